This is an optimization exercise on Yosys and OpenROAD, whose aim is small area, not a production implementation. Function was checked by simulation only, so behaviour that the tests miss may differ from the original. Runs are listed by start time; runs that overlapped did not see each other's results, and the first one shown may already differ from the original design. Not every run is shown, and edits may drop behaviour that the tests do not exercise.

==> flow/design.v <==
module Multiplier #(parameter INT_BITS = 4) (
  input  [15:0] io_op1   ,
  input  [15:0] io_op2   ,
  output [15:0] io_output
);
  wire [16+INT_BITS:0] _zz__zz_io_output    ;
  wire [16+INT_BITS:0] _zz__zz_io_output_1  ;
  wire [         31:0] _zz__zz_io_output_2  ;
  wire [         47:0] _zz__zz_io_output_3  ;
  wire [         47:0] _zz__zz_io_output_4  ;
  wire [         31:0] _zz__zz_io_output_5  ;
  wire [         15:0] _zz__zz_io_output_6  ;
  wire [         15:0] _zz__zz_io_output_7  ;
  wire [16+INT_BITS:0] _zz_when_AFix_l756   ;
  wire [         15:0] _zz_when_AFix_l756_1 ;
  wire [16+INT_BITS:0] _zz_when_AFix_l756_2 ;
  wire [         15:0] _zz__zz_io_output_1_1;
  wire [         15:0] _zz__zz_io_output_1_2;
  wire [         15:0] _zz__zz_io_output_1_3;
  wire [         15:0] _zz__zz_io_output_1_4;
  wire [         15:0] _zz__zz_io_output_1_5;
  wire [16+INT_BITS:0] _zz__zz_io_output_1_6;
  wire [16+INT_BITS:0] _zz_when_AFix_l761   ;
  wire [16+INT_BITS:0] _zz_when_AFix_l761_1 ;
  wire [         15:0] _zz_when_AFix_l761_2 ;
  wire [         15:0] _zz_when_AFix_l761_3 ;
  wire [         15:0] _zz_io_output_2      ;
  wire [         15:0] _zz_io_output_3      ;
  wire [16+INT_BITS:0] _zz_io_output        ;
  reg  [         15:0] _zz_io_output_1      ;
  wire                 when_AFix_l756       ;
  wire                 when_AFix_l761       ;
  assign _zz__zz_io_output_1   = (_zz__zz_io_output_2 >>> (15-INT_BITS));
  assign _zz__zz_io_output     = _zz__zz_io_output_1;
  assign _zz__zz_io_output_2   = _zz__zz_io_output_3[31 : 0];
  assign _zz__zz_io_output_3   = _zz__zz_io_output_4;
  assign _zz__zz_io_output_4   = ($signed(_zz__zz_io_output_5) * $signed(_zz__zz_io_output_7));
  assign _zz__zz_io_output_6   = io_op1;
  assign _zz__zz_io_output_5   = {{16{_zz__zz_io_output_6[15]}}, _zz__zz_io_output_6};
  assign _zz__zz_io_output_7   = io_op2;
  assign _zz_when_AFix_l756_1  = {1'b0,15'h7fff};
  assign _zz_when_AFix_l756    = {{(1 + INT_BITS){_zz_when_AFix_l756_1[15]}}, _zz_when_AFix_l756_1};
  assign _zz_when_AFix_l756_2  = _zz_io_output;
  assign _zz__zz_io_output_1_2 = 16'h7fff;
  assign _zz__zz_io_output_1_1 = _zz__zz_io_output_1_2;
  assign _zz__zz_io_output_1_4 = 16'h8000;
  assign _zz__zz_io_output_1_3 = _zz__zz_io_output_1_4;
  assign _zz__zz_io_output_1_6 = _zz_io_output;
  assign _zz__zz_io_output_1_5 = _zz__zz_io_output_1_6[15:0];
  assign _zz_when_AFix_l761    = _zz_io_output;
  assign _zz_when_AFix_l761_2  = _zz_when_AFix_l761_3;
  assign _zz_when_AFix_l761_1  = {{(1 + INT_BITS){_zz_when_AFix_l761_2[15]}}, _zz_when_AFix_l761_2};
  assign _zz_when_AFix_l761_3  = 16'h8000;
  assign _zz_io_output_3       = _zz_io_output_1;
  assign _zz_io_output_2       = _zz_io_output_3;
  assign _zz_io_output         = _zz__zz_io_output;
  assign when_AFix_l756        = ($signed(_zz_when_AFix_l756) < $signed(_zz_when_AFix_l756_2));
  always @(*) begin
    if(when_AFix_l756) begin
      _zz_io_output_1 = _zz__zz_io_output_1_1;
    end else begin
      if(when_AFix_l761) begin
        _zz_io_output_1 = _zz__zz_io_output_1_3;
      end else begin
        _zz_io_output_1 = _zz__zz_io_output_1_5;
      end
    end
  end
  assign when_AFix_l761 = ($signed(_zz_when_AFix_l761) < $signed(_zz_when_AFix_l761_1));
  assign io_output      = _zz_io_output_2;
endmodule
module Serializer #(
  parameter POX = 3,
  parameter POY = 3
) (
  input                       clk             ,
  input                       rst             ,
  input      [POY*POX*16-1:0] mac_output      ,
  input                       mac_output_valid,
  input                       mux_sel         ,
  output reg [    POX*16-1:0] serializer_out
);
  reg [POY*POX*16-1:0] mac_output_reg     ;
  reg [POY*POX*16-1:0] mac_output_reg_next;  
  wire [POX*16-1:0] serializer_out_next;
  assign serializer_out_next = mac_output_reg[POX*16-1:0];
  always @(posedge clk or posedge rst) begin
    if (rst) begin
      serializer_out <= 0;
      mac_output_reg <= 0;
    end
    else begin
      serializer_out <= serializer_out_next;
      mac_output_reg <= mac_output_reg_next;
    end
  end
  genvar poy;
  generate
    for (poy = 0; poy < POY; poy = poy + 1) begin
      always @(*) begin
        if (mac_output_valid) begin
          mac_output_reg_next[(poy+1)*(POX*16)-1 : poy*(POX*16)]
            = mac_output[(poy+1)*(POX*16)-1 : poy*(POX*16)];
        end
        else begin
          if (mux_sel) begin
            if (poy < POY - 1)
              mac_output_reg_next[(poy+1)*(POX*16)-1 : poy*(POX*16)]
                = mac_output_reg[(poy+2)*(POX*16)-1 : (poy+1)*(POX*16)];
            else mac_output_reg_next[(poy+1)*(POX*16)-1 : poy*(POX*16)] = 0;
          end
          else mac_output_reg_next[(poy+1)*(POX*16)-1 : poy*(POX*16)]
            = mac_output_reg[(poy+1)*(POX*16)-1 : poy*(POX*16)];
        end
      end
    end
  endgenerate
endmodule
module Mux #(
  parameter CHANNEL_N = 2,
  parameter POX       = 4,
  parameter POY       = 4
) (
  input                              clk               ,
  input                              rst               ,
  input      [ CHANNEL_N*POX*16-1:0] all_serializer_out,
  input                              mac_output_valid  ,
  input      [      $clog2(POY)-1:0] mac_valid_number  ,
  output reg [$clog2(CHANNEL_N)-1:0] mux_sel           ,  
  output reg                         mux_active        ,  
  output reg [           POX*16-1:0] mux_out           ,
  output reg                         mux_out_valid
);
  wire [POX*16-1:0] all_serializer_out_array[CHANNEL_N-1:0];
  reg  [      $clog2(POY)-1:0] last_row    ;
  reg  [      $clog2(POY)-1:0] transmit_cnt;
  reg  [$clog2(CHANNEL_N)-1:0] out_sel     ;
  reg                          out_valid   ;
  genvar c;
  generate
    for (c = 0; c < CHANNEL_N; c = c + 1) begin
      assign all_serializer_out_array[c] = all_serializer_out[(c+1)*POX*16-1:c*POX*16];
    end
  endgenerate
  always @(posedge clk or posedge rst) begin
    if (rst) begin
      mux_sel       <= 0;
      mux_active    <= 0;
      transmit_cnt  <= 0;
      last_row      <= 0;
      out_sel       <= 0;
      out_valid     <= 0;
      mux_out       <= 0;
      mux_out_valid <= 0;
    end
    else begin
      if (mac_output_valid) begin
        mux_sel      <= 0;
        mux_active   <= 1'b1;
        transmit_cnt <= 0;
        last_row     <= mac_valid_number - 1'b1;
      end
      else if (mux_active) begin
        if (transmit_cnt == last_row) begin
          transmit_cnt <= 0;
          if (mux_sel == CHANNEL_N - 1) mux_active <= 1'b0;
          else mux_sel <= mux_sel + 1'b1;
        end
        else transmit_cnt <= transmit_cnt + 1'b1;
      end
      out_sel       <= mux_sel;
      out_valid     <= mux_active;
      mux_out       <= all_serializer_out_array[out_sel];
      mux_out_valid <= out_valid;
    end
  end
endmodule
module PostProcess #(
  parameter POX      = 4,
  parameter INT_BITS = 4
) (
  input                   clk                  ,
  input                   rst                  ,
  input      [POX*16-1:0] mux_postprocess_data ,
  input                   mux_postprocess_valid,
  input      [      15:0] K                    ,
  input      [      15:0] B                    ,
  input      [POX*16-1:0] bias                 ,
  output reg [POX*16-1:0] relu_out             ,
  output reg              relu_out_valid       ,
  output reg [POX*16-1:0] post_out             ,
  output reg              post_out_valid
);
  wire [POX*16-1:0] relu_out_next;
  wire [POX*16-1:0] post_out_next;
  wire [POX*16-1:0] bn_result    ;
  wire [POX*16-1:0] add_result   ;
  wire [POX*32-1:0] mul_results  ;  
  genvar pox;
  generate
    for (pox = 0; pox < POX; pox = pox + 1) begin
      assign add_result[(pox+1)*16-1:pox*16]    = mux_postprocess_data[(pox+1)*16-1:pox*16] + bias[(pox+1)*16-1:pox*16];
      assign relu_out_next[(pox+1)*16-1:pox*16] =
        (add_result[(pox+1)*16-1] == 1'b0) ? add_result[(pox+1)*16-1:pox*16] : 16'b0;  
      Multiplier #(.INT_BITS(INT_BITS)) U_Multiplier (
        .io_op1   (relu_out[(pox+1)*16-1:pox*16]     ),
        .io_op2   (K                                 ),
        .io_output(post_out_next[(pox+1)*16-1:pox*16])
      );
      assign bn_result[(pox+1)*16-1:pox*16] = post_out_next[(pox+1)*16-1:pox*16] + B;
    end
  endgenerate
  always @(posedge clk or posedge rst) begin
    if (rst) begin
      post_out <= 0;
      relu_out <= 0;
      relu_out_valid <= 0;
      post_out_valid <= 0;
    end
    else begin
      relu_out <= relu_out_next;
      post_out <= bn_result;
      relu_out_valid <= mux_postprocess_valid;
      post_out_valid <= relu_out_valid;
    end
  end
endmodule
module Pooling #(parameter POX = 4) (
  input                     clk              ,
  input                     rst              ,
  input      [  POX*16-1:0] post_to_pooling  ,
  input                     post_out_valid   ,
  output reg [POX/2*16-1:0] pooling_out      ,
  output reg                pooling_out_valid
);
  reg status;
  wire [POX/2*16-1:0] compare_results;
  reg  [POX/2*16-1:0] pooling_reg    ;
  always @(posedge clk or posedge rst) begin
    if (rst) begin
      status            <= 0;
      pooling_out_valid <= 0;
    end
    else begin
      status            <= post_out_valid ? status + 1'b1 : status;
      pooling_out_valid <= post_out_valid & status;
    end
  end
  genvar half_pox;
  generate
    for(half_pox = 0; half_pox < POX / 2; half_pox = half_pox + 1) begin
      assign compare_results[(half_pox+1)*16-1:half_pox*16] =
        $signed(post_to_pooling[(2*half_pox+1)*16-1:(2*half_pox)*16]) >
          $signed(post_to_pooling[(2*(half_pox+1))*16-1:(2*half_pox+1)*16]) ?
            post_to_pooling[(2*half_pox+1)*16-1:(2*half_pox)*16] :
              post_to_pooling[(2*(half_pox+1))*16-1:(2*half_pox+1)*16];
      always @(posedge clk or posedge rst) begin
        if (rst) begin
          pooling_reg[(half_pox+1)*16-1:half_pox*16] <= 0;
          pooling_out[(half_pox+1)*16-1:half_pox*16] <= 0;
        end
        else if (post_out_valid) begin
          case (status)
            1'b0 : begin
              pooling_reg[(half_pox+1)*16-1:half_pox*16] <=
                compare_results[(half_pox+1)*16-1:half_pox*16];
            end
            1'b1 : begin
              pooling_out[(half_pox+1)*16-1:half_pox*16] <=
                $signed(compare_results[(half_pox+1)*16-1:half_pox*16]) >
                  $signed(pooling_reg[(half_pox+1)*16-1:half_pox*16]) ?
                    compare_results[(half_pox+1)*16-1:half_pox*16]  :
                      pooling_reg[(half_pox+1)*16-1:half_pox*16];
            end
          endcase
        end
        else ;  
      end
    end
  endgenerate
endmodule
module Post_top #(
  parameter INT_BITS  = 4,  
  parameter POX       = 4,
  parameter POY       = 4,
  parameter CHANNEL_N = 2   
) (
  input                             clk              ,
  input                             rst              ,
  input  [CHANNEL_N*POY*POX*16-1:0] mac_to_serializer,  
  input                             mac_output_valid ,  
  input  [         $clog2(POY)-1:0] mac_valid_number ,  
  input  [                    15:0] K                ,  
  input  [                    15:0] B                ,  
  input  [              POX*16-1:0] bias             ,  
  output [              POX*16-1:0] relu_out         ,  
  output                            relu_out_valid   ,
  output [              POX*16-1:0] post_out         ,  
  output                            post_out_valid   ,
  output [            POX/2*16-1:0] pooling_out      ,  
  output                            pooling_out_valid
);
  wire [CHANNEL_N*POX*16-1:0] all_serializer_out;
  wire [$clog2(CHANNEL_N)-1:0] mux_sel        ;
  wire                         mux_active     ;
  wire [        CHANNEL_N-1:0] mux_sel_one_hot;
  wire [POX*16-1:0] mux_postprocess_data ;
  wire              mux_postprocess_valid;
  Mux #(
    .CHANNEL_N(CHANNEL_N),
    .POX      (POX      ),
    .POY      (POY      )
  ) U_Mux (
    .clk               (clk                  ),
    .rst               (rst                  ),
    .all_serializer_out(all_serializer_out   ),
    .mac_output_valid  (mac_output_valid     ),
    .mac_valid_number  (mac_valid_number     ),
    .mux_sel           (mux_sel              ),
    .mux_active        (mux_active           ),
    .mux_out           (mux_postprocess_data ),
    .mux_out_valid     (mux_postprocess_valid)
  );
  genvar c;
  generate
    for (c = 0; c < CHANNEL_N; c = c + 1) begin
      assign mux_sel_one_hot[c] = mux_active & (mux_sel == c);
      Serializer #(
        .POX(POX),
        .POY(POY)
      ) U_Serializer (
        .clk             (clk                                               ),
        .rst             (rst                                               ),
        .mac_output      (mac_to_serializer[(c+1)*POY*POX*16-1:c*POY*POX*16]),
        .mac_output_valid(mac_output_valid                                  ),
        .mux_sel         (mux_sel_one_hot[c]                                ),
        .serializer_out  (all_serializer_out[(c+1)*POX*16-1:c*POX*16]       )
      );
    end
  endgenerate
  PostProcess #(
    .POX     (POX     ),
    .INT_BITS(INT_BITS)
  ) U_PostProcess (
    .clk                  (clk                  ),
    .rst                  (rst                  ),
    .mux_postprocess_data (mux_postprocess_data ),
    .mux_postprocess_valid(mux_postprocess_valid),
    .K                    (K                    ),
    .B                    (B                    ),
    .bias                 (bias                 ),
    .relu_out             (relu_out             ),
    .relu_out_valid       (relu_out_valid       ),
    .post_out             (post_out             ),
    .post_out_valid       (post_out_valid       )
  );
  Pooling #(.POX(POX)) U_Pooling (
    .clk              (clk              ),
    .rst              (rst              ),
    .post_to_pooling  (post_out         ),
    .post_out_valid   (post_out_valid   ),
    .pooling_out      (pooling_out      ),
    .pooling_out_valid(pooling_out_valid)
  );
endmodule
==> flow/run.sh <==
#!/bin/bash
# synth_recipe.tcl (not shown) runs the flow's synth.tcl, then flattens the netlist and writes it again
# the make line also repeats each setting of config.mk as NAME=value (left out here)
make -C /OpenROAD-flow-scripts/flow DESIGN_CONFIG=/design/flow/config.mk WORK_HOME=/design/flow/orfs CLKGATE_MAP_FILE= SYNTH_SCRIPT=/design/flow/synth_recipe.tcl finish
==> flow/config.mk <==
export PLATFORM = sky130hd
export DESIGN_NAME = Post_top
export DESIGN_NICKNAME = Post_top
export VERILOG_FILES = /design/flow/design.v
export SDC_FILE = /design/flow/constraint.sdc
export NUM_CORES = 4
export LEC_CHECK = 0
export CAP_MARGIN = 20
export CORE_MARGIN = 2
export CORE_UTILIZATION = 40
export SLEW_MARGIN = 20
==> flow/constraint.sdc <==
create_clock -name core_clock -period 12.0 [get_ports {clk}]
set_input_delay 2.4000 -clock core_clock [delete_from_list [all_inputs] [get_ports {clk}]]
set_output_delay 2.4000 -clock core_clock [all_outputs]
set_load 0.01 [all_outputs]
==> results of run 1 <==
==> critical path, delay by kind of cell <==
| kind | cells | cell delay [ns] |
|---|---|---|
| XOR/XNOR | 3 | 0.46 |
| AND/OR/NAND/NOR | 2 | 0.41 |
| AO/OA/AOI/OAI | 16 | 4.28 |
| adder cells (fa/ha/maj) | 8 | 3.28 |
| buffers and inverters | 4 | 1.10 |
==> per-layer routing <==
metal / vias up / share of wire [%] / track usage [%]
met4: 40 / 3.3 / 8.54
met3: 363 / 5.8 / 4.14
met2: 1598 / 48 / 39.2
li1: 25700 / - / -
met5: - / 0.11 / 0
met1: 27200 / 42 / 30.8
==> through the flow <==
stage	worst slack, ns	TNS (ns)
2_1_floorplan	-2.85	-2578.73
3_3_place_gp	0.226	0
3_5_place_dp	0.0416	0
4_1_cts	0.772	0
5_1_grt	0.0961	0
6_report	0.676	0
==> worst max path at each step <==
stage | slack (ns) | end
finish | 0.68 | U_PostProcess.post_out[63]$_DFF_PP0_
global route | 0.1 | U_PostProcess.post_out[63]$_DFF_PP0_
CTS | 0.77 | U_PostProcess.post_out[63]$_DFF_PP0_
detailed placement | 0.04 | U_PostProcess.post_out[63]$_DFF_PP0_
global placement | 0.23 | U_PostProcess.post_out[14]$_DFF_PP0_
floorplan | -2.85 | U_Mux.last_row[0]$_DFFE_PP0P_
==> synthesized netlist by cell type, drive strengths merged (7+ instances only) <==
master,count,area [sq um]
xnor2,131,1150
and4,11,96.3
a21o,112,841
inv,1018,3820
a21boi,8,60.1
fa,724,14500
a31o,12,114
o21a,28,210
a31oi,29,203
mux2i,407,4070
o41ai,12,150
nand2b,33,206
or3,8,50.1
o211ai,31,233
buf,28,139
nor3,44,220
xor2,69,604
nand4,22,138
a21oi,135,679
o21bai,26,195
o22ai,16,100
nand2,1214,4560
or2,12,75.1
nor4,10,62.6
o21ai,627,3150
dfrtp,905,22600
o31ai,7,57.6
o31a,7,61.3
clkbuf,359,1350
and3,19,119
mux2,80,901
nand3,75,375
nor2b,69,432
nor2,143,537
and2,443,2770
a211oi,15,113
o221a,16,180
ha,660,8260
==> final cells by class <==
class,instances,area (sq um)
Antenna cell,31,77.6
Clock buffer,148,3020
Clock inverter,31,423
Fill cell,17200,95800
Inverter,1018,3820
Multi-Input combinational cell,5307,46000
Sequential cell,905,22700
Tap cell,2464,3080
Timing Repair Buffer,853,8440
==> cell usage in the layout (no fill, tap or decap), types with 12 or more instances in the layout <==
cell type / count
buf_2: 12
xor2_1: 69
nor3_1: 43
dfrtp_1: 904
nand4_1: 22
o21bai_1: 26
inv_1: 1017
o22ai_1: 16
or2_2: 12
mux2_2: 80
clkdlybuf4s50_1: 757
a31oi_1: 27
nand2b_1: 31
nand3_1: 75
and2_1: 442
fa_1: 724
ha_1: 660
nand2_1: 1213
clkbuf_8: 27
and3_1: 19
clkbuf_16: 103
buf_4: 68
a211oi_1: 15
a21o_1: 112
nor2_1: 142
o21ai_1: 25
o221a_2: 16
nor2b_1: 69
xnor2_1: 130
diode_2: 31
mux2i_1: 407
o21a_1: 28
clkbuf_1: 18
o211ai_1: 31
a21oi_1: 134
o21ai_0: 599
==> kinds of logic after synthesis <==
group                    Yosys count
AO/OA/AOI/OAI                   1118
adder cells (fa/ha/maj)         1384
buffers and inverters           1405
XOR/XNOR                         200
multiplexers                     487
AND/OR/NAND/NOR                 2114
flip-flops                       905
other                              1
==> flow_summary.toml, run 1 <==
[status]
status = "no timing/DRC/antenna violations"

[route]
viasPerCell = 5.10
drtIter0Drc = 3828
drcViolationCount = 0
wl_per_cell_um = 20.8
routed_wl_mm = 223
vias = 54900
antenna_left = 0
first_pass_iters = 6

[critical_path]
max_stage_delay_ns = 0.68
reg2reg_setup_slack_ns = 2.20
crit_slowest_cell = "clkdlybuf4s50_1"
cp-start-kind = "input port"
startpoint = "K[6]"
r2r-start = "U_PostProcess.relu_out[59]$_DFF_PP0_"
reg2reg_depth = 33
end_kind = "flip-flop"
crit_fanout = 15
crit_type = "in2reg"
cp.arrival_ns = 11.93
r2r-end = "U_PostProcess.post_out[63]$_DFF_PP0_"
required_ns = 12.61
critPathMostFrequentCell = "fa_1"

[die]
dieArea_sq_um = 188000
rows = 157
die_w_um = 434
start_util_pct = 40.3
coreArea_sq_um = 183000
die_height_um = 434
boundaryPins = 776

[clock_network]
cts_root_buf = "clkbuf_16"
clkTransAtPathRegs_ns = 0.06
cts_resized = 0
cts_setup_buffers = 0
clockBufferDepth = 3
cts_sinks = 905
cts_max_level = 3
cts_buffers = 102
worstSkewPairLatency_ns = 0.73
hold_buffers = 0
cts_tree = "done"

[yosys]
synth_area_sq_um = 73900
avgSynthCellArea_sq_um = 9.70
synthCells = 7614
synth-seq-area-share_pct = 30.7
synth_cell_type_count = 80
ys_ff_latch = 905
synthSimpleGateAreaFrac_pct = 13.2
synthFlopType = "dfrtp_1"
synthMuxAreaShare_pct = 6.73
synth_xor_area_share_pct = 2.37
async_flop_share_pct = 100
synth_edf_count = 0
yosysWarningCount = 5
synth_fa_ha_area_share_pct = 30.8
synth_compound_area_share_pct = 9.07
synth_top_family_by_area = "adder cells"

[timing]
rsz0062_at_grt = "no"
setup_violations = 0
fin_skew_ns = 0.0476
worst_pin_slew_ns = 1.13
whs_ns = 0.345
hold_viol = 0
timing.final.crit_share_pct = 94.4
fmax_ghz = 0.0883
final_max_slew_viol_count = 0
slew_headroom_pct = 24.4
fin_crit_ns = 11.32

[layout]
nets = 10200
fin_area_sq_um = 87500
final_cells = 10800
layout-drive-gt1-share_pct = 4.84
syn2layout_area_growth_pct = 18.4
fin_util_pct = 47.7
largest_reg_flops = 512

[grt]
grt_pass1_vias = 56200
grt_first_pass_wirelength_mm = 339
grt_max_degree = 251
track_usage_pct = 23.6
overflow = 0
antenna_found_initial = 71

[place]
placedCellCount = 10500
gp_congestion = 0.876
dp.final_hpwl_mm = 175
port_buffers = 771
placed_area_sq_um = 83900

[job]
max_cap_viol_count = 0

[min_path]
hold_path_depth = 0
worstHoldStart = "U_Mux.mux_out_valid$_DFF_PP0_"
hold_path.class = "reg2reg"
worstHoldEndpoint = "U_PostProcess.relu_out_valid$_DFF_PP0_"
Power of run 1 is not shown: default switching activity piles up to over one toggle a cycle in this logic, so the estimate is an artifact.
==> run 2: changes to the inputs <==
==> flow/design.v (replaced) <==
module BnMul (
  input  [14:0] r  ,
  input  [ 7:0] one,
  input  [ 7:0] two,
  input  [ 7:0] neg,
  output [15:0] q
);
  wire n1 = (one[0] & r[0]) ^ neg[0];
  wire n2 = ((one[0] & r[1]) | (two[0] & r[0])) ^ neg[0];
  wire n3 = ((one[0] & r[2]) | (two[0] & r[1])) ^ neg[0];
  wire n4 = ((one[0] & r[3]) | (two[0] & r[2])) ^ neg[0];
  wire n5 = ((one[0] & r[4]) | (two[0] & r[3])) ^ neg[0];
  wire n6 = ((one[0] & r[5]) | (two[0] & r[4])) ^ neg[0];
  wire n7 = ((one[0] & r[6]) | (two[0] & r[5])) ^ neg[0];
  wire n8 = ((one[0] & r[7]) | (two[0] & r[6])) ^ neg[0];
  wire n9 = ((one[0] & r[8]) | (two[0] & r[7])) ^ neg[0];
  wire n10 = ((one[0] & r[9]) | (two[0] & r[8])) ^ neg[0];
  wire n11 = ((one[0] & r[10]) | (two[0] & r[9])) ^ neg[0];
  wire n12 = ((one[0] & r[11]) | (two[0] & r[10])) ^ neg[0];
  wire n13 = ((one[0] & r[12]) | (two[0] & r[11])) ^ neg[0];
  wire n14 = ((one[0] & r[13]) | (two[0] & r[12])) ^ neg[0];
  wire n15 = ((one[0] & r[14]) | (two[0] & r[13])) ^ neg[0];
  wire n16 = (two[0] & r[14]) ^ neg[0];
  wire n17 = ~neg[0];
  wire n18 = (one[1] & r[0]) ^ neg[1];
  wire n19 = ((one[1] & r[1]) | (two[1] & r[0])) ^ neg[1];
  wire n20 = ((one[1] & r[2]) | (two[1] & r[1])) ^ neg[1];
  wire n21 = ((one[1] & r[3]) | (two[1] & r[2])) ^ neg[1];
  wire n22 = ((one[1] & r[4]) | (two[1] & r[3])) ^ neg[1];
  wire n23 = ((one[1] & r[5]) | (two[1] & r[4])) ^ neg[1];
  wire n24 = ((one[1] & r[6]) | (two[1] & r[5])) ^ neg[1];
  wire n25 = ((one[1] & r[7]) | (two[1] & r[6])) ^ neg[1];
  wire n26 = ((one[1] & r[8]) | (two[1] & r[7])) ^ neg[1];
  wire n27 = ((one[1] & r[9]) | (two[1] & r[8])) ^ neg[1];
  wire n28 = ((one[1] & r[10]) | (two[1] & r[9])) ^ neg[1];
  wire n29 = ((one[1] & r[11]) | (two[1] & r[10])) ^ neg[1];
  wire n30 = ((one[1] & r[12]) | (two[1] & r[11])) ^ neg[1];
  wire n31 = ((one[1] & r[13]) | (two[1] & r[12])) ^ neg[1];
  wire n32 = ((one[1] & r[14]) | (two[1] & r[13])) ^ neg[1];
  wire n33 = (two[1] & r[14]) ^ neg[1];
  wire n34 = ~neg[1];
  wire n35 = (one[2] & r[0]) ^ neg[2];
  wire n36 = ((one[2] & r[1]) | (two[2] & r[0])) ^ neg[2];
  wire n37 = ((one[2] & r[2]) | (two[2] & r[1])) ^ neg[2];
  wire n38 = ((one[2] & r[3]) | (two[2] & r[2])) ^ neg[2];
  wire n39 = ((one[2] & r[4]) | (two[2] & r[3])) ^ neg[2];
  wire n40 = ((one[2] & r[5]) | (two[2] & r[4])) ^ neg[2];
  wire n41 = ((one[2] & r[6]) | (two[2] & r[5])) ^ neg[2];
  wire n42 = ((one[2] & r[7]) | (two[2] & r[6])) ^ neg[2];
  wire n43 = ((one[2] & r[8]) | (two[2] & r[7])) ^ neg[2];
  wire n44 = ((one[2] & r[9]) | (two[2] & r[8])) ^ neg[2];
  wire n45 = ((one[2] & r[10]) | (two[2] & r[9])) ^ neg[2];
  wire n46 = ((one[2] & r[11]) | (two[2] & r[10])) ^ neg[2];
  wire n47 = ((one[2] & r[12]) | (two[2] & r[11])) ^ neg[2];
  wire n48 = ((one[2] & r[13]) | (two[2] & r[12])) ^ neg[2];
  wire n49 = ((one[2] & r[14]) | (two[2] & r[13])) ^ neg[2];
  wire n50 = (two[2] & r[14]) ^ neg[2];
  wire n51 = ~neg[2];
  wire n52 = (one[3] & r[0]) ^ neg[3];
  wire n53 = ((one[3] & r[1]) | (two[3] & r[0])) ^ neg[3];
  wire n54 = ((one[3] & r[2]) | (two[3] & r[1])) ^ neg[3];
  wire n55 = ((one[3] & r[3]) | (two[3] & r[2])) ^ neg[3];
  wire n56 = ((one[3] & r[4]) | (two[3] & r[3])) ^ neg[3];
  wire n57 = ((one[3] & r[5]) | (two[3] & r[4])) ^ neg[3];
  wire n58 = ((one[3] & r[6]) | (two[3] & r[5])) ^ neg[3];
  wire n59 = ((one[3] & r[7]) | (two[3] & r[6])) ^ neg[3];
  wire n60 = ((one[3] & r[8]) | (two[3] & r[7])) ^ neg[3];
  wire n61 = ((one[3] & r[9]) | (two[3] & r[8])) ^ neg[3];
  wire n62 = ((one[3] & r[10]) | (two[3] & r[9])) ^ neg[3];
  wire n63 = ((one[3] & r[11]) | (two[3] & r[10])) ^ neg[3];
  wire n64 = ((one[3] & r[12]) | (two[3] & r[11])) ^ neg[3];
  wire n65 = ((one[3] & r[13]) | (two[3] & r[12])) ^ neg[3];
  wire n66 = ((one[3] & r[14]) | (two[3] & r[13])) ^ neg[3];
  wire n67 = (two[3] & r[14]) ^ neg[3];
  wire n68 = ~neg[3];
  wire n69 = (one[4] & r[0]) ^ neg[4];
  wire n70 = ((one[4] & r[1]) | (two[4] & r[0])) ^ neg[4];
  wire n71 = ((one[4] & r[2]) | (two[4] & r[1])) ^ neg[4];
  wire n72 = ((one[4] & r[3]) | (two[4] & r[2])) ^ neg[4];
  wire n73 = ((one[4] & r[4]) | (two[4] & r[3])) ^ neg[4];
  wire n74 = ((one[4] & r[5]) | (two[4] & r[4])) ^ neg[4];
  wire n75 = ((one[4] & r[6]) | (two[4] & r[5])) ^ neg[4];
  wire n76 = ((one[4] & r[7]) | (two[4] & r[6])) ^ neg[4];
  wire n77 = ((one[4] & r[8]) | (two[4] & r[7])) ^ neg[4];
  wire n78 = ((one[4] & r[9]) | (two[4] & r[8])) ^ neg[4];
  wire n79 = ((one[4] & r[10]) | (two[4] & r[9])) ^ neg[4];
  wire n80 = ((one[4] & r[11]) | (two[4] & r[10])) ^ neg[4];
  wire n81 = ((one[4] & r[12]) | (two[4] & r[11])) ^ neg[4];
  wire n82 = ((one[4] & r[13]) | (two[4] & r[12])) ^ neg[4];
  wire n83 = ((one[4] & r[14]) | (two[4] & r[13])) ^ neg[4];
  wire n84 = (two[4] & r[14]) ^ neg[4];
  wire n85 = ~neg[4];
  wire n86 = (one[5] & r[0]) ^ neg[5];
  wire n87 = ((one[5] & r[1]) | (two[5] & r[0])) ^ neg[5];
  wire n88 = ((one[5] & r[2]) | (two[5] & r[1])) ^ neg[5];
  wire n89 = ((one[5] & r[3]) | (two[5] & r[2])) ^ neg[5];
  wire n90 = ((one[5] & r[4]) | (two[5] & r[3])) ^ neg[5];
  wire n91 = ((one[5] & r[5]) | (two[5] & r[4])) ^ neg[5];
  wire n92 = ((one[5] & r[6]) | (two[5] & r[5])) ^ neg[5];
  wire n93 = ((one[5] & r[7]) | (two[5] & r[6])) ^ neg[5];
  wire n94 = ((one[5] & r[8]) | (two[5] & r[7])) ^ neg[5];
  wire n95 = ((one[5] & r[9]) | (two[5] & r[8])) ^ neg[5];
  wire n96 = ((one[5] & r[10]) | (two[5] & r[9])) ^ neg[5];
  wire n97 = ((one[5] & r[11]) | (two[5] & r[10])) ^ neg[5];
  wire n98 = ((one[5] & r[12]) | (two[5] & r[11])) ^ neg[5];
  wire n99 = ((one[5] & r[13]) | (two[5] & r[12])) ^ neg[5];
  wire n100 = ((one[5] & r[14]) | (two[5] & r[13])) ^ neg[5];
  wire n101 = (two[5] & r[14]) ^ neg[5];
  wire n102 = ~neg[5];
  wire n103 = (one[6] & r[0]) ^ neg[6];
  wire n104 = ((one[6] & r[1]) | (two[6] & r[0])) ^ neg[6];
  wire n105 = ((one[6] & r[2]) | (two[6] & r[1])) ^ neg[6];
  wire n106 = ((one[6] & r[3]) | (two[6] & r[2])) ^ neg[6];
  wire n107 = ((one[6] & r[4]) | (two[6] & r[3])) ^ neg[6];
  wire n108 = ((one[6] & r[5]) | (two[6] & r[4])) ^ neg[6];
  wire n109 = ((one[6] & r[6]) | (two[6] & r[5])) ^ neg[6];
  wire n110 = ((one[6] & r[7]) | (two[6] & r[6])) ^ neg[6];
  wire n111 = ((one[6] & r[8]) | (two[6] & r[7])) ^ neg[6];
  wire n112 = ((one[6] & r[9]) | (two[6] & r[8])) ^ neg[6];
  wire n113 = ((one[6] & r[10]) | (two[6] & r[9])) ^ neg[6];
  wire n114 = ((one[6] & r[11]) | (two[6] & r[10])) ^ neg[6];
  wire n115 = ((one[6] & r[12]) | (two[6] & r[11])) ^ neg[6];
  wire n116 = ((one[6] & r[13]) | (two[6] & r[12])) ^ neg[6];
  wire n117 = ((one[6] & r[14]) | (two[6] & r[13])) ^ neg[6];
  wire n118 = (two[6] & r[14]) ^ neg[6];
  wire n119 = ~neg[6];
  wire n120 = (one[7] & r[0]) ^ neg[7];
  wire n121 = ((one[7] & r[1]) | (two[7] & r[0])) ^ neg[7];
  wire n122 = ((one[7] & r[2]) | (two[7] & r[1])) ^ neg[7];
  wire n123 = ((one[7] & r[3]) | (two[7] & r[2])) ^ neg[7];
  wire n124 = ((one[7] & r[4]) | (two[7] & r[3])) ^ neg[7];
  wire n125 = ((one[7] & r[5]) | (two[7] & r[4])) ^ neg[7];
  wire n126 = ((one[7] & r[6]) | (two[7] & r[5])) ^ neg[7];
  wire n127 = ((one[7] & r[7]) | (two[7] & r[6])) ^ neg[7];
  wire n128 = ((one[7] & r[8]) | (two[7] & r[7])) ^ neg[7];
  wire n129 = ((one[7] & r[9]) | (two[7] & r[8])) ^ neg[7];
  wire n130 = ((one[7] & r[10]) | (two[7] & r[9])) ^ neg[7];
  wire n131 = ((one[7] & r[11]) | (two[7] & r[10])) ^ neg[7];
  wire n132 = ((one[7] & r[12]) | (two[7] & r[11])) ^ neg[7];
  wire n133 = ((one[7] & r[13]) | (two[7] & r[12])) ^ neg[7];
  wire n134 = ((one[7] & r[14]) | (two[7] & r[13])) ^ neg[7];
  wire n135 = (two[7] & r[14]) ^ neg[7];
  wire n136 = ~neg[7];
  wire n137 = n11 ^ n26;
  wire n138 = n11 & n26;
  wire n139 = n12 ^ n27;
  wire n140 = n12 & n27;
  wire n141 = n13 ^ n28 ^ n43;
  wire n142 = (n13 & n28) | (n13 & n43) | (n28 & n43);
  wire n143 = n58 ^ n73;
  wire n144 = n58 & n73;
  wire n145 = n14 ^ n29 ^ n44;
  wire n146 = (n14 & n29) | (n14 & n44) | (n29 & n44);
  wire n147 = n59 ^ n74;
  wire n148 = n59 & n74;
  wire n149 = n15 ^ n30 ^ n45;
  wire n150 = (n15 & n30) | (n15 & n45) | (n30 & n45);
  wire n151 = n60 ^ n75 ^ n90;
  wire n152 = (n60 & n75) | (n60 & n90) | (n75 & n90);
  wire n153 = n105 ^ n120;
  wire n154 = n105 & n120;
  wire n155 = n16 ^ n31 ^ n46;
  wire n156 = (n16 & n31) | (n16 & n46) | (n31 & n46);
  wire n157 = n61 ^ n76 ^ n91;
  wire n158 = (n61 & n76) | (n61 & n91) | (n76 & n91);
  wire n159 = n106 ^ n121;
  wire n160 = n106 & n121;
  wire n161 = n17 ^ n32 ^ n47;
  wire n162 = (n17 & n32) | (n17 & n47) | (n32 & n47);
  wire n163 = n62 ^ n77 ^ n92;
  wire n164 = (n62 & n77) | (n62 & n92) | (n77 & n92);
  wire n165 = n107 ^ n122 ^ 1'b1;
  wire n166 = (n107 & n122) | (n107 & 1'b1) | (n122 & 1'b1);
  wire n167 = n33 ^ n48 ^ n63;
  wire n168 = (n33 & n48) | (n33 & n63) | (n48 & n63);
  wire n169 = n78 ^ n93 ^ n108;
  wire n170 = (n78 & n93) | (n78 & n108) | (n93 & n108);
  wire n171 = n123 ^ 1'b1;
  wire n172 = n123 & 1'b1;
  wire n173 = n34 ^ n49 ^ n64;
  wire n174 = (n34 & n49) | (n34 & n64) | (n49 & n64);
  wire n175 = n79 ^ n94 ^ n109;
  wire n176 = (n79 & n94) | (n79 & n109) | (n94 & n109);
  wire n177 = n50 ^ n65 ^ n80;
  wire n178 = (n50 & n65) | (n50 & n80) | (n65 & n80);
  wire n179 = n95 ^ n110;
  wire n180 = n95 & n110;
  wire n181 = n51 ^ n66 ^ n81;
  wire n182 = (n51 & n66) | (n51 & n81) | (n66 & n81);
  wire n183 = n67 ^ n82;
  wire n184 = n67 & n82;
  wire n185 = n7 ^ n22;
  wire n186 = n7 & n22;
  wire n187 = n8 ^ n23;
  wire n188 = n8 & n23;
  wire n189 = n9 ^ n24 ^ n39;
  wire n190 = (n9 & n24) | (n9 & n39) | (n24 & n39);
  wire n191 = n54 ^ n69;
  wire n192 = n54 & n69;
  wire n193 = n10 ^ n25 ^ n40;
  wire n194 = (n10 & n25) | (n10 & n40) | (n25 & n40);
  wire n195 = n55 ^ n70;
  wire n196 = n55 & n70;
  wire n197 = n137 ^ n41 ^ n56;
  wire n198 = (n137 & n41) | (n137 & n56) | (n41 & n56);
  wire n199 = n71 ^ n86 ^ neg[5];
  wire n200 = (n71 & n86) | (n71 & neg[5]) | (n86 & neg[5]);
  wire n201 = n138 ^ n139 ^ n42;
  wire n202 = (n138 & n139) | (n138 & n42) | (n139 & n42);
  wire n203 = n57 ^ n72 ^ n87;
  wire n204 = (n57 & n72) | (n57 & n87) | (n72 & n87);
  wire n205 = n140 ^ n141 ^ n143;
  wire n206 = (n140 & n141) | (n140 & n143) | (n141 & n143);
  wire n207 = n88 ^ n103 ^ neg[6];
  wire n208 = (n88 & n103) | (n88 & neg[6]) | (n103 & neg[6]);
  wire n209 = n142 ^ n144 ^ n145;
  wire n210 = (n142 & n144) | (n142 & n145) | (n144 & n145);
  wire n211 = n147 ^ n89 ^ n104;
  wire n212 = (n147 & n89) | (n147 & n104) | (n89 & n104);
  wire n213 = n146 ^ n148 ^ n149;
  wire n214 = (n146 & n148) | (n146 & n149) | (n148 & n149);
  wire n215 = n151 ^ n153 ^ neg[7];
  wire n216 = (n151 & n153) | (n151 & neg[7]) | (n153 & neg[7]);
  wire n217 = n150 ^ n152 ^ n154;
  wire n218 = (n150 & n152) | (n150 & n154) | (n152 & n154);
  wire n219 = n155 ^ n157 ^ n159;
  wire n220 = (n155 & n157) | (n155 & n159) | (n157 & n159);
  wire n221 = n156 ^ n158 ^ n160;
  wire n222 = (n156 & n158) | (n156 & n160) | (n158 & n160);
  wire n223 = n161 ^ n163 ^ n165;
  wire n224 = (n161 & n163) | (n161 & n165) | (n163 & n165);
  wire n225 = n162 ^ n164 ^ n166;
  wire n226 = (n162 & n164) | (n162 & n166) | (n164 & n166);
  wire n227 = n167 ^ n169 ^ n171;
  wire n228 = (n167 & n169) | (n167 & n171) | (n169 & n171);
  wire n229 = n168 ^ n170 ^ n172;
  wire n230 = (n168 & n170) | (n168 & n172) | (n170 & n172);
  wire n231 = n173 ^ n175 ^ n124;
  wire n232 = (n173 & n175) | (n173 & n124) | (n175 & n124);
  wire n233 = n174 ^ n176 ^ n177;
  wire n234 = (n174 & n176) | (n174 & n177) | (n176 & n177);
  wire n235 = n179 ^ n125 ^ 1'b1;
  wire n236 = (n179 & n125) | (n179 & 1'b1) | (n125 & 1'b1);
  wire n237 = n178 ^ n180 ^ n181;
  wire n238 = (n178 & n180) | (n178 & n181) | (n180 & n181);
  wire n239 = n96 ^ n111 ^ n126;
  wire n240 = (n96 & n111) | (n96 & n126) | (n111 & n126);
  wire n241 = n182 ^ n183 ^ n97;
  wire n242 = (n182 & n183) | (n182 & n97) | (n183 & n97);
  wire n243 = n112 ^ n127 ^ 1'b1;
  wire n244 = (n112 & n127) | (n112 & 1'b1) | (n127 & 1'b1);
  wire n245 = n184 ^ n68 ^ n83;
  wire n246 = (n184 & n68) | (n184 & n83) | (n68 & n83);
  wire n247 = n98 ^ n113 ^ n128;
  wire n248 = (n98 & n113) | (n98 & n128) | (n113 & n128);
  wire n249 = n84 ^ n99 ^ n114;
  wire n250 = (n84 & n99) | (n84 & n114) | (n99 & n114);
  wire n251 = n129 ^ 1'b1;
  wire n252 = n129 & 1'b1;
  wire n253 = n85 ^ n100 ^ n115;
  wire n254 = (n85 & n100) | (n85 & n115) | (n100 & n115);
  wire n255 = n101 ^ n116;
  wire n256 = n101 & n116;
  wire n257 = n5 ^ n20;
  wire n258 = n5 & n20;
  wire n259 = n6 ^ n21;
  wire n260 = n6 & n21;
  wire n261 = n185 ^ n37 ^ n52;
  wire n262 = (n185 & n37) | (n185 & n52) | (n37 & n52);
  wire n263 = n186 ^ n187 ^ n38;
  wire n264 = (n186 & n187) | (n186 & n38) | (n187 & n38);
  wire n265 = n188 ^ n189 ^ n191;
  wire n266 = (n188 & n189) | (n188 & n191) | (n189 & n191);
  wire n267 = n190 ^ n192 ^ n193;
  wire n268 = (n190 & n192) | (n190 & n193) | (n192 & n193);
  wire n269 = n194 ^ n196 ^ n197;
  wire n270 = (n194 & n196) | (n194 & n197) | (n196 & n197);
  wire n271 = n198 ^ n200 ^ n201;
  wire n272 = (n198 & n200) | (n198 & n201) | (n200 & n201);
  wire n273 = n202 ^ n204 ^ n205;
  wire n274 = (n202 & n204) | (n202 & n205) | (n204 & n205);
  wire n275 = n206 ^ n208 ^ n209;
  wire n276 = (n206 & n208) | (n206 & n209) | (n208 & n209);
  wire n277 = n210 ^ n212 ^ n213;
  wire n278 = (n210 & n212) | (n210 & n213) | (n212 & n213);
  wire n279 = n214 ^ n216 ^ n217;
  wire n280 = (n214 & n216) | (n214 & n217) | (n216 & n217);
  wire n281 = n218 ^ n220 ^ n221;
  wire n282 = (n218 & n220) | (n218 & n221) | (n220 & n221);
  wire n283 = n222 ^ n224 ^ n225;
  wire n284 = (n222 & n224) | (n222 & n225) | (n224 & n225);
  wire n285 = n226 ^ n228 ^ n229;
  wire n286 = (n226 & n228) | (n226 & n229) | (n228 & n229);
  wire n287 = n230 ^ n232 ^ n233;
  wire n288 = (n230 & n232) | (n230 & n233) | (n232 & n233);
  wire n289 = n234 ^ n236 ^ n237;
  wire n290 = (n234 & n236) | (n234 & n237) | (n236 & n237);
  wire n291 = n238 ^ n240 ^ n241;
  wire n292 = (n238 & n240) | (n238 & n241) | (n240 & n241);
  wire n293 = n242 ^ n244 ^ n245;
  wire n294 = (n242 & n244) | (n242 & n245) | (n244 & n245);
  wire n295 = n246 ^ n248 ^ n249;
  wire n296 = (n246 & n248) | (n246 & n249) | (n248 & n249);
  wire n297 = n250 ^ n252 ^ n253;
  wire n298 = (n250 & n252) | (n250 & n253) | (n252 & n253);
  wire n299 = n254 ^ n255 ^ n131;
  wire n300 = (n254 & n255) | (n254 & n131) | (n255 & n131);
  wire n301 = n256 ^ n102 ^ n117;
  wire n302 = (n256 & n102) | (n256 & n117) | (n102 & n117);
  wire n303 = n118 ^ n133;
  wire n304 = n118 & n133;
  wire n305 = n3 ^ n18;
  wire n306 = n3 & n18;
  wire n307 = n4 ^ n19;
  wire n308 = n4 & n19;
  wire n309 = n257 ^ n35 ^ neg[2];
  wire n310 = (n257 & n35) | (n257 & neg[2]) | (n35 & neg[2]);
  wire n311 = n258 ^ n259 ^ n36;
  wire n312 = (n258 & n259) | (n258 & n36) | (n259 & n36);
  wire n313 = n260 ^ n261 ^ neg[3];
  wire n314 = (n260 & n261) | (n260 & neg[3]) | (n261 & neg[3]);
  wire n315 = n262 ^ n263 ^ n53;
  wire n316 = (n262 & n263) | (n262 & n53) | (n263 & n53);
  wire n317 = n264 ^ n265 ^ neg[4];
  wire n318 = (n264 & n265) | (n264 & neg[4]) | (n265 & neg[4]);
  wire n319 = n266 ^ n267 ^ n195;
  wire n320 = (n266 & n267) | (n266 & n195) | (n267 & n195);
  wire n321 = n268 ^ n269 ^ n199;
  wire n322 = (n268 & n269) | (n268 & n199) | (n269 & n199);
  wire n323 = n270 ^ n271 ^ n203;
  wire n324 = (n270 & n271) | (n270 & n203) | (n271 & n203);
  wire n325 = n272 ^ n273 ^ n207;
  wire n326 = (n272 & n273) | (n272 & n207) | (n273 & n207);
  wire n327 = n274 ^ n275 ^ n211;
  wire n328 = (n274 & n275) | (n274 & n211) | (n275 & n211);
  wire n329 = n276 ^ n277 ^ n215;
  wire n330 = (n276 & n277) | (n276 & n215) | (n277 & n215);
  wire n331 = n278 ^ n279 ^ n219;
  wire n332 = (n278 & n279) | (n278 & n219) | (n279 & n219);
  wire n333 = n280 ^ n281 ^ n223;
  wire n334 = (n280 & n281) | (n280 & n223) | (n281 & n223);
  wire n335 = n282 ^ n283 ^ n227;
  wire n336 = (n282 & n283) | (n282 & n227) | (n283 & n227);
  wire n337 = n284 ^ n285 ^ n231;
  wire n338 = (n284 & n285) | (n284 & n231) | (n285 & n231);
  wire n339 = n286 ^ n287 ^ n235;
  wire n340 = (n286 & n287) | (n286 & n235) | (n287 & n235);
  wire n341 = n288 ^ n289 ^ n239;
  wire n342 = (n288 & n289) | (n288 & n239) | (n289 & n239);
  wire n343 = n290 ^ n291 ^ n243;
  wire n344 = (n290 & n291) | (n290 & n243) | (n291 & n243);
  wire n345 = n292 ^ n293 ^ n247;
  wire n346 = (n292 & n293) | (n292 & n247) | (n293 & n247);
  wire n347 = n294 ^ n295 ^ n251;
  wire n348 = (n294 & n295) | (n294 & n251) | (n295 & n251);
  wire n349 = n296 ^ n297 ^ n130;
  wire n350 = (n296 & n297) | (n296 & n130) | (n297 & n130);
  wire n351 = n298 ^ n299 ^ 1'b1;
  wire n352 = (n298 & n299) | (n298 & 1'b1) | (n299 & 1'b1);
  wire n353 = n300 ^ n301 ^ n132;
  wire n354 = (n300 & n301) | (n300 & n132) | (n301 & n132);
  wire n355 = n302 ^ n303 ^ 1'b1;
  wire n356 = (n302 & n303) | (n302 & 1'b1) | (n303 & 1'b1);
  wire n357 = n304 ^ n119 ^ n134;
  wire n358 = (n304 & n119) | (n304 & n134) | (n119 & n134);
  wire n359 = n135 ^ 1'b1;
  wire n360 = n135 & 1'b1;
  wire n361 = n1 ^ neg[0];
  wire n362 = n1 & neg[0];
  wire n363 = n2 ^ n362;
  wire n364 = n2 & n362;
  wire n365 = n305 ^ neg[1] ^ n364;
  wire n366 = (n305 & neg[1]) | (n305 & n364) | (neg[1] & n364);
  wire n367 = n306 ^ n307 ^ n366;
  wire n368 = (n306 & n307) | (n306 & n366) | (n307 & n366);
  wire n369 = n308 ^ n309 ^ n368;
  wire n370 = (n308 & n309) | (n308 & n368) | (n309 & n368);
  wire n371 = n310 ^ n311 ^ n370;
  wire n372 = (n310 & n311) | (n310 & n370) | (n311 & n370);
  wire n373 = n312 ^ n313 ^ n372;
  wire n374 = (n312 & n313) | (n312 & n372) | (n313 & n372);
  wire n375 = n314 ^ n315 ^ n374;
  wire n376 = (n314 & n315) | (n314 & n374) | (n315 & n374);
  wire n377 = n316 ^ n317 ^ n376;
  wire n378 = (n316 & n317) | (n316 & n376) | (n317 & n376);
  wire n379 = n318 ^ n319 ^ n378;
  wire n380 = (n318 & n319) | (n318 & n378) | (n319 & n378);
  wire n381 = n320 ^ n321 ^ n380;
  wire n382 = (n320 & n321) | (n320 & n380) | (n321 & n380);
  wire n383 = n322 ^ n323 ^ n382;
  wire n384 = (n322 & n323) | (n322 & n382) | (n323 & n382);
  wire n385 = n324 ^ n325 ^ n384;
  wire n386 = (n324 & n325) | (n324 & n384) | (n325 & n384);
  wire n387 = n326 ^ n327 ^ n386;
  wire n388 = (n326 & n327) | (n326 & n386) | (n327 & n386);
  wire n389 = n328 ^ n329 ^ n388;
  wire n390 = (n328 & n329) | (n328 & n388) | (n329 & n388);
  wire n391 = n330 ^ n331 ^ n390;
  wire n392 = (n330 & n331) | (n330 & n390) | (n331 & n390);
  wire n393 = n332 ^ n333 ^ n392;
  wire n394 = (n332 & n333) | (n332 & n392) | (n333 & n392);
  wire n395 = n334 ^ n335 ^ n394;
  wire n396 = (n334 & n335) | (n334 & n394) | (n335 & n394);
  wire n397 = n336 ^ n337 ^ n396;
  wire n398 = (n336 & n337) | (n336 & n396) | (n337 & n396);
  wire n399 = n338 ^ n339 ^ 1'b0;
  wire n400 = (n338 & n339) | (n338 & 1'b0) | (n339 & 1'b0);
  wire n401 = n340 ^ n341 ^ n400;
  wire n402 = (n340 & n341) | (n340 & n400) | (n341 & n400);
  wire n403 = n342 ^ n343 ^ n402;
  wire n404 = (n342 & n343) | (n342 & n402) | (n343 & n402);
  wire n405 = n344 ^ n345 ^ n404;
  wire n406 = (n344 & n345) | (n344 & n404) | (n345 & n404);
  wire n407 = n346 ^ n347 ^ n406;
  wire n408 = (n346 & n347) | (n346 & n406) | (n347 & n406);
  wire n409 = n348 ^ n349 ^ n408;
  wire n410 = (n348 & n349) | (n348 & n408) | (n349 & n408);
  wire n411 = n350 ^ n351 ^ n410;
  wire n412 = (n350 & n351) | (n350 & n410) | (n351 & n410);
  wire n413 = n352 ^ n353 ^ n412;
  wire n414 = (n352 & n353) | (n352 & n412) | (n353 & n412);
  wire n415 = n354 ^ n355 ^ n414;
  wire n416 = (n354 & n355) | (n354 & n414) | (n355 & n414);
  wire n417 = n356 ^ n357 ^ n416;
  wire n418 = (n356 & n357) | (n356 & n416) | (n357 & n416);
  wire n419 = n358 ^ n359 ^ n418;
  wire n420 = (n358 & n359) | (n358 & n418) | (n359 & n418);
  wire n421 = n360 ^ n136 ^ n420;
  wire n422 = (n360 & n136) | (n360 & n420) | (n136 & n420);
  wire n423 = n338 ^ n339 ^ 1'b1;
  wire n424 = (n338 & n339) | (n338 & 1'b1) | (n339 & 1'b1);
  wire n425 = n340 ^ n341 ^ n424;
  wire n426 = (n340 & n341) | (n340 & n424) | (n341 & n424);
  wire n427 = n342 ^ n343 ^ n426;
  wire n428 = (n342 & n343) | (n342 & n426) | (n343 & n426);
  wire n429 = n344 ^ n345 ^ n428;
  wire n430 = (n344 & n345) | (n344 & n428) | (n345 & n428);
  wire n431 = n346 ^ n347 ^ n430;
  wire n432 = (n346 & n347) | (n346 & n430) | (n347 & n430);
  wire n433 = n348 ^ n349 ^ n432;
  wire n434 = (n348 & n349) | (n348 & n432) | (n349 & n432);
  wire n435 = n350 ^ n351 ^ n434;
  wire n436 = (n350 & n351) | (n350 & n434) | (n351 & n434);
  wire n437 = n352 ^ n353 ^ n436;
  wire n438 = (n352 & n353) | (n352 & n436) | (n353 & n436);
  wire n439 = n354 ^ n355 ^ n438;
  wire n440 = (n354 & n355) | (n354 & n438) | (n355 & n438);
  wire n441 = n356 ^ n357 ^ n440;
  wire n442 = (n356 & n357) | (n356 & n440) | (n357 & n440);
  wire n443 = n358 ^ n359 ^ n442;
  wire n444 = (n358 & n359) | (n358 & n442) | (n359 & n442);
  wire n445 = n360 ^ n136 ^ n444;
  wire n446 = (n360 & n136) | (n360 & n444) | (n136 & n444);
  wire n447 = n398 ? n423 : n399;
  wire n448 = n398 ? n425 : n401;
  wire n449 = n398 ? n427 : n403;
  wire n450 = n398 ? n429 : n405;
  wire n451 = n398 ? n431 : n407;
  wire n452 = n398 ? n433 : n409;
  wire n453 = n398 ? n435 : n411;
  wire n454 = n398 ? n437 : n413;
  wire n455 = n398 ? n439 : n415;
  wire n456 = n398 ? n441 : n417;
  wire n457 = n398 ? n443 : n419;
  wire n458 = n398 ? n445 : n421;
  wire [30:0] p = {n458, n457, n456, n455, n454, n453, n452, n451, n450, n449, n448, n447, n397, n395, n393, n391, n389, n387, n385, n383, n381, n379, n377, n375, n373, n371, n369, n367, n365, n363, n361};
  wire        ovf = p[30:26] != {5{p[30]}};
  assign q = ovf ? {p[30], {15{~p[30]}}} : p[26:11];
endmodule
module Post_top #(
  parameter INT_BITS  = 4,
  parameter POX       = 4,
  parameter POY       = 4,
  parameter CHANNEL_N = 2
) (
  input                             clk              ,
  input                             rst              ,
  input  [CHANNEL_N*POY*POX*16-1:0] mac_to_serializer,
  input                             mac_output_valid ,
  input  [         $clog2(POY)-1:0] mac_valid_number ,
  input  [                    15:0] K                ,
  input  [                    15:0] B                ,
  input  [              POX*16-1:0] bias             ,
  output [              POX*16-1:0] relu_out         ,
  output                            relu_out_valid   ,
  output [              POX*16-1:0] post_out         ,
  output                            post_out_valid   ,
  output [            POX/2*16-1:0] pooling_out      ,
  output                            pooling_out_valid
);
  reg  [447:0] chain;
  reg          active;
  reg  [  2:0] cnt;        
  reg  [  1:0] rm1;        
  always @(posedge clk) begin
    if (mac_output_valid) chain[383:0] <= mac_to_serializer[447:64];
    else                  chain[383:0] <= chain[447:64];
    chain[447:384] <= mac_to_serializer[511:448];
  end
  always @(posedge clk or posedge rst) begin
    if (rst) begin
      active <= 1'b0;
      cnt    <= 3'd0;
      rm1    <= 2'd0;
    end
    else if (mac_output_valid) begin
      active <= 1'b1;
      cnt    <= 3'd1;
      rm1    <= mac_valid_number - 1'b1;
    end
    else if (active) begin
      cnt <= cnt + 1'b1;
      if (cnt == {rm1, 1'b1}) active <= 1'b0;
    end
  end
  wire [ 1:0] slot = (cnt > {1'b0, rm1}) ? ~rm1 : 2'd0;
  reg  [63:0] chain_row;
  always @(*) begin
    case (slot)
      2'd0:    chain_row = chain[ 63:  0];
      2'd1:    chain_row = chain[127: 64];
      2'd2:    chain_row = chain[191:128];
      default: chain_row = chain[255:192];
    endcase
  end
  wire [63:0] row    = mac_output_valid ? mac_to_serializer[63:0] : chain_row;
  wire        row_ok = mac_output_valid | active;
  reg  [59:0] relu_r;
  reg         v1, v2;
  genvar x, i;
  generate
    for (x = 0; x < POX; x = x + 1) begin : g_relu
      wire [15:0] a = row[16*x +: 16];
      wire [15:0] b = bias[16*x +: 16];
      wire [16:0] c;
      assign c[0] = 1'b0;
      for (i = 0; i < 16; i = i + 1) begin : g_c
        assign c[i+1] = (a[i] & b[i]) | (a[i] & c[i]) | (b[i] & c[i]);
      end
      wire [15:0] s = a ^ b ^ c[15:0];
      always @(posedge clk) relu_r[15*x +: 15] <= s[15] ? 15'd0 : s[14:0];
      assign relu_out[16*x +: 16] = {1'b0, relu_r[15*x +: 15]};
    end
  endgenerate
  always @(posedge clk or posedge rst) begin
    if (rst) begin
      v1 <= 1'b0;
      v2 <= 1'b0;
    end
    else begin
      v1 <= row_ok;
      v2 <= v1;
    end
  end
  assign relu_out_valid = v1;
  wire [16:0] kx = {K, 1'b0};
  wire [ 7:0] one, two, neg;
  generate
    for (i = 0; i < 8; i = i + 1) begin : g_booth
      assign one[i] = kx[2*i+1] ^ kx[2*i];
      assign two[i] = (kx[2*i+2] & ~kx[2*i+1] & ~kx[2*i]) | (~kx[2*i+2] & kx[2*i+1] & kx[2*i]);
      assign neg[i] = kx[2*i+2];
    end
  endgenerate
  reg [63:0] q_r;
  generate
    for (x = 0; x < POX; x = x + 1) begin : g_mul
      wire [15:0] q;
      BnMul U_BnMul (
        .r  (relu_r[15*x +: 15]),
        .one(one               ),
        .two(two               ),
        .neg(neg               ),
        .q  (q                 )
      );
      always @(posedge clk) q_r[16*x +: 16] <= q;
    end
  endgenerate
  generate
    for (x = 0; x < POX; x = x + 1) begin : g_bn
      wire [15:0] a = q_r[16*x +: 16];
      wire [16:0] c;
      assign c[0] = 1'b0;
      for (i = 0; i < 16; i = i + 1) begin : g_c
        assign c[i+1] = (a[i] & B[i]) | (a[i] & c[i]) | (B[i] & c[i]);
      end
      assign post_out[16*x +: 16] = a ^ B ^ c[15:0];
    end
  endgenerate
  assign post_out_valid = v2;
  reg        second;
  reg [31:0] pool_r;
  reg        pool_valid;
  generate
    for (x = 0; x < POX/2; x = x + 1) begin : g_pool
      wire [15:0] a = post_out[32*x +: 16];
      wire [15:0] b = post_out[32*x+16 +: 16];
      wire [15:0] m = pool_r[16*x +: 16];
      wire [16:0] ab, ma, mb;
      assign ab[0] = 1'b0;
      assign ma[0] = 1'b0;
      assign mb[0] = 1'b0;
      for (i = 0; i < 16; i = i + 1) begin : g_cmp
        if (i < 15) begin : g_lo
          assign ab[i+1] = (a[i] & ~b[i]) | (a[i] & ab[i]) | (~b[i] & ab[i]);
          assign ma[i+1] = (m[i] & ~a[i]) | (m[i] & ma[i]) | (~a[i] & ma[i]);
          assign mb[i+1] = (m[i] & ~b[i]) | (m[i] & mb[i]) | (~b[i] & mb[i]);
        end
        else begin : g_hi
          assign ab[i+1] = (~a[i] & b[i]) | (~a[i] & ab[i]) | (b[i] & ab[i]);
          assign ma[i+1] = (~m[i] & a[i]) | (~m[i] & ma[i]) | (a[i] & ma[i]);
          assign mb[i+1] = (~m[i] & b[i]) | (~m[i] & mb[i]) | (b[i] & mb[i]);
        end
      end
      wire [15:0] ab_max = ab[16] ? a : b;
      always @(posedge clk)
        pool_r[16*x +: 16] <= (second & ma[16] & mb[16]) ? m : ab_max;
    end
  endgenerate
  always @(posedge clk or posedge rst) begin
    if (rst) begin
      second     <= 1'b0;
      pool_valid <= 1'b0;
    end
    else begin
      if (v2) second <= ~second;
      pool_valid <= v2 & second;
    end
  end
  assign pooling_out       = pool_r;
  assign pooling_out_valid = pool_valid;
endmodule
==> flow_summary.toml, run 2 <==
[timing]
worst_pin_slew_ns = 0.933
whs_ns = 0.411
finalWorstSetupSlack_ns = 0.215
slew_headroom_pct = 37.8
fin_skew_ns = 0.0489
timing.final.crit_share_pct = 98.2
fin_crit_ns = 11.79
fmax_ghz = 0.0849
rsz0062_at_grt = "no"
hold_viol = 0
final_max_slew_viol_count = 0
setup_violations = 0

[critical_path]
crit_slowest_cell = "clkdlybuf4s50_1"
cp.arrival_ns = 9.39
end_kind = "output pin"
crit_type = "in2out"
critPathMostFrequentCell = "fa_1"
max_stage_delay_ns = 0.56
required_ns = 9.60
crit_path_cell_trace = "clkdlybuf4s50_1 > buf_4 > ha_1 > fa_1 > inv_1 > fa_1 > fa_1 > inv_1 > fa_1 > fa_1 > fa_1 > fa_1 > fa_1 > fa_1 > fa_1 > fa_1 > fa_1 > fa_1 > inv_1 > fa_1 > inv_1 > clkdlybuf4s50_1"
crit_fanout = 5
cp-start-kind = "input port"

[grt]
overflow = 0
grt_pass1_vias = 50800
grt_max_degree = 143
track_usage_pct = 29.3
grt_first_pass_wirelength_mm = 329
antenna_found_initial = 68

[yosys]
synth_top_area_share_pct = 19.9
synthTopCellsByCount = "582 x a21oi_1, 578 x clkbuf_1, 572 x dfxtp_1, 560 x inv_1, 466 x nor2_1"
synth_area_sq_um = 57500
synth_edf_count = 32
synth.most_common_cell = "a21oi_1"
synthCells = 6826
ys_ff_latch = 614
synth_area_leaders = "dfxtp_1 20%, fa_1 16%, mux2_2 8.0%, a21oi_1 5.1%, maj3_1 4.4%"
async_flop_share_pct = 1.63
synth-seq-area-share_pct = 22.0
synthFlopType = "dfxtp_1"
avgSynthCellArea_sq_um = 8.42
yosysWarningCount = 1
synth_cell_type_count = 87
synth_top_area_cell = "dfxtp_1"

[die]
coreArea_sq_um = 143000
rows = 139
die_height_um = 383
start_util_pct = 40.2
boundaryPins = 776
die_w_um = 383
dieArea_sq_um = 147000

[route]
wl_per_cell_um = 24.1
viasPerCell = 5.79
routed_wl_mm = 222
first_pass_iters = 9
antenna_left = 0
drtIter0Drc = 4960
vias = 53300
drcViolationCount = 0

[clock_network]
clockBufferDepth = 3
cts_buffers = 71
cts_tree = "done"
cts_sinks = 614
cts_max_level = 3
cts_root_buf = "clkbuf_16"
clkTransAtPathRegs_ns = 0.06
worstSkewPairLatency_ns = 0.70

[layout]
largest_reg_flops = 448
layout-drive-gt1-share_pct = 12.6
final_common_cell = "clkdlybuf4s50_1"
final_cell_mix = "754 x clkdlybuf4s50_1, 580 x a21oi_1, 570 x dfxtp_1, 559 x inv_1, 458 x nor2_1"
nets = 8457
syn2layout_area_growth_pct = 21.6

[place]
gp_congestion = 0.953
port_buffers = 771
dp_slack_ns = -0.347
dp.final_hpwl_mm = 168

[status]
status = "no timing/DRC/antenna violations"

[job]
max_cap_viol_count = 0

[min_path]
hold_path.class = "reg2reg"
-- run 2: final cells by class --
type / instances / area [sq um]
clock inverter: 28 / 420
tap: 1903 / 2380
sequential: 614 / 12700
antenna: 29 / 72.6
inverter: 567 / 2130
timing repair buffer: 1050 / 10000
clock buffer: 101 / 2070
multi-input combinational: 4925 / 40100
fill: 13700 / 73200
-- run 2: layer usage --
metal | vias to the layer above | part of all wire (%) | GRT usage, %
met1 | 25900 | 40 | 36.7
li1 | 24800 | - | -
met2 | 2189 | 48 | 49.3
met3 | 381 | 8.0 | 6.28
met4 | 58 | 3.8 | 10.8
met5 | - | 0.17 | 0
-- run 2: kinds of logic after synthesis --
logic type	after synthesis	synth area share [%]
compound gates	2052	23.3
simple gates	1390	10.9
buf+inv	1290	8.54
fa+ha+maj	879	24.1
flops	614	22.0
mux	500	9.59
xor+xnor	100	1.54
other cells	1	0.00652
-- run 2: critical path: cells and delay by family --
kind,cells,cell delay [ns]
fa+ha+maj,15,5.41
buf+inv,7,1.57
-- run 2: repair_timing --
action,in CTS,in global routing
hold buffers,0,0
buffers inserted,0,0
endpoints found under the setup margin,0,24
resized for setup,0,6
-- run 2: final timing paths --
check	from	endpoint	slack, ns	depth (start not counted)
setup / recovery	B[0]	post_out[46]	0.21	22
hold / removal	v1$_DFF_PP0_	v2$_DFF_PP0_	0.41	0
setup reg to reg	relu_r[2]$_SDFF_PP0_	q_r[13]$_DFF_P_	1.72	34
hold reg to reg	v1$_DFF_PP0_	v2$_DFF_PP0_	0.41	0
max in group asynchronous	rst	rm1[1]$_DFFE_PP0P_	9.58	2
min in group asynchronous	rst	second$_DFFE_PP0P_	2.07	2
-- run 2: through the flow --
stage | setup TNS (ns) | cells | instance area (sq um) | util (%)
floorplan | 0 | 6829 | 57600 | -
global placement | -5.86 | 9058 | 67300 | 47.0
detailed placement | -11.02 | 9058 | 67300 | 47.0
CTS | 0 | 9187 | 69800 | 48.7
global route | 0 | 9205 | 69900 | 48.8
finish | 0 | 9217 | 69900 | 48.8
Power of run 2 is not shown: the default activity estimate is doubtful for this run.
==> run 3: changes to the inputs <==
--- a/flow/design.v
+++ b/flow/design.v
@@ -553,7 +553,9 @@
     end
   end
   assign relu_out_valid = v1;
-  wire [16:0] kx = {K, 1'b0};
+  reg  [15:0] k_r;
+  always @(posedge clk) k_r <= K;
+  wire [16:0] kx = {k_r, 1'b0};
   wire [ 7:0] one, two, neg;
   generate
     for (i = 0; i < 8; i = i + 1) begin : g_booth
--- a/flow/config.mk
+++ b/flow/config.mk
@@ -5,6 +5,7 @@
 export SDC_FILE = /design/flow/constraint.sdc
 export NUM_CORES = 4
 export LEC_CHECK = 0
+export ABC_AREA = 1
 export CAP_MARGIN = 20
 export CORE_MARGIN = 2
 export CORE_UTILIZATION = 40
==> flow_summary.toml, run 3 <==
[layout]
layout-drive-gt1-share_pct = 5.92
final_cell_mix = "1,393 x nand2_1, 885 x inv_1, 770 x clkdlybuf4s50_1, 581 x dfxtp_1, 512 x xor2_1"
nets = 7664
fillers = 11300
syn2layout_area_growth_pct = 24.5
final_common_cell = "nand2_1"
largest_reg_flops = 448

[yosys]
ys_ff_latch = 630
synth_area_sq_um = 47500
synth_edf_count = 32
avgSynthCellArea_sq_um = 8.12
synth.most_common_cell = "nand2_1"
synth_cell_type_count = 51
synth_top_area_cell = "dfxtp_1"
synthFlopType = "dfxtp_1"
synth-seq-area-share_pct = 27.3
synthCells = 5850
synth_top_area_share_pct = 24.8
synth_area_leaders = "dfxtp_1 25%, fa_1 20%, nand2_1 11%, xor2_1 9.5%, inv_1 7.0%"
yosysWarningCount = 1
synthTopCellsByCount = "1,394 x nand2_1, 888 x inv_1, 588 x dfxtp_1, 514 x xor2_1, 496 x o22ai_1"
async_flop_share_pct = 1.59

[critical_path]
required_ns = 9.60
crit_fanout = 4
startpoint = "B[0]"
r2r-start = "k_r[5]$_DFF_P_"
end_kind = "output pin"
cp.arrival_ns = 9.26
cp-start-kind = "input port"
crit_type = "in2out"

[min_path]
worstHoldStart = "chain[327]$_DFF_P_"
hold_path.class = "reg2reg"

[clock_network]
cts_resized = 0
hold_buffers = 0
cts_buffers = 75
cts_setup_buffers = 0
clkTransAtPathRegs_ns = 0.06
cts_root_buf = "clkbuf_16"
worstSkewPairLatency_ns = 0.68
cts_sinks = 630
cts_max_level = 3
cts_tree = "done"
clockBufferDepth = 3

[die]
dieArea_sq_um = 122000
boundaryPins = 776
coreArea_sq_um = 118000
die_height_um = 349
start_util_pct = 40.3
rows = 126
die_w_um = 349

[place]
port_buffers = 771
dp.final_hpwl_mm = 144
gp_congestion = 0.937

[timing]
slew_headroom_pct = 29.0
final_max_slew_viol_count = 0
fmax_ghz = 0.0857
hold_viol = 0
worst_pin_slew_ns = 1.06
timing.final.crit_share_pct = 97.2
rsz0062_at_grt = "no"
fin_skew_ns = 0.0402
setup-tns-final_ns = 0
fin_crit_ns = 11.66
setup_violations = 0

[route]
drtIter0Drc = 3518
wl_per_cell_um = 22.9
antenna_left = 0
routed_wl_mm = 185
first_pass_iters = 6
drcViolationCount = 0
vias = 42100
viasPerCell = 5.22

[grt]
grt_first_pass_wirelength_mm = 273
overflow = 0
antenna_found_initial = 54
grt_max_degree = 181
track_usage_pct = 30.0
grt_pass1_vias = 42000

[job]
max_cap_viol_count = 0

[status]
status = "no timing/DRC/antenna violations"
run 3: cell families after synthesis:
logic type	synth area share (%)
flops	27.3
buf+inv	10.4
compound gates	13.1
other cells	0.00790
xor+xnor	10.1
simple gates	15.3
fa+ha+maj	23.7
run 3: through the flow:
step                      worst slack (ns)  instances  instance area (sq um)  util, %  hold slack [ns]
after CTS                            0.304       8023                  59100     50.1            0.413
after global routing                0.0539       8048                  59100     50.1            0.432
final                                0.338       8061                  59200     50.2            0.414
after global placement               0.339       7895                  56500     47.9            0.402
after detailed placement             0.308       7895                  56500     47.9            0.402
after floorplan                       1.71       5853                  47500        -            0.396
run 3: final cells by class:
class	instances	area, sq um	share of cell area [%]
diodes	38	95.1	0.161
flip-flops and latches	630	13000	22.0
clock inverters	25	372	0.628
multi-input cells	3951	29700	50.1
inverters	900	3400	5.74
well taps	1536	1920	3.25
clock buffers	103	2150	3.63
repair buffers	878	8580	14.5
run 3: critical path, stage by stage:
cell	delay, ns
clkdlybuf4s50_1	0.51
ha_1	0.26
fa_1	0.36
inv_1	0.08
fa_1	0.18
fa_1	0.16
inv_1	0.05
fa_1	0.37
fa_1	0.38
fa_1	0.39
fa_1	0.40
fa_1	0.40
fa_1	0.39
fa_1	0.40
fa_1	0.40
fa_1	0.43
fa_1	0.40
fa_1	0.42
xor2_2	0.22
inv_1	0.12
clkdlybuf4s50_1	0.54
run 3: per-layer routing:
layer / part of all wire, % / track usage (%) / vias to the layer above
met3: 9.1 / 7.40 / 356
met5: 0.078 / 0 / -
met2: 48 / 50.1 / 1898
met4: 4.3 / 12.4 / 22
li1: - / - / 19700
met1: 39 / 37.0 / 20100
run 3: worst paths after layout:
kind / end / slack (ns) / cells past startpoint
max: post_out[63] / 0.34 / 21
min: chain[263]$_DFF_P_ / 0.41 / 2
min reg2reg: chain[263]$_DFF_P_ / 0.41 / 2
min in group asynchronous: rm1[1]$_DFFE_PP0P_ / 2.03 / 2
max in group asynchronous: cnt[0]$_DFFE_PP0P_ / 9.65 / 2
max reg2reg: q_r[0]$_DFF_P_ / 1.26 / 45
Power of run 3 is left out: the tool's default activity adds up to more than one toggle a clock period on the data nets, which glitch-free logic cannot reach.
==> run 4: changes to the inputs <==
==> flow/flow/run.sh (new file) <==
#!/bin/bash
# The standard layout, except that the port buffers are the smallest
# buffer (buf_1) rather than the one buffer_ports picks by default.
# make's output (and every ORFS step's log under orfs/logs/) stays in this
# folder.
set -euo pipefail
bash standard.sh "BUFFER_PORTS_ARGS=-buffer_cell sky130_fd_sc_hd__buf_1" finish > make_finish.log 2>&1
==> flow/standard.sh (new file) <==
#!/bin/bash
# synth_recipe.tcl (not shown) runs the flow's synth.tcl, then flattens the netlist and writes it again
# the make line also repeats each setting of config.mk as NAME=value (left out here)
make -C /OpenROAD-flow-scripts/flow DESIGN_CONFIG=/design/flow/config.mk WORK_HOME=/design/flow/orfs CLKGATE_MAP_FILE= SYNTH_SCRIPT=/design/flow/synth_recipe.tcl "${@:-finish}"
--- a/flow/config.mk
+++ b/flow/config.mk
@@ -9,4 +9,5 @@
 export CAP_MARGIN = 20
 export CORE_MARGIN = 2
 export CORE_UTILIZATION = 40
+export CTS_BUF_LIST = sky130_fd_sc_hd__clkbuf_4 sky130_fd_sc_hd__clkbuf_8
 export SLEW_MARGIN = 20
removed: flow/run.sh
==> flow_summary.toml, run 4 <==
[yosys]
synthCells = 5850
synth_area_leaders = "dfxtp_1 25%, fa_1 20%, nand2_1 11%, xor2_1 9.5%, inv_1 7.0%"
async_flop_share_pct = 1.59
yosysWarningCount = 1
synth-seq-area-share_pct = 27.3
synth_area_sq_um = 47500
avgSynthCellArea_sq_um = 8.12
synth_top_area_cell = "dfxtp_1"
synth_edf_count = 32
synthFlopType = "dfxtp_1"
synthTopCellsByCount = "1,394 x nand2_1, 888 x inv_1, 588 x dfxtp_1, 514 x xor2_1, 496 x o22ai_1"
synth_top_area_share_pct = 24.8
ys_ff_latch = 630
synth_cell_type_count = 51
synth.most_common_cell = "nand2_1"

[layout]
largest_reg_flops = 448
syn2layout_area_growth_pct = 13.9
final_cells = 8102
layout-drive-gt1-share_pct = 6.85
nets = 7687
final_cell_mix = "1,393 x nand2_1, 885 x inv_1, 770 x buf_1, 582 x dfxtp_1, 512 x xor2_1"
final_common_cell = "nand2_1"
fin_area_sq_um = 54100

[critical_path]
r2r-start = "k_r[5]$_DFF_P_"
crit_type = "in2out"
end_kind = "output pin"
crit_fanout = 4
reg2reg_depth = 44
required_ns = 9.60
reg2reg_setup_slack_ns = 1.36
cp.arrival_ns = 8.55
r2r-end = "q_r[8]$_DFF_P_"
cp-start-kind = "input port"

[status]
status = "no timing/DRC/antenna violations"

[timing]
setup_violations = 0
fin_crit_ns = 10.95
setup-tns-final_ns = 0
slew_headroom_pct = 30.7
timing.final.crit_share_pct = 91.2
worst_pin_slew_ns = 1.04
rsz0062_at_grt = "no"
final_max_slew_viol_count = 0
fin_skew_ns = 0.0546
fmax_ghz = 0.0913
hold_viol = 0

[grt]
overflow = 0
grt_first_pass_wirelength_mm = 266
antenna_found_initial = 49
grt_max_degree = 171
track_usage_pct = 29.1
grt_pass1_vias = 41800

[die]
die_w_um = 349
dieArea_sq_um = 122000
coreArea_sq_um = 118000
rows = 126
start_util_pct = 40.3
die_height_um = 349
boundaryPins = 776

[min_path]
hold_path_depth = 2
worstHoldStart = "chain[343]$_DFF_P_"
worstHoldEndpoint = "chain[279]$_DFF_P_"
hold_path.class = "reg2reg"

[clock_network]
clkTransAtPathRegs_ns = 0.06
hold_buffers = 0
cts_setup_buffers = 0
clockBufferDepth = 3
worstSkewPairLatency_ns = 0.83
cts_tree = "done"
cts_sinks = 630
cts_resized = 0
cts_buffers = 109
cts_max_level = 3
cts_root_buf = "clkbuf_8"

[place]
port_buffers = 771
placedCellCount = 7884
placed_area_sq_um = 51600
dp.final_hpwl_mm = 140
gp_congestion = 0.941

[route]
viasPerCell = 5.24
first_pass_iters = 6
vias = 42400
drtIter0Drc = 4193
antenna_left = 0
wl_per_cell_um = 22.2
drcViolationCount = 0
routed_wl_mm = 180

[job]
max_cap_viol_count = 0
## run 4: cell counts after synthesis
No cell type changed its count.
## run 4: worst max path at each step
stage / slack, ns / depth (start not counted) / to / from
floorplan: 1.71 / 19 / post_out[31] / B[0]
global placement: 1.17 / 21 / post_out[63] / B[0]
detailed placement: 1.08 / 21 / post_out[63] / B[0]
CTS: 1.07 / 21 / post_out[63] / B[0]
global route: 0.69 / 44 / q_r[2]$_DFF_P_ / k_r[5]$_DFF_P_
finish: 1.05 / 21 / post_out[63] / B[0]
## run 4: kinds of logic after synthesis
kind of cell | count (synthesis) | synth area share, %
buffers and inverters | 1272 | 10.4
adders and majority gates | 624 | 23.7
AOI/OAI and AO/OA | 1016 | 13.1
and+or+nand+nor | 1760 | 15.3
xor gates and xnor gates | 547 | 10.1
other | 1 | 0.00790
DFF | 630 | 27.3
## run 4: area by class of cell
class | count | area (sq um)
Multi-Input combinational cell | 3951 | 29700
Inverter | 900 | 3400
Sequential cell | 630 | 13000
Fill cell | 11900 | 63800
Antenna cell | 29 | 72.6
Clock buffer | 162 | 2020
Clock inverter | 27 | 357
Tap cell | 1536 | 1920
Timing Repair Buffer | 867 | 3690
## run 4: per-layer routing
metal | vias to the layer above | track usage, % | wire length [um]
met3 | 379 | 6.00 | 14900
met1 | 20300 | 36.8 | 71500
li1 | 19700 | - | -
met2 | 1969 | 48.3 | 84700
met5 | - | 0 | 213
met4 | 30 | 12.1 | 8360
## run 4: metrics by stage
stage | util, % | setup WS [ns] | hold WS, ns
finish | 45.9 | 1.05 | 0.405
global route | 45.9 | 0.694 | 0.412
CTS | 45.8 | 1.07 | 0.401
detailed placement | 43.8 | 1.08 | 0.402
global placement | 43.8 | 1.17 | 0.402
floorplan | - | 1.71 | 0.396
## run 4: critical path, stage by stage
cell and delay [ns]:
buf_1 0.14, ha_1 0.23, fa_1 0.36, inv_1 0.08, fa_1 0.18, fa_1 0.17
inv_1 0.05, fa_1 0.37, fa_1 0.39, fa_1 0.38, fa_1 0.39, fa_1 0.39
fa_1 0.39, fa_1 0.39, fa_1 0.39, fa_1 0.40, fa_1 0.42, fa_1 0.39
xor2_1 0.36, inv_1 0.12, buf_1 0.15
Power of run 4 is left out for the same reason.
==> run 5: changes to the inputs <==
==> flow/flow/run.sh (replaced) <==
#!/bin/bash
# The standard layout with two changes:
#  - synthesis maps with an area-oriented ABC script (amap) and skips the
#    generic pre-mapping ABC pass (synth -noabc); the registers, their names
#    and cell types are those of the standard synthesis;
#  - the port buffers are the smallest buffer (buf_1) rather than the one
#    buffer_ports picks by default.
# make's output goes to a log per step here; ORFS's step logs are under orfs/logs/.
set -euo pipefail
rm -rf scripts_local
cp -r "$FLOW_HOME/scripts" scripts_local
cp flow/abc_area.script scripts_local/abc_area.script
bash standard.sh "SCRIPTS_DIR=$PWD/scripts_local" "SYNTH_ARGS=-noabc" synth > make_synth.log 2>&1
bash standard.sh "BUFFER_PORTS_ARGS=-buffer_cell sky130_fd_sc_hd__buf_1" finish > make_finish.log 2>&1
==> flow/flow/abc_area.script (new file) <==
strash
dch
amap
topo
==> flow_summary.toml, run 5 <==
[place]
placedCellCount = 7193
port_buffers = 771
gp_congestion = 0.952
dp.final_hpwl_mm = 125

[min_path]
hold_path.class = "reg2reg"

[die]
boundaryPins = 776
rows = 120
coreArea_sq_um = 107000
start_util_pct = 40.4
die_w_um = 333
dieArea_sq_um = 111000
die_height_um = 333

[clock_network]
hold_buffers = 0
cts_buffers = 103
cts_root_buf = "clkbuf_8"
clkTransAtPathRegs_ns = 0.06
clockBufferDepth = 3
cts_tree = "done"
worstSkewPairLatency_ns = 0.80
cts_sinks = 630
cts_max_level = 3

[layout]
layout-drive-gt1-share_pct = 7.01
fin_util_pct = 48.4
final_cell_mix = "770 x buf_1, 654 x nor2_1, 578 x dfxtp_1, 521 x clkinv_1, 508 x o22ai_1"
nets = 7178
syn2layout_area_growth_pct = 19.9
final_common_cell = "buf_1"
largest_reg_flops = 448
final_cells = 7406

[grt]
grt_first_pass_wirelength_mm = 245
antenna_found_initial = 26
track_usage_pct = 28.6
grt_pass1_vias = 39700
grt_max_degree = 126
overflow = 0

[yosys]
synth_top_area_cell = "dfxtp_1"
synth.most_common_cell = "nor2_1"
async_flop_share_pct = 1.59
synth_top_area_share_pct = 27.2
yosysWarningCount = 1
synth-seq-area-share_pct = 30.0
synthFlopType = "dfxtp_1"
avgSynthCellArea_sq_um = 8.88
synthTopCellsByCount = "667 x nor2_1, 588 x dfxtp_1, 526 x clkinv_1, 509 x o22ai_1, 488 x fa_1"
synth_cell_type_count = 32
synth_area_sq_um = 43300
synth_area_leaders = "dfxtp_1 27%, fa_1 23%, o22ai_1 7.4%, nor2_1 5.8%, o21ai_0 5.6%"
synthCells = 4873
synth_edf_count = 32
ys_ff_latch = 630

[timing]
setup_violations = 0
slew_headroom_pct = 21.4
timing.final.crit_share_pct = 96.8
fin_skew_ns = 0.0568
fmax_ghz = 0.0861
fin_crit_ns = 11.62
whs_ns = 0.391
setup-tns-final_ns = 0
final_max_slew_viol_count = 0
hold_viol = 0
worst_pin_slew_ns = 1.17

[route]
viasPerCell = 5.57
drtIter0Drc = 3760
wl_per_cell_um = 22.0
routed_wl_mm = 163
drcViolationCount = 0
antenna_left = 0
first_pass_iters = 10
vias = 41300

[status]
status = "no timing/DRC/antenna violations"

[critical_path]
required_ns = 9.60
end_kind = "output pin"
crit_fanout = 4
crit_type = "in2out"
cp.arrival_ns = 9.22
cp-start-kind = "input port"

[job]
max_cap_viol_count = 0
-- run 5: through the flow --
| stage | worst slack (ns) | area [sq um] |
|---|---|---|
| final | 0.379 | 51900 |
| after global routing | -0.0364 | 51900 |
| after CTS | 0.00606 | 51600 |
| after detailed placement | -0.0343 | 49300 |
| after global placement | 0.132 | 49300 |
| after floorplan | 0.0328 | 43400 |
-- run 5: worst max-delay path, cell delays in order --
cell and delay (ns):
buf_1 0.15, ha_1 0.25, fa_1 0.39, fa_1 0.39, fa_1 0.38, fa_1 0.39, fa_1 0.40, fa_1 0.40
fa_1 0.39, fa_1 0.40, fa_1 0.43, fa_1 0.41, fa_1 0.41, fa_1 0.40, fa_1 0.40, fa_1 0.40
o21ai_0 0.22, nand2_1 0.08, o21ai_1 0.18, clkinv_1 0.19, buf_1 0.16
-- run 5: cells by family after synthesis --
group           count (synthesis)  synth area share [%]
fa+ha+maj                     659                  27.5
simple gates                 1165                  10.6
compound gates               1888                  27.2
flops                         630                  30.0
other cells                     1               0.00866
buf+inv                       530                  4.63
-- run 5: area by class of cell --
| cell class | count | area, sq um |
|---|---|---|
| antenna | 22 | 55.1 |
| clock buffer | 156 | 1920 |
| clock inverter | 24 | 304 |
| fill | 10500 | 55300 |
| inverter | 526 | 1980 |
| multi-input combinational | 3717 | 28700 |
| sequential | 630 | 13000 |
| tap | 1403 | 1760 |
| timing repair buffer | 928 | 4180 |
-- run 5: routing by layer --
layer	routed length (um)	part of all wire, %	up-vias	global-route usage [%]
met5	53	0.032	-	0
met4	5480	3.4	8	9.98
met3	14100	8.6	285	6.04
met2	77500	47	1916	47.4
met1	66200	41	19400	36.9
li1	-	-	19700	-
-- run 5: final timing paths --
path / startpoint / to / slack [ns] / cells after the start
min reg2reg: v1$_DFF_PP0_ / v2$_DFF_PP0_ / 0.39 / 0
max in group asynchronous: rst / active$_DFF_PP0_ / 10.18 / 2
min: v1$_DFF_PP0_ / v2$_DFF_PP0_ / 0.39 / 0
min in group asynchronous: rst / cnt[2]$_DFFE_PP0P_ / 1.55 / 2
max reg2reg: k_r[1]$_DFF_P_ / q_r[1]$_DFF_P_ / 0.80 / 62
max: B[0] / post_out[15] / 0.38 / 21
-- run 5: repair_timing --
item / 4_1_cts / 5_1_grt
resized for setup: 2 / 73
pin swaps: 0 / 19
setup endpoints to repair: 28 / 63
gates cloned: 0 / 1
buffers inserted: 0 / 10
Power of run 5 is left out for the same reason.
==> run 6: changes to the inputs <==
==> flow/flow/run.sh (replaced) <==
#!/bin/bash
# The standard layout, except that the port buffers are the smallest
# buffer (buf_1) rather than the one buffer_ports picks by default.
# make's output (and every ORFS step's log under orfs/logs/) stays in this
# folder.
set -euo pipefail
bash standard.sh "BUFFER_PORTS_ARGS=-buffer_cell sky130_fd_sc_hd__buf_1" finish > make_finish.log 2>&1
--- a/flow/config.mk
+++ b/flow/config.mk
@@ -8,6 +8,6 @@
 export ABC_AREA = 1
 export CAP_MARGIN = 20
 export CORE_MARGIN = 2
-export CORE_UTILIZATION = 40
-export CTS_BUF_LIST = sky130_fd_sc_hd__clkbuf_4 sky130_fd_sc_hd__clkbuf_8
+export CORE_UTILIZATION = 60
+export CTS_BUF_LIST = sky130_fd_sc_hd__clkbuf_4
 export SLEW_MARGIN = 20
removed: flow/flow/abc_area.script
==> flow_summary.toml, run 6 <==
[yosys]
async_flop_share_pct = 1.59
synth_edf_count = 32
synth_area_sq_um = 47500
synth_area_leaders = "dfxtp_1 25%, fa_1 20%, nand2_1 11%, xor2_1 9.5%, inv_1 7.0%"
synth_cell_type_count = 51
synth_top_area_share_pct = 24.8
ys_ff_latch = 630
synth-seq-area-share_pct = 27.3
synthCells = 5850
synthTopCellsByCount = "1,394 x nand2_1, 888 x inv_1, 588 x dfxtp_1, 514 x xor2_1, 496 x o22ai_1"
avgSynthCellArea_sq_um = 8.12
synthFlopType = "dfxtp_1"
synth_top_area_cell = "dfxtp_1"
synth.most_common_cell = "nand2_1"
yosysWarningCount = 1

[die]
start_util_pct = 60.3
die_height_um = 285
dieArea_sq_um = 81400
coreArea_sq_um = 78700
boundaryPins = 776
die_w_um = 285
rows = 103

[place]
port_buffers = 771
dp.final_hpwl_mm = 137
dp_slack_ns = 1.15
gp_congestion = 1.01
placed_area_sq_um = 51000

[grt]
grt_max_degree = 183
overflow = 0
grt_busiest_layer = "met2"
antenna_found_initial = 35
track_usage_pct = 43.2
use_met3_pct = 12.9
grt_first_pass_wirelength_mm = 264
use_met1_pct = 54.2
grt_pass1_vias = 42700
use_met2_pct = 66.1

[timing]
hold_viol = 0
rsz0062_at_grt = "no"
setup_violations = 0
setup-tns-final_ns = 0
fin_skew_ns = 0.112
fin_crit_ns = 10.84
slew_headroom_pct = 30.0
final_max_slew_viol_count = 0
timing.final.crit_share_pct = 90.3
fmax_ghz = 0.0923
worst_pin_slew_ns = 1.05
finalWorstSetupSlack_ns = 1.16

[layout]
nets = 7744
final_cell_mix = "1,393 x nand2_1, 884 x inv_1, 770 x buf_1, 582 x dfxtp_1, 514 x xor2_1"
syn2layout_area_growth_pct = 12.0
largest_reg_flops = 448
final_common_cell = "nand2_1"
fin_area_sq_um = 53200
layout-drive-gt1-share_pct = 7.80

[critical_path]
cp-start-kind = "input port"
r2r-start = "k_r[5]$_DFF_P_"
end_kind = "output pin"
required_ns = 9.60
r2r-end = "q_r[61]$_DFF_P_"
crit_end = "post_out[31]"
crit_fanout = 4
startpoint = "B[0]"
cp.arrival_ns = 8.44
crit_type = "in2out"
reg2reg_setup_slack_ns = 1.53
reg2reg_depth = 50

[route]
drtIter0Drc = 4471
wl_per_cell_um = 23.1
drcViolationCount = 0
antenna_left = 0
first_pass_iters = 8
vias = 43900
viasPerCell = 5.69
routed_wl_mm = 178

[clock_network]
cts_buffers = 164
cts_root_buf = "clkbuf_4"
clkTransAtPathRegs_ns = 0.07
cts_resized = 0
hold_buffers = 0
cts_max_level = 4
cts_setup_buffers = 0
cts_sinks = 630
worstSkewPairLatency_ns = 1.05
cts_tree = "done"
clockBufferDepth = 3

[status]
status = "no timing/DRC/antenna violations"

[min_path]
worstHoldStart = "chain[387]$_DFF_P_"
hold_path.class = "reg2reg"

[job]
max_cap_viol_count = 0
-- run 6: changes by cell type in the layout (fill, tap and decap cells not counted), moves of 67 or more --
| cell | delta |
|---|---|
| a21oi_1 | -397 |
| a222oi_1 | -100 |
| a22o_1 | -271 |
| clkbuf_4 | +203 |
| clkbuf_8 | -120 |
| clkinv_1 | -494 |
| inv_1 | +884 |
| nand2_1 | +995 |
| nand3_1 | +97 |
| nor2_1 | -520 |
| nor2b_1 | -67 |
| o21ai_0 | -171 |
| xor2_1 | +514 |
-- run 6: kinds of logic after synthesis --
family	after synthesis	synth area share, %
other cells	1	0.00790
buf+inv	1272	10.4
flops	630	27.3
compound gates	1016	13.1
simple gates	1760	15.3
xor+xnor	547	10.1
fa+ha+maj	624	23.7
-- run 6: routing by layer --
layer | up-vias | share of wire [%]
li1 | 19900 | -
met1 | 20900 | 37
met2 | 2562 | 45
met3 | 533 | 12
met4 | 14 | 6.4
met5 | - | 0.057
-- run 6: how the worst min path moves through the flow --
stage,end,cells after the start
after floorplan,chain[192]$_DFF_P_,2
after global placement,chain[276]$_DFF_P_,2
after detailed placement,chain[255]$_DFF_P_,2
after CTS,chain[323]$_DFF_P_,2
after global routing,chain[334]$_DFF_P_,2
final,chain[323]$_DFF_P_,2
-- run 6: stage by stage --
step / utilization [%] / instances / hold slack [ns]
floorplan: - / 5853 / 0.396
global placement: 64.8 / 7399 / 0.400
detailed placement: 64.8 / 7399 / 0.401
CTS: 67.5 / 7680 / 0.367
global route: 67.6 / 7703 / 0.395
finish: 67.6 / 7708 / 0.374
-- run 6: cell type report --
class                      instances  area (sq um)
inverter                         900          3400
multi-input combinational       3951         29600
clock inverter                    43           314
timing repair buffer             869          3710
sequential                       630         13000
tap                             1050          1310
clock buffer                     238          1790
fill                            7060         25500
antenna                           27          67.6
-- run 6: critical path, cell delays in order --
cell and delay, ns:
buf_1 0.15, ha_1 0.25, fa_1 0.35, inv_1 0.07, fa_1 0.17, fa_1 0.16
inv_1 0.05, fa_1 0.37, fa_1 0.39, fa_1 0.39, fa_1 0.39, fa_1 0.39
fa_1 0.39, fa_1 0.39, fa_1 0.38, fa_1 0.39, fa_1 0.39, fa_1 0.38
xor2_1 0.31, inv_1 0.11, buf_1 0.16
Power of run 6 is left out for the same reason.
==> run 7: changes to the inputs <==
==> flow/design.v (replaced) <==
module BnMul (
  input  [14:0] r  ,
  input  [ 7:0] one,
  input  [ 7:0] two,
  input  [ 7:0] neg,
  output [15:0] q
);
  wire n1 = (one[0] & r[0]) ^ neg[0];
  wire n2 = ((one[0] & r[1]) | (two[0] & r[0])) ^ neg[0];
  wire n3 = ((one[0] & r[2]) | (two[0] & r[1])) ^ neg[0];
  wire n4 = ((one[0] & r[3]) | (two[0] & r[2])) ^ neg[0];
  wire n5 = ((one[0] & r[4]) | (two[0] & r[3])) ^ neg[0];
  wire n6 = ((one[0] & r[5]) | (two[0] & r[4])) ^ neg[0];
  wire n7 = ((one[0] & r[6]) | (two[0] & r[5])) ^ neg[0];
  wire n8 = ((one[0] & r[7]) | (two[0] & r[6])) ^ neg[0];
  wire n9 = ((one[0] & r[8]) | (two[0] & r[7])) ^ neg[0];
  wire n10 = ((one[0] & r[9]) | (two[0] & r[8])) ^ neg[0];
  wire n11 = ((one[0] & r[10]) | (two[0] & r[9])) ^ neg[0];
  wire n12 = ((one[0] & r[11]) | (two[0] & r[10])) ^ neg[0];
  wire n13 = ((one[0] & r[12]) | (two[0] & r[11])) ^ neg[0];
  wire n14 = ((one[0] & r[13]) | (two[0] & r[12])) ^ neg[0];
  wire n15 = ((one[0] & r[14]) | (two[0] & r[13])) ^ neg[0];
  wire n16 = (two[0] & r[14]) ^ neg[0];
  wire n17 = ~neg[0];
  wire n18 = (one[1] & r[0]) ^ neg[1];
  wire n19 = ((one[1] & r[1]) | (two[1] & r[0])) ^ neg[1];
  wire n20 = ((one[1] & r[2]) | (two[1] & r[1])) ^ neg[1];
  wire n21 = ((one[1] & r[3]) | (two[1] & r[2])) ^ neg[1];
  wire n22 = ((one[1] & r[4]) | (two[1] & r[3])) ^ neg[1];
  wire n23 = ((one[1] & r[5]) | (two[1] & r[4])) ^ neg[1];
  wire n24 = ((one[1] & r[6]) | (two[1] & r[5])) ^ neg[1];
  wire n25 = ((one[1] & r[7]) | (two[1] & r[6])) ^ neg[1];
  wire n26 = ((one[1] & r[8]) | (two[1] & r[7])) ^ neg[1];
  wire n27 = ((one[1] & r[9]) | (two[1] & r[8])) ^ neg[1];
  wire n28 = ((one[1] & r[10]) | (two[1] & r[9])) ^ neg[1];
  wire n29 = ((one[1] & r[11]) | (two[1] & r[10])) ^ neg[1];
  wire n30 = ((one[1] & r[12]) | (two[1] & r[11])) ^ neg[1];
  wire n31 = ((one[1] & r[13]) | (two[1] & r[12])) ^ neg[1];
  wire n32 = ((one[1] & r[14]) | (two[1] & r[13])) ^ neg[1];
  wire n33 = (two[1] & r[14]) ^ neg[1];
  wire n34 = ~neg[1];
  wire n35 = (one[2] & r[0]) ^ neg[2];
  wire n36 = ((one[2] & r[1]) | (two[2] & r[0])) ^ neg[2];
  wire n37 = ((one[2] & r[2]) | (two[2] & r[1])) ^ neg[2];
  wire n38 = ((one[2] & r[3]) | (two[2] & r[2])) ^ neg[2];
  wire n39 = ((one[2] & r[4]) | (two[2] & r[3])) ^ neg[2];
  wire n40 = ((one[2] & r[5]) | (two[2] & r[4])) ^ neg[2];
  wire n41 = ((one[2] & r[6]) | (two[2] & r[5])) ^ neg[2];
  wire n42 = ((one[2] & r[7]) | (two[2] & r[6])) ^ neg[2];
  wire n43 = ((one[2] & r[8]) | (two[2] & r[7])) ^ neg[2];
  wire n44 = ((one[2] & r[9]) | (two[2] & r[8])) ^ neg[2];
  wire n45 = ((one[2] & r[10]) | (two[2] & r[9])) ^ neg[2];
  wire n46 = ((one[2] & r[11]) | (two[2] & r[10])) ^ neg[2];
  wire n47 = ((one[2] & r[12]) | (two[2] & r[11])) ^ neg[2];
  wire n48 = ((one[2] & r[13]) | (two[2] & r[12])) ^ neg[2];
  wire n49 = ((one[2] & r[14]) | (two[2] & r[13])) ^ neg[2];
  wire n50 = (two[2] & r[14]) ^ neg[2];
  wire n51 = ~neg[2];
  wire n52 = (one[3] & r[0]) ^ neg[3];
  wire n53 = ((one[3] & r[1]) | (two[3] & r[0])) ^ neg[3];
  wire n54 = ((one[3] & r[2]) | (two[3] & r[1])) ^ neg[3];
  wire n55 = ((one[3] & r[3]) | (two[3] & r[2])) ^ neg[3];
  wire n56 = ((one[3] & r[4]) | (two[3] & r[3])) ^ neg[3];
  wire n57 = ((one[3] & r[5]) | (two[3] & r[4])) ^ neg[3];
  wire n58 = ((one[3] & r[6]) | (two[3] & r[5])) ^ neg[3];
  wire n59 = ((one[3] & r[7]) | (two[3] & r[6])) ^ neg[3];
  wire n60 = ((one[3] & r[8]) | (two[3] & r[7])) ^ neg[3];
  wire n61 = ((one[3] & r[9]) | (two[3] & r[8])) ^ neg[3];
  wire n62 = ((one[3] & r[10]) | (two[3] & r[9])) ^ neg[3];
  wire n63 = ((one[3] & r[11]) | (two[3] & r[10])) ^ neg[3];
  wire n64 = ((one[3] & r[12]) | (two[3] & r[11])) ^ neg[3];
  wire n65 = ((one[3] & r[13]) | (two[3] & r[12])) ^ neg[3];
  wire n66 = ((one[3] & r[14]) | (two[3] & r[13])) ^ neg[3];
  wire n67 = (two[3] & r[14]) ^ neg[3];
  wire n68 = ~neg[3];
  wire n69 = (one[4] & r[0]) ^ neg[4];
  wire n70 = ((one[4] & r[1]) | (two[4] & r[0])) ^ neg[4];
  wire n71 = ((one[4] & r[2]) | (two[4] & r[1])) ^ neg[4];
  wire n72 = ((one[4] & r[3]) | (two[4] & r[2])) ^ neg[4];
  wire n73 = ((one[4] & r[4]) | (two[4] & r[3])) ^ neg[4];
  wire n74 = ((one[4] & r[5]) | (two[4] & r[4])) ^ neg[4];
  wire n75 = ((one[4] & r[6]) | (two[4] & r[5])) ^ neg[4];
  wire n76 = ((one[4] & r[7]) | (two[4] & r[6])) ^ neg[4];
  wire n77 = ((one[4] & r[8]) | (two[4] & r[7])) ^ neg[4];
  wire n78 = ((one[4] & r[9]) | (two[4] & r[8])) ^ neg[4];
  wire n79 = ((one[4] & r[10]) | (two[4] & r[9])) ^ neg[4];
  wire n80 = ((one[4] & r[11]) | (two[4] & r[10])) ^ neg[4];
  wire n81 = ((one[4] & r[12]) | (two[4] & r[11])) ^ neg[4];
  wire n82 = ((one[4] & r[13]) | (two[4] & r[12])) ^ neg[4];
  wire n83 = ((one[4] & r[14]) | (two[4] & r[13])) ^ neg[4];
  wire n84 = (two[4] & r[14]) ^ neg[4];
  wire n85 = ~neg[4];
  wire n86 = (one[5] & r[0]) ^ neg[5];
  wire n87 = ((one[5] & r[1]) | (two[5] & r[0])) ^ neg[5];
  wire n88 = ((one[5] & r[2]) | (two[5] & r[1])) ^ neg[5];
  wire n89 = ((one[5] & r[3]) | (two[5] & r[2])) ^ neg[5];
  wire n90 = ((one[5] & r[4]) | (two[5] & r[3])) ^ neg[5];
  wire n91 = ((one[5] & r[5]) | (two[5] & r[4])) ^ neg[5];
  wire n92 = ((one[5] & r[6]) | (two[5] & r[5])) ^ neg[5];
  wire n93 = ((one[5] & r[7]) | (two[5] & r[6])) ^ neg[5];
  wire n94 = ((one[5] & r[8]) | (two[5] & r[7])) ^ neg[5];
  wire n95 = ((one[5] & r[9]) | (two[5] & r[8])) ^ neg[5];
  wire n96 = ((one[5] & r[10]) | (two[5] & r[9])) ^ neg[5];
  wire n97 = ((one[5] & r[11]) | (two[5] & r[10])) ^ neg[5];
  wire n98 = ((one[5] & r[12]) | (two[5] & r[11])) ^ neg[5];
  wire n99 = ((one[5] & r[13]) | (two[5] & r[12])) ^ neg[5];
  wire n100 = ((one[5] & r[14]) | (two[5] & r[13])) ^ neg[5];
  wire n101 = (two[5] & r[14]) ^ neg[5];
  wire n102 = ~neg[5];
  wire n103 = (one[6] & r[0]) ^ neg[6];
  wire n104 = ((one[6] & r[1]) | (two[6] & r[0])) ^ neg[6];
  wire n105 = ((one[6] & r[2]) | (two[6] & r[1])) ^ neg[6];
  wire n106 = ((one[6] & r[3]) | (two[6] & r[2])) ^ neg[6];
  wire n107 = ((one[6] & r[4]) | (two[6] & r[3])) ^ neg[6];
  wire n108 = ((one[6] & r[5]) | (two[6] & r[4])) ^ neg[6];
  wire n109 = ((one[6] & r[6]) | (two[6] & r[5])) ^ neg[6];
  wire n110 = ((one[6] & r[7]) | (two[6] & r[6])) ^ neg[6];
  wire n111 = ((one[6] & r[8]) | (two[6] & r[7])) ^ neg[6];
  wire n112 = ((one[6] & r[9]) | (two[6] & r[8])) ^ neg[6];
  wire n113 = ((one[6] & r[10]) | (two[6] & r[9])) ^ neg[6];
  wire n114 = ((one[6] & r[11]) | (two[6] & r[10])) ^ neg[6];
  wire n115 = ((one[6] & r[12]) | (two[6] & r[11])) ^ neg[6];
  wire n116 = ((one[6] & r[13]) | (two[6] & r[12])) ^ neg[6];
  wire n117 = ((one[6] & r[14]) | (two[6] & r[13])) ^ neg[6];
  wire n118 = (two[6] & r[14]) ^ neg[6];
  wire n119 = ~neg[6];
  wire n120 = (one[7] & r[0]) ^ neg[7];
  wire n121 = ((one[7] & r[1]) | (two[7] & r[0])) ^ neg[7];
  wire n122 = ((one[7] & r[2]) | (two[7] & r[1])) ^ neg[7];
  wire n123 = ((one[7] & r[3]) | (two[7] & r[2])) ^ neg[7];
  wire n124 = ((one[7] & r[4]) | (two[7] & r[3])) ^ neg[7];
  wire n125 = ((one[7] & r[5]) | (two[7] & r[4])) ^ neg[7];
  wire n126 = ((one[7] & r[6]) | (two[7] & r[5])) ^ neg[7];
  wire n127 = ((one[7] & r[7]) | (two[7] & r[6])) ^ neg[7];
  wire n128 = ((one[7] & r[8]) | (two[7] & r[7])) ^ neg[7];
  wire n129 = ((one[7] & r[9]) | (two[7] & r[8])) ^ neg[7];
  wire n130 = ((one[7] & r[10]) | (two[7] & r[9])) ^ neg[7];
  wire n131 = ((one[7] & r[11]) | (two[7] & r[10])) ^ neg[7];
  wire n132 = ((one[7] & r[12]) | (two[7] & r[11])) ^ neg[7];
  wire n133 = ((one[7] & r[13]) | (two[7] & r[12])) ^ neg[7];
  wire n134 = ((one[7] & r[14]) | (two[7] & r[13])) ^ neg[7];
  wire n135 = (two[7] & r[14]) ^ neg[7];
  wire n136 = ~neg[7];
  wire n137 = n11 ^ n26;
  wire n138 = n11 & n26;
  wire n139 = n12 ^ n27;
  wire n140 = n12 & n27;
  wire n141 = n13 ^ n28;
  wire n142 = n141 ^ n43;
  wire n143 = (n13 & n28) | (n141 & n43);
  wire n144 = n58 ^ n73;
  wire n145 = n58 & n73;
  wire n146 = n14 ^ n29;
  wire n147 = n146 ^ n44;
  wire n148 = (n14 & n29) | (n146 & n44);
  wire n149 = n59 ^ n74;
  wire n150 = n59 & n74;
  wire n151 = n15 ^ n30;
  wire n152 = n151 ^ n45;
  wire n153 = (n15 & n30) | (n151 & n45);
  wire n154 = n60 ^ n75;
  wire n155 = n154 ^ n90;
  wire n156 = (n60 & n75) | (n154 & n90);
  wire n157 = n105 ^ n120;
  wire n158 = n105 & n120;
  wire n159 = n16 ^ n31;
  wire n160 = n159 ^ n46;
  wire n161 = (n16 & n31) | (n159 & n46);
  wire n162 = n61 ^ n76;
  wire n163 = n162 ^ n91;
  wire n164 = (n61 & n76) | (n162 & n91);
  wire n165 = n106 ^ n121;
  wire n166 = n106 & n121;
  wire n167 = n17 ^ n32;
  wire n168 = n167 ^ n47;
  wire n169 = (n17 & n32) | (n167 & n47);
  wire n170 = n62 ^ n77;
  wire n171 = n170 ^ n92;
  wire n172 = (n62 & n77) | (n170 & n92);
  wire n173 = n107 ^ n122;
  wire n174 = n173 ^ 1'b1;
  wire n175 = (n107 & n122) | (n173 & 1'b1);
  wire n176 = n33 ^ n48;
  wire n177 = n176 ^ n63;
  wire n178 = (n33 & n48) | (n176 & n63);
  wire n179 = n78 ^ n93;
  wire n180 = n179 ^ n108;
  wire n181 = (n78 & n93) | (n179 & n108);
  wire n182 = n123 ^ 1'b1;
  wire n183 = n123 & 1'b1;
  wire n184 = n34 ^ n49;
  wire n185 = n184 ^ n64;
  wire n186 = (n34 & n49) | (n184 & n64);
  wire n187 = n79 ^ n94;
  wire n188 = n187 ^ n109;
  wire n189 = (n79 & n94) | (n187 & n109);
  wire n190 = n50 ^ n65;
  wire n191 = n190 ^ n80;
  wire n192 = (n50 & n65) | (n190 & n80);
  wire n193 = n95 ^ n110;
  wire n194 = n95 & n110;
  wire n195 = n51 ^ n66;
  wire n196 = n195 ^ n81;
  wire n197 = (n51 & n66) | (n195 & n81);
  wire n198 = n67 ^ n82;
  wire n199 = n67 & n82;
  wire n200 = n7 ^ n22;
  wire n201 = n7 & n22;
  wire n202 = n8 ^ n23;
  wire n203 = n8 & n23;
  wire n204 = n9 ^ n24;
  wire n205 = n204 ^ n39;
  wire n206 = (n9 & n24) | (n204 & n39);
  wire n207 = n54 ^ n69;
  wire n208 = n54 & n69;
  wire n209 = n10 ^ n25;
  wire n210 = n209 ^ n40;
  wire n211 = (n10 & n25) | (n209 & n40);
  wire n212 = n55 ^ n70;
  wire n213 = n55 & n70;
  wire n214 = n137 ^ n41;
  wire n215 = n214 ^ n56;
  wire n216 = (n137 & n41) | (n214 & n56);
  wire n217 = n71 ^ n86;
  wire n218 = n217 ^ neg[5];
  wire n219 = (n71 & n86) | (n217 & neg[5]);
  wire n220 = n138 ^ n139;
  wire n221 = n220 ^ n42;
  wire n222 = (n138 & n139) | (n220 & n42);
  wire n223 = n57 ^ n72;
  wire n224 = n223 ^ n87;
  wire n225 = (n57 & n72) | (n223 & n87);
  wire n226 = n140 ^ n142;
  wire n227 = n226 ^ n144;
  wire n228 = (n140 & n142) | (n226 & n144);
  wire n229 = n88 ^ n103;
  wire n230 = n229 ^ neg[6];
  wire n231 = (n88 & n103) | (n229 & neg[6]);
  wire n232 = n143 ^ n145;
  wire n233 = n232 ^ n147;
  wire n234 = (n143 & n145) | (n232 & n147);
  wire n235 = n149 ^ n89;
  wire n236 = n235 ^ n104;
  wire n237 = (n149 & n89) | (n235 & n104);
  wire n238 = n148 ^ n150;
  wire n239 = n238 ^ n152;
  wire n240 = (n148 & n150) | (n238 & n152);
  wire n241 = n155 ^ n157;
  wire n242 = n241 ^ neg[7];
  wire n243 = (n155 & n157) | (n241 & neg[7]);
  wire n244 = n153 ^ n156;
  wire n245 = n244 ^ n158;
  wire n246 = (n153 & n156) | (n244 & n158);
  wire n247 = n160 ^ n163;
  wire n248 = n247 ^ n165;
  wire n249 = (n160 & n163) | (n247 & n165);
  wire n250 = n161 ^ n164;
  wire n251 = n250 ^ n166;
  wire n252 = (n161 & n164) | (n250 & n166);
  wire n253 = n168 ^ n171;
  wire n254 = n253 ^ n174;
  wire n255 = (n168 & n171) | (n253 & n174);
  wire n256 = n169 ^ n172;
  wire n257 = n256 ^ n175;
  wire n258 = (n169 & n172) | (n256 & n175);
  wire n259 = n177 ^ n180;
  wire n260 = n259 ^ n182;
  wire n261 = (n177 & n180) | (n259 & n182);
  wire n262 = n178 ^ n181;
  wire n263 = n262 ^ n183;
  wire n264 = (n178 & n181) | (n262 & n183);
  wire n265 = n185 ^ n188;
  wire n266 = n265 ^ n124;
  wire n267 = (n185 & n188) | (n265 & n124);
  wire n268 = n186 ^ n189;
  wire n269 = n268 ^ n191;
  wire n270 = (n186 & n189) | (n268 & n191);
  wire n271 = n193 ^ n125;
  wire n272 = n271 ^ 1'b1;
  wire n273 = (n193 & n125) | (n271 & 1'b1);
  wire n274 = n192 ^ n194;
  wire n275 = n274 ^ n196;
  wire n276 = (n192 & n194) | (n274 & n196);
  wire n277 = n96 ^ n111;
  wire n278 = n277 ^ n126;
  wire n279 = (n96 & n111) | (n277 & n126);
  wire n280 = n197 ^ n198;
  wire n281 = n280 ^ n97;
  wire n282 = (n197 & n198) | (n280 & n97);
  wire n283 = n112 ^ n127;
  wire n284 = n283 ^ 1'b1;
  wire n285 = (n112 & n127) | (n283 & 1'b1);
  wire n286 = n199 ^ n68;
  wire n287 = n286 ^ n83;
  wire n288 = (n199 & n68) | (n286 & n83);
  wire n289 = n98 ^ n113;
  wire n290 = n289 ^ n128;
  wire n291 = (n98 & n113) | (n289 & n128);
  wire n292 = n84 ^ n99;
  wire n293 = n292 ^ n114;
  wire n294 = (n84 & n99) | (n292 & n114);
  wire n295 = n129 ^ 1'b1;
  wire n296 = n129 & 1'b1;
  wire n297 = n85 ^ n100;
  wire n298 = n297 ^ n115;
  wire n299 = (n85 & n100) | (n297 & n115);
  wire n300 = n101 ^ n116;
  wire n301 = n101 & n116;
  wire n302 = n5 ^ n20;
  wire n303 = n5 & n20;
  wire n304 = n6 ^ n21;
  wire n305 = n6 & n21;
  wire n306 = n200 ^ n37;
  wire n307 = n306 ^ n52;
  wire n308 = (n200 & n37) | (n306 & n52);
  wire n309 = n201 ^ n202;
  wire n310 = n309 ^ n38;
  wire n311 = (n201 & n202) | (n309 & n38);
  wire n312 = n203 ^ n205;
  wire n313 = n312 ^ n207;
  wire n314 = (n203 & n205) | (n312 & n207);
  wire n315 = n206 ^ n208;
  wire n316 = n315 ^ n210;
  wire n317 = (n206 & n208) | (n315 & n210);
  wire n318 = n211 ^ n213;
  wire n319 = n318 ^ n215;
  wire n320 = (n211 & n213) | (n318 & n215);
  wire n321 = n216 ^ n219;
  wire n322 = n321 ^ n221;
  wire n323 = (n216 & n219) | (n321 & n221);
  wire n324 = n222 ^ n225;
  wire n325 = n324 ^ n227;
  wire n326 = (n222 & n225) | (n324 & n227);
  wire n327 = n228 ^ n231;
  wire n328 = n327 ^ n233;
  wire n329 = (n228 & n231) | (n327 & n233);
  wire n330 = n234 ^ n237;
  wire n331 = n330 ^ n239;
  wire n332 = (n234 & n237) | (n330 & n239);
  wire n333 = n240 ^ n243;
  wire n334 = n333 ^ n245;
  wire n335 = (n240 & n243) | (n333 & n245);
  wire n336 = n246 ^ n249;
  wire n337 = n336 ^ n251;
  wire n338 = (n246 & n249) | (n336 & n251);
  wire n339 = n252 ^ n255;
  wire n340 = n339 ^ n257;
  wire n341 = (n252 & n255) | (n339 & n257);
  wire n342 = n258 ^ n261;
  wire n343 = n342 ^ n263;
  wire n344 = (n258 & n261) | (n342 & n263);
  wire n345 = n264 ^ n267;
  wire n346 = n345 ^ n269;
  wire n347 = (n264 & n267) | (n345 & n269);
  wire n348 = n270 ^ n273;
  wire n349 = n348 ^ n275;
  wire n350 = (n270 & n273) | (n348 & n275);
  wire n351 = n276 ^ n279;
  wire n352 = n351 ^ n281;
  wire n353 = (n276 & n279) | (n351 & n281);
  wire n354 = n282 ^ n285;
  wire n355 = n354 ^ n287;
  wire n356 = (n282 & n285) | (n354 & n287);
  wire n357 = n288 ^ n291;
  wire n358 = n357 ^ n293;
  wire n359 = (n288 & n291) | (n357 & n293);
  wire n360 = n294 ^ n296;
  wire n361 = n360 ^ n298;
  wire n362 = (n294 & n296) | (n360 & n298);
  wire n363 = n299 ^ n300;
  wire n364 = n363 ^ n131;
  wire n365 = (n299 & n300) | (n363 & n131);
  wire n366 = n301 ^ n102;
  wire n367 = n366 ^ n117;
  wire n368 = (n301 & n102) | (n366 & n117);
  wire n369 = n118 ^ n133;
  wire n370 = n118 & n133;
  wire n371 = n3 ^ n18;
  wire n372 = n3 & n18;
  wire n373 = n4 ^ n19;
  wire n374 = n4 & n19;
  wire n375 = n302 ^ n35;
  wire n376 = n375 ^ neg[2];
  wire n377 = (n302 & n35) | (n375 & neg[2]);
  wire n378 = n303 ^ n304;
  wire n379 = n378 ^ n36;
  wire n380 = (n303 & n304) | (n378 & n36);
  wire n381 = n305 ^ n307;
  wire n382 = n381 ^ neg[3];
  wire n383 = (n305 & n307) | (n381 & neg[3]);
  wire n384 = n308 ^ n310;
  wire n385 = n384 ^ n53;
  wire n386 = (n308 & n310) | (n384 & n53);
  wire n387 = n311 ^ n313;
  wire n388 = n387 ^ neg[4];
  wire n389 = (n311 & n313) | (n387 & neg[4]);
  wire n390 = n314 ^ n316;
  wire n391 = n390 ^ n212;
  wire n392 = (n314 & n316) | (n390 & n212);
  wire n393 = n317 ^ n319;
  wire n394 = n393 ^ n218;
  wire n395 = (n317 & n319) | (n393 & n218);
  wire n396 = n320 ^ n322;
  wire n397 = n396 ^ n224;
  wire n398 = (n320 & n322) | (n396 & n224);
  wire n399 = n323 ^ n325;
  wire n400 = n399 ^ n230;
  wire n401 = (n323 & n325) | (n399 & n230);
  wire n402 = n326 ^ n328;
  wire n403 = n402 ^ n236;
  wire n404 = (n326 & n328) | (n402 & n236);
  wire n405 = n329 ^ n331;
  wire n406 = n405 ^ n242;
  wire n407 = (n329 & n331) | (n405 & n242);
  wire n408 = n332 ^ n334;
  wire n409 = n408 ^ n248;
  wire n410 = (n332 & n334) | (n408 & n248);
  wire n411 = n335 ^ n337;
  wire n412 = n411 ^ n254;
  wire n413 = (n335 & n337) | (n411 & n254);
  wire n414 = n338 ^ n340;
  wire n415 = n414 ^ n260;
  wire n416 = (n338 & n340) | (n414 & n260);
  wire n417 = n341 ^ n343;
  wire n418 = n417 ^ n266;
  wire n419 = (n341 & n343) | (n417 & n266);
  wire n420 = n344 ^ n346;
  wire n421 = n420 ^ n272;
  wire n422 = (n344 & n346) | (n420 & n272);
  wire n423 = n347 ^ n349;
  wire n424 = n423 ^ n278;
  wire n425 = (n347 & n349) | (n423 & n278);
  wire n426 = n350 ^ n352;
  wire n427 = n426 ^ n284;
  wire n428 = (n350 & n352) | (n426 & n284);
  wire n429 = n353 ^ n355;
  wire n430 = n429 ^ n290;
  wire n431 = (n353 & n355) | (n429 & n290);
  wire n432 = n356 ^ n358;
  wire n433 = n432 ^ n295;
  wire n434 = (n356 & n358) | (n432 & n295);
  wire n435 = n359 ^ n361;
  wire n436 = n435 ^ n130;
  wire n437 = (n359 & n361) | (n435 & n130);
  wire n438 = n362 ^ n364;
  wire n439 = n438 ^ 1'b1;
  wire n440 = (n362 & n364) | (n438 & 1'b1);
  wire n441 = n365 ^ n367;
  wire n442 = n441 ^ n132;
  wire n443 = (n365 & n367) | (n441 & n132);
  wire n444 = n368 ^ n369;
  wire n445 = n444 ^ 1'b1;
  wire n446 = (n368 & n369) | (n444 & 1'b1);
  wire n447 = n370 ^ n119;
  wire n448 = n447 ^ n134;
  wire n449 = (n370 & n119) | (n447 & n134);
  wire n450 = n135 ^ 1'b1;
  wire n451 = n135 & 1'b1;
  wire n452 = n1 ^ neg[0];
  wire n453 = n1 & neg[0];
  wire n454 = n2 ^ n453;
  wire n455 = n2 & n453;
  wire n456 = n371 ^ neg[1];
  wire n457 = n456 ^ n455;
  wire n458 = (n371 & neg[1]) | (n456 & n455);
  wire n459 = n372 ^ n373;
  wire n460 = n459 ^ n458;
  wire n461 = (n372 & n373) | (n459 & n458);
  wire n462 = n374 ^ n376;
  wire n463 = n462 ^ n461;
  wire n464 = (n374 & n376) | (n462 & n461);
  wire n465 = n377 ^ n379;
  wire n466 = n465 ^ n464;
  wire n467 = (n377 & n379) | (n465 & n464);
  wire n468 = n380 ^ n382;
  wire n469 = n468 ^ n467;
  wire n470 = (n380 & n382) | (n468 & n467);
  wire n471 = n383 ^ n385;
  wire n472 = n471 ^ n470;
  wire n473 = (n383 & n385) | (n471 & n470);
  wire n474 = n386 ^ n388;
  wire n475 = n474 ^ n473;
  wire n476 = (n386 & n388) | (n474 & n473);
  wire n477 = n389 ^ n391;
  wire n478 = n477 ^ n476;
  wire n479 = (n389 & n391) | (n477 & n476);
  wire n480 = n392 ^ n394;
  wire n481 = n480 ^ n479;
  wire n482 = (n392 & n394) | (n480 & n479);
  wire n483 = n395 ^ n397;
  wire n484 = n483 ^ n482;
  wire n485 = (n395 & n397) | (n483 & n482);
  wire n486 = n398 ^ n400;
  wire n487 = n486 ^ n485;
  wire n488 = (n398 & n400) | (n486 & n485);
  wire n489 = n401 ^ n403;
  wire n490 = n489 ^ n488;
  wire n491 = (n401 & n403) | (n489 & n488);
  wire n492 = n404 ^ n406;
  wire n493 = n492 ^ n491;
  wire n494 = (n404 & n406) | (n492 & n491);
  wire n495 = n407 ^ n409;
  wire n496 = n495 ^ n494;
  wire n497 = (n407 & n409) | (n495 & n494);
  wire n498 = n410 ^ n412;
  wire n499 = n498 ^ n497;
  wire n500 = (n410 & n412) | (n498 & n497);
  wire n501 = n413 ^ n415;
  wire n502 = n501 ^ n500;
  wire n503 = (n413 & n415) | (n501 & n500);
  wire n504 = n416 ^ n418;
  wire n505 = n504 ^ n503;
  wire n506 = (n416 & n418) | (n504 & n503);
  wire n507 = n419 ^ n421;
  wire n508 = n507 ^ 1'b0;
  wire n509 = (n419 & n421) | (n507 & 1'b0);
  wire n510 = n422 ^ n424;
  wire n511 = n510 ^ n509;
  wire n512 = (n422 & n424) | (n510 & n509);
  wire n513 = n425 ^ n427;
  wire n514 = n513 ^ n512;
  wire n515 = (n425 & n427) | (n513 & n512);
  wire n516 = n428 ^ n430;
  wire n517 = n516 ^ n515;
  wire n518 = (n428 & n430) | (n516 & n515);
  wire n519 = n431 ^ n433;
  wire n520 = n519 ^ n518;
  wire n521 = (n431 & n433) | (n519 & n518);
  wire n522 = n434 ^ n436;
  wire n523 = n522 ^ n521;
  wire n524 = (n434 & n436) | (n522 & n521);
  wire n525 = n437 ^ n439;
  wire n526 = n525 ^ n524;
  wire n527 = (n437 & n439) | (n525 & n524);
  wire n528 = n440 ^ n442;
  wire n529 = n528 ^ n527;
  wire n530 = (n440 & n442) | (n528 & n527);
  wire n531 = n443 ^ n445;
  wire n532 = n531 ^ n530;
  wire n533 = (n443 & n445) | (n531 & n530);
  wire n534 = n446 ^ n448;
  wire n535 = n534 ^ n533;
  wire n536 = (n446 & n448) | (n534 & n533);
  wire n537 = n449 ^ n450;
  wire n538 = n537 ^ n536;
  wire n539 = (n449 & n450) | (n537 & n536);
  wire n540 = n451 ^ n136;
  wire n541 = n540 ^ n539;
  wire n542 = (n451 & n136) | (n540 & n539);
  wire n543 = n419 ^ n421;
  wire n544 = n543 ^ 1'b1;
  wire n545 = (n419 & n421) | (n543 & 1'b1);
  wire n546 = n422 ^ n424;
  wire n547 = n546 ^ n545;
  wire n548 = (n422 & n424) | (n546 & n545);
  wire n549 = n425 ^ n427;
  wire n550 = n549 ^ n548;
  wire n551 = (n425 & n427) | (n549 & n548);
  wire n552 = n428 ^ n430;
  wire n553 = n552 ^ n551;
  wire n554 = (n428 & n430) | (n552 & n551);
  wire n555 = n431 ^ n433;
  wire n556 = n555 ^ n554;
  wire n557 = (n431 & n433) | (n555 & n554);
  wire n558 = n434 ^ n436;
  wire n559 = n558 ^ n557;
  wire n560 = (n434 & n436) | (n558 & n557);
  wire n561 = n437 ^ n439;
  wire n562 = n561 ^ n560;
  wire n563 = (n437 & n439) | (n561 & n560);
  wire n564 = n440 ^ n442;
  wire n565 = n564 ^ n563;
  wire n566 = (n440 & n442) | (n564 & n563);
  wire n567 = n443 ^ n445;
  wire n568 = n567 ^ n566;
  wire n569 = (n443 & n445) | (n567 & n566);
  wire n570 = n446 ^ n448;
  wire n571 = n570 ^ n569;
  wire n572 = (n446 & n448) | (n570 & n569);
  wire n573 = n449 ^ n450;
  wire n574 = n573 ^ n572;
  wire n575 = (n449 & n450) | (n573 & n572);
  wire n576 = n451 ^ n136;
  wire n577 = n576 ^ n575;
  wire n578 = (n451 & n136) | (n576 & n575);
  wire n579 = n506 ? n544 : n508;
  wire n580 = n506 ? n547 : n511;
  wire n581 = n506 ? n550 : n514;
  wire n582 = n506 ? n553 : n517;
  wire n583 = n506 ? n556 : n520;
  wire n584 = n506 ? n559 : n523;
  wire n585 = n506 ? n562 : n526;
  wire n586 = n506 ? n565 : n529;
  wire n587 = n506 ? n568 : n532;
  wire n588 = n506 ? n571 : n535;
  wire n589 = n506 ? n574 : n538;
  wire n590 = n506 ? n577 : n541;
  wire [30:0] p = {n590, n589, n588, n587, n586, n585, n584, n583, n582, n581, n580, n579, n505, n502, n499, n496, n493, n490, n487, n484, n481, n478, n475, n472, n469, n466, n463, n460, n457, n454, n452};
  wire        ovf = p[30:26] != {5{p[30]}};
  assign q = ovf ? {p[30], {15{~p[30]}}} : p[26:11];
endmodule
module Post_top #(
  parameter INT_BITS  = 4,
  parameter POX       = 4,
  parameter POY       = 4,
  parameter CHANNEL_N = 2
) (
  input                             clk              ,
  input                             rst              ,
  input  [CHANNEL_N*POY*POX*16-1:0] mac_to_serializer,
  input                             mac_output_valid ,
  input  [         $clog2(POY)-1:0] mac_valid_number ,
  input  [                    15:0] K                ,
  input  [                    15:0] B                ,
  input  [              POX*16-1:0] bias             ,
  output [              POX*16-1:0] relu_out         ,
  output                            relu_out_valid   ,
  output [              POX*16-1:0] post_out         ,
  output                            post_out_valid   ,
  output [            POX/2*16-1:0] pooling_out      ,
  output                            pooling_out_valid
);
  reg  [447:0] chain;
  reg          active;
  reg  [  2:0] cnt;        
  reg  [  1:0] rm1;        
  always @(posedge clk) begin
    if (mac_output_valid) chain[383:0] <= mac_to_serializer[447:64];
    else                  chain[383:0] <= chain[447:64];
    chain[447:384] <= mac_to_serializer[511:448];
  end
  always @(posedge clk or posedge rst) begin
    if (rst) begin
      active <= 1'b0;
      cnt    <= 3'd0;
      rm1    <= 2'd0;
    end
    else if (mac_output_valid) begin
      active <= 1'b1;
      cnt    <= 3'd1;
      rm1    <= mac_valid_number - 1'b1;
    end
    else if (active) begin
      cnt <= cnt + 1'b1;
      if (cnt == {rm1, 1'b1}) active <= 1'b0;
    end
  end
  wire [ 1:0] slot = (cnt > {1'b0, rm1}) ? ~rm1 : 2'd0;
  reg  [63:0] chain_row;
  always @(*) begin
    case (slot)
      2'd0:    chain_row = chain[ 63:  0];
      2'd1:    chain_row = chain[127: 64];
      2'd2:    chain_row = chain[191:128];
      default: chain_row = chain[255:192];
    endcase
  end
  wire [63:0] row    = mac_output_valid ? mac_to_serializer[63:0] : chain_row;
  wire        row_ok = mac_output_valid | active;
  reg  [59:0] relu_r;
  reg         v1, v2;
  genvar x, i;
  generate
    for (x = 0; x < POX; x = x + 1) begin : g_relu
      wire [15:0] a = row[16*x +: 16];
      wire [15:0] b = bias[16*x +: 16];
      wire [15:0] h = a ^ b;
      wire [16:0] c;
      assign c[0] = 1'b0;
      for (i = 0; i < 16; i = i + 1) begin : g_c
        assign c[i+1] = (a[i] & b[i]) | (h[i] & c[i]);
      end
      wire [15:0] s = h ^ c[15:0];
      always @(posedge clk) relu_r[15*x +: 15] <= s[15] ? 15'd0 : s[14:0];
      assign relu_out[16*x +: 16] = {1'b0, relu_r[15*x +: 15]};
    end
  endgenerate
  always @(posedge clk or posedge rst) begin
    if (rst) begin
      v1 <= 1'b0;
      v2 <= 1'b0;
    end
    else begin
      v1 <= row_ok;
      v2 <= v1;
    end
  end
  assign relu_out_valid = v1;
  wire [16:0] kx = {K, 1'b0};
  reg  [ 7:0] one, two, neg;
  always @(posedge clk) begin : p_booth
    integer j;
    for (j = 0; j < 8; j = j + 1) begin
      one[j] <= kx[2*j+1] ^ kx[2*j];
      two[j] <= (kx[2*j+2] & ~kx[2*j+1] & ~kx[2*j]) | (~kx[2*j+2] & kx[2*j+1] & kx[2*j]);
      neg[j] <= kx[2*j+2];
    end
  end
  reg [63:0] q_r;
  generate
    for (x = 0; x < POX; x = x + 1) begin : g_mul
      wire [15:0] q;
      BnMul U_BnMul (
        .r  (relu_r[15*x +: 15]),
        .one(one               ),
        .two(two               ),
        .neg(neg               ),
        .q  (q                 )
      );
      always @(posedge clk) q_r[16*x +: 16] <= q;
    end
  endgenerate
  generate
    for (x = 0; x < POX; x = x + 1) begin : g_bn
      wire [15:0] a = q_r[16*x +: 16];
      wire [15:0] h = a ^ B;
      wire [16:0] c;
      assign c[0] = 1'b0;
      for (i = 0; i < 16; i = i + 1) begin : g_c
        assign c[i+1] = (a[i] & B[i]) | (h[i] & c[i]);
      end
      assign post_out[16*x +: 16] = h ^ c[15:0];
    end
  endgenerate
  assign post_out_valid = v2;
  reg        second;
  reg [31:0] pool_r;
  reg        pool_valid;
  generate
    for (x = 0; x < POX/2; x = x + 1) begin : g_pool
      wire [15:0] a = post_out[32*x +: 16];
      wire [15:0] b = post_out[32*x+16 +: 16];
      wire [15:0] m = pool_r[16*x +: 16];
      wire [16:0] ab, ma, mb;
      assign ab[0] = 1'b0;
      assign ma[0] = 1'b0;
      assign mb[0] = 1'b0;
      for (i = 0; i < 16; i = i + 1) begin : g_cmp
        if (i < 15) begin : g_lo
          assign ab[i+1] = (a[i] & ~b[i]) | (a[i] & ab[i]) | (~b[i] & ab[i]);
          assign ma[i+1] = (m[i] & ~a[i]) | (m[i] & ma[i]) | (~a[i] & ma[i]);
          assign mb[i+1] = (m[i] & ~b[i]) | (m[i] & mb[i]) | (~b[i] & mb[i]);
        end
        else begin : g_hi
          assign ab[i+1] = (~a[i] & b[i]) | (~a[i] & ab[i]) | (b[i] & ab[i]);
          assign ma[i+1] = (~m[i] & a[i]) | (~m[i] & ma[i]) | (a[i] & ma[i]);
          assign mb[i+1] = (~m[i] & b[i]) | (~m[i] & mb[i]) | (b[i] & mb[i]);
        end
      end
      wire [15:0] ab_max = ab[16] ? a : b;
      always @(posedge clk)
        pool_r[16*x +: 16] <= (second & ma[16] & mb[16]) ? m : ab_max;
    end
  endgenerate
  always @(posedge clk or posedge rst) begin
    if (rst) begin
      second     <= 1'b0;
      pool_valid <= 1'b0;
    end
    else begin
      if (v2) second <= ~second;
      pool_valid <= v2 & second;
    end
  end
  assign pooling_out       = pool_r;
  assign pooling_out_valid = pool_valid;
endmodule
==> flow/flow/run.sh (replaced) <==
#!/bin/bash
# The standard layout with two changes:
#  - synthesis maps with an area-oriented ABC script (amap) and skips the
#    generic pre-mapping ABC pass (synth -noabc); the registers, their names
#    and cell types are those of the standard synthesis;
#  - the port buffers are the smallest buffer (buf_1) rather than the one
#    buffer_ports picks by default.
# make's output goes to a log per step here; ORFS's step logs are under orfs/logs/.
set -euo pipefail
rm -rf scripts_local
cp -r "$FLOW_HOME/scripts" scripts_local
cp flow/abc_area.script scripts_local/abc_area.script
bash standard.sh "SCRIPTS_DIR=$PWD/scripts_local" "SYNTH_ARGS=-noabc" synth > make_synth.log 2>&1
bash standard.sh "BUFFER_PORTS_ARGS=-buffer_cell sky130_fd_sc_hd__buf_1" finish > make_finish.log 2>&1
==> flow/flow/abc_area.script (new file) <==
strash
dc2
dch -f
amap
topo
--- a/flow/config.mk
+++ b/flow/config.mk
@@ -9,5 +9,5 @@
 export CAP_MARGIN = 20
 export CORE_MARGIN = 2
 export CORE_UTILIZATION = 60
-export CTS_BUF_LIST = sky130_fd_sc_hd__clkbuf_4
+export CTS_BUF_LIST = sky130_fd_sc_hd__clkbuf_4 sky130_fd_sc_hd__clkbuf_8
 export SLEW_MARGIN = 20
==> flow_summary.toml, run 7 <==
[die]
dieArea_sq_um = 73200
rows = 97
boundaryPins = 776
start_util_pct = 60.8
die_height_um = 271
die_w_um = 271
coreArea_sq_um = 70100

[yosys]
ys_ff_latch = 638
synth_cell_type_count = 37
synthFlopType = "dfxtp_1"
synth_top_area_cell = "dfxtp_1"
synth.most_common_cell = "dfxtp_1"
synth_top_area_share_pct = 28.0
avgSynthCellArea_sq_um = 9.54
synth-seq-area-share_pct = 30.8
yosysWarningCount = 1
async_flop_share_pct = 1.57
synth_area_sq_um = 42700
synthCells = 4470
synth_area_leaders = "dfxtp_1 28%, fa_1 25%, a22o_1 7.8%, o22ai_1 7.1%, o21ai_0 6.6%"
synthTopCellsByCount = "596 x dfxtp_1, 565 x o21ai_0, 564 x nand2_1, 528 x fa_1, 485 x o22ai_1"
synth_edf_count = 32

[clock_network]
cts_max_level = 3
clkTransAtPathRegs_ns = 0.07
cts_buffers = 100
clockBufferDepth = 3
cts_sinks = 638
hold_buffers = 0
cts_root_buf = "clkbuf_8"
worstSkewPairLatency_ns = 0.77
cts_tree = "done"

[critical_path]
cp-start-kind = "flip-flop"
end_kind = "flip-flop"
cp.arrival_ns = 12.27
crit_slowest_cell = "fa_1"
critPathMostFrequentCell = "fa_2"
required_ns = 12.65
crit_fanout = 14
max_stage_delay_ns = 0.57
crit_type = "reg2reg"

[layout]
syn2layout_area_growth_pct = 22.6
multi_input_area_sq_um = 28400
largest_reg_flops = 448
fillers = 5382
final_common_cell = "buf_1"
layout-drive-gt1-share_pct = 11.6
nets = 6954
final_cells = 6697
final_cell_mix = "770 x buf_1, 586 x dfxtp_1, 562 x nand2_1, 544 x o21ai_0, 479 x fa_1"
seqCellArea_sq_um = 13200

[route]
drcViolationCount = 0
drtIter0Drc = 4753
first_pass_iters = 10
wl_per_cell_um = 22.5
routed_wl_mm = 151
viasPerCell = 6.15
antenna_left = 0
vias = 41200

[timing]
hold_viol = 0
timing.final.crit_share_pct = 96.8
worst_pin_slew_ns = 0.971
setup_violations = 0
fin_crit_ns = 11.62
slew_headroom_pct = 35.3
final_max_slew_viol_count = 0
fmax_ghz = 0.0861
fin_skew_ns = 0.0607
setup-tns-final_ns = 0

[grt]
grt_max_degree = 156
overflow = 0
antenna_found_initial = 19
track_usage_pct = 40.2
grt_first_pass_wirelength_mm = 229
grt_pass1_vias = 39600

[place]
dp.final_hpwl_mm = 114
gp_congestion = 0.993
placedCellCount = 6478
port_buffers = 771

[min_path]
hold_path.class = "reg2reg"

[job]
max_cap_viol_count = 0

[status]
status = "no timing/DRC/antenna violations"
==> run 7: cell count changes after synthesis, sizes merged, moves of 58 or more <==
cell	change
fa	+64
buf	-58
nand2	-867
nor2b	+73
a222oi	+70
o21ai	+278
clkbuf	-306
clkinv	+404
a22o	+380
nand3	-140
a21oi	+97
nor2	+167
inv	-897
xor2	-515
==> run 7: metal layers <==
layer	track usage (%)	vias up	routed length, um
li1	-	18800	-
met5	0	-	21
met2	63.7	2476	69100
met3	10.2	427	17000
met1	51.5	19500	56500
met4	19.4	4	8280
==> run 7: cell type report <==
class / instances / share of cell area (%)
clock buffer: 167 / 3.92
timing repair buffer: 1088 / 10.6
multi-input combinational: 3420 / 54.3
inverter: 407 / 3.21
sequential: 638 / 25.2
tap: 940 / 2.25
antenna: 16 / 0.0766
timing repair inverter: 3 / 0.0359
clock inverter: 18 / 0.421
==> run 7: logic make-up after synthesis <==
| logic type | count (synthesis) | synth area share, % |
|---|---|---|
| AOI/OAI and AO/OA | 1773 | 27.2 |
| and+or+nand+nor | 960 | 8.94 |
| adders and majority gates | 683 | 29.3 |
| DFF | 638 | 30.8 |
| buffers and inverters | 415 | 3.72 |
| other | 1 | 0.00879 |
==> run 7: worst paths after layout <==
path	startpoint	to	slack, ns	cells after the start
max	two[1]$_DFF_P_	q_r[23]$_DFF_P_	0.38	41
max reg2reg	two[1]$_DFF_P_	q_r[23]$_DFF_P_	0.38	41
min in group asynchronous	rst	v2$_DFF_PP0_	1.55	2
max in group asynchronous	rst	cnt[0]$_DFFE_PP0P_	10.24	2
min	v1$_DFF_PP0_	v2$_DFF_PP0_	0.39	0
min reg2reg	v1$_DFF_PP0_	v2$_DFF_PP0_	0.39	0
==> run 7: timing repair <==
item / CTS / global route
gates resized for setup: 49 / 73
pin swaps: 6 / 35
endpoints found under the setup margin: 61 / 63
buffers inserted: 11 / 3
cloned: 2 / 2
==> run 7: stage by stage <==
| step | cell area, sq um | hold WS, ns | worst slack, ns | util [%] |
|---|---|---|---|---|
| floorplan | 42900 | 0.416 | -0.0603 | - |
| global placement | 49400 | 0.373 | -0.383 | 70.5 |
| detailed placement | 49400 | 0.386 | -0.592 | 70.5 |
| CTS | 52000 | 0.395 | 0.00553 | 74.1 |
| global route | 52300 | 0.405 | -0.0191 | 74.5 |
| finish | 52300 | 0.390 | 0.380 | 74.5 |
==> run 7: worst max-delay path, delay by kind of cell (launching register included) <==
family	cells	cell delay (ns)
buf+inv	9	0.97
compound gates	5	0.58
simple gates	4	0.61
fa+ha+maj	23	9.01
flops	1	0.35
Power of run 7 is left out for the same reason.
==> run 8: changes to the inputs <==
==> flow/flow/run.sh (replaced) <==
#!/bin/bash
# The standard layout with these changes:
#  - synthesis maps with an area-oriented ABC script (flow/abc_area.script)
#    and skips the generic pre-mapping ABC pass (synth -noabc); the
#    registers, their names and cell types are those of the standard
#    synthesis;
#  - the port buffers are the smallest buffer (buf_1) rather than the one
#    buffer_ports picks by default;
#  - CTS uses clkbuf_8 for larger sink clusters and no dummy loads.
# make's output goes to a log per call here; ORFS's step logs are under orfs/logs/.
set -euo pipefail
rm -rf scripts_local
cp -r "$FLOW_HOME/scripts" scripts_local
cp flow/abc_area.script scripts_local/abc_area.script
bash standard.sh "SCRIPTS_DIR=$PWD/scripts_local" "SYNTH_ARGS=-noabc" synth > make_synth.log 2>&1
bash standard.sh "BUFFER_PORTS_ARGS=-buffer_cell sky130_fd_sc_hd__buf_1" \
  "CTS_ARGS=-sink_clustering_enable -repair_clock_nets -buf_list sky130_fd_sc_hd__clkbuf_8 -sink_clustering_size 18 -sink_clustering_max_diameter 60 -dont_use_dummy_load" \
  finish > make_finish.log 2>&1
--- a/flow/config.mk
+++ b/flow/config.mk
@@ -8,6 +8,6 @@
 export ABC_AREA = 1
 export CAP_MARGIN = 20
 export CORE_MARGIN = 2
-export CORE_UTILIZATION = 60
-export CTS_BUF_LIST = sky130_fd_sc_hd__clkbuf_4 sky130_fd_sc_hd__clkbuf_8
+export CORE_UTILIZATION = 50
+export GPL_TIMING_DRIVEN = 0
 export SLEW_MARGIN = 20
==> flow_summary.toml, run 8 <==
[layout]
final_common_cell = "buf_1"
nets = 6715
multi_input_area_sq_um = 28600
layout-drive-gt1-share_pct = 7.18
seqCellArea_sq_um = 13200
largest_reg_flops = 448
final_cell_mix = "770 x buf_1, 579 x dfxtp_1, 564 x nand2_1, 528 x o21ai_0, 477 x fa_1"
fin_area_sq_um = 50600
syn2layout_area_growth_pct = 18.6
fillers = 7658

[critical_path]
max_stage_delay_ns = 0.56
end_kind = "flip-flop"
crit_fanout = 7
r2r-start = "one[0]$_DFF_P_"
cp.arrival_ns = 12.30
critPathMostFrequentCell = "fa_2"
crit_slowest_cell = "fa_1"
r2r-end = "q_r[50]$_DFF_P_"
crit_type = "reg2reg"
reg2reg_setup_slack_ns = 0.34
required_ns = 12.64
reg2reg_depth = 45
cp-start-kind = "flip-flop"
startpoint = "one[0]$_DFF_P_"

[yosys]
ys_ff_latch = 638
synthTopCellsByCount = "596 x dfxtp_1, 565 x o21ai_0, 564 x nand2_1, 528 x fa_1, 485 x o22ai_1"
synthCells = 4470
synth_area_leaders = "dfxtp_1 28%, fa_1 25%, a22o_1 7.8%, o22ai_1 7.1%, o21ai_0 6.6%"
synthFlopType = "dfxtp_1"
synth_edf_count = 32
avgSynthCellArea_sq_um = 9.54
synth_area_sq_um = 42700
synth.most_common_cell = "dfxtp_1"
synth_cell_type_count = 37
async_flop_share_pct = 1.57
yosysWarningCount = 1
synth-seq-area-share_pct = 30.8
synth_top_area_cell = "dfxtp_1"
synth_top_area_share_pct = 28.0

[die]
start_util_pct = 50.2
dieArea_sq_um = 87700
die_w_um = 296
boundaryPins = 776
coreArea_sq_um = 84900
rows = 107
die_height_um = 296

[timing]
final_max_slew_viol_count = 0
whs_ns = 0.370
fin_skew_ns = 0.129
finalWorstSetupSlack_ns = 0.335
slew_headroom_pct = 24.8
worst_pin_slew_ns = 1.13
timing.final.crit_share_pct = 97.2
setup_violations = 0
fin_crit_ns = 11.66
fmax_ghz = 0.0857
hold_viol = 0

[clock_network]
cts_buffers = 55
cts_root_buf = "clkbuf_8"
clkTransAtPathRegs_ns = 0.11
cts_sinks = 638
worstSkewPairLatency_ns = 0.78
cts_max_level = 2
cts_tree = "done"
clockBufferDepth = 3

[grt]
grt_first_pass_wirelength_mm = 230
antenna_found_initial = 4
grt_pass1_vias = 37500
track_usage_pct = 34.6
overflow = 0
grt_max_degree = 129

[route]
wl_per_cell_um = 23.9
vias = 39500
first_pass_iters = 6
drcViolationCount = 0
drtIter0Drc = 3633
routed_wl_mm = 157
viasPerCell = 6.02
antenna_left = 0

[min_path]
hold_path.class = "reg2reg"
worstHoldEndpoint = "chain[308]$_DFF_P_"
hold_path_depth = 1
worstHoldStart = "chain[372]$_DFF_P_"

[place]
port_buffers = 771
dp_slack_ns = -1.71
placed_area_sq_um = 48100
dp.final_hpwl_mm = 99.9
gp_congestion = 0.871

[job]
max_cap_viol_count = 0

[status]
status = "no timing/DRC/antenna violations"
==> run 8: changes by cell type in the layout (fill, tap and decap cells not counted), sizes merged <==
cell      delta
buf        -213
clkbuf     -114
diode       -11
inv         +11
clkinv       -6
bufinv       -2
bufbuf       +1
clkinvlp     -1
==> run 8: cells by family after synthesis <==
family	count (synthesis)	synth area share, %
buffers and inverters	415	3.72
AOI/OAI and AO/OA	1773	27.2
DFF	638	30.8
adders and majority gates	683	29.3
other	1	0.00879
and+or+nand+nor	960	8.94
==> run 8: area by class of cell <==
cell class / count / area share (%)
Multi-Input combinational cell: 3420 / 56.4
Timing Repair Buffer: 866 / 8.46
Timing Repair inverter: 23 / 0.579
Inverter: 407 / 3.95
Clock buffer: 55 / 1.50
Antenna cell: 5 / 0.0247
Tap cell: 1144 / 2.83
Buffer: 8 / 0.119
Sequential cell: 638 / 26.1
==> run 8: worst max-delay path by stage <==
stage | to | slack [ns] | cells past startpoint
after floorplan | q_r[8]$_DFF_P_ | -0.06 | 38
after global placement | relu_r[5]$_SDFF_PP0_ | -29.58 | 5
after detailed placement | q_r[50]$_DFF_P_ | -1.71 | 43
after CTS | q_r[26]$_DFF_P_ | -0.0008 | 46
after global routing | q_r[50]$_DFF_P_ | -0.02 | 47
final | q_r[50]$_DFF_P_ | 0.34 | 45
==> run 8: critical path, delay by kind of cell (launching register included) <==
kind,cells,cell delay (ns)
compound gates,5,0.53
flops,1,0.34
buf+inv,9,1.11
simple gates,9,1.14
fa+ha+maj,22,8.42
==> run 8: layer usage <==
metal	wire, um	GRT usage, %	vias up
li1	-	-	18200
met1	61700	45.7	19000
met2	71000	54.3	2053
met3	17200	8.39	318
met4	6780	14.8	0
met5	0	0	-
==> run 8: metrics by stage <==
step | setup TNS [ns] | utilization, % | cells
after floorplan | -0.136 | - | 4473
after global placement | - | 55.7 | 6388
after detailed placement | -93.46 | 56.6 | 6421
after CTS | -0.000825 | 58.8 | 6521
after global routing | -0.0181 | 59.6 | 6563
final | 0 | 59.6 | 6566
==> run 8: what timing repair did <==
item / CTS / global route
setup endpoints to repair: 64 / 64
setup buffers: 25 / 36
hold buffers: 0 / 0
resized for setup: 185 / 87
pin swaps: 22 / 78
gates cloned: 20 / 4
Power of run 8 is left out for the same reason.
==> run 9: changes to the inputs <==
==> flow/flow/run.sh (replaced) <==
#!/bin/bash
# The standard layout with two changes:
#  - synthesis maps with an area-oriented ABC script (amap) and skips the
#    generic pre-mapping ABC pass (synth -noabc); the registers, their names
#    and cell types are those of the standard synthesis;
#  - the port buffers are the smallest buffer (buf_1) rather than the one
#    buffer_ports picks by default.
# make's output goes to a log per step here; ORFS's step logs are under orfs/logs/.
set -euo pipefail
rm -rf scripts_local
cp -r "$FLOW_HOME/scripts" scripts_local
cp flow/abc_area.script scripts_local/abc_area.script
bash standard.sh "SCRIPTS_DIR=$PWD/scripts_local" "SYNTH_ARGS=-noabc" synth > make_synth.log 2>&1
bash standard.sh "BUFFER_PORTS_ARGS=-buffer_cell sky130_fd_sc_hd__buf_1" finish > make_finish.log 2>&1
--- a/flow/config.mk
+++ b/flow/config.mk
@@ -8,6 +8,7 @@
 export ABC_AREA = 1
 export CAP_MARGIN = 20
 export CORE_MARGIN = 2
-export CORE_UTILIZATION = 50
+export CORE_UTILIZATION = 40
+export CTS_BUF_LIST = sky130_fd_sc_hd__clkbuf_4 sky130_fd_sc_hd__clkbuf_8
 export GPL_TIMING_DRIVEN = 0
 export SLEW_MARGIN = 20
==> flow_summary.toml, run 9 <==
[status]
status = "no timing/DRC/antenna violations"

[yosys]
synth_top_area_cell = "dfxtp_1"
synth-seq-area-share_pct = 30.8
synth_edf_count = 32
avgSynthCellArea_sq_um = 9.54
synth_area_sq_um = 42700
synthTopCellsByCount = "596 x dfxtp_1, 565 x o21ai_0, 564 x nand2_1, 528 x fa_1, 485 x o22ai_1"
synth_cell_type_count = 37
ys_ff_latch = 638
synth_top_area_share_pct = 28.0
synth_area_leaders = "dfxtp_1 28%, fa_1 25%, a22o_1 7.8%, o22ai_1 7.1%, o21ai_0 6.6%"
synthCells = 4470
yosysWarningCount = 1
synth.most_common_cell = "dfxtp_1"
async_flop_share_pct = 1.57
synthFlopType = "dfxtp_1"

[grt]
grt_max_degree = 129
grt_pass1_vias = 39000
grt_first_pass_wirelength_mm = 232
track_usage_pct = 27.5
overflow = 0
antenna_found_initial = 7

[critical_path]
critPathMostFrequentCell = "fa_1"
crit_family = "adder cells"
crit_slowest_cell = "o21ai_1"
crit_buf_inv = 3
cp.arrival_ns = 9.30
r2r-start = "one[0]$_DFF_P_"
crit_fanout = 5
max_stage_delay_ns = 0.43
startpoint = "B[0]"
cp-start-kind = "input port"
crit_type = "in2out"
end_kind = "output pin"
required_ns = 9.60
crit_path_cell_trace = "buf_1 > ha_1 > fa_1 > fa_1 > fa_1 > fa_1 > fa_1 > fa_1 > fa_1 > fa_1 > fa_1 > fa_1 > fa_1 > fa_1 > fa_1 > fa_1 > nor2_1 > a21oi_1 > o21ai_1 > clkinv_1 > buf_1"

[timing]
setup_violations = 0
fin_skew_ns = 0.0344
timing.final.crit_share_pct = 97.5
worst_pin_slew_ns = 1.24
setup-tns-final_ns = 0
hold_viol = 0
fin_crit_ns = 11.70
final_max_slew_viol_count = 0
fmax_ghz = 0.0855
slew_headroom_pct = 17.2

[route]
first_pass_iters = 9
drcViolationCount = 0
routed_wl_mm = 155
vias = 39800
antenna_left = 0
drtIter0Drc = 3873
viasPerCell = 5.71
wl_per_cell_um = 22.3

[layout]
fin_area_sq_um = 52700
final_common_cell = "buf_1"
seqCellArea_sq_um = 13200
largest_reg_flops = 448
layout-drive-gt1-share_pct = 10.1
multi_input_area_sq_um = 28700
nets = 6777
syn2layout_area_growth_pct = 23.5
final_cell_mix = "770 x buf_1, 577 x dfxtp_1, 563 x nand2_1, 526 x o21ai_0, 478 x fa_1"
fin_util_pct = 49.9
fillers = 9977

[min_path]
hold_path.class = "reg2reg"
worstHoldStart = "v1$_DFF_PP0_"

[clock_network]
clkTransAtPathRegs_ns = 0.06
cts_tree = "done"
clockBufferDepth = 3
cts_max_level = 3
cts_root_buf = "clkbuf_8"
cts_sinks = 638
hold_buffers = 0
worstSkewPairLatency_ns = 0.79
cts_buffers = 111

[place]
gp_congestion = 0.896
port_buffers = 771
dp.final_hpwl_mm = 97.7
placed_area_sq_um = 48300

[die]
die_w_um = 331
dieArea_sq_um = 109000
start_util_pct = 40.4
die_height_um = 331
rows = 119
boundaryPins = 776
coreArea_sq_um = 106000

[job]
max_cap_viol_count = 0
-- run 9: final cells by class --
class | count | area share [%]
Inverter | 407 | 3.83
Multi-Input combinational cell | 3420 | 54.5
Buffer | 8 | 0.114
Clock inverter | 30 | 0.577
Sequential cell | 638 | 25.1
Timing Repair inverter | 20 | 0.499
Clock buffer | 176 | 4.05
Timing Repair Buffer | 875 | 8.03
Antenna cell | 4 | 0.0190
Tap cell | 1391 | 3.31
-- run 9: path summary, 6_finish.rpt --
path                       cells after the start  slack [ns]                  to
max                                           21        0.30        post_out[63]
min                                            0        0.39        v2$_DFF_PP0_
max reg2reg                                   44        0.41     q_r[59]$_DFF_P_
min reg2reg                                    0        0.39        v2$_DFF_PP0_
max in group asynchronous                      2       10.27  second$_DFFE_PP0P_
min in group asynchronous                      2        1.51  cnt[0]$_DFFE_PP0P_
-- run 9: metal layers --
metal | GRT usage (%) | vias up | part of all wire [%]
met4 | 12.0 | 6 | 3.7
met3 | 5.96 | 324 | 9.4
met2 | 44.2 | 1991 | 47
met5 | 0 | - | 0.028
met1 | 35.6 | 19100 | 40
li1 | - | 18400 | -
-- run 9: logic make-up (layout without fill, tap and decap cells) --
kind of cell	Yosys count	after routing	synth area share, %
other cells	1	8	0.00879
fa+ha+maj	683	683	29.3
simple gates	960	960	8.94
buf+inv	415	1516	3.72
compound gates	1773	1773	27.2
flops	638	638	30.8
-- run 9: through the flow --
stage	hold WS [ns]	worst slack, ns	instances
final	0.394	0.304	6969
after floorplan	0.416	-0.0603	4473
after global routing	0.409	-0.00533	6969
after CTS	0.394	0.00203	6944
after detailed placement	0.380	-1.89	6662
after global placement	0.387	-29.59	6635
-- run 9: what timing repair did --
action                     4_1_cts  5_1_grt
setup buffers                   58       19
setup endpoints to repair       64       63
gates resized for setup        224       78
cloned                          18        2
pin swaps                       16       60
Power of run 9 is left out for the same reason.
==> run 10: changes to the inputs <==
--- a/flow/design.v
+++ b/flow/design.v
@@ -512,14 +512,14 @@
   wire n505 = n504 ^ n503;
   wire n506 = (n416 & n418) | (n504 & n503);
   wire n507 = n419 ^ n421;
-  wire n508 = n507 ^ 1'b0;
-  wire n509 = (n419 & n421) | (n507 & 1'b0);
+  wire n508 = n507 ^ n506;
+  wire n509 = (n419 & n421) | (n507 & n506);
   wire n510 = n422 ^ n424;
   wire n511 = n510 ^ n509;
   wire n512 = (n422 & n424) | (n510 & n509);
   wire n513 = n425 ^ n427;
-  wire n514 = n513 ^ n512;
-  wire n515 = (n425 & n427) | (n513 & n512);
+  wire n514 = n513 ^ 1'b0;
+  wire n515 = (n425 & n427) | (n513 & 1'b0);
   wire n516 = n428 ^ n430;
   wire n517 = n516 ^ n515;
   wire n518 = (n428 & n430) | (n516 & n515);
@@ -547,55 +547,47 @@
   wire n540 = n451 ^ n136;
   wire n541 = n540 ^ n539;
   wire n542 = (n451 & n136) | (n540 & n539);
-  wire n543 = n419 ^ n421;
+  wire n543 = n425 ^ n427;
   wire n544 = n543 ^ 1'b1;
-  wire n545 = (n419 & n421) | (n543 & 1'b1);
-  wire n546 = n422 ^ n424;
+  wire n545 = (n425 & n427) | (n543 & 1'b1);
+  wire n546 = n428 ^ n430;
   wire n547 = n546 ^ n545;
-  wire n548 = (n422 & n424) | (n546 & n545);
-  wire n549 = n425 ^ n427;
+  wire n548 = (n428 & n430) | (n546 & n545);
+  wire n549 = n431 ^ n433;
   wire n550 = n549 ^ n548;
-  wire n551 = (n425 & n427) | (n549 & n548);
-  wire n552 = n428 ^ n430;
+  wire n551 = (n431 & n433) | (n549 & n548);
+  wire n552 = n434 ^ n436;
   wire n553 = n552 ^ n551;
-  wire n554 = (n428 & n430) | (n552 & n551);
-  wire n555 = n431 ^ n433;
+  wire n554 = (n434 & n436) | (n552 & n551);
+  wire n555 = n437 ^ n439;
   wire n556 = n555 ^ n554;
-  wire n557 = (n431 & n433) | (n555 & n554);
-  wire n558 = n434 ^ n436;
+  wire n557 = (n437 & n439) | (n555 & n554);
+  wire n558 = n440 ^ n442;
   wire n559 = n558 ^ n557;
-  wire n560 = (n434 & n436) | (n558 & n557);
-  wire n561 = n437 ^ n439;
+  wire n560 = (n440 & n442) | (n558 & n557);
+  wire n561 = n443 ^ n445;
   wire n562 = n561 ^ n560;
-  wire n563 = (n437 & n439) | (n561 & n560);
-  wire n564 = n440 ^ n442;
+  wire n563 = (n443 & n445) | (n561 & n560);
+  wire n564 = n446 ^ n448;
   wire n565 = n564 ^ n563;
-  wire n566 = (n440 & n442) | (n564 & n563);
-  wire n567 = n443 ^ n445;
+  wire n566 = (n446 & n448) | (n564 & n563);
+  wire n567 = n449 ^ n450;
   wire n568 = n567 ^ n566;
-  wire n569 = (n443 & n445) | (n567 & n566);
-  wire n570 = n446 ^ n448;
+  wire n569 = (n449 & n450) | (n567 & n566);
+  wire n570 = n451 ^ n136;
   wire n571 = n570 ^ n569;
-  wire n572 = (n446 & n448) | (n570 & n569);
-  wire n573 = n449 ^ n450;
-  wire n574 = n573 ^ n572;
-  wire n575 = (n449 & n450) | (n573 & n572);
-  wire n576 = n451 ^ n136;
-  wire n577 = n576 ^ n575;
-  wire n578 = (n451 & n136) | (n576 & n575);
-  wire n579 = n506 ? n544 : n508;
-  wire n580 = n506 ? n547 : n511;
-  wire n581 = n506 ? n550 : n514;
-  wire n582 = n506 ? n553 : n517;
-  wire n583 = n506 ? n556 : n520;
-  wire n584 = n506 ? n559 : n523;
-  wire n585 = n506 ? n562 : n526;
-  wire n586 = n506 ? n565 : n529;
-  wire n587 = n506 ? n568 : n532;
-  wire n588 = n506 ? n571 : n535;
-  wire n589 = n506 ? n574 : n538;
-  wire n590 = n506 ? n577 : n541;
-  wire [30:0] p = {n590, n589, n588, n587, n586, n585, n584, n583, n582, n581, n580, n579, n505, n502, n499, n496, n493, n490, n487, n484, n481, n478, n475, n472, n469, n466, n463, n460, n457, n454, n452};
+  wire n572 = (n451 & n136) | (n570 & n569);
+  wire n573 = (n512 & n544) | (~n512 & n514);
+  wire n574 = (n512 & n547) | (~n512 & n517);
+  wire n575 = (n512 & n550) | (~n512 & n520);
+  wire n576 = (n512 & n553) | (~n512 & n523);
+  wire n577 = (n512 & n556) | (~n512 & n526);
+  wire n578 = (n512 & n559) | (~n512 & n529);
+  wire n579 = (n512 & n562) | (~n512 & n532);
+  wire n580 = (n512 & n565) | (~n512 & n535);
+  wire n581 = (n512 & n568) | (~n512 & n538);
+  wire n582 = (n512 & n571) | (~n512 & n541);
+  wire [30:0] p = {n582, n581, n580, n579, n578, n577, n576, n575, n574, n573, n511, n508, n505, n502, n499, n496, n493, n490, n487, n484, n481, n478, n475, n472, n469, n466, n463, n460, n457, n454, n452};
   wire        ovf = p[30:26] != {5{p[30]}};
   assign q = ovf ? {p[30], {15{~p[30]}}} : p[26:11];
 endmodule
==> flow/flow/run.sh (replaced) <==
#!/bin/bash
# The standard layout with these changes:
#  - synthesis maps with an area-oriented ABC script (flow/abc_area.script)
#    and skips the generic pre-mapping ABC pass (synth -noabc); the
#    registers, their names and cell types are those of the standard
#    synthesis;
#  - the port buffers are the smallest buffer (buf_1) rather than the one
#    buffer_ports picks by default;
#  - CTS uses clkbuf_8 for larger sink clusters and no dummy loads.
# make's output goes to a log per call here; ORFS's step logs are under orfs/logs/.
set -euo pipefail
rm -rf scripts_local
cp -r "$FLOW_HOME/scripts" scripts_local
cp flow/abc_area.script scripts_local/abc_area.script
bash standard.sh "SCRIPTS_DIR=$PWD/scripts_local" "SYNTH_ARGS=-noabc" synth > make_synth.log 2>&1
bash standard.sh "BUFFER_PORTS_ARGS=-buffer_cell sky130_fd_sc_hd__buf_1" \
  "CTS_ARGS=-sink_clustering_enable -repair_clock_nets -buf_list sky130_fd_sc_hd__clkbuf_8 -sink_clustering_size 16 -sink_clustering_max_diameter 60 -dont_use_dummy_load" \
  finish > make_finish.log 2>&1
--- a/flow/config.mk
+++ b/flow/config.mk
@@ -8,7 +8,6 @@
 export ABC_AREA = 1
 export CAP_MARGIN = 20
 export CORE_MARGIN = 2
-export CORE_UTILIZATION = 40
-export CTS_BUF_LIST = sky130_fd_sc_hd__clkbuf_4 sky130_fd_sc_hd__clkbuf_8
+export CORE_UTILIZATION = 50
 export GPL_TIMING_DRIVEN = 0
 export SLEW_MARGIN = 20
==> flow_summary.toml, run 10 <==
[status]
status = "no timing/DRC/antenna violations"

[yosys]
synth_top_area_cell = "dfxtp_1"
synth_area_sq_um = 43700
synth_compound_area_share_pct = 27.2
synth-seq-area-share_pct = 30.1
synthSimpleGateAreaFrac_pct = 8.78
synth_edf_count = 32
synthCells = 4544
synth_cell_type_count = 38
synth_fa_ha_area_share_pct = 30.2
async_flop_share_pct = 1.57
synthTopCellsByCount = "596 x dfxtp_1, 576 x nand2_1, 560 x fa_1, 548 x o21ai_0, 491 x o22ai_1"
synth_top_area_share_pct = 27.3
synth_area_leaders = "dfxtp_1 27%, fa_1 26%, a22o_1 7.6%, o22ai_1 7.0%, o21ai_0 6.3%"
avgSynthCellArea_sq_um = 9.62
ys_ff_latch = 638
synth_xor_area_share_pct = 0
synth.most_common_cell = "dfxtp_1"
synthFlopType = "dfxtp_1"
synthMuxAreaShare_pct = 0
yosysWarningCount = 1
synth_top_family_by_area = "adder cells"

[timing]
timing.final.crit_share_pct = 97.6
setup_violations = 0
rsz0062_at_grt = "no"
finalWorstSetupSlack_ns = 0.283
fmax_ghz = 0.0853
final_max_slew_viol_count = 0
fin_crit_ns = 11.72
hold_viol = 0
setup-tns-final_ns = 0
worst_pin_slew_ns = 1.17
fin_skew_ns = 0.0945
slew_headroom_pct = 21.7

[layout]
final_common_cell = "buf_1"
final_cell_mix = "770 x buf_1, 589 x dfxtp_1, 576 x nand2_1, 560 x fa_1, 537 x o21ai_0"
largest_reg_flops = 448
syn2layout_area_growth_pct = 14.9
nets = 6761
layout-drive-gt1-share_pct = 2.95

[route]
first_pass_iters = 7
routed_wl_mm = 168
antenna_left = 0
drcViolationCount = 0
viasPerCell = 6.09
wl_per_cell_um = 25.3
vias = 40300
drtIter0Drc = 4937

[die]
start_util_pct = 50.4
boundaryPins = 776
dieArea_sq_um = 89800
rows = 108
coreArea_sq_um = 86800
die_height_um = 300
die_w_um = 300

[place]
dp.final_hpwl_mm = 125
gp_congestion = 0.963
dp_slack_ns = 0.138
port_buffers = 771

[critical_path]
crit_type = "in2out"
reg2reg_setup_slack_ns = 0.57
cp.arrival_ns = 9.32
r2r-start = "one[0]$_DFF_P_"
r2r-end = "q_r[26]$_DFF_P_"
end_kind = "output pin"
required_ns = 9.60
crit_fanout = 5
cp-start-kind = "input port"
reg2reg_depth = 27

[grt]
grt_max_degree = 113
overflow = 0
grt_pass1_vias = 37800
track_usage_pct = 36.5
antenna_found_initial = 60
grt_first_pass_wirelength_mm = 248

[min_path]
worstHoldStart = "v1$_DFF_PP0_"
hold_path.class = "reg2reg"
hold_path_depth = 0
worstHoldEndpoint = "v2$_DFF_PP0_"

[clock_network]
worstSkewPairLatency_ns = 0.77
clkTransAtPathRegs_ns = 0.05
clockBufferDepth = 3
cts_tree = "done"
cts_setup_buffers = 0
cts_buffers = 60
cts_sinks = 638
cts_root_buf = "clkbuf_8"
cts_max_level = 2

[job]
max_cap_viol_count = 0
-- run 10: cell families after synthesis --
group,after synthesis
AO/OA/AOI/OAI,1804
flip-flops,638
other,1
AND/OR/NAND/NOR,950
adder cells (fa/ha/maj),719
buffers and inverters,432
-- run 10: critical path, cell delays in order --
cell	delay [ns]
buf_1	0.17
ha_1	0.26
fa_1	0.38
fa_1	0.39
fa_1	0.40
fa_1	0.41
fa_1	0.40
fa_1	0.39
fa_1	0.39
fa_1	0.40
fa_1	0.41
fa_1	0.40
fa_1	0.40
fa_1	0.39
fa_1	0.40
fa_1	0.40
a21oi_1	0.21
nand2_1	0.07
o21ai_1	0.24
clkinv_1	0.23
buf_1	0.17
-- run 10: layout make-up --
| type | instances | area, sq um |
|---|---|---|
| fill | 8000 | 36500 |
| timing repair buffer | 820 | 3970 |
| clock buffer | 60 | 826 |
| antenna | 38 | 95.1 |
| sequential | 638 | 13200 |
| inverter | 424 | 1690 |
| multi-input combinational | 3477 | 29000 |
| buffer | 8 | 60.1 |
| tap | 1155 | 1450 |
-- run 10: how the worst max path moves through the flow --
stage	slack [ns]	start	to	cells after the start
2_1_floorplan	0.38	neg[2]$_DFF_P_	q_r[10]$_DFF_P_	28
3_3_place_gp	-29.58	mac_output_valid	relu_r[13]$_SDFF_PP0_	5
3_5_place_dp	0.14	B[0]	post_out[15]	21
4_1_cts	0.13	B[0]	post_out[15]	21
5_1_grt	0.02	B[0]	post_out[63]	21
6_report	0.28	B[0]	post_out[47]	21
-- run 10: what timing repair did --
item	CTS	global route
hold buffers	0	0
endpoints found under the setup margin	0	13
resized for setup	0	5
-- run 10: routing by layer --
layer | vias up | global-route usage, % | wire (um)
li1 | 18400 | - | -
met1 | 19500 | 51.3 | 69700
met2 | 2152 | 55.9 | 74200
met3 | 247 | 8.90 | 18300
met4 | 32 | 11.0 | 5130
met5 | - | 0 | 212
-- run 10: metrics by stage --
| stage | util, % | cells | hold slack [ns] | area (sq um) |
|---|---|---|---|---|
| after detailed placement | 56.9 | 6522 | 0.383 | 49300 |
| final | 57.9 | 6620 | 0.394 | 50300 |
| after global routing | 57.9 | 6607 | 0.406 | 50200 |
| after floorplan | - | 4547 | 0.416 | 43700 |
| after CTS | 57.8 | 6582 | 0.395 | 50200 |
| after global placement | 55.4 | 6473 | 0.356 | 48100 |
Power of run 10 is left out for the same reason.
==> run 11: changes to the inputs <==
==> flow/design.v: back to that of run 7 <==
--- a/flow/config.mk
+++ b/flow/config.mk
@@ -8,6 +8,6 @@
 export ABC_AREA = 1
 export CAP_MARGIN = 20
 export CORE_MARGIN = 2
-export CORE_UTILIZATION = 50
+export CORE_UTILIZATION = 60
 export GPL_TIMING_DRIVEN = 0
 export SLEW_MARGIN = 20
==> flow_summary.toml, run 11 <==
[timing]
slew_headroom_pct = 20.4
timing.final.crit_share_pct = 97.8
final_max_slew_viol_count = 0
setup_violations = 0
worst_pin_slew_ns = 1.19
setup-tns-final_ns = 0
hold_viol = 0
fin_crit_ns = 11.73
fmax_ghz = 0.0852
fin_skew_ns = 0.108

[route]
drtIter0Drc = 5320
viasPerCell = 6.38
antenna_left = 0
wl_per_cell_um = 24.4
drcViolationCount = 0
wl_met2_mm = 70.2
routed_wl_mm = 156
vias = 40800
top_layer_used = "met5"
first_pass_iters = 10
wl_met1_mm = 55.8
dr_wl_met3_mm = 19.6

[critical_path]
crit_type = "in2out"
crit_family = "adder cells"
required_ns = 9.60
crit_buf_inv = 3
max_stage_delay_ns = 0.43
cp-start-kind = "input port"
crit_fanout = 4
crit_slowest_cell = "fa_1"
crit_path_cell_trace = "buf_1 > ha_1 > fa_1 > fa_1 > fa_1 > fa_1 > fa_1 > fa_1 > fa_1 > fa_1 > fa_1 > fa_1 > fa_1 > fa_1 > fa_1 > fa_1 > a21oi_1 > nand2_1 > o21ai_1 > clkinv_1 > buf_1"
cp.arrival_ns = 9.33
end_kind = "output pin"
critPathMostFrequentCell = "fa_1"

[clock_network]
cts_tree = "done"
clkTransAtPathRegs_ns = 0.10
cts_sinks = 638
cts_root_buf = "clkbuf_8"
cts_max_level = 2
hold_buffers = 0
cts_buffers = 53
worstSkewPairLatency_ns = 0.73
clockBufferDepth = 3

[yosys]
synth_edf_count = 32
avgSynthCellArea_sq_um = 9.54
synth_top_area_share_pct = 28.0
yosysWarningCount = 1
ys_ff_latch = 638
synth_area_sq_um = 42700
synthCells = 4470
synth_top_area_cell = "dfxtp_1"
async_flop_share_pct = 1.57
synth_area_leaders = "dfxtp_1 28%, fa_1 25%, a22o_1 7.8%, o22ai_1 7.1%, o21ai_0 6.6%"
synth_cell_type_count = 37
synth-seq-area-share_pct = 30.8
synthTopCellsByCount = "596 x dfxtp_1, 565 x o21ai_0, 564 x nand2_1, 528 x fa_1, 485 x o22ai_1"
synthFlopType = "dfxtp_1"
synth.most_common_cell = "dfxtp_1"

[layout]
nets = 6740
syn2layout_area_growth_pct = 18.3
fillers = 5598
final_common_cell = "buf_1"
final_cell_mix = "770 x buf_1, 574 x dfxtp_1, 563 x nand2_1, 532 x o21ai_0, 477 x fa_1"
layout-drive-gt1-share_pct = 7.72
largest_reg_flops = 448

[status]
status = "no timing/DRC/antenna violations"

[min_path]
hold_path.class = "reg2reg"

[grt]
antenna_found_initial = 18
grt_first_pass_wirelength_mm = 233
overflow = 0
grt_max_degree = 129
track_usage_pct = 41.3
grt_pass1_vias = 38700

[die]
die_height_um = 271
die_w_um = 271
dieArea_sq_um = 73200
rows = 97
coreArea_sq_um = 70100
start_util_pct = 60.8
boundaryPins = 776

[job]
max_cap_viol_count = 0

[place]
dp.final_hpwl_mm = 104
gp_congestion = 0.986
port_buffers = 771
==> run 11: cell count changes after synthesis, sizes merged, moves of 6 or more <==
cell and delta:
a21o -29, a31o -12, clkinv -17, fa -32
nand2 -12, nor2 +48, nor4 -6, o21ai +17
o22ai -6, or2 -18
==> run 11: cell families (layout without fill, tap and decap cells) <==
kind of cell,count (synthesis),count (layout),synth area share (%)
DFF,638,638,30.8
AOI/OAI and AO/OA,1773,1773,27.2
and+or+nand+nor,960,960,8.94
adders and majority gates,683,683,29.3
buffers and inverters,415,1384,3.72
other,1,18,0.00879
==> run 11: final timing paths <==
path	cells past startpoint	slack, ns	startpoint	endpoint
setup / recovery	21	0.27	B[0]	post_out[47]
hold / removal	0	0.40	v1$_DFF_PP0_	v2$_DFF_PP0_
setup reg to reg	39	0.31	neg[5]$_DFF_P_	q_r[32]$_DFF_P_
hold reg to reg	0	0.40	v1$_DFF_PP0_	v2$_DFF_PP0_
max in group asynchronous	2	10.18	rst	active$_DFF_PP0_
min in group asynchronous	2	1.62	rst	v2$_DFF_PP0_
==> run 11: worst reg2reg max path: cells and delay by family, from the launching register on <==
| family | cells | cell delay (ns) |
|---|---|---|
| adders and majority gates | 21 | 8.08 |
| buffers and inverters | 10 | 1.37 |
| DFF | 1 | 0.93 |
| and+or+nand+nor | 5 | 0.65 |
| AOI/OAI and AO/OA | 3 | 0.54 |
==> run 11: metrics by stage <==
step           utilization, %  hold WS, ns  setup slack, ns  instance area (sq um)  std cells
2_1_floorplan               -        0.416          -0.0603                  42900       4473
6_report                 71.9        0.395            0.266                  50400       6396
3_3_place_gp             67.0        0.376           -27.45                  47000       6184
3_5_place_dp             68.2        0.379            -1.58                  47800       6219
5_1_grt                  71.9        0.414          -0.0537                  50400       6395
4_1_cts                  71.0        0.391         0.000699                  49800       6342
==> run 11: per-layer routing <==
metal / GRT usage (%) / up-vias
li1: - / 18200
met2: 63.8 / 2780
met4: 23.2 / 4
met3: 11.1 / 575
met1: 52.6 / 19200
met5: 0 / -
==> run 11: what timing repair did <==
item	CTS	global route
endpoints found under the hold margin	0	0
gates cloned	20	1
endpoints found under the setup margin	64	65
pin swaps	17	63
buffers inserted	50	39
gates resized for setup	180	86
==> run 11: final cells by class <==
| class | instances | area (sq um) | area share, % |
|---|---|---|---|
| clock buffers | 53 | 729 | 1.45 |
| plain buffers | 8 | 60.1 | 0.119 |
| well taps | 940 | 1180 | 2.33 |
| diodes | 14 | 35.0 | 0.0695 |
| inverters | 407 | 2000 | 3.97 |
| flip-flops and latches | 638 | 13200 | 26.2 |
| repair buffers | 895 | 4420 | 8.77 |
| repair inverters | 21 | 269 | 0.533 |
| multi-input cells | 3420 | 28500 | 56.6 |
Power of run 11 is left out for the same reason.
==> run 12: changes to the inputs <==
==> flow/design.v: back to that of run 10 <==
==> flow_summary.toml, run 12 <==
[yosys]
synth_top_area_share_pct = 27.3
synth_edf_count = 32
ys_ff_latch = 638
synth.most_common_cell = "dfxtp_1"
synthTopCellsByCount = "596 x dfxtp_1, 576 x nand2_1, 560 x fa_1, 548 x o21ai_0, 491 x o22ai_1"
synthSimpleGateAreaFrac_pct = 8.78
async_flop_share_pct = 1.57
synth-seq-area-share_pct = 30.1
synth_area_leaders = "dfxtp_1 27%, fa_1 26%, a22o_1 7.6%, o22ai_1 7.0%, o21ai_0 6.3%"
synthFlopType = "dfxtp_1"
synthCells = 4544
synth_fa_ha_area_share_pct = 30.2
synth_top_family_by_area = "adder cells"
avgSynthCellArea_sq_um = 9.62
synth_xor_area_share_pct = 0
yosysWarningCount = 1
synth_compound_area_share_pct = 27.2
synth_area_sq_um = 43700
synthMuxAreaShare_pct = 0
synth_top_area_cell = "dfxtp_1"
synth_cell_type_count = 38

[status]
status = "no timing/DRC/antenna violations"

[timing]
timing.final.crit_share_pct = 98.8
worst_pin_slew_ns = 1.04
final_max_slew_viol_count = 0
hold_viol = 0
setup-tns-final_ns = 0
fin_crit_ns = 11.86
setup_violations = 0
fmax_ghz = 0.0843
fin_skew_ns = 0.0859
slew_headroom_pct = 29.8
rsz0062_at_grt = "no"

[die]
dieArea_sq_um = 75000
start_util_pct = 60.9
coreArea_sq_um = 71900
die_height_um = 274
rows = 98
die_w_um = 274
boundaryPins = 776

[layout]
nets = 6758
multi_input_area_sq_um = 29000
seqCellArea_sq_um = 13200
final_common_cell = "buf_1"
fillers = 5885
syn2layout_area_growth_pct = 14.2
layout-drive-gt1-share_pct = 2.93
largest_reg_flops = 448
final_cell_mix = "770 x buf_1, 588 x dfxtp_1, 576 x nand2_1, 560 x fa_1, 538 x o21ai_0"

[grt]
track_usage_pct = 43.9
use_met2_pct = 62.7
grt_first_pass_wirelength_mm = 247
overflow = 0
use_met1_pct = 59.1
grt_pass1_vias = 38900
grt_busiest_layer = "met2"
grt_max_degree = 113
antenna_found_initial = 49
use_met3_pct = 18.8

[critical_path]
critPathMostFrequentCell = "fa_1"
cp.arrival_ns = 9.46
crit_slowest_cell = "fa_1"
end_kind = "output pin"
cp-start-kind = "input port"
crit_type = "in2out"
max_stage_delay_ns = 0.45
required_ns = 9.60
crit_fanout = 4
crit_path_cell_trace = "buf_1 > ha_1 > fa_1 > fa_1 > fa_1 > fa_1 > fa_1 > fa_1 > fa_1 > fa_1 > fa_1 > fa_1 > fa_1 > fa_1 > fa_1 > fa_1 > nor2_1 > a21oi_1 > o21ai_0 > clkinv_1 > buf_1"

[job]
max_cap_viol_count = 0

[route]
routed_wl_mm = 167
drcViolationCount = 0
first_pass_iters = 10
wl_per_cell_um = 26.1
vias = 41600
viasPerCell = 6.49
antenna_left = 0
drtIter0Drc = 6040

[clock_network]
cts_root_buf = "clkbuf_8"
worstSkewPairLatency_ns = 0.72
cts_buffers = 53
cts_setup_buffers = 0
clockBufferDepth = 3
cts_tree = "done"
cts_sinks = 638
clkTransAtPathRegs_ns = 0.06
cts_max_level = 2

[min_path]
hold_path.class = "reg2reg"

[place]
dp.final_hpwl_mm = 127
gp_congestion = 1.04
port_buffers = 771
==> run 12: cell count changes in the layout (fill, tap and decap cells not counted), moves of 30 or more <==
cell      previous run  this run
fa_1               477       560
buf_4               88        15
clkinv_1           330       399
fa_2                51         0
nor2_1             302       261
o22ai_1            455       491
clkinv_4            41        11
==> run 12: cell families after synthesis <==
logic type / Yosys count
other: 1
buffers and inverters: 432
DFF: 638
AOI/OAI and AO/OA: 1804
and+or+nand+nor: 950
adders and majority gates: 719
==> run 12: timing repair <==
action / in CTS / in global routing
hold buffers: 0 / 0
gates resized for setup: 0 / 4
endpoints found under the setup margin: 0 / 3
==> run 12: layout make-up <==
cell class / count / area share, %
antenna: 29 / 0.145
buffer: 8 / 0.120
inverter: 424 / 3.33
tap: 950 / 2.38
multi-input combinational: 3477 / 58.1
sequential: 638 / 26.3
clock buffer: 53 / 1.46
timing repair buffer: 824 / 8.07
==> run 12: metrics by stage <==
| step | util, % | area (sq um) | std cells | hold slack, ns | setup slack (ns) |
|---|---|---|---|---|---|
| finish | 69.5 | 49900 | 6403 | 0.379 | 0.138 |
| global route | 69.4 | 49900 | 6389 | 0.386 | 0.0154 |
| CTS | 69.4 | 49800 | 6374 | 0.382 | 0.0862 |
| detailed placement | 68.3 | 49100 | 6321 | 0.367 | 0.101 |
| global placement | 66.5 | 47800 | 6268 | 0.355 | -28.01 |
| floorplan | - | 43700 | 4547 | 0.416 | 0.378 |
==> run 12: path summary, 6_finish.rpt <==
kind / slack (ns) / to / startpoint / cells past startpoint
worst max-delay path: 0.14 / post_out[31] / B[0] / 21
worst min-delay path: 0.38 / v2$_DFF_PP0_ / v1$_DFF_PP0_ / 0
worst max register to register: 0.54 / q_r[16]$_DFF_P_ / neg[0]$_DFF_P_ / 29
worst min register to register: 0.38 / v2$_DFF_PP0_ / v1$_DFF_PP0_ / 0
max in group asynchronous: 10.16 / cnt[2]$_DFFE_PP0P_ / rst / 2
min in group asynchronous: 1.61 / rm1[1]$_DFFE_PP0P_ / rst / 2
==> run 12: worst max-delay path, delay by kind of cell <==
kind	cells	cell delay (ns)
buf+inv	3	0.54
simple gates	1	0.12
compound gates	2	0.45
fa+ha+maj	15	5.97
==> run 12: routing by layer <==
layer / wire length (um) / part of all wire [%] / vias up
li1: - / - / 18400
met2: 70200 / 42 / 2940
met4: 6800 / 4.1 / 42
met1: 63100 / 38 / 19800
met5: 298 / 0.18 / -
met3: 27000 / 16 / 435
Power of run 12 is left out for the same reason.
==> run 13: changes to the inputs <==
--- a/flow/design.v
+++ b/flow/design.v
@@ -518,14 +518,14 @@
   wire n511 = n510 ^ n509;
   wire n512 = (n422 & n424) | (n510 & n509);
   wire n513 = n425 ^ n427;
-  wire n514 = n513 ^ 1'b0;
-  wire n515 = (n425 & n427) | (n513 & 1'b0);
+  wire n514 = n513 ^ n512;
+  wire n515 = (n425 & n427) | (n513 & n512);
   wire n516 = n428 ^ n430;
   wire n517 = n516 ^ n515;
   wire n518 = (n428 & n430) | (n516 & n515);
   wire n519 = n431 ^ n433;
-  wire n520 = n519 ^ n518;
-  wire n521 = (n431 & n433) | (n519 & n518);
+  wire n520 = n519 ^ 1'b0;
+  wire n521 = (n431 & n433) | (n519 & 1'b0);
   wire n522 = n434 ^ n436;
   wire n523 = n522 ^ n521;
   wire n524 = (n434 & n436) | (n522 & n521);
@@ -547,47 +547,39 @@
   wire n540 = n451 ^ n136;
   wire n541 = n540 ^ n539;
   wire n542 = (n451 & n136) | (n540 & n539);
-  wire n543 = n425 ^ n427;
+  wire n543 = n431 ^ n433;
   wire n544 = n543 ^ 1'b1;
-  wire n545 = (n425 & n427) | (n543 & 1'b1);
-  wire n546 = n428 ^ n430;
+  wire n545 = (n431 & n433) | (n543 & 1'b1);
+  wire n546 = n434 ^ n436;
   wire n547 = n546 ^ n545;
-  wire n548 = (n428 & n430) | (n546 & n545);
-  wire n549 = n431 ^ n433;
+  wire n548 = (n434 & n436) | (n546 & n545);
+  wire n549 = n437 ^ n439;
   wire n550 = n549 ^ n548;
-  wire n551 = (n431 & n433) | (n549 & n548);
-  wire n552 = n434 ^ n436;
+  wire n551 = (n437 & n439) | (n549 & n548);
+  wire n552 = n440 ^ n442;
   wire n553 = n552 ^ n551;
-  wire n554 = (n434 & n436) | (n552 & n551);
-  wire n555 = n437 ^ n439;
+  wire n554 = (n440 & n442) | (n552 & n551);
+  wire n555 = n443 ^ n445;
   wire n556 = n555 ^ n554;
-  wire n557 = (n437 & n439) | (n555 & n554);
-  wire n558 = n440 ^ n442;
+  wire n557 = (n443 & n445) | (n555 & n554);
+  wire n558 = n446 ^ n448;
   wire n559 = n558 ^ n557;
-  wire n560 = (n440 & n442) | (n558 & n557);
-  wire n561 = n443 ^ n445;
+  wire n560 = (n446 & n448) | (n558 & n557);
+  wire n561 = n449 ^ n450;
   wire n562 = n561 ^ n560;
-  wire n563 = (n443 & n445) | (n561 & n560);
-  wire n564 = n446 ^ n448;
+  wire n563 = (n449 & n450) | (n561 & n560);
+  wire n564 = n451 ^ n136;
   wire n565 = n564 ^ n563;
-  wire n566 = (n446 & n448) | (n564 & n563);
-  wire n567 = n449 ^ n450;
-  wire n568 = n567 ^ n566;
-  wire n569 = (n449 & n450) | (n567 & n566);
-  wire n570 = n451 ^ n136;
-  wire n571 = n570 ^ n569;
-  wire n572 = (n451 & n136) | (n570 & n569);
-  wire n573 = (n512 & n544) | (~n512 & n514);
-  wire n574 = (n512 & n547) | (~n512 & n517);
-  wire n575 = (n512 & n550) | (~n512 & n520);
-  wire n576 = (n512 & n553) | (~n512 & n523);
-  wire n577 = (n512 & n556) | (~n512 & n526);
-  wire n578 = (n512 & n559) | (~n512 & n529);
-  wire n579 = (n512 & n562) | (~n512 & n532);
-  wire n580 = (n512 & n565) | (~n512 & n535);
-  wire n581 = (n512 & n568) | (~n512 & n538);
-  wire n582 = (n512 & n571) | (~n512 & n541);
-  wire [30:0] p = {n582, n581, n580, n579, n578, n577, n576, n575, n574, n573, n511, n508, n505, n502, n499, n496, n493, n490, n487, n484, n481, n478, n475, n472, n469, n466, n463, n460, n457, n454, n452};
+  wire n566 = (n451 & n136) | (n564 & n563);
+  wire n567 = (n518 & n544) | (~n518 & n520);
+  wire n568 = (n518 & n547) | (~n518 & n523);
+  wire n569 = (n518 & n550) | (~n518 & n526);
+  wire n570 = (n518 & n553) | (~n518 & n529);
+  wire n571 = (n518 & n556) | (~n518 & n532);
+  wire n572 = (n518 & n559) | (~n518 & n535);
+  wire n573 = (n518 & n562) | (~n518 & n538);
+  wire n574 = (n518 & n565) | (~n518 & n541);
+  wire [30:0] p = {n574, n573, n572, n571, n570, n569, n568, n567, n517, n514, n511, n508, n505, n502, n499, n496, n493, n490, n487, n484, n481, n478, n475, n472, n469, n466, n463, n460, n457, n454, n452};
   wire        ovf = p[30:26] != {5{p[30]}};
   assign q = ovf ? {p[30], {15{~p[30]}}} : p[26:11];
 endmodule
==> flow_summary.toml, run 13 <==
[yosys]
synth_edf_count = 32
avgSynthCellArea_sq_um = 9.58
synth_area_leaders = "dfxtp_1 27%, fa_1 25%, a22o_1 7.7%, o22ai_1 7.0%, o21ai_0 6.4%"
synth_top_area_share_pct = 27.4
synth_cell_type_count = 39
async_flop_share_pct = 1.57
synthCells = 4536
synthTopCellsByCount = "624 x nand2_1, 596 x dfxtp_1, 557 x o21ai_0, 552 x fa_1, 483 x o22ai_1"
synth_area_sq_um = 43500
synth_top_area_cell = "dfxtp_1"
yosysWarningCount = 1
ys_ff_latch = 638
synthFlopType = "dfxtp_1"
synth-seq-area-share_pct = 30.2
synth.most_common_cell = "nand2_1"

[clock_network]
clockBufferDepth = 3
clkTransAtPathRegs_ns = 0.10
cts_buffers = 52
cts_sinks = 638
worstSkewPairLatency_ns = 0.73
cts_tree = "done"
cts_max_level = 2
cts_root_buf = "clkbuf_8"

[route]
wl_per_cell_um = 26.1
routed_wl_mm = 167
antenna_left = 0
viasPerCell = 6.45
first_pass_iters = 8
vias = 41300
drcViolationCount = 0
drtIter0Drc = 6387

[layout]
fillers = 5935
nets = 6749
final_cells = 6399
final_common_cell = "buf_1"
final_cell_mix = "770 x buf_1, 624 x nand2_1, 588 x dfxtp_1, 552 x fa_1, 544 x o21ai_0"
largest_reg_flops = 448
fin_util_pct = 69.5
multi_input_area_sq_um = 28800
syn2layout_area_growth_pct = 14.5
layout-drive-gt1-share_pct = 3.43
seqCellArea_sq_um = 13200

[timing]
worst_pin_slew_ns = 1.18
setup_violations = 0
fin_crit_ns = 11.74
fmax_ghz = 0.0852
timing.final.crit_share_pct = 97.8
slew_headroom_pct = 21.4
final_max_slew_viol_count = 0
setup-tns-final_ns = 0
rsz0062_at_grt = "no"
fin_skew_ns = 0.108
hold_viol = 0

[critical_path]
cp.arrival_ns = 9.34
crit_fanout = 4
r2r-start = "relu_r[53]$_SDFF_PP0_"
reg2reg_depth = 31
end_kind = "output pin"
cp-start-kind = "input port"
reg2reg_setup_slack_ns = 0.36
crit_type = "in2out"
required_ns = 9.60
r2r-end = "q_r[49]$_DFF_P_"

[grt]
track_usage_pct = 44.0
antenna_found_initial = 34
overflow = 0
grt_max_degree = 113
grt_pass1_vias = 38500
grt_first_pass_wirelength_mm = 245

[die]
die_height_um = 273
coreArea_sq_um = 71600
boundaryPins = 776
dieArea_sq_um = 74600
rows = 98
start_util_pct = 60.7
die_w_um = 273

[status]
status = "no timing/DRC/antenna violations"

[min_path]
hold_path_depth = 1
worstHoldStart = "chain[397]$_DFF_P_"
hold_path.class = "reg2reg"
worstHoldEndpoint = "chain[333]$_DFF_P_"

[place]
dp.final_hpwl_mm = 126
port_buffers = 771
placedCellCount = 6309
gp_congestion = 0.981

[job]
max_cap_viol_count = 0
[run 13: changes by cell type after synthesis, sizes merged, moves of 7 or more]
| cell | previous run | this run |
|---|---|---|
| nand2 | 576 | 624 |
| nor2 | 261 | 242 |
| a21o | 46 | 31 |
| or2 | 26 | 12 |
| o21a | 4 | 17 |
| o21ai | 548 | 557 |
| a31o | 12 | 4 |
| fa | 560 | 552 |
| o22ai | 491 | 483 |
| a22oi | 6 | 13 |
[run 13: layout make-up]
| type | instances | share of cell area (%) |
|---|---|---|
| Sequential cell | 638 | 26.5 |
| Inverter | 422 | 3.50 |
| Multi-Input combinational cell | 3471 | 57.9 |
| Tap cell | 950 | 2.39 |
| Antenna cell | 26 | 0.131 |
| Clock buffer | 52 | 1.44 |
| Buffer | 8 | 0.121 |
| Timing Repair Buffer | 832 | 8.12 |
[run 13: worst max-delay path by stage]
stage	startpoint	to	slack, ns	cells past startpoint
global placement	mac_output_valid	relu_r[29]$_SDFF_PP0_	-28.80	5
global route	neg[2]$_DFF_P_	q_r[49]$_DFF_P_	0.0006	30
finish	B[0]	post_out[63]	0.26	21
detailed placement	neg[1]$_DFF_P_	q_r[19]$_DFF_P_	-0.64	36
floorplan	neg[5]$_DFF_P_	q_r[16]$_DFF_P_	0.15	27
CTS	one[0]$_DFF_P_	q_r[19]$_DFF_P_	0.02	37
[run 13: cell families after synthesis]
group	share of synthesized area, %
other	0.00863
adder cells (fa/ha/maj)	30.0
flip-flops	30.2
AO/OA/AOI/OAI	27.1
AND/OR/NAND/NOR	8.88
buffers and inverters	3.78
[run 13: layer usage]
metal | GRT usage, % | up-vias | share of wire [%]
li1 | - | 18300 | -
met1 | 59.5 | 19600 | 38
met2 | 64.1 | 2936 | 43
met3 | 18.2 | 387 | 16
met4 | 14.4 | 26 | 4.0
met5 | 0 | - | 0.10
[run 13: through the flow]
step                      hold WS (ns)  setup slack [ns]  instance area, sq um
final                            0.428             0.260                 49800
after global placement           0.409            -28.80                 47600
after global routing             0.423          0.000630                 49700
after detailed placement         0.405            -0.638                 48800
after CTS                        0.417            0.0240                 49500
after floorplan                  0.416             0.145                 43500
[run 13: worst max-delay path, cell delays in order]
cell and delay [ns]:
buf_1 0.17, ha_1 0.25, fa_1 0.38, fa_1 0.39, fa_1 0.39, fa_1 0.43, fa_1 0.40, fa_1 0.40
fa_1 0.40, fa_1 0.40, fa_1 0.40, fa_1 0.39, fa_1 0.40, fa_1 0.39, fa_1 0.39, fa_1 0.39
a21oi_1 0.28, nand2_1 0.09, o21ai_1 0.19, clkinv_1 0.22, buf_1 0.17
[run 13: timing repair]
action,CTS,global route
gates resized for setup,9,33
pin swaps,0,0
endpoints found under the setup margin,34,42
hold buffers,0,0
buffers inserted,0,12
Power of run 13 is left out for the same reason.
==> run 14: changes to the inputs <==
--- a/flow/design.v
+++ b/flow/design.v
@@ -518,14 +518,14 @@
   wire n511 = n510 ^ n509;
   wire n512 = (n422 & n424) | (n510 & n509);
   wire n513 = n425 ^ n427;
-  wire n514 = n513 ^ n512;
-  wire n515 = (n425 & n427) | (n513 & n512);
+  wire n514 = n513 ^ 1'b0;
+  wire n515 = (n425 & n427) | (n513 & 1'b0);
   wire n516 = n428 ^ n430;
   wire n517 = n516 ^ n515;
   wire n518 = (n428 & n430) | (n516 & n515);
   wire n519 = n431 ^ n433;
-  wire n520 = n519 ^ 1'b0;
-  wire n521 = (n431 & n433) | (n519 & 1'b0);
+  wire n520 = n519 ^ n518;
+  wire n521 = (n431 & n433) | (n519 & n518);
   wire n522 = n434 ^ n436;
   wire n523 = n522 ^ n521;
   wire n524 = (n434 & n436) | (n522 & n521);
@@ -547,39 +547,47 @@
   wire n540 = n451 ^ n136;
   wire n541 = n540 ^ n539;
   wire n542 = (n451 & n136) | (n540 & n539);
-  wire n543 = n431 ^ n433;
+  wire n543 = n425 ^ n427;
   wire n544 = n543 ^ 1'b1;
-  wire n545 = (n431 & n433) | (n543 & 1'b1);
-  wire n546 = n434 ^ n436;
+  wire n545 = (n425 & n427) | (n543 & 1'b1);
+  wire n546 = n428 ^ n430;
   wire n547 = n546 ^ n545;
-  wire n548 = (n434 & n436) | (n546 & n545);
-  wire n549 = n437 ^ n439;
+  wire n548 = (n428 & n430) | (n546 & n545);
+  wire n549 = n431 ^ n433;
   wire n550 = n549 ^ n548;
-  wire n551 = (n437 & n439) | (n549 & n548);
-  wire n552 = n440 ^ n442;
+  wire n551 = (n431 & n433) | (n549 & n548);
+  wire n552 = n434 ^ n436;
   wire n553 = n552 ^ n551;
-  wire n554 = (n440 & n442) | (n552 & n551);
-  wire n555 = n443 ^ n445;
+  wire n554 = (n434 & n436) | (n552 & n551);
+  wire n555 = n437 ^ n439;
   wire n556 = n555 ^ n554;
-  wire n557 = (n443 & n445) | (n555 & n554);
-  wire n558 = n446 ^ n448;
+  wire n557 = (n437 & n439) | (n555 & n554);
+  wire n558 = n440 ^ n442;
   wire n559 = n558 ^ n557;
-  wire n560 = (n446 & n448) | (n558 & n557);
-  wire n561 = n449 ^ n450;
+  wire n560 = (n440 & n442) | (n558 & n557);
+  wire n561 = n443 ^ n445;
   wire n562 = n561 ^ n560;
-  wire n563 = (n449 & n450) | (n561 & n560);
-  wire n564 = n451 ^ n136;
+  wire n563 = (n443 & n445) | (n561 & n560);
+  wire n564 = n446 ^ n448;
   wire n565 = n564 ^ n563;
-  wire n566 = (n451 & n136) | (n564 & n563);
-  wire n567 = (n518 & n544) | (~n518 & n520);
-  wire n568 = (n518 & n547) | (~n518 & n523);
-  wire n569 = (n518 & n550) | (~n518 & n526);
-  wire n570 = (n518 & n553) | (~n518 & n529);
-  wire n571 = (n518 & n556) | (~n518 & n532);
-  wire n572 = (n518 & n559) | (~n518 & n535);
-  wire n573 = (n518 & n562) | (~n518 & n538);
-  wire n574 = (n518 & n565) | (~n518 & n541);
-  wire [30:0] p = {n574, n573, n572, n571, n570, n569, n568, n567, n517, n514, n511, n508, n505, n502, n499, n496, n493, n490, n487, n484, n481, n478, n475, n472, n469, n466, n463, n460, n457, n454, n452};
+  wire n566 = (n446 & n448) | (n564 & n563);
+  wire n567 = n449 ^ n450;
+  wire n568 = n567 ^ n566;
+  wire n569 = (n449 & n450) | (n567 & n566);
+  wire n570 = n451 ^ n136;
+  wire n571 = n570 ^ n569;
+  wire n572 = (n451 & n136) | (n570 & n569);
+  wire n573 = (n512 & n544) | (~n512 & n514);
+  wire n574 = (n512 & n547) | (~n512 & n517);
+  wire n575 = (n512 & n550) | (~n512 & n520);
+  wire n576 = (n512 & n553) | (~n512 & n523);
+  wire n577 = (n512 & n556) | (~n512 & n526);
+  wire n578 = (n512 & n559) | (~n512 & n529);
+  wire n579 = (n512 & n562) | (~n512 & n532);
+  wire n580 = (n512 & n565) | (~n512 & n535);
+  wire n581 = (n512 & n568) | (~n512 & n538);
+  wire n582 = (n512 & n571) | (~n512 & n541);
+  wire [30:0] p = {n582, n581, n580, n579, n578, n577, n576, n575, n574, n573, n511, n508, n505, n502, n499, n496, n493, n490, n487, n484, n481, n478, n475, n472, n469, n466, n463, n460, n457, n454, n452};
   wire        ovf = p[30:26] != {5{p[30]}};
   assign q = ovf ? {p[30], {15{~p[30]}}} : p[26:11];
 endmodule
@@ -608,9 +616,10 @@
   reg          active;
   reg  [  2:0] cnt;        
   reg  [  1:0] rm1;        
+  wire [447:0] chain_n = {64'd0, {64{1'b1}}, 64'd0, {64{1'b1}}, 64'd0, {64{1'b1}}, 64'd0};
   always @(posedge clk) begin
-    if (mac_output_valid) chain[383:0] <= mac_to_serializer[447:64];
-    else                  chain[383:0] <= chain[447:64];
+    if (mac_output_valid) chain[383:0] <= mac_to_serializer[447:64] ^ chain_n[383:0];
+    else                  chain[383:0] <= chain[447:64] ^ chain_n[447:64] ^ chain_n[383:0];
     chain[447:384] <= mac_to_serializer[511:448];
   end
   always @(posedge clk or posedge rst) begin
@@ -633,10 +642,10 @@
   reg  [63:0] chain_row;
   always @(*) begin
     case (slot)
-      2'd0:    chain_row = chain[ 63:  0];
-      2'd1:    chain_row = chain[127: 64];
-      2'd2:    chain_row = chain[191:128];
-      default: chain_row = chain[255:192];
+      2'd0:    chain_row =  chain[ 63:  0];
+      2'd1:    chain_row = ~chain[127: 64];
+      2'd2:    chain_row =  chain[191:128];
+      default: chain_row = ~chain[255:192];
     endcase
   end
   wire [63:0] row    = mac_output_valid ? mac_to_serializer[63:0] : chain_row;
--- a/flow/config.mk
+++ b/flow/config.mk
@@ -8,6 +8,6 @@
 export ABC_AREA = 1
 export CAP_MARGIN = 20
 export CORE_MARGIN = 2
-export CORE_UTILIZATION = 60
+export CORE_UTILIZATION = 50
 export GPL_TIMING_DRIVEN = 0
 export SLEW_MARGIN = 20
==> flow_summary.toml, run 14 <==
[status]
status = "no timing/DRC/antenna violations"

[clock_network]
cts_tree = "done"
cts_sinks = 638
cts_max_level = 2
worstSkewPairLatency_ns = 0.76
cts_setup_buffers = 0
clockBufferDepth = 3
hold_buffers = 0
cts_buffers = 58
cts_resized = 0
cts_root_buf = "clkbuf_8"
clkTransAtPathRegs_ns = 0.10

[timing]
fmax_ghz = 0.0856
fin_crit_ns = 11.68
fin_skew_ns = 0.0884
setup_violations = 0
slew_headroom_pct = 31.3
hold_viol = 0
final_max_slew_viol_count = 0
timing.final.crit_share_pct = 97.4
whs_ns = 0.357
worst_pin_slew_ns = 1.02
setup-tns-final_ns = 0
rsz0062_at_grt = "no"

[grt]
grt_first_pass_wirelength_mm = 244
grt_max_degree = 113
antenna_found_initial = 63
overflow = 0
track_usage_pct = 36.2
grt_pass1_vias = 38300

[yosys]
async_flop_share_pct = 1.57
synth-seq-area-share_pct = 30.4
synth_area_leaders = "dfxtp_1 28%, fa_1 26%, o22ai_1 10%, o21ai_0 9.3%, nand2_1 7.1%"
synth.most_common_cell = "nand2_1"
yosysWarningCount = 1
synth_edf_count = 32
ys_ff_latch = 638
synthCells = 4797
synth_top_area_share_pct = 27.6
avgSynthCellArea_sq_um = 9.02
synth_top_area_cell = "dfxtp_1"
synthFlopType = "dfxtp_1"
synth_area_sq_um = 43300
synthTopCellsByCount = "814 x nand2_1, 807 x o21ai_0, 691 x o22ai_1, 596 x dfxtp_1, 560 x fa_1"
synth_cell_type_count = 40

[layout]
final_cell_mix = "814 x nand2_1, 796 x o21ai_0, 770 x buf_1, 691 x o22ai_1, 588 x dfxtp_1"
fillers = 8040
layout-drive-gt1-share_pct = 2.78
largest_reg_flops = 448
syn2layout_area_growth_pct = 14.7
nets = 7010
final_common_cell = "nand2_1"

[route]
antenna_left = 0
drcViolationCount = 0
wl_per_cell_um = 24.0
drtIter0Drc = 4140
routed_wl_mm = 164
viasPerCell = 5.92
vias = 40500
first_pass_iters = 5

[place]
port_buffers = 771
dp.final_hpwl_mm = 124
gp_congestion = 0.943

[die]
start_util_pct = 50.6
boundaryPins = 776
die_height_um = 298
dieArea_sq_um = 88900
coreArea_sq_um = 85400
rows = 107
die_w_um = 298

[critical_path]
cp.arrival_ns = 9.28
end_kind = "output pin"
crit_type = "in2out"
max_stage_delay_ns = 0.41
crit_path_cell_trace = "buf_1 > ha_1 > fa_1 > fa_1 > fa_1 > fa_1 > fa_1 > fa_1 > fa_1 > fa_1 > fa_1 > fa_1 > fa_1 > fa_1 > fa_1 > fa_1 > a21oi_1 > nand2_1 > o21ai_1 > clkinv_1 > buf_1"
crit_buf_inv = 3
critPathMostFrequentCell = "fa_1"
crit_family = "adder cells"
required_ns = 9.60
cp-start-kind = "input port"
crit_fanout = 4
crit_slowest_cell = "fa_1"

[min_path]
hold_path.class = "reg2reg"

[job]
max_cap_viol_count = 0
-- run 14: changes by cell type after synthesis, sizes merged, moves of 19 or more --
cell / before / now
nor2: 242 / 261
a22o: 382 / 4
a222oi: 70 / 5
o21ai: 557 / 807
o22ai: 483 / 691
nand2: 624 / 814
a22oi: 13 / 72
-- run 14: worst paths after layout --
check | startpoint | end | slack [ns] | cells past startpoint
max | B[0] | post_out[63] | 0.32 | 21
min | chain[88]$_DFF_P_ | chain[24]$_DFF_P_ | 0.36 | 1
max reg2reg | neg[2]$_DFF_P_ | q_r[30]$_DFF_P_ | 0.56 | 30
min reg2reg | chain[88]$_DFF_P_ | chain[24]$_DFF_P_ | 0.36 | 1
max in group asynchronous | rst | pool_valid$_DFF_PP0_ | 10.15 | 2
min in group asynchronous | rst | rm1[1]$_DFFE_PP0P_ | 1.54 | 2
-- run 14: worst register-to-register path: cells and delay by family, from the launching register on --
kind | cells | cell delay (ns)
fa+ha+maj | 14 | 6.68
buf+inv | 4 | 1.54
compound gates | 5 | 1.49
flops | 1 | 0.83
simple gates | 7 | 0.76
-- run 14: kinds of logic (layout without fill, tap and decap cells) --
family | count (synthesis) | count (layout) | synth area share, %
DFF | 638 | 638 | 30.4
other | 1 | 33 | 0.00867
adders and majority gates | 719 | 719 | 30.5
AOI/OAI and AO/OA | 1847 | 1847 | 24.7
and+or+nand+nor | 1162 | 1162 | 10.6
buffers and inverters | 430 | 1306 | 3.80
-- run 14: layout make-up --
type | instances | area, sq um | area share, %
Inverter | 422 | 1690 | 3.40
Multi-Input combinational cell | 3732 | 28500 | 57.5
Tap cell | 1144 | 1430 | 2.88
Clock buffer | 58 | 798 | 1.61
Buffer | 8 | 60.1 | 0.121
Timing Repair Buffer | 818 | 3890 | 7.84
Sequential cell | 638 | 13200 | 26.5
Antenna cell | 29 | 72.6 | 0.146
-- run 14: per-stage QoR --
step / utilization (%) / worst slack (ns) / area [sq um] / std cells
2_1_floorplan: - / 0.168 / 43300 / 4800
3_3_place_gp: 55.7 / -28.92 / 47600 / 6715
3_5_place_dp: 57.1 / 0.146 / 48700 / 6762
4_1_cts: 58.0 / 0.124 / 49500 / 6820
5_1_grt: 58.1 / 0.00647 / 49600 / 6842
6_report: 58.1 / 0.316 / 49600 / 6849
-- run 14: per-layer routing --
| metal | vias up | part of all wire [%] | global-route usage [%] |
|---|---|---|---|
| li1 | 18900 | - | - |
| met3 | 282 | 11 | 9.76 |
| met4 | 38 | 2.5 | 9.74 |
| met5 | - | 0.20 | 0 |
| met2 | 1978 | 45 | 56.8 |
| met1 | 19300 | 41 | 49.5 |
Power of run 14 is left out for the same reason.
==> run 15: changes to the inputs <==
--- a/flow/design.v
+++ b/flow/design.v
@@ -518,14 +518,14 @@
   wire n511 = n510 ^ n509;
   wire n512 = (n422 & n424) | (n510 & n509);
   wire n513 = n425 ^ n427;
-  wire n514 = n513 ^ 1'b0;
-  wire n515 = (n425 & n427) | (n513 & 1'b0);
+  wire n514 = n513 ^ n512;
+  wire n515 = (n425 & n427) | (n513 & n512);
   wire n516 = n428 ^ n430;
   wire n517 = n516 ^ n515;
   wire n518 = (n428 & n430) | (n516 & n515);
   wire n519 = n431 ^ n433;
-  wire n520 = n519 ^ n518;
-  wire n521 = (n431 & n433) | (n519 & n518);
+  wire n520 = n519 ^ 1'b0;
+  wire n521 = (n431 & n433) | (n519 & 1'b0);
   wire n522 = n434 ^ n436;
   wire n523 = n522 ^ n521;
   wire n524 = (n434 & n436) | (n522 & n521);
@@ -547,47 +547,39 @@
   wire n540 = n451 ^ n136;
   wire n541 = n540 ^ n539;
   wire n542 = (n451 & n136) | (n540 & n539);
-  wire n543 = n425 ^ n427;
+  wire n543 = n431 ^ n433;
   wire n544 = n543 ^ 1'b1;
-  wire n545 = (n425 & n427) | (n543 & 1'b1);
-  wire n546 = n428 ^ n430;
+  wire n545 = (n431 & n433) | (n543 & 1'b1);
+  wire n546 = n434 ^ n436;
   wire n547 = n546 ^ n545;
-  wire n548 = (n428 & n430) | (n546 & n545);
-  wire n549 = n431 ^ n433;
+  wire n548 = (n434 & n436) | (n546 & n545);
+  wire n549 = n437 ^ n439;
   wire n550 = n549 ^ n548;
-  wire n551 = (n431 & n433) | (n549 & n548);
-  wire n552 = n434 ^ n436;
+  wire n551 = (n437 & n439) | (n549 & n548);
+  wire n552 = n440 ^ n442;
   wire n553 = n552 ^ n551;
-  wire n554 = (n434 & n436) | (n552 & n551);
-  wire n555 = n437 ^ n439;
+  wire n554 = (n440 & n442) | (n552 & n551);
+  wire n555 = n443 ^ n445;
   wire n556 = n555 ^ n554;
-  wire n557 = (n437 & n439) | (n555 & n554);
-  wire n558 = n440 ^ n442;
+  wire n557 = (n443 & n445) | (n555 & n554);
+  wire n558 = n446 ^ n448;
   wire n559 = n558 ^ n557;
-  wire n560 = (n440 & n442) | (n558 & n557);
-  wire n561 = n443 ^ n445;
+  wire n560 = (n446 & n448) | (n558 & n557);
+  wire n561 = n449 ^ n450;
   wire n562 = n561 ^ n560;
-  wire n563 = (n443 & n445) | (n561 & n560);
-  wire n564 = n446 ^ n448;
+  wire n563 = (n449 & n450) | (n561 & n560);
+  wire n564 = n451 ^ n136;
   wire n565 = n564 ^ n563;
-  wire n566 = (n446 & n448) | (n564 & n563);
-  wire n567 = n449 ^ n450;
-  wire n568 = n567 ^ n566;
-  wire n569 = (n449 & n450) | (n567 & n566);
-  wire n570 = n451 ^ n136;
-  wire n571 = n570 ^ n569;
-  wire n572 = (n451 & n136) | (n570 & n569);
-  wire n573 = (n512 & n544) | (~n512 & n514);
-  wire n574 = (n512 & n547) | (~n512 & n517);
-  wire n575 = (n512 & n550) | (~n512 & n520);
-  wire n576 = (n512 & n553) | (~n512 & n523);
-  wire n577 = (n512 & n556) | (~n512 & n526);
-  wire n578 = (n512 & n559) | (~n512 & n529);
-  wire n579 = (n512 & n562) | (~n512 & n532);
-  wire n580 = (n512 & n565) | (~n512 & n535);
-  wire n581 = (n512 & n568) | (~n512 & n538);
-  wire n582 = (n512 & n571) | (~n512 & n541);
-  wire [30:0] p = {n582, n581, n580, n579, n578, n577, n576, n575, n574, n573, n511, n508, n505, n502, n499, n496, n493, n490, n487, n484, n481, n478, n475, n472, n469, n466, n463, n460, n457, n454, n452};
+  wire n566 = (n451 & n136) | (n564 & n563);
+  wire n567 = (n518 & n544) | (~n518 & n520);
+  wire n568 = (n518 & n547) | (~n518 & n523);
+  wire n569 = (n518 & n550) | (~n518 & n526);
+  wire n570 = (n518 & n553) | (~n518 & n529);
+  wire n571 = (n518 & n556) | (~n518 & n532);
+  wire n572 = (n518 & n559) | (~n518 & n535);
+  wire n573 = (n518 & n562) | (~n518 & n538);
+  wire n574 = (n518 & n565) | (~n518 & n541);
+  wire [30:0] p = {n574, n573, n572, n571, n570, n569, n568, n567, n517, n514, n511, n508, n505, n502, n499, n496, n493, n490, n487, n484, n481, n478, n475, n472, n469, n466, n463, n460, n457, n454, n452};
   wire        ovf = p[30:26] != {5{p[30]}};
   assign q = ovf ? {p[30], {15{~p[30]}}} : p[26:11];
 endmodule
==> flow_summary.toml, run 15 <==
[critical_path]
cp.arrival_ns = 9.35
crit_slowest_cell = "fa_1"
required_ns = 9.60
r2r-end = "q_r[46]$_DFF_P_"
crit_type = "in2out"
max_stage_delay_ns = 0.42
end_kind = "output pin"
reg2reg_depth = 32
cp-start-kind = "input port"
crit_path_cell_trace = "buf_1 > ha_1 > fa_1 > fa_1 > fa_1 > fa_1 > fa_1 > fa_1 > fa_1 > fa_1 > fa_1 > fa_1 > fa_1 > fa_1 > fa_1 > fa_1 > nor2_1 > a21oi_2 > o21ai_1 > clkinv_1 > buf_1"
r2r-start = "relu_r[37]$_SDFF_PP0_"
crit_fanout = 4
critPathMostFrequentCell = "fa_1"
reg2reg_setup_slack_ns = 0.38

[layout]
final_cell_mix = "774 x o21ai_0, 770 x buf_1, 759 x nand2_1, 683 x o22ai_1, 586 x dfxtp_1"
nets = 6975
largest_reg_flops = 448
multi_input_area_sq_um = 28400
final_common_cell = "o21ai_0"
fin_util_pct = 58.2
fillers = 7911
syn2layout_area_growth_pct = 15.0
seqCellArea_sq_um = 13200
layout-drive-gt1-share_pct = 3.27
final_cells = 6825

[clock_network]
clkTransAtPathRegs_ns = 0.10
cts_tree = "done"
clockBufferDepth = 3
worstSkewPairLatency_ns = 0.74
cts_max_level = 2
cts_sinks = 638
cts_buffers = 56
cts_root_buf = "clkbuf_8"

[route]
drtIter0Drc = 3867
wl_per_cell_um = 23.7
viasPerCell = 5.85
vias = 40000
first_pass_iters = 8
antenna_left = 0
drcViolationCount = 0
routed_wl_mm = 162

[timing]
setup_violations = 0
timing.final.crit_share_pct = 97.9
hold_viol = 0
final_max_slew_viol_count = 0
slew_headroom_pct = 34.1
fin_skew_ns = 0.120
fmax_ghz = 0.0851
rsz0062_at_grt = "no"
worst_pin_slew_ns = 0.983
whs_ns = 0.373
fin_crit_ns = 11.75

[job]
max_cap_viol_count = 0

[min_path]
worstHoldStart = "chain[129]$_DFF_P_"
hold_path.class = "reg2reg"
worstHoldEndpoint = "chain[65]$_DFF_P_"
hold_path_depth = 1

[grt]
track_usage_pct = 35.8
grt_max_degree = 129
antenna_found_initial = 54
grt_pass1_vias = 38000
overflow = 0
grt_first_pass_wirelength_mm = 242

[yosys]
synth_top_area_cell = "dfxtp_1"
synthTopCellsByCount = "782 x o21ai_0, 760 x nand2_1, 683 x o22ai_1, 596 x dfxtp_1, 552 x fa_1"
synth_area_sq_um = 43100
async_flop_share_pct = 1.57
synth_cell_type_count = 39
synthFlopType = "dfxtp_1"
synth_top_area_share_pct = 27.7
synthCells = 4761
synth-seq-area-share_pct = 30.5
yosysWarningCount = 1
synth_area_leaders = "dfxtp_1 28%, fa_1 26%, o22ai_1 9.9%, o21ai_0 9.1%, nand2_1 6.6%"
avgSynthCellArea_sq_um = 9.06
synth_edf_count = 32
synth.most_common_cell = "o21ai_0"
ys_ff_latch = 638

[die]
coreArea_sq_um = 85300
die_w_um = 298
boundaryPins = 776
die_height_um = 298
start_util_pct = 50.6
dieArea_sq_um = 88600
rows = 107

[place]
port_buffers = 771
placedCellCount = 6723
dp.final_hpwl_mm = 121
gp_congestion = 0.968

[status]
status = "no timing/DRC/antenna violations"
==> run 15: per-layer routing <==
metal / part of all wire [%] / vias up / wire length [um] / global-route usage [%]
met2: 45 / 1871 / 72900 / 55.1
met5: 0.11 / - / 172 / 0
met4: 2.9 / 26 / 4690 / 11.1
met1: 41 / 19000 / 67000 / 48.8
li1: - / 18800 / - / -
met3: 11 / 266 / 17200 / 10.2
==> run 15: worst max-delay path: cells and delay by family <==
| kind | cells | cell delay (ns) |
|---|---|---|
| buffers and inverters | 3 | 0.58 |
| AO/OA/AOI/OAI | 2 | 0.35 |
| AND/OR/NAND/NOR | 1 | 0.15 |
| adder cells (fa/ha/maj) | 15 | 5.89 |
==> run 15: metrics by stage <==
stage,setup WS (ns),TNS (ns),cell area (sq um)
global route,0.0208,0,49600
finish,0.250,0,49600
CTS,0.155,0,49300
detailed placement,-0.509,-9.65,48500
floorplan,0.00181,0,43200
global placement,-29.35,-9332.75,47500
==> run 15: final cells by class <==
cell class	count	share of cell area, %
multi-input combinational	3694	57.3
sequential	638	26.5
buffer	8	0.121
antenna	32	0.161
inverter	424	3.55
timing repair buffer	829	7.89
clock buffer	56	1.55
tap	1144	2.89
==> run 15: cell families (layout without fill, tap and decap cells) <==
family,after synthesis,after routing,synth area share [%]
adder cells (fa/ha/maj),711,711,30.2
buffers and inverters,432,1317,3.83
AND/OR/NAND/NOR,1118,1118,10.3
other,1,36,0.00869
flip-flops,638,638,30.5
AO/OA/AOI/OAI,1861,1861,25.2
==> run 15: worst max path at each step <==
stage | from | endpoint | slack (ns) | depth (start not counted)
after floorplan | neg[0]$_DFF_P_ | q_r[29]$_DFF_P_ | 0.002 | 28
after global placement | mac_output_valid | relu_r[17]$_SDFF_PP0_ | -29.35 | 5
final | B[0] | post_out[47] | 0.25 | 21
after CTS | neg[2]$_DFF_P_ | q_r[13]$_DFF_P_ | 0.16 | 29
after global routing | relu_r[37]$_SDFF_PP0_ | q_r[46]$_DFF_P_ | 0.02 | 31
after detailed placement | neg[1]$_DFF_P_ | q_r[28]$_DFF_P_ | -0.51 | 36
==> run 15: repair_timing <==
| action | 4_1_cts | 5_1_grt |
|---|---|---|
| setup endpoints to repair | 42 | 63 |
| setup buffers | 0 | 14 |
| gates resized for setup | 4 | 28 |
| hold buffers | 0 | 0 |
Power of run 15 is left out for the same reason.
==> run 16: changes to the inputs <==
--- a/flow/config.mk
+++ b/flow/config.mk
@@ -8,6 +8,6 @@
 export ABC_AREA = 1
 export CAP_MARGIN = 20
 export CORE_MARGIN = 2
-export CORE_UTILIZATION = 50
+export CORE_UTILIZATION = 60
 export GPL_TIMING_DRIVEN = 0
 export SLEW_MARGIN = 20
==> flow_summary.toml, run 16 <==
[clock_network]
cts_tree = "done"
clkTransAtPathRegs_ns = 0.10
clockBufferDepth = 3
hold_buffers = 0
cts_buffers = 49
cts_max_level = 2
worstSkewPairLatency_ns = 0.73
cts_root_buf = "clkbuf_8"
cts_sinks = 638

[die]
dieArea_sq_um = 74100
boundaryPins = 776
start_util_pct = 60.5
rows = 98
die_w_um = 272
die_height_um = 272
coreArea_sq_um = 71400

[yosys]
ys_ff_latch = 638
async_flop_share_pct = 1.57
synth_edf_count = 32
synth_cell_type_count = 39
synth_area_sq_um = 43100
synth_area_leaders = "dfxtp_1 28%, fa_1 26%, o22ai_1 9.9%, o21ai_0 9.1%, nand2_1 6.6%"
synth-seq-area-share_pct = 30.5
synth_top_area_cell = "dfxtp_1"
yosysWarningCount = 1
avgSynthCellArea_sq_um = 9.06
synthTopCellsByCount = "782 x o21ai_0, 760 x nand2_1, 683 x o22ai_1, 596 x dfxtp_1, 552 x fa_1"
synth_top_area_share_pct = 27.7
synthFlopType = "dfxtp_1"
synthCells = 4761
synth.most_common_cell = "o21ai_0"

[grt]
overflow = 0
grt_busiest_layer = "met2"
use_met2_pct = 62.5
track_usage_pct = 42.3
antenna_found_initial = 37
use_met1_pct = 57.3
grt_pass1_vias = 38000
grt_max_degree = 129
grt_first_pass_wirelength_mm = 236
use_met3_pct = 16.6

[critical_path]
crit_type = "reg2reg"
critPathMostFrequentCell = "fa_1"
reg2reg_depth = 31
crit_slowest_cell = "dfxtp_1"
required_ns = 12.50
crit_fanout = 16
reg2reg_setup_slack_ns = 0.20
r2r-start = "relu_r[24]$_SDFF_PP0_"
r2r-end = "q_r[16]$_DFF_P_"
cp-start-kind = "flip-flop"
max_stage_delay_ns = 0.66
crit_buf_inv = 3
cp.arrival_ns = 12.30
end_kind = "flip-flop"
crit_family = "adder cells"

[status]
status = "no timing/DRC/antenna violations"

[route]
wl_per_cell_um = 24.2
drcViolationCount = 0
drtIter0Drc = 4863
routed_wl_mm = 160
viasPerCell = 6.24
first_pass_iters = 6
antenna_left = 0
vias = 41300

[place]
port_buffers = 771
gp_congestion = 0.992
placed_area_sq_um = 48400
dp_slack_ns = -0.932
dp.final_hpwl_mm = 121

[min_path]
hold_path.class = "reg2reg"
worstHoldEndpoint = "chain[249]$_DFF_P_"
worstHoldStart = "chain[313]$_DFF_P_"
hold_path_depth = 1

[layout]
syn2layout_area_growth_pct = 14.6
layout-drive-gt1-share_pct = 3.36
final_common_cell = "o21ai_0"
fin_area_sq_um = 49400
fin_util_pct = 69.3
nets = 6979
fillers = 5966
final_cell_mix = "773 x o21ai_0, 770 x buf_1, 759 x nand2_1, 683 x o22ai_1, 587 x dfxtp_1"
largest_reg_flops = 448

[timing]
final_max_slew_viol_count = 0
hold_viol = 0
slew_headroom_pct = 32.2
fin_crit_ns = 11.80
fmax_ghz = 0.0848
finalWorstSetupSlack_ns = 0.201
worst_pin_slew_ns = 1.01
whs_ns = 0.408
timing.final.crit_share_pct = 98.3
setup_violations = 0
fin_skew_ns = 0.115

[job]
max_cap_viol_count = 0
[run 16: cell families after synthesis]
| logic type | Yosys count | synth area share [%] |
|---|---|---|
| other | 1 | 0.00869 |
| and+or+nand+nor | 1118 | 10.3 |
| buffers and inverters | 432 | 3.83 |
| DFF | 638 | 30.5 |
| AOI/OAI and AO/OA | 1861 | 25.2 |
| adders and majority gates | 711 | 30.2 |
[run 16: worst max-delay path by stage]
stage | startpoint | to | cells after the start
final | relu_r[24]$_SDFF_PP0_ | q_r[16]$_DFF_P_ | 31
after global routing | B[0] | post_out[63] | 21
after global placement | mac_output_valid | relu_r[22]$_SDFF_PP0_ | 5
after detailed placement | neg[0]$_DFF_P_ | q_r[29]$_DFF_P_ | 28
after floorplan | neg[0]$_DFF_P_ | q_r[29]$_DFF_P_ | 28
after CTS | B[0] | post_out[47] | 21
[run 16: metrics by stage]
step                cells  setup TNS (ns)
floorplan            4764               0
global placement     6485        -8803.98
detailed placement   6536          -25.87
CTS                  6586               0
global route         6617        -0.00594
finish               6623               0
[run 16: layer usage]
metal  part of all wire (%)  vias to the layer above
met3                     15                      381
met4                    3.7                       24
met1                     38                    19400
li1                       -                    18800
met2                     43                     2654
met5                   0.11                        -
[run 16: final cells by class]
type / instances / area (sq um) / area share [%]
clock buffer: 49 / 674 / 1.36
multi-input combinational: 3694 / 28400 / 57.5
tap: 950 / 1190 / 2.40
antenna: 20 / 50.0 / 0.101
buffer: 8 / 60.1 / 0.121
timing repair buffer: 840 / 4110 / 8.31
inverter: 424 / 1770 / 3.57
sequential: 638 / 13200 / 26.6
[run 16: timing repair]
| action | 4_1_cts | 5_1_grt |
|---|---|---|
| pin swaps | 1 | 0 |
| gates resized for setup | 7 | 32 |
| buffers inserted | 1 | 17 |
| setup endpoints to repair | 60 | 52 |
Power of run 16 is left out for the same reason.
==> run 17: changes to the inputs <==
--- a/flow/design.v
+++ b/flow/design.v
@@ -524,11 +524,11 @@
   wire n517 = n516 ^ n515;
   wire n518 = (n428 & n430) | (n516 & n515);
   wire n519 = n431 ^ n433;
-  wire n520 = n519 ^ 1'b0;
-  wire n521 = (n431 & n433) | (n519 & 1'b0);
+  wire n520 = n519 ^ n518;
+  wire n521 = (n431 & n433) | (n519 & n518);
   wire n522 = n434 ^ n436;
-  wire n523 = n522 ^ n521;
-  wire n524 = (n434 & n436) | (n522 & n521);
+  wire n523 = n522 ^ 1'b0;
+  wire n524 = (n434 & n436) | (n522 & 1'b0);
   wire n525 = n437 ^ n439;
   wire n526 = n525 ^ n524;
   wire n527 = (n437 & n439) | (n525 & n524);
@@ -547,39 +547,35 @@
   wire n540 = n451 ^ n136;
   wire n541 = n540 ^ n539;
   wire n542 = (n451 & n136) | (n540 & n539);
-  wire n543 = n431 ^ n433;
+  wire n543 = n434 ^ n436;
   wire n544 = n543 ^ 1'b1;
-  wire n545 = (n431 & n433) | (n543 & 1'b1);
-  wire n546 = n434 ^ n436;
+  wire n545 = (n434 & n436) | (n543 & 1'b1);
+  wire n546 = n437 ^ n439;
   wire n547 = n546 ^ n545;
-  wire n548 = (n434 & n436) | (n546 & n545);
-  wire n549 = n437 ^ n439;
+  wire n548 = (n437 & n439) | (n546 & n545);
+  wire n549 = n440 ^ n442;
   wire n550 = n549 ^ n548;
-  wire n551 = (n437 & n439) | (n549 & n548);
-  wire n552 = n440 ^ n442;
+  wire n551 = (n440 & n442) | (n549 & n548);
+  wire n552 = n443 ^ n445;
   wire n553 = n552 ^ n551;
-  wire n554 = (n440 & n442) | (n552 & n551);
-  wire n555 = n443 ^ n445;
+  wire n554 = (n443 & n445) | (n552 & n551);
+  wire n555 = n446 ^ n448;
   wire n556 = n555 ^ n554;
-  wire n557 = (n443 & n445) | (n555 & n554);
-  wire n558 = n446 ^ n448;
+  wire n557 = (n446 & n448) | (n555 & n554);
+  wire n558 = n449 ^ n450;
   wire n559 = n558 ^ n557;
-  wire n560 = (n446 & n448) | (n558 & n557);
-  wire n561 = n449 ^ n450;
+  wire n560 = (n449 & n450) | (n558 & n557);
+  wire n561 = n451 ^ n136;
   wire n562 = n561 ^ n560;
-  wire n563 = (n449 & n450) | (n561 & n560);
-  wire n564 = n451 ^ n136;
-  wire n565 = n564 ^ n563;
-  wire n566 = (n451 & n136) | (n564 & n563);
-  wire n567 = (n518 & n544) | (~n518 & n520);
-  wire n568 = (n518 & n547) | (~n518 & n523);
-  wire n569 = (n518 & n550) | (~n518 & n526);
-  wire n570 = (n518 & n553) | (~n518 & n529);
-  wire n571 = (n518 & n556) | (~n518 & n532);
-  wire n572 = (n518 & n559) | (~n518 & n535);
-  wire n573 = (n518 & n562) | (~n518 & n538);
-  wire n574 = (n518 & n565) | (~n518 & n541);
-  wire [30:0] p = {n574, n573, n572, n571, n570, n569, n568, n567, n517, n514, n511, n508, n505, n502, n499, n496, n493, n490, n487, n484, n481, n478, n475, n472, n469, n466, n463, n460, n457, n454, n452};
+  wire n563 = (n451 & n136) | (n561 & n560);
+  wire n564 = (n521 & n544) | (~n521 & n523);
+  wire n565 = (n521 & n547) | (~n521 & n526);
+  wire n566 = (n521 & n550) | (~n521 & n529);
+  wire n567 = (n521 & n553) | (~n521 & n532);
+  wire n568 = (n521 & n556) | (~n521 & n535);
+  wire n569 = (n521 & n559) | (~n521 & n538);
+  wire n570 = (n521 & n562) | (~n521 & n541);
+  wire [30:0] p = {n570, n569, n568, n567, n566, n565, n564, n520, n517, n514, n511, n508, n505, n502, n499, n496, n493, n490, n487, n484, n481, n478, n475, n472, n469, n466, n463, n460, n457, n454, n452};
   wire        ovf = p[30:26] != {5{p[30]}};
   assign q = ovf ? {p[30], {15{~p[30]}}} : p[26:11];
 endmodule
--- a/flow/config.mk
+++ b/flow/config.mk
@@ -8,6 +8,6 @@
 export ABC_AREA = 1
 export CAP_MARGIN = 20
 export CORE_MARGIN = 2
-export CORE_UTILIZATION = 60
+export CORE_UTILIZATION = 50
 export GPL_TIMING_DRIVEN = 0
 export SLEW_MARGIN = 20
==> flow_summary.toml, run 17 <==
[yosys]
synthFlopType = "dfxtp_1"
synth.most_common_cell = "o21ai_0"
synth_top_area_cell = "dfxtp_1"
synth_cell_type_count = 40
synth_area_leaders = "dfxtp_1 28%, fa_1 26%, o22ai_1 9.9%, o21ai_0 9.2%, nand2_1 6.8%"
synthCells = 4746
synth_edf_count = 32
synthTopCellsByCount = "792 x o21ai_0, 778 x nand2_1, 678 x o22ai_1, 596 x dfxtp_1, 548 x fa_1"
yosysWarningCount = 1
synth_top_area_share_pct = 27.8
synth_area_sq_um = 43000
synth-seq-area-share_pct = 30.6
ys_ff_latch = 638
avgSynthCellArea_sq_um = 9.05
async_flop_share_pct = 1.57

[layout]
layout-drive-gt1-share_pct = 4.01
final_cell_mix = "778 x o21ai_0, 777 x nand2_1, 770 x buf_1, 678 x o22ai_1, 587 x dfxtp_1"
final_common_cell = "o21ai_0"
syn2layout_area_growth_pct = 15.7
largest_reg_flops = 448
fillers = 7968
fin_area_sq_um = 49700
nets = 6980

[clock_network]
clkTransAtPathRegs_ns = 0.10
cts_buffers = 57
clockBufferDepth = 3
cts_max_level = 2
cts_root_buf = "clkbuf_8"
hold_buffers = 0
cts_sinks = 638
cts_tree = "done"
worstSkewPairLatency_ns = 0.76

[grt]
grt_max_degree = 103
overflow = 0
grt_pass1_vias = 38100
track_usage_pct = 36.0
grt_first_pass_wirelength_mm = 242
antenna_found_initial = 38

[timing]
slew_headroom_pct = 40.4
fin_skew_ns = 0.101
fmax_ghz = 0.0855
setup_violations = 0
fin_crit_ns = 11.70
hold_viol = 0
rsz0062_at_grt = "no"
final_max_slew_viol_count = 0
timing.final.crit_share_pct = 97.5
worst_pin_slew_ns = 0.894

[critical_path]
crit_fanout = 5
reg2reg_setup_slack_ns = 0.46
end_kind = "output pin"
crit_type = "in2out"
cp.arrival_ns = 9.30
required_ns = 9.60
cp-start-kind = "input port"

[route]
first_pass_iters = 7
viasPerCell = 5.87
antenna_left = 0
drtIter0Drc = 3949
wl_per_cell_um = 23.9
drcViolationCount = 0
routed_wl_mm = 163
vias = 40000

[die]
start_util_pct = 50.5
coreArea_sq_um = 85100
die_height_um = 297
dieArea_sq_um = 88300
boundaryPins = 776
rows = 107
die_w_um = 297

[place]
gp_congestion = 0.935
port_buffers = 771
placed_area_sq_um = 48400
dp.final_hpwl_mm = 120

[status]
status = "no timing/DRC/antenna violations"

[job]
max_cap_viol_count = 0

[min_path]
hold_path.class = "reg2reg"
-- run 17: cell count changes after synthesis, sizes merged, moves of 5 or more --
cell | before | now
a221oi | 26 | 20
nand2 | 760 | 778
o21ai | 782 | 792
clkinv | 424 | 412
o22ai | 683 | 678
a31o | 8 | 3
or2 | 16 | 8
a21o | 63 | 57
-- run 17: cell type report --
cell class / instances / area (sq um) / area share [%]
multi-input cells: 3691 / 28300 / 56.9
flip-flops and latches: 638 / 13200 / 26.5
repair buffers: 852 / 4110 / 8.26
inverters: 412 / 1830 / 3.67
well taps: 1144 / 1430 / 2.88
clock buffers: 57 / 785 / 1.58
plain buffers: 8 / 60.1 / 0.121
diodes: 17 / 42.5 / 0.0856
-- run 17: worst max-delay path, cell delays in order --
cell      delay (ns)
buf_1           0.16
ha_1            0.25
fa_1            0.37
fa_1            0.39
fa_1            0.40
fa_1            0.40
fa_1            0.39
fa_1            0.41
fa_1            0.40
fa_1            0.41
fa_1            0.40
fa_1            0.40
fa_1            0.42
fa_1            0.40
fa_1            0.39
fa_1            0.39
a21oi_1         0.21
nand2_1         0.07
o21ai_1         0.23
clkinv_1        0.20
buf_1           0.18
-- run 17: logic make-up (layout without fill, tap and decap cells) --
| group | Yosys count | count (layout) | synth area share, % |
|---|---|---|---|
| fa+ha+maj | 707 | 707 | 30.2 |
| simple gates | 1119 | 1119 | 10.3 |
| compound gates | 1861 | 1861 | 25.2 |
| buf+inv | 420 | 1329 | 3.74 |
| flops | 638 | 638 | 30.6 |
| other cells | 1 | 21 | 0.00873 |
-- run 17: layer usage --
metal | global-route usage [%] | wire length, um
met5 | 0 | 115
met2 | 56.6 | 73600
met4 | 11.1 | 5340
met1 | 49.0 | 67000
met3 | 9.16 | 16900
-- run 17: path summary, 6_finish.rpt --
| path | startpoint | endpoint | cells past startpoint |
|---|---|---|---|
| max reg2reg | relu_r[39]$_SDFF_PP0_ | q_r[46]$_DFF_P_ | 29 |
| min | chain[374]$_DFF_P_ | chain[310]$_DFF_P_ | 1 |
| max in group asynchronous | rst | cnt[2]$_DFFE_PP0P_ | 2 |
| min in group asynchronous | rst | rm1[1]$_DFFE_PP0P_ | 2 |
| min reg2reg | chain[374]$_DFF_P_ | chain[310]$_DFF_P_ | 1 |
| max | B[0] | post_out[63] | 21 |
-- run 17: through the flow --
stage | TNS, ns | hold WS (ns) | worst slack, ns | util [%] | std cells
CTS | 0 | 0.366 | 0.0178 | 57.9 | 6769
floorplan | 0 | 0.388 | 0.00984 | - | 4749
finish | 0 | 0.368 | 0.300 | 58.4 | 6819
detailed placement | -9.31 | 0.362 | -0.463 | 56.9 | 6711
global placement | -9224.72 | 0.358 | -28.76 | 55.6 | 6664
global route | 0 | 0.395 | 0.0143 | 58.4 | 6814
-- run 17: repair_timing --
item	4_1_cts	5_1_grt
buffers inserted	1	33
gates cloned	0	0
setup endpoints to repair	59	61
resized for setup	12	58
Power of run 17 is left out for the same reason.
==> run 18: changes to the inputs <==
==> flow/design.v (replaced) <==
module BnMul (
  input  [14:0] r  ,
  input  [ 6:0] s1 ,
  input  [ 6:0] s2 ,
  input  [ 6:0] s3 ,
  input         one7,
  input         two7,
  input         neg7,
  output [15:0] q
);
  wire n1 = r[1] ^ r[0];
  wire n2 = r[1] & r[0];
  wire n3 = r[2] ^ r[1];
  wire n4 = n3 ^ n2;
  wire n5 = (r[2] & r[1]) | (n3 & n2);
  wire n6 = r[3] ^ r[2];
  wire n7 = n6 ^ n5;
  wire n8 = (r[3] & r[2]) | (n6 & n5);
  wire n9 = r[4] ^ r[3];
  wire n10 = n9 ^ n8;
  wire n11 = (r[4] & r[3]) | (n9 & n8);
  wire n12 = r[5] ^ r[4];
  wire n13 = n12 ^ n11;
  wire n14 = (r[5] & r[4]) | (n12 & n11);
  wire n15 = r[6] ^ r[5];
  wire n16 = n15 ^ n14;
  wire n17 = (r[6] & r[5]) | (n15 & n14);
  wire n18 = r[7] ^ r[6];
  wire n19 = n18 ^ n17;
  wire n20 = (r[7] & r[6]) | (n18 & n17);
  wire n21 = r[8] ^ r[7];
  wire n22 = n21 ^ n20;
  wire n23 = (r[8] & r[7]) | (n21 & n20);
  wire n24 = r[9] ^ r[8];
  wire n25 = n24 ^ 1'b0;
  wire n26 = (r[9] & r[8]) | (n24 & 1'b0);
  wire n27 = r[10] ^ r[9];
  wire n28 = n27 ^ n26;
  wire n29 = (r[10] & r[9]) | (n27 & n26);
  wire n30 = r[11] ^ r[10];
  wire n31 = n30 ^ n29;
  wire n32 = (r[11] & r[10]) | (n30 & n29);
  wire n33 = r[12] ^ r[11];
  wire n34 = n33 ^ n32;
  wire n35 = (r[12] & r[11]) | (n33 & n32);
  wire n36 = r[13] ^ r[12];
  wire n37 = n36 ^ n35;
  wire n38 = (r[13] & r[12]) | (n36 & n35);
  wire n39 = r[14] ^ r[13];
  wire n40 = n39 ^ n38;
  wire n41 = (r[14] & r[13]) | (n39 & n38);
  wire n42 = r[14] ^ n41;
  wire n43 = r[14] & n41;
  wire n44 = r[9] ^ r[8];
  wire n45 = n44 ^ 1'b1;
  wire n46 = (r[9] & r[8]) | (n44 & 1'b1);
  wire n47 = r[10] ^ r[9];
  wire n48 = n47 ^ n46;
  wire n49 = (r[10] & r[9]) | (n47 & n46);
  wire n50 = r[11] ^ r[10];
  wire n51 = n50 ^ n49;
  wire n52 = (r[11] & r[10]) | (n50 & n49);
  wire n53 = r[12] ^ r[11];
  wire n54 = n53 ^ n52;
  wire n55 = (r[12] & r[11]) | (n53 & n52);
  wire n56 = r[13] ^ r[12];
  wire n57 = n56 ^ n55;
  wire n58 = (r[13] & r[12]) | (n56 & n55);
  wire n59 = r[14] ^ r[13];
  wire n60 = n59 ^ n58;
  wire n61 = (r[14] & r[13]) | (n59 & n58);
  wire n62 = r[14] ^ n61;
  wire n63 = r[14] & n61;
  wire n64 = (n23 & n45) | (~n23 & n25);
  wire n65 = (n23 & n48) | (~n23 & n28);
  wire n66 = (n23 & n51) | (~n23 & n31);
  wire n67 = (n23 & n54) | (~n23 & n34);
  wire n68 = (n23 & n57) | (~n23 & n37);
  wire n69 = (n23 & n60) | (~n23 & n40);
  wire n70 = (n23 & n62) | (~n23 & n42);
  wire n71 = (n23 & n63) | (~n23 & n43);
  wire n72 = (s1[0] & r[0]) | (s3[0] & r[0]);
  wire n73 = (s1[0] & r[1]) | (s2[0] & r[0]) | (s3[0] & n1);
  wire n74 = (s1[0] & r[2]) | (s2[0] & r[1]) | (s3[0] & n4);
  wire n75 = (s1[0] & r[3]) | (s2[0] & r[2]) | (s3[0] & n7);
  wire n76 = (s1[0] & r[4]) | (s2[0] & r[3]) | (s3[0] & n10);
  wire n77 = (s1[0] & r[5]) | (s2[0] & r[4]) | (s3[0] & n13);
  wire n78 = (s1[0] & r[6]) | (s2[0] & r[5]) | (s3[0] & n16);
  wire n79 = (s1[0] & r[7]) | (s2[0] & r[6]) | (s3[0] & n19);
  wire n80 = (s1[0] & r[8]) | (s2[0] & r[7]) | (s3[0] & n22);
  wire n81 = (s1[0] & r[9]) | (s2[0] & r[8]) | (s3[0] & n64);
  wire n82 = (s1[0] & r[10]) | (s2[0] & r[9]) | (s3[0] & n65);
  wire n83 = (s1[0] & r[11]) | (s2[0] & r[10]) | (s3[0] & n66);
  wire n84 = (s1[0] & r[12]) | (s2[0] & r[11]) | (s3[0] & n67);
  wire n85 = (s1[0] & r[13]) | (s2[0] & r[12]) | (s3[0] & n68);
  wire n86 = (s1[0] & r[14]) | (s2[0] & r[13]) | (s3[0] & n69);
  wire n87 = (s2[0] & r[14]) | (s3[0] & n70);
  wire n88 = (s3[0] & n71);
  wire n89 = (s1[1] & r[0]) | (s3[1] & r[0]);
  wire n90 = (s1[1] & r[1]) | (s2[1] & r[0]) | (s3[1] & n1);
  wire n91 = (s1[1] & r[2]) | (s2[1] & r[1]) | (s3[1] & n4);
  wire n92 = (s1[1] & r[3]) | (s2[1] & r[2]) | (s3[1] & n7);
  wire n93 = (s1[1] & r[4]) | (s2[1] & r[3]) | (s3[1] & n10);
  wire n94 = (s1[1] & r[5]) | (s2[1] & r[4]) | (s3[1] & n13);
  wire n95 = (s1[1] & r[6]) | (s2[1] & r[5]) | (s3[1] & n16);
  wire n96 = (s1[1] & r[7]) | (s2[1] & r[6]) | (s3[1] & n19);
  wire n97 = (s1[1] & r[8]) | (s2[1] & r[7]) | (s3[1] & n22);
  wire n98 = (s1[1] & r[9]) | (s2[1] & r[8]) | (s3[1] & n64);
  wire n99 = (s1[1] & r[10]) | (s2[1] & r[9]) | (s3[1] & n65);
  wire n100 = (s1[1] & r[11]) | (s2[1] & r[10]) | (s3[1] & n66);
  wire n101 = (s1[1] & r[12]) | (s2[1] & r[11]) | (s3[1] & n67);
  wire n102 = (s1[1] & r[13]) | (s2[1] & r[12]) | (s3[1] & n68);
  wire n103 = (s1[1] & r[14]) | (s2[1] & r[13]) | (s3[1] & n69);
  wire n104 = (s2[1] & r[14]) | (s3[1] & n70);
  wire n105 = (s3[1] & n71);
  wire n106 = (s1[2] & r[0]) | (s3[2] & r[0]);
  wire n107 = (s1[2] & r[1]) | (s2[2] & r[0]) | (s3[2] & n1);
  wire n108 = (s1[2] & r[2]) | (s2[2] & r[1]) | (s3[2] & n4);
  wire n109 = (s1[2] & r[3]) | (s2[2] & r[2]) | (s3[2] & n7);
  wire n110 = (s1[2] & r[4]) | (s2[2] & r[3]) | (s3[2] & n10);
  wire n111 = (s1[2] & r[5]) | (s2[2] & r[4]) | (s3[2] & n13);
  wire n112 = (s1[2] & r[6]) | (s2[2] & r[5]) | (s3[2] & n16);
  wire n113 = (s1[2] & r[7]) | (s2[2] & r[6]) | (s3[2] & n19);
  wire n114 = (s1[2] & r[8]) | (s2[2] & r[7]) | (s3[2] & n22);
  wire n115 = (s1[2] & r[9]) | (s2[2] & r[8]) | (s3[2] & n64);
  wire n116 = (s1[2] & r[10]) | (s2[2] & r[9]) | (s3[2] & n65);
  wire n117 = (s1[2] & r[11]) | (s2[2] & r[10]) | (s3[2] & n66);
  wire n118 = (s1[2] & r[12]) | (s2[2] & r[11]) | (s3[2] & n67);
  wire n119 = (s1[2] & r[13]) | (s2[2] & r[12]) | (s3[2] & n68);
  wire n120 = (s1[2] & r[14]) | (s2[2] & r[13]) | (s3[2] & n69);
  wire n121 = (s2[2] & r[14]) | (s3[2] & n70);
  wire n122 = (s3[2] & n71);
  wire n123 = (s1[3] & r[0]) | (s3[3] & r[0]);
  wire n124 = (s1[3] & r[1]) | (s2[3] & r[0]) | (s3[3] & n1);
  wire n125 = (s1[3] & r[2]) | (s2[3] & r[1]) | (s3[3] & n4);
  wire n126 = (s1[3] & r[3]) | (s2[3] & r[2]) | (s3[3] & n7);
  wire n127 = (s1[3] & r[4]) | (s2[3] & r[3]) | (s3[3] & n10);
  wire n128 = (s1[3] & r[5]) | (s2[3] & r[4]) | (s3[3] & n13);
  wire n129 = (s1[3] & r[6]) | (s2[3] & r[5]) | (s3[3] & n16);
  wire n130 = (s1[3] & r[7]) | (s2[3] & r[6]) | (s3[3] & n19);
  wire n131 = (s1[3] & r[8]) | (s2[3] & r[7]) | (s3[3] & n22);
  wire n132 = (s1[3] & r[9]) | (s2[3] & r[8]) | (s3[3] & n64);
  wire n133 = (s1[3] & r[10]) | (s2[3] & r[9]) | (s3[3] & n65);
  wire n134 = (s1[3] & r[11]) | (s2[3] & r[10]) | (s3[3] & n66);
  wire n135 = (s1[3] & r[12]) | (s2[3] & r[11]) | (s3[3] & n67);
  wire n136 = (s1[3] & r[13]) | (s2[3] & r[12]) | (s3[3] & n68);
  wire n137 = (s1[3] & r[14]) | (s2[3] & r[13]) | (s3[3] & n69);
  wire n138 = (s2[3] & r[14]) | (s3[3] & n70);
  wire n139 = (s3[3] & n71);
  wire n140 = (s1[4] & r[0]) | (s3[4] & r[0]);
  wire n141 = (s1[4] & r[1]) | (s2[4] & r[0]) | (s3[4] & n1);
  wire n142 = (s1[4] & r[2]) | (s2[4] & r[1]) | (s3[4] & n4);
  wire n143 = (s1[4] & r[3]) | (s2[4] & r[2]) | (s3[4] & n7);
  wire n144 = (s1[4] & r[4]) | (s2[4] & r[3]) | (s3[4] & n10);
  wire n145 = (s1[4] & r[5]) | (s2[4] & r[4]) | (s3[4] & n13);
  wire n146 = (s1[4] & r[6]) | (s2[4] & r[5]) | (s3[4] & n16);
  wire n147 = (s1[4] & r[7]) | (s2[4] & r[6]) | (s3[4] & n19);
  wire n148 = (s1[4] & r[8]) | (s2[4] & r[7]) | (s3[4] & n22);
  wire n149 = (s1[4] & r[9]) | (s2[4] & r[8]) | (s3[4] & n64);
  wire n150 = (s1[4] & r[10]) | (s2[4] & r[9]) | (s3[4] & n65);
  wire n151 = (s1[4] & r[11]) | (s2[4] & r[10]) | (s3[4] & n66);
  wire n152 = (s1[4] & r[12]) | (s2[4] & r[11]) | (s3[4] & n67);
  wire n153 = (s1[4] & r[13]) | (s2[4] & r[12]) | (s3[4] & n68);
  wire n154 = (s1[4] & r[14]) | (s2[4] & r[13]) | (s3[4] & n69);
  wire n155 = (s2[4] & r[14]) | (s3[4] & n70);
  wire n156 = (s3[4] & n71);
  wire n157 = (s1[5] & r[0]) | (s3[5] & r[0]);
  wire n158 = (s1[5] & r[1]) | (s2[5] & r[0]) | (s3[5] & n1);
  wire n159 = (s1[5] & r[2]) | (s2[5] & r[1]) | (s3[5] & n4);
  wire n160 = (s1[5] & r[3]) | (s2[5] & r[2]) | (s3[5] & n7);
  wire n161 = (s1[5] & r[4]) | (s2[5] & r[3]) | (s3[5] & n10);
  wire n162 = (s1[5] & r[5]) | (s2[5] & r[4]) | (s3[5] & n13);
  wire n163 = (s1[5] & r[6]) | (s2[5] & r[5]) | (s3[5] & n16);
  wire n164 = (s1[5] & r[7]) | (s2[5] & r[6]) | (s3[5] & n19);
  wire n165 = (s1[5] & r[8]) | (s2[5] & r[7]) | (s3[5] & n22);
  wire n166 = (s1[5] & r[9]) | (s2[5] & r[8]) | (s3[5] & n64);
  wire n167 = (s1[5] & r[10]) | (s2[5] & r[9]) | (s3[5] & n65);
  wire n168 = (s1[5] & r[11]) | (s2[5] & r[10]) | (s3[5] & n66);
  wire n169 = (s1[5] & r[12]) | (s2[5] & r[11]) | (s3[5] & n67);
  wire n170 = (s1[5] & r[13]) | (s2[5] & r[12]) | (s3[5] & n68);
  wire n171 = (s1[5] & r[14]) | (s2[5] & r[13]) | (s3[5] & n69);
  wire n172 = (s2[5] & r[14]) | (s3[5] & n70);
  wire n173 = (s3[5] & n71);
  wire n174 = (s1[6] & r[0]) | (s3[6] & r[0]);
  wire n175 = (s1[6] & r[1]) | (s2[6] & r[0]) | (s3[6] & n1);
  wire n176 = (s1[6] & r[2]) | (s2[6] & r[1]) | (s3[6] & n4);
  wire n177 = (s1[6] & r[3]) | (s2[6] & r[2]) | (s3[6] & n7);
  wire n178 = (s1[6] & r[4]) | (s2[6] & r[3]) | (s3[6] & n10);
  wire n179 = (s1[6] & r[5]) | (s2[6] & r[4]) | (s3[6] & n13);
  wire n180 = (s1[6] & r[6]) | (s2[6] & r[5]) | (s3[6] & n16);
  wire n181 = (s1[6] & r[7]) | (s2[6] & r[6]) | (s3[6] & n19);
  wire n182 = (s1[6] & r[8]) | (s2[6] & r[7]) | (s3[6] & n22);
  wire n183 = (s1[6] & r[9]) | (s2[6] & r[8]) | (s3[6] & n64);
  wire n184 = (s1[6] & r[10]) | (s2[6] & r[9]) | (s3[6] & n65);
  wire n185 = (s1[6] & r[11]) | (s2[6] & r[10]) | (s3[6] & n66);
  wire n186 = (s1[6] & r[12]) | (s2[6] & r[11]) | (s3[6] & n67);
  wire n187 = (s1[6] & r[13]) | (s2[6] & r[12]) | (s3[6] & n68);
  wire n188 = (s1[6] & r[14]) | (s2[6] & r[13]) | (s3[6] & n69);
  wire n189 = (s2[6] & r[14]) | (s3[6] & n70);
  wire n190 = (s3[6] & n71);
  wire n191 = ((one7 & r[0])) ^ neg7;
  wire n192 = ((one7 & r[1]) | (two7 & r[0])) ^ neg7;
  wire n193 = ((one7 & r[2]) | (two7 & r[1])) ^ neg7;
  wire n194 = ((one7 & r[3]) | (two7 & r[2])) ^ neg7;
  wire n195 = ((one7 & r[4]) | (two7 & r[3])) ^ neg7;
  wire n196 = ((one7 & r[5]) | (two7 & r[4])) ^ neg7;
  wire n197 = ((one7 & r[6]) | (two7 & r[5])) ^ neg7;
  wire n198 = ((one7 & r[7]) | (two7 & r[6])) ^ neg7;
  wire n199 = ((one7 & r[8]) | (two7 & r[7])) ^ neg7;
  wire n200 = ((one7 & r[9]) | (two7 & r[8])) ^ neg7;
  wire n201 = ((one7 & r[10]) | (two7 & r[9])) ^ neg7;
  wire n202 = ((one7 & r[11]) | (two7 & r[10])) ^ neg7;
  wire n203 = ((one7 & r[12]) | (two7 & r[11])) ^ neg7;
  wire n204 = ((one7 & r[13]) | (two7 & r[12])) ^ neg7;
  wire n205 = ((one7 & r[14]) | (two7 & r[13])) ^ neg7;
  wire n206 = ((two7 & r[14])) ^ neg7;
  wire n207 = ~neg7;
  wire n208 = n84 ^ n99;
  wire n209 = n84 & n99;
  wire n210 = n85 ^ n100;
  wire n211 = n210 ^ n115;
  wire n212 = (n85 & n100) | (n210 & n115);
  wire n213 = n86 ^ n101;
  wire n214 = n213 ^ n116;
  wire n215 = (n86 & n101) | (n213 & n116);
  wire n216 = n131 ^ n146;
  wire n217 = n216 ^ n161;
  wire n218 = (n131 & n146) | (n216 & n161);
  wire n219 = n87 ^ n102;
  wire n220 = n219 ^ n117;
  wire n221 = (n87 & n102) | (n219 & n117);
  wire n222 = n132 ^ n147;
  wire n223 = n222 ^ n162;
  wire n224 = (n132 & n147) | (n222 & n162);
  wire n225 = n88 ^ n103;
  wire n226 = n225 ^ n118;
  wire n227 = (n88 & n103) | (n225 & n118);
  wire n228 = n133 ^ n148;
  wire n229 = n228 ^ n163;
  wire n230 = (n133 & n148) | (n228 & n163);
  wire n231 = n104 ^ n119;
  wire n232 = n231 ^ n134;
  wire n233 = (n104 & n119) | (n231 & n134);
  wire n234 = n149 ^ n164;
  wire n235 = n149 & n164;
  wire n236 = n105 ^ n120;
  wire n237 = n236 ^ n135;
  wire n238 = (n105 & n120) | (n236 & n135);
  wire n239 = n150 ^ n165;
  wire n240 = n150 & n165;
  wire n241 = n121 ^ n136;
  wire n242 = n241 ^ n151;
  wire n243 = (n121 & n136) | (n241 & n151);
  wire n244 = n122 ^ n137;
  wire n245 = n122 & n137;
  wire n246 = n80 ^ n95;
  wire n247 = n80 & n95;
  wire n248 = n81 ^ n96;
  wire n249 = n248 ^ n111;
  wire n250 = (n81 & n96) | (n248 & n111);
  wire n251 = n82 ^ n97;
  wire n252 = n251 ^ n112;
  wire n253 = (n82 & n97) | (n251 & n112);
  wire n254 = n127 ^ n142;
  wire n255 = n127 & n142;
  wire n256 = n83 ^ n98;
  wire n257 = n256 ^ n113;
  wire n258 = (n83 & n98) | (n256 & n113);
  wire n259 = n128 ^ n143;
  wire n260 = n259 ^ n158;
  wire n261 = (n128 & n143) | (n259 & n158);
  wire n262 = n208 ^ n114;
  wire n263 = n262 ^ n129;
  wire n264 = (n208 & n114) | (n262 & n129);
  wire n265 = n144 ^ n159;
  wire n266 = n265 ^ n174;
  wire n267 = (n144 & n159) | (n265 & n174);
  wire n268 = n209 ^ n211;
  wire n269 = n268 ^ n130;
  wire n270 = (n209 & n211) | (n268 & n130);
  wire n271 = n145 ^ n160;
  wire n272 = n271 ^ n175;
  wire n273 = (n145 & n160) | (n271 & n175);
  wire n274 = n212 ^ n214;
  wire n275 = n274 ^ n217;
  wire n276 = (n212 & n214) | (n274 & n217);
  wire n277 = n176 ^ n191;
  wire n278 = n277 ^ neg7;
  wire n279 = (n176 & n191) | (n277 & neg7);
  wire n280 = n215 ^ n218;
  wire n281 = n280 ^ n220;
  wire n282 = (n215 & n218) | (n280 & n220);
  wire n283 = n223 ^ n177;
  wire n284 = n283 ^ n192;
  wire n285 = (n223 & n177) | (n283 & n192);
  wire n286 = n221 ^ n224;
  wire n287 = n286 ^ n226;
  wire n288 = (n221 & n224) | (n286 & n226);
  wire n289 = n229 ^ n178;
  wire n290 = n289 ^ n193;
  wire n291 = (n229 & n178) | (n289 & n193);
  wire n292 = n227 ^ n230;
  wire n293 = n292 ^ n232;
  wire n294 = (n227 & n230) | (n292 & n232);
  wire n295 = n234 ^ n179;
  wire n296 = n295 ^ n194;
  wire n297 = (n234 & n179) | (n295 & n194);
  wire n298 = n233 ^ n235;
  wire n299 = n298 ^ n237;
  wire n300 = (n233 & n235) | (n298 & n237);
  wire n301 = n239 ^ n180;
  wire n302 = n301 ^ n195;
  wire n303 = (n239 & n180) | (n301 & n195);
  wire n304 = n238 ^ n240;
  wire n305 = n304 ^ n242;
  wire n306 = (n238 & n240) | (n304 & n242);
  wire n307 = n166 ^ n181;
  wire n308 = n307 ^ n196;
  wire n309 = (n166 & n181) | (n307 & n196);
  wire n310 = n243 ^ n244;
  wire n311 = n310 ^ n152;
  wire n312 = (n243 & n244) | (n310 & n152);
  wire n313 = n167 ^ n182;
  wire n314 = n313 ^ n197;
  wire n315 = (n167 & n182) | (n313 & n197);
  wire n316 = n245 ^ n138;
  wire n317 = n316 ^ n153;
  wire n318 = (n245 & n138) | (n316 & n153);
  wire n319 = n168 ^ n183;
  wire n320 = n319 ^ n198;
  wire n321 = (n168 & n183) | (n319 & n198);
  wire n322 = n139 ^ n154;
  wire n323 = n322 ^ n169;
  wire n324 = (n139 & n154) | (n322 & n169);
  wire n325 = n184 ^ n199;
  wire n326 = n184 & n199;
  wire n327 = n155 ^ n170;
  wire n328 = n327 ^ n185;
  wire n329 = (n155 & n170) | (n327 & n185);
  wire n330 = n156 ^ n171;
  wire n331 = n156 & n171;
  wire n332 = n78 ^ n93;
  wire n333 = n78 & n93;
  wire n334 = n79 ^ n94;
  wire n335 = n334 ^ n109;
  wire n336 = (n79 & n94) | (n334 & n109);
  wire n337 = n246 ^ n110;
  wire n338 = n337 ^ n125;
  wire n339 = (n246 & n110) | (n337 & n125);
  wire n340 = n247 ^ n249;
  wire n341 = n340 ^ n126;
  wire n342 = (n247 & n249) | (n340 & n126);
  wire n343 = n250 ^ n252;
  wire n344 = n343 ^ n254;
  wire n345 = (n250 & n252) | (n343 & n254);
  wire n346 = n253 ^ n255;
  wire n347 = n346 ^ n257;
  wire n348 = (n253 & n255) | (n346 & n257);
  wire n349 = n258 ^ n261;
  wire n350 = n349 ^ n263;
  wire n351 = (n258 & n261) | (n349 & n263);
  wire n352 = n264 ^ n267;
  wire n353 = n352 ^ n269;
  wire n354 = (n264 & n267) | (n352 & n269);
  wire n355 = n270 ^ n273;
  wire n356 = n355 ^ n275;
  wire n357 = (n270 & n273) | (n355 & n275);
  wire n358 = n276 ^ n279;
  wire n359 = n358 ^ n281;
  wire n360 = (n276 & n279) | (n358 & n281);
  wire n361 = n282 ^ n285;
  wire n362 = n361 ^ n287;
  wire n363 = (n282 & n285) | (n361 & n287);
  wire n364 = n288 ^ n291;
  wire n365 = n364 ^ n293;
  wire n366 = (n288 & n291) | (n364 & n293);
  wire n367 = n294 ^ n297;
  wire n368 = n367 ^ n299;
  wire n369 = (n294 & n297) | (n367 & n299);
  wire n370 = n300 ^ n303;
  wire n371 = n370 ^ n305;
  wire n372 = (n300 & n303) | (n370 & n305);
  wire n373 = n306 ^ n309;
  wire n374 = n373 ^ n311;
  wire n375 = (n306 & n309) | (n373 & n311);
  wire n376 = n312 ^ n315;
  wire n377 = n376 ^ n317;
  wire n378 = (n312 & n315) | (n376 & n317);
  wire n379 = n318 ^ n321;
  wire n380 = n379 ^ n323;
  wire n381 = (n318 & n321) | (n379 & n323);
  wire n382 = n324 ^ n326;
  wire n383 = n382 ^ n328;
  wire n384 = (n324 & n326) | (n382 & n328);
  wire n385 = n329 ^ n330;
  wire n386 = n385 ^ n186;
  wire n387 = (n329 & n330) | (n385 & n186);
  wire n388 = n331 ^ n172;
  wire n389 = n388 ^ n187;
  wire n390 = (n331 & n172) | (n388 & n187);
  wire n391 = n173 ^ n188;
  wire n392 = n173 & n188;
  wire n393 = n76 ^ n91;
  wire n394 = n76 & n91;
  wire n395 = n77 ^ n92;
  wire n396 = n395 ^ n107;
  wire n397 = (n77 & n92) | (n395 & n107);
  wire n398 = n332 ^ n108;
  wire n399 = n398 ^ n123;
  wire n400 = (n332 & n108) | (n398 & n123);
  wire n401 = n333 ^ n335;
  wire n402 = n401 ^ n124;
  wire n403 = (n333 & n335) | (n401 & n124);
  wire n404 = n336 ^ n338;
  wire n405 = n404 ^ n140;
  wire n406 = (n336 & n338) | (n404 & n140);
  wire n407 = n339 ^ n341;
  wire n408 = n407 ^ n141;
  wire n409 = (n339 & n341) | (n407 & n141);
  wire n410 = n342 ^ n344;
  wire n411 = n410 ^ n157;
  wire n412 = (n342 & n344) | (n410 & n157);
  wire n413 = n345 ^ n347;
  wire n414 = n413 ^ n260;
  wire n415 = (n345 & n347) | (n413 & n260);
  wire n416 = n348 ^ n350;
  wire n417 = n416 ^ n266;
  wire n418 = (n348 & n350) | (n416 & n266);
  wire n419 = n351 ^ n353;
  wire n420 = n419 ^ n272;
  wire n421 = (n351 & n353) | (n419 & n272);
  wire n422 = n354 ^ n356;
  wire n423 = n422 ^ n278;
  wire n424 = (n354 & n356) | (n422 & n278);
  wire n425 = n357 ^ n359;
  wire n426 = n425 ^ n284;
  wire n427 = (n357 & n359) | (n425 & n284);
  wire n428 = n360 ^ n362;
  wire n429 = n428 ^ n290;
  wire n430 = (n360 & n362) | (n428 & n290);
  wire n431 = n363 ^ n365;
  wire n432 = n431 ^ n296;
  wire n433 = (n363 & n365) | (n431 & n296);
  wire n434 = n366 ^ n368;
  wire n435 = n434 ^ n302;
  wire n436 = (n366 & n368) | (n434 & n302);
  wire n437 = n369 ^ n371;
  wire n438 = n437 ^ n308;
  wire n439 = (n369 & n371) | (n437 & n308);
  wire n440 = n372 ^ n374;
  wire n441 = n440 ^ n314;
  wire n442 = (n372 & n374) | (n440 & n314);
  wire n443 = n375 ^ n377;
  wire n444 = n443 ^ n320;
  wire n445 = (n375 & n377) | (n443 & n320);
  wire n446 = n378 ^ n380;
  wire n447 = n446 ^ n325;
  wire n448 = (n378 & n380) | (n446 & n325);
  wire n449 = n381 ^ n383;
  wire n450 = n449 ^ n200;
  wire n451 = (n381 & n383) | (n449 & n200);
  wire n452 = n384 ^ n386;
  wire n453 = n452 ^ n201;
  wire n454 = (n384 & n386) | (n452 & n201);
  wire n455 = n387 ^ n389;
  wire n456 = n455 ^ n202;
  wire n457 = (n387 & n389) | (n455 & n202);
  wire n458 = n390 ^ n391;
  wire n459 = n458 ^ n203;
  wire n460 = (n390 & n391) | (n458 & n203);
  wire n461 = n392 ^ n189;
  wire n462 = n461 ^ n204;
  wire n463 = (n392 & n189) | (n461 & n204);
  wire n464 = n190 ^ n205;
  wire n465 = n190 & n205;
  wire n466 = n74 ^ n89;
  wire n467 = n74 & n89;
  wire n468 = n75 ^ n90;
  wire n469 = n468 ^ n467;
  wire n470 = (n75 & n90) | (n468 & n467);
  wire n471 = n393 ^ n106;
  wire n472 = n471 ^ n470;
  wire n473 = (n393 & n106) | (n471 & n470);
  wire n474 = n394 ^ n396;
  wire n475 = n474 ^ n473;
  wire n476 = (n394 & n396) | (n474 & n473);
  wire n477 = n397 ^ n399;
  wire n478 = n477 ^ n476;
  wire n479 = (n397 & n399) | (n477 & n476);
  wire n480 = n400 ^ n402;
  wire n481 = n480 ^ n479;
  wire n482 = (n400 & n402) | (n480 & n479);
  wire n483 = n403 ^ n405;
  wire n484 = n483 ^ n482;
  wire n485 = (n403 & n405) | (n483 & n482);
  wire n486 = n406 ^ n408;
  wire n487 = n486 ^ n485;
  wire n488 = (n406 & n408) | (n486 & n485);
  wire n489 = n409 ^ n411;
  wire n490 = n489 ^ n488;
  wire n491 = (n409 & n411) | (n489 & n488);
  wire n492 = n412 ^ n414;
  wire n493 = n492 ^ n491;
  wire n494 = (n412 & n414) | (n492 & n491);
  wire n495 = n415 ^ n417;
  wire n496 = n495 ^ n494;
  wire n497 = (n415 & n417) | (n495 & n494);
  wire n498 = n418 ^ n420;
  wire n499 = n498 ^ n497;
  wire n500 = (n418 & n420) | (n498 & n497);
  wire n501 = n421 ^ n423;
  wire n502 = n501 ^ n500;
  wire n503 = (n421 & n423) | (n501 & n500);
  wire n504 = n424 ^ n426;
  wire n505 = n504 ^ n503;
  wire n506 = (n424 & n426) | (n504 & n503);
  wire n507 = n427 ^ n429;
  wire n508 = n507 ^ n506;
  wire n509 = (n427 & n429) | (n507 & n506);
  wire n510 = n430 ^ n432;
  wire n511 = n510 ^ n509;
  wire n512 = (n430 & n432) | (n510 & n509);
  wire n513 = n433 ^ n435;
  wire n514 = n513 ^ n512;
  wire n515 = (n433 & n435) | (n513 & n512);
  wire n516 = n436 ^ n438;
  wire n517 = n516 ^ n515;
  wire n518 = (n436 & n438) | (n516 & n515);
  wire n519 = n439 ^ n441;
  wire n520 = n519 ^ 1'b0;
  wire n521 = (n439 & n441) | (n519 & 1'b0);
  wire n522 = n442 ^ n444;
  wire n523 = n522 ^ n521;
  wire n524 = (n442 & n444) | (n522 & n521);
  wire n525 = n445 ^ n447;
  wire n526 = n525 ^ n524;
  wire n527 = (n445 & n447) | (n525 & n524);
  wire n528 = n448 ^ n450;
  wire n529 = n528 ^ n527;
  wire n530 = (n448 & n450) | (n528 & n527);
  wire n531 = n451 ^ n453;
  wire n532 = n531 ^ n530;
  wire n533 = (n451 & n453) | (n531 & n530);
  wire n534 = n454 ^ n456;
  wire n535 = n534 ^ n533;
  wire n536 = (n454 & n456) | (n534 & n533);
  wire n537 = n457 ^ n459;
  wire n538 = n537 ^ n536;
  wire n539 = (n457 & n459) | (n537 & n536);
  wire n540 = n460 ^ n462;
  wire n541 = n540 ^ n539;
  wire n542 = (n460 & n462) | (n540 & n539);
  wire n543 = n463 ^ n464;
  wire n544 = n543 ^ n542;
  wire n545 = (n463 & n464) | (n543 & n542);
  wire n546 = n465 ^ n206;
  wire n547 = n546 ^ n545;
  wire n548 = (n465 & n206) | (n546 & n545);
  wire n549 = n207 ^ 1'b1;
  wire n550 = n549 ^ n548;
  wire n551 = (n207 & 1'b1) | (n549 & n548);
  wire n552 = n439 ^ n441;
  wire n553 = n552 ^ 1'b1;
  wire n554 = (n439 & n441) | (n552 & 1'b1);
  wire n555 = n442 ^ n444;
  wire n556 = n555 ^ n554;
  wire n557 = (n442 & n444) | (n555 & n554);
  wire n558 = n445 ^ n447;
  wire n559 = n558 ^ n557;
  wire n560 = (n445 & n447) | (n558 & n557);
  wire n561 = n448 ^ n450;
  wire n562 = n561 ^ n560;
  wire n563 = (n448 & n450) | (n561 & n560);
  wire n564 = n451 ^ n453;
  wire n565 = n564 ^ n563;
  wire n566 = (n451 & n453) | (n564 & n563);
  wire n567 = n454 ^ n456;
  wire n568 = n567 ^ n566;
  wire n569 = (n454 & n456) | (n567 & n566);
  wire n570 = n457 ^ n459;
  wire n571 = n570 ^ n569;
  wire n572 = (n457 & n459) | (n570 & n569);
  wire n573 = n460 ^ n462;
  wire n574 = n573 ^ n572;
  wire n575 = (n460 & n462) | (n573 & n572);
  wire n576 = n463 ^ n464;
  wire n577 = n576 ^ n575;
  wire n578 = (n463 & n464) | (n576 & n575);
  wire n579 = n465 ^ n206;
  wire n580 = n579 ^ n578;
  wire n581 = (n465 & n206) | (n579 & n578);
  wire n582 = n207 ^ 1'b1;
  wire n583 = n582 ^ n581;
  wire n584 = (n207 & 1'b1) | (n582 & n581);
  wire n585 = (n518 & n553) | (~n518 & n520);
  wire n586 = (n518 & n556) | (~n518 & n523);
  wire n587 = (n518 & n559) | (~n518 & n526);
  wire n588 = (n518 & n562) | (~n518 & n529);
  wire n589 = (n518 & n565) | (~n518 & n532);
  wire n590 = (n518 & n568) | (~n518 & n535);
  wire n591 = (n518 & n571) | (~n518 & n538);
  wire n592 = (n518 & n574) | (~n518 & n541);
  wire n593 = (n518 & n577) | (~n518 & n544);
  wire n594 = (n518 & n580) | (~n518 & n547);
  wire n595 = (n518 & n583) | (~n518 & n550);
  wire [30:0] p = {n595, n594, n593, n592, n591, n590, n589, n588, n587, n586, n585, n517, n514, n511, n508, n505, n502, n499, n496, n493, n490, n487, n484, n481, n478, n475, n472, n469, n466, n73, n72};
  wire        ovf = p[30:26] != {5{p[30]}};
  assign q = ovf ? {p[30], {15{~p[30]}}} : p[26:11];
endmodule
module Post_top #(
  parameter INT_BITS  = 4,
  parameter POX       = 4,
  parameter POY       = 4,
  parameter CHANNEL_N = 2
) (
  input                             clk              ,
  input                             rst              ,
  input  [CHANNEL_N*POY*POX*16-1:0] mac_to_serializer,
  input                             mac_output_valid ,
  input  [         $clog2(POY)-1:0] mac_valid_number ,
  input  [                    15:0] K                ,
  input  [                    15:0] B                ,
  input  [              POX*16-1:0] bias             ,
  output [              POX*16-1:0] relu_out         ,
  output                            relu_out_valid   ,
  output [              POX*16-1:0] post_out         ,
  output                            post_out_valid   ,
  output [            POX/2*16-1:0] pooling_out      ,
  output                            pooling_out_valid
);
  reg  [447:0] chain;
  reg          active;
  reg  [  2:0] cnt;        
  reg  [  1:0] rm1;        
  wire [447:0] chain_n = {64'd0, {64{1'b1}}, 64'd0, {64{1'b1}}, 64'd0, {64{1'b1}}, 64'd0};
  always @(posedge clk) begin
    if (mac_output_valid) chain[383:0] <= mac_to_serializer[447:64] ^ chain_n[383:0];
    else                  chain[383:0] <= chain[447:64] ^ chain_n[447:64] ^ chain_n[383:0];
    chain[447:384] <= mac_to_serializer[511:448];
  end
  always @(posedge clk or posedge rst) begin
    if (rst) begin
      active <= 1'b0;
      cnt    <= 3'd0;
      rm1    <= 2'd0;
    end
    else if (mac_output_valid) begin
      active <= 1'b1;
      cnt    <= 3'd1;
      rm1    <= mac_valid_number - 1'b1;
    end
    else if (active) begin
      cnt <= cnt + 1'b1;
      if (cnt == {rm1, 1'b1}) active <= 1'b0;
    end
  end
  wire [ 1:0] slot = (cnt > {1'b0, rm1}) ? ~rm1 : 2'd0;
  reg  [63:0] chain_row;
  always @(*) begin
    case (slot)
      2'd0:    chain_row =  chain[ 63:  0];
      2'd1:    chain_row = ~chain[127: 64];
      2'd2:    chain_row =  chain[191:128];
      default: chain_row = ~chain[255:192];
    endcase
  end
  wire [63:0] row    = mac_output_valid ? mac_to_serializer[63:0] : chain_row;
  wire        row_ok = mac_output_valid | active;
  reg  [59:0] relu_r;
  reg         v1, v2;
  genvar x, i;
  generate
    for (x = 0; x < POX; x = x + 1) begin : g_relu
      wire [15:0] a = row[16*x +: 16];
      wire [15:0] b = bias[16*x +: 16];
      wire [15:0] h = a ^ b;
      wire [16:0] c;
      assign c[0] = 1'b0;
      for (i = 0; i < 16; i = i + 1) begin : g_c
        assign c[i+1] = (a[i] & b[i]) | (h[i] & c[i]);
      end
      wire [15:0] s = h ^ c[15:0];
      always @(posedge clk) relu_r[15*x +: 15] <= s[15] ? 15'd0 : s[14:0];
      assign relu_out[16*x +: 16] = {1'b0, relu_r[15*x +: 15]};
    end
  endgenerate
  always @(posedge clk or posedge rst) begin
    if (rst) begin
      v1 <= 1'b0;
      v2 <= 1'b0;
    end
    else begin
      v1 <= row_ok;
      v2 <= v1;
    end
  end
  assign relu_out_valid = v1;
  reg  [ 6:0] s1, s2, s3;
  reg         one7, two7, neg7;
  always @(posedge clk) begin : p_digits
    integer j;
    for (j = 0; j < 7; j = j + 1) begin
      s1[j] <= ~K[2*j+1] &  K[2*j];
      s2[j] <=  K[2*j+1] & ~K[2*j];
      s3[j] <=  K[2*j+1] &  K[2*j];
    end
    one7 <= K[14];
    two7 <= K[15] & ~K[14];
    neg7 <= K[15];
  end
  reg [63:0] q_r;
  generate
    for (x = 0; x < POX; x = x + 1) begin : g_mul
      wire [15:0] q;
      BnMul U_BnMul (
        .r   (relu_r[15*x +: 15]),
        .s1  (s1                ),
        .s2  (s2                ),
        .s3  (s3                ),
        .one7(one7              ),
        .two7(two7              ),
        .neg7(neg7              ),
        .q   (q                 )
      );
      always @(posedge clk) q_r[16*x +: 16] <= q;
    end
  endgenerate
  generate
    for (x = 0; x < POX; x = x + 1) begin : g_bn
      wire [15:0] a = q_r[16*x +: 16];
      wire [15:0] h = a ^ B;
      wire [16:0] c;
      assign c[0] = 1'b0;
      for (i = 0; i < 16; i = i + 1) begin : g_c
        assign c[i+1] = (a[i] & B[i]) | (h[i] & c[i]);
      end
      assign post_out[16*x +: 16] = h ^ c[15:0];
    end
  endgenerate
  assign post_out_valid = v2;
  reg        second;
  reg [31:0] pool_r;
  reg        pool_valid;
  generate
    for (x = 0; x < POX/2; x = x + 1) begin : g_pool
      wire [15:0] a = post_out[32*x +: 16];
      wire [15:0] b = post_out[32*x+16 +: 16];
      wire [15:0] m = pool_r[16*x +: 16];
      wire [16:0] ab, ma, mb;
      assign ab[0] = 1'b0;
      assign ma[0] = 1'b0;
      assign mb[0] = 1'b0;
      for (i = 0; i < 16; i = i + 1) begin : g_cmp
        if (i < 15) begin : g_lo
          assign ab[i+1] = (a[i] & ~b[i]) | (a[i] & ab[i]) | (~b[i] & ab[i]);
          assign ma[i+1] = (m[i] & ~a[i]) | (m[i] & ma[i]) | (~a[i] & ma[i]);
          assign mb[i+1] = (m[i] & ~b[i]) | (m[i] & mb[i]) | (~b[i] & mb[i]);
        end
        else begin : g_hi
          assign ab[i+1] = (~a[i] & b[i]) | (~a[i] & ab[i]) | (b[i] & ab[i]);
          assign ma[i+1] = (~m[i] & a[i]) | (~m[i] & ma[i]) | (a[i] & ma[i]);
          assign mb[i+1] = (~m[i] & b[i]) | (~m[i] & mb[i]) | (b[i] & mb[i]);
        end
      end
      wire [15:0] ab_max = ab[16] ? a : b;
      always @(posedge clk)
        pool_r[16*x +: 16] <= (second & ma[16] & mb[16]) ? m : ab_max;
    end
  endgenerate
  always @(posedge clk or posedge rst) begin
    if (rst) begin
      second     <= 1'b0;
      pool_valid <= 1'b0;
    end
    else begin
      if (v2) second <= ~second;
      pool_valid <= v2 & second;
    end
  end
  assign pooling_out       = pool_r;
  assign pooling_out_valid = pool_valid;
endmodule
==> flow_summary.toml, run 18 <==
[critical_path]
reg2reg_setup_slack_ns = 0.30
max_stage_delay_ns = 0.43
crit_fanout = 5
critPathMostFrequentCell = "fa_1"
r2r-start = "relu_r[30]$_SDFF_PP0_"
required_ns = 9.60
cp.arrival_ns = 9.41
r2r-end = "q_r[41]$_DFF_P_"
crit_slowest_cell = "fa_1"
end_kind = "output pin"
reg2reg_depth = 34
crit_path_cell_trace = "buf_1 > ha_1 > fa_1 > fa_1 > fa_1 > fa_1 > fa_1 > fa_1 > fa_1 > fa_1 > fa_1 > fa_1 > fa_1 > fa_1 > fa_1 > fa_1 > a21oi_1 > nor2_1 > a21oi_2 > buf_1"
cp-start-kind = "input port"
crit_type = "in2out"

[status]
status = "no timing/DRC/antenna violations"

[timing]
setup_violations = 0
timing.final.crit_share_pct = 98.5
final_max_slew_viol_count = 0
worst_pin_slew_ns = 1.21
hold_viol = 0
slew_headroom_pct = 19.1
fmax_ghz = 0.0846
fin_crit_ns = 11.81
finalWorstSetupSlack_ns = 0.186
fin_skew_ns = 0.114

[die]
die_height_um = 294
dieArea_sq_um = 86500
coreArea_sq_um = 83400
boundaryPins = 776
start_util_pct = 50.4
rows = 106
die_w_um = 294

[clock_network]
cts_tree = "done"
cts_sinks = 638
clkTransAtPathRegs_ns = 0.10
cts_max_level = 3
cts_buffers = 66
clockBufferDepth = 3
cts_root_buf = "clkbuf_8"
worstSkewPairLatency_ns = 0.74

[yosys]
async_flop_share_pct = 1.57
synthTopCellsByCount = "600 x fa_1, 596 x dfxtp_1, 546 x o21ai_0, 378 x nand2_1, 320 x o22ai_1"
synth_top_area_share_pct = 28.5
ys_ff_latch = 638
synth_edf_count = 32
synth_area_sq_um = 42100
synthFlopType = "dfxtp_1"
synth_cell_type_count = 36
synthCells = 4054
synth-seq-area-share_pct = 31.2
avgSynthCellArea_sq_um = 10.4
yosysWarningCount = 1
synth_area_leaders = "fa_1 29%, dfxtp_1 28%, o21ai_0 6.5%, o22ai_1 4.8%, a22oi_1 4.7%"
synth_top_area_cell = "fa_1"
synth.most_common_cell = "fa_1"

[min_path]
worstHoldEndpoint = "chain[299]$_DFF_P_"
hold_path.class = "reg2reg"
hold_path_depth = 1
worstHoldStart = "chain[363]$_DFF_P_"

[route]
drtIter0Drc = 4269
vias = 38300
antenna_left = 0
first_pass_iters = 9
viasPerCell = 6.28
wl_per_cell_um = 25.9
routed_wl_mm = 158
drcViolationCount = 0

[grt]
grt_first_pass_wirelength_mm = 233
antenna_found_initial = 9
grt_max_degree = 141
grt_pass1_vias = 37900
track_usage_pct = 35.3
overflow = 0

[layout]
layout-drive-gt1-share_pct = 7.55
multi_input_area_sq_um = 28500
seqCellArea_sq_um = 13200
final_common_cell = "buf_1"
fin_area_sq_um = 49700
largest_reg_flops = 448
final_cell_mix = "770 x buf_1, 574 x dfxtp_1, 533 x fa_1, 522 x o21ai_0, 378 x nand2_1"
nets = 6350
fillers = 7516
syn2layout_area_growth_pct = 18.2

[place]
port_buffers = 771
dp.final_hpwl_mm = 115
placed_area_sq_um = 47400
dp_slack_ns = -1.13
gp_congestion = 0.931

[job]
max_cap_viol_count = 0
## run 18: logic make-up after synthesis
family / after synthesis / share of synthesized area [%]
and+or+nand+nor: 737 / 7.25
DFF: 638 / 31.2
adders and majority gates: 731 / 32.4
other: 1 / 0.00891
buffers and inverters: 324 / 2.96
AOI/OAI and AO/OA: 1623 / 26.1
## run 18: routing by layer
layer	up-vias	track usage, %	routed length (um)
met5	-	0.227	23
met4	4	14.1	7210
met3	345	9.06	16500
met2	2100	56.2	72500
met1	18800	46.1	61500
li1	17000	-	-
## run 18: final cells by class
cell class,instances,area share (%)
multi-input combinational,3096,57.4
sequential,638,26.6
timing repair buffer,878,8.77
tap,1080,2.72
inverter,316,2.53
clock buffer,66,1.83
buffer,8,0.121
timing repair inverter,2,0.0453
antenna,4,0.0201
## run 18: stage by stage
stage	setup TNS (ns)	hold WS, ns	util [%]	instances
3_3_place_gp	-8117.03	0.367	55.5	5908
5_1_grt	-0.359	0.372	59.6	6087
2_1_floorplan	0	0.388	-	4057
6_report	0	0.372	59.6	6088
4_1_cts	0	0.370	58.5	6036
3_5_place_dp	-95.89	0.360	56.8	5952
## run 18: timing repair
item,4_1_cts,5_1_grt
pin swaps,12,43
cloned,1,4
setup endpoints to repair,109,110
setup buffers,17,44
hold buffers,0,0
resized for setup,76,142
## run 18: worst max-delay path by stage
stage / cells after the start / start / end / slack [ns]
final: 20 / B[0] / post_out[15] / 0.19
after global placement: 22 / mac_output_valid / relu_r[15]$_SDFF_PP0_ / -30.76
after floorplan: 31 / relu_r[16]$_SDFF_PP0_ / q_r[25]$_DFF_P_ / 0.17
after detailed placement: 32 / mac_output_valid / relu_r[24]$_SDFF_PP0_ / -1.13
after global routing: 37 / relu_r[30]$_SDFF_PP0_ / q_r[32]$_DFF_P_ / -0.03
after CTS: 29 / relu_r[46]$_SDFF_PP0_ / q_r[51]$_DFF_P_ / 0.00004
## run 18: critical path, delay by kind of cell
kind	cells	cell delay (ns)
adders and majority gates	15	5.98
buffers and inverters	2	0.42
AOI/OAI and AO/OA	2	0.56
and+or+nand+nor	1	0.08
Power of run 18 is left out for the same reason.
==> run 19: changes to the inputs <==
--- a/flow/design.v
+++ b/flow/design.v
@@ -518,8 +518,8 @@
   wire n508 = n507 ^ n506;
   wire n509 = (n427 & n429) | (n507 & n506);
   wire n510 = n430 ^ n432;
-  wire n511 = n510 ^ n509;
-  wire n512 = (n430 & n432) | (n510 & n509);
+  wire n511 = n510 ^ 1'b0;
+  wire n512 = (n430 & n432) | (n510 & 1'b0);
   wire n513 = n433 ^ n435;
   wire n514 = n513 ^ n512;
   wire n515 = (n433 & n435) | (n513 & n512);
@@ -527,83 +527,96 @@
   wire n517 = n516 ^ n515;
   wire n518 = (n436 & n438) | (n516 & n515);
   wire n519 = n439 ^ n441;
-  wire n520 = n519 ^ 1'b0;
-  wire n521 = (n439 & n441) | (n519 & 1'b0);
+  wire n520 = n519 ^ n518;
+  wire n521 = (n439 & n441) | (n519 & n518);
   wire n522 = n442 ^ n444;
   wire n523 = n522 ^ n521;
   wire n524 = (n442 & n444) | (n522 & n521);
   wire n525 = n445 ^ n447;
   wire n526 = n525 ^ n524;
   wire n527 = (n445 & n447) | (n525 & n524);
-  wire n528 = n448 ^ n450;
-  wire n529 = n528 ^ n527;
-  wire n530 = (n448 & n450) | (n528 & n527);
-  wire n531 = n451 ^ n453;
+  wire n528 = n430 ^ n432;
+  wire n529 = n528 ^ 1'b1;
+  wire n530 = (n430 & n432) | (n528 & 1'b1);
+  wire n531 = n433 ^ n435;
   wire n532 = n531 ^ n530;
-  wire n533 = (n451 & n453) | (n531 & n530);
-  wire n534 = n454 ^ n456;
+  wire n533 = (n433 & n435) | (n531 & n530);
+  wire n534 = n436 ^ n438;
   wire n535 = n534 ^ n533;
-  wire n536 = (n454 & n456) | (n534 & n533);
-  wire n537 = n457 ^ n459;
+  wire n536 = (n436 & n438) | (n534 & n533);
+  wire n537 = n439 ^ n441;
   wire n538 = n537 ^ n536;
-  wire n539 = (n457 & n459) | (n537 & n536);
-  wire n540 = n460 ^ n462;
+  wire n539 = (n439 & n441) | (n537 & n536);
+  wire n540 = n442 ^ n444;
   wire n541 = n540 ^ n539;
-  wire n542 = (n460 & n462) | (n540 & n539);
-  wire n543 = n463 ^ n464;
+  wire n542 = (n442 & n444) | (n540 & n539);
+  wire n543 = n445 ^ n447;
   wire n544 = n543 ^ n542;
-  wire n545 = (n463 & n464) | (n543 & n542);
-  wire n546 = n465 ^ n206;
-  wire n547 = n546 ^ n545;
-  wire n548 = (n465 & n206) | (n546 & n545);
-  wire n549 = n207 ^ 1'b1;
-  wire n550 = n549 ^ n548;
-  wire n551 = (n207 & 1'b1) | (n549 & n548);
-  wire n552 = n439 ^ n441;
-  wire n553 = n552 ^ 1'b1;
-  wire n554 = (n439 & n441) | (n552 & 1'b1);
-  wire n555 = n442 ^ n444;
-  wire n556 = n555 ^ n554;
-  wire n557 = (n442 & n444) | (n555 & n554);
-  wire n558 = n445 ^ n447;
-  wire n559 = n558 ^ n557;
-  wire n560 = (n445 & n447) | (n558 & n557);
-  wire n561 = n448 ^ n450;
-  wire n562 = n561 ^ n560;
-  wire n563 = (n448 & n450) | (n561 & n560);
-  wire n564 = n451 ^ n453;
-  wire n565 = n564 ^ n563;
-  wire n566 = (n451 & n453) | (n564 & n563);
-  wire n567 = n454 ^ n456;
-  wire n568 = n567 ^ n566;
-  wire n569 = (n454 & n456) | (n567 & n566);
-  wire n570 = n457 ^ n459;
-  wire n571 = n570 ^ n569;
-  wire n572 = (n457 & n459) | (n570 & n569);
-  wire n573 = n460 ^ n462;
-  wire n574 = n573 ^ n572;
-  wire n575 = (n460 & n462) | (n573 & n572);
-  wire n576 = n463 ^ n464;
-  wire n577 = n576 ^ n575;
-  wire n578 = (n463 & n464) | (n576 & n575);
-  wire n579 = n465 ^ n206;
-  wire n580 = n579 ^ n578;
-  wire n581 = (n465 & n206) | (n579 & n578);
-  wire n582 = n207 ^ 1'b1;
-  wire n583 = n582 ^ n581;
-  wire n584 = (n207 & 1'b1) | (n582 & n581);
-  wire n585 = (n518 & n553) | (~n518 & n520);
-  wire n586 = (n518 & n556) | (~n518 & n523);
-  wire n587 = (n518 & n559) | (~n518 & n526);
-  wire n588 = (n518 & n562) | (~n518 & n529);
-  wire n589 = (n518 & n565) | (~n518 & n532);
-  wire n590 = (n518 & n568) | (~n518 & n535);
-  wire n591 = (n518 & n571) | (~n518 & n538);
-  wire n592 = (n518 & n574) | (~n518 & n541);
-  wire n593 = (n518 & n577) | (~n518 & n544);
-  wire n594 = (n518 & n580) | (~n518 & n547);
-  wire n595 = (n518 & n583) | (~n518 & n550);
-  wire [30:0] p = {n595, n594, n593, n592, n591, n590, n589, n588, n587, n586, n585, n517, n514, n511, n508, n505, n502, n499, n496, n493, n490, n487, n484, n481, n478, n475, n472, n469, n466, n73, n72};
+  wire n545 = (n445 & n447) | (n543 & n542);
+  wire n546 = (n509 & n529) | (~n509 & n511);
+  wire n547 = (n509 & n532) | (~n509 & n514);
+  wire n548 = (n509 & n535) | (~n509 & n517);
+  wire n549 = (n509 & n538) | (~n509 & n520);
+  wire n550 = (n509 & n541) | (~n509 & n523);
+  wire n551 = (n509 & n544) | (~n509 & n526);
+  wire n552 = (n509 & n545) | (~n509 & n527);
+  wire n553 = n448 ^ n450;
+  wire n554 = n553 ^ 1'b0;
+  wire n555 = (n448 & n450) | (n553 & 1'b0);
+  wire n556 = n451 ^ n453;
+  wire n557 = n556 ^ n555;
+  wire n558 = (n451 & n453) | (n556 & n555);
+  wire n559 = n454 ^ n456;
+  wire n560 = n559 ^ n558;
+  wire n561 = (n454 & n456) | (n559 & n558);
+  wire n562 = n457 ^ n459;
+  wire n563 = n562 ^ n561;
+  wire n564 = (n457 & n459) | (n562 & n561);
+  wire n565 = n460 ^ n462;
+  wire n566 = n565 ^ n564;
+  wire n567 = (n460 & n462) | (n565 & n564);
+  wire n568 = n463 ^ n464;
+  wire n569 = n568 ^ n567;
+  wire n570 = (n463 & n464) | (n568 & n567);
+  wire n571 = n465 ^ n206;
+  wire n572 = n571 ^ n570;
+  wire n573 = (n465 & n206) | (n571 & n570);
+  wire n574 = n207 ^ 1'b1;
+  wire n575 = n574 ^ n573;
+  wire n576 = (n207 & 1'b1) | (n574 & n573);
+  wire n577 = n448 ^ n450;
+  wire n578 = n577 ^ 1'b1;
+  wire n579 = (n448 & n450) | (n577 & 1'b1);
+  wire n580 = n451 ^ n453;
+  wire n581 = n580 ^ n579;
+  wire n582 = (n451 & n453) | (n580 & n579);
+  wire n583 = n454 ^ n456;
+  wire n584 = n583 ^ n582;
+  wire n585 = (n454 & n456) | (n583 & n582);
+  wire n586 = n457 ^ n459;
+  wire n587 = n586 ^ n585;
+  wire n588 = (n457 & n459) | (n586 & n585);
+  wire n589 = n460 ^ n462;
+  wire n590 = n589 ^ n588;
+  wire n591 = (n460 & n462) | (n589 & n588);
+  wire n592 = n463 ^ n464;
+  wire n593 = n592 ^ n591;
+  wire n594 = (n463 & n464) | (n592 & n591);
+  wire n595 = n465 ^ n206;
+  wire n596 = n595 ^ n594;
+  wire n597 = (n465 & n206) | (n595 & n594);
+  wire n598 = n207 ^ 1'b1;
+  wire n599 = n598 ^ n597;
+  wire n600 = (n207 & 1'b1) | (n598 & n597);
+  wire n601 = (n552 & n578) | (~n552 & n554);
+  wire n602 = (n552 & n581) | (~n552 & n557);
+  wire n603 = (n552 & n584) | (~n552 & n560);
+  wire n604 = (n552 & n587) | (~n552 & n563);
+  wire n605 = (n552 & n590) | (~n552 & n566);
+  wire n606 = (n552 & n593) | (~n552 & n569);
+  wire n607 = (n552 & n596) | (~n552 & n572);
+  wire n608 = (n552 & n599) | (~n552 & n575);
+  wire [30:0] p = {n608, n607, n606, n605, n604, n603, n602, n601, n551, n550, n549, n548, n547, n546, n508, n505, n502, n499, n496, n493, n490, n487, n484, n481, n478, n475, n472, n469, n466, n73, n72};
   wire        ovf = p[30:26] != {5{p[30]}};
   assign q = ovf ? {p[30], {15{~p[30]}}} : p[26:11];
 endmodule
==> flow_summary.toml, run 19 <==
[status]
status = "no timing/DRC/antenna violations"

[route]
first_pass_iters = 10
drtIter0Drc = 4422
vias = 38300
routed_wl_mm = 157
viasPerCell = 6.25
wl_per_cell_um = 25.5
antenna_left = 0
drcViolationCount = 0

[critical_path]
critPathMostFrequentCell = "fa_1"
max_stage_delay_ns = 0.42
crit_slowest_cell = "fa_1"
r2r-start = "relu_r[46]$_SDFF_PP0_"
end_kind = "output pin"
required_ns = 9.60
startpoint = "B[0]"
crit_path_cell_trace = "buf_1 > ha_1 > fa_1 > fa_1 > fa_1 > fa_1 > fa_1 > fa_1 > fa_1 > fa_1 > fa_1 > fa_1 > fa_1 > fa_1 > fa_1 > fa_1 > nor2_1 > a21oi_1 > o21ai_0 > clkinv_1 > buf_1"
crit_family = "adder cells"
crit_type = "in2out"
crit_fanout = 4
cp.arrival_ns = 9.38
cp-start-kind = "input port"
crit_buf_inv = 3

[die]
boundaryPins = 776
die_w_um = 295
coreArea_sq_um = 83700
start_util_pct = 50.5
rows = 106
die_height_um = 295
dieArea_sq_um = 86900

[grt]
overflow = 0
grt_pass1_vias = 37700
track_usage_pct = 34.9
grt_max_degree = 132
antenna_found_initial = 7
grt_first_pass_wirelength_mm = 231

[timing]
timing.final.crit_share_pct = 98.2
fin_skew_ns = 0.0998
fmax_ghz = 0.0849
setup_violations = 0
fin_crit_ns = 11.78
hold_viol = 0
final_max_slew_viol_count = 0
worst_pin_slew_ns = 1.26
finalWorstSetupSlack_ns = 0.218
slew_headroom_pct = 15.2

[yosys]
yosysWarningCount = 1
synthFlopType = "dfxtp_1"
synth_top_area_cell = "fa_1"
avgSynthCellArea_sq_um = 10.3
synth_cell_type_count = 37
synth.most_common_cell = "fa_1"
synthCells = 4117
synth_area_sq_um = 42300
synth_top_area_share_pct = 28.6
synthTopCellsByCount = "604 x fa_1, 596 x dfxtp_1, 568 x o21ai_0, 410 x nand2_1, 351 x o22ai_1"
synth-seq-area-share_pct = 31.1
ys_ff_latch = 638
synth_edf_count = 32
synth_area_leaders = "fa_1 29%, dfxtp_1 28%, o21ai_0 6.7%, o22ai_1 5.2%, a22oi_1 4.6%"
async_flop_share_pct = 1.57

[clock_network]
cts_max_level = 2
clockBufferDepth = 3
cts_buffers = 55
cts_root_buf = "clkbuf_8"
clkTransAtPathRegs_ns = 0.10
worstSkewPairLatency_ns = 0.72
cts_tree = "done"
cts_sinks = 638

[job]
max_cap_viol_count = 0

[min_path]
hold_path.class = "reg2reg"
worstHoldStart = "chain[119]$_DFF_P_"

[layout]
layout-drive-gt1-share_pct = 3.54
largest_reg_flops = 448
fillers = 7668
final_common_cell = "buf_1"
nets = 6355
final_cells = 6132
fin_area_sq_um = 48700
final_cell_mix = "770 x buf_1, 601 x fa_1, 582 x dfxtp_1, 555 x o21ai_0, 410 x nand2_1"
syn2layout_area_growth_pct = 15.2

[place]
gp_congestion = 0.912
dp_slack_ns = -0.854
placedCellCount = 6067
dp.final_hpwl_mm = 113
port_buffers = 771
placed_area_sq_um = 47600
-- run 19: cell types whose count changed after synthesis, moves of 20 or more --
cell	before	now
clkinv_1	316	346
or2_0	45	5
a21o_1	58	23
o22ai_1	320	351
nand2_1	378	410
a31o_1	20	0
nor2_1	242	268
o21ai_0	546	568
-- run 19: logic make-up after synthesis --
family          after synthesis  synth area share [%]
fa+ha+maj                   747                  32.8
flops                       638                  31.1
compound gates             1611                  25.5
buf+inv                     354                  3.22
simple gates                766                  7.30
other cells                   1               0.00887
-- run 19: final timing paths --
kind | slack (ns) | to | depth (start not counted)
hold reg to reg | 0.38 | chain[55]$_DFF_P_ | 1
max in group asynchronous | 10.19 | second$_DFFE_PP0P_ | 2
setup reg to reg | 0.42 | q_r[56]$_DFF_P_ | 32
min in group asynchronous | 1.61 | rm1[0]$_DFFE_PP0P_ | 2
setup / recovery | 0.22 | post_out[31] | 21
hold / removal | 0.38 | chain[55]$_DFF_P_ | 1
-- run 19: area by class of cell --
cell class / count / area, sq um / share of cell area [%]
repair inverters: 2 / 22.5 / 0.0463
flip-flops and latches: 638 / 13200 / 27.1
plain buffers: 8 / 60.1 / 0.123
clock buffers: 55 / 757 / 1.56
diodes: 5 / 12.5 / 0.0257
repair buffers: 816 / 3850 / 7.91
well taps: 1134 / 1420 / 2.92
inverters: 346 / 1360 / 2.78
multi-input cells: 3128 / 28000 / 57.5
-- run 19: what timing repair did --
| action | in CTS | in global routing |
|---|---|---|
| pin swaps | 0 | 0 |
| hold buffers | 0 | 0 |
| resized for setup | 19 | 35 |
| gates cloned | 0 | 4 |
| buffers inserted | 0 | 0 |
| setup endpoints to repair | 62 | 122 |
-- run 19: layer usage --
layer  part of all wire (%)  GRT usage (%)  vias up
li1                       -              -    17100
met5                  0.019              0        -
met3                     11           9.81      430
met2                     46           55.7     2204
met4                    4.3           13.0        4
met1                     39           45.1    18600
-- run 19: worst register-to-register path, delay by kind of cell, from the launching register on --
family	cells	cell delay (ns)
fa+ha+maj	19	8.56
compound gates	8	1.74
flops	1	0.44
buf+inv	2	0.36
simple gates	3	0.35
-- run 19: metrics by stage --
step                setup TNS (ns)  hold WS, ns  utilization, %
floorplan                        0        0.388               -
global placement          -8078.17        0.361            55.7
detailed placement          -52.98        0.366            56.9
CTS                              0        0.384            57.9
global route                -0.257        0.385            58.2
finish                           0        0.377            58.2
Power of run 19 is left out for the same reason.
==> run 20: changes to the inputs <==
--- a/flow/design.v
+++ b/flow/design.v
@@ -215,408 +215,401 @@
   wire n205 = ((one7 & r[14]) | (two7 & r[13])) ^ neg7;
   wire n206 = ((two7 & r[14])) ^ neg7;
   wire n207 = ~neg7;
-  wire n208 = n84 ^ n99;
-  wire n209 = n84 & n99;
-  wire n210 = n85 ^ n100;
-  wire n211 = n210 ^ n115;
-  wire n212 = (n85 & n100) | (n210 & n115);
-  wire n213 = n86 ^ n101;
-  wire n214 = n213 ^ n116;
-  wire n215 = (n86 & n101) | (n213 & n116);
-  wire n216 = n131 ^ n146;
-  wire n217 = n216 ^ n161;
-  wire n218 = (n131 & n146) | (n216 & n161);
-  wire n219 = n87 ^ n102;
-  wire n220 = n219 ^ n117;
-  wire n221 = (n87 & n102) | (n219 & n117);
-  wire n222 = n132 ^ n147;
-  wire n223 = n222 ^ n162;
-  wire n224 = (n132 & n147) | (n222 & n162);
-  wire n225 = n88 ^ n103;
-  wire n226 = n225 ^ n118;
-  wire n227 = (n88 & n103) | (n225 & n118);
-  wire n228 = n133 ^ n148;
-  wire n229 = n228 ^ n163;
-  wire n230 = (n133 & n148) | (n228 & n163);
-  wire n231 = n104 ^ n119;
-  wire n232 = n231 ^ n134;
-  wire n233 = (n104 & n119) | (n231 & n134);
-  wire n234 = n149 ^ n164;
-  wire n235 = n149 & n164;
-  wire n236 = n105 ^ n120;
-  wire n237 = n236 ^ n135;
-  wire n238 = (n105 & n120) | (n236 & n135);
-  wire n239 = n150 ^ n165;
-  wire n240 = n150 & n165;
-  wire n241 = n121 ^ n136;
-  wire n242 = n241 ^ n151;
-  wire n243 = (n121 & n136) | (n241 & n151);
-  wire n244 = n122 ^ n137;
-  wire n245 = n122 & n137;
-  wire n246 = n80 ^ n95;
-  wire n247 = n80 & n95;
-  wire n248 = n81 ^ n96;
-  wire n249 = n248 ^ n111;
-  wire n250 = (n81 & n96) | (n248 & n111);
-  wire n251 = n82 ^ n97;
-  wire n252 = n251 ^ n112;
-  wire n253 = (n82 & n97) | (n251 & n112);
-  wire n254 = n127 ^ n142;
-  wire n255 = n127 & n142;
-  wire n256 = n83 ^ n98;
-  wire n257 = n256 ^ n113;
-  wire n258 = (n83 & n98) | (n256 & n113);
-  wire n259 = n128 ^ n143;
-  wire n260 = n259 ^ n158;
-  wire n261 = (n128 & n143) | (n259 & n158);
-  wire n262 = n208 ^ n114;
-  wire n263 = n262 ^ n129;
-  wire n264 = (n208 & n114) | (n262 & n129);
-  wire n265 = n144 ^ n159;
-  wire n266 = n265 ^ n174;
-  wire n267 = (n144 & n159) | (n265 & n174);
-  wire n268 = n209 ^ n211;
-  wire n269 = n268 ^ n130;
-  wire n270 = (n209 & n211) | (n268 & n130);
-  wire n271 = n145 ^ n160;
-  wire n272 = n271 ^ n175;
-  wire n273 = (n145 & n160) | (n271 & n175);
-  wire n274 = n212 ^ n214;
-  wire n275 = n274 ^ n217;
-  wire n276 = (n212 & n214) | (n274 & n217);
-  wire n277 = n176 ^ n191;
-  wire n278 = n277 ^ neg7;
-  wire n279 = (n176 & n191) | (n277 & neg7);
-  wire n280 = n215 ^ n218;
-  wire n281 = n280 ^ n220;
-  wire n282 = (n215 & n218) | (n280 & n220);
-  wire n283 = n223 ^ n177;
-  wire n284 = n283 ^ n192;
-  wire n285 = (n223 & n177) | (n283 & n192);
-  wire n286 = n221 ^ n224;
-  wire n287 = n286 ^ n226;
-  wire n288 = (n221 & n224) | (n286 & n226);
-  wire n289 = n229 ^ n178;
-  wire n290 = n289 ^ n193;
-  wire n291 = (n229 & n178) | (n289 & n193);
-  wire n292 = n227 ^ n230;
-  wire n293 = n292 ^ n232;
-  wire n294 = (n227 & n230) | (n292 & n232);
-  wire n295 = n234 ^ n179;
-  wire n296 = n295 ^ n194;
-  wire n297 = (n234 & n179) | (n295 & n194);
-  wire n298 = n233 ^ n235;
-  wire n299 = n298 ^ n237;
-  wire n300 = (n233 & n235) | (n298 & n237);
-  wire n301 = n239 ^ n180;
-  wire n302 = n301 ^ n195;
-  wire n303 = (n239 & n180) | (n301 & n195);
-  wire n304 = n238 ^ n240;
-  wire n305 = n304 ^ n242;
-  wire n306 = (n238 & n240) | (n304 & n242);
-  wire n307 = n166 ^ n181;
-  wire n308 = n307 ^ n196;
-  wire n309 = (n166 & n181) | (n307 & n196);
-  wire n310 = n243 ^ n244;
-  wire n311 = n310 ^ n152;
-  wire n312 = (n243 & n244) | (n310 & n152);
-  wire n313 = n167 ^ n182;
-  wire n314 = n313 ^ n197;
-  wire n315 = (n167 & n182) | (n313 & n197);
-  wire n316 = n245 ^ n138;
-  wire n317 = n316 ^ n153;
-  wire n318 = (n245 & n138) | (n316 & n153);
-  wire n319 = n168 ^ n183;
-  wire n320 = n319 ^ n198;
-  wire n321 = (n168 & n183) | (n319 & n198);
-  wire n322 = n139 ^ n154;
-  wire n323 = n322 ^ n169;
-  wire n324 = (n139 & n154) | (n322 & n169);
-  wire n325 = n184 ^ n199;
-  wire n326 = n184 & n199;
-  wire n327 = n155 ^ n170;
-  wire n328 = n327 ^ n185;
-  wire n329 = (n155 & n170) | (n327 & n185);
-  wire n330 = n156 ^ n171;
-  wire n331 = n156 & n171;
-  wire n332 = n78 ^ n93;
-  wire n333 = n78 & n93;
-  wire n334 = n79 ^ n94;
-  wire n335 = n334 ^ n109;
-  wire n336 = (n79 & n94) | (n334 & n109);
-  wire n337 = n246 ^ n110;
-  wire n338 = n337 ^ n125;
-  wire n339 = (n246 & n110) | (n337 & n125);
-  wire n340 = n247 ^ n249;
-  wire n341 = n340 ^ n126;
-  wire n342 = (n247 & n249) | (n340 & n126);
-  wire n343 = n250 ^ n252;
-  wire n344 = n343 ^ n254;
-  wire n345 = (n250 & n252) | (n343 & n254);
-  wire n346 = n253 ^ n255;
-  wire n347 = n346 ^ n257;
-  wire n348 = (n253 & n255) | (n346 & n257);
-  wire n349 = n258 ^ n261;
-  wire n350 = n349 ^ n263;
-  wire n351 = (n258 & n261) | (n349 & n263);
-  wire n352 = n264 ^ n267;
-  wire n353 = n352 ^ n269;
-  wire n354 = (n264 & n267) | (n352 & n269);
-  wire n355 = n270 ^ n273;
-  wire n356 = n355 ^ n275;
-  wire n357 = (n270 & n273) | (n355 & n275);
-  wire n358 = n276 ^ n279;
-  wire n359 = n358 ^ n281;
-  wire n360 = (n276 & n279) | (n358 & n281);
-  wire n361 = n282 ^ n285;
-  wire n362 = n361 ^ n287;
-  wire n363 = (n282 & n285) | (n361 & n287);
-  wire n364 = n288 ^ n291;
-  wire n365 = n364 ^ n293;
-  wire n366 = (n288 & n291) | (n364 & n293);
-  wire n367 = n294 ^ n297;
-  wire n368 = n367 ^ n299;
-  wire n369 = (n294 & n297) | (n367 & n299);
-  wire n370 = n300 ^ n303;
-  wire n371 = n370 ^ n305;
-  wire n372 = (n300 & n303) | (n370 & n305);
-  wire n373 = n306 ^ n309;
-  wire n374 = n373 ^ n311;
-  wire n375 = (n306 & n309) | (n373 & n311);
-  wire n376 = n312 ^ n315;
-  wire n377 = n376 ^ n317;
-  wire n378 = (n312 & n315) | (n376 & n317);
-  wire n379 = n318 ^ n321;
-  wire n380 = n379 ^ n323;
-  wire n381 = (n318 & n321) | (n379 & n323);
-  wire n382 = n324 ^ n326;
-  wire n383 = n382 ^ n328;
-  wire n384 = (n324 & n326) | (n382 & n328);
-  wire n385 = n329 ^ n330;
-  wire n386 = n385 ^ n186;
-  wire n387 = (n329 & n330) | (n385 & n186);
-  wire n388 = n331 ^ n172;
-  wire n389 = n388 ^ n187;
-  wire n390 = (n331 & n172) | (n388 & n187);
-  wire n391 = n173 ^ n188;
-  wire n392 = n173 & n188;
-  wire n393 = n76 ^ n91;
-  wire n394 = n76 & n91;
-  wire n395 = n77 ^ n92;
-  wire n396 = n395 ^ n107;
-  wire n397 = (n77 & n92) | (n395 & n107);
-  wire n398 = n332 ^ n108;
-  wire n399 = n398 ^ n123;
-  wire n400 = (n332 & n108) | (n398 & n123);
-  wire n401 = n333 ^ n335;
-  wire n402 = n401 ^ n124;
-  wire n403 = (n333 & n335) | (n401 & n124);
-  wire n404 = n336 ^ n338;
-  wire n405 = n404 ^ n140;
-  wire n406 = (n336 & n338) | (n404 & n140);
-  wire n407 = n339 ^ n341;
-  wire n408 = n407 ^ n141;
-  wire n409 = (n339 & n341) | (n407 & n141);
-  wire n410 = n342 ^ n344;
-  wire n411 = n410 ^ n157;
-  wire n412 = (n342 & n344) | (n410 & n157);
-  wire n413 = n345 ^ n347;
-  wire n414 = n413 ^ n260;
-  wire n415 = (n345 & n347) | (n413 & n260);
-  wire n416 = n348 ^ n350;
-  wire n417 = n416 ^ n266;
-  wire n418 = (n348 & n350) | (n416 & n266);
-  wire n419 = n351 ^ n353;
-  wire n420 = n419 ^ n272;
-  wire n421 = (n351 & n353) | (n419 & n272);
-  wire n422 = n354 ^ n356;
-  wire n423 = n422 ^ n278;
-  wire n424 = (n354 & n356) | (n422 & n278);
-  wire n425 = n357 ^ n359;
-  wire n426 = n425 ^ n284;
-  wire n427 = (n357 & n359) | (n425 & n284);
-  wire n428 = n360 ^ n362;
-  wire n429 = n428 ^ n290;
-  wire n430 = (n360 & n362) | (n428 & n290);
-  wire n431 = n363 ^ n365;
-  wire n432 = n431 ^ n296;
-  wire n433 = (n363 & n365) | (n431 & n296);
-  wire n434 = n366 ^ n368;
-  wire n435 = n434 ^ n302;
-  wire n436 = (n366 & n368) | (n434 & n302);
-  wire n437 = n369 ^ n371;
-  wire n438 = n437 ^ n308;
-  wire n439 = (n369 & n371) | (n437 & n308);
-  wire n440 = n372 ^ n374;
-  wire n441 = n440 ^ n314;
-  wire n442 = (n372 & n374) | (n440 & n314);
-  wire n443 = n375 ^ n377;
-  wire n444 = n443 ^ n320;
-  wire n445 = (n375 & n377) | (n443 & n320);
-  wire n446 = n378 ^ n380;
-  wire n447 = n446 ^ n325;
-  wire n448 = (n378 & n380) | (n446 & n325);
-  wire n449 = n381 ^ n383;
-  wire n450 = n449 ^ n200;
-  wire n451 = (n381 & n383) | (n449 & n200);
-  wire n452 = n384 ^ n386;
-  wire n453 = n452 ^ n201;
-  wire n454 = (n384 & n386) | (n452 & n201);
-  wire n455 = n387 ^ n389;
-  wire n456 = n455 ^ n202;
-  wire n457 = (n387 & n389) | (n455 & n202);
-  wire n458 = n390 ^ n391;
-  wire n459 = n458 ^ n203;
-  wire n460 = (n390 & n391) | (n458 & n203);
-  wire n461 = n392 ^ n189;
-  wire n462 = n461 ^ n204;
-  wire n463 = (n392 & n189) | (n461 & n204);
-  wire n464 = n190 ^ n205;
-  wire n465 = n190 & n205;
-  wire n466 = n74 ^ n89;
-  wire n467 = n74 & n89;
-  wire n468 = n75 ^ n90;
-  wire n469 = n468 ^ n467;
-  wire n470 = (n75 & n90) | (n468 & n467);
-  wire n471 = n393 ^ n106;
-  wire n472 = n471 ^ n470;
-  wire n473 = (n393 & n106) | (n471 & n470);
-  wire n474 = n394 ^ n396;
-  wire n475 = n474 ^ n473;
-  wire n476 = (n394 & n396) | (n474 & n473);
-  wire n477 = n397 ^ n399;
-  wire n478 = n477 ^ n476;
-  wire n479 = (n397 & n399) | (n477 & n476);
-  wire n480 = n400 ^ n402;
+  wire n208 = n76 ^ n91;
+  wire n209 = n208 ^ n106;
+  wire n210 = (n76 & n91) | (n208 & n106);
+  wire n211 = n77 ^ n92;
+  wire n212 = n211 ^ n107;
+  wire n213 = (n77 & n92) | (n211 & n107);
+  wire n214 = n78 ^ n93;
+  wire n215 = n214 ^ n108;
+  wire n216 = (n78 & n93) | (n214 & n108);
+  wire n217 = n79 ^ n94;
+  wire n218 = n217 ^ n109;
+  wire n219 = (n79 & n94) | (n217 & n109);
+  wire n220 = n80 ^ n95;
+  wire n221 = n220 ^ n110;
+  wire n222 = (n80 & n95) | (n220 & n110);
+  wire n223 = n81 ^ n96;
+  wire n224 = n223 ^ n111;
+  wire n225 = (n81 & n96) | (n223 & n111);
+  wire n226 = n82 ^ n97;
+  wire n227 = n226 ^ n112;
+  wire n228 = (n82 & n97) | (n226 & n112);
+  wire n229 = n127 ^ n142;
+  wire n230 = n229 ^ n157;
+  wire n231 = (n127 & n142) | (n229 & n157);
+  wire n232 = n83 ^ n98;
+  wire n233 = n232 ^ n113;
+  wire n234 = (n83 & n98) | (n232 & n113);
+  wire n235 = n128 ^ n143;
+  wire n236 = n235 ^ n158;
+  wire n237 = (n128 & n143) | (n235 & n158);
+  wire n238 = n84 ^ n99;
+  wire n239 = n238 ^ n114;
+  wire n240 = (n84 & n99) | (n238 & n114);
+  wire n241 = n129 ^ n144;
+  wire n242 = n241 ^ n159;
+  wire n243 = (n129 & n144) | (n241 & n159);
+  wire n244 = n85 ^ n100;
+  wire n245 = n244 ^ n115;
+  wire n246 = (n85 & n100) | (n244 & n115);
+  wire n247 = n130 ^ n145;
+  wire n248 = n247 ^ n160;
+  wire n249 = (n130 & n145) | (n247 & n160);
+  wire n250 = n86 ^ n101;
+  wire n251 = n250 ^ n116;
+  wire n252 = (n86 & n101) | (n250 & n116);
+  wire n253 = n131 ^ n146;
+  wire n254 = n253 ^ n161;
+  wire n255 = (n131 & n146) | (n253 & n161);
+  wire n256 = n176 ^ n191;
+  wire n257 = n256 ^ neg7;
+  wire n258 = (n176 & n191) | (n256 & neg7);
+  wire n259 = n87 ^ n102;
+  wire n260 = n259 ^ n117;
+  wire n261 = (n87 & n102) | (n259 & n117);
+  wire n262 = n132 ^ n147;
+  wire n263 = n262 ^ n162;
+  wire n264 = (n132 & n147) | (n262 & n162);
+  wire n265 = n88 ^ n103;
+  wire n266 = n265 ^ n118;
+  wire n267 = (n88 & n103) | (n265 & n118);
+  wire n268 = n133 ^ n148;
+  wire n269 = n268 ^ n163;
+  wire n270 = (n133 & n148) | (n268 & n163);
+  wire n271 = n104 ^ n119;
+  wire n272 = n271 ^ n134;
+  wire n273 = (n104 & n119) | (n271 & n134);
+  wire n274 = n149 ^ n164;
+  wire n275 = n274 ^ n179;
+  wire n276 = (n149 & n164) | (n274 & n179);
+  wire n277 = n105 ^ n120;
+  wire n278 = n277 ^ n135;
+  wire n279 = (n105 & n120) | (n277 & n135);
+  wire n280 = n150 ^ n165;
+  wire n281 = n280 ^ n180;
+  wire n282 = (n150 & n165) | (n280 & n180);
+  wire n283 = n121 ^ n136;
+  wire n284 = n283 ^ n151;
+  wire n285 = (n121 & n136) | (n283 & n151);
+  wire n286 = n166 ^ n181;
+  wire n287 = n286 ^ n196;
+  wire n288 = (n166 & n181) | (n286 & n196);
+  wire n289 = n122 ^ n137;
+  wire n290 = n289 ^ n152;
+  wire n291 = (n122 & n137) | (n289 & n152);
+  wire n292 = n167 ^ n182;
+  wire n293 = n292 ^ n197;
+  wire n294 = (n167 & n182) | (n292 & n197);
+  wire n295 = n138 ^ n153;
+  wire n296 = n295 ^ n168;
+  wire n297 = (n138 & n153) | (n295 & n168);
+  wire n298 = n139 ^ n154;
+  wire n299 = n298 ^ n169;
+  wire n300 = (n139 & n154) | (n298 & n169);
+  wire n301 = n155 ^ n170;
+  wire n302 = n301 ^ n185;
+  wire n303 = (n155 & n170) | (n301 & n185);
+  wire n304 = n156 ^ n171;
+  wire n305 = n304 ^ n186;
+  wire n306 = (n156 & n171) | (n304 & n186);
+  wire n307 = n172 ^ n187;
+  wire n308 = n307 ^ n202;
+  wire n309 = (n172 & n187) | (n307 & n202);
+  wire n310 = n173 ^ n188;
+  wire n311 = n310 ^ n203;
+  wire n312 = (n173 & n188) | (n310 & n203);
+  wire n313 = n213 ^ n215;
+  wire n314 = n313 ^ n123;
+  wire n315 = (n213 & n215) | (n313 & n123);
+  wire n316 = n216 ^ n218;
+  wire n317 = n316 ^ n124;
+  wire n318 = (n216 & n218) | (n316 & n124);
+  wire n319 = n219 ^ n221;
+  wire n320 = n319 ^ n125;
+  wire n321 = (n219 & n221) | (n319 & n125);
+  wire n322 = n222 ^ n224;
+  wire n323 = n322 ^ n126;
+  wire n324 = (n222 & n224) | (n322 & n126);
+  wire n325 = n225 ^ n227;
+  wire n326 = n325 ^ n230;
+  wire n327 = (n225 & n227) | (n325 & n230);
+  wire n328 = n228 ^ n231;
+  wire n329 = n328 ^ n233;
+  wire n330 = (n228 & n231) | (n328 & n233);
+  wire n331 = n234 ^ n237;
+  wire n332 = n331 ^ n239;
+  wire n333 = (n234 & n237) | (n331 & n239);
+  wire n334 = n240 ^ n243;
+  wire n335 = n334 ^ n245;
+  wire n336 = (n240 & n243) | (n334 & n245);
+  wire n337 = n246 ^ n249;
+  wire n338 = n337 ^ n251;
+  wire n339 = (n246 & n249) | (n337 & n251);
+  wire n340 = n252 ^ n255;
+  wire n341 = n340 ^ n258;
+  wire n342 = (n252 & n255) | (n340 & n258);
+  wire n343 = n260 ^ n263;
+  wire n344 = n343 ^ n177;
+  wire n345 = (n260 & n263) | (n343 & n177);
+  wire n346 = n261 ^ n264;
+  wire n347 = n346 ^ n266;
+  wire n348 = (n261 & n264) | (n346 & n266);
+  wire n349 = n269 ^ n178;
+  wire n350 = n349 ^ n193;
+  wire n351 = (n269 & n178) | (n349 & n193);
+  wire n352 = n267 ^ n270;
+  wire n353 = n352 ^ n272;
+  wire n354 = (n267 & n270) | (n352 & n272);
+  wire n355 = n273 ^ n276;
+  wire n356 = n355 ^ n278;
+  wire n357 = (n273 & n276) | (n355 & n278);
+  wire n358 = n279 ^ n282;
+  wire n359 = n358 ^ n284;
+  wire n360 = (n279 & n282) | (n358 & n284);
+  wire n361 = n285 ^ n288;
+  wire n362 = n361 ^ n290;
+  wire n363 = (n285 & n288) | (n361 & n290);
+  wire n364 = n291 ^ n294;
+  wire n365 = n364 ^ n296;
+  wire n366 = (n291 & n294) | (n364 & n296);
+  wire n367 = n297 ^ n299;
+  wire n368 = n367 ^ n184;
+  wire n369 = (n297 & n299) | (n367 & n184);
+  wire n370 = n300 ^ n302;
+  wire n371 = n370 ^ n200;
+  wire n372 = (n300 & n302) | (n370 & n200);
+  wire n373 = n303 ^ n305;
+  wire n374 = n373 ^ n201;
+  wire n375 = (n303 & n305) | (n373 & n201);
+  wire n376 = n312 ^ n189;
+  wire n377 = n376 ^ n204;
+  wire n378 = (n312 & n189) | (n376 & n204);
+  wire n379 = n318 ^ n320;
+  wire n380 = n379 ^ n140;
+  wire n381 = (n318 & n320) | (n379 & n140);
+  wire n382 = n321 ^ n323;
+  wire n383 = n382 ^ n141;
+  wire n384 = (n321 & n323) | (n382 & n141);
+  wire n385 = n327 ^ n329;
+  wire n386 = n385 ^ n236;
+  wire n387 = (n327 & n329) | (n385 & n236);
+  wire n388 = n330 ^ n332;
+  wire n389 = n388 ^ n242;
+  wire n390 = (n330 & n332) | (n388 & n242);
+  wire n391 = n333 ^ n335;
+  wire n392 = n391 ^ n248;
+  wire n393 = (n333 & n335) | (n391 & n248);
+  wire n394 = n336 ^ n338;
+  wire n395 = n394 ^ n254;
+  wire n396 = (n336 & n338) | (n394 & n254);
+  wire n397 = n339 ^ n341;
+  wire n398 = n397 ^ n344;
+  wire n399 = (n339 & n341) | (n397 & n344);
+  wire n400 = n342 ^ n345;
+  wire n401 = n400 ^ n347;
+  wire n402 = (n342 & n345) | (n400 & n347);
+  wire n403 = n348 ^ n351;
+  wire n404 = n403 ^ n353;
+  wire n405 = (n348 & n351) | (n403 & n353);
+  wire n406 = n354 ^ n356;
+  wire n407 = n406 ^ n281;
+  wire n408 = (n354 & n356) | (n406 & n281);
+  wire n409 = n357 ^ n359;
+  wire n410 = n409 ^ n287;
+  wire n411 = (n357 & n359) | (n409 & n287);
+  wire n412 = n360 ^ n362;
+  wire n413 = n412 ^ n293;
+  wire n414 = (n360 & n362) | (n412 & n293);
+  wire n415 = n363 ^ n365;
+  wire n416 = n415 ^ n183;
+  wire n417 = (n363 & n365) | (n415 & n183);
+  wire n418 = n366 ^ n368;
+  wire n419 = n418 ^ n199;
+  wire n420 = (n366 & n368) | (n418 & n199);
+  wire n421 = n375 ^ n306;
+  wire n422 = n421 ^ n308;
+  wire n423 = (n375 & n306) | (n421 & n308);
+  wire n424 = n378 ^ n190;
+  wire n425 = n424 ^ n205;
+  wire n426 = (n378 & n190) | (n424 & n205);
+  wire n427 = n384 ^ n324;
+  wire n428 = n427 ^ n326;
+  wire n429 = (n384 & n324) | (n427 & n326);
+  wire n430 = n387 ^ n389;
+  wire n431 = n430 ^ n174;
+  wire n432 = (n387 & n389) | (n430 & n174);
+  wire n433 = n390 ^ n392;
+  wire n434 = n433 ^ n175;
+  wire n435 = (n390 & n392) | (n433 & n175);
+  wire n436 = n393 ^ n395;
+  wire n437 = n436 ^ n257;
+  wire n438 = (n393 & n395) | (n436 & n257);
+  wire n439 = n396 ^ n398;
+  wire n440 = n439 ^ n192;
+  wire n441 = (n396 & n398) | (n439 & n192);
+  wire n442 = n399 ^ n401;
+  wire n443 = n442 ^ n350;
+  wire n444 = (n399 & n401) | (n442 & n350);
+  wire n445 = n402 ^ n404;
+  wire n446 = n445 ^ n275;
+  wire n447 = (n402 & n404) | (n445 & n275);
+  wire n448 = n405 ^ n407;
+  wire n449 = n448 ^ n195;
+  wire n450 = (n405 & n407) | (n448 & n195);
+  wire n451 = n414 ^ n416;
+  wire n452 = n451 ^ n198;
+  wire n453 = (n414 & n416) | (n451 & n198);
+  wire n454 = n420 ^ n369;
+  wire n455 = n454 ^ n371;
+  wire n456 = (n420 & n369) | (n454 & n371);
+  wire n457 = n423 ^ n309;
+  wire n458 = n457 ^ n311;
+  wire n459 = (n423 & n309) | (n457 & n311);
+  wire n460 = n444 ^ n446;
+  wire n461 = n460 ^ n194;
+  wire n462 = (n444 & n446) | (n460 & n194);
+  wire n463 = n450 ^ n408;
+  wire n464 = n463 ^ n410;
+  wire n465 = (n450 & n408) | (n463 & n410);
+  wire n466 = n453 ^ n417;
+  wire n467 = n466 ^ n419;
+  wire n468 = (n453 & n417) | (n466 & n419);
+  wire n469 = n456 ^ n372;
+  wire n470 = n469 ^ n374;
+  wire n471 = (n456 & n372) | (n469 & n374);
+  wire n472 = n462 ^ n447;
+  wire n473 = n472 ^ n449;
+  wire n474 = (n462 & n447) | (n472 & n449);
+  wire n475 = n465 ^ n411;
+  wire n476 = n475 ^ n413;
+  wire n477 = (n465 & n411) | (n475 & n413);
+  wire n478 = n74 ^ n89;
+  wire n479 = n74 & n89;
+  wire n480 = n75 ^ n90;
   wire n481 = n480 ^ n479;
-  wire n482 = (n400 & n402) | (n480 & n479);
-  wire n483 = n403 ^ n405;
-  wire n484 = n483 ^ n482;
-  wire n485 = (n403 & n405) | (n483 & n482);
-  wire n486 = n406 ^ n408;
-  wire n487 = n486 ^ n485;
-  wire n488 = (n406 & n408) | (n486 & n485);
-  wire n489 = n409 ^ n411;
-  wire n490 = n489 ^ n488;
-  wire n491 = (n409 & n411) | (n489 & n488);
-  wire n492 = n412 ^ n414;
-  wire n493 = n492 ^ n491;
-  wire n494 = (n412 & n414) | (n492 & n491);
-  wire n495 = n415 ^ n417;
+  wire n482 = (n75 & n90) | (n480 & n479);
+  wire n483 = n209 ^ n482;
+  wire n484 = n209 & n482;
+  wire n485 = n210 ^ n212;
+  wire n486 = n485 ^ n484;
+  wire n487 = (n210 & n212) | (n485 & n484);
+  wire n488 = n314 ^ n487;
+  wire n489 = n314 & n487;
+  wire n490 = n315 ^ n317;
+  wire n491 = n490 ^ n489;
+  wire n492 = (n315 & n317) | (n490 & n489);
+  wire n493 = n380 ^ n492;
+  wire n494 = n380 & n492;
+  wire n495 = n381 ^ n383;
   wire n496 = n495 ^ n494;
-  wire n497 = (n415 & n417) | (n495 & n494);
-  wire n498 = n418 ^ n420;
-  wire n499 = n498 ^ n497;
-  wire n500 = (n418 & n420) | (n498 & n497);
-  wire n501 = n421 ^ n423;
-  wire n502 = n501 ^ n500;
-  wire n503 = (n421 & n423) | (n501 & n500);
-  wire n504 = n424 ^ n426;
-  wire n505 = n504 ^ n503;
-  wire n506 = (n424 & n426) | (n504 & n503);
-  wire n507 = n427 ^ n429;
-  wire n508 = n507 ^ n506;
-  wire n509 = (n427 & n429) | (n507 & n506);
-  wire n510 = n430 ^ n432;
-  wire n511 = n510 ^ 1'b0;
-  wire n512 = (n430 & n432) | (n510 & 1'b0);
-  wire n513 = n433 ^ n435;
-  wire n514 = n513 ^ n512;
-  wire n515 = (n433 & n435) | (n513 & n512);
-  wire n516 = n436 ^ n438;
-  wire n517 = n516 ^ n515;
-  wire n518 = (n436 & n438) | (n516 & n515);
-  wire n519 = n439 ^ n441;
-  wire n520 = n519 ^ n518;
-  wire n521 = (n439 & n441) | (n519 & n518);
-  wire n522 = n442 ^ n444;
-  wire n523 = n522 ^ n521;
-  wire n524 = (n442 & n444) | (n522 & n521);
-  wire n525 = n445 ^ n447;
-  wire n526 = n525 ^ n524;
-  wire n527 = (n445 & n447) | (n525 & n524);
-  wire n528 = n430 ^ n432;
-  wire n529 = n528 ^ 1'b1;
-  wire n530 = (n430 & n432) | (n528 & 1'b1);
-  wire n531 = n433 ^ n435;
-  wire n532 = n531 ^ n530;
-  wire n533 = (n433 & n435) | (n531 & n530);
-  wire n534 = n436 ^ n438;
-  wire n535 = n534 ^ n533;
-  wire n536 = (n436 & n438) | (n534 & n533);
-  wire n537 = n439 ^ n441;
-  wire n538 = n537 ^ n536;
-  wire n539 = (n439 & n441) | (n537 & n536);
-  wire n540 = n442 ^ n444;
+  wire n497 = (n381 & n383) | (n495 & n494);
+  wire n498 = n428 ^ n497;
+  wire n499 = n428 & n497;
+  wire n500 = n429 ^ n386;
+  wire n501 = n500 ^ n499;
+  wire n502 = (n429 & n386) | (n500 & n499);
+  wire n503 = n431 ^ n502;
+  wire n504 = n431 & n502;
+  wire n505 = n432 ^ n434;
+  wire n506 = n505 ^ n504;
+  wire n507 = (n432 & n434) | (n505 & n504);
+  wire n508 = n435 ^ n437;
+  wire n509 = n508 ^ n507;
+  wire n510 = (n435 & n437) | (n508 & n507);
+  wire n511 = n438 ^ n440;
+  wire n512 = n511 ^ n510;
+  wire n513 = (n438 & n440) | (n511 & n510);
+  wire n514 = n441 ^ n443;
+  wire n515 = n514 ^ n513;
+  wire n516 = (n441 & n443) | (n514 & n513);
+  wire n517 = n461 ^ 1'b0;
+  wire n518 = n461 & 1'b0;
+  wire n519 = n473 ^ n518;
+  wire n520 = n473 & n518;
+  wire n521 = n474 ^ n464;
+  wire n522 = n521 ^ n520;
+  wire n523 = (n474 & n464) | (n521 & n520);
+  wire n524 = n476 ^ n523;
+  wire n525 = n476 & n523;
+  wire n526 = n477 ^ n452;
+  wire n527 = n526 ^ n525;
+  wire n528 = (n477 & n452) | (n526 & n525);
+  wire n529 = n467 ^ n528;
+  wire n530 = n467 & n528;
+  wire n531 = n461 ^ 1'b1;
+  wire n532 = n461 & 1'b1;
+  wire n533 = n473 ^ n532;
+  wire n534 = n473 & n532;
+  wire n535 = n474 ^ n464;
+  wire n536 = n535 ^ n534;
+  wire n537 = (n474 & n464) | (n535 & n534);
+  wire n538 = n476 ^ n537;
+  wire n539 = n476 & n537;
+  wire n540 = n477 ^ n452;
   wire n541 = n540 ^ n539;
-  wire n542 = (n442 & n444) | (n540 & n539);
-  wire n543 = n445 ^ n447;
-  wire n544 = n543 ^ n542;
-  wire n545 = (n445 & n447) | (n543 & n542);
-  wire n546 = (n509 & n529) | (~n509 & n511);
-  wire n547 = (n509 & n532) | (~n509 & n514);
-  wire n548 = (n509 & n535) | (~n509 & n517);
-  wire n549 = (n509 & n538) | (~n509 & n520);
-  wire n550 = (n509 & n541) | (~n509 & n523);
-  wire n551 = (n509 & n544) | (~n509 & n526);
-  wire n552 = (n509 & n545) | (~n509 & n527);
-  wire n553 = n448 ^ n450;
-  wire n554 = n553 ^ 1'b0;
-  wire n555 = (n448 & n450) | (n553 & 1'b0);
-  wire n556 = n451 ^ n453;
-  wire n557 = n556 ^ n555;
-  wire n558 = (n451 & n453) | (n556 & n555);
-  wire n559 = n454 ^ n456;
-  wire n560 = n559 ^ n558;
-  wire n561 = (n454 & n456) | (n559 & n558);
-  wire n562 = n457 ^ n459;
+  wire n542 = (n477 & n452) | (n540 & n539);
+  wire n543 = n467 ^ n542;
+  wire n544 = n467 & n542;
+  wire n545 = (n516 & n531) | (~n516 & n517);
+  wire n546 = (n516 & n533) | (~n516 & n519);
+  wire n547 = (n516 & n536) | (~n516 & n522);
+  wire n548 = (n516 & n538) | (~n516 & n524);
+  wire n549 = (n516 & n541) | (~n516 & n527);
+  wire n550 = (n516 & n543) | (~n516 & n529);
+  wire n551 = (n516 & n544) | (~n516 & n530);
+  wire n552 = n468 ^ n455;
+  wire n553 = n552 ^ 1'b0;
+  wire n554 = (n468 & n455) | (n552 & 1'b0);
+  wire n555 = n470 ^ n554;
+  wire n556 = n470 & n554;
+  wire n557 = n471 ^ n422;
+  wire n558 = n557 ^ n556;
+  wire n559 = (n471 & n422) | (n557 & n556);
+  wire n560 = n458 ^ n559;
+  wire n561 = n458 & n559;
+  wire n562 = n459 ^ n377;
   wire n563 = n562 ^ n561;
-  wire n564 = (n457 & n459) | (n562 & n561);
-  wire n565 = n460 ^ n462;
-  wire n566 = n565 ^ n564;
-  wire n567 = (n460 & n462) | (n565 & n564);
-  wire n568 = n463 ^ n464;
-  wire n569 = n568 ^ n567;
-  wire n570 = (n463 & n464) | (n568 & n567);
-  wire n571 = n465 ^ n206;
-  wire n572 = n571 ^ n570;
-  wire n573 = (n465 & n206) | (n571 & n570);
-  wire n574 = n207 ^ 1'b1;
-  wire n575 = n574 ^ n573;
-  wire n576 = (n207 & 1'b1) | (n574 & n573);
-  wire n577 = n448 ^ n450;
-  wire n578 = n577 ^ 1'b1;
-  wire n579 = (n448 & n450) | (n577 & 1'b1);
-  wire n580 = n451 ^ n453;
-  wire n581 = n580 ^ n579;
-  wire n582 = (n451 & n453) | (n580 & n579);
-  wire n583 = n454 ^ n456;
+  wire n564 = (n459 & n377) | (n562 & n561);
+  wire n565 = n425 ^ n564;
+  wire n566 = n425 & n564;
+  wire n567 = n426 ^ n206;
+  wire n568 = n567 ^ n566;
+  wire n569 = (n426 & n206) | (n567 & n566);
+  wire n570 = n207 ^ 1'b1;
+  wire n571 = n570 ^ n569;
+  wire n572 = (n207 & 1'b1) | (n570 & n569);
+  wire n573 = n468 ^ n455;
+  wire n574 = n573 ^ 1'b1;
+  wire n575 = (n468 & n455) | (n573 & 1'b1);
+  wire n576 = n470 ^ n575;
+  wire n577 = n470 & n575;
+  wire n578 = n471 ^ n422;
+  wire n579 = n578 ^ n577;
+  wire n580 = (n471 & n422) | (n578 & n577);
+  wire n581 = n458 ^ n580;
+  wire n582 = n458 & n580;
+  wire n583 = n459 ^ n377;
   wire n584 = n583 ^ n582;
-  wire n585 = (n454 & n456) | (n583 & n582);
-  wire n586 = n457 ^ n459;
-  wire n587 = n586 ^ n585;
-  wire n588 = (n457 & n459) | (n586 & n585);
-  wire n589 = n460 ^ n462;
-  wire n590 = n589 ^ n588;
-  wire n591 = (n460 & n462) | (n589 & n588);
-  wire n592 = n463 ^ n464;
-  wire n593 = n592 ^ n591;
-  wire n594 = (n463 & n464) | (n592 & n591);
-  wire n595 = n465 ^ n206;
-  wire n596 = n595 ^ n594;
-  wire n597 = (n465 & n206) | (n595 & n594);
-  wire n598 = n207 ^ 1'b1;
-  wire n599 = n598 ^ n597;
-  wire n600 = (n207 & 1'b1) | (n598 & n597);
-  wire n601 = (n552 & n578) | (~n552 & n554);
-  wire n602 = (n552 & n581) | (~n552 & n557);
-  wire n603 = (n552 & n584) | (~n552 & n560);
-  wire n604 = (n552 & n587) | (~n552 & n563);
-  wire n605 = (n552 & n590) | (~n552 & n566);
-  wire n606 = (n552 & n593) | (~n552 & n569);
-  wire n607 = (n552 & n596) | (~n552 & n572);
-  wire n608 = (n552 & n599) | (~n552 & n575);
-  wire [30:0] p = {n608, n607, n606, n605, n604, n603, n602, n601, n551, n550, n549, n548, n547, n546, n508, n505, n502, n499, n496, n493, n490, n487, n484, n481, n478, n475, n472, n469, n466, n73, n72};
+  wire n585 = (n459 & n377) | (n583 & n582);
+  wire n586 = n425 ^ n585;
+  wire n587 = n425 & n585;
+  wire n588 = n426 ^ n206;
+  wire n589 = n588 ^ n587;
+  wire n590 = (n426 & n206) | (n588 & n587);
+  wire n591 = n207 ^ 1'b1;
+  wire n592 = n591 ^ n590;
+  wire n593 = (n207 & 1'b1) | (n591 & n590);
+  wire n594 = (n551 & n574) | (~n551 & n553);
+  wire n595 = (n551 & n576) | (~n551 & n555);
+  wire n596 = (n551 & n579) | (~n551 & n558);
+  wire n597 = (n551 & n581) | (~n551 & n560);
+  wire n598 = (n551 & n584) | (~n551 & n563);
+  wire n599 = (n551 & n586) | (~n551 & n565);
+  wire n600 = (n551 & n589) | (~n551 & n568);
+  wire n601 = (n551 & n592) | (~n551 & n571);
+  wire [30:0] p = {n601, n600, n599, n598, n597, n596, n595, n594, n550, n549, n548, n547, n546, n545, n515, n512, n509, n506, n503, n501, n498, n496, n493, n491, n488, n486, n483, n481, n478, n73, n72};
   wire        ovf = p[30:26] != {5{p[30]}};
   assign q = ovf ? {p[30], {15{~p[30]}}} : p[26:11];
 endmodule
==> flow_summary.toml, run 20 <==
[place]
placedCellCount = 5938
dp_slack_ns = 0.0182
gp_congestion = 0.953
dp.final_hpwl_mm = 113
port_buffers = 771

[timing]
final_max_slew_viol_count = 0
timing.final.crit_share_pct = 97.9
fin_skew_ns = 0.0755
fin_crit_ns = 11.75
finalWorstSetupSlack_ns = 0.246
whs_ns = 0.396
hold_viol = 0
rsz0062_at_grt = "no"
slew_headroom_pct = 24.6
setup_violations = 0
worst_pin_slew_ns = 1.13
fmax_ghz = 0.0851

[route]
drtIter0Drc = 4401
routed_wl_mm = 154
first_pass_iters = 8
viasPerCell = 6.28
antenna_left = 0
drcViolationCount = 0
wl_per_cell_um = 25.6
vias = 37700

[clock_network]
cts_root_buf = "clkbuf_8"
hold_buffers = 0
clockBufferDepth = 3
cts_tree = "done"
cts_setup_buffers = 0
cts_max_level = 2
cts_buffers = 57
worstSkewPairLatency_ns = 0.72
cts_sinks = 638
clkTransAtPathRegs_ns = 0.08

[yosys]
synth_top_area_share_pct = 28.6
synth_edf_count = 32
synthCells = 4049
yosysWarningCount = 1
ys_ff_latch = 638
avgSynthCellArea_sq_um = 10.3
synthTopCellsByCount = "623 x o21ai_0, 596 x dfxtp_1, 596 x fa_1, 345 x o22ai_1, 344 x nand2_1"
synth_area_sq_um = 41700
async_flop_share_pct = 1.57
synth.most_common_cell = "o21ai_0"
synth-seq-area-share_pct = 31.5
synth_area_leaders = "dfxtp_1 29%, fa_1 29%, o21ai_0 7.5%, a22oi_1 5.9%, o22ai_1 5.2%"
synth_cell_type_count = 38
synthFlopType = "dfxtp_1"
synth_top_area_cell = "dfxtp_1"

[layout]
syn2layout_area_growth_pct = 14.8
final_cell_mix = "768 x buf_1, 615 x o21ai_0, 595 x fa_1, 582 x dfxtp_1, 344 x nand2_1"
largest_reg_flops = 448
nets = 6259
fin_util_pct = 58.1
final_cells = 6000
final_common_cell = "buf_1"
layout-drive-gt1-share_pct = 3.19

[critical_path]
r2r-start = "relu_r[1]$_SDFF_PP0_"
crit_slowest_cell = "fa_2"
crit_buf_inv = 3
reg2reg_depth = 30
reg2reg_setup_slack_ns = 0.52
max_stage_delay_ns = 0.42
critPathMostFrequentCell = "fa_1"
r2r-end = "q_r[1]$_DFF_P_"
crit_fanout = 4
cp-start-kind = "input port"
cp.arrival_ns = 9.35
required_ns = 9.60
path_depth = 21
crit_family = "adder cells"
crit_path_cell_trace = "clkbuf_2 > ha_1 > fa_1 > fa_1 > fa_1 > fa_2 > fa_1 > fa_1 > fa_1 > fa_1 > fa_1 > fa_1 > fa_1 > fa_1 > fa_1 > fa_1 > a21oi_2 > nand2_1 > o21ai_1 > clkinv_1 > buf_1"
crit_type = "in2out"
end_kind = "output pin"

[die]
dieArea_sq_um = 85800
die_w_um = 293
rows = 105
start_util_pct = 50.6
boundaryPins = 776
die_height_um = 293
coreArea_sq_um = 82400

[job]
max_cap_viol_count = 0

[grt]
grt_pass1_vias = 37400
grt_first_pass_wirelength_mm = 230
use_met3_pct = 10.4
grt_max_degree = 140
use_met1_pct = 45.4
overflow = 0
antenna_found_initial = 7
use_met2_pct = 55.6
track_usage_pct = 35.1
grt_busiest_layer = "met2"

[min_path]
worstHoldStart = "chain[324]$_DFF_P_"
worstHoldEndpoint = "chain[260]$_DFF_P_"
hold_path.class = "reg2reg"
hold_path_depth = 1

[status]
status = "no timing/DRC/antenna violations"
-- run 20: worst reg2reg max path: cells and delay by family (launching register included) --
kind | cells | cell delay (ns)
buf+inv | 1 | 0.25
simple gates | 4 | 0.40
flops | 1 | 0.50
fa+ha+maj | 19 | 8.21
compound gates | 6 | 1.97
-- run 20: what timing repair did --
item	4_1_cts	5_1_grt
hold endpoints to repair	0	0
setup endpoints to repair	1	44
gates cloned	0	0
gates resized for setup	1	15
pin swaps	0	0
-- run 20: how the worst max path moves through the flow --
stage / startpoint / endpoint / slack [ns]
after floorplan: mac_output_valid / relu_r[0]$_SDFF_PP0_ / 0.52
after CTS: B[0] / post_out[63] / 0.03
final: B[0] / post_out[63] / 0.25
after global routing: B[0] / post_out[63] / 0.02
after global placement: mac_output_valid / relu_r[44]$_SDFF_PP0_ / -30.21
after detailed placement: B[0] / post_out[47] / 0.02
-- run 20: stage by stage --
step / setup TNS [ns] / instance area (sq um)
3_5_place_dp: 0 / 47000
2_1_floorplan: 0 / 41700
6_report: 0 / 47900
3_3_place_gp: -8035.06 / 46000
4_1_cts: 0 / 47800
5_1_grt: 0 / 47900
-- run 20: layout make-up --
type,count,area [sq um]
Multi-Input combinational cell,3078,27400
Clock buffer,57,785
Timing Repair Buffer,816,3820
Fill cell,7593,34500
Buffer,8,60.1
Tap cell,1070,1340
Sequential cell,638,13200
Antenna cell,5,12.5
Inverter,328,1260
-- run 20: cells by family (layout without fill, tap and decap cells) --
family,count (synthesis),count (layout),share of synthesized area (%)
buf+inv,336,1209,3.10
other cells,1,9,0.00899
flops,638,638,31.5
fa+ha+maj,719,719,32.3
simple gates,698,698,6.81
compound gates,1657,1657,26.3
-- run 20: layer usage --
metal / wire (um) / up-vias
li1: - / 16900
met1: 59100 / 18200
met2: 70200 / 2212
met3: 17500 / 386
met4: 6790 / 4
met5: 92 / -
Power of run 20 is left out for the same reason.

-- afterwards: timing with drivers on the ports --
Ports are ideal in the flow. The routed layouts listed here were re-timed in OpenROAD. Step 1 assumes that a clkbuf_16 drives the clock port and a buf_2 every other input. Step 2 moves the port delays by t, midway between the first and last clock arrival at a register: inputs arrive t later, outputs are due t later. That takes back most of the time a late clock gives input paths. a / b / c = ideal / step 1 / step 2; a / b = the first two.
run	shift t [ns]	setup slack, ns	worst setup path after step 2
run 1	0.810	0.676 / 0.696 / -0.114	input to register
run 2	0.762	0.215 / 0.191 / -0.308	input to register
run 3	0.740	0.338 / 0.292 / 0.292	input to output
run 4	0.889	1.051 / 1.012 / 1.012	input to output
run 5	0.847	0.379 / 0.356 / 0.356	input to output
run 6	1.063	1.164 / 1.113 / 1.113	input to output
run 7	0.809	0.380 / 0.369 / 0.369	input to output
run 8	0.783	0.335 / 0.326 / 0.326	input to output
run 9	0.847	0.304 / 0.266 / 0.266	input to output
run 10	0.805	0.283 / 0.252 / 0.252	input to output
run 11	0.744	0.266 / 0.246 / 0.246	input to output
run 12	0.752	0.138 / 0.115 / 0.115	input to output
run 13	0.748	0.260 / 0.238 / 0.238	input to output
run 14	0.795	0.316 / 0.293 / 0.179	input to register
run 15	0.768	0.250 / 0.229 / 0.094	input to register
run 16	0.738	0.201 / 0.201 / 0.201	register to register
run 17	0.789	0.300 / 0.280 / 0.280	input to output
run 18	0.754	0.186 / 0.164 / -0.454	input to register
run 19	0.744	0.218 / 0.185 / -0.399	input to register
run 20	0.754	0.246 / 0.221 / 0.194	input to register
Met with ideal ports but missed after step 2: setup timing in run 1, run 2, run 18 and run 19. For run 1, which loses most, drivers alone change the setup slack by +0.020 ns; drivers and shift together by -0.790 ns.
